This is an optimization exercise on Yosys and OpenROAD, whose aim is small area and a short achievable clock period, not a production implementation.
RTL that was checked went through simulation tests only; none was proved equivalent to the original.
Order is by start time. A run may have started before the one above it ended, and the first run may already hold edits.
The series may have gaps, and a smaller design here may also do less where the tests do not look.
The RTL of runs 2, 7 to 12, 18 to 20 and 28 was laid out without a check of its function.
The flow treats the clock pin as an ideal source, which a real chip does not have.
Power and IR drop assume default switching activity.

--- flow/config.mk ---
export PLATFORM = sky130hd
export DESIGN_NAME = karatsaub
export DESIGN_NICKNAME = karatsaub
export VERILOG_FILES = /design/flow/design.v
export SDC_FILE = /design/flow/constraint.sdc
export NUM_CORES = 4
export LEC_CHECK = 0
export CAP_MARGIN = 20
export CORE_MARGIN = 2
export CORE_UTILIZATION = 40
export SLEW_MARGIN = 20
--- flow/constraint.sdc ---
create_clock -name core_clock -period 10.0 [get_ports {clk}]
set_input_delay 2.0000 -clock core_clock [delete_from_list [all_inputs] [get_ports {clk}]]
set_output_delay 2.0000 -clock core_clock [all_outputs]
set_load 0.01 [all_outputs]
--- flow/design.v ---
`timescale 1ns / 1ps
module MBA 
#(
    parameter LOGQ       = 64,
    parameter IS_Q_FIXED = 0,
    parameter Q          = 64'd18446744069414584321,
    parameter DELAY_ADD  = 2,   
    parameter DELAY_SUB  = 2,   
    parameter DELAY_MUL  = 2, 
    parameter DELAY_RED  = 3,
    parameter DELAY_BRAM = 1,  
    parameter DELAY_BROM = 1,  
    parameter DELAY_FIFO = 1   
)(
    input                   clk,
    input                   rst,
    input  [LOGQ/4:0]       in_a,
    input  [LOGQ/4:0]       in_b,
    output reg [LOGQ/2+1:0] out_c
);
    localparam NPP = LOGQ/8 + 1;    
    reg [LOGQ/2+1:0] ans [NPP-1:0];
    reg [LOGQ/2+1:0] extended_a_r;
    reg [LOGQ/2+1:0] a_r2;
    reg [LOGQ/2-1:0] extended_b_r;
    reg [2:0] lookme [NPP-1:0];
    reg [2:0] look_r [NPP-1:0];
    reg [LOGQ/2+1:0] out1, out4;
    always @(posedge clk or posedge rst) begin
        if (rst) begin
            extended_a_r <= 0;
            extended_b_r <= 0;
        end else begin
            extended_a_r <= {{LOGQ{1'b0}}, in_a};
            extended_b_r <= {{LOGQ{1'b0}}, in_b};
        end
    end
    generate
        for (genvar m = 0; m <= LOGQ/4; m = m + 2) begin : g_enc
            always @(posedge clk) begin
                lookme[m/2] <= {extended_b_r[m+1], extended_b_r[m], ((m == 0) ? 1'b0 : extended_b_r[m-1])};
            end
        end
    endgenerate
    always @(posedge clk) begin
        a_r2 <= extended_a_r;
    end
    always @(posedge clk) begin : pp_gen
        integer i;
        for (i = 0; i <= LOGQ/4; i = i + 2) begin
            case (lookme[i/2])
                3'b001, 3'b010, 3'b101, 3'b110 : ans[i/2] <= a_r2 << i;
                3'b011, 3'b100                 : ans[i/2] <= a_r2 << (i + 1);
                default                        : ans[i/2] <= 0;
            endcase
            look_r[i/2] <= lookme[i/2];
        end
    end
    always @(posedge clk) begin : acc_lo
        reg [LOGQ/2+1:0] s;
        integer i;
        s = 0;
        for (i = 0; i < LOGQ/8; i = i + 2) begin
            case (look_r[i/2])
                3'b001, 3'b010, 3'b011 : s = s + ans[i/2];
                3'b101, 3'b110, 3'b100 : s = s - ans[i/2];
                default: ;
            endcase
        end
        out1 <= s;
    end
    always @(posedge clk) begin : acc_hi
        reg [LOGQ/2+1:0] s;
        integer i;
        s = 0;
        for (i = LOGQ/8; i <= LOGQ/4; i = i + 2) begin
            case (look_r[i/2])
                3'b001, 3'b010, 3'b011 : s = s + ans[i/2];
                3'b101, 3'b110, 3'b100 : s = s - ans[i/2];
                default: ;
            endcase
        end
        out4 <= s;
    end
    always @(posedge clk) begin
        out_c <= out1 + out4;
    end
endmodule
`timescale 1ns / 1ps
module karatsaub 
#(
    parameter LOGQ       = 64,
    parameter IS_Q_FIXED = 0,
    parameter Q          = 64'd18446744069414584321,
    parameter DELAY_ADD  = 2,   
    parameter DELAY_SUB  = 2,   
    parameter DELAY_MUL  = 2, 
    parameter DELAY_RED  = 3,
    parameter DELAY_BRAM = 1,  
    parameter DELAY_BROM = 1,  
    parameter DELAY_FIFO = 1   
)(
    input                   clk,
    input                   rst,
    input                   in_valid,
    input  [LOGQ/2-1:0]     in_a,
    input  [LOGQ/2-1:0]     in_b,
    output                  out_valid,
    output reg [(LOGQ)-1:0] out_c
);
    localparam LAT = 9;
    reg [(LOGQ)-1:0] z1, inter4;
    reg [LOGQ/4:0] x1, x0, y1, y0;
    reg [LAT-1:0] vld;
    always @(posedge clk or posedge rst) begin
        if (rst) begin
            x0 <= 0;
            x1 <= 0;
            y0 <= 0;
            y1 <= 0;
        end else begin
            x0 <= in_a[(LOGQ/4)-1:0];
            x1 <= in_a[(LOGQ/2)-1:(LOGQ/4)];
            y0 <= in_b[(LOGQ/4)-1:0];
            y1 <= in_b[(LOGQ/2)-1:(LOGQ/4)];
        end
    end
    always @(posedge clk or posedge rst) begin
        if (rst) vld <= 0;
        else     vld <= {vld[LAT-2:0], in_valid};
    end
    assign out_valid = vld[LAT-1];
    wire [LOGQ/4:0] sum_x = x0 + x1;
    wire [LOGQ/4:0] sum_y = y0 + y1;
    wire [LOGQ/2+1:0] z0_wire, z2_wire, z3_wire;
    MBA #(.LOGQ(LOGQ)) inst1 (.clk(clk), .rst(rst), .in_a(x0),    .in_b(y0),    .out_c(z0_wire));
    MBA #(.LOGQ(LOGQ)) inst2 (.clk(clk), .rst(rst), .in_a(x1),    .in_b(y1),    .out_c(z2_wire));
    MBA #(.LOGQ(LOGQ)) inst3 (.clk(clk), .rst(rst), .in_a(sum_x), .in_b(sum_y), .out_c(z3_wire));
    reg [LOGQ/2+1:0] z0_d, z2_d, z3_d, z0_dd, z2_dd;
    always @(posedge clk or posedge rst) begin
        if (rst) begin
            inter4 <= 0;
            z1     <= 0;
            z0_d   <= 0;
            z2_d   <= 0;
            z3_d   <= 0;
            z0_dd  <= 0;
            z2_dd  <= 0;
        end else begin
            inter4 <= -(z2_wire + z0_wire);
            z3_d   <= z3_wire;
            z0_d   <= z0_wire;
            z2_d   <= z2_wire;
            z1     <= z3_d + inter4;
            z0_dd  <= z0_d;
            z2_dd  <= z2_d;
        end
    end
    always @(posedge clk or posedge rst) begin
        if (rst) begin
            out_c <= 0;
        end else begin
            out_c <= (z2_dd << LOGQ/2) + (z1 << (LOGQ/4)) + z0_dd;
        end
    end
endmodule
--- flow/run.sh ---
#!/bin/bash
# synth_recipe.tcl (not shown) runs the flow's synth.tcl, then flattens the netlist and writes it again
# the make line also repeats each setting of config.mk as NAME=value (left out here)
make -C /OpenROAD-flow-scripts/flow DESIGN_CONFIG=/design/flow/config.mk WORK_HOME=/design/flow/orfs CLKGATE_MAP_FILE= SYNTH_SCRIPT=/design/flow/synth_recipe.tcl finish
==> results of run 1 <==
worst max path at each step:
stage	endpoint	slack, ns	cells past startpoint
final	inst1.out4[33]	0.51	42
after global routing	inst1.out4[33]	-0.07	42
after CTS	inst1.out4[33]	0.25	42
after detailed placement	inst1.out4[33]	0.31	42
after global placement	inst1.out4[33]	0.39	42
after floorplan	inst1.out4[33]	1.16	43
cell type report:
cell class / instances / share of cell area [%]
clock buffer: 210 / 4.72
antenna: 4 / 0.0107
sequential: 1392 / 32.3
timing repair buffer: 215 / 2.13
multi-input combinational: 7063 / 54.3
tap: 2805 / 3.74
inverter: 411 / 1.65
clock inverter: 84 / 1.15
stage by stage:
| step | setup WS [ns] | area, um2 |
|---|---|---|
| global placement | 0.394 | 88000 |
| CTS | 0.249 | 93600 |
| floorplan | 1.16 | 83900 |
| detailed placement | 0.305 | 88000 |
| finish | 0.506 | 93900 |
| global route | -0.0663 | 93900 |
routing by layer:
| layer | wire (um) | track usage, % |
|---|---|---|
| met5 | 0 | 0 |
| met4 | 7520 | 7.16 |
| met3 | 11600 | 2.60 |
| met2 | 101000 | 33.9 |
| met1 | 110000 | 29.5 |
sequential cells by signal, indices dropped and copies added, names as in the netlist, 48 cells and up:
signal	count
inst2.ans	152
inter4	48
inst1.ans	152
z1	48
inst3.ans	162
out_c	64
synthesized netlist by cell type (16+ instances only):
| library cell | instances |
|---|---|
| or4_1 | 26 |
| nand3_1 | 139 |
| a211oi_1 | 44 |
| dfrtp_1 | 497 |
| a22o_1 | 417 |
| xor2_1 | 341 |
| a21o_1 | 179 |
| xnor2_1 | 584 |
| a21oi_1 | 581 |
| o211ai_1 | 21 |
| ha_1 | 842 |
| o31ai_1 | 133 |
| nor2_1 | 654 |
| and3_1 | 57 |
| a41oi_1 | 16 |
| o2111ai_1 | 17 |
| buf_1 | 30 |
| o31a_1 | 23 |
| o21bai_1 | 67 |
| mux2_2 | 82 |
| or2_2 | 46 |
| o21ai_0 | 528 |
| inv_1 | 409 |
| mux2i_1 | 56 |
| dfxtp_1 | 895 |
| nor2b_1 | 96 |
| nor3_1 | 271 |
| o21ai_1 | 30 |
| o211a_1 | 18 |
| o41ai_1 | 34 |
| clkbuf_1 | 328 |
| nand2_1 | 649 |
| o21a_1 | 220 |
| a21boi_0 | 45 |
| a31oi_1 | 70 |
| nand2b_1 | 80 |
| nand4_1 | 34 |
| and2_1 | 168 |
| or3_1 | 111 |
| nor3b_1 | 22 |
| nor4_1 | 64 |
| nand3b_1 | 27 |
| a31o_2 | 24 |
layout by cell type, fill, tap and decap left out, types with 82 or more instances in the layout:
cell,n
a21o_1,178
o21a_1,220
nand3_1,138
nor2b_1,93
dfxtp_1,884
inv_1,408
mux2_2,82
nand2_1,648
xor2_1,327
or3_1,111
clkdlybuf4s50_1,131
nor2_1,646
nor3_1,271
dfrtp_1,497
and2_1,167
a22o_1,417
xnor2_1,584
o31ai_1,133
a21oi_1,580
ha_1,842
o21ai_0,526
clkbuf_16,162
timing repair:
item                       in CTS  in global routing
buffers inserted                0                  4
setup endpoints to repair       0                  6
gates resized for setup         0                 29
worst max-delay path: cells and delay by family (launching register included):
family	cells	cell delay, ns
AOI/OAI and AO/OA	22	4.53
and+or+nand+nor	8	1.95
adders and majority gates	4	1.28
xor gates and xnor gates	4	0.66
muxes	2	0.46
DFF	1	0.33
buffers and inverters	2	0.18
cell families after synthesis:
logic type / Yosys count / share of synthesized area [%]
AO/OA/AOI/OAI: 2641 / 21.4
XOR/XNOR: 932 / 9.84
adder cells (fa/ha/maj): 855 / 12.9
buffers and inverters: 774 / 3.48
flip-flops: 1392 / 36.2
multiplexers: 141 / 1.84
AND/OR/NAND/NOR: 2494 / 14.4
==> impl_metrics.env, run 1 <==
export IMPL_fillers=19900
export IMPL_core_area_um2=209000
export IMPL_async_reset_ff_share_pct=35.7
export IMPL_path_max_fanout=6
export IMPL_worstReg2RegStart="inst1.ans[4][9]"
export IMPL_outcome="finished clean"
export IMPL_worstHoldPathType="flop to flop"
export IMPL_rows=168
export IMPL_fin_nets=10200
export IMPL_gp_congestion=0.893
export IMPL_grt_max_degree=179
export IMPL_grt_first_pass_wirelength_um=358000
export IMPL_tns_ns=0
export IMPL_ant_nets=0
export IMPL_multi_input_area_um2=51000
export IMPL_ys_warn_count=5
export IMPL_relSlewSlack_pct=18.2
export IMPL_drt_iter0_markers=4523
export IMPL_grt_use_total_pct=21.2
export IMPL_cpMaxStageDelayCell="or3_1"
export IMPL_r2r_cells=42
export IMPL_critPathMaxStageDelay_ns=0.46
export IMPL_drv_cap=0
export IMPL_yosysUniqueCellTypes=106
export IMPL_holdWs_ns=0.312
export IMPL_synthCells=9229
export IMPL_antenna_found_initial=13
export IMPL_chipWidth_um=462
export IMPL_r2r_end="inst1.out4[33]"
export IMPL_max_freq_mhz=105
export IMPL_worstMarginPinSlew_ns=1.23
export IMPL_drt_total_wl_um=230000
export IMPL_min_delay_start="z0_d[21]"
export IMPL_vias_per_cell=5.48
export IMPL_num_vias=66800
export IMPL_numCtsBuffers=158
export IMPL_ios=132
export IMPL_dr_pass1_iters=6
export IMPL_cts_buffer_depth=3
export IMPL_cp_end_kind="flop"
export IMPL_synth_edf_count=0
export IMPL_period_needed_ns=9.49
export IMPL_crit_arrival_ns=10.18
export IMPL_syn_to_final_growth_pct=11.9
export IMPL_htreeDepth=4
export IMPL_drc=0
export IMPL_final_hold_viol_count=0
export IMPL_syn_area_per_cell_um2=9.09
export IMPL_fin_util_pct=44.9
export IMPL_synth_top_cells_by_area="dfxtp_1, dfrtp_1, ha_1"
export IMPL_fin_crit_sh_pct=94.9
export IMPL_grt_pass1_vias=64500
export IMPL_initial_utilization_pct=40.2
export IMPL_clock_latency_ns=0.83
export IMPL_regToRegSetupSlack_ns=0.51
export IMPL_crit_required_ns=10.69
export IMPL_cts_sinks=1392
export IMPL_overflow=0
export IMPL_cp_startpoint="inst1.ans[4][9]"
export IMPL_die_y_um=462
export IMPL_slew_violations=0
export IMPL_cts_root_buf="clkbuf_16"
export IMPL_fp_dieArea_um2=213000
export IMPL_skew_ns=0.0589
export IMPL_setup_violations=0
export IMPL_ctsHoldBuffers=0
export IMPL_portBuffers=131
export IMPL_place_inst=11900
export IMPL_dp_hpwl_um=178000
export IMPL_synth_top_area_share_pct=21.4
export IMPL_critPathLaunchType="flop"
export IMPL_drive_above_1_share_pct=6.62
export IMPL_ys_seq_area_share_pct=36.2
export IMPL_crit_top_cell="a21o_1"
export IMPL_hold_depth=0
export IMPL_synthFlopType="dfxtp_1"
export IMPL_regArea_um2=30400
export IMPL_final_cells=12200
export IMPL_grt_setup_unrepaired="yes"
export IMPL_clk_pin_slew_ns=0.06
export IMPL_synthesis_area_um2=83900
export IMPL_cts_tree="yes"
export IMPL_wire_per_inst_um=18.9
export IMPL_yosys_area_top_type="dfxtp_1"
export IMPL_synth_seq_cells=1392
export IMPL_criticalPathCategory="flop to flop"
export IMPL_holdPathEnd="z0_dd[21]"
Power of run 1 is left out: the tool's default activity adds up to more than one toggle a clock period on the data nets, which glitch-free logic cannot reach.
--- run 2: outline of the changes from run 1 ---
flow/design.v: 166 -> 2807 lines; modules unchanged: 0
  karatsaub: edited, 77 -> 2806 lines, shown in part
  removed: MBA
  code outside the modules changed too, not shown
==> module karatsaub, changes in run 2, first 57 of 2877 lines <==
@@ -1,77 +1,2806 @@
-module karatsaub 
-#(
-    parameter LOGQ       = 64,
-    parameter IS_Q_FIXED = 0,
-    parameter Q          = 64'd18446744069414584321,
-    parameter DELAY_ADD  = 2,   
-    parameter DELAY_SUB  = 2,   
-    parameter DELAY_MUL  = 2, 
-    parameter DELAY_RED  = 3,
-    parameter DELAY_BRAM = 1,  
-    parameter DELAY_BROM = 1,  
-    parameter DELAY_FIFO = 1   
-)(
-    input                   clk,
-    input                   rst,
-    input                   in_valid,
-    input  [LOGQ/2-1:0]     in_a,
-    input  [LOGQ/2-1:0]     in_b,
-    output                  out_valid,
-    output reg [(LOGQ)-1:0] out_c
+module karatsaub (
+    input             clk,
+    input             rst,
+    input             in_valid,
+    input      [31:0] in_a,
+    input      [31:0] in_b,
+    output            out_valid,
+    output reg [63:0] out_c
 );
-    localparam LAT = 9;
-    reg [(LOGQ)-1:0] z1, inter4;
-    reg [LOGQ/4:0] x1, x0, y1, y0;
-    reg [LAT-1:0] vld;
-    always @(posedge clk or posedge rst) begin
-        if (rst) begin
-            x0 <= 0;
-            x1 <= 0;
-            y0 <= 0;
-            y1 <= 0;
-        end else begin
-            x0 <= in_a[(LOGQ/4)-1:0];
-            x1 <= in_a[(LOGQ/2)-1:(LOGQ/4)];
-            y0 <= in_b[(LOGQ/4)-1:0];
-            y1 <= in_b[(LOGQ/2)-1:(LOGQ/4)];
-        end
-    end
+    reg [2:0] vld;
     always @(posedge clk or posedge rst) begin
         if (rst) vld <= 0;
-        else     vld <= {vld[LAT-2:0], in_valid};
+        else     vld <= {vld[1:0], in_valid};
     end
-    assign out_valid = vld[LAT-1];
-    wire [LOGQ/4:0] sum_x = x0 + x1;
-    wire [LOGQ/4:0] sum_y = y0 + y1;
-    wire [LOGQ/2+1:0] z0_wire, z2_wire, z3_wire;
==> impl_metrics.env, run 2 <==
export IMPL_slew_violations=0
export IMPL_max_freq_mhz=178
export IMPL_seqPwrFrac_pct=19.0
export IMPL_cts_tree="yes"
export IMPL_holdWs_ns=0.331
export IMPL_fin_util_pct=43.3
export IMPL_drive_above_1_share_pct=5.66
export IMPL_grt_max_degree=94
export IMPL_wire_per_inst_um=26.1
export IMPL_synth_seq_cells=317
export IMPL_cts_root_buf="clkbuf_16"
export IMPL_clk_pin_slew_ns=0.06
export IMPL_path_max_fanout=36
export IMPL_async_reset_ff_share_pct=0.946
export IMPL_cpMaxStageDelayCell="dfxtp_2"
export IMPL_final_hold_viol_count=0
export IMPL_fin_area_um2=43300
export IMPL_yosysUniqueCellTypes=59
export IMPL_switchingPower_mw=5.42
export IMPL_crit_required_ns=10.50
export IMPL_synth_edf_count=0
export IMPL_relSlewSlack_pct=18.0
export IMPL_ys_seq_area_share_pct=15.8
export IMPL_crit_arrival_ns=6.12
export IMPL_ctsResizeCount=0
export IMPL_fp_dieArea_um2=103000
export IMPL_leakage_nw=17.3
export IMPL_ant_nets=0
export IMPL_cts_buffer_depth=3
export IMPL_yosysMostFrequentCell="inv_1"
export IMPL_setup_violations=0
export IMPL_regMostFlops="out_c"
export IMPL_postCtsSetupRepairBufs=0
export IMPL_synthCells=5254
export IMPL_ys_top_cells_by_count="inv_1, clkbuf_1, a21oi_1"
export IMPL_syn_to_final_growth_pct=7.60
export IMPL_fin_nets=5523
export IMPL_gp_congestion=1.02
export IMPL_synth_top_cells_by_area="fa_1, dfxtp_1, a21oi_1"
export IMPL_ys_warn_count=1
export IMPL_syn_area_per_cell_um2=7.65
export IMPL_period_needed_ns=5.62
export IMPL_worst_slack_ns=4.38
export IMPL_antenna_found_initial=7
export IMPL_critPathMaxStageDelay_ns=0.77
export IMPL_grt_use_total_pct=31.0
export IMPL_final_cells=6226
export IMPL_placedInstanceArea_um2=41800
export IMPL_skew_ns=0.0458
export IMPL_fin_crit_sh_pct=56.2
export IMPL_ctsHoldBuffers=0
export IMPL_crit_path_cell_trace="buf_4 -> nand2_1 -> o211ai_1 -> o21ai_0 -> o21ai_0 -> fa_1 -> fa_1 -> inv_1 -> fa_1 -> fa_1 -> fa_1"
export IMPL_cts_sinks=317
export IMPL_worstHoldPathType="flop to flop"
export IMPL_clock_latency_ns=0.64
export IMPL_reg_top3="out_c (64), vld (3)"
export IMPL_final_common_cell="inv_1"
export IMPL_grt_setup_unrepaired="no"
export IMPL_core_area_um2=99900
export IMPL_criticalPathCategory="flop to flop"
export IMPL_drt_total_wl_um=162000
export IMPL_rows=116
export IMPL_final_cell_mix="inv_1, a21oi_1, nand2_1"
export IMPL_crit_top_cell="fa_1"
export IMPL_drc=0
export IMPL_grt_pass1_vias=35900
export IMPL_overflow=0
export IMPL_outcome="finished clean"
export IMPL_place_inst=6147
export IMPL_numCtsBuffers=42
export IMPL_internal_power_mw=5.98
export IMPL_chipWidth_um=321
export IMPL_worstMarginPinSlew_ns=1.23
export IMPL_regToRegSetupSlack_ns=4.38
export IMPL_htreeDepth=2
export IMPL_portBuffers=131
export IMPL_ios=132
export IMPL_synthesis_area_um2=40200
export IMPL_dp_hpwl_um=111000
export IMPL_yosys_area_top_type="fa_1"
export IMPL_grt_first_pass_wirelength_um=241000
export IMPL_pre_cts_slack_ns=4.54
export IMPL_drt_iter0_markers=5819
export IMPL_critPathLaunchType="flop"
export IMPL_p_comb_share_pct=66.3
export IMPL_power_total_mw=11.4
export IMPL_num_vias=38800
export IMPL_tns_ns=0
export IMPL_synthFlopType="dfxtp_1"
export IMPL_die_y_um=321
export IMPL_vias_per_cell=6.24
export IMPL_p_sw_share_pct=47.5
export IMPL_largest_reg_flops=64
export IMPL_ir_drop_mv=0.203
export IMPL_dr_pass1_iters=7
export IMPL_power_frac_clock_pct=14.7
export IMPL_initial_utilization_pct=40.3
export IMPL_cp_end_kind="flop"
export IMPL_fillers=10000
export IMPL_power_density_nw_per_um2=264
export IMPL_drv_cap=0
export IMPL_synth_top_area_share_pct=24.5
run 2: cell types whose count changed after synthesis, moves of 215 or more:
cell and delta:
xnor2_1 -533, o22ai_1 +215, a22o_1 -417, dfrtp_1 -494
dfxtp_1 -581, o21a_1 -218, xor2_1 -274, fa_1 +480
nor2_1 -271, nor3_1 -264, ha_1 -772
run 2: cells by family (layout without fill, tap and decap cells):
logic type                 after synthesis  in the layout  synth area share, %
buffers and inverters                 1229            902                 11.5
AOI/OAI and AO/OA                     1742           1742                 27.6
and+or+nand+nor                       1141           1141                 12.2
adders and majority gates              707            707                 30.3
other                                    0              1                    0
xor gates and xnor gates               118            118                 2.57
DFF                                    317            317                 15.8
run 2: worst paths after layout:
path,from,endpoint,depth (start not counted)
max in group asynchronous,rst,vld[1],2
setup reg to reg,r1_in_b_6,r2_n1116,11
setup / recovery,r1_in_b_6,r2_n1116,11
hold reg to reg,r2_n2089,out_c[1],0
min in group asynchronous,rst,vld[2],2
hold / removal,r2_n2089,out_c[1],0
run 2: routing by layer:
metal | vias to the layer above | track usage (%) | part of all wire (%)
li1 | 17100 | - | -
met1 | 18800 | 42.0 | 39
met2 | 2510 | 44.4 | 41
met3 | 416 | 10.1 | 14
met4 | 8 | 14.7 | 5.5
met5 | - | 0 | 0.035
run 2: power groups by stage:
stage | logic, mW | registers, mW | clock network (mW)
4_1_cts | 7.59 | 2.17 | 1.72
5_1_grt | 8.59 | 2.21 | 1.77
6_report | 7.56 | 2.17 | 1.68
3_3_place_gp | 7.39 | 2.19 | 0
3_5_place_dp | 7.54 | 2.19 | 0
2_1_floorplan | 4.99 | 2.13 | 0
run 2: critical path, delay by kind of cell (launching register included):
kind                       cells  cell delay [ns]
DFF                            1             0.77
AOI/OAI and AO/OA              3             0.68
buffers and inverters          2             0.63
and+or+nand+nor                1             0.72
adders and majority gates      5             2.67
run 2: area by class of cell:
type | count | area, um2 | share of cell area [%]
timing repair buffer | 253 | 2230 | 5.15
clock inverter | 27 | 348 | 0.804
inverter | 571 | 2140 | 4.95
antenna | 1 | 2.50 | 0.00578
tap | 1298 | 1620 | 3.75
clock buffer | 51 | 1170 | 2.70
sequential | 317 | 6450 | 14.9
multi-input combinational | 3708 | 29300 | 67.7
--- run 3: outline of the changes from run 2 ---
flow/design.v: 2807 -> 2924 lines; modules unchanged: 0
  fa: new, 10 lines
  ha: new, 9 lines
  karatsaub: edited, 2806 -> 2903 lines, shown in part
  code outside the modules changed too, not shown
==> module fa as of run 3 <==
module fa (
    input  a,
    input  b,
    input  c,
    output s,
    output co
);
    assign s  = a ^ b ^ c;
    assign co = (a & b) | (a & c) | (b & c);
endmodule
==> module ha as of run 3 <==
module ha (
    input  a,
    input  b,
    output s,
    output co
);
    assign s  = a ^ b;
    assign co = a & b;
endmodule
==> module karatsaub, changes in run 3, first 86 of 5537 lines <==
@@ -7,14 +7,12 @@
     output            out_valid,
     output reg [63:0] out_c
 );
-    reg [2:0] vld;
+    reg [3:0] vld;
     always @(posedge clk or posedge rst) begin
         if (rst) vld <= 0;
-        else     vld <= {vld[1:0], in_valid};
+        else     vld <= {vld[2:0], in_valid};
     end
-    assign out_valid = vld[2];
-    reg r1_in_b_0;
-    reg r1_in_b_1;
+    assign out_valid = vld[3];
     reg r1_in_a_0;
     reg r1_in_a_1;
     reg r1_in_a_2;
@@ -47,2443 +45,2454 @@
     reg r1_in_a_29;
     reg r1_in_a_30;
     reg r1_in_a_31;
-    reg r1_in_b_2;
+    reg r1_in_b_0;
+    reg r1_in_b_1;
     reg r1_in_b_3;
-    reg r1_in_b_4;
     reg r1_in_b_5;
-    reg r1_in_b_6;
     reg r1_in_b_7;
-    reg r1_in_b_8;
     reg r1_in_b_9;
-    reg r1_in_b_10;
     reg r1_in_b_11;
-    reg r1_in_b_12;
     reg r1_in_b_13;
-    reg r1_in_b_14;
     reg r1_in_b_15;
-    reg r1_in_b_16;
     reg r1_in_b_17;
-    reg r1_in_b_18;
     reg r1_in_b_19;
-    reg r1_in_b_20;
     reg r1_in_b_21;
-    reg r1_in_b_22;
     reg r1_in_b_23;
-    reg r1_in_b_24;
     reg r1_in_b_25;
-    reg r1_in_b_26;
     reg r1_in_b_27;
-    reg r1_in_b_28;
     reg r1_in_b_29;
-    reg r1_in_b_30;
     reg r1_in_b_31;
-    reg r2_n625;
-    reg r2_n630;
-    reg r2_n627;
-    reg r2_n631;
-    reg r2_n638;
-    reg r2_n657;
-    reg r2_n666;
-    reg r2_n659;
-    reg r2_n667;
-    reg r2_n678;
-    reg r2_n691;
-    reg r2_n704;
-    reg r2_n693;
-    reg r2_n705;
-    reg r2_n718;
-    reg r2_n735;
-    reg r2_n750;
-    reg r2_n737;
-    reg r2_n751;
-    reg r2_n768;
-    reg r2_n769;
-    reg r2_n786;
-    reg r2_n787;
-    reg r2_n806;
-    reg r2_n807;
-    reg r2_n826;
-    reg r2_n827;
-    reg r2_n848;
-    reg r2_n849;
-    reg r2_n870;
-    reg r2_n871;
-    reg r2_n894;
--- a/flow/config.mk
+++ b/flow/config.mk
@@ -5,7 +5,9 @@
 export SDC_FILE = /design/flow/constraint.sdc
 export NUM_CORES = 4
 export LEC_CHECK = 0
+export ABC_AREA = 1
 export CAP_MARGIN = 20
 export CORE_MARGIN = 2
 export CORE_UTILIZATION = 40
 export SLEW_MARGIN = 20
+export SYNTH_HIERARCHICAL = 1
==> impl_metrics.env, run 3 <==
export IMPL_relSlewSlack_pct=23.7
export IMPL_grt_setup_unrepaired="no"
export IMPL_crit_arrival_ns=4.08
export IMPL_crit_required_ns=10.48
export IMPL_p_comb_share_pct=54.2
export IMPL_leakage_nw=15.7
export IMPL_ys_seq_area_share_pct=29.1
export IMPL_switchingPower_mw=4.85
export IMPL_outcome="finished clean"
export IMPL_portBuffers=131
export IMPL_ios=132
export IMPL_setup_violations=0
export IMPL_tns_ns=0
export IMPL_reg_top3="out_c (64), vld (4)"
export IMPL_critPathMaxStageDelay_ns=0.59
export IMPL_antenna_found_initial=2
export IMPL_ant_nets=0
export IMPL_path_max_fanout=33
export IMPL_ir_drop_mv=0.194
export IMPL_grt_max_degree=65
export IMPL_grt_first_pass_wirelength_um=153000
export IMPL_holdWs_ns=0.324
export IMPL_final_common_cell="xor2_1"
export IMPL_cpMaxStageDelayCell="buf_4"
export IMPL_internal_power_mw=7.27
export IMPL_drv_cap=0
export IMPL_worstHoldPathType="flop to flop"
export IMPL_critPathLaunchType="flop"
export IMPL_cts_sinks=471
export IMPL_slew_violations=0
export IMPL_fillers=7442
export IMPL_power_density_nw_per_um2=330
export IMPL_worstMarginPinSlew_ns=1.14
export IMPL_ys_top_cells_by_count="xor2_1, fa_1, o22ai_1"
export IMPL_wire_per_inst_um=23.8
export IMPL_power_frac_clock_pct=17.7
export IMPL_yosysUniqueCellTypes=40
export IMPL_yosys_area_top_type="fa_1"
export IMPL_die_y_um=289
export IMPL_drive_above_1_share_pct=6.89
export IMPL_drt_total_wl_um=100000
export IMPL_regMostFlops="out_c"
export IMPL_p_sw_share_pct=40.0
export IMPL_cts_root_buf="clkbuf_16"
export IMPL_syn_to_final_growth_pct=12.8
export IMPL_diodes=0
export IMPL_synthCells=3089
export IMPL_synth_edf_count=0
export IMPL_regToRegSetupSlack_ns=6.40
export IMPL_synth_seq_cells=471
export IMPL_final_cell_mix="xor2_1, fa_1, o22ai_1"
export IMPL_initial_utilization_pct=40.4
export IMPL_synthesis_area_um2=32500
export IMPL_clock_latency_ns=0.62
export IMPL_cp_end_kind="flop"
export IMPL_ctsHoldBuffers=0
export IMPL_synthFlopType="dfxtp_1"
export IMPL_critPathTopFamily="adder cells"
export IMPL_period_needed_ns=3.60
export IMPL_crit_top_cell="fa_1"
export IMPL_synth_top_area_share_pct=31.3
export IMPL_postCtsSetupRepairBufs=0
export IMPL_seqPwrFrac_pct=28.1
export IMPL_cts_buffer_depth=3
export IMPL_largest_reg_flops=64
export IMPL_synth_top_cells_by_area="fa_1, dfxtp_1, xor2_1"
export IMPL_clk_pin_slew_ns=0.06
export IMPL_gp_congestion=0.926
export IMPL_numCtsBuffers=54
export IMPL_dp_hpwl_um=65300
export IMPL_syn_area_per_cell_um2=10.5
export IMPL_power_total_mw=12.1
export IMPL_yosysMostFrequentCell="xor2_1"
export IMPL_fin_crit_sh_pct=36.0
export IMPL_core_area_um2=80500
export IMPL_grt_use_total_pct=24.4
export IMPL_final_hold_viol_count=0
export IMPL_path_buf_inv=2
export IMPL_cts_tree="yes"
export IMPL_ctsResizeCount=0
export IMPL_htreeDepth=2
export IMPL_drc=0
export IMPL_dr_pass1_iters=6
export IMPL_grt_pass1_vias=24800
export IMPL_criticalPathCategory="flop to flop"
export IMPL_fp_dieArea_um2=83600
export IMPL_async_reset_ff_share_pct=0.849
export IMPL_vias_per_cell=5.54
export IMPL_ys_warn_count=7
export IMPL_crit_path_cell_trace="buf_4 -> inv_1 -> xor2_1 -> fa_1 -> fa_1 -> fa_1"
export IMPL_chipWidth_um=289
export IMPL_skew_ns=0.0237
export IMPL_fin_nets=3735
export IMPL_drt_iter0_markers=2230
export IMPL_max_freq_mhz=278
export IMPL_overflow=0
export IMPL_num_vias=23300
export IMPL_rows=104
-- run 3: changes by cell type in the layout (fill, tap and decap cells not counted), moves of 97 or more --
cell / previous run / this run
nor2_1: 373 / 102
a221oi_1: 110 / 0
nand2_1: 495 / 270
a22oi_1: 198 / 0
nor2b_1: 97 / 0
xor2_1: 67 / 543
a211oi_1: 146 / 0
o22ai_1: 223 / 496
o21ai_0: 330 / 3
dfxtp_1: 258 / 451
inv_1: 562 / 225
a21oi_1: 509 / 34
maj3_1: 144 / 0
-- run 3: cell families (layout without fill, tap and decap cells) --
kind of cell | count (synthesis) | count (layout) | synth area share [%]
compound gates | 552 | 552 | 10.6
xor+xnor | 546 | 546 | 14.7
fa+ha+maj | 566 | 566 | 33.5
buf+inv | 493 | 537 | 5.99
flops | 471 | 471 | 29.1
mux | 15 | 15 | 0.519
other cells | 1 | 16 | 0.0115
simple gates | 445 | 445 | 5.61
-- run 3: metrics by stage --
| step | cell area (um2) | utilization, % | instances | setup WS, ns |
|---|---|---|---|---|
| floorplan | 32600 | - | 3104 | 7.26 |
| global placement | 34700 | 43.1 | 4105 | 6.59 |
| detailed placement | 34700 | 43.1 | 4106 | 6.53 |
| CTS | 36700 | 45.5 | 4208 | 6.40 |
| global route | 36700 | 45.5 | 4208 | 6.39 |
| finish | 36700 | 45.5 | 4208 | 6.40 |
-- run 3: power groups by stage --
stage                     clock network, mW  registers (mW)  logic, mW
after global routing                   2.28            3.51       7.72
after floorplan                           0            3.38       4.39
after CTS                              2.20            3.42       6.73
after detailed placement                  0            3.46       6.65
after global placement                    0            3.45       6.53
final                                  2.14            3.41       6.56
-- run 3: cell type report --
type                    instances  area, um2  area share (%)
multi-input cells            2140      21200            57.7
flip-flops and latches        471       9470            25.8
repair buffers                207       1900            5.18
clock buffers                  77       1610            4.39
well taps                    1060       1330            3.62
inverters                     228        856            2.33
clock inverters                25        344           0.938
-- run 3: Yosys stat by module, one instance, submodules excluded --
module     flip-flops and latches  times used
fa                              0         509
ha                              0          51
karatsaub                     471           1
-- run 3: layer usage --
metal  part of all wire [%]  routed length, um  global-route usage, %  up-vias
met4                    5.5               5550                   12.4        4
li1                       -                  -                      -    10100
met1                     38              38500                   30.8    11400
met2                     44              44100                   37.3     1406
met5                  0.027                 27                      0        -
met3                     12              12000                   8.32      368
-- run 3: final timing paths --
| check | from | endpoint | depth (start not counted) |
|---|---|---|---|
| hold / removal | r3_n1592 | out_c[3] | 0 |
| hold reg to reg | r3_n1592 | out_c[3] | 0 |
| max in group asynchronous | rst | vld[3] | 2 |
| setup / recovery | r1_in_b_9 | r2_n1049_0 | 6 |
| setup reg to reg | r1_in_b_9 | r2_n1049_0 | 6 |
| min in group asynchronous | rst | vld[0] | 2 |
## Run 4: large edit since run 3, in outline
flow/design.v: 2924 -> 3082 lines; modules unchanged: 2
  karatsaub: edited, 2903 -> 3061 lines, shown in part
==> module karatsaub, changes in run 4, first 91 of 2497 lines <==
@@ -67,6 +67,7 @@
     reg r1_n100;
     reg r1_n135;
     reg r1_n136;
+    reg r2_n137;
     reg r1_n171;
     reg r1_n172;
     reg r1_n207;
@@ -93,247 +94,375 @@
     reg r1_n568;
     reg r1_n603;
     reg r1_n604;
-    reg r1_n640;
+    reg r2_n671_0;
+    reg r2_n672_0;
+    reg r2_n672_1;
+    reg r2_n673_0;
     reg r2_n673_1;
-    reg r2_n674_0;
-    reg r2_n674_1;
     reg r2_n675_0;
     reg r2_n677_0;
     reg r2_n678_0;
     reg r2_n678_1;
     reg r2_n681_0;
     reg r2_n681_1;
+    reg r2_n684_1;
     reg r2_n685_0;
+    reg r2_n685_1;
     reg r3_n686_0;
+    reg r2_n687_0;
     reg r2_n688_0;
-    reg r2_n689_0;
-    reg r2_n689_1;
-    reg r2_n694_0;
-    reg r2_n694_1;
+    reg r2_n688_1;
+    reg r2_n692_0;
+    reg r2_n693_0;
+    reg r2_n693_1;
     reg r3_n695_0;
-    reg r2_n699_0;
-    reg r2_n699_1;
+    reg r2_n697_0;
+    reg r2_n698_0;
+    reg r2_n698_1;
     reg r3_n700_0;
+    reg r2_n703_0;
+    reg r2_n703_1;
+    reg r2_n704_0;
     reg r2_n704_1;
-    reg r2_n705_0;
-    reg r2_n705_1;
     reg r3_n706_0;
+    reg r3_n706_1;
+    reg r2_n707_0;
+    reg r2_n708_0;
     reg r2_n709_0;
-    reg r2_n710_0;
-    reg r2_n710_1;
+    reg r2_n709_1;
+    reg r3_n712_0;
+    reg r2_n714_0;
+    reg r2_n715_0;
     reg r2_n716_0;
-    reg r2_n717_0;
-    reg r2_n717_1;
+    reg r2_n716_1;
     reg r3_n719_0;
+    reg r2_n721_0;
+    reg r2_n722_0;
+    reg r2_n722_1;
     reg r2_n723_0;
-    reg r2_n724_0;
-    reg r2_n724_1;
+    reg r2_n723_1;
     reg r3_n726_0;
+    reg r3_n726_1;
+    reg r2_n730_0;
+    reg r2_n730_1;
     reg r2_n731_0;
-    reg r2_n732_0;
-    reg r2_n732_1;
+    reg r2_n731_1;
+    reg r3_n734_0;
+    reg r2_n738_0;
+    reg r2_n738_1;
     reg r2_n739_0;
-    reg r2_n740_0;
-    reg r2_n740_1;
+    reg r2_n739_1;
==> impl_metrics.env, run 4 <==
export IMPL_postCtsSetupRepairBufs=0
export IMPL_synth_top_area_share_pct=32.1
export IMPL_criticalPathCategory="flop to primary output"
export IMPL_largest_reg_flops=64
export IMPL_portBuffers=131
export IMPL_reg_top3="out_c (64), vld (4)"
export IMPL_fp_dieArea_um2=87500
export IMPL_num_vias=24000
export IMPL_multi_input_area_um2=21200
export IMPL_pre_cts_slack_ns=6.82
export IMPL_grt_first_pass_wirelength_um=157000
export IMPL_antenna_found_initial=9
export IMPL_dr_pass1_iters=6
export IMPL_fin_crit_sh_pct=34.7
export IMPL_drive_above_1_share_pct=7.63
export IMPL_placedInstanceArea_um2=36400
export IMPL_min_delay_start="r2_n1590"
export IMPL_yosysUniqueCellTypes=41
export IMPL_yosysMostFrequentCell="dfxtp_1"
export IMPL_worstMarginPinSlew_ns=1.06
export IMPL_core_area_um2=84700
export IMPL_clk_pin_slew_ns=0.06
export IMPL_regArea_um2=11100
export IMPL_final_common_cell="xor2_1"
export IMPL_leakage_nw=16.4
export IMPL_ios=132
export IMPL_grt_pass1_vias=25000
export IMPL_wire_per_inst_um=23.8
export IMPL_cts_tree="yes"
export IMPL_dp_hpwl_um=69600
export IMPL_worstReg2RegStart="r1_n99"
export IMPL_grt_use_total_pct=24.1
export IMPL_path_max_fanout=1
export IMPL_synthesis_area_um2=34100
export IMPL_power_total_mw=13.5
export IMPL_ys_top_cells_by_count="dfxtp_1, xor2_1, fa_1"
export IMPL_power_frac_clock_pct=18.7
export IMPL_initial_utilization_pct=40.2
export IMPL_crit_arrival_ns=1.47
export IMPL_fin_util_pct=45.7
export IMPL_ctsResizeCount=0
export IMPL_drc=0
export IMPL_fillers=7784
export IMPL_regMostFlops="out_c"
export IMPL_async_reset_ff_share_pct=0.727
export IMPL_critPathTopFamily="buffers and inverters"
export IMPL_ir_drop_mv=0.158
export IMPL_worst_slack_ns=6.53
export IMPL_numCtsBuffers=67
export IMPL_ctsHoldBuffers=0
export IMPL_rows=107
export IMPL_vias_per_cell=5.49
export IMPL_internal_power_mw=8.11
export IMPL_synth_top_cells_by_area="dfxtp_1, fa_1, xor2_1"
export IMPL_setup_violations=0
export IMPL_p_comb_share_pct=53.0
export IMPL_htreeDepth=3
export IMPL_synthCells=3151
export IMPL_cpMaxStageDelayCell="clkdlybuf4s50_1"
export IMPL_final_hold_viol_count=0
export IMPL_critPathLaunchType="flop"
export IMPL_p_sw_share_pct=40.0
export IMPL_ys_warn_count=7
export IMPL_diodes=0
export IMPL_seqPwrFrac_pct=28.3
export IMPL_power_density_nw_per_um2=349
export IMPL_drv_cap=0
export IMPL_crit_path_cell_trace="clkdlybuf4s50_1"
export IMPL_ant_nets=0
export IMPL_syn_area_per_cell_um2=10.8
export IMPL_outcome="finished clean"
export IMPL_gp_congestion=0.891
export IMPL_ys_seq_area_share_pct=32.4
export IMPL_relSlewSlack_pct=28.6
export IMPL_slew_violations=0
export IMPL_fin_area_um2=38700
export IMPL_final_cell_mix="xor2_1, dfxtp_1, fa_1"
export IMPL_cts_root_buf="clkbuf_16"
export IMPL_chipWidth_um=296
export IMPL_switchingPower_mw=5.40
export IMPL_cts_buffer_depth=3
export IMPL_drt_total_wl_um=104000
export IMPL_fin_nets=3812
export IMPL_max_freq_mhz=288
export IMPL_period_needed_ns=3.47
export IMPL_die_y_um=296
export IMPL_tns_ns=0
export IMPL_grt_setup_unrepaired="no"
export IMPL_critPathMaxStageDelay_ns=0.56
export IMPL_clock_latency_ns=0.61
export IMPL_holdWs_ns=0.328
export IMPL_path_buf_inv=1
export IMPL_syn_to_final_growth_pct=13.6
export IMPL_cp_end_kind="primary output"
export IMPL_synthFlopType="dfxtp_1"
export IMPL_grt_max_degree=40
export IMPL_cts_sinks=550
export IMPL_synth_edf_count=0
export IMPL_yosys_area_top_type="dfxtp_1"
export IMPL_final_cells=4369
export IMPL_worstHoldPathType="flop to flop"
export IMPL_skew_ns=0.0382
export IMPL_cp_startpoint="out_c[2]"
export IMPL_drt_iter0_markers=2110
export IMPL_synth_seq_cells=550
export IMPL_place_inst=4253
export IMPL_overflow=0
export IMPL_crit_required_ns=8.00
[run 4: cell count changes after synthesis, sizes merged, moves of 5 or more]
cell    change
a21o        -8
clkbuf      +5
o21ai       +6
a21oi       -9
buf         -6
nand2       -7
nand4      +14
nor2        -6
dfxtp      +79
[run 4: power by group through the flow]
stage               Combinational [mW]  Clock (mW)  Sequential, mW
floorplan                         4.76           0            3.80
global placement                  7.12           0            3.86
detailed placement                7.34           0            3.88
CTS                               7.39        2.59            3.84
global route                      8.43        2.68            3.92
finish                            7.16        2.53            3.82
[run 4: logic make-up after synthesis]
logic type / after synthesis / synth area share (%)
muxes: 15 / 0.496
other: 1 / 0.0110
AOI/OAI and AO/OA: 542 / 9.89
xor gates and xnor gates: 545 / 14.0
and+or+nand+nor: 444 / 5.54
DFF: 550 / 32.4
buffers and inverters: 488 / 5.65
adders and majority gates: 566 / 32.0
[run 4: per-layer routing]
layer	track usage [%]	vias up	wire, um
met4	12.4	12	5440
li1	-	10300	-
met3	7.85	338	12200
met1	31.5	11900	41200
met2	35.7	1432	45100
met5	0	-	84
[run 4: path summary, 6_finish.rpt]
| kind | endpoint | slack (ns) | depth (start not counted) |
|---|---|---|---|
| max in group asynchronous | vld[3] | 8.28 | 2 |
| min in group asynchronous | vld[1] | 1.57 | 2 |
| hold / removal | r3_n1590 | 0.33 | 0 |
| setup reg to reg | r2_n873_0 | 6.86 | 5 |
| hold reg to reg | r3_n1590 | 0.33 | 0 |
| setup / recovery | out_c[2] | 6.53 | 1 |
[run 4: cell type report]
class,instances,share of cell area [%]
clock buffers,91,5.09
clock inverters,24,0.860
inverters,224,2.17
multi-input cells,2128,54.7
repair buffers,208,4.93
flip-flops and latches,550,28.6
well taps,1144,3.70
[run 4: Yosys stat by module (local to each module, per instance)]
module	area (um2)	copies in the design	cells
karatsaub	23200	1	2591
ha	12.5	51	1
fa	20.0	509	1
==> run 5: changes to the inputs <==
==> flow/flow/run.sh (new file) <==
#!/bin/bash
# Layout flow: the standard synthesis unchanged, then the standard ORFS
# layout steps with timing repair aimed below the clock period (a larger
# setup slack margin).  Each step's output goes to its own log.
set -e
bash standard.sh synth > synth.log 2>&1
bash standard.sh SETUP_SLACK_MARGIN=6.9 finish > layout.log 2>&1
==> flow/standard.sh (new file) <==
#!/bin/bash
# synth_recipe.tcl (not shown) runs the flow's synth.tcl, then flattens the netlist and writes it again
# the make line also repeats each setting of config.mk as NAME=value (left out here)
make -C /OpenROAD-flow-scripts/flow DESIGN_CONFIG=/design/flow/config.mk WORK_HOME=/design/flow/orfs CLKGATE_MAP_FILE= SYNTH_SCRIPT=/design/flow/synth_recipe.tcl "${@:-finish}"
removed: flow/run.sh
==> impl_metrics.env, run 5 <==
export IMPL_synthCells=3151
export IMPL_grt_max_degree=40
export IMPL_grt_first_pass_wirelength_um=157000
export IMPL_criticalPathCategory="flop to primary output"
export IMPL_final_hold_viol_count=0
export IMPL_core_area_um2=84700
export IMPL_cts_tree="yes"
export IMPL_critPathTopFamily="flip-flops"
export IMPL_final_cell_mix="xor2_1, dfxtp_1, fa_1"
export IMPL_power_density_nw_per_um2=349
export IMPL_clock_latency_ns=0.61
export IMPL_wire_per_inst_um=23.8
export IMPL_synth_seq_cells=550
export IMPL_setup_violations=0
export IMPL_grt_use_total_pct=24.1
export IMPL_fp_dieArea_um2=87500
export IMPL_die_y_um=296
export IMPL_vias_per_cell=5.51
export IMPL_ios=132
export IMPL_cts_root_buf="clkbuf_16"
export IMPL_ctsHoldBuffers=0
export IMPL_cpMaxStageDelayCell="dfrtp_1"
export IMPL_critPathMaxStageDelay_ns=0.38
export IMPL_leakage_nw=16.4
export IMPL_overflow=0
export IMPL_htreeDepth=3
export IMPL_outcome="finished clean"
export IMPL_dr_pass1_iters=5
export IMPL_syn_area_per_cell_um2=10.8
export IMPL_tns_ns=0
export IMPL_place_inst=4253
export IMPL_relSlewSlack_pct=39.7
export IMPL_synthesis_area_um2=34100
export IMPL_num_vias=24100
export IMPL_grt_pass1_vias=25000
export IMPL_numCtsBuffers=67
export IMPL_cts_buffer_depth=3
export IMPL_gp_congestion=0.891
export IMPL_route_met3_wl_um=12300
export IMPL_final_cells=4370
export IMPL_ir_drop_mv=0.157
export IMPL_crit_arrival_ns=1.09
export IMPL_drc=0
export IMPL_skew_ns=0.0379
export IMPL_initial_utilization_pct=40.2
export IMPL_yosysMostFrequentCell="dfxtp_1"
export IMPL_wl_met2_um=45200
export IMPL_reg_top3="out_c (64), vld (4)"
export IMPL_synth_top_cells_by_area="dfxtp_1, fa_1, xor2_1"
export IMPL_worstMarginPinSlew_ns=0.904
export IMPL_worstHoldPathType="flop to flop"
export IMPL_cts_sinks=550
export IMPL_chipWidth_um=296
export IMPL_fin_util_pct=45.3
export IMPL_antenna_found_initial=9
export IMPL_slew_violations=0
export IMPL_fin_nets=3813
export IMPL_routed_top_layer="met5"
export IMPL_yosys_area_top_type="dfxtp_1"
export IMPL_drt_total_wl_um=104000
export IMPL_power_total_mw=13.4
export IMPL_m1WireLength_um=40900
export IMPL_largest_reg_flops=64
export IMPL_portBuffers=131
export IMPL_synthFlopType="dfxtp_1"
export IMPL_dp_hpwl_um=69600
export IMPL_drive_above_1_share_pct=9.80
export IMPL_diodes=0
export IMPL_path_buf_inv=1
export IMPL_rows=107
export IMPL_regMostFlops="out_c"
export IMPL_syn_to_final_growth_pct=12.7
export IMPL_max_freq_mhz=323
export IMPL_fin_crit_sh_pct=30.9
export IMPL_crit_required_ns=8.00
export IMPL_cp_end_kind="primary output"
export IMPL_ys_seq_area_share_pct=32.4
export IMPL_final_common_cell="xor2_1"
export IMPL_yosysUniqueCellTypes=41
export IMPL_synth_top_area_share_pct=32.1
export IMPL_clk_pin_slew_ns=0.07
export IMPL_async_reset_ff_share_pct=0.727
export IMPL_synth_edf_count=0
export IMPL_ys_top_cells_by_count="dfxtp_1, xor2_1, fa_1"
export IMPL_ys_warn_count=7
export IMPL_drt_iter0_markers=2201
export IMPL_crit_path_cell_trace="buf_6"
export IMPL_grt_setup_unrepaired="yes"
export IMPL_period_needed_ns=3.09
export IMPL_path_max_fanout=1
export IMPL_ant_nets=0
export IMPL_critPathLaunchType="flop"
export IMPL_drv_cap=0
==> run 5: cell type report <==
class	count	area [um2]
repair buffers	209	1600
multi-input cells	2128	21200
clock buffers	91	1970
inverters	224	852
well taps	1144	1430
clock inverters	24	333
fillers	7819	46400
flip-flops and latches	550	11100
==> run 5: modules after synthesis (local to each module, per instance) <==
| module | cells | times used | flip-flops and latches | cell area, um2 |
|---|---|---|---|---|
| fa | 1 | 509 | 0 | 20.0 |
| ha | 1 | 51 | 0 | 12.5 |
| karatsaub | 2591 | 1 | 550 | 23200 |
==> run 5: worst paths after layout <==
check | endpoint | cells after the start | startpoint | slack (ns)
worst max-delay path | out_valid | 1 | vld[3] | 6.91
worst min-delay path | r3_n1590 | 0 | r2_n1590 | 0.33
worst max register to register | r2_n860_0 | 6 | r1_in_a_13 | 6.98
worst min register to register | r3_n1590 | 0 | r2_n1590 | 0.33
max in group asynchronous | vld[3] | 2 | rst | 8.28
min in group asynchronous | vld[1] | 2 | rst | 1.57
==> run 5: power by group <==
group          leakage, nW  internal, mW  switching [mW]  total (mW)
combinational         10.6          3.11            3.93        7.04
clock                 1.12          1.54           0.983        2.53
sequential            4.65          3.33           0.487        3.82
total                 16.4          7.99            5.40        13.4
==> run 5: kinds of logic after synthesis <==
| logic type | after synthesis | share of synthesized area (%) |
|---|---|---|
| adders and majority gates | 566 | 32.0 |
| DFF | 550 | 32.4 |
| xor gates and xnor gates | 545 | 14.0 |
| AOI/OAI and AO/OA | 542 | 9.89 |
| buffers and inverters | 488 | 5.65 |
| and+or+nand+nor | 444 | 5.54 |
| muxes | 15 | 0.496 |
| other | 1 | 0.0110 |
==> run 5: worst reg2reg max path, stage by stage, from the launching register on <==
cell,delay (ns)
dfxtp_1,0.37
inv_1,0.69
buf_4,0.39
o22ai_1,0.16
xor2_1,0.19
fa_1,0.64
fa_1,0.44
==> run 5: layer usage <==
metal	track usage, %	vias to the layer above
met5	0	-
met4	12.4	12
met3	7.88	365
met2	35.7	1466
met1	31.5	11900
li1	-	10300
==> run 5: through the flow <==
step                      cell area, um2  hold WS [ns]  worst slack, ns
after floorplan                    34100         0.310             7.35
after global placement             36400         0.311             6.81
after detailed placement           36400         0.312             6.82
after CTS                          38300         0.327             6.82
after global routing               38400         0.347             6.86
final                              38400         0.328             6.91
==> run 5: timing repair <==
| item | CTS | global route |
|---|---|---|
| pin swaps | 0 | 0 |
| endpoints found under the setup margin | 65 | 50 |
| gates resized for setup | 259 | 6 |
| setup buffers | 0 | 1 |
==> run 6: changes to the inputs <==
--- a/flow/flow/run.sh
+++ b/flow/flow/run.sh
@@ -4,4 +4,4 @@
 # setup slack margin).  Each step's output goes to its own log.
 set -e
 bash standard.sh synth > synth.log 2>&1
-bash standard.sh SETUP_SLACK_MARGIN=6.9 finish > layout.log 2>&1
+bash standard.sh SETUP_SLACK_MARGIN=6.9 MATCH_CELL_FOOTPRINT=0 finish > layout.log 2>&1
==> impl_metrics.env, run 6 <==
export IMPL_max_freq_mhz=324
export IMPL_critPathTopFamily="flip-flops"
export IMPL_fin_crit_sh_pct=30.8
export IMPL_regMostFlops="out_c"
export IMPL_syn_area_per_cell_um2=10.8
export IMPL_vias_per_cell=5.50
export IMPL_drive_above_1_share_pct=9.39
export IMPL_overflow=0
export IMPL_final_common_cell="xor2_1"
export IMPL_leakage_nw=16.5
export IMPL_grt_busiest_layer="met2"
export IMPL_grtUsageMet3_pct=7.83
export IMPL_numCtsBuffers=67
export IMPL_crit_path_cell_trace="clkbuf_2"
export IMPL_yosysMostFrequentCell="dfxtp_1"
export IMPL_crit_required_ns=8.00
export IMPL_globalRouteMet1Util_pct=31.6
export IMPL_synthCells=3151
export IMPL_cp_startpoint="vld[3]"
export IMPL_synth_top_cells_by_area="dfxtp_1, fa_1, xor2_1"
export IMPL_synth_top_area_share_pct=32.1
export IMPL_ys_warn_count=7
export IMPL_cp_end_kind="primary output"
export IMPL_dr_pass1_iters=6
export IMPL_r2r_cells=6
export IMPL_p_sw_share_pct=40.3
export IMPL_cts_tree="yes"
export IMPL_cp_depth=1
export IMPL_synthFlopType="dfxtp_1"
export IMPL_relSlewSlack_pct=39.5
export IMPL_chipWidth_um=296
export IMPL_num_vias=24000
export IMPL_wire_per_inst_um=23.8
export IMPL_critPathLaunchType="flop"
export IMPL_grt_setup_unrepaired="yes"
export IMPL_drc=0
export IMPL_drv_cap=0
export IMPL_fin_area_um2=38500
export IMPL_fin_util_pct=45.4
export IMPL_regArea_um2=11100
export IMPL_final_cell_mix="xor2_1, dfxtp_1, fa_1"
export IMPL_cts_sinks=550
export IMPL_multi_input_area_um2=21200
export IMPL_ys_seq_area_share_pct=32.4
export IMPL_cts_buffer_depth=3
export IMPL_placedInstanceArea_um2=36400
export IMPL_path_buf_inv=1
export IMPL_fp_dieArea_um2=87500
export IMPL_crit_end="out_valid"
export IMPL_crit_arrival_ns=1.08
export IMPL_initial_utilization_pct=40.2
export IMPL_synth_edf_count=0
export IMPL_slew_violations=0
export IMPL_fin_nets=3813
export IMPL_portBuffers=131
export IMPL_cts_root_buf="clkbuf_16"
export IMPL_critPathMaxStageDelay_ns=0.36
export IMPL_synthesis_area_um2=34100
export IMPL_final_hold_viol_count=0
export IMPL_rows=107
export IMPL_yosys_area_top_type="dfxtp_1"
export IMPL_ctsHoldBuffers=0
export IMPL_ys_top_cells_by_count="dfxtp_1, xor2_1, fa_1"
export IMPL_setup_violations=0
export IMPL_die_y_um=296
export IMPL_switchingPower_mw=5.40
export IMPL_drt_total_wl_um=104000
export IMPL_clk_pin_slew_ns=0.06
export IMPL_worstReg2RegStart="r1_in_a_13"
export IMPL_htreeDepth=3
export IMPL_power_frac_clock_pct=18.8
export IMPL_ir_drop_mv=0.158
export IMPL_largest_reg_flops=64
export IMPL_use_met2_pct=35.8
export IMPL_worstHoldPathType="flop to flop"
export IMPL_grt_first_pass_wirelength_um=158000
export IMPL_tns_ns=0
export IMPL_ant_nets=0
export IMPL_ios=132
export IMPL_outcome="finished clean"
export IMPL_period_needed_ns=3.08
export IMPL_worstMarginPinSlew_ns=0.908
export IMPL_path_max_fanout=1
export IMPL_seqPwrFrac_pct=28.5
export IMPL_grt_max_degree=40
export IMPL_p_comb_share_pct=52.6
export IMPL_skew_ns=0.0391
export IMPL_gp_congestion=0.891
export IMPL_yosysUniqueCellTypes=41
export IMPL_r2r_end="r2_n860_0"
export IMPL_power_total_mw=13.4
export IMPL_drt_iter0_markers=2100
export IMPL_grt_use_total_pct=24.1
export IMPL_fillers=7823
export IMPL_cpMaxStageDelayCell="dfrtp_1"
export IMPL_internal_power_mw=8.00
export IMPL_criticalPathCategory="flop to primary output"
export IMPL_regToRegSetupSlack_ns=6.99
export IMPL_dp_hpwl_um=69600
export IMPL_syn_to_final_growth_pct=13.0
export IMPL_clock_latency_ns=0.61
export IMPL_async_reset_ff_share_pct=0.727
export IMPL_power_density_nw_per_um2=348
export IMPL_core_area_um2=84700
export IMPL_synth_seq_cells=550
export IMPL_antenna_found_initial=9
export IMPL_reg_top3="out_c (64), vld (4)"
export IMPL_grt_pass1_vias=25100
## run 6: cell counts after synthesis
No cell type changed its count.
## run 6: how the worst min path moves through the flow
stage,startpoint,to,cells after the start
CTS,r2_n1590,r3_n1590,0
global route,r3_n1592,out_c[3],0
floorplan,r3_n1197_0,out_c[0],0
finish,r2_n1590,r3_n1590,0
global placement,r2_n1590,r3_n1590,0
detailed placement,r3_n1593,out_c[4],0
## run 6: logic make-up after synthesis
| group | share of synthesized area [%] |
|---|---|
| adders and majority gates | 32.0 |
| buffers and inverters | 5.65 |
| xor gates and xnor gates | 14.0 |
| and+or+nand+nor | 5.54 |
| muxes | 0.496 |
| DFF | 32.4 |
| AOI/OAI and AO/OA | 9.89 |
| other | 0.0110 |
## run 6: layout make-up
| cell class | count | share of cell area (%) |
|---|---|---|
| inverters | 224 | 2.21 |
| repair buffers | 209 | 4.37 |
| clock inverters | 24 | 0.865 |
| multi-input cells | 2128 | 55.0 |
| well taps | 1144 | 3.72 |
| flip-flops and latches | 550 | 28.7 |
| diodes | 1 | 0.00650 |
| clock buffers | 91 | 5.12 |
## run 6: routing by layer
metal / part of all wire [%] / wire (um) / vias to the layer above
li1: - / - / 10300
met1: 40 / 41400 / 11900
met2: 43 / 44900 / 1452
met3: 11 / 11900 / 372
met4: 5.6 / 5850 / 12
met5: 0.078 / 81 / -
## run 6: what timing repair did
item	in CTS	in global routing
buffers inserted	0	1
gates cloned	0	0
setup endpoints to repair	65	80
gates resized for setup	89	35
## run 6: through the flow
| step | hold slack [ns] | worst slack, ns | cells |
|---|---|---|---|
| 4_1_cts | 0.327 | 6.87 | 4368 |
| 3_5_place_dp | 0.312 | 6.82 | 4253 |
| 6_report | 0.328 | 6.92 | 4371 |
| 2_1_floorplan | 0.310 | 7.35 | 3166 |
| 5_1_grt | 0.347 | 6.86 | 4370 |
| 3_3_place_gp | 0.311 | 6.81 | 4253 |
## run 6: Yosys stat by module (local to each module, per instance)
| module | cell area (um2) | flops+latches |
|---|---|---|
| fa | 20.0 | 0 |
| karatsaub | 23200 | 550 |
| ha | 12.5 | 0 |
## run 6: power groups by stage
stage	combinational, mW	clock [mW]	sequential [mW]
finish	7.05	2.53	3.82
global placement	7.12	0	3.86
floorplan	4.76	0	3.80
global route	8.32	2.68	3.92
detailed placement	7.34	0	3.88
CTS	7.32	2.59	3.83
## Run 7: large edit since run 6, in outline
flow/design.v: 3082 -> 2957 lines; modules unchanged: 2
  karatsaub: edited, 3061 -> 2936 lines, shown in part
==> module karatsaub as of run 7, first 96 of 2936 lines <==
module karatsaub (
    input             clk,
    input             rst,
    input             in_valid,
    input      [31:0] in_a,
    input      [31:0] in_b,
    output            out_valid,
    output reg [63:0] out_c
);
    reg [3:0] vld;
    always @(posedge clk or posedge rst) begin
        if (rst) vld <= 0;
        else     vld <= {vld[2:0], in_valid};
    end
    assign out_valid = vld[3];
    reg r1_in_b_1;
    reg r1_in_b_3;
    reg r1_in_b_5;
    reg r1_in_b_7;
    reg r1_in_b_9;
    reg r1_in_b_11;
    reg r1_in_b_13;
    reg r1_in_b_15;
    reg r1_in_b_17;
    reg r1_in_b_19;
    reg r1_in_b_21;
    reg r1_in_b_23;
    reg r1_in_b_25;
    reg r1_in_b_27;
    reg r1_in_b_29;
    reg r1_in_b_31;
    reg r1_n64;
    reg r1_n65;
    reg r1_n66;
    reg r1_n67;
    reg r1_n68;
    reg r1_n69;
    reg r1_n70;
    reg r1_n71;
    reg r1_n72;
    reg r1_n73;
    reg r1_n74;
    reg r1_n75;
    reg r1_n76;
    reg r1_n77;
    reg r1_n78;
    reg r1_n79;
    reg r1_n80;
    reg r1_n81;
    reg r1_n82;
    reg r1_n83;
    reg r1_n84;
    reg r1_n85;
    reg r1_n86;
    reg r1_n87;
    reg r1_n88;
    reg r1_n89;
    reg r1_n90;
    reg r1_n91;
    reg r1_n92;
    reg r1_n93;
    reg r1_n94;
    reg r1_n95;
    reg r1_n96;
    reg r1_n97;
    reg r1_n132;
    reg r1_n133;
    reg r1_n168;
    reg r1_n169;
    reg r1_n204;
    reg r1_n205;
    reg r1_n240;
    reg r1_n241;
    reg r1_n276;
    reg r1_n277;
    reg r1_n312;
    reg r1_n313;
    reg r1_n348;
    reg r1_n349;
    reg r1_n384;
    reg r1_n385;
    reg r1_n420;
    reg r1_n421;
    reg r1_n456;
    reg r1_n457;
    reg r1_n492;
    reg r1_n493;
    reg r1_n528;
    reg r1_n529;
    reg r1_n564;
    reg r1_n565;
    reg r1_n600;
    reg r1_n601;
    reg r1_n636;
    reg r1_n637;
    reg r1_n673;
--- a/flow/flow/run.sh
+++ b/flow/flow/run.sh
@@ -4,4 +4,4 @@
 # setup slack margin).  Each step's output goes to its own log.
 set -e
 bash standard.sh synth > synth.log 2>&1
-bash standard.sh SETUP_SLACK_MARGIN=6.9 MATCH_CELL_FOOTPRINT=0 finish > layout.log 2>&1
+bash standard.sh SETUP_SLACK_MARGIN=6.95 finish > layout.log 2>&1
==> impl_metrics.env, run 7 <==
export IMPL_outcome="finished clean"
export IMPL_synthFlopType="dfxtp_1"
export IMPL_antenna_found_initial=1
export IMPL_ys_seq_area_share_pct=29.0
export IMPL_yosys_area_top_type="fa_1"
export IMPL_grt_setup_unrepaired="yes"
export IMPL_portBuffers=131
export IMPL_grt_first_pass_wirelength_um=152000
export IMPL_path_max_fanout=1
export IMPL_synthesis_area_um2=32500
export IMPL_num_vias=23500
export IMPL_worstMarginPinSlew_ns=0.994
export IMPL_crit_path_cell_trace="buf_6"
export IMPL_final_cell_mix="xor2_1, fa_1, o22ai_1"
export IMPL_die_y_um=289
export IMPL_worstHoldPathType="flop to flop"
export IMPL_ctsHoldBuffers=0
export IMPL_synth_seq_cells=471
export IMPL_ios=132
export IMPL_yosysMostFrequentCell="xor2_1"
export IMPL_slew_violations=0
export IMPL_async_reset_ff_share_pct=0.849
export IMPL_numCtsBuffers=54
export IMPL_power_density_nw_per_um2=341
export IMPL_crit_required_ns=8.00
export IMPL_vias_per_cell=5.71
export IMPL_ys_top_cells_by_count="xor2_1, fa_1, o22ai_1"
export IMPL_ant_nets=0
export IMPL_drive_above_1_share_pct=11.1
export IMPL_cts_tree="yes"
export IMPL_fin_nets=3645
export IMPL_max_freq_mhz=323
export IMPL_critPathMaxStageDelay_ns=0.37
export IMPL_initial_utilization_pct=40.4
export IMPL_synth_top_area_share_pct=31.3
export IMPL_diodes=0
export IMPL_cp_end_kind="primary output"
export IMPL_clock_latency_ns=0.64
export IMPL_cpMaxStageDelayCell="dfrtp_1"
export IMPL_critPathLaunchType="flop"
export IMPL_crit_arrival_ns=1.09
export IMPL_grt_pass1_vias=25000
export IMPL_skew_ns=0.0476
export IMPL_synth_edf_count=0
export IMPL_tns_ns=0
export IMPL_syn_area_per_cell_um2=10.6
export IMPL_wire_per_inst_um=24.2
export IMPL_yosysUniqueCellTypes=37
export IMPL_core_area_um2=80500
export IMPL_grt_max_degree=36
export IMPL_ys_warn_count=7
export IMPL_critPathTopFamily="flip-flops"
export IMPL_final_hold_viol_count=0
export IMPL_htreeDepth=2
export IMPL_final_cells=4116
export IMPL_cts_sinks=471
export IMPL_grt_use_total_pct=24.1
export IMPL_synthCells=3076
export IMPL_gp_congestion=0.854
export IMPL_place_inst=4015
export IMPL_path_buf_inv=1
export IMPL_fp_dieArea_um2=83600
export IMPL_syn_to_final_growth_pct=11.3
export IMPL_regMostFlops="out_c"
export IMPL_fillers=7449
export IMPL_dr_pass1_iters=6
export IMPL_criticalPathCategory="flop to primary output"
export IMPL_final_common_cell="xor2_1"
export IMPL_fin_crit_sh_pct=30.9
export IMPL_cts_buffer_depth=3
export IMPL_rows=104
export IMPL_cts_root_buf="clkbuf_16"
export IMPL_overflow=0
export IMPL_setup_violations=0
export IMPL_clk_pin_slew_ns=0.06
export IMPL_chipWidth_um=289
export IMPL_drv_cap=0
export IMPL_largest_reg_flops=64
export IMPL_reg_top3="out_c (64), vld (4)"
export IMPL_drc=0
export IMPL_drt_iter0_markers=2546
export IMPL_drt_total_wl_um=99600
export IMPL_dp_hpwl_um=60500
export IMPL_relSlewSlack_pct=33.7
export IMPL_ir_drop_mv=0.176
export IMPL_synth_top_cells_by_area="fa_1, dfxtp_1, xor2_1"
export IMPL_leakage_nw=15.1
export IMPL_period_needed_ns=3.09
-- run 7: changes by cell type after synthesis, moves of 14 or more --
cell      previous run  this run
dfxtp_1            546       467
inv_1              219       144
nor2_1              96       165
nand2_1            260       198
clkbuf_1           210       242
a21oi_1             25        52
mux2_2              15         0
nand2_2              7        22
xnor2_1              5        19
-- run 7: final timing paths --
check / start / end / slack [ns] / depth (start not counted)
min in group asynchronous: rst / vld[3] / 1.57 / 2
worst min-delay path: r3_n1629 / out_c[7] / 0.32 / 0
worst max register to register: r1_n600 / r2_n924_1 / 6.96 / 5
max in group asynchronous: rst / vld[1] / 8.29 / 2
worst min register to register: r3_n1629 / out_c[7] / 0.32 / 0
worst max-delay path: vld[3] / out_valid / 6.91 / 1
-- run 7: cell type report --
cell class | instances | area (um2) | share of cell area (%)
clock buffer | 73 | 1510 | 4.18
clock inverter | 27 | 263 | 0.726
inverter | 149 | 563 | 1.56
multi-input combinational | 2175 | 21400 | 59.0
sequential | 471 | 9720 | 26.8
tap | 1060 | 1330 | 3.66
timing repair buffer | 161 | 1460 | 4.02
-- run 7: Yosys stat by module, one instance, submodules excluded --
module / times used / flops+latches / cells inside
fa: 509 / 0 / 1
karatsaub: 1 / 471 / 2516
ha: 51 / 0 / 1
-- run 7: power by group --
group | internal, mW | switching, mW | leakage, nW
combinational | 3.14 | 3.55 | 10.3
sequential | 2.96 | 0.716 | 4.00
clock | 1.14 | 0.839 | 0.862
-- run 7: timing repair --
| action | in CTS | in global routing |
|---|---|---|
| pin swaps | 0 | 0 |
| setup buffers | 0 | 1 |
| setup endpoints to repair | 155 | 127 |
| gates resized for setup | 321 | 76 |
-- run 7: per-layer routing --
metal	wire length, um	track usage (%)	part of all wire, %	up-vias
met5	0	0	0	-
met4	4240	10.2	4.3	0
met3	12300	7.77	12	361
met2	44400	37.4	45	1551
met1	38600	31.0	39	11600
li1	-	-	-	9955
-- run 7: cells by family after synthesis --
kind of cell    after synthesis  synth area share, %
compound gates              578                 11.0
buf+inv                     445                 5.46
other cells                   1               0.0115
fa+ha+maj                   566                 33.5
simple gates                459                 6.02
xor+xnor                    556                 15.0
flops                       471                 29.0
-- run 7: through the flow --
step	hold WS, ns	util, %	setup slack, ns	area (um2)	total power [mW]
6_report	0.323	44.9	6.91	36200	12.4
3_5_place_dp	0.314	42.6	6.74	34300	10.5
2_1_floorplan	0.310	-	6.99	32600	8.00
5_1_grt	0.335	44.9	6.85	36200	13.7
3_3_place_gp	0.311	42.6	6.76	34300	10.3
4_1_cts	0.328	44.6	6.86	36000	12.5
==> run 8: changes to the inputs <==
--- a/flow/config.mk
+++ b/flow/config.mk
@@ -8,6 +8,6 @@
 export ABC_AREA = 1
 export CAP_MARGIN = 20
 export CORE_MARGIN = 2
-export CORE_UTILIZATION = 40
+export CORE_UTILIZATION = 65
 export SLEW_MARGIN = 20
 export SYNTH_HIERARCHICAL = 1
==> impl_metrics.env, run 8 <==
export IMPL_syn_to_final_growth_pct=9.60
export IMPL_syn_area_per_cell_um2=10.6
export IMPL_worst_slack_ns=6.93
export IMPL_drt_iter0_markers=3046
export IMPL_critPathTopFamily="flip-flops"
export IMPL_multi_input_area_um2=21400
export IMPL_vias_per_cell=6.56
export IMPL_fin_crit_sh_pct=30.7
export IMPL_relSlewSlack_pct=31.8
export IMPL_regArea_um2=9660
export IMPL_yosysUniqueCellTypes=37
export IMPL_num_vias=24400
export IMPL_htreeDepth=2
export IMPL_drv_cap=0
export IMPL_regMostFlops="out_c"
export IMPL_final_cell_mix="xor2_1, fa_1, o22ai_1"
export IMPL_fp_dieArea_um2=51900
export IMPL_crit_required_ns=8.00
export IMPL_setup_violations=0
export IMPL_synth_top_cells_by_area="fa_1, dfxtp_1, xor2_1"
export IMPL_reg_top3="out_c (64), vld (4)"
export IMPL_ys_warn_count=7
export IMPL_synth_seq_cells=471
export IMPL_wire_per_inst_um=25.7
export IMPL_clock_latency_ns=0.61
export IMPL_path_max_fanout=1
export IMPL_critPathLaunchType="flop"
export IMPL_critPathMaxStageDelay_ns=0.35
export IMPL_skew_ns=0.0335
export IMPL_worstHoldPathType="flop to flop"
export IMPL_final_common_cell="xor2_1"
export IMPL_slew_violations=0
export IMPL_period_needed_ns=3.07
export IMPL_grt_first_pass_wirelength_um=149000
export IMPL_crit_arrival_ns=1.07
export IMPL_yosys_area_top_type="fa_1"
export IMPL_core_area_um2=49200
export IMPL_gp_congestion=0.912
export IMPL_cts_tree="yes"
export IMPL_cts_sinks=471
export IMPL_rows=81
export IMPL_largest_reg_flops=64
export IMPL_grt_use_total_pct=37.2
export IMPL_criticalPathCategory="flop to primary output"
export IMPL_dr_pass1_iters=7
export IMPL_yosysMostFrequentCell="xor2_1"
export IMPL_cts_buffer_depth=3
export IMPL_drive_above_1_share_pct=10.4
export IMPL_synth_top_area_share_pct=31.3
export IMPL_cts_root_buf="clkbuf_16"
export IMPL_cpMaxStageDelayCell="dfrtp_1"
export IMPL_portBuffers=131
export IMPL_outcome="finished clean"
export IMPL_fillers=3529
export IMPL_max_freq_mhz=326
export IMPL_synthesis_area_um2=32500
export IMPL_power_density_nw_per_um2=348
export IMPL_clk_pin_slew_ns=0.06
export IMPL_grt_pass1_vias=26500
export IMPL_grt_setup_unrepaired="yes"
export IMPL_synthCells=3076
export IMPL_dp_hpwl_um=59500
export IMPL_fin_nets=3653
export IMPL_async_reset_ff_share_pct=0.849
export IMPL_final_hold_viol_count=0
export IMPL_crit_path_cell_trace="buf_2"
export IMPL_ys_top_cells_by_count="xor2_1, fa_1, o22ai_1"
export IMPL_initial_utilization_pct=66.2
export IMPL_ctsHoldBuffers=0
export IMPL_ir_drop_mv=0.227
export IMPL_grt_max_degree=36
export IMPL_tns_ns=0
export IMPL_antenna_found_initial=4
export IMPL_drc=0
export IMPL_ios=132
export IMPL_chipWidth_um=228
export IMPL_pre_cts_slack_ns=6.76
export IMPL_worstMarginPinSlew_ns=1.02
export IMPL_path_buf_inv=1
export IMPL_overflow=0
export IMPL_leakage_nw=15.2
export IMPL_drt_total_wl_um=95800
export IMPL_cp_end_kind="primary output"
export IMPL_ant_nets=0
export IMPL_ys_seq_area_share_pct=29.0
export IMPL_synth_edf_count=0
export IMPL_die_y_um=228
export IMPL_numCtsBuffers=49
export IMPL_synthFlopType="dfxtp_1"
[run 8: cell count changes in the layout (fill, tap and decap cells not counted), sizes merged]
| cell | before | now |
|---|---|---|
| buf | 95 | 108 |
| bufinv | 3 | 11 |
| clkbuf | 73 | 59 |
| clkinvlp | 7 | 5 |
| diode | 0 | 1 |
| inv | 152 | 150 |
[run 8: stage by stage]
step                instance area [um2]  util, %  power [mW]  instances  hold slack (ns)
floorplan                         32600        -        8.00       3091            0.310
global placement                  33900     69.0        10.2       3631            0.315
detailed placement                33900     69.0        10.5       3631            0.315
CTS                               35400     72.0        12.4       3721            0.326
global route                      35700     72.5        13.6       3723            0.338
finish                            35700     72.5        12.4       3724            0.323
[run 8: modules after synthesis (local to each module, per instance)]
module | cells inside | times used | cell area [um2] | flops+latches
karatsaub | 2516 | 1 | 21700 | 471
fa | 1 | 509 | 20.0 | 0
ha | 1 | 51 | 12.5 | 0
[run 8: cells by family (layout without fill, tap and decap cells)]
family | count (synthesis) | count (layout) | synth area share [%]
AOI/OAI and AO/OA | 578 | 578 | 11.0
xor gates and xnor gates | 556 | 556 | 15.0
adders and majority gates | 566 | 566 | 33.5
buffers and inverters | 445 | 413 | 5.46
DFF | 471 | 471 | 29.0
other | 1 | 17 | 0.0115
and+or+nand+nor | 459 | 459 | 6.02
[run 8: timing repair]
action,CTS,global route
pin swaps,0,0
setup endpoints to repair,112,107
setup buffers,0,2
gates resized for setup,287,73
[run 8: layer usage]
| layer | vias to the layer above | GRT usage (%) | part of all wire, % |
|---|---|---|---|
| met3 | 507 | 13.0 | 13 |
| met4 | 10 | 18.0 | 5.4 |
| li1 | 9975 | - | - |
| met1 | 12100 | 47.4 | 37 |
| met5 | - | 0 | 0.12 |
| met2 | 1846 | 57.1 | 45 |
[run 8: final cells by class]
| type | count | share of cell area, % |
|---|---|---|
| diodes | 1 | 0.00702 |
| repair buffers | 174 | 4.14 |
| clock inverters | 31 | 1.33 |
| well taps | 664 | 2.33 |
| clock buffers | 59 | 3.60 |
| inverters | 149 | 1.58 |
| multi-input cells | 2175 | 59.9 |
| flip-flops and latches | 471 | 27.1 |
[run 8: final timing paths]
kind	from	to	slack, ns	cells after the start
worst max register to register	r1_n601	r2_n1044_0	6.96	5
max in group asynchronous	rst	vld[2]	8.25	2
worst min-delay path	r2_n1230_0	r3_n1230_0	0.32	0
worst min register to register	r2_n1230_0	r3_n1230_0	0.32	0
worst max-delay path	vld[3]	out_valid	6.93	1
min in group asynchronous	rst	vld[0]	1.60	2
[run 8: report_power, final]
| group | internal, mW | total (mW) | switching, mW | leakage [nW] |
|---|---|---|---|---|
| Combinational | 3.15 | 6.81 | 3.65 | 10.3 |
| Sequential | 2.95 | 3.61 | 0.661 | 3.99 |
| Clock | 1.21 | 1.99 | 0.784 | 0.855 |
==> run 9: changes to the inputs <==
--- a/flow/config.mk
+++ b/flow/config.mk
@@ -8,6 +8,8 @@
 export ABC_AREA = 1
 export CAP_MARGIN = 20
 export CORE_MARGIN = 2
-export CORE_UTILIZATION = 65
+export CORE_UTILIZATION = 40
+export CTS_CLUSTER_DIAMETER = 200
+export CTS_CLUSTER_SIZE = 15
 export SLEW_MARGIN = 20
 export SYNTH_HIERARCHICAL = 1
==> impl_metrics.env, run 9 <==
export IMPL_outcome="finished clean"
export IMPL_worstMarginPinSlew_ns=1.01
export IMPL_drt_total_wl_um=99600
export IMPL_numCtsBuffers=37
export IMPL_final_cell_mix="xor2_1, fa_1, o22ai_1"
export IMPL_cts_root_buf="clkbuf_16"
export IMPL_dr_pass1_iters=5
export IMPL_cts_tree="yes"
export IMPL_dp_hpwl_um=60500
export IMPL_synthesis_area_um2=32500
export IMPL_cp_end_kind="flop"
export IMPL_final_common_cell="xor2_1"
export IMPL_fin_nets=3630
export IMPL_core_area_um2=80500
export IMPL_ios=132
export IMPL_chipWidth_um=289
export IMPL_regMostFlops="out_c"
export IMPL_drc=0
export IMPL_drv_cap=0
export IMPL_fin_util_pct=43.8
export IMPL_synth_top_cells_by_area="fa_1, dfxtp_1, xor2_1"
export IMPL_cts_sinks=471
export IMPL_ys_seq_area_share_pct=29.0
export IMPL_ant_nets=0
export IMPL_final_hold_viol_count=0
export IMPL_relSlewSlack_pct=32.9
export IMPL_portBuffers=131
export IMPL_critPathLaunchType="flop"
export IMPL_largest_reg_flops=64
export IMPL_p_sw_share_pct=42.4
export IMPL_worst_slack_ns=6.92
export IMPL_max_freq_mhz=325
export IMPL_yosys_area_top_type="fa_1"
export IMPL_grt_setup_unrepaired="yes"
export IMPL_async_reset_ff_share_pct=0.849
export IMPL_skew_ns=0.0412
export IMPL_synth_edf_count=0
export IMPL_ys_warn_count=7
export IMPL_overflow=0
export IMPL_clock_latency_ns=0.60
export IMPL_die_y_um=289
export IMPL_wire_per_inst_um=24.5
export IMPL_grt_use_total_pct=24.1
export IMPL_synthFlopType="dfxtp_1"
export IMPL_htreeDepth=2
export IMPL_drt_iter0_markers=2370
export IMPL_synth_top_area_share_pct=31.3
export IMPL_grt_first_pass_wirelength_um=152000
export IMPL_vias_per_cell=5.76
export IMPL_power_density_nw_per_um2=332
export IMPL_leakage_nw=14.7
export IMPL_yosysUniqueCellTypes=37
export IMPL_syn_to_final_growth_pct=8.50
export IMPL_fin_crit_sh_pct=30.8
export IMPL_initial_utilization_pct=40.4
export IMPL_fp_dieArea_um2=83600
export IMPL_crit_arrival_ns=3.51
export IMPL_tns_ns=0
export IMPL_grt_max_degree=36
export IMPL_ctsHoldBuffers=0
export IMPL_grt_pass1_vias=24900
export IMPL_criticalPathCategory="flop to flop"
export IMPL_seqPwrFrac_pct=31.2
export IMPL_clk_pin_slew_ns=0.06
export IMPL_syn_area_per_cell_um2=10.6
export IMPL_cts_buffer_depth=3
export IMPL_ys_top_cells_by_count="xor2_1, fa_1, o22ai_1"
export IMPL_yosysMostFrequentCell="xor2_1"
export IMPL_synthCells=3076
export IMPL_crit_required_ns=10.44
export IMPL_setup_violations=0
export IMPL_period_needed_ns=3.08
export IMPL_antenna_found_initial=0
export IMPL_regToRegSetupSlack_ns=6.92
export IMPL_num_vias=23400
export IMPL_reg_top3="out_c (64), vld (4)"
export IMPL_diodes=0
export IMPL_ir_drop_mv=0.168
export IMPL_path_max_fanout=32
export IMPL_gp_congestion=0.854
export IMPL_synth_seq_cells=471
export IMPL_slew_violations=0
export IMPL_worstHoldPathType="flop to flop"
export IMPL_power_frac_clock_pct=12.0
export IMPL_pre_cts_slack_ns=6.74
export IMPL_switchingPower_mw=4.97
export IMPL_p_comb_share_pct=56.8
export IMPL_rows=104
export IMPL_drive_above_1_share_pct=9.37
export IMPL_internal_power_mw=6.74
[run 9: stage by stage]
step	total power, mW	hold WS (ns)	cell area, um2	cells
finish	11.7	0.327	35300	4060
global route	13.1	0.337	35300	4060
CTS	11.9	0.329	35100	4057
detailed placement	10.5	0.314	34300	4015
global placement	10.3	0.311	34300	4015
floorplan	8.00	0.310	32600	3091
[run 9: cell type report]
class	instances	area, um2
Sequential cell	471	9700
Inverter	149	563
Fill cell	7544	45200
Clock inverter	2	20.0
Timing Repair Buffer	163	1340
Clock buffer	40	980
Multi-Input combinational cell	2175	21400
Tap cell	1060	1330
[run 9: worst paths after layout]
check                              start        end  cells past startpoint
min in group asynchronous            rst     vld[3]                      2
worst min register to register  r3_n1626   out_c[4]                      0
worst min-delay path            r3_n1626   out_c[4]                      0
worst max-delay path             r1_n600  r2_n938_0                      5
max in group asynchronous            rst     vld[1]                      2
worst max register to register   r1_n600  r2_n938_0                      5
[run 9: logic make-up (layout without fill, tap and decap cells)]
family,after synthesis,in the layout,share of synthesized area (%)
other,1,16,0.0115
adder cells (fa/ha/maj),566,566,33.5
buffers and inverters,445,354,5.46
XOR/XNOR,556,556,15.0
flip-flops,471,471,29.0
AND/OR/NAND/NOR,459,459,6.02
AO/OA/AOI/OAI,578,578,11.0
[run 9: per-module statistics from Yosys (local to each module, per instance)]
| module | flip-flops and latches | area, um2 | times used |
|---|---|---|---|
| ha | 0 | 12.5 | 51 |
| fa | 0 | 20.0 | 509 |
| karatsaub | 471 | 21700 | 1 |
[run 9: power by group through the flow]
stage	sequential, mW	combinational, mW	clock, mW
5_1_grt	3.74	7.81	1.51
4_1_cts	3.64	6.78	1.45
3_3_place_gp	3.67	6.67	0
3_5_place_dp	3.68	6.83	0
6_report	3.66	6.66	1.40
2_1_floorplan	3.40	4.60	0
[run 9: what timing repair did]
item                       4_1_cts  5_1_grt
gates resized for setup        316       48
setup endpoints to repair      149       78
setup buffers                    0        3
[run 9: worst max-delay path: stages, from the launching register on]
cell and delay [ns]:
dfxtp_2 0.97, o22ai_1 0.19, xor2_1 0.21, fa_1 0.46
fa_1 0.58, fa_1 0.49
[run 9: routing by layer]
| metal | wire [um] | global-route usage [%] | up-vias |
|---|---|---|---|
| met5 | 0 | 0 | - |
| li1 | - | - | 9897 |
| met3 | 11900 | 7.88 | 372 |
| met2 | 44300 | 37.5 | 1499 |
| met1 | 38900 | 30.9 | 11600 |
| met4 | 4440 | 10.2 | 0 |
==> run 10: changes to the inputs <==
--- a/flow/config.mk
+++ b/flow/config.mk
@@ -8,8 +8,8 @@
 export ABC_AREA = 1
 export CAP_MARGIN = 20
 export CORE_MARGIN = 2
-export CORE_UTILIZATION = 40
-export CTS_CLUSTER_DIAMETER = 200
-export CTS_CLUSTER_SIZE = 15
+export CORE_UTILIZATION = 60
+export CTS_CLUSTER_DIAMETER = 150
+export CTS_CLUSTER_SIZE = 25
 export SLEW_MARGIN = 20
 export SYNTH_HIERARCHICAL = 1
==> impl_metrics.env, run 10 <==
export IMPL_holdPathEnd="out_c[1]"
export IMPL_fillers=4301
export IMPL_overflow=0
export IMPL_r2r_end="r2_n1095_0"
export IMPL_portBuffers=131
export IMPL_regMostFlops="out_c"
export IMPL_die_y_um=237
export IMPL_synth_edf_count=0
export IMPL_cpMaxStageDelayCell="dfxtp_1"
export IMPL_worstHoldPathType="flop to flop"
export IMPL_cp_end_kind="primary output"
export IMPL_cts_buffer_depth=3
export IMPL_grt_use_total_pct=34.6
export IMPL_ys_seq_area_share_pct=29.0
export IMPL_routed_top_layer="met4"
export IMPL_regToRegSetupSlack_ns=6.94
export IMPL_outcome="finished clean"
export IMPL_setup_violations=0
export IMPL_synth_top_area_share_pct=31.3
export IMPL_fp_dieArea_um2=56100
export IMPL_vias_per_cell=6.48
export IMPL_rows=85
export IMPL_ios=132
export IMPL_clk_pin_slew_ns=0.09
export IMPL_fin_nets=3620
export IMPL_cts_sinks=471
export IMPL_ys_warn_count=7
export IMPL_fin_area_um2=34500
export IMPL_synthCells=3076
export IMPL_dp_hpwl_um=60100
export IMPL_worstMarginPinSlew_ns=1.06
export IMPL_syn_area_per_cell_um2=10.6
export IMPL_ant_nets=0
export IMPL_async_reset_ff_share_pct=0.849
export IMPL_drc=0
export IMPL_initial_utilization_pct=60.6
export IMPL_max_freq_mhz=324
export IMPL_grt_setup_unrepaired="yes"
export IMPL_numCtsBuffers=22
export IMPL_synth_seq_cells=471
export IMPL_critPathTopFamily="flip-flops"
export IMPL_criticalPathCategory="flop to primary output"
export IMPL_grt_first_pass_wirelength_um=148000
export IMPL_synthFlopType="dfxtp_1"
export IMPL_multi_input_area_um2=21400
export IMPL_wire_per_inst_um=25.9
export IMPL_crit_arrival_ns=1.08
export IMPL_route_met3_wl_um=11900
export IMPL_slew_violations=0
export IMPL_gp_congestion=0.903
export IMPL_crit_required_ns=8.00
export IMPL_skew_ns=0.0319
export IMPL_placedInstanceArea_um2=33900
export IMPL_holdWs_ns=0.332
export IMPL_grt_max_degree=36
export IMPL_yosysUniqueCellTypes=37
export IMPL_worstReg2RegStart="r1_n601"
export IMPL_critPathLaunchType="flop"
export IMPL_cts_root_buf="clkbuf_16"
export IMPL_drt_total_wl_um=95300
export IMPL_final_common_cell="xor2_1"
export IMPL_power_density_nw_per_um2=329
export IMPL_wl_met2_um=42800
export IMPL_m1WireLength_um=36200
export IMPL_chipWidth_um=237
export IMPL_critPathMaxStageDelay_ns=0.34
export IMPL_synthesis_area_um2=32500
export IMPL_clock_latency_ns=0.60
export IMPL_reg_top3="out_c (64), vld (4)"
export IMPL_r2r_cells=5
export IMPL_min_delay_start="r3_n1623"
export IMPL_regArea_um2=9670
export IMPL_leakage_nw=14.6
export IMPL_syn_to_final_growth_pct=5.99
export IMPL_path_max_fanout=1
export IMPL_period_needed_ns=3.08
export IMPL_ctsHoldBuffers=0
export IMPL_crit_path_cell_trace="buf_2"
export IMPL_hold_depth=0
export IMPL_path_buf_inv=1
export IMPL_synth_top_cells_by_area="fa_1, dfxtp_1, xor2_1"
export IMPL_drive_above_1_share_pct=8.50
export IMPL_relSlewSlack_pct=29.3
export IMPL_num_vias=23900
export IMPL_antenna_found_initial=2
export IMPL_tns_ns=0
export IMPL_largest_reg_flops=64
export IMPL_final_cell_mix="xor2_1, fa_1, o22ai_1"
export IMPL_drt_iter0_markers=2256
export IMPL_yosysMostFrequentCell="xor2_1"
export IMPL_core_area_um2=53700
export IMPL_htreeDepth=1
export IMPL_grt_pass1_vias=25500
export IMPL_ys_top_cells_by_count="xor2_1, fa_1, o22ai_1"
export IMPL_dr_pass1_iters=9
export IMPL_final_hold_viol_count=0
export IMPL_cts_tree="yes"
export IMPL_ir_drop_mv=0.221
export IMPL_fin_crit_sh_pct=30.8
export IMPL_yosys_area_top_type="fa_1"
export IMPL_drv_cap=0
==> run 10: final cells by class <==
| type | count | area share (%) |
|---|---|---|
| multi-input cells | 2175 | 62.0 |
| flip-flops and latches | 471 | 28.0 |
| repair buffers | 168 | 4.06 |
| well taps | 696 | 2.53 |
| clock buffers | 24 | 1.68 |
| inverters | 149 | 1.63 |
| clock inverters | 1 | 0.0871 |
| diodes | 1 | 0.00726 |
==> run 10: cells by family after synthesis <==
logic type | after synthesis | synth area share, %
AO/OA/AOI/OAI | 578 | 11.0
XOR/XNOR | 556 | 15.0
adder cells (fa/ha/maj) | 566 | 33.5
buffers and inverters | 445 | 5.46
flip-flops | 471 | 29.0
other | 1 | 0.0115
AND/OR/NAND/NOR | 459 | 6.02
==> run 10: worst register-to-register path, stage by stage (launching register included) <==
cell	delay [ns]
dfxtp_2	1.04
o22ai_1	0.22
xor2_1	0.20
fa_1	0.49
fa_1	0.58
fa_1	0.44
==> run 10: worst max path at each step <==
stage | to | startpoint | cells past startpoint | slack [ns]
after floorplan | r2_n970_0 | r1_in_b_1 | 7 | 6.99
after global placement | r2_n1117_0 | r1_in_b_31 | 7 | 6.68
after detailed placement | r2_n1044_0 | r1_in_b_31 | 7 | 6.59
after CTS | out_c[48] | out_c[48] | 1 | 6.80
after global routing | out_valid | vld[3] | 1 | 6.89
final | out_c[48] | out_c[48] | 1 | 6.92
==> run 10: modules after synthesis, one instance, submodules excluded <==
module / cells inside / cell area (um2)
karatsaub: 2516 / 21700
fa: 1 / 20.0
ha: 1 / 12.5
==> run 10: metal layers <==
metal	GRT usage, %	vias up
li1	-	9858
met1	45.9	11900
met2	53.8	1704
met3	9.35	440
met4	14.8	0
met5	0	-
==> run 10: timing repair <==
action | CTS | global route
pin swaps | 0 | 0
setup endpoints to repair | 132 | 107
setup buffers | 2 | 0
gates resized for setup | 297 | 57
==> run 10: metrics by stage <==
stage               setup slack (ns)  power (mW)  cells  util (%)
floorplan                       6.99        8.00   3091         -
global placement                6.68        10.2   3657      63.1
detailed placement              6.59        10.5   3657      63.1
CTS                             6.80        11.5   3684      63.9
global route                    6.89        12.6   3684      64.2
finish                          6.92        11.4   3685      64.2
==> run 10: power by group <==
group | leakage (nW) | switching, mW | internal (mW) | total [mW]
clock | 0.299 | 0.601 | 0.439 | 1.04
combinational | 10.3 | 3.56 | 3.12 | 6.68
sequential | 3.99 | 0.688 | 2.94 | 3.63
==> run 11: changes to the inputs <==
--- a/flow/design.v
+++ b/flow/design.v
@@ -384,16 +384,19 @@
     reg r3_n1242_1;
     reg r3_n1243_0;
     reg r3_n1244_0;
+    reg r3_n1244_1;
     reg r3_n1245_0;
     reg r3_n1246_0;
     reg r3_n1246_1;
     reg r3_n1247_0;
     reg r3_n1248_0;
+    reg r3_n1248_1;
     reg r3_n1249_0;
     reg r3_n1250_0;
     reg r3_n1250_1;
     reg r3_n1251_0;
     reg r3_n1252_0;
+    reg r3_n1252_1;
     reg r3_n1253_0;
     reg r3_n1254_0;
     reg r3_n1254_1;
@@ -423,9 +426,6 @@
     reg r3_n1293;
     reg r2_n1307;
     reg r3_n1331;
-    reg r3_n1335;
-    reg r3_n1339;
-    reg r3_n1343;
     reg r3_n1373;
     reg r2_n1623;
     reg r3_n1623;
@@ -1930,7 +1930,7 @@
     wire n1129_0, n1129_1;
     fa u1129 (.a(r2_n1117_1), .b(r2_n1127_0), .c(n1118_1), .s(n1129_0), .co(n1129_1));
     wire n1130_0, n1130_1;
-    fa u1130 (.a(n1128_0), .b(n1129_0), .c(n1119_1), .s(n1130_0), .co(n1130_1));
+    fa u1130 (.a(n1128_0), .b(n1119_1), .c(n1129_0), .s(n1130_0), .co(n1130_1));
     wire n1131_0, n1131_1;
     fa u1131 (.a(1'b1), .b(n686), .c(n382), .s(n1131_0), .co(n1131_1));
     wire n1132_0, n1132_1;
@@ -1968,7 +1968,7 @@
     wire n1148_0, n1148_1;
     fa u1148 (.a(r2_n1137_1), .b(r2_n1146_0), .c(n1138_1), .s(n1148_0), .co(n1148_1));
     wire n1149_0, n1149_1;
-    fa u1149 (.a(n1147_0), .b(n1148_0), .c(n1139_1), .s(n1149_0), .co(n1149_1));
+    fa u1149 (.a(n1147_0), .b(n1139_1), .c(n1148_0), .s(n1149_0), .co(n1149_1));
     wire n1150_0, n1150_1;
     fa u1150 (.a(1'b1), .b(n688), .c(n418), .s(n1150_0), .co(n1150_1));
     wire n1151_0, n1151_1;
@@ -2264,15 +2264,15 @@
     wire n1332 = r3_n1240_0 & n1280;
     wire n1333 = r3_n1281 | (n1282 & r3_n1239_1);
     wire n1334 = n1282 & n1280;
-    wire n1335 = n1244_1 | (n1244_0 & n1283);
+    wire n1335 = r3_n1244_1 | (r3_n1244_0 & r3_n1283);
     wire n1336 = r3_n1244_0 & n1284;
     wire n1337 = r3_n1285 | (n1286 & r3_n1283);
     wire n1338 = n1286 & n1284;
-    wire n1339 = n1248_1 | (n1248_0 & n1287);
+    wire n1339 = r3_n1248_1 | (r3_n1248_0 & r3_n1287);
     wire n1340 = r3_n1248_0 & n1288;
     wire n1341 = r3_n1289 | (n1290 & r3_n1287);
     wire n1342 = n1290 & n1288;
-    wire n1343 = n1252_1 | (n1252_0 & n1291);
+    wire n1343 = r3_n1252_1 | (r3_n1252_0 & r3_n1291);
     wire n1344 = r3_n1252_0 & n1292;
     wire n1345 = r3_n1293 | (n1294 & r3_n1291);
     wire n1346 = n1294 & n1292;
@@ -2326,7 +2326,7 @@
     wire n1400 = r3_n1246_0 & n1338;
     wire n1401 = r3_n1287 | (n1288 & n1337);
     wire n1402 = n1288 & n1338;
-    wire n1403 = r3_n1339 | (n1340 & n1337);
+    wire n1403 = n1339 | (n1340 & n1337);
     wire n1404 = n1340 & n1338;
     wire n1405 = n1341 | (n1342 & n1337);
     wire n1406 = n1342 & n1338;
@@ -2380,7 +2380,7 @@
     wire n1464 = r3_n1250_0 & n1406;
     wire n1465 = r3_n1291 | (n1292 & n1405);
     wire n1466 = n1292 & n1406;
-    wire n1467 = r3_n1343 | (n1344 & n1405);
+    wire n1467 = n1343 | (n1344 & n1405);
     wire n1468 = n1344 & n1406;
     wire n1469 = n1345 | (n1346 & n1405);
     wire n1470 = n1346 & n1406;
@@ -2454,7 +2454,7 @@
     wire n1556 = n1492 & n1478;
     wire n1559 = r3_n1242_1 | (r3_n1242_0 & n1525);
     wire n1561 = r3_n1283 | (n1284 & n1525);
-    wire n1563 = r3_n1335 | (n1336 & n1525);
+    wire n1563 = n1335 | (n1336 & n1525);
     wire n1565 = n1337 | (n1338 & n1525);
     wire n1567 = n1399 | (n1400 & n1525);
     wire n1569 = n1401 | (n1402 & n1525);
@@ -2897,16 +2897,19 @@
         r3_n1242_1 <= n1242_1;
         r3_n1243_0 <= n1243_0;
         r3_n1244_0 <= n1244_0;
+        r3_n1244_1 <= n1244_1;
         r3_n1245_0 <= n1245_0;
         r3_n1246_0 <= n1246_0;
         r3_n1246_1 <= n1246_1;
         r3_n1247_0 <= n1247_0;
         r3_n1248_0 <= n1248_0;
+        r3_n1248_1 <= n1248_1;
         r3_n1249_0 <= n1249_0;
         r3_n1250_0 <= n1250_0;
         r3_n1250_1 <= n1250_1;
         r3_n1251_0 <= n1251_0;
         r3_n1252_0 <= n1252_0;
+        r3_n1252_1 <= n1252_1;
         r3_n1253_0 <= n1253_0;
         r3_n1254_0 <= n1254_0;
         r3_n1254_1 <= n1254_1;
@@ -2936,9 +2939,6 @@
         r3_n1293 <= n1293;
         r2_n1307 <= n1307;
         r3_n1331 <= n1331;
-        r3_n1335 <= n1335;
-        r3_n1339 <= n1339;
-        r3_n1343 <= n1343;
         r3_n1373 <= n1373;
         r2_n1623 <= n1623;
         r3_n1623 <= r2_n1623;
==> flow/flow/run.sh (replaced) <==
#!/bin/bash
# Layout flow: the standard synthesis unchanged, then the standard ORFS
# layout steps with timing repair aimed below the clock period (a larger
# setup slack margin), and before CTS the port buffers made plain
# buffers (pre_cts.tcl).  Each step's output goes to its own log.
set -e
bash standard.sh synth > synth.log 2>&1
bash standard.sh SETUP_SLACK_MARGIN=6.95 PRE_CTS_TCL=$PWD/flow/pre_cts.tcl HOOK_IN_BUF=sky130_fd_sc_hd__buf_1 HOOK_OUT_BUF=sky130_fd_sc_hd__buf_4 HOOK_FF_SIZE=2  finish > layout.log 2>&1
==> flow/flow/pre_cts.tcl (new file) <==
# Port buffers: plain buffers instead of delay cells; output-stage flops
# one size up.  Only drive strengths and buffer types change.
set block [ord::get_db_block]
foreach bterm [$block getBTerms] {
  set net [$bterm getNet]
  if {$net == "NULL"} continue
  set name [$bterm getName]
  if {$name == "clk"} continue
  if {[$bterm getIoType] == "INPUT"} {
    foreach it [$net getITerms] {
      set inst [$it getInst]
      set m [[$inst getMaster] getName]
      if {[string match "*dlybuf*" $m] || [string match "*dlygate*" $m]} {
        replace_cell [$inst getName] $::env(HOOK_IN_BUF)
      }
    }
  } else {
    foreach it [$net getITerms] {
      if {![$it isOutputSignal]} continue
      set inst [$it getInst]
      replace_cell [$inst getName] $::env(HOOK_OUT_BUF)
      # the flop behind the output buffer
      foreach it2 [$inst getITerms] {
        if {![$it2 isInputSignal]} continue
        set n2 [$it2 getNet]
        foreach it3 [$n2 getITerms] {
          if {![$it3 isOutputSignal]} continue
          set f [$it3 getInst]
          set fm [[$f getMaster] getName]
          if {[regsub {_1$} $fm "_$::env(HOOK_FF_SIZE)" nm]} {
            if {[string match "*df*" $fm]} { replace_cell [$f getName] $nm }
          }
        }
      }
    }
  }
}
--- a/flow/config.mk
+++ b/flow/config.mk
@@ -9,7 +9,7 @@
 export CAP_MARGIN = 20
 export CORE_MARGIN = 2
 export CORE_UTILIZATION = 60
-export CTS_CLUSTER_DIAMETER = 150
-export CTS_CLUSTER_SIZE = 25
+export CTS_CLUSTER_DIAMETER = 200
+export CTS_CLUSTER_SIZE = 15
 export SLEW_MARGIN = 20
 export SYNTH_HIERARCHICAL = 1
==> impl_metrics.env, run 11 <==
export IMPL_grt_use_total_pct=35.5
export IMPL_crit_required_ns=8.00
export IMPL_ant_nets=0
export IMPL_worstMarginPinSlew_ns=0.967
export IMPL_final_hold_viol_count=0
export IMPL_r2r_cells=5
export IMPL_cp_startpoint="vld[3]"
export IMPL_period_needed_ns=3.08
export IMPL_path_buf_inv=1
export IMPL_wire_per_inst_um=26.6
export IMPL_drt_iter0_markers=2701
export IMPL_yosys_area_top_type="fa_1"
export IMPL_final_cells=3678
export IMPL_grt_setup_unrepaired="yes"
export IMPL_syn_area_per_cell_um2=10.6
export IMPL_grt_first_pass_wirelength_um=150000
export IMPL_leakage_nw=14.6
export IMPL_initial_utilization_pct=60.5
export IMPL_crit_end="out_valid"
export IMPL_ys_warn_count=7
export IMPL_dp_hpwl_um=59600
export IMPL_antenna_found_initial=2
export IMPL_grt_max_degree=36
export IMPL_yosysMostFrequentCell="xor2_1"
export IMPL_cp_end_kind="primary output"
export IMPL_dr_pass1_iters=6
export IMPL_fin_crit_sh_pct=30.8
export IMPL_outcome="finished clean"
export IMPL_grt_pass1_vias=25800
export IMPL_die_y_um=236
export IMPL_ir_drop_mv=0.197
export IMPL_power_density_nw_per_um2=337
export IMPL_rows=85
export IMPL_synthesis_area_um2=32400
export IMPL_crit_path_cell_trace="buf_6"
export IMPL_cp_depth=1
export IMPL_synthCells=3056
export IMPL_numCtsBuffers=37
export IMPL_critPathTopFamily="flip-flops"
export IMPL_cpMaxStageDelayCell="dfrtp_2"
export IMPL_synthFlopType="dfxtp_1"
export IMPL_yosysUniqueCellTypes=37
export IMPL_chipWidth_um=236
export IMPL_core_area_um2=53600
export IMPL_syn_to_final_growth_pct=6.56
export IMPL_synth_edf_count=0
export IMPL_path_max_fanout=1
export IMPL_vias_per_cell=6.49
export IMPL_tns_ns=0
export IMPL_clock_latency_ns=0.59
export IMPL_fin_area_um2=34600
export IMPL_gp_congestion=0.875
export IMPL_largest_reg_flops=64
export IMPL_synth_top_cells_by_area="fa_1, dfxtp_1, xor2_1"
export IMPL_ctsHoldBuffers=0
export IMPL_drc=0
export IMPL_ys_seq_area_share_pct=29.1
export IMPL_reg_top3="out_c (64), vld (4)"
export IMPL_slew_violations=0
export IMPL_synth_seq_cells=471
export IMPL_setup_violations=0
export IMPL_r2r_end="r2_n869_0"
export IMPL_regToRegSetupSlack_ns=6.98
export IMPL_crit_arrival_ns=1.08
export IMPL_final_common_cell="xor2_1"
export IMPL_final_cell_mix="xor2_1, fa_1, o22ai_1"
export IMPL_overflow=0
export IMPL_ys_top_cells_by_count="xor2_1, fa_1, o22ai_1"
export IMPL_place_inst=3635
export IMPL_regMostFlops="out_c"
export IMPL_num_vias=23900
export IMPL_skew_ns=0.0363
export IMPL_fin_util_pct=64.5
export IMPL_worstReg2RegStart="r1_n65"
export IMPL_drt_total_wl_um=97900
export IMPL_cts_tree="yes"
export IMPL_relSlewSlack_pct=35.6
export IMPL_worstHoldPathType="flop to flop"
export IMPL_max_freq_mhz=324
export IMPL_synth_top_area_share_pct=31.4
export IMPL_diodes=0
export IMPL_drv_cap=0
export IMPL_fin_nets=3611
export IMPL_critPathLaunchType="flop"
export IMPL_portBuffers=131
export IMPL_placedInstanceArea_um2=33800
export IMPL_cts_sinks=471
export IMPL_drive_above_1_share_pct=10.5
export IMPL_async_reset_ff_share_pct=0.849
export IMPL_criticalPathCategory="flop to primary output"
export IMPL_critPathMaxStageDelay_ns=0.40
export IMPL_clk_pin_slew_ns=0.07
export IMPL_fp_dieArea_um2=55900
export IMPL_ios=132
-- run 11: how the worst min path moves through the flow --
| stage | startpoint | endpoint | depth (start not counted) |
|---|---|---|---|
| 2_1_floorplan | r3_n1230_0 | out_c[0] | 0 |
| 3_3_place_gp | r2_n1623 | r3_n1623 | 0 |
| 3_5_place_dp | r2_n1230_0 | r3_n1230_0 | 0 |
| 4_1_cts | r3_n1626 | out_c[4] | 0 |
| 5_1_grt | r3_n1626 | out_c[4] | 0 |
| 6_report | r3_n1626 | out_c[4] | 0 |
-- run 11: stage by stage --
stage / setup slack, ns / total power [mW] / hold slack [ns]
final: 6.92 / 11.6 / 0.324
after global routing: 6.88 / 12.9 / 0.325
after CTS: 6.89 / 11.7 / 0.326
after detailed placement: 6.73 / 10.4 / 0.314
after global placement: 6.79 / 10.1 / 0.317
after floorplan: 6.99 / 7.84 / 0.310
-- run 11: kinds of logic (layout without fill, tap and decap cells) --
logic type | Yosys count | after routing | share of synthesized area [%]
AOI/OAI and AO/OA | 570 | 570 | 10.9
xor gates and xnor gates | 560 | 560 | 15.1
adders and majority gates | 566 | 566 | 33.6
buffers and inverters | 443 | 354 | 5.45
DFF | 471 | 471 | 29.1
other | 1 | 16 | 0.0116
and+or+nand+nor | 445 | 445 | 5.77
-- run 11: timing repair --
action,4_1_cts,5_1_grt
resized for setup,35,55
buffers inserted,0,0
setup endpoints to repair,95,95
-- run 11: layer usage --
metal	up-vias	global-route usage, %	routed length, um
met4	4	16.9	5410
met1	11800	44.9	35800
met3	472	11.7	12500
met2	1754	55.2	44100
met5	-	0	27
li1	9819	-	-
-- run 11: layout make-up --
| cell class | count | area, um2 |
|---|---|---|
| repair buffers | 164 | 1140 |
| inverters | 147 | 554 |
| well taps | 696 | 871 |
| clock inverters | 4 | 52.6 |
| flip-flops and latches | 471 | 9730 |
| fillers | 4361 | 19000 |
| clock buffers | 39 | 933 |
| multi-input cells | 2157 | 21300 |
-- run 11: modules after synthesis (local to each module, per instance) --
| module | flops+latches | times used | cell area (um2) | cells inside |
|---|---|---|---|---|
| fa | 0 | 509 | 20.0 | 1 |
| ha | 0 | 51 | 12.5 | 1 |
| karatsaub | 471 | 1 | 21600 | 2496 |
-- run 11: report_power, final --
group / switching, mW / internal (mW)
Sequential: 0.691 / 2.96
Clock: 0.684 / 0.669
Combinational: 3.52 / 3.11
==> run 12: changes to the inputs <==
==> flow/flow/run.sh (replaced) <==
#!/bin/bash
# Layout flow: the standard synthesis unchanged, then the standard ORFS
# layout steps with timing repair aimed below the clock period (a larger
# setup slack margin).  Each step's output goes to its own log.
set -e
bash standard.sh synth > synth.log 2>&1
bash standard.sh SETUP_SLACK_MARGIN=6.95   finish > layout.log 2>&1
removed: flow/flow/pre_cts.tcl
==> impl_metrics.env, run 12 <==
export IMPL_crit_required_ns=8.00
export IMPL_yosysUniqueCellTypes=37
export IMPL_r2r_cells=5
export IMPL_numCtsBuffers=37
export IMPL_critPathTopFamily="flip-flops"
export IMPL_synth_top_cells_by_area="fa_1, dfxtp_1, xor2_1"
export IMPL_power_density_nw_per_um2=332
export IMPL_slew_violations=0
export IMPL_criticalPathCategory="flop to primary output"
export IMPL_final_cell_mix="xor2_1, fa_1, o22ai_1"
export IMPL_synth_edf_count=0
export IMPL_portBuffers=131
export IMPL_yosysMostFrequentCell="xor2_1"
export IMPL_cts_root_buf="clkbuf_16"
export IMPL_cts_tree="yes"
export IMPL_num_vias=23900
export IMPL_setup_violations=0
export IMPL_async_reset_ff_share_pct=0.849
export IMPL_fin_util_pct=64.8
export IMPL_tns_ns=0
export IMPL_ctsHoldBuffers=0
export IMPL_initial_utilization_pct=60.5
export IMPL_ys_warn_count=7
export IMPL_critPathLaunchType="flop"
export IMPL_synth_simple_area_share_pct=5.77
export IMPL_overflow=0
export IMPL_grt_first_pass_wirelength_um=150000
export IMPL_critPathMaxStageDelay_ns=0.36
export IMPL_ys_seq_area_share_pct=29.1
export IMPL_ys_top_cells_by_count="xor2_1, fa_1, o22ai_1"
export IMPL_ant_nets=0
export IMPL_synth_top_family_by_area="adder cells"
export IMPL_final_hold_viol_count=0
export IMPL_period_needed_ns=3.06
export IMPL_core_area_um2=53600
export IMPL_ios=132
export IMPL_synth_compound_area_share_pct=10.9
export IMPL_multi_input_area_um2=21300
export IMPL_worstHoldPathType="flop to flop"
export IMPL_htreeDepth=2
export IMPL_drt_iter0_markers=2790
export IMPL_clk_pin_slew_ns=0.07
export IMPL_synth_xor_area_share_pct=15.1
export IMPL_gp_congestion=0.875
export IMPL_outcome="finished clean"
export IMPL_regMostFlops="out_c"
export IMPL_cp_depth=1
export IMPL_path_max_fanout=1
export IMPL_leakage_nw=14.7
export IMPL_clock_latency_ns=0.59
export IMPL_drt_total_wl_um=97600
export IMPL_crit_path_cell_trace="buf_2"
export IMPL_dp_hpwl_um=59600
export IMPL_dr_pass1_iters=7
export IMPL_drv_cap=0
export IMPL_synthFlopType="dfxtp_1"
export IMPL_grt_setup_unrepaired="yes"
export IMPL_die_y_um=236
export IMPL_chipWidth_um=236
export IMPL_skew_ns=0.0360
export IMPL_wire_per_inst_um=26.5
export IMPL_relSlewSlack_pct=35.2
export IMPL_cp_end_kind="primary output"
export IMPL_path_buf_inv=1
export IMPL_cts_buffer_depth=3
export IMPL_fin_crit_sh_pct=30.6
export IMPL_yosys_area_top_type="fa_1"
export IMPL_synth_top_area_share_pct=31.4
export IMPL_grt_pass1_vias=25800
export IMPL_syn_to_final_growth_pct=7.04
export IMPL_synthCells=3056
export IMPL_rows=85
export IMPL_fin_nets=3611
export IMPL_drc=0
export IMPL_hold_depth=0
export IMPL_cts_sinks=471
export IMPL_ir_drop_mv=0.193
export IMPL_synth_seq_cells=471
export IMPL_fp_dieArea_um2=55900
export IMPL_grt_use_total_pct=35.4
export IMPL_synthesis_area_um2=32400
export IMPL_largest_reg_flops=64
export IMPL_worstMarginPinSlew_ns=0.972
export IMPL_max_freq_mhz=327
export IMPL_vias_per_cell=6.49
export IMPL_syn_area_per_cell_um2=10.6
export IMPL_regArea_um2=9670
export IMPL_fillers=4338
export IMPL_antenna_found_initial=2
export IMPL_diodes=0
export IMPL_cpMaxStageDelayCell="dfrtp_1"
export IMPL_grt_max_degree=36
export IMPL_reg_top3="out_c (64), vld (4)"
export IMPL_crit_arrival_ns=1.06
export IMPL_final_common_cell="xor2_1"
export IMPL_synthMuxAreaShare_pct=0
export IMPL_synth_adder_area_share_pct=33.6
export IMPL_drive_above_1_share_pct=8.92
[run 12: kinds of logic (layout without fill, tap and decap cells)]
kind of cell    count (synthesis)  in the layout
buf+inv                       443            354
compound gates                570            570
xor+xnor                      560            560
other cells                     1             16
simple gates                  445            445
fa+ha+maj                     566            566
flops                         471            471
[run 12: timing repair]
action | 4_1_cts | 5_1_grt
gates resized for setup | 288 | 60
setup endpoints to repair | 153 | 90
buffers inserted | 0 | 0
[run 12: power by group]
part,total [mW],internal (mW),switching [mW]
Combinational,6.56,3.05,3.51
Clock,1.35,0.669,0.686
Sequential,3.62,2.94,0.679
Total,11.5,6.66,4.87
[run 12: worst paths after layout]
kind,start,to,slack [ns]
setup / recovery,vld[3],out_valid,6.94
hold / removal,r3_n1626,out_c[4],0.33
max in group asynchronous,rst,vld[2],8.23
min in group asynchronous,rst,vld[0],1.61
hold reg to reg,r3_n1626,out_c[4],0.33
setup reg to reg,r1_n65,r2_n869_0,6.98
[run 12: per-stage QoR]
stage | hold slack (ns) | power (mW) | cell area [um2] | setup WS (ns) | cells
after floorplan | 0.310 | 7.84 | 32500 | 6.99 | 3071
after global placement | 0.317 | 10.1 | 33800 | 6.79 | 3635
after detailed placement | 0.314 | 10.4 | 33800 | 6.73 | 3635
after CTS | 0.329 | 11.6 | 34500 | 6.85 | 3678
after global routing | 0.325 | 12.8 | 34700 | 6.90 | 3678
final | 0.325 | 11.5 | 34700 | 6.94 | 3678
[run 12: metal layers]
metal / global-route usage (%) / part of all wire (%)
met2: 55.1 / 45
met1: 44.8 / 37
met3: 11.7 / 13
met5: 0 / 0.028
met4: 16.9 / 5.4
[run 12: final cells by class]
class	count	area share, %
Tap cell	696	2.51
Sequential cell	471	27.9
Clock buffer	39	2.69
Clock inverter	4	0.151
Inverter	147	1.60
Multi-Input combinational cell	2157	61.3
Timing Repair Buffer	164	3.91
[run 12: Yosys stat by module (local to each module, per instance)]
module,flops+latches,copies in the design,cells
karatsaub,471,1,2496
fa,0,509,1
ha,0,51,1
==> run 13: changes to the inputs <==
--- a/flow/design.v
+++ b/flow/design.v
@@ -352,8 +352,10 @@
     reg r2_n1220_1;
     reg r2_n1223_0;
     reg r3_n1224_0;
+    reg r3_n1224_1;
     reg r2_n1225_1;
     reg r2_n1226_0;
+    reg r3_n1226_0;
     reg r2_n1226_1;
     reg r2_n1227_0;
     reg r3_n1228_0;
@@ -379,6 +381,7 @@
     reg r3_n1239_0;
     reg r3_n1239_1;
     reg r3_n1240_0;
+    reg r3_n1240_1;
     reg r3_n1241_0;
     reg r3_n1242_0;
     reg r3_n1242_1;
@@ -414,8 +417,6 @@
     reg r3_n1260_1;
     reg r3_n1261_0;
     reg r3_n1261_1;
-    reg r3_n1262_0;
-    reg r3_n1262_1;
     reg r3_n1263_0;
     reg r3_n1281;
     reg r3_n1283;
@@ -424,19 +425,18 @@
     reg r3_n1289;
     reg r3_n1291;
     reg r3_n1293;
-    reg r2_n1307;
-    reg r3_n1331;
-    reg r3_n1373;
-    reg r2_n1623;
-    reg r3_n1623;
-    reg r2_n1624;
-    reg r3_n1624;
-    reg r2_n1625;
-    reg r3_n1625;
-    reg r3_n1626;
-    reg r3_n1627;
-    reg r3_n1628;
-    reg r3_n1629;
+    reg r2_n1305;
+    reg r3_n1336;
+    reg r2_n1480;
+    reg r3_n1480;
+    reg r2_n1481;
+    reg r3_n1481;
+    reg r2_n1482;
+    reg r3_n1482;
+    reg r3_n1483;
+    reg r3_n1484;
+    reg r3_n1485;
+    reg r3_n1486;
     wire n64 = ~in_a[0];
     wire n65 = ~in_a[1];
     wire n66 = ~in_a[2];
@@ -2194,7 +2194,7 @@
     wire n1261_0, n1261_1;
     ha u1261 (.a(n1218_1), .b(n1221_0), .s(n1261_0), .co(n1261_1));
     wire n1262_0, n1262_1;
-    ha u1262 (.a(n1224_1), .b(r2_n1226_0), .s(n1262_0), .co(n1262_1));
+    ha u1262 (.a(r3_n1224_1), .b(r3_n1226_0), .s(n1262_0), .co(n1262_1));
     wire n1263_0, n1263_1;
     ha u1263 (.a(n1228_1), .b(r2_n1229_0), .s(n1263_0), .co(n1263_1));
     wire n1264 = n99 & n1230_1;
@@ -2235,317 +2235,174 @@
     wire n1300 = r3_n1259_0 & r3_n1200_0;
     wire n1301 = r3_n1260_0 & r3_n1210_0;
     wire n1302 = r3_n1261_0 & r3_n1218_0;
-    wire n1303 = r3_n1262_0 & r3_n1224_0;
-    wire n1305 = n704_0 & n1264;
-    wire n1307 = n1266 & n1264;
-    wire n1309 = n712_0 & n1267;
-    wire n1310 = n1268 & n1267;
-    wire n1311 = r3_n728_0 & r3_n1231_1;
-    wire n1312 = r3_n728_0 & n1269;
-    wire n1313 = n1270 & r3_n1231_1;
-    wire n1314 = n1270 & n1269;
-    wire n1315 = r3_n752_0 & r3_n1232_1;
-    wire n1316 = r3_n752_0 & n1271;
-    wire n1317 = n1272 & r3_n1232_1;
-    wire n1318 = n1272 & n1271;
-    wire n1319 = r3_n784_0 & n1273;
-    wire n1320 = r3_n784_0 & n1274;
-    wire n1321 = r3_n1234_1 | (n1275 & n1273);
-    wire n1322 = n1275 & n1274;
-    wire n1323 = r3_n824_0 & r3_n1235_1;
-    wire n1324 = r3_n824_0 & n1276;
-    wire n1325 = r3_n1236_1 | (n1277 & r3_n1235_1);
-    wire n1326 = n1277 & n1276;
-    wire n1327 = r3_n872_0 & r3_n1237_1;
-    wire n1328 = r3_n872_0 & n1278;
-    wire n1329 = r3_n1238_1 | (n1279 & r3_n1237_1);
-    wire n1330 = n1279 & n1278;
-    wire n1331 = n1240_1 | (n1240_0 & n1239_1);
-    wire n1332 = r3_n1240_0 & n1280;
-    wire n1333 = r3_n1281 | (n1282 & r3_n1239_1);
-    wire n1334 = n1282 & n1280;
-    wire n1335 = r3_n1244_1 | (r3_n1244_0 & r3_n1283);
-    wire n1336 = r3_n1244_0 & n1284;
-    wire n1337 = r3_n1285 | (n1286 & r3_n1283);
-    wire n1338 = n1286 & n1284;
-    wire n1339 = r3_n1248_1 | (r3_n1248_0 & r3_n1287);
-    wire n1340 = r3_n1248_0 & n1288;
-    wire n1341 = r3_n1289 | (n1290 & r3_n1287);
-    wire n1342 = n1290 & n1288;
-    wire n1343 = r3_n1252_1 | (r3_n1252_0 & r3_n1291);
-    wire n1344 = r3_n1252_0 & n1292;
-    wire n1345 = r3_n1293 | (n1294 & r3_n1291);
-    wire n1346 = n1294 & n1292;
-    wire n1347 = r3_n1140_0 & r3_n1254_1;
-    wire n1348 = r3_n1140_0 & n1295;
-    wire n1349 = r3_n1255_1 | (n1296 & r3_n1254_1);
-    wire n1350 = n1296 & n1295;
-    wire n1351 = r3_n1174_0 & r3_n1256_1;
-    wire n1352 = r3_n1174_0 & n1297;
-    wire n1353 = r3_n1257_1 | (n1298 & r3_n1256_1);
-    wire n1354 = n1298 & n1297;
-    wire n1355 = r3_n1200_0 & r3_n1258_1;
-    wire n1356 = r3_n1200_0 & n1299;
-    wire n1357 = r3_n1259_1 | (n1300 & r3_n1258_1);
-    wire n1358 = n1300 & n1299;
-    wire n1359 = r3_n1218_0 & r3_n1260_1;
-    wire n1360 = r3_n1218_0 & n1301;
-    wire n1361 = r3_n1261_1 | (n1302 & r3_n1260_1);
-    wire n1362 = n1302 & n1301;
-    wire n1363 = r3_n1228_0 & r3_n1262_1;
-    wire n1364 = r3_n1228_0 & n1303;
-    wire n1367 = r2_n707_0 & r2_n1307;
-    wire n1369 = n1267 & r2_n1307;
-    wire n1371 = n1309 & r2_n1307;
-    wire n1373 = n1310 & r2_n1307;
-    wire n1375 = r3_n739_0 & n1313;
-    wire n1376 = r3_n739_0 & n1314;
-    wire n1377 = r3_n1232_1 | (n1271 & n1313);
-    wire n1378 = n1271 & n1314;
-    wire n1379 = n1315 | (n1316 & n1313);
-    wire n1380 = n1316 & n1314;
-    wire n1381 = n1317 | (n1318 & n1313);
-    wire n1382 = n1318 & n1314;
-    wire n1383 = r3_n803_0 & n1321;
-    wire n1384 = r3_n803_0 & n1322;
-    wire n1385 = r3_n1235_1 | (n1276 & n1321);
-    wire n1386 = n1276 & n1322;
-    wire n1387 = n1323 | (n1324 & n1321);
-    wire n1388 = n1324 & n1322;
-    wire n1389 = n1325 | (n1326 & n1321);
-    wire n1390 = n1326 & n1322;
-    wire n1391 = r3_n899_0 & n1329;
-    wire n1392 = r3_n899_0 & n1330;
-    wire n1393 = r3_n1239_1 | (n1280 & n1329);
-    wire n1394 = n1280 & n1330;
-    wire n1395 = r3_n1331 | (n1332 & n1329);
-    wire n1396 = n1332 & n1330;
-    wire n1397 = n1333 | (n1334 & n1329);
-    wire n1398 = n1334 & n1330;
-    wire n1399 = r3_n1246_1 | (r3_n1246_0 & n1337);
-    wire n1400 = r3_n1246_0 & n1338;
-    wire n1401 = r3_n1287 | (n1288 & n1337);
-    wire n1402 = n1288 & n1338;
-    wire n1403 = n1339 | (n1340 & n1337);
-    wire n1404 = n1340 & n1338;
-    wire n1405 = n1341 | (n1342 & n1337);
-    wire n1406 = n1342 & n1338;
-    wire n1407 = r3_n1120_0 & n1345;
-    wire n1408 = r3_n1120_0 & n1346;
-    wire n1409 = r3_n1254_1 | (n1295 & n1345);
-    wire n1410 = n1295 & n1346;
-    wire n1411 = n1347 | (n1348 & n1345);
-    wire n1412 = n1348 & n1346;
-    wire n1413 = n1349 | (n1350 & n1345);
-    wire n1414 = n1350 & n1346;
-    wire n1415 = r3_n1188_0 & n1353;
-    wire n1416 = r3_n1188_0 & n1354;
-    wire n1417 = r3_n1258_1 | (n1299 & n1353);
-    wire n1418 = n1299 & n1354;
-    wire n1419 = n1355 | (n1356 & n1353);
-    wire n1420 = n1356 & n1354;
-    wire n1421 = n1357 | (n1358 & n1353);
-    wire n1422 = n1358 & n1354;
-    wire n1423 = r3_n1224_0 & n1361;
-    wire n1424 = r3_n1224_0 & n1362;
-    wire n1425 = r3_n1262_1 | (n1303 & n1361);
-    wire n1426 = n1303 & n1362;
-    wire n1427 = n1363 | (n1364 & n1361);
-    wire n1428 = n1364 & n1362;
-    wire n1431 = r3_n719_0 & r3_n1373;
-    wire n1433 = r3_n1231_1 | (n1269 & r3_n1373);
-    wire n1435 = n1311 | (n1312 & r3_n1373);
-    wire n1437 = n1313 | (n1314 & r3_n1373);
-    wire n1439 = n1375 | (n1376 & r3_n1373);
-    wire n1441 = n1377 | (n1378 & r3_n1373);
-    wire n1443 = n1379 | (n1380 & r3_n1373);
-    wire n1445 = n1381 | (n1382 & r3_n1373);
-    wire n1447 = r3_n847_0 & n1389;
-    wire n1448 = r3_n847_0 & n1390;
-    wire n1449 = r3_n1237_1 | (n1278 & n1389);
-    wire n1450 = n1278 & n1390;
-    wire n1451 = n1327 | (n1328 & n1389);
-    wire n1452 = n1328 & n1390;
-    wire n1453 = n1329 | (n1330 & n1389);
-    wire n1454 = n1330 & n1390;
-    wire n1455 = n1391 | (n1392 & n1389);
-    wire n1456 = n1392 & n1390;
-    wire n1457 = n1393 | (n1394 & n1389);
-    wire n1458 = n1394 & n1390;
-    wire n1459 = n1395 | (n1396 & n1389);
-    wire n1460 = n1396 & n1390;
-    wire n1461 = n1397 | (n1398 & n1389);
-    wire n1462 = n1398 & n1390;
-    wire n1463 = r3_n1250_1 | (r3_n1250_0 & n1405);
-    wire n1464 = r3_n1250_0 & n1406;
-    wire n1465 = r3_n1291 | (n1292 & n1405);
-    wire n1466 = n1292 & n1406;
-    wire n1467 = n1343 | (n1344 & n1405);
-    wire n1468 = n1344 & n1406;
-    wire n1469 = n1345 | (n1346 & n1405);
-    wire n1470 = n1346 & n1406;
-    wire n1471 = n1407 | (n1408 & n1405);
-    wire n1472 = n1408 & n1406;
-    wire n1473 = n1409 | (n1410 & n1405);
-    wire n1474 = n1410 & n1406;
-    wire n1475 = n1411 | (n1412 & n1405);
-    wire n1476 = n1412 & n1406;
-    wire n1477 = n1413 | (n1414 & n1405);
-    wire n1478 = n1414 & n1406;
-    wire n1479 = r3_n1210_0 & n1421;
-    wire n1480 = r3_n1210_0 & n1422;
-    wire n1481 = r3_n1260_1 | (n1301 & n1421);
-    wire n1482 = n1301 & n1422;
-    wire n1483 = n1359 | (n1360 & n1421);
-    wire n1484 = n1360 & n1422;
-    wire n1485 = n1361 | (n1362 & n1421);
-    wire n1486 = n1362 & n1422;
-    wire n1487 = n1423 | (n1424 & n1421);
-    wire n1488 = n1424 & n1422;
-    wire n1489 = n1425 | (n1426 & n1421);
-    wire n1490 = n1426 & n1422;
-    wire n1491 = n1427 | (n1428 & n1421);
-    wire n1492 = n1428 & n1422;
-    wire n1495 = r3_n1233_1 | (r3_n1233_0 & n1445);
-    wire n1497 = n1273 | (n1274 & n1445);
-    wire n1499 = n1319 | (n1320 & n1445);
-    wire n1501 = n1321 | (n1322 & n1445);
-    wire n1503 = n1383 | (n1384 & n1445);
-    wire n1505 = n1385 | (n1386 & n1445);
-    wire n1507 = n1387 | (n1388 & n1445);
-    wire n1509 = n1389 | (n1390 & n1445);
-    wire n1511 = n1447 | (n1448 & n1445);
-    wire n1513 = n1449 | (n1450 & n1445);
-    wire n1515 = n1451 | (n1452 & n1445);
-    wire n1517 = n1453 | (n1454 & n1445);
-    wire n1519 = n1455 | (n1456 & n1445);
-    wire n1521 = n1457 | (n1458 & n1445);
-    wire n1523 = n1459 | (n1460 & n1445);
-    wire n1525 = n1461 | (n1462 & n1445);
-    wire n1527 = r3_n1158_0 & n1477;
-    wire n1528 = r3_n1158_0 & n1478;
-    wire n1529 = r3_n1256_1 | (n1297 & n1477);
-    wire n1530 = n1297 & n1478;
-    wire n1531 = n1351 | (n1352 & n1477);
-    wire n1532 = n1352 & n1478;
-    wire n1533 = n1353 | (n1354 & n1477);
-    wire n1534 = n1354 & n1478;
-    wire n1535 = n1415 | (n1416 & n1477);
-    wire n1536 = n1416 & n1478;
-    wire n1537 = n1417 | (n1418 & n1477);
-    wire n1538 = n1418 & n1478;
-    wire n1539 = n1419 | (n1420 & n1477);
-    wire n1540 = n1420 & n1478;
-    wire n1541 = n1421 | (n1422 & n1477);
-    wire n1542 = n1422 & n1478;
-    wire n1543 = n1479 | (n1480 & n1477);
-    wire n1544 = n1480 & n1478;
-    wire n1545 = n1481 | (n1482 & n1477);
-    wire n1546 = n1482 & n1478;
-    wire n1547 = n1483 | (n1484 & n1477);
-    wire n1548 = n1484 & n1478;
-    wire n1549 = n1485 | (n1486 & n1477);
-    wire n1550 = n1486 & n1478;
-    wire n1551 = n1487 | (n1488 & n1477);
-    wire n1552 = n1488 & n1478;
-    wire n1553 = n1489 | (n1490 & n1477);
-    wire n1554 = n1490 & n1478;
-    wire n1555 = n1491 | (n1492 & n1477);
-    wire n1556 = n1492 & n1478;
-    wire n1559 = r3_n1242_1 | (r3_n1242_0 & n1525);
-    wire n1561 = r3_n1283 | (n1284 & n1525);
-    wire n1563 = n1335 | (n1336 & n1525);
-    wire n1565 = n1337 | (n1338 & n1525);
-    wire n1567 = n1399 | (n1400 & n1525);
-    wire n1569 = n1401 | (n1402 & n1525);
-    wire n1571 = n1403 | (n1404 & n1525);
-    wire n1573 = n1405 | (n1406 & n1525);
-    wire n1575 = n1463 | (n1464 & n1525);
-    wire n1577 = n1465 | (n1466 & n1525);
-    wire n1579 = n1467 | (n1468 & n1525);
-    wire n1581 = n1469 | (n1470 & n1525);
-    wire n1583 = n1471 | (n1472 & n1525);
-    wire n1585 = n1473 | (n1474 & n1525);
-    wire n1587 = n1475 | (n1476 & n1525);
-    wire n1589 = n1477 | (n1478 & n1525);
-    wire n1591 = n1527 | (n1528 & n1525);
-    wire n1593 = n1529 | (n1530 & n1525);
-    wire n1595 = n1531 | (n1532 & n1525);
-    wire n1597 = n1533 | (n1534 & n1525);
-    wire n1599 = n1535 | (n1536 & n1525);
-    wire n1601 = n1537 | (n1538 & n1525);
-    wire n1603 = n1539 | (n1540 & n1525);
-    wire n1605 = n1541 | (n1542 & n1525);
-    wire n1607 = n1543 | (n1544 & n1525);
-    wire n1609 = n1545 | (n1546 & n1525);
-    wire n1611 = n1547 | (n1548 & n1525);
-    wire n1613 = n1549 | (n1550 & n1525);
-    wire n1615 = n1551 | (n1552 & n1525);
-    wire n1617 = n1553 | (n1554 & n1525);
-    wire n1619 = n1555 | (n1556 & n1525);
-    wire n1623 = n99 ^ n1230_1;
-    wire n1624 = n704_0 ^ n1264;
-    wire n1625 = n705_0 ^ n1305;
-    wire n1626 = r2_n707_0 ^ r2_n1307;
-    wire n1627 = n709_0 ^ n1367;
-    wire n1628 = n712_0 ^ n1369;
-    wire n1629 = n715_0 ^ n1371;
-    wire n1630 = r3_n719_0 ^ r3_n1373;
-    wire n1631 = r3_n1231_0 ^ n1431;
-    wire n1632 = r3_n728_0 ^ n1433;
-    wire n1633 = r3_n733_0 ^ n1435;
-    wire n1634 = r3_n739_0 ^ n1437;
-    wire n1635 = r3_n1232_0 ^ n1439;
-    wire n1636 = r3_n752_0 ^ n1441;
-    wire n1637 = r3_n759_0 ^ n1443;
-    wire n1638 = r3_n1233_0 ^ n1445;
-    wire n1639 = r3_n775_0 ^ n1495;
-    wire n1640 = r3_n784_0 ^ n1497;
-    wire n1641 = r3_n1234_0 ^ n1499;
-    wire n1642 = r3_n803_0 ^ n1501;
-    wire n1643 = r3_n1235_0 ^ n1503;
-    wire n1644 = r3_n824_0 ^ n1505;
-    wire n1645 = r3_n1236_0 ^ n1507;
-    wire n1646 = r3_n847_0 ^ n1509;
-    wire n1647 = r3_n1237_0 ^ n1511;
-    wire n1648 = r3_n872_0 ^ n1513;
-    wire n1649 = r3_n1238_0 ^ n1515;
-    wire n1650 = r3_n899_0 ^ n1517;
-    wire n1651 = r3_n1239_0 ^ n1519;
-    wire n1652 = r3_n1240_0 ^ n1521;
-    wire n1653 = r3_n1241_0 ^ n1523;
-    wire n1654 = r3_n1242_0 ^ n1525;
-    wire n1655 = r3_n1243_0 ^ n1559;
-    wire n1656 = r3_n1244_0 ^ n1561;
-    wire n1657 = r3_n1245_0 ^ n1563;
-    wire n1658 = r3_n1246_0 ^ n1565;
-    wire n1659 = r3_n1247_0 ^ n1567;
-    wire n1660 = r3_n1248_0 ^ n1569;
-    wire n1661 = r3_n1249_0 ^ n1571;
-    wire n1662 = r3_n1250_0 ^ n1573;
-    wire n1663 = r3_n1251_0 ^ n1575;
-    wire n1664 = r3_n1252_0 ^ n1577;
-    wire n1665 = r3_n1253_0 ^ n1579;
-    wire n1666 = r3_n1120_0 ^ n1581;
-    wire n1667 = r3_n1254_0 ^ n1583;
-    wire n1668 = r3_n1140_0 ^ n1585;
-    wire n1669 = r3_n1255_0 ^ n1587;
-    wire n1670 = r3_n1158_0 ^ n1589;
-    wire n1671 = r3_n1256_0 ^ n1591;
-    wire n1672 = r3_n1174_0 ^ n1593;
-    wire n1673 = r3_n1257_0 ^ n1595;
-    wire n1674 = r3_n1188_0 ^ n1597;
-    wire n1675 = r3_n1258_0 ^ n1599;
-    wire n1676 = r3_n1200_0 ^ n1601;
-    wire n1677 = r3_n1259_0 ^ n1603;
-    wire n1678 = r3_n1210_0 ^ n1605;
-    wire n1679 = r3_n1260_0 ^ n1607;
-    wire n1680 = r3_n1218_0 ^ n1609;
-    wire n1681 = r3_n1261_0 ^ n1611;
-    wire n1682 = r3_n1224_0 ^ n1613;
-    wire n1683 = r3_n1262_0 ^ n1615;
-    wire n1684 = r3_n1228_0 ^ n1617;
-    wire n1685 = r3_n1263_0 ^ n1619;
+    wire n1303 = n1262_0 & r3_n1224_0;
+    wire n1305 = n1266 & n1264;
+    wire n1307 = n1268 & n1267;
+    wire n1308 = n1270 & r3_n1231_1;
+    wire n1309 = n1270 & n1269;
+    wire n1310 = n1272 & r3_n1232_1;
+    wire n1311 = n1272 & n1271;
+    wire n1312 = r3_n1234_1 | (n1275 & n1273);
+    wire n1313 = n1275 & n1274;
+    wire n1314 = r3_n1236_1 | (n1277 & r3_n1235_1);
+    wire n1315 = n1277 & n1276;
+    wire n1316 = r3_n1238_1 | (n1279 & r3_n1237_1);
+    wire n1317 = n1279 & n1278;
+    wire n1318 = r3_n1281 | (n1282 & r3_n1239_1);
+    wire n1319 = n1282 & n1280;
+    wire n1320 = r3_n1285 | (n1286 & r3_n1283);
+    wire n1321 = n1286 & n1284;
+    wire n1322 = r3_n1289 | (n1290 & r3_n1287);
+    wire n1323 = n1290 & n1288;
+    wire n1324 = r3_n1293 | (n1294 & r3_n1291);
+    wire n1325 = n1294 & n1292;
+    wire n1326 = r3_n1255_1 | (n1296 & r3_n1254_1);
+    wire n1327 = n1296 & n1295;
+    wire n1328 = r3_n1257_1 | (n1298 & r3_n1256_1);
+    wire n1329 = n1298 & n1297;
+    wire n1330 = r3_n1259_1 | (n1300 & r3_n1258_1);
+    wire n1331 = n1300 & n1299;
+    wire n1332 = r3_n1261_1 | (n1302 & r3_n1260_1);
+    wire n1333 = n1302 & n1301;
+    wire n1336 = n1307 & r2_n1305;
+    wire n1338 = n1310 | (n1311 & n1308);
+    wire n1339 = n1311 & n1309;
+    wire n1340 = n1314 | (n1315 & n1312);
+    wire n1341 = n1315 & n1313;
+    wire n1342 = n1318 | (n1319 & n1316);
+    wire n1343 = n1319 & n1317;
+    wire n1344 = n1322 | (n1323 & n1320);
+    wire n1345 = n1323 & n1321;
+    wire n1346 = n1326 | (n1327 & n1324);
+    wire n1347 = n1327 & n1325;
+    wire n1348 = n1330 | (n1331 & n1328);
+    wire n1349 = n1331 & n1329;
+    wire n1352 = n1338 | (n1339 & r3_n1336);
+    wire n1354 = n1342 | (n1343 & n1340);
+    wire n1355 = n1343 & n1341;
+    wire n1356 = n1346 | (n1347 & n1344);
+    wire n1357 = n1347 & n1345;
+    wire n1360 = n1354 | (n1355 & n1352);
+    wire n1366 = n1356 | (n1357 & n1360);
+    wire n1368 = n1340 | (n1341 & n1352);
+    wire n1370 = n1344 | (n1345 & n1360);
+    wire n1372 = n1348 | (n1349 & n1366);
+    wire n1374 = n1308 | (n1309 & r3_n1336);
+    wire n1376 = n1312 | (n1313 & n1352);
+    wire n1378 = n1316 | (n1317 & n1368);
+    wire n1380 = n1320 | (n1321 & n1360);
+    wire n1382 = n1324 | (n1325 & n1370);
+    wire n1384 = n1328 | (n1329 & n1366);
+    wire n1386 = n1332 | (n1333 & n1372);
+    wire n1388 = n1267 & r2_n1305;
+    wire n1390 = r3_n1231_1 | (n1269 & r3_n1336);
+    wire n1392 = r3_n1232_1 | (n1271 & n1374);
+    wire n1394 = n1273 | (n1274 & n1352);
+    wire n1396 = r3_n1235_1 | (n1276 & n1376);
+    wire n1398 = r3_n1237_1 | (n1278 & n1368);
+    wire n1400 = r3_n1239_1 | (n1280 & n1378);
+    wire n1402 = r3_n1283 | (n1284 & n1360);
+    wire n1404 = r3_n1287 | (n1288 & n1380);
+    wire n1406 = r3_n1291 | (n1292 & n1370);
+    wire n1408 = r3_n1254_1 | (n1295 & n1382);
+    wire n1410 = r3_n1256_1 | (n1297 & n1366);
+    wire n1412 = r3_n1258_1 | (n1299 & n1384);
+    wire n1414 = r3_n1260_1 | (n1301 & n1372);
+    wire n1416 = n1262_1 | (n1303 & n1386);
+    wire n1418 = n704_0 & n1264;
+    wire n1420 = r2_n707_0 & r2_n1305;
+    wire n1422 = n712_0 & n1388;
+    wire n1424 = r3_n719_0 & r3_n1336;
+    wire n1426 = r3_n728_0 & n1390;
+    wire n1428 = r3_n739_0 & n1374;
+    wire n1430 = r3_n752_0 & n1392;
+    wire n1432 = r3_n1233_1 | (r3_n1233_0 & n1352);
+    wire n1434 = r3_n784_0 & n1394;
+    wire n1436 = r3_n803_0 & n1376;
+    wire n1438 = r3_n824_0 & n1396;
+    wire n1440 = r3_n847_0 & n1368;
+    wire n1442 = r3_n872_0 & n1398;
+    wire n1444 = r3_n899_0 & n1378;
+    wire n1446 = r3_n1240_1 | (r3_n1240_0 & n1400);
+    wire n1448 = r3_n1242_1 | (r3_n1242_0 & n1360);
+    wire n1450 = r3_n1244_1 | (r3_n1244_0 & n1402);
+    wire n1452 = r3_n1246_1 | (r3_n1246_0 & n1380);
+    wire n1454 = r3_n1248_1 | (r3_n1248_0 & n1404);
+    wire n1456 = r3_n1250_1 | (r3_n1250_0 & n1370);
+    wire n1458 = r3_n1252_1 | (r3_n1252_0 & n1406);
+    wire n1460 = r3_n1120_0 & n1382;
+    wire n1462 = r3_n1140_0 & n1408;
+    wire n1464 = r3_n1158_0 & n1366;
+    wire n1466 = r3_n1174_0 & n1410;
+    wire n1468 = r3_n1188_0 & n1384;
+    wire n1470 = r3_n1200_0 & n1412;
+    wire n1472 = r3_n1210_0 & n1372;
+    wire n1474 = r3_n1218_0 & n1414;
+    wire n1476 = r3_n1224_0 & n1386;
+    wire n1478 = r3_n1228_0 & n1416;
+    wire n1480 = n99 ^ n1230_1;
+    wire n1481 = n704_0 ^ n1264;
+    wire n1482 = n705_0 ^ n1418;
+    wire n1483 = r2_n707_0 ^ r2_n1305;
+    wire n1484 = n709_0 ^ n1420;
+    wire n1485 = n712_0 ^ n1388;
+    wire n1486 = n715_0 ^ n1422;
+    wire n1487 = r3_n719_0 ^ r3_n1336;
+    wire n1488 = r3_n1231_0 ^ n1424;
+    wire n1489 = r3_n728_0 ^ n1390;
+    wire n1490 = r3_n733_0 ^ n1426;
+    wire n1491 = r3_n739_0 ^ n1374;
+    wire n1492 = r3_n1232_0 ^ n1428;
+    wire n1493 = r3_n752_0 ^ n1392;
+    wire n1494 = r3_n759_0 ^ n1430;
+    wire n1495 = r3_n1233_0 ^ n1352;
+    wire n1496 = r3_n775_0 ^ n1432;
+    wire n1497 = r3_n784_0 ^ n1394;
+    wire n1498 = r3_n1234_0 ^ n1434;
+    wire n1499 = r3_n803_0 ^ n1376;
+    wire n1500 = r3_n1235_0 ^ n1436;
+    wire n1501 = r3_n824_0 ^ n1396;
+    wire n1502 = r3_n1236_0 ^ n1438;
+    wire n1503 = r3_n847_0 ^ n1368;
+    wire n1504 = r3_n1237_0 ^ n1440;
+    wire n1505 = r3_n872_0 ^ n1398;
+    wire n1506 = r3_n1238_0 ^ n1442;
+    wire n1507 = r3_n899_0 ^ n1378;
+    wire n1508 = r3_n1239_0 ^ n1444;
+    wire n1509 = r3_n1240_0 ^ n1400;
+    wire n1510 = r3_n1241_0 ^ n1446;
+    wire n1511 = r3_n1242_0 ^ n1360;
+    wire n1512 = r3_n1243_0 ^ n1448;
+    wire n1513 = r3_n1244_0 ^ n1402;
+    wire n1514 = r3_n1245_0 ^ n1450;
+    wire n1515 = r3_n1246_0 ^ n1380;
+    wire n1516 = r3_n1247_0 ^ n1452;
+    wire n1517 = r3_n1248_0 ^ n1404;
+    wire n1518 = r3_n1249_0 ^ n1454;
+    wire n1519 = r3_n1250_0 ^ n1370;
+    wire n1520 = r3_n1251_0 ^ n1456;
+    wire n1521 = r3_n1252_0 ^ n1406;
+    wire n1522 = r3_n1253_0 ^ n1458;
+    wire n1523 = r3_n1120_0 ^ n1382;
+    wire n1524 = r3_n1254_0 ^ n1460;
+    wire n1525 = r3_n1140_0 ^ n1408;
+    wire n1526 = r3_n1255_0 ^ n1462;
+    wire n1527 = r3_n1158_0 ^ n1366;
+    wire n1528 = r3_n1256_0 ^ n1464;
+    wire n1529 = r3_n1174_0 ^ n1410;
+    wire n1530 = r3_n1257_0 ^ n1466;
+    wire n1531 = r3_n1188_0 ^ n1384;
+    wire n1532 = r3_n1258_0 ^ n1468;
+    wire n1533 = r3_n1200_0 ^ n1412;
+    wire n1534 = r3_n1259_0 ^ n1470;
+    wire n1535 = r3_n1210_0 ^ n1372;
+    wire n1536 = r3_n1260_0 ^ n1472;
+    wire n1537 = r3_n1218_0 ^ n1414;
+    wire n1538 = r3_n1261_0 ^ n1474;
+    wire n1539 = r3_n1224_0 ^ n1386;
+    wire n1540 = n1262_0 ^ n1476;
+    wire n1541 = r3_n1228_0 ^ n1416;
+    wire n1542 = r3_n1263_0 ^ n1478;
     always @(posedge clk) begin
         r1_in_b_1 <= in_b[1];
         r1_in_b_3 <= in_b[3];
@@ -2865,8 +2722,10 @@
         r2_n1220_1 <= n1220_1;
         r2_n1223_0 <= n1223_0;
         r3_n1224_0 <= n1224_0;
+        r3_n1224_1 <= n1224_1;
         r2_n1225_1 <= n1225_1;
         r2_n1226_0 <= n1226_0;
+        r3_n1226_0 <= r2_n1226_0;
         r2_n1226_1 <= n1226_1;
         r2_n1227_0 <= n1227_0;
         r3_n1228_0 <= n1228_0;
@@ -2892,6 +2751,7 @@
         r3_n1239_0 <= n1239_0;
         r3_n1239_1 <= n1239_1;
         r3_n1240_0 <= n1240_0;
+        r3_n1240_1 <= n1240_1;
         r3_n1241_0 <= n1241_0;
         r3_n1242_0 <= n1242_0;
         r3_n1242_1 <= n1242_1;
@@ -2927,8 +2787,6 @@
         r3_n1260_1 <= n1260_1;
         r3_n1261_0 <= n1261_0;
         r3_n1261_1 <= n1261_1;
-        r3_n1262_0 <= n1262_0;
-        r3_n1262_1 <= n1262_1;
         r3_n1263_0 <= n1263_0;
         r3_n1281 <= n1281;
         r3_n1283 <= n1283;
@@ -2937,21 +2795,20 @@
         r3_n1289 <= n1289;
         r3_n1291 <= n1291;
         r3_n1293 <= n1293;
-        r2_n1307 <= n1307;
-        r3_n1331 <= n1331;
-        r3_n1373 <= n1373;
-        r2_n1623 <= n1623;
-        r3_n1623 <= r2_n1623;
-        r2_n1624 <= n1624;
-        r3_n1624 <= r2_n1624;
-        r2_n1625 <= n1625;
-        r3_n1625 <= r2_n1625;
-        r3_n1626 <= n1626;
-        r3_n1627 <= n1627;
-        r3_n1628 <= n1628;
-        r3_n1629 <= n1629;
+        r2_n1305 <= n1305;
+        r3_n1336 <= n1336;
+        r2_n1480 <= n1480;
+        r3_n1480 <= r2_n1480;
+        r2_n1481 <= n1481;
+        r3_n1481 <= r2_n1481;
+        r2_n1482 <= n1482;
+        r3_n1482 <= r2_n1482;
+        r3_n1483 <= n1483;
+        r3_n1484 <= n1484;
+        r3_n1485 <= n1485;
+        r3_n1486 <= n1486;
     end
     always @(posedge clk) begin
-        out_c <= {n1685, n1684, n1683, n1682, n1681, n1680, n1679, n1678, n1677, n1676, n1675, n1674, n1673, n1672, n1671, n1670, n1669, n1668, n1667, n1666, n1665, n1664, n1663, n1662, n1661, n1660, n1659, n1658, n1657, n1656, n1655, n1654, n1653, n1652, n1651, n1650, n1649, n1648, n1647, n1646, n1645, n1644, n1643, n1642, n1641, n1640, n1639, n1638, n1637, n1636, n1635, n1634, n1633, n1632, n1631, n1630, r3_n1629, r3_n1628, r3_n1627, r3_n1626, r3_n1625, r3_n1624, r3_n1623, r3_n1230_0};
+        out_c <= {n1542, n1541, n1540, n1539, n1538, n1537, n1536, n1535, n1534, n1533, n1532, n1531, n1530, n1529, n1528, n1527, n1526, n1525, n1524, n1523, n1522, n1521, n1520, n1519, n1518, n1517, n1516, n1515, n1514, n1513, n1512, n1511, n1510, n1509, n1508, n1507, n1506, n1505, n1504, n1503, n1502, n1501, n1500, n1499, n1498, n1497, n1496, n1495, n1494, n1493, n1492, n1491, n1490, n1489, n1488, n1487, r3_n1486, r3_n1485, r3_n1484, r3_n1483, r3_n1482, r3_n1481, r3_n1480, r3_n1230_0};
     end
 endmodule
==> flow/flow/run.sh (replaced) <==
#!/bin/bash
# Layout flow: the standard synthesis unchanged, then the standard ORFS
# layout steps with timing repair aimed below the clock period (a larger
# setup slack margin), and before CTS the port buffers made plain
# buffers (pre_cts.tcl).  Each step's output goes to its own log.
set -e
bash standard.sh synth > synth.log 2>&1
bash standard.sh SETUP_SLACK_MARGIN=6.95 PRE_CTS_TCL=$PWD/flow/pre_cts.tcl HOOK_IN_BUF=sky130_fd_sc_hd__buf_1 HOOK_OUT_BUF=sky130_fd_sc_hd__buf_4 HOOK_FF_SIZE=2  finish > layout.log 2>&1
==> flow/flow/pre_cts.tcl (new file) <==
# Port buffers: plain buffers instead of delay cells; output-stage flops
# one size up.  Only drive strengths and buffer types change.
set block [ord::get_db_block]
foreach bterm [$block getBTerms] {
  set net [$bterm getNet]
  if {$net == "NULL"} continue
  set name [$bterm getName]
  if {$name == "clk"} continue
  if {[$bterm getIoType] == "INPUT"} {
    foreach it [$net getITerms] {
      set inst [$it getInst]
      set m [[$inst getMaster] getName]
      if {[string match "*dlybuf*" $m] || [string match "*dlygate*" $m]} {
        replace_cell [$inst getName] $::env(HOOK_IN_BUF)
      }
    }
  } else {
    foreach it [$net getITerms] {
      if {![$it isOutputSignal]} continue
      set inst [$it getInst]
      replace_cell [$inst getName] $::env(HOOK_OUT_BUF)
      # the flop behind the output buffer
      foreach it2 [$inst getITerms] {
        if {![$it2 isInputSignal]} continue
        set n2 [$it2 getNet]
        foreach it3 [$n2 getITerms] {
          if {![$it3 isOutputSignal]} continue
          set f [$it3 getInst]
          set fm [[$f getMaster] getName]
          if {[regsub {_1$} $fm "_$::env(HOOK_FF_SIZE)" nm]} {
            if {[string match "*df*" $fm]} { replace_cell [$f getName] $nm }
          }
        }
      }
    }
  }
}
--- a/flow/config.mk
+++ b/flow/config.mk
@@ -13,3 +13,4 @@
 export CTS_CLUSTER_SIZE = 15
 export SLEW_MARGIN = 20
 export SYNTH_HIERARCHICAL = 1
+export TNS_END_PERCENT = 20
==> impl_metrics.env, run 13 <==
export IMPL_grt_first_pass_wirelength_um=143000
export IMPL_worstHoldPathType="flop to flop"
export IMPL_r2r_end="r2_n924_0"
export IMPL_setup_violations=0
export IMPL_syn_to_final_growth_pct=6.41
export IMPL_regToRegSetupSlack_ns=6.90
export IMPL_fillers=4041
export IMPL_hold_depth=0
export IMPL_synth_edf_count=0
export IMPL_ios=132
export IMPL_antenna_found_initial=1
export IMPL_ys_top_cells_by_count="xor2_1, fa_1, o22ai_1"
export IMPL_yosysUniqueCellTypes=32
export IMPL_synth_compound_area_share_pct=10.8
export IMPL_drv_cap=0
export IMPL_fin_crit_sh_pct=31.0
export IMPL_synthMuxAreaShare_pct=0
export IMPL_grt_use_total_pct=35.5
export IMPL_ir_drop_mv=0.195
export IMPL_yosysMostFrequentCell="xor2_1"
export IMPL_grt_pass1_vias=23600
export IMPL_ys_seq_area_share_pct=30.1
export IMPL_critPathTopFamily="flip-flops"
export IMPL_clk_pin_slew_ns=0.06
export IMPL_fp_dieArea_um2=54200
export IMPL_postCtsSetupRepairBufs=0
export IMPL_crit_path_cell_trace="buf_6"
export IMPL_ant_nets=0
export IMPL_drt_total_wl_um=93300
export IMPL_final_cell_mix="xor2_1, fa_1, o22ai_1"
export IMPL_path_buf_inv=1
export IMPL_regArea_um2=9720
export IMPL_drive_above_1_share_pct=10.7
export IMPL_power_density_nw_per_um2=337
export IMPL_relSlewSlack_pct=28.4
export IMPL_chipWidth_um=233
export IMPL_worstMarginPinSlew_ns=1.07
export IMPL_skew_ns=0.0321
export IMPL_synth_seq_cells=471
export IMPL_final_common_cell="xor2_1"
export IMPL_numCtsBuffers=37
export IMPL_tns_ns=0
export IMPL_period_needed_ns=3.10
export IMPL_gp_congestion=0.878
export IMPL_synthCells=2753
export IMPL_drt_iter0_markers=2580
export IMPL_grt_max_degree=36
export IMPL_yosys_area_top_type="fa_1"
export IMPL_leakage_nw=13.9
export IMPL_cpMaxStageDelayCell="dfrtp_2"
export IMPL_core_area_um2=51500
export IMPL_die_y_um=233
export IMPL_final_hold_viol_count=0
export IMPL_ys_warn_count=7
export IMPL_dp_hpwl_um=57300
export IMPL_r2r_cells=5
export IMPL_synthesis_area_um2=31400
export IMPL_multi_input_area_um2=20600
export IMPL_synth_top_family_by_area="adder cells"
export IMPL_outcome="finished clean"
export IMPL_slew_violations=0
export IMPL_worstReg2RegStart="r1_n600"
export IMPL_num_vias=21900
export IMPL_dr_pass1_iters=7
export IMPL_path_max_fanout=1
export IMPL_critPathMaxStageDelay_ns=0.40
export IMPL_synth_top_cells_by_area="fa_1, dfxtp_1, xor2_1"
export IMPL_syn_area_per_cell_um2=11.4
export IMPL_drc=0
export IMPL_async_reset_ff_share_pct=0.849
export IMPL_fin_nets=3339
export IMPL_synthFlopType="dfxtp_1"
export IMPL_synth_adder_area_share_pct=35.7
export IMPL_largest_reg_flops=64
export IMPL_crit_required_ns=8.00
export IMPL_cts_tree="yes"
export IMPL_diodes=0
export IMPL_overflow=0
export IMPL_crit_arrival_ns=1.10
export IMPL_synth_xor_area_share_pct=16.0
export IMPL_portBuffers=131
export IMPL_rows=83
export IMPL_power_total_mw=11.3
export IMPL_initial_utilization_pct=61.0
export IMPL_wire_per_inst_um=27.8
export IMPL_cts_sinks=471
export IMPL_vias_per_cell=6.51
export IMPL_synth_top_area_share_pct=32.4
export IMPL_regMostFlops="out_c"
export IMPL_max_freq_mhz=322
export IMPL_reg_top3="out_c (64), vld (4)"
export IMPL_holdPathEnd="out_c[4]"
export IMPL_criticalPathCategory="flop to primary output"
export IMPL_grt_setup_unrepaired="yes"
export IMPL_synth_simple_area_share_pct=2.80
export IMPL_min_delay_start="r3_n1483"
export IMPL_clock_latency_ns=0.60
export IMPL_cp_end_kind="primary output"
export IMPL_critPathLaunchType="flop"
[run 13: cell types whose count changed after synthesis, moves of 5 or more]
cell / before / now
ha_1: 57 / 83
nand3_1: 42 / 11
nor2_2: 11 / 3
buf_6: 5 / 0
xor2_1: 540 / 551
nand2_1: 206 / 65
nand4_1: 8 / 3
nand2_2: 12 / 4
a21oi_1: 48 / 19
inv_2: 7 / 0
nor2_1: 151 / 111
inv_1: 138 / 76
[run 13: where the power goes]
part / switching [mW] / internal [mW]
Clock: 0.681 / 0.667
Combinational: 3.30 / 2.99
Sequential: 0.652 / 2.96
[run 13: routing by layer]
layer  up-vias  GRT usage, %  share of wire [%]
met5         -             0              0.014
met4         2          14.6                4.6
met3       390          11.6                 13
met2      1643          51.9                 43
met1     10900          49.0                 39
li1       8929             -                  -
[run 13: per-stage QoR]
| stage | setup WS [ns] | utilization, % | cell area, um2 | cells | hold WS (ns) |
|---|---|---|---|---|---|
| 2_1_floorplan | 6.99 | - | 31500 | 2768 | 0.310 |
| 3_3_place_gp | 6.86 | 63.7 | 32800 | 3321 | 0.316 |
| 3_5_place_dp | 6.78 | 63.7 | 32800 | 3321 | 0.314 |
| 4_1_cts | 6.87 | 64.7 | 33300 | 3363 | 0.321 |
| 5_1_grt | 6.85 | 64.9 | 33400 | 3363 | 0.338 |
| 6_report | 6.90 | 64.9 | 33400 | 3363 | 0.329 |
[run 13: logic make-up (layout without fill, tap and decap cells)]
kind of cell	after synthesis	in the layout
buffers and inverters	366	281
xor gates and xnor gates	574	574
AOI/OAI and AO/OA	541	541
other	1	16
and+or+nand+nor	208	208
DFF	471	471
adders and majority gates	592	592
[run 13: final cells by class]
cell class,count,share of cell area (%)
Sequential cell,471,29.1
Multi-Input combinational cell,1931,61.6
Inverter,76,0.853
Clock buffer,38,2.78
Tap cell,680,2.54
Clock inverter,4,0.157
Timing Repair Buffer,163,2.99
[run 13: how the worst max path moves through the flow]
stage                from          to  slack (ns)  cells past startpoint
2_1_floorplan   r1_in_b_1   r2_n970_0        6.99                      7
3_3_place_gp   r1_in_b_31  r2_n1016_0        6.86                      7
3_5_place_dp   r1_in_b_31  r2_n1016_0        6.78                      7
4_1_cts            vld[3]   out_valid        6.87                      1
5_1_grt            vld[3]   out_valid        6.85                      1
6_report           vld[3]   out_valid        6.90                      1
[run 13: repair_timing]
item                       4_1_cts  5_1_grt
setup endpoints to repair       68      112
resized for setup                3       49
hold buffers                     0        0
[run 13: Yosys stat by module (local to each module, per instance)]
module	cell area, um2	cells inside	flip-flops and latches	times used
karatsaub	20600	2193	471	1
ha	12.5	1	0	51
fa	20.0	1	0	509
==> run 14: changes to the inputs <==
--- a/flow/config.mk
+++ b/flow/config.mk
@@ -13,4 +13,3 @@
 export CTS_CLUSTER_SIZE = 15
 export SLEW_MARGIN = 20
 export SYNTH_HIERARCHICAL = 1
-export TNS_END_PERCENT = 20
==> impl_metrics.env, run 14 <==
export IMPL_path_max_fanout=1
export IMPL_worstMarginPinSlew_ns=1.03
export IMPL_wire_per_inst_um=27.8
export IMPL_crit_path_cell_trace="buf_6"
export IMPL_path_buf_inv=1
export IMPL_syn_to_final_growth_pct=6.73
export IMPL_antenna_found_initial=1
export IMPL_largest_reg_flops=64
export IMPL_synth_seq_cells=471
export IMPL_slew_violations=0
export IMPL_syn_area_per_cell_um2=11.4
export IMPL_numCtsBuffers=37
export IMPL_crit_required_ns=8.00
export IMPL_initial_utilization_pct=61.0
export IMPL_ios=132
export IMPL_final_cell_mix="xor2_1, fa_1, o22ai_1"
export IMPL_final_hold_viol_count=0
export IMPL_dp_hpwl_um=57300
export IMPL_cts_sinks=471
export IMPL_drive_above_1_share_pct=10.7
export IMPL_num_vias=21800
export IMPL_ir_drop_mv=0.199
export IMPL_worst_slack_ns=6.90
export IMPL_grt_max_degree=36
export IMPL_portBuffers=131
export IMPL_diodes=0
export IMPL_ys_seq_area_share_pct=30.1
export IMPL_ant_nets=0
export IMPL_fin_crit_sh_pct=31.0
export IMPL_multi_input_area_um2=20600
export IMPL_synthMuxAreaShare_pct=0
export IMPL_grt_setup_unrepaired="yes"
export IMPL_clk_pin_slew_ns=0.08
export IMPL_fin_util_pct=65.1
export IMPL_grt_first_pass_wirelength_um=143000
export IMPL_regMostFlops="out_c"
export IMPL_synth_top_area_share_pct=32.4
export IMPL_reg_top3="out_c (64), vld (4)"
export IMPL_max_freq_mhz=322
export IMPL_tns_ns=0
export IMPL_relSlewSlack_pct=31.5
export IMPL_rows=83
export IMPL_drt_iter0_markers=2380
export IMPL_synth_edf_count=0
export IMPL_period_needed_ns=3.10
export IMPL_ys_top_cells_by_count="xor2_1, fa_1, o22ai_1"
export IMPL_pre_cts_slack_ns=6.78
export IMPL_yosysUniqueCellTypes=32
export IMPL_final_common_cell="xor2_1"
export IMPL_fp_dieArea_um2=54200
export IMPL_clock_latency_ns=0.59
export IMPL_cpMaxStageDelayCell="dfrtp_2"
export IMPL_critPathLaunchType="flop"
export IMPL_cp_end_kind="primary output"
export IMPL_yosys_area_top_type="fa_1"
export IMPL_skew_ns=0.0296
export IMPL_dr_pass1_iters=5
export IMPL_synth_adder_area_share_pct=35.7
export IMPL_drt_total_wl_um=93300
export IMPL_async_reset_ff_share_pct=0.849
export IMPL_outcome="finished clean"
export IMPL_ys_warn_count=7
export IMPL_holdWs_ns=0.329
export IMPL_cts_tree="yes"
export IMPL_vias_per_cell=6.48
export IMPL_yosysMostFrequentCell="xor2_1"
export IMPL_overflow=0
export IMPL_die_y_um=233
export IMPL_fin_area_um2=33500
export IMPL_placedInstanceArea_um2=32800
export IMPL_critPathTopFamily="flip-flops"
export IMPL_fillers=4024
export IMPL_crit_arrival_ns=1.10
export IMPL_gp_congestion=0.878
export IMPL_criticalPathCategory="flop to primary output"
export IMPL_power_density_nw_per_um2=337
export IMPL_setup_violations=0
export IMPL_worstHoldPathType="flop to flop"
export IMPL_synthesis_area_um2=31400
export IMPL_synthFlopType="dfxtp_1"
export IMPL_drc=0
export IMPL_critPathMaxStageDelay_ns=0.40
export IMPL_regArea_um2=9730
export IMPL_synth_compound_area_share_pct=10.8
export IMPL_synth_top_cells_by_area="fa_1, dfxtp_1, xor2_1"
export IMPL_drv_cap=0
export IMPL_synth_simple_area_share_pct=2.80
export IMPL_leakage_nw=13.9
export IMPL_synthCells=2753
export IMPL_grt_pass1_vias=23600
export IMPL_fin_nets=3339
export IMPL_synth_top_family_by_area="adder cells"
export IMPL_synth_xor_area_share_pct=16.0
export IMPL_grt_use_total_pct=35.5
export IMPL_chipWidth_um=233
export IMPL_core_area_um2=51500
-- run 14: cell count changes in the layout (fill, tap and decap cells not counted) --
cell | before | now
buf_4 | 92 | 66
buf_6 | 4 | 30
dfxtp_2 | 84 | 83
dfxtp_4 | 45 | 46
-- run 14: repair_timing --
action,CTS,global route
endpoints found under the setup margin,68,84
resized for setup,36,43
hold buffers,0,0
buffers inserted,0,0
gates cloned,0,0
-- run 14: area by class of cell --
type / instances / share of cell area [%]
well taps: 680 / 2.54
clock buffers: 38 / 2.77
repair buffers: 163 / 3.27
multi-input cells: 1931 / 61.4
flip-flops and latches: 471 / 29.0
inverters: 76 / 0.851
clock inverters: 4 / 0.157
-- run 14: power breakdown --
group          total (mW)  internal, mW  switching (mW)
registers            3.63          2.96           0.663
clock network        1.35         0.667           0.679
logic                6.32          3.02            3.30
-- run 14: cell families after synthesis --
| family | after synthesis |
|---|---|
| other | 1 |
| AO/OA/AOI/OAI | 541 |
| flip-flops | 471 |
| AND/OR/NAND/NOR | 208 |
| adder cells (fa/ha/maj) | 592 |
| XOR/XNOR | 574 |
| buffers and inverters | 366 |
-- run 14: worst paths after layout --
kind	startpoint	end	slack (ns)	cells past startpoint
min in group asynchronous	rst	vld[0]	1.26	2
worst max register to register	r1_n457	r2_n869_0	6.95	5
worst min-delay path	r2_n1226_0	r3_n1226_0	0.33	0
max in group asynchronous	rst	vld[3]	8.58	2
worst max-delay path	vld[3]	out_valid	6.90	1
worst min register to register	r2_n1226_0	r3_n1226_0	0.33	0
-- run 14: Yosys stat by module, one instance, submodules excluded --
module     area, um2  cells  times used  flops+latches
fa              20.0      1         509              0
ha              12.5      1          51              0
karatsaub      20600   2193           1            471
-- run 14: per-stage QoR --
stage / std cells / total power [mW]
CTS: 3363 / 11.4
floorplan: 2768 / 7.58
global placement: 3321 / 9.81
global route: 3363 / 12.6
finish: 3363 / 11.3
detailed placement: 3321 / 10.0
-- run 14: metal layers --
metal  GRT usage (%)  part of all wire, %  wire, um
met1            48.8                   39     36700
met5               0                0.014        13
met3            11.7                   13     12100
met4            14.7                  4.3      4000
met2            51.9                   43     40500
==> run 15: changes to the inputs <==
==> flow/flow/run.sh (replaced) <==
#!/bin/bash
# Layout flow: the standard synthesis unchanged, then the standard ORFS
# layout steps with timing repair aimed below the clock period (a larger
# setup slack margin), and before CTS the port buffers made plain
# buffers (pre_cts.tcl).  Each step's output goes to its own log.
set -e
bash standard.sh synth > synth.log 2>&1
bash standard.sh SETUP_SLACK_MARGIN=6.95 PRE_CTS_TCL=$PWD/flow/pre_cts.tcl HOOK_IN_BUF=sky130_fd_sc_hd__buf_1 HOOK_OUT_BUF=sky130_fd_sc_hd__buf_2 HOOK_FF_SIZE=2 HOOK_R1_SIZE=  finish > layout.log 2>&1
--- a/flow/flow/pre_cts.tcl
+++ b/flow/flow/pre_cts.tcl
@@ -35,3 +35,17 @@
     }
   }
 }
+if {[info exists ::env(HOOK_R1_SIZE)] && $::env(HOOK_R1_SIZE) != ""} {
+  foreach inst [$block getInsts] {
+    set iname [$inst getName]
+    if {![string match "r1_*" $iname]} continue
+    set m [[$inst getMaster] getName]
+    if {![string match "*dfxtp*" $m]} continue
+    foreach it [$inst getITerms] {
+      if {![$it isOutputSignal]} continue
+      set n [$it getNet]
+      if {$n == "NULL"} continue
+      if {[llength [$n getITerms]] > 17} { replace_cell $iname sky130_fd_sc_hd__dfxtp_$::env(HOOK_R1_SIZE) }
+    }
+  }
+}
--- a/flow/config.mk
+++ b/flow/config.mk
@@ -5,7 +5,6 @@
 export SDC_FILE = /design/flow/constraint.sdc
 export NUM_CORES = 4
 export LEC_CHECK = 0
-export ABC_AREA = 1
 export CAP_MARGIN = 20
 export CORE_MARGIN = 2
 export CORE_UTILIZATION = 60
==> impl_metrics.env, run 15 <==
export IMPL_async_reset_ff_share_pct=0.849
export IMPL_numCtsBuffers=37
export IMPL_fp_dieArea_um2=53800
export IMPL_setup_violations=0
export IMPL_ys_seq_area_share_pct=30.3
export IMPL_synthCells=2690
export IMPL_grt_pass1_vias=24000
export IMPL_rows=83
export IMPL_synth_top_cells_by_area="fa_1, dfxtp_1, xnor2_1"
export IMPL_antenna_found_initial=0
export IMPL_wire_per_inst_um=28.8
export IMPL_syn_area_per_cell_um2=11.6
export IMPL_power_frac_clock_pct=11.8
export IMPL_crit_required_ns=8.00
export IMPL_synth_adder_area_share_pct=36.0
export IMPL_ctsHoldBuffers=0
export IMPL_diodes=0
export IMPL_power_total_mw=11.4
export IMPL_p_sw_share_pct=41.4
export IMPL_cp_end_kind="primary output"
export IMPL_final_cell_mix="xnor2_1, fa_1, o22ai_1"
export IMPL_synthesis_area_um2=31200
export IMPL_synth_seq_cells=471
export IMPL_dp_hpwl_um=58800
export IMPL_gp_congestion=0.859
export IMPL_initial_utilization_pct=60.8
export IMPL_reg_top3="out_c (64), vld (4)"
export IMPL_drv_cap=0
export IMPL_outcome="finished clean"
export IMPL_synth_edf_count=0
export IMPL_chipWidth_um=232
export IMPL_drive_above_1_share_pct=10.3
export IMPL_final_common_cell="xnor2_1"
export IMPL_largest_reg_flops=64
export IMPL_die_y_um=232
export IMPL_holdPathEnd="out_c[2]"
export IMPL_vias_per_cell=6.68
export IMPL_synthFlopType="dfxtp_1"
export IMPL_slew_violations=0
export IMPL_ant_nets=0
export IMPL_portBuffers=131
export IMPL_yosys_area_top_type="fa_1"
export IMPL_fin_util_pct=64.6
export IMPL_crit_arrival_ns=1.08
export IMPL_synthMuxAreaShare_pct=0
export IMPL_crit_path_cell_trace="buf_6"
export IMPL_regToRegSetupSlack_ns=6.93
export IMPL_ctsResizeCount=38
export IMPL_synth_compound_area_share_pct=11.5
export IMPL_clock_latency_ns=0.59
export IMPL_worstHoldPathType="flop to flop"
export IMPL_grt_first_pass_wirelength_um=146000
export IMPL_use_met2_pct=55.6
export IMPL_regMostFlops="out_c"
export IMPL_r2r_end="r2_n1095_0"
export IMPL_grt_busiest_layer="met2"
export IMPL_final_hold_viol_count=0
export IMPL_relSlewSlack_pct=30.8
export IMPL_internal_power_mw=6.67
export IMPL_grt_use_total_pct=36.4
export IMPL_hold_depth=0
export IMPL_drt_iter0_markers=2550
export IMPL_ys_warn_count=7
export IMPL_overflow=0
export IMPL_critPathTopFamily="flip-flops"
export IMPL_num_vias=22100
export IMPL_cts_tree="yes"
export IMPL_worstReg2RegStart="r1_in_b_23"
export IMPL_ir_drop_mv=0.298
export IMPL_yosysMostFrequentCell="xnor2_1"
export IMPL_p_comb_share_pct=56.3
export IMPL_max_freq_mhz=325
export IMPL_grtUsageMet3_pct=11.8
export IMPL_dr_pass1_iters=7
export IMPL_syn_to_final_growth_pct=6.21
export IMPL_synth_top_family_by_area="adder cells"
export IMPL_fin_nets=3287
export IMPL_grt_setup_unrepaired="yes"
export IMPL_fin_crit_sh_pct=30.8
export IMPL_worstMarginPinSlew_ns=1.04
export IMPL_seqPwrFrac_pct=31.9
export IMPL_path_buf_inv=1
export IMPL_critPathMaxStageDelay_ns=0.40
export IMPL_core_area_um2=51300
export IMPL_period_needed_ns=3.08
export IMPL_tns_ns=0
export IMPL_cpMaxStageDelayCell="dfrtp_2"
export IMPL_critPathLaunchType="flop"
export IMPL_globalRouteMet1Util_pct=46.5
export IMPL_yosysUniqueCellTypes=42
export IMPL_criticalPathCategory="flop to primary output"
export IMPL_postCtsSetupRepairBufs=0
export IMPL_power_density_nw_per_um2=344
export IMPL_drc=0
export IMPL_leakage_nw=12.1
export IMPL_r2r_cells=6
export IMPL_synth_simple_area_share_pct=2.07
export IMPL_clk_pin_slew_ns=0.07
export IMPL_cts_sinks=471
export IMPL_switchingPower_mw=4.72
export IMPL_ys_top_cells_by_count="xnor2_1, fa_1, o22ai_1"
export IMPL_path_max_fanout=1
export IMPL_drt_total_wl_um=95400
export IMPL_synth_top_area_share_pct=32.7
export IMPL_min_delay_start="r3_n1481"
export IMPL_synth_xor_area_share_pct=16.1
export IMPL_skew_ns=0.0387
export IMPL_grt_max_degree=66
export IMPL_ios=132
run 15: cell count changes in the layout (fill, tap and decap cells not counted), sizes merged, moves of 8 or more:
cell | before | now
inv | 78 | 57
xnor2 | 23 | 551
nand3 | 13 | 5
xor2 | 551 | 23
nand2 | 74 | 28
a31oi | 0 | 11
run 15: cell families (layout without fill, tap and decap cells):
logic type	count (synthesis)	after routing
compound gates	565	565
xor+xnor	574	574
fa+ha+maj	592	592
buf+inv	329	255
flops	471	471
other cells	1	16
simple gates	158	158
run 15: metrics by stage:
stage          setup slack (ns)  hold WS, ns  area, um2  std cells
2_1_floorplan              7.00        0.310      31200       2705
3_3_place_gp               6.61        0.313      32600       3269
6_report                   6.92        0.327      33100       3311
5_1_grt                    6.90        0.331      33100       3311
3_5_place_dp               6.67        0.314      32600       3269
4_1_cts                    6.90        0.328      33100       3311
run 15: final cells by class:
cell class / count / area [um2]
Timing Repair Buffer: 159 / 822
Clock buffer: 39 / 933
Multi-Input combinational cell: 1905 / 20600
Clock inverter: 3 / 28.8
Sequential cell: 471 / 9700
Inverter: 54 / 233
Tap cell: 680 / 851
Fill cell: 4070 / 18200
run 15: modules after synthesis (local to each module, per instance):
module / area [um2] / flops+latches
karatsaub: 20400 / 471
ha: 12.5 / 0
fa: 20.0 / 0
run 15: how the worst max path moves through the flow:
stage,start,endpoint,slack (ns),cells after the start
final,vld[3],out_valid,6.92,1
after global routing,vld[3],out_valid,6.90,1
after CTS,vld[3],out_valid,6.90,1
after detailed placement,r1_in_b_1,r2_n970_0,6.67,5
after global placement,r1_n97,r2_n939_0,6.61,5
after floorplan,r1_in_b_1,r2_n970_0,7.00,6
run 15: power by group through the flow:
stage                     Sequential [mW]  Clock [mW]  Combinational, mW
final                                3.64        1.34               6.41
after global routing                 3.71        1.44               7.37
after CTS                            3.62        1.37               6.58
after detailed placement             3.64           0               6.64
after global placement               3.62           0               6.41
after floorplan                      3.40           0               4.26
run 15: layer usage:
metal / up-vias / share of wire [%]
met4: 0 / 5.5
met2: 1786 / 45
met1: 11000 / 36
met3: 443 / 14
li1: 8867 / -
met5: - / 0
==> run 16: changes to the inputs <==
--- a/flow/config.mk
+++ b/flow/config.mk
@@ -7,7 +7,7 @@
 export LEC_CHECK = 0
 export CAP_MARGIN = 20
 export CORE_MARGIN = 2
-export CORE_UTILIZATION = 60
+export CORE_UTILIZATION = 70
 export CTS_CLUSTER_DIAMETER = 200
 export CTS_CLUSTER_SIZE = 15
 export SLEW_MARGIN = 20
==> impl_metrics.env, run 16 <==
export IMPL_chipWidth_um=215
export IMPL_synthFlopType="dfxtp_1"
export IMPL_synth_top_area_share_pct=32.7
export IMPL_yosys_area_top_type="fa_1"
export IMPL_grt_max_degree=66
export IMPL_seqPwrFrac_pct=31.0
export IMPL_gp_congestion=0.916
export IMPL_power_frac_clock_pct=11.7
export IMPL_outcome="finished clean"
export IMPL_num_vias=22600
export IMPL_dp_hpwl_um=57500
export IMPL_postCtsSetupRepairBufs=0
export IMPL_cts_tree="yes"
export IMPL_synth_top_cells_by_area="fa_1, dfxtp_1, xnor2_1"
export IMPL_period_needed_ns=3.13
export IMPL_fp_dieArea_um2=46300
export IMPL_tns_ns=0
export IMPL_internal_power_mw=6.67
export IMPL_final_cell_mix="xnor2_1, fa_1, o22ai_1"
export IMPL_drt_total_wl_um=92900
export IMPL_wire_per_inst_um=28.6
export IMPL_ant_nets=0
export IMPL_power_density_nw_per_um2=344
export IMPL_rows=77
export IMPL_syn_to_final_growth_pct=6.03
export IMPL_synth_edf_count=0
export IMPL_reg_top3="out_c (64), vld (4)"
export IMPL_critPathLaunchType="flop"
export IMPL_regMostFlops="out_c"
export IMPL_async_reset_ff_share_pct=0.849
export IMPL_path_max_fanout=32
export IMPL_drc=0
export IMPL_drive_above_1_share_pct=10.0
export IMPL_yosysUniqueCellTypes=42
export IMPL_cp_end_kind="flop"
export IMPL_overflow=0
export IMPL_worstMarginPinSlew_ns=1.05
export IMPL_vias_per_cell=6.96
export IMPL_clk_pin_slew_ns=0.07
export IMPL_synth_seq_cells=471
export IMPL_relSlewSlack_pct=30.1
export IMPL_ys_seq_area_share_pct=30.3
export IMPL_ir_drop_mv=0.332
export IMPL_crit_arrival_ns=3.55
export IMPL_p_sw_share_pct=41.4
export IMPL_final_hold_viol_count=0
export IMPL_grt_use_total_pct=41.2
export IMPL_grt_first_pass_wirelength_um=144000
export IMPL_crit_required_ns=10.42
export IMPL_antenna_found_initial=1
export IMPL_fin_crit_sh_pct=31.3
export IMPL_final_common_cell="xnor2_1"
export IMPL_slew_violations=0
export IMPL_grt_setup_unrepaired="yes"
export IMPL_synthCells=2690
export IMPL_worstHoldPathType="flop to flop"
export IMPL_largest_reg_flops=64
export IMPL_clock_latency_ns=0.59
export IMPL_criticalPathCategory="flop to flop"
export IMPL_cts_sinks=471
export IMPL_p_comb_share_pct=57.3
export IMPL_setup_violations=0
export IMPL_grt_pass1_vias=24900
export IMPL_syn_area_per_cell_um2=11.6
export IMPL_drv_cap=0
export IMPL_yosysMostFrequentCell="xnor2_1"
export IMPL_die_y_um=215
export IMPL_drt_iter0_markers=2959
export IMPL_initial_utilization_pct=70.7
export IMPL_synthesis_area_um2=31200
export IMPL_core_area_um2=44100
export IMPL_ys_warn_count=7
export IMPL_skew_ns=0.0406
export IMPL_switchingPower_mw=4.71
export IMPL_leakage_nw=12.2
export IMPL_power_total_mw=11.4
export IMPL_ctsHoldBuffers=0
export IMPL_portBuffers=131
export IMPL_ios=132
export IMPL_ys_top_cells_by_count="xnor2_1, fa_1, o22ai_1"
export IMPL_max_freq_mhz=320
export IMPL_numCtsBuffers=37
export IMPL_dr_pass1_iters=8
export IMPL_fin_nets=3306
-- run 16: cell counts after synthesis --
Identical to the previous run, type by type.
-- run 16: what timing repair did --
action	in CTS	in global routing
resized for setup	15	28
endpoints found under the setup margin	39	67
pin swaps	0	0
-- run 16: worst paths after layout --
check,from,to,slack (ns),cells after the start
worst max-delay path,r1_n636,r2_n1001_0,6.87,5
worst min-delay path,r3_n1481,out_c[2],0.33,0
worst max register to register,r1_n636,r2_n1001_0,6.87,5
worst min register to register,r3_n1481,out_c[2],0.33,0
max in group asynchronous,rst,vld[3],8.56,2
min in group asynchronous,rst,vld[2],1.28,2
-- run 16: per-module statistics from Yosys (local to each module, per instance) --
module | copies in the design | flops+latches | cells inside
karatsaub | 1 | 471 | 2130
fa | 509 | 0 | 1
ha | 51 | 0 | 1
-- run 16: cells by family after synthesis --
group,synth area share (%)
AO/OA/AOI/OAI,11.5
XOR/XNOR,16.1
adder cells (fa/ha/maj),36.0
buffers and inverters,3.96
flip-flops,30.3
other,0.0120
AND/OR/NAND/NOR,2.07
-- run 16: power by group through the flow --
stage	clock network, mW	logic [mW]	registers [mW]
2_1_floorplan	0	4.26	3.40
3_3_place_gp	0	6.34	3.50
3_5_place_dp	0	6.61	3.54
4_1_cts	1.35	6.62	3.52
5_1_grt	1.42	7.49	3.61
6_report	1.33	6.52	3.53
-- run 16: layout make-up --
class	instances	area, um2
well taps	592	741
fillers	3094	11100
multi-input cells	1905	20600
repair buffers	178	963
inverters	54	233
diodes	1	2.50
clock inverters	3	28.8
clock buffers	38	930
flip-flops and latches	471	9610
-- run 16: critical path, cell delays in order, from the launching register on --
cell,delay [ns]
dfxtp_2,1.03
o22ai_1,0.24
xnor2_1,0.23
fa_1,0.45
fa_1,0.57
fa_1,0.46
-- run 16: through the flow --
| stage | utilization (%) | instances | area [um2] | hold WS (ns) | worst slack (ns) |
|---|---|---|---|---|---|
| floorplan | - | 2705 | 31200 | 0.310 | 7.00 |
| global placement | 74.0 | 3200 | 32600 | 0.312 | 6.70 |
| detailed placement | 74.0 | 3200 | 32700 | 0.312 | 6.84 |
| CTS | 74.8 | 3241 | 33000 | 0.327 | 6.89 |
| global route | 74.9 | 3241 | 33100 | 0.332 | 6.88 |
| finish | 74.9 | 3242 | 33100 | 0.327 | 6.87 |
-- run 16: per-layer routing --
metal | wire length, um | track usage (%)
met5 | 0 | 0
met3 | 13500 | 14.6
met1 | 31200 | 50.8
met2 | 41500 | 63.3
met4 | 6730 | 24.2
==> run 17: changes to the inputs <==
==> flow/flow/run.sh (replaced) <==
#!/bin/bash
# Layout flow: the standard synthesis unchanged, then the standard ORFS
# layout steps with timing repair aimed below the clock period (a larger
# setup slack margin), and before CTS the port buffers made plain
# buffers (pre_cts.tcl).  Each step's output goes to its own log.
set -e
bash standard.sh synth > synth.log 2>&1
bash standard.sh SETUP_SLACK_MARGIN=6.95 PRE_CTS_TCL=$PWD/flow/pre_cts.tcl HOOK_IN_BUF=sky130_fd_sc_hd__buf_1 HOOK_OUT_BUF=sky130_fd_sc_hd__buf_2 HOOK_FF_SIZE=2 HOOK_R1_SIZE=4  finish > layout.log 2>&1
--- a/flow/config.mk
+++ b/flow/config.mk
@@ -7,7 +7,7 @@
 export LEC_CHECK = 0
 export CAP_MARGIN = 20
 export CORE_MARGIN = 2
-export CORE_UTILIZATION = 70
+export CORE_UTILIZATION = 60
 export CTS_CLUSTER_DIAMETER = 200
 export CTS_CLUSTER_SIZE = 15
 export SLEW_MARGIN = 20
==> impl_metrics.env, run 17 <==
export IMPL_outcome="finished clean"
export IMPL_ant_nets=0
export IMPL_core_area_um2=51300
export IMPL_setup_violations=0
export IMPL_ios=132
export IMPL_drc=0
export IMPL_antenna_found_initial=0
export IMPL_worstHoldPathType="flop to flop"
export IMPL_cts_tree="yes"
export IMPL_fp_dieArea_um2=53800
export IMPL_synthFlopType="dfxtp_1"
export IMPL_fin_util_pct=64.7
export IMPL_final_hold_viol_count=0
export IMPL_skew_ns=0.0366
export IMPL_placedInstanceArea_um2=32600
export IMPL_num_vias=22100
export IMPL_ctsHoldBuffers=0
export IMPL_grt_use_total_pct=36.4
export IMPL_synth_top_cells_by_area="fa_1, dfxtp_1, xnor2_1"
export IMPL_grt_pass1_vias=24000
export IMPL_initial_utilization_pct=60.8
export IMPL_final_common_cell="xnor2_1"
export IMPL_crit_required_ns=8.00
export IMPL_fin_nets=3287
export IMPL_wire_per_inst_um=28.7
export IMPL_diodes=0
export IMPL_synthCells=2690
export IMPL_synth_seq_cells=471
export IMPL_critPathTopFamily="flip-flops"
export IMPL_relSlewSlack_pct=47.2
export IMPL_clock_latency_ns=0.58
export IMPL_power_density_nw_per_um2=344
export IMPL_grt_first_pass_wirelength_um=146000
export IMPL_fillers=4076
export IMPL_cp_end_kind="primary output"
export IMPL_reg_top3="out_c (64), vld (4)"
export IMPL_multi_input_area_um2=20600
export IMPL_regArea_um2=9710
export IMPL_period_needed_ns=3.08
export IMPL_path_buf_inv=1
export IMPL_drt_total_wl_um=95300
export IMPL_gp_congestion=0.859
export IMPL_ir_drop_mv=0.309
export IMPL_yosysUniqueCellTypes=42
export IMPL_fin_area_um2=33200
export IMPL_critPathLaunchType="flop"
export IMPL_clk_pin_slew_ns=0.07
export IMPL_async_reset_ff_share_pct=0.849
export IMPL_worstMarginPinSlew_ns=0.792
export IMPL_die_y_um=232
export IMPL_dr_pass1_iters=6
export IMPL_final_cell_mix="xnor2_1, fa_1, o22ai_1"
export IMPL_overflow=0
export IMPL_dp_hpwl_um=58800
export IMPL_holdWs_ns=0.325
export IMPL_path_max_fanout=1
export IMPL_synth_top_area_share_pct=32.7
export IMPL_drv_cap=0
export IMPL_grt_setup_unrepaired="yes"
export IMPL_chipWidth_um=232
export IMPL_numCtsBuffers=37
export IMPL_yosysMostFrequentCell="xnor2_1"
export IMPL_syn_to_final_growth_pct=6.48
export IMPL_max_freq_mhz=325
export IMPL_synthesis_area_um2=31200
export IMPL_yosys_area_top_type="fa_1"
export IMPL_drt_iter0_markers=2724
export IMPL_grt_max_degree=66
export IMPL_drive_above_1_share_pct=10.3
export IMPL_crit_path_cell_trace="buf_6"
export IMPL_syn_area_per_cell_um2=11.6
export IMPL_ys_seq_area_share_pct=30.3
export IMPL_critPathMaxStageDelay_ns=0.40
export IMPL_cpMaxStageDelayCell="dfrtp_2"
export IMPL_ys_top_cells_by_count="xnor2_1, fa_1, o22ai_1"
export IMPL_postCtsSetupRepairBufs=0
export IMPL_cts_sinks=471
export IMPL_regMostFlops="out_c"
export IMPL_synth_edf_count=0
export IMPL_ys_warn_count=7
export IMPL_leakage_nw=12.1
export IMPL_crit_arrival_ns=1.08
export IMPL_vias_per_cell=6.65
export IMPL_criticalPathCategory="flop to primary output"
export IMPL_slew_violations=0
export IMPL_portBuffers=131
export IMPL_rows=83
export IMPL_fin_crit_sh_pct=30.8
export IMPL_largest_reg_flops=64
export IMPL_tns_ns=0
[run 17: repair_timing]
action,4_1_cts,5_1_grt
pin swaps,0,0
resized for setup,17,11
gates cloned,0,0
hold endpoints to repair,0,0
endpoints found under the setup margin,77,27
[run 17: cells by family (layout without fill, tap and decap cells)]
kind of cell    after synthesis  count (layout)  share of synthesized area, %
compound gates              565             565                          11.5
buf+inv                     329             269                          3.96
simple gates                158             158                          2.07
fa+ha+maj                   592             592                          36.0
other cells                   1              16                        0.0120
xor+xnor                    574             574                          16.1
flops                       471             471                          30.3
[run 17: worst register-to-register path, cell delays in order, from the launching register on]
cell	delay, ns
dfxtp_1	0.39
inv_2	0.27
buf_6	0.45
xnor2_1	0.20
fa_1	0.52
fa_1	0.57
fa_1	0.48
[run 17: report_power, final]
part           switching (mW)  internal, mW  leakage, nW
sequential              0.673          2.96         3.99
clock                   0.687         0.687        0.490
combinational            3.37          3.05         7.62
[run 17: final cells by class]
cell class                 instances  share of cell area (%)
tap                              680                    2.56
timing repair buffer             159                    2.52
inverter                          54                   0.701
clock inverter                     3                  0.0867
clock buffer                      53                    2.97
sequential                       471                    29.2
multi-input combinational       1905                    61.9
[run 17: per-layer routing]
metal	wire, um	track usage [%]	part of all wire (%)	vias up
met1	34500	46.7	36	11000
met5	0	0	0	-
li1	-	-	-	8865
met2	42500	55.3	45	1798
met4	5680	19.4	6.0	0
met3	12500	11.5	13	457
[run 17: per-module statistics from Yosys (local to each module, per instance)]
module / cells inside / times used / area (um2)
karatsaub: 2130 / 1 / 20400
ha: 1 / 51 / 12.5
fa: 1 / 509 / 20.0
[run 17: final timing paths]
check	startpoint	to	slack [ns]	depth (start not counted)
setup / recovery	vld[3]	out_valid	6.92	1
hold / removal	r3_n1230_0	out_c[0]	0.33	0
setup reg to reg	r1_in_b_21	r2_n1095_0	6.98	6
hold reg to reg	r3_n1230_0	out_c[0]	0.33	0
max in group asynchronous	rst	vld[3]	8.56	2
min in group asynchronous	rst	vld[3]	1.27	2
[run 17: stage by stage]
stage / std cells / power [mW] / worst slack (ns)
2_1_floorplan: 2705 / 7.66 / 7.00
3_3_place_gp: 3269 / 10.0 / 6.61
3_5_place_dp: 3269 / 10.3 / 6.67
4_1_cts: 3325 / 11.6 / 6.90
5_1_grt: 3325 / 12.6 / 6.90
6_report: 3325 / 11.4 / 6.92
==> run 18: too many edits to list; what changed since run 17 <==
flow/design.v: 2814 -> 2814 lines; modules unchanged: 2
  karatsaub: edited, 2793 -> 2793 lines, shown in part
==> module karatsaub, changes in run 18, first 86 of 2105 lines <==
@@ -211,175 +211,150 @@
     reg r2_n953_1;
     reg r2_n954_0;
     reg r2_n954_1;
-    reg r2_n968_0;
-    reg r2_n968_1;
     reg r2_n969_0;
     reg r2_n969_1;
     reg r2_n970_0;
     reg r2_n970_1;
-    reg r2_n982_0;
-    reg r2_n983_0;
+    reg r2_n971_0;
+    reg r2_n971_1;
     reg r2_n984_0;
-    reg r2_n984_1;
     reg r2_n985_0;
-    reg r2_n985_1;
-    reg r2_n999_0;
-    reg r2_n1000_0;
-    reg r2_n1000_1;
+    reg r2_n986_0;
+    reg r2_n986_1;
+    reg r2_n987_0;
+    reg r2_n987_1;
     reg r2_n1001_0;
-    reg r2_n1001_1;
-    reg r2_n1014_0;
-    reg r2_n1014_1;
-    reg r2_n1015_0;
-    reg r2_n1015_1;
-    reg r2_n1016_0;
-    reg r2_n1016_1;
-    reg r2_n1028_0;
-    reg r2_n1029_0;
-    reg r2_n1029_1;
-    reg r2_n1030_0;
-    reg r2_n1030_1;
-    reg r2_n1042_0;
-    reg r2_n1043_0;
-    reg r2_n1043_1;
-    reg r2_n1044_0;
-    reg r2_n1044_1;
-    reg r2_n1054_0;
-    reg r2_n1055_0;
-    reg r2_n1056_0;
-    reg r2_n1056_1;
-    reg r2_n1057_0;
-    reg r2_n1057_1;
-    reg r2_n1068_0;
-    reg r2_n1069_0;
-    reg r2_n1069_1;
-    reg r2_n1070_0;
-    reg r2_n1070_1;
-    reg r2_n1082_0;
-    reg r2_n1082_1;
-    reg r2_n1083_0;
-    reg r2_n1083_1;
-    reg r2_n1094_0;
-    reg r2_n1094_1;
-    reg r2_n1095_0;
-    reg r2_n1095_1;
-    reg r2_n1104_0;
-    reg r2_n1105_0;
-    reg r2_n1105_1;
-    reg r2_n1106_0;
-    reg r2_n1106_1;
-    reg r2_n1116_0;
-    reg r2_n1116_1;
-    reg r2_n1117_0;
-    reg r2_n1117_1;
-    reg r3_n1120_0;
-    reg r2_n1125_0;
-    reg r2_n1126_0;
-    reg r2_n1127_0;
-    reg r2_n1127_1;
-    reg r2_n1135_0;
-    reg r2_n1136_0;
-    reg r2_n1136_1;
-    reg r2_n1137_0;
-    reg r2_n1137_1;
-    reg r3_n1140_0;
+    reg r2_n1002_0;
+    reg r2_n1002_1;
+    reg r2_n1003_0;
+    reg r2_n1003_1;
==> impl_metrics.env, run 18 <==
export IMPL_worstReg2RegStart="r1_in_b_21"
export IMPL_regToRegSetupSlack_ns=6.94
export IMPL_ant_nets=0
export IMPL_ios=132
export IMPL_critPathLaunchType="flop"
export IMPL_die_y_um=232
export IMPL_ys_seq_area_share_pct=30.2
export IMPL_async_reset_ff_share_pct=0.849
export IMPL_core_area_um2=51400
export IMPL_yosys_area_top_type="fa_1"
export IMPL_criticalPathCategory="flop to primary output"
export IMPL_postCtsSetupRepairBufs=0
export IMPL_tns_ns=0
export IMPL_max_freq_mhz=326
export IMPL_leakage_nw=12.3
export IMPL_grt_max_degree=36
export IMPL_reg_top3="out_c (64), vld (4)"
export IMPL_fin_crit_sh_pct=30.7
export IMPL_grt_setup_unrepaired="yes"
export IMPL_slew_violations=0
export IMPL_largest_reg_flops=64
export IMPL_clk_pin_slew_ns=0.06
export IMPL_drt_total_wl_um=98000
export IMPL_drive_above_1_share_pct=10.2
export IMPL_ys_warn_count=7
export IMPL_fin_nets=3324
export IMPL_diodes=0
export IMPL_regMostFlops="out_c"
export IMPL_cts_tree="yes"
export IMPL_crit_end="out_valid"
export IMPL_r2r_end="r2_n869_0"
export IMPL_cts_sinks=471
export IMPL_gp_congestion=0.873
export IMPL_ys_top_cells_by_count="xnor2_1, o22ai_1, fa_1"
export IMPL_syn_to_final_growth_pct=6.41
export IMPL_drt_iter0_markers=2868
export IMPL_vias_per_cell=6.68
export IMPL_synthFlopType="dfxtp_1"
export IMPL_num_vias=22500
export IMPL_worstMarginPinSlew_ns=0.856
export IMPL_numCtsBuffers=37
export IMPL_yosysUniqueCellTypes=43
export IMPL_synthCells=2737
export IMPL_outcome="finished clean"
export IMPL_skew_ns=0.0444
export IMPL_final_cell_mix="xnor2_1, o22ai_1, fa_1"
export IMPL_initial_utilization_pct=60.9
export IMPL_rows=83
export IMPL_final_cells=3364
export IMPL_synthesis_area_um2=31300
export IMPL_dr_pass1_iters=8
export IMPL_overflow=0
export IMPL_crit_required_ns=8.00
export IMPL_grt_pass1_vias=24200
export IMPL_ctsHoldBuffers=0
export IMPL_worstHoldPathType="flop to flop"
export IMPL_critPathTopFamily="flip-flops"
export IMPL_cp_startpoint="vld[3]"
export IMPL_crit_arrival_ns=1.07
export IMPL_drc=0
export IMPL_grt_use_total_pct=37.3
export IMPL_fin_util_pct=64.8
export IMPL_dp_hpwl_um=60000
export IMPL_multi_input_area_um2=20500
export IMPL_final_hold_viol_count=0
export IMPL_wire_per_inst_um=29.1
export IMPL_clock_latency_ns=0.60
export IMPL_synth_seq_cells=471
export IMPL_r2r_cells=6
export IMPL_syn_area_per_cell_um2=11.4
export IMPL_regArea_um2=9690
export IMPL_cp_end_kind="primary output"
export IMPL_path_buf_inv=1
export IMPL_relSlewSlack_pct=42.9
export IMPL_cp_depth=1
export IMPL_crit_path_cell_trace="buf_6"
export IMPL_fp_dieArea_um2=54000
export IMPL_setup_violations=0
export IMPL_grt_first_pass_wirelength_um=148000
export IMPL_chipWidth_um=232
export IMPL_portBuffers=131
export IMPL_place_inst=3306
export IMPL_drv_cap=0
export IMPL_critPathMaxStageDelay_ns=0.40
export IMPL_ir_drop_mv=0.225
export IMPL_path_max_fanout=1
export IMPL_synth_top_area_share_pct=31.5
export IMPL_synth_top_cells_by_area="fa_1, dfxtp_1, xnor2_1"
export IMPL_fillers=4137
export IMPL_yosysMostFrequentCell="xnor2_1"
export IMPL_final_common_cell="xnor2_1"
export IMPL_period_needed_ns=3.07
export IMPL_synth_edf_count=0
export IMPL_power_density_nw_per_um2=344
export IMPL_cpMaxStageDelayCell="dfrtp_2"
export IMPL_antenna_found_initial=0
-- run 18: modules after synthesis (local to each module, per instance) --
module,copies in the design,cells,flip-flops and latches,cell area (um2)
karatsaub,1,2193,471,20800
fa,493,1,0,20.0
ha,51,1,0,12.5
-- run 18: worst min-delay path by stage --
| stage | from | endpoint | slack [ns] | cells after the start |
|---|---|---|---|---|
| after floorplan | r3_n1246_0 | out_c[0] | 0.31 | 0 |
| after global placement | r2_n1496 | r3_n1496 | 0.32 | 0 |
| after detailed placement | r3_n1502 | out_c[7] | 0.31 | 0 |
| after CTS | r3_n1499 | out_c[4] | 0.33 | 0 |
| after global routing | r2_n1246_0 | r3_n1246_0 | 0.34 | 0 |
| final | r3_n1499 | out_c[4] | 0.33 | 0 |
-- run 18: cell type report --
class	instances	area share (%)
Sequential cell	471	29.1
Tap cell	680	2.55
Timing Repair Buffer	164	2.64
Clock buffer	54	2.97
Inverter	88	1.04
Clock inverter	4	0.158
Multi-Input combinational cell	1903	61.5
-- run 18: power by group --
group / total [mW] / switching (mW) / internal [mW]
Clock: 1.37 / 0.681 / 0.692
Sequential: 3.63 / 0.670 / 2.96
Combinational: 6.44 / 3.41 / 3.04
-- run 18: cells by family (layout without fill, tap and decap cells) --
logic type	after synthesis	count (layout)	synth area share (%)
adder cells (fa/ha/maj)	592	592	35.5
AO/OA/AOI/OAI	569	569	11.6
flip-flops	471	471	30.2
buffers and inverters	363	310	4.35
AND/OR/NAND/NOR	168	168	2.35
XOR/XNOR	574	574	16.1
-- run 18: through the flow --
stage / area, um2 / hold WS (ns) / setup slack [ns] / power, mW
detailed placement: 32700 / 0.313 / 6.58 / 10.2
finish: 33300 / 0.330 / 6.93 / 11.4
global route: 33300 / 0.336 / 6.90 / 12.7
floorplan: 31300 / 0.310 / 7.10 / 7.67
global placement: 32700 / 0.316 / 6.66 / 9.96
CTS: 33300 / 0.332 / 6.91 / 11.6
-- run 18: per-layer routing --
metal | vias up | global-route usage [%] | part of all wire (%)
met3 | 494 | 13.0 | 15
met1 | 11100 | 48.7 | 37
met2 | 1841 | 54.9 | 43
met4 | 0 | 19.4 | 6.0
met5 | - | 0 | 0
li1 | 9031 | - | -
-- run 18: repair_timing --
action | in CTS | in global routing
gates resized for setup | 14 | 8
endpoints found under the setup margin | 55 | 34
hold endpoints to repair | 0 | 0
pin swaps | 0 | 0
==> run 19: changes to the inputs <==
--- a/flow/config.mk
+++ b/flow/config.mk
@@ -8,7 +8,7 @@
 export CAP_MARGIN = 20
 export CORE_MARGIN = 2
 export CORE_UTILIZATION = 60
-export CTS_CLUSTER_DIAMETER = 200
-export CTS_CLUSTER_SIZE = 15
+export CTS_CLUSTER_DIAMETER = 300
+export CTS_CLUSTER_SIZE = 25
 export SLEW_MARGIN = 20
 export SYNTH_HIERARCHICAL = 1
==> impl_metrics.env, run 19 <==
export IMPL_outcome="finished clean"
export IMPL_grt_setup_unrepaired="yes"
export IMPL_synth_xor_area_share_pct=16.1
export IMPL_synth_seq_cells=471
export IMPL_yosysMostFrequentCell="xnor2_1"
export IMPL_crit_path_cell_trace="buf_6"
export IMPL_async_reset_ff_share_pct=0.849
export IMPL_wire_per_inst_um=29.2
export IMPL_path_buf_inv=1
export IMPL_worst_slack_ns=6.88
export IMPL_internal_power_mw=6.56
export IMPL_p_comb_share_pct=58.1
export IMPL_ant_nets=0
export IMPL_reg_top3="out_c (64), vld (4)"
export IMPL_gp_congestion=0.873
export IMPL_grt_use_total_pct=37.0
export IMPL_worstHoldPathType="flop to flop"
export IMPL_regArea_um2=9690
export IMPL_drt_total_wl_um=97600
export IMPL_grt_pass1_vias=24000
export IMPL_slew_violations=0
export IMPL_largest_reg_flops=64
export IMPL_ir_drop_mv=0.214
export IMPL_postCtsSetupRepairBufs=0
export IMPL_drc=0
export IMPL_leakage_nw=12.3
export IMPL_ys_warn_count=7
export IMPL_critPathTopFamily="flip-flops"
export IMPL_ys_seq_area_share_pct=30.2
export IMPL_multi_input_area_um2=20500
export IMPL_dp_hpwl_um=60000
export IMPL_place_inst=3306
export IMPL_final_hold_viol_count=0
export IMPL_holdWs_ns=0.332
export IMPL_chipWidth_um=232
export IMPL_switchingPower_mw=4.70
export IMPL_worstMarginPinSlew_ns=0.846
export IMPL_cts_sinks=471
export IMPL_critPathMaxStageDelay_ns=0.41
export IMPL_regMostFlops="out_c"
export IMPL_fin_crit_sh_pct=31.2
export IMPL_tns_ns=0
export IMPL_synth_top_cells_by_area="fa_1, dfxtp_1, xnor2_1"
export IMPL_max_freq_mhz=321
export IMPL_synthFlopType="dfxtp_1"
export IMPL_fp_dieArea_um2=54000
export IMPL_p_sw_share_pct=41.7
export IMPL_fin_area_um2=33300
export IMPL_synthMuxAreaShare_pct=0
export IMPL_relSlewSlack_pct=43.6
export IMPL_die_y_um=232
export IMPL_critPathLaunchType="flop"
export IMPL_ys_top_cells_by_count="xnor2_1, o22ai_1, fa_1"
export IMPL_ctsHoldBuffers=0
export IMPL_synth_top_area_share_pct=31.5
export IMPL_grt_max_degree=36
export IMPL_synth_edf_count=0
export IMPL_synthCells=2737
export IMPL_syn_to_final_growth_pct=6.25
export IMPL_setup_violations=0
export IMPL_pre_cts_slack_ns=6.58
export IMPL_fin_util_pct=64.7
export IMPL_synth_adder_area_share_pct=35.5
export IMPL_synthesis_area_um2=31300
export IMPL_numCtsBuffers=22
export IMPL_clock_latency_ns=0.62
export IMPL_path_max_fanout=1
export IMPL_vias_per_cell=6.72
export IMPL_drive_above_1_share_pct=9.68
export IMPL_skew_ns=0.0536
export IMPL_cts_tree="yes"
export IMPL_fillers=4124
export IMPL_drv_cap=0
export IMPL_yosys_area_top_type="fa_1"
export IMPL_core_area_um2=51400
export IMPL_placedInstanceArea_um2=32700
export IMPL_power_frac_clock_pct=9.4
export IMPL_cp_end_kind="primary output"
export IMPL_dr_pass1_iters=8
export IMPL_power_density_nw_per_um2=338
export IMPL_syn_area_per_cell_um2=11.4
export IMPL_drt_iter0_markers=2900
export IMPL_synth_simple_area_share_pct=2.35
export IMPL_num_vias=22500
export IMPL_period_needed_ns=3.12
export IMPL_initial_utilization_pct=60.9
export IMPL_ios=132
export IMPL_final_cells=3345
export IMPL_fin_nets=3309
export IMPL_rows=83
export IMPL_clk_pin_slew_ns=0.09
export IMPL_synth_compound_area_share_pct=11.6
export IMPL_power_total_mw=11.3
export IMPL_grt_first_pass_wirelength_um=148000
export IMPL_yosysUniqueCellTypes=43
export IMPL_final_common_cell="xnor2_1"
export IMPL_criticalPathCategory="flop to primary output"
export IMPL_final_cell_mix="xnor2_1, o22ai_1, fa_1"
export IMPL_seqPwrFrac_pct=32.5
export IMPL_synth_top_family_by_area="adder cells"
export IMPL_antenna_found_initial=1
export IMPL_diodes=0
export IMPL_portBuffers=131
export IMPL_crit_required_ns=8.00
export IMPL_overflow=0
export IMPL_crit_arrival_ns=1.12
export IMPL_cpMaxStageDelayCell="dfrtp_2"
run 19: cell count changes in the layout (fill, tap and decap cells not counted), moves of 2 or more:
cell,change
clkinv_8,-2
clkbuf_1,-2
clkbuf_16,-13
buf_2,-53
buf_6,+53
run 19: power by group through the flow:
stage | sequential [mW] | clock (mW) | combinational (mW)
6_report | 3.65 | 1.06 | 6.55
5_1_grt | 3.74 | 1.15 | 7.58
4_1_cts | 3.63 | 1.09 | 6.60
3_5_place_dp | 3.63 | 0 | 6.57
3_3_place_gp | 3.62 | 0 | 6.34
2_1_floorplan | 3.41 | 0 | 4.26
run 19: modules after synthesis, one instance, submodules excluded:
module,cells,flops+latches,cell area (um2),times used
fa,1,0,20.0,493
ha,1,0,12.5,51
karatsaub,2193,471,20800,1
run 19: what timing repair did:
action                     CTS  global route
gates resized for setup     46            32
pin swaps                    0             1
setup endpoints to repair   71            87
run 19: kinds of logic (layout without fill, tap and decap cells):
family	count (synthesis)	in the layout
AO/OA/AOI/OAI	569	569
XOR/XNOR	574	574
adder cells (fa/ha/maj)	592	592
buffers and inverters	363	291
flip-flops	471	471
AND/OR/NAND/NOR	168	168
run 19: layout make-up:
class                           count  area share [%]
Tap cell                          680            2.56
Inverter                           88            1.04
Clock buffer                       39            1.97
Timing Repair Buffer              164            3.64
Multi-Input combinational cell   1903            61.7
Sequential cell                   471            29.1
run 19: worst paths after layout:
| path | startpoint | to | slack [ns] | depth (start not counted) |
|---|---|---|---|---|
| min in group asynchronous | rst | vld[3] | 1.24 | 2 |
| worst max register to register | r1_in_b_21 | r2_n869_0 | 6.91 | 6 |
| worst max-delay path | vld[3] | out_valid | 6.88 | 1 |
| worst min register to register | r3_n1501 | out_c[6] | 0.33 | 0 |
| worst min-delay path | r3_n1501 | out_c[6] | 0.33 | 0 |
| max in group asynchronous | rst | vld[3] | 8.61 | 2 |
run 19: layer usage:
layer,track usage (%),part of all wire [%]
met5,0.827,0.068
met1,48.4,37
met2,54.5,42
met3,12.6,15
met4,19.1,6.3
==> run 20: changes to the inputs <==
==> flow/flow/run.sh (replaced) <==
#!/bin/bash
# Layout flow: the standard synthesis unchanged, then the standard ORFS
# layout steps with timing repair aimed below the clock period (a larger
# setup slack margin), and before CTS the port buffers made plain
# buffers (pre_cts.tcl).  Each step's output goes to its own log.
set -e
bash standard.sh synth > synth.log 2>&1
bash standard.sh SETUP_SLACK_MARGIN=7.05 PRE_CTS_TCL=$PWD/flow/pre_cts.tcl HOOK_IN_BUF=sky130_fd_sc_hd__buf_1 HOOK_OUT_BUF=sky130_fd_sc_hd__buf_2 HOOK_FF_SIZE=2 HOOK_R1_SIZE=4  finish > layout.log 2>&1
--- a/flow/config.mk
+++ b/flow/config.mk
@@ -8,7 +8,7 @@
 export CAP_MARGIN = 20
 export CORE_MARGIN = 2
 export CORE_UTILIZATION = 60
-export CTS_CLUSTER_DIAMETER = 300
-export CTS_CLUSTER_SIZE = 25
+export CTS_CLUSTER_DIAMETER = 200
+export CTS_CLUSTER_SIZE = 15
 export SLEW_MARGIN = 20
 export SYNTH_HIERARCHICAL = 1
==> impl_metrics.env, run 20 <==
export IMPL_crit_arrival_ns=1.07
export IMPL_outcome="finished clean"
export IMPL_fp_dieArea_um2=54000
export IMPL_grt_max_degree=36
export IMPL_syn_area_per_cell_um2=11.4
export IMPL_regToRegSetupSlack_ns=7.05
export IMPL_synth_xor_area_share_pct=16.1
export IMPL_relSlewSlack_pct=50.3
export IMPL_crit_required_ns=8.00
export IMPL_final_hold_viol_count=0
export IMPL_skew_ns=0.0475
export IMPL_critPathTopFamily="flip-flops"
export IMPL_clock_latency_ns=0.60
export IMPL_fin_nets=3328
export IMPL_ys_top_cells_by_count="xnor2_1, o22ai_1, fa_1"
export IMPL_power_frac_clock_pct=11.8
export IMPL_synth_top_area_share_pct=31.5
export IMPL_drive_above_1_share_pct=10.6
export IMPL_max_freq_mhz=326
export IMPL_synth_top_cells_by_area="fa_1, dfxtp_1, xnor2_1"
export IMPL_clk_pin_slew_ns=0.06
export IMPL_yosys_area_top_type="fa_1"
export IMPL_ys_warn_count=7
export IMPL_crit_path_cell_trace="buf_6"
export IMPL_power_density_nw_per_um2=345
export IMPL_drv_cap=0
export IMPL_cp_end_kind="primary output"
export IMPL_final_common_cell="xnor2_1"
export IMPL_drt_total_wl_um=98600
export IMPL_portBuffers=131
export IMPL_grt_use_total_pct=37.3
export IMPL_seqPwrFrac_pct=31.4
export IMPL_criticalPathCategory="flop to primary output"
export IMPL_fin_crit_sh_pct=30.7
export IMPL_period_needed_ns=3.07
export IMPL_core_area_um2=51400
export IMPL_num_vias=22700
export IMPL_reg_top3="out_c (64), vld (4)"
export IMPL_syn_to_final_growth_pct=8.06
export IMPL_antenna_found_initial=1
export IMPL_critPathLaunchType="flop"
export IMPL_setup_violations=0
export IMPL_drt_iter0_markers=2985
export IMPL_final_cell_mix="xnor2_1, o22ai_1, fa_1"
export IMPL_synth_adder_area_share_pct=35.5
export IMPL_die_y_um=232
export IMPL_leakage_nw=12.5
export IMPL_critPathMaxStageDelay_ns=0.40
export IMPL_synth_seq_cells=471
export IMPL_synth_simple_area_share_pct=2.35
export IMPL_holdWs_ns=0.328
export IMPL_synthCells=2737
export IMPL_internal_power_mw=6.84
export IMPL_overflow=0
export IMPL_numCtsBuffers=37
export IMPL_switchingPower_mw=4.82
export IMPL_cts_sinks=471
export IMPL_grt_first_pass_wirelength_um=148000
export IMPL_cts_tree="yes"
export IMPL_synthMuxAreaShare_pct=0
export IMPL_rows=83
export IMPL_ys_seq_area_share_pct=30.2
export IMPL_grt_setup_unrepaired="yes"
export IMPL_drc=0
export IMPL_chipWidth_um=232
export IMPL_ir_drop_mv=0.242
export IMPL_dp_hpwl_um=60000
export IMPL_p_sw_share_pct=41.3
export IMPL_path_max_fanout=1
export IMPL_cpMaxStageDelayCell="dfrtp_2"
export IMPL_worstMarginPinSlew_ns=0.745
export IMPL_async_reset_ff_share_pct=0.849
export IMPL_fin_util_pct=65.8
export IMPL_path_buf_inv=1
export IMPL_gp_congestion=0.873
export IMPL_synth_edf_count=0
export IMPL_p_comb_share_pct=56.8
export IMPL_dr_pass1_iters=7
export IMPL_worstHoldPathType="flop to flop"
export IMPL_synthFlopType="dfxtp_1"
export IMPL_yosysUniqueCellTypes=43
export IMPL_ios=132
export IMPL_slew_violations=0
export IMPL_largest_reg_flops=64
export IMPL_regMostFlops="out_c"
export IMPL_synth_compound_area_share_pct=11.6
export IMPL_ant_nets=0
export IMPL_synth_top_family_by_area="adder cells"
export IMPL_tns_ns=0
export IMPL_vias_per_cell=6.73
export IMPL_wire_per_inst_um=29.3
export IMPL_yosysMostFrequentCell="xnor2_1"
export IMPL_grt_pass1_vias=24200
export IMPL_synthesis_area_um2=31300
export IMPL_initial_utilization_pct=60.9
[run 20: cell count changes in the layout (fill, tap and decap cells not counted), moves of 3 or more]
cell | previous run | this run
clkbuf_8 | 0 | 3
clkbuf_16 | 24 | 37
dfxtp_1 | 357 | 354
dfxtp_2 | 68 | 71
buf_6 | 64 | 70
buf_2 | 8 | 0
[run 20: worst paths after layout]
check	startpoint	endpoint	depth (start not counted)
min in group asynchronous	rst	vld[0]	2
worst min-delay path	r3_n1499	out_c[4]	0
max in group asynchronous	rst	vld[3]	2
worst min register to register	r3_n1499	out_c[4]	0
worst max register to register	r1_n89	r2_n869_0	6
worst max-delay path	vld[3]	out_valid	1
[run 20: final cells by class]
cell class	instances	area, um2
multi-input cells	1903	20500
fillers	4060	17600
flip-flops and latches	471	9700
repair buffers	168	1360
clock buffers	54	990
well taps	680	851
inverters	88	353
clock inverters	4	52.6
diodes	1	2.50
[run 20: logic make-up after synthesis]
kind of cell | after synthesis
adder cells (fa/ha/maj) | 592
AND/OR/NAND/NOR | 168
buffers and inverters | 363
flip-flops | 471
AO/OA/AOI/OAI | 569
XOR/XNOR | 574
[run 20: stage by stage]
step	area [um2]	setup WS, ns	cells	power [mW]
2_1_floorplan	31300	7.10	2737	7.67
3_3_place_gp	32700	6.66	3306	9.96
3_5_place_dp	32700	6.58	3306	10.2
4_1_cts	33700	6.91	3364	11.7
5_1_grt	33800	6.90	3368	12.9
6_report	33800	6.93	3369	11.7
[run 20: per-module statistics from Yosys, one instance, submodules excluded]
module | cells inside | times used | flops+latches
fa | 1 | 493 | 0
karatsaub | 2193 | 1 | 471
ha | 1 | 51 | 0
[run 20: metal layers]
layer	global-route usage, %	part of all wire, %
met5	0	0.018
met4	19.2	5.6
met3	13.1	14
met2	54.9	43
met1	48.7	37
[run 20: what timing repair did]
| item | 4_1_cts | 5_1_grt |
|---|---|---|
| hold buffers | 0 | 0 |
| gates resized for setup | 83 | 19 |
| pin swaps | 0 | 1 |
| setup buffers | 0 | 4 |
| endpoints found under the setup margin | 182 | 110 |
[run 20: worst reg2reg max path: cells and delay by family, from the launching register on]
| family | cells | cell delay [ns] |
|---|---|---|
| buf+inv | 1 | 0.46 |
| flops | 1 | 0.31 |
| xor+xnor | 1 | 0.20 |
| fa+ha+maj | 3 | 1.64 |
| compound gates | 1 | 0.22 |
[run 20: power by group through the flow]
| stage | Combinational (mW) | Clock [mW] | Sequential (mW) |
|---|---|---|---|
| 6_report | 6.62 | 1.37 | 3.66 |
| 5_1_grt | 7.63 | 1.48 | 3.74 |
| 2_1_floorplan | 4.26 | 0 | 3.41 |
| 3_5_place_dp | 6.57 | 0 | 3.63 |
| 4_1_cts | 6.67 | 1.41 | 3.65 |
| 3_3_place_gp | 6.34 | 0 | 3.62 |
==> run 21: changes to the inputs <==
--- a/flow/design.v
+++ b/flow/design.v
@@ -129,9 +129,9 @@
     reg r2_n721_0;
     reg r2_n722_0;
     reg r2_n722_1;
+    reg r3_n723_0;
     reg r2_n727_0;
     reg r2_n727_1;
-    reg r3_n728_0;
     reg r2_n732_0;
     reg r2_n732_1;
     reg r3_n733_0;
@@ -142,10 +142,12 @@
     reg r2_n742_0;
     reg r2_n743_0;
     reg r2_n743_1;
+    reg r3_n745_0;
     reg r2_n749_0;
     reg r2_n750_0;
     reg r2_n750_1;
     reg r3_n752_0;
+    reg r3_n752_1;
     reg r2_n756_0;
     reg r2_n757_0;
     reg r2_n757_1;
@@ -153,6 +155,7 @@
     reg r2_n764_0;
     reg r2_n765_0;
     reg r2_n765_1;
+    reg r3_n767_0;
     reg r2_n772_0;
     reg r2_n773_0;
     reg r2_n773_1;
@@ -162,10 +165,12 @@
     reg r2_n782_0;
     reg r2_n782_1;
     reg r3_n784_0;
+    reg r3_n784_1;
     reg r2_n788_0;
     reg r2_n789_0;
     reg r2_n790_0;
     reg r2_n790_1;
+    reg r3_n793_0;
     reg r2_n798_0;
     reg r2_n799_0;
     reg r2_n800_0;
@@ -175,6 +180,8 @@
     reg r2_n809_0;
     reg r2_n810_0;
     reg r2_n810_1;
+    reg r3_n813_0;
+    reg r3_n813_1;
     reg r2_n819_0;
     reg r2_n820_0;
     reg r2_n820_1;
@@ -185,15 +192,18 @@
     reg r2_n831_1;
     reg r2_n832_0;
     reg r2_n832_1;
+    reg r3_n835_0;
     reg r2_n843_0;
     reg r2_n843_1;
     reg r2_n844_0;
     reg r2_n844_1;
     reg r3_n847_0;
+    reg r3_n847_1;
     reg r2_n855_0;
     reg r2_n855_1;
     reg r2_n856_0;
     reg r2_n856_1;
+    reg r3_n859_0;
     reg r2_n868_0;
     reg r2_n868_1;
     reg r2_n869_0;
@@ -205,6 +215,8 @@
     reg r2_n880_1;
     reg r2_n881_0;
     reg r2_n881_1;
+    reg r3_n885_0;
+    reg r3_n885_1;
     reg r2_n893_0;
     reg r2_n894_0;
     reg r2_n894_1;
@@ -216,79 +228,102 @@
     reg r2_n908_1;
     reg r2_n909_0;
     reg r2_n909_1;
+    reg r3_n913_0;
+    reg r3_n913_1;
     reg r2_n922_0;
     reg r2_n923_0;
     reg r2_n923_1;
     reg r2_n924_0;
     reg r2_n924_1;
+    reg r3_n928_0;
     reg r2_n937_0;
     reg r2_n937_1;
     reg r2_n938_0;
     reg r2_n938_1;
     reg r2_n939_0;
     reg r2_n939_1;
+    reg r3_n943_0;
+    reg r3_n943_1;
     reg r2_n952_0;
     reg r2_n953_0;
     reg r2_n953_1;
     reg r2_n954_0;
     reg r2_n954_1;
+    reg r3_n958_0;
     reg r2_n969_0;
     reg r2_n969_1;
     reg r2_n970_0;
     reg r2_n970_1;
     reg r2_n971_0;
     reg r2_n971_1;
+    reg r3_n974_1;
+    reg r3_n975_0;
+    reg r3_n975_1;
     reg r2_n984_0;
     reg r2_n985_0;
     reg r2_n986_0;
     reg r2_n986_1;
     reg r2_n987_0;
     reg r2_n987_1;
+    reg r3_n991_0;
     reg r2_n1001_0;
     reg r2_n1002_0;
     reg r2_n1002_1;
     reg r2_n1003_0;
     reg r2_n1003_1;
+    reg r3_n1007_0;
     reg r2_n1017_0;
     reg r2_n1017_1;
     reg r2_n1018_0;
     reg r2_n1018_1;
     reg r2_n1019_0;
     reg r2_n1019_1;
+    reg r3_n1023_0;
+    reg r3_n1023_1;
     reg r2_n1031_0;
     reg r2_n1032_0;
     reg r2_n1032_1;
     reg r2_n1033_0;
     reg r2_n1033_1;
+    reg r3_n1037_0;
     reg r2_n1046_0;
     reg r2_n1047_0;
     reg r2_n1047_1;
     reg r2_n1048_0;
     reg r2_n1048_1;
+    reg r3_n1052_0;
+    reg r3_n1052_1;
     reg r2_n1058_0;
     reg r2_n1059_0;
     reg r2_n1060_0;
     reg r2_n1060_1;
     reg r2_n1061_0;
     reg r2_n1061_1;
+    reg r3_n1065_0;
     reg r2_n1073_0;
     reg r2_n1074_0;
     reg r2_n1074_1;
     reg r2_n1075_0;
     reg r2_n1075_1;
+    reg r3_n1079_0;
+    reg r3_n1079_1;
     reg r2_n1087_0;
     reg r2_n1087_1;
     reg r2_n1088_0;
     reg r2_n1088_1;
+    reg r3_n1091_0;
     reg r2_n1100_0;
     reg r2_n1100_1;
     reg r2_n1101_0;
     reg r2_n1101_1;
+    reg r3_n1104_0;
+    reg r3_n1104_1;
     reg r2_n1110_0;
     reg r2_n1111_0;
     reg r2_n1111_1;
     reg r2_n1112_0;
     reg r2_n1112_1;
+    reg r3_n1115_0;
     reg r2_n1123_0;
     reg r2_n1123_1;
     reg r2_n1124_0;
@@ -364,79 +399,35 @@
     reg r3_n1246_0;
     reg r3_n1247_0;
     reg r3_n1247_1;
-    reg r3_n1248_0;
-    reg r3_n1248_1;
-    reg r3_n1249_0;
-    reg r3_n1249_1;
-    reg r3_n1250_0;
-    reg r3_n1250_1;
-    reg r3_n1251_0;
-    reg r3_n1251_1;
-    reg r3_n1252_0;
-    reg r3_n1252_1;
-    reg r3_n1253_0;
-    reg r3_n1253_1;
-    reg r3_n1254_0;
-    reg r3_n1254_1;
-    reg r3_n1255_0;
-    reg r3_n1255_1;
-    reg r3_n1256_0;
-    reg r3_n1256_1;
-    reg r3_n1257_0;
-    reg r3_n1258_0;
-    reg r3_n1258_1;
-    reg r3_n1259_0;
-    reg r3_n1260_0;
-    reg r3_n1260_1;
     reg r3_n1261_0;
+    reg r3_n1261_1;
     reg r3_n1262_0;
     reg r3_n1262_1;
     reg r3_n1263_0;
+    reg r3_n1263_1;
     reg r3_n1264_0;
     reg r3_n1264_1;
     reg r3_n1265_0;
+    reg r3_n1265_1;
     reg r3_n1266_0;
     reg r3_n1266_1;
     reg r3_n1267_0;
+    reg r3_n1267_1;
     reg r3_n1268_0;
     reg r3_n1268_1;
-    reg r3_n1269_0;
     reg r3_n1270_0;
-    reg r3_n1270_1;
-    reg r3_n1271_0;
-    reg r3_n1271_1;
-    reg r3_n1272_0;
-    reg r3_n1272_1;
-    reg r3_n1273_0;
-    reg r3_n1273_1;
-    reg r3_n1274_0;
-    reg r3_n1274_1;
-    reg r3_n1275_0;
-    reg r3_n1275_1;
-    reg r3_n1276_0;
-    reg r3_n1276_1;
-    reg r3_n1277_0;
-    reg r3_n1277_1;
-    reg r3_n1279_0;
-    reg r3_n1297;
-    reg r3_n1299;
-    reg r3_n1301;
-    reg r3_n1303;
-    reg r3_n1305;
-    reg r3_n1307;
-    reg r3_n1309;
-    reg r2_n1321;
-    reg r3_n1352;
-    reg r2_n1496;
-    reg r3_n1496;
-    reg r2_n1497;
-    reg r3_n1497;
-    reg r2_n1498;
-    reg r3_n1498;
-    reg r3_n1499;
-    reg r3_n1500;
-    reg r3_n1501;
-    reg r3_n1502;
+    reg r2_n1310;
+    reg r3_n1337;
+    reg r2_n1481;
+    reg r3_n1481;
+    reg r2_n1482;
+    reg r3_n1482;
+    reg r2_n1483;
+    reg r3_n1483;
+    reg r3_n1484;
+    reg r3_n1485;
+    reg r3_n1486;
+    reg r3_n1487;
     wire n64 = ~in_a[0];
     wire n65 = ~in_a[1];
     wire n66 = ~in_a[2];
@@ -1116,7 +1107,7 @@
     wire n722_0, n722_1;
     fa u722 (.a(n717_1), .b(n720_0), .c(n718_1), .s(n722_0), .co(n722_1));
     wire n723_0, n723_1;
-    ha u723 (.a(r2_n721_0), .b(r2_n722_0), .s(n723_0), .co(n723_1));
+    fa u723 (.a(r2_n721_0), .b(r2_n722_0), .c(n719_1), .s(n723_0), .co(n723_1));
     wire n724_0, n724_1;
     fa u724 (.a(r1_in_b_11), .b(n108), .c(n142), .s(n724_0), .co(n724_1));
     wire n725_0, n725_1;
@@ -1126,7 +1117,7 @@
     wire n727_0, n727_1;
     fa u727 (.a(n725_0), .b(n721_1), .c(n726_0), .s(n727_0), .co(n727_1));
     wire n728_0, n728_1;
-    fa u728 (.a(r2_n722_1), .b(r2_n727_0), .c(n723_1), .s(n728_0), .co(n728_1));
+    ha u728 (.a(r2_n722_1), .b(r2_n727_0), .s(n728_0), .co(n728_1));
     wire n729_0, n729_1;
     fa u729 (.a(n109), .b(n143), .c(n177), .s(n729_0), .co(n729_1));
     wire n730_0, n730_1;
@@ -1160,7 +1151,7 @@
     wire n744_0, n744_1;
     fa u744 (.a(r2_n737_1), .b(r2_n742_0), .c(r2_n743_0), .s(n744_0), .co(n744_1));
     wire n745_0, n745_1;
-    ha u745 (.a(r2_n738_1), .b(n744_0), .s(n745_0), .co(n745_1));
+    fa u745 (.a(r2_n738_1), .b(n744_0), .c(n739_1), .s(n745_0), .co(n745_1));
     wire n746_0, n746_1;
     fa u746 (.a(r1_in_b_15), .b(n112), .c(n146), .s(n746_0), .co(n746_1));
     wire n747_0, n747_1;
@@ -1188,7 +1179,7 @@
     wire n758_0, n758_1;
     fa u758 (.a(r2_n756_0), .b(r2_n750_1), .c(r2_n757_0), .s(n758_0), .co(n758_1));
     wire n759_0, n759_1;
-    fa u759 (.a(n751_1), .b(n758_0), .c(n752_1), .s(n759_0), .co(n759_1));
+    ha u759 (.a(n751_1), .b(n758_0), .s(n759_0), .co(n759_1));
     wire n760_0, n760_1;
     fa u760 (.a(r1_in_b_17), .b(n114), .c(n148), .s(n760_0), .co(n760_1));
     wire n761_0, n761_1;
@@ -1204,7 +1195,7 @@
     wire n766_0, n766_1;
     fa u766 (.a(r2_n764_0), .b(r2_n757_1), .c(r2_n765_0), .s(n766_0), .co(n766_1));
     wire n767_0, n767_1;
-    ha u767 (.a(n758_1), .b(n766_0), .s(n767_0), .co(n767_1));
+    fa u767 (.a(n758_1), .b(n766_0), .c(n759_1), .s(n767_0), .co(n767_1));
     wire n768_0, n768_1;
     fa u768 (.a(n115), .b(n149), .c(n183), .s(n768_0), .co(n768_1));
     wire n769_0, n769_1;
@@ -1296,7 +1287,7 @@
     wire n812_0, n812_1;
     fa u812 (.a(r2_n810_0), .b(n801_1), .c(n811_0), .s(n812_0), .co(n812_1));
     wire n813_0, n813_1;
-    ha u813 (.a(n802_1), .b(n812_0), .s(n813_0), .co(n813_1));
+    fa u813 (.a(n802_1), .b(n812_0), .c(n803_1), .s(n813_0), .co(n813_1));
     wire n814_0, n814_1;
     fa u814 (.a(r1_in_b_23), .b(n120), .c(n154), .s(n814_0), .co(n814_1));
     wire n815_0, n815_1;
@@ -1318,7 +1309,7 @@
     wire n823_0, n823_1;
     fa u823 (.a(r2_n821_0), .b(n811_1), .c(n822_0), .s(n823_0), .co(n823_1));
     wire n824_0, n824_1;
-    fa u824 (.a(n812_1), .b(n823_0), .c(n813_1), .s(n824_0), .co(n824_1));
+    ha u824 (.a(n812_1), .b(n823_0), .s(n824_0), .co(n824_1));
     wire n825_0, n825_1;
     fa u825 (.a(n121), .b(n155), .c(n189), .s(n825_0), .co(n825_1));
     wire n826_0, n826_1;
@@ -1340,7 +1331,7 @@
     wire n834_0, n834_1;
     fa u834 (.a(r2_n832_0), .b(n822_1), .c(n833_0), .s(n834_0), .co(n834_1));
     wire n835_0, n835_1;
-    ha u835 (.a(n823_1), .b(n834_0), .s(n835_0), .co(n835_1));
+    fa u835 (.a(n823_1), .b(n834_0), .c(n824_1), .s(n835_0), .co(n835_1));
     wire n836_0, n836_1;
     fa u836 (.a(r1_in_b_25), .b(n122), .c(n156), .s(n836_0), .co(n836_1));
     wire n837_0, n837_1;
@@ -1440,7 +1431,7 @@
     wire n884_0, n884_1;
     fa u884 (.a(n870_1), .b(n882_0), .c(n883_0), .s(n884_0), .co(n884_1));
     wire n885_0, n885_1;
-    ha u885 (.a(n871_1), .b(n884_0), .s(n885_0), .co(n885_1));
+    fa u885 (.a(n871_1), .b(n884_0), .c(n872_1), .s(n885_0), .co(n885_1));
     wire n886_0, n886_1;
     fa u886 (.a(r1_in_b_29), .b(n126), .c(n160), .s(n886_0), .co(n886_1));
     wire n887_0, n887_1;
@@ -1468,7 +1459,7 @@
     wire n898_0, n898_1;
     fa u898 (.a(n883_1), .b(n896_0), .c(n897_0), .s(n898_0), .co(n898_1));
     wire n899_0, n899_1;
-    fa u899 (.a(n884_1), .b(n885_1), .c(n898_0), .s(n899_0), .co(n899_1));
+    ha u899 (.a(n884_1), .b(n898_0), .s(n899_0), .co(n899_1));
     wire n900_0, n900_1;
     fa u900 (.a(n127), .b(n161), .c(n195), .s(n900_0), .co(n900_1));
     wire n901_0, n901_1;
@@ -1496,7 +1487,7 @@
     wire n912_0, n912_1;
     fa u912 (.a(n910_0), .b(n897_1), .c(n911_0), .s(n912_0), .co(n912_1));
     wire n913_0, n913_1;
-    ha u913 (.a(n898_1), .b(n912_0), .s(n913_0), .co(n913_1));
+    fa u913 (.a(n898_1), .b(n912_0), .c(n899_1), .s(n913_0), .co(n913_1));
     wire n914_0, n914_1;
     fa u914 (.a(r1_in_b_31), .b(n128), .c(n162), .s(n914_0), .co(n914_1));
     wire n915_0, n915_1;
@@ -1556,7 +1547,7 @@
     wire n942_0, n942_1;
     fa u942 (.a(n940_0), .b(n926_1), .c(n941_0), .s(n942_0), .co(n942_1));
     wire n943_0, n943_1;
-    ha u943 (.a(n927_1), .b(n942_0), .s(n943_0), .co(n943_1));
+    fa u943 (.a(n927_1), .b(n942_0), .c(n928_1), .s(n943_0), .co(n943_1));
     wire n944_0, n944_1;
     fa u944 (.a(n672), .b(n130), .c(n164), .s(n944_0), .co(n944_1));
     wire n945_0, n945_1;
@@ -1618,7 +1609,7 @@
     wire n974_0, n974_1;
     fa u974 (.a(n956_1), .b(n972_0), .c(n973_0), .s(n974_0), .co(n974_1));
     wire n975_0, n975_1;
-    ha u975 (.a(n957_1), .b(n974_0), .s(n975_0), .co(n975_1));
+    fa u975 (.a(n957_1), .b(n974_0), .c(n958_1), .s(n975_0), .co(n975_1));
     wire n976 = ~(n674 ^ n960);
     wire n977 = n674 | n960;
     wire n978_0, n978_1;
@@ -1650,7 +1641,7 @@
     wire n991_0, n991_1;
     fa u991 (.a(n989_0), .b(n973_1), .c(n990_0), .s(n991_0), .co(n991_1));
     wire n992_0, n992_1;
-    ha u992 (.a(n974_1), .b(n991_0), .s(n992_0), .co(n992_1));
+    ha u992 (.a(r3_n974_1), .b(r3_n991_0), .s(n992_0), .co(n992_1));
     wire n993_0, n993_1;
     fa u993 (.a(n167), .b(n675), .c(n201), .s(n993_0), .co(n993_1));
     wire n994_0, n994_1;
@@ -1710,7 +1701,7 @@
     wire n1022_0, n1022_1;
     fa u1022 (.a(n1020_0), .b(n1005_1), .c(n1021_0), .s(n1022_0), .co(n1022_1));
     wire n1023_0, n1023_1;
-    ha u1023 (.a(n1006_1), .b(n1022_0), .s(n1023_0), .co(n1023_1));
+    fa u1023 (.a(n1006_1), .b(n1022_0), .c(n1007_1), .s(n1023_0), .co(n1023_1));
     wire n1024_0, n1024_1;
     fa u1024 (.a(n203), .b(n677), .c(n237), .s(n1024_0), .co(n1024_1));
     wire n1025_0, n1025_1;
@@ -1766,7 +1757,7 @@
     wire n1051_0, n1051_1;
     fa u1051 (.a(n1035_1), .b(n1049_0), .c(n1050_0), .s(n1051_0), .co(n1051_1));
     wire n1052_0, n1052_1;
-    ha u1052 (.a(n1036_1), .b(n1051_0), .s(n1052_0), .co(n1052_1));
+    fa u1052 (.a(n1036_1), .b(n1051_0), .c(n1037_1), .s(n1052_0), .co(n1052_1));
     wire n1053_0, n1053_1;
     fa u1053 (.a(n239), .b(n679), .c(n273), .s(n1053_0), .co(n1053_1));
     wire n1054_0, n1054_1;
@@ -1818,7 +1809,7 @@
     wire n1078_0, n1078_1;
     fa u1078 (.a(n1076_0), .b(n1063_1), .c(n1077_0), .s(n1078_0), .co(n1078_1));
     wire n1079_0, n1079_1;
-    ha u1079 (.a(n1064_1), .b(n1078_0), .s(n1079_0), .co(n1079_1));
+    fa u1079 (.a(n1064_1), .b(n1078_0), .c(n1065_1), .s(n1079_0), .co(n1079_1));
     wire n1080_0, n1080_1;
     fa u1080 (.a(n275), .b(n681), .c(n309), .s(n1080_0), .co(n1080_1));
     wire n1081_0, n1081_1;
@@ -1866,7 +1857,7 @@
     wire n1103_0, n1103_1;
     fa u1103 (.a(r2_n1101_0), .b(n1089_1), .c(n1102_0), .s(n1103_0), .co(n1103_1));
     wire n1104_0, n1104_1;
-    ha u1104 (.a(n1090_1), .b(n1103_0), .s(n1104_0), .co(n1104_1));
+    fa u1104 (.a(n1090_1), .b(n1103_0), .c(n1091_1), .s(n1104_0), .co(n1104_1));
     wire n1105_0, n1105_1;
     fa u1105 (.a(n311), .b(n683), .c(n345), .s(n1105_0), .co(n1105_1));
     wire n1106_0, n1106_1;
@@ -2132,277 +2123,253 @@
     wire n1246_0, n1246_1;
     ha u1246 (.a(n98), .b(r1_in_b_1), .s(n1246_0), .co(n1246_1));
     wire n1247_0, n1247_1;
-    ha u1247 (.a(n719_1), .b(n723_0), .s(n1247_0), .co(n1247_1));
+    ha u1247 (.a(n723_1), .b(n728_0), .s(n1247_0), .co(n1247_1));
     wire n1248_0, n1248_1;
-    ha u1248 (.a(n739_1), .b(n745_0), .s(n1248_0), .co(n1248_1));
+    ha u1248 (.a(r3_n752_1), .b(r3_n759_0), .s(n1248_0), .co(n1248_1));
     wire n1249_0, n1249_1;
-    ha u1249 (.a(n759_1), .b(n767_0), .s(n1249_0), .co(n1249_1));
+    ha u1249 (.a(r3_n784_1), .b(r3_n793_0), .s(n1249_0), .co(n1249_1));
     wire n1250_0, n1250_1;
-    ha u1250 (.a(n784_1), .b(n793_0), .s(n1250_0), .co(n1250_1));
+    ha u1250 (.a(r3_n813_1), .b(r3_n824_0), .s(n1250_0), .co(n1250_1));
     wire n1251_0, n1251_1;
-    ha u1251 (.a(n803_1), .b(n813_0), .s(n1251_0), .co(n1251_1));
+    ha u1251 (.a(r3_n847_1), .b(r3_n859_0), .s(n1251_0), .co(n1251_1));
     wire n1252_0, n1252_1;
-    ha u1252 (.a(n824_1), .b(n835_0), .s(n1252_0), .co(n1252_1));
+    ha u1252 (.a(r3_n885_1), .b(r3_n899_0), .s(n1252_0), .co(n1252_1));
     wire n1253_0, n1253_1;
-    ha u1253 (.a(n847_1), .b(n859_0), .s(n1253_0), .co(n1253_1));
+    ha u1253 (.a(r3_n913_1), .b(r3_n928_0), .s(n1253_0), .co(n1253_1));
     wire n1254_0, n1254_1;
-    ha u1254 (.a(n872_1), .b(n885_0), .s(n1254_0), .co(n1254_1));
+    ha u1254 (.a(r3_n943_1), .b(r3_n958_0), .s(n1254_0), .co(n1254_1));
     wire n1255_0, n1255_1;
-    ha u1255 (.a(n899_1), .b(n913_0), .s(n1255_0), .co(n1255_1));
+    ha u1255 (.a(r3_n975_1), .b(n992_0), .s(n1255_0), .co(n1255_1));
     wire n1256_0, n1256_1;
-    ha u1256 (.a(n913_1), .b(n928_0), .s(n1256_0), .co(n1256_1));
+    ha u1256 (.a(n992_1), .b(r3_n1007_0), .s(n1256_0), .co(n1256_1));
     wire n1257_0, n1257_1;
-    ha u1257 (.a(n928_1), .b(n943_0), .s(n1257_0), .co(n1257_1));
+    ha u1257 (.a(r3_n1023_1), .b(r3_n1037_0), .s(n1257_0), .co(n1257_1));
     wire n1258_0, n1258_1;
-    ha u1258 (.a(n943_1), .b(n958_0), .s(n1258_0), .co(n1258_1));
+    ha u1258 (.a(r3_n1052_1), .b(r3_n1065_0), .s(n1258_0), .co(n1258_1));
     wire n1259_0, n1259_1;
-    ha u1259 (.a(n958_1), .b(n975_0), .s(n1259_0), .co(n1259_1));
+    ha u1259 (.a(r3_n1079_1), .b(r3_n1091_0), .s(n1259_0), .co(n1259_1));
     wire n1260_0, n1260_1;
-    ha u1260 (.a(n975_1), .b(n992_0), .s(n1260_0), .co(n1260_1));
+    ha u1260 (.a(r3_n1104_1), .b(r3_n1115_0), .s(n1260_0), .co(n1260_1));
     wire n1261_0, n1261_1;
-    ha u1261 (.a(n992_1), .b(n1007_0), .s(n1261_0), .co(n1261_1));
+    ha u1261 (.a(n1127_1), .b(n1137_0), .s(n1261_0), .co(n1261_1));
     wire n1262_0, n1262_1;
-    ha u1262 (.a(n1007_1), .b(n1023_0), .s(n1262_0), .co(n1262_1));
+    ha u1262 (.a(n1148_1), .b(n1157_0), .s(n1262_0), .co(n1262_1));
     wire n1263_0, n1263_1;
-    ha u1263 (.a(n1023_1), .b(n1037_0), .s(n1263_0), .co(n1263_1));
+    ha u1263 (.a(n1167_1), .b(n1175_0), .s(n1263_0), .co(n1263_1));
     wire n1264_0, n1264_1;
-    ha u1264 (.a(n1037_1), .b(n1052_0), .s(n1264_0), .co(n1264_1));
+    ha u1264 (.a(n1184_1), .b(n1191_0), .s(n1264_0), .co(n1264_1));
     wire n1265_0, n1265_1;
-    ha u1265 (.a(n1052_1), .b(n1065_0), .s(n1265_0), .co(n1265_1));
+    ha u1265 (.a(n1199_1), .b(n1205_0), .s(n1265_0), .co(n1265_1));
     wire n1266_0, n1266_1;
-    ha u1266 (.a(n1065_1), .b(n1079_0), .s(n1266_0), .co(n1266_1));
+    ha u1266 (.a(n1212_1), .b(n1217_0), .s(n1266_0), .co(n1266_1));
     wire n1267_0, n1267_1;
-    ha u1267 (.a(n1079_1), .b(n1091_0), .s(n1267_0), .co(n1267_1));
+    ha u1267 (.a(n1223_1), .b(n1227_0), .s(n1267_0), .co(n1267_1));
     wire n1268_0, n1268_1;
-    ha u1268 (.a(n1091_1), .b(n1104_0), .s(n1268_0), .co(n1268_1));
+    ha u1268 (.a(n1232_1), .b(n1235_0), .s(n1268_0), .co(n1268_1));
     wire n1269_0, n1269_1;
-    ha u1269 (.a(n1104_1), .b(n1115_0), .s(n1269_0), .co(n1269_1));
+    ha u1269 (.a(r3_n1239_1), .b(r3_n1241_0), .s(n1269_0), .co(n1269_1));
     wire n1270_0, n1270_1;
-    ha u1270 (.a(n1127_1), .b(n1137_0), .s(n1270_0), .co(n1270_1));
-    wire n1271_0, n1271_1;
-    ha u1271 (.a(n1148_1), .b(n1157_0), .s(n1271_0), .co(n1271_1));
-    wire n1272_0, n1272_1;
-    ha u1272 (.a(n1167_1), .b(n1175_0), .s(n1272_0), .co(n1272_1));
-    wire n1273_0, n1273_1;
-    ha u1273 (.a(n1184_1), .b(n1191_0), .s(n1273_0), .co(n1273_1));
-    wire n1274_0, n1274_1;
-    ha u1274 (.a(n1199_1), .b(n1205_0), .s(n1274_0), .co(n1274_1));
-    wire n1275_0, n1275_1;
-    ha u1275 (.a(n1212_1), .b(n1217_0), .s(n1275_0), .co(n1275_1));
-    wire n1276_0, n1276_1;
-    ha u1276 (.a(n1223_1), .b(n1227_0), .s(n1276_0), .co(n1276_1));
-    wire n1277_0, n1277_1;
-    ha u1277 (.a(n1232_1), .b(n1235_0), .s(n1277_0), .co(n1277_1));
-    wire n1278_0, n1278_1;
-    ha u1278 (.a(r3_n1239_1), .b(r3_n1241_0), .s(n1278_0), .co(n1278_1));
-    wire n1279_0, n1279_1;
-    ha u1279 (.a(n1244_1), .b(r2_n1245_0), .s(n1279_0), .co(n1279_1));
-    wire n1280 = n99 & n1246_1;
-    wire n1282 = n705_0 & n704_0;
-    wire n1283 = n709_0 & r2_n707_0;
-    wire n1284 = n715_0 & n712_0;
-    wire n1285 = r3_n1247_0 & r3_n719_0;
-    wire n1286 = r3_n733_0 & r3_n728_0;
-    wire n1287 = r3_n1248_0 & r3_n739_0;
-    wire n1288 = r3_n759_0 & r3_n752_0;
-    wire n1289 = r3_n775_0 & r3_n1249_1;
-    wire n1290 = r3_n775_0 & r3_n1249_0;
-    wire n1291 = r3_n1250_0 & r3_n784_0;
-    wire n1292 = r3_n1251_0 & r3_n803_0;
-    wire n1293 = r3_n1252_0 & r3_n824_0;
-    wire n1294 = r3_n1253_0 & r3_n847_0;
-    wire n1295 = r3_n1254_0 & r3_n872_0;
-    wire n1296 = r3_n1255_0 & r3_n899_0;
-    wire n1297 = n1257_1 | (n1257_0 & n1256_1);
-    wire n1298 = r3_n1257_0 & r3_n1256_0;
-    wire n1299 = n1259_1 | (n1259_0 & n1258_1);
-    wire n1300 = r3_n1259_0 & r3_n1258_0;
-    wire n1301 = n1261_1 | (n1261_0 & n1260_1);
-    wire n1302 = r3_n1261_0 & r3_n1260_0;
-    wire n1303 = n1263_1 | (n1263_0 & n1262_1);
-    wire n1304 = r3_n1263_0 & r3_n1262_0;
-    wire n1305 = n1265_1 | (n1265_0 & n1264_1);
-    wire n1306 = r3_n1265_0 & r3_n1264_0;
-    wire n1307 = n1267_1 | (n1267_0 & n1266_1);
-    wire n1308 = r3_n1267_0 & r3_n1266_0;
-    wire n1309 = n1269_1 | (n1269_0 & n1268_1);
-    wire n1310 = r3_n1269_0 & r3_n1268_0;
-    wire n1311 = r3_n1270_0 & r3_n1127_0;
-    wire n1312 = r3_n1271_0 & r3_n1148_0;
-    wire n1313 = r3_n1272_0 & r3_n1167_0;
-    wire n1314 = r3_n1273_0 & r3_n1184_0;
-    wire n1315 = r3_n1274_0 & r3_n1199_0;
-    wire n1316 = r3_n1275_0 & r3_n1212_0;
-    wire n1317 = r3_n1276_0 & r3_n1223_0;
-    wire n1318 = r3_n1277_0 & r3_n1232_0;
-    wire n1319 = n1278_0 & r3_n1239_0;
-    wire n1321 = n1282 & n1280;
-    wire n1323 = n1284 & n1283;
-    wire n1324 = n1286 & r3_n1247_1;
-    wire n1325 = n1286 & n1285;
-    wire n1326 = n1288 & r3_n1248_1;
-    wire n1327 = n1288 & n1287;
-    wire n1328 = r3_n1250_1 | (n1291 & n1289);
-    wire n1329 = n1291 & n1290;
-    wire n1330 = r3_n1252_1 | (n1293 & r3_n1251_1);
-    wire n1331 = n1293 & n1292;
-    wire n1332 = r3_n1254_1 | (n1295 & r3_n1253_1);
-    wire n1333 = n1295 & n1294;
-    wire n1334 = r3_n1297 | (n1298 & r3_n1255_1);
-    wire n1335 = n1298 & n1296;
-    wire n1336 = r3_n1301 | (n1302 & r3_n1299);
-    wire n1337 = n1302 & n1300;
-    wire n1338 = r3_n1305 | (n1306 & r3_n1303);
-    wire n1339 = n1306 & n1304;
-    wire n1340 = r3_n1309 | (n1310 & r3_n1307);
-    wire n1341 = n1310 & n1308;
-    wire n1342 = r3_n1271_1 | (n1312 & r3_n1270_1);
-    wire n1343 = n1312 & n1311;
-    wire n1344 = r3_n1273_1 | (n1314 & r3_n1272_1);
-    wire n1345 = n1314 & n1313;
-    wire n1346 = r3_n1275_1 | (n1316 & r3_n1274_1);
-    wire n1347 = n1316 & n1315;
-    wire n1348 = r3_n1277_1 | (n1318 & r3_n1276_1);
-    wire n1349 = n1318 & n1317;
-    wire n1352 = n1323 & r2_n1321;
-    wire n1354 = n1326 | (n1327 & n1324);
-    wire n1355 = n1327 & n1325;
-    wire n1356 = n1330 | (n1331 & n1328);
-    wire n1357 = n1331 & n1329;
-    wire n1358 = n1334 | (n1335 & n1332);
-    wire n1359 = n1335 & n1333;
-    wire n1360 = n1338 | (n1339 & n1336);
-    wire n1361 = n1339 & n1337;
-    wire n1362 = n1342 | (n1343 & n1340);
-    wire n1363 = n1343 & n1341;
-    wire n1364 = n1346 | (n1347 & n1344);
-    wire n1365 = n1347 & n1345;
-    wire n1368 = n1354 | (n1355 & r3_n1352);
-    wire n1370 = n1358 | (n1359 & n1356);
-    wire n1371 = n1359 & n1357;
-    wire n1372 = n1362 | (n1363 & n1360);
-    wire n1373 = n1363 & n1361;
-    wire n1376 = n1370 | (n1371 & n1368);
-    wire n1382 = n1372 | (n1373 & n1376);
-    wire n1384 = n1356 | (n1357 & n1368);
-    wire n1386 = n1360 | (n1361 & n1376);
-    wire n1388 = n1364 | (n1365 & n1382);
-    wire n1390 = n1324 | (n1325 & r3_n1352);
-    wire n1392 = n1328 | (n1329 & n1368);
-    wire n1394 = n1332 | (n1333 & n1384);
-    wire n1396 = n1336 | (n1337 & n1376);
-    wire n1398 = n1340 | (n1341 & n1386);
-    wire n1400 = n1344 | (n1345 & n1382);
-    wire n1402 = n1348 | (n1349 & n1388);
-    wire n1404 = n1283 & r2_n1321;
-    wire n1406 = r3_n1247_1 | (n1285 & r3_n1352);
-    wire n1408 = r3_n1248_1 | (n1287 & n1390);
-    wire n1410 = n1289 | (n1290 & n1368);
-    wire n1412 = r3_n1251_1 | (n1292 & n1392);
-    wire n1414 = r3_n1253_1 | (n1294 & n1384);
-    wire n1416 = r3_n1255_1 | (n1296 & n1394);
-    wire n1418 = r3_n1299 | (n1300 & n1376);
-    wire n1420 = r3_n1303 | (n1304 & n1396);
-    wire n1422 = r3_n1307 | (n1308 & n1386);
-    wire n1424 = r3_n1270_1 | (n1311 & n1398);
-    wire n1426 = r3_n1272_1 | (n1313 & n1382);
-    wire n1428 = r3_n1274_1 | (n1315 & n1400);
-    wire n1430 = r3_n1276_1 | (n1317 & n1388);
-    wire n1432 = n1278_1 | (n1319 & n1402);
-    wire n1434 = n704_0 & n1280;
-    wire n1436 = r2_n707_0 & r2_n1321;
-    wire n1438 = n712_0 & n1404;
-    wire n1440 = r3_n719_0 & r3_n1352;
-    wire n1442 = r3_n728_0 & n1406;
-    wire n1444 = r3_n739_0 & n1390;
-    wire n1446 = r3_n752_0 & n1408;
-    wire n1448 = r3_n1249_1 | (r3_n1249_0 & n1368);
-    wire n1450 = r3_n784_0 & n1410;
-    wire n1452 = r3_n803_0 & n1392;
-    wire n1454 = r3_n824_0 & n1412;
-    wire n1456 = r3_n847_0 & n1384;
-    wire n1458 = r3_n872_0 & n1414;
-    wire n1460 = r3_n899_0 & n1394;
-    wire n1462 = r3_n1256_1 | (r3_n1256_0 & n1416);
-    wire n1464 = r3_n1258_1 | (r3_n1258_0 & n1376);
-    wire n1466 = r3_n1260_1 | (r3_n1260_0 & n1418);
-    wire n1468 = r3_n1262_1 | (r3_n1262_0 & n1396);
-    wire n1470 = r3_n1264_1 | (r3_n1264_0 & n1420);
-    wire n1472 = r3_n1266_1 | (r3_n1266_0 & n1386);
-    wire n1474 = r3_n1268_1 | (r3_n1268_0 & n1422);
-    wire n1476 = r3_n1127_0 & n1398;
-    wire n1478 = r3_n1148_0 & n1424;
-    wire n1480 = r3_n1167_0 & n1382;
-    wire n1482 = r3_n1184_0 & n1426;
-    wire n1484 = r3_n1199_0 & n1400;
-    wire n1486 = r3_n1212_0 & n1428;
-    wire n1488 = r3_n1223_0 & n1388;
-    wire n1490 = r3_n1232_0 & n1430;
-    wire n1492 = r3_n1239_0 & n1402;
-    wire n1494 = r3_n1244_0 & n1432;
-    wire n1496 = n99 ^ n1246_1;
-    wire n1497 = n704_0 ^ n1280;
-    wire n1498 = n705_0 ^ n1434;
-    wire n1499 = r2_n707_0 ^ r2_n1321;
-    wire n1500 = n709_0 ^ n1436;
-    wire n1501 = n712_0 ^ n1404;
-    wire n1502 = n715_0 ^ n1438;
-    wire n1503 = r3_n719_0 ^ r3_n1352;
-    wire n1504 = r3_n1247_0 ^ n1440;
-    wire n1505 = r3_n728_0 ^ n1406;
-    wire n1506 = r3_n733_0 ^ n1442;
-    wire n1507 = r3_n739_0 ^ n1390;
-    wire n1508 = r3_n1248_0 ^ n1444;
-    wire n1509 = r3_n752_0 ^ n1408;
-    wire n1510 = r3_n759_0 ^ n1446;
-    wire n1511 = r3_n1249_0 ^ n1368;
-    wire n1512 = r3_n775_0 ^ n1448;
-    wire n1513 = r3_n784_0 ^ n1410;
-    wire n1514 = r3_n1250_0 ^ n1450;
-    wire n1515 = r3_n803_0 ^ n1392;
-    wire n1516 = r3_n1251_0 ^ n1452;
-    wire n1517 = r3_n824_0 ^ n1412;
-    wire n1518 = r3_n1252_0 ^ n1454;
-    wire n1519 = r3_n847_0 ^ n1384;
-    wire n1520 = r3_n1253_0 ^ n1456;
-    wire n1521 = r3_n872_0 ^ n1414;
-    wire n1522 = r3_n1254_0 ^ n1458;
-    wire n1523 = r3_n899_0 ^ n1394;
-    wire n1524 = r3_n1255_0 ^ n1460;
-    wire n1525 = r3_n1256_0 ^ n1416;
-    wire n1526 = r3_n1257_0 ^ n1462;
-    wire n1527 = r3_n1258_0 ^ n1376;
-    wire n1528 = r3_n1259_0 ^ n1464;
-    wire n1529 = r3_n1260_0 ^ n1418;
-    wire n1530 = r3_n1261_0 ^ n1466;
-    wire n1531 = r3_n1262_0 ^ n1396;
-    wire n1532 = r3_n1263_0 ^ n1468;
-    wire n1533 = r3_n1264_0 ^ n1420;
-    wire n1534 = r3_n1265_0 ^ n1470;
-    wire n1535 = r3_n1266_0 ^ n1386;
-    wire n1536 = r3_n1267_0 ^ n1472;
-    wire n1537 = r3_n1268_0 ^ n1422;
-    wire n1538 = r3_n1269_0 ^ n1474;
-    wire n1539 = r3_n1127_0 ^ n1398;
-    wire n1540 = r3_n1270_0 ^ n1476;
-    wire n1541 = r3_n1148_0 ^ n1424;
-    wire n1542 = r3_n1271_0 ^ n1478;
-    wire n1543 = r3_n1167_0 ^ n1382;
-    wire n1544 = r3_n1272_0 ^ n1480;
-    wire n1545 = r3_n1184_0 ^ n1426;
-    wire n1546 = r3_n1273_0 ^ n1482;
-    wire n1547 = r3_n1199_0 ^ n1400;
-    wire n1548 = r3_n1274_0 ^ n1484;
-    wire n1549 = r3_n1212_0 ^ n1428;
-    wire n1550 = r3_n1275_0 ^ n1486;
-    wire n1551 = r3_n1223_0 ^ n1388;
-    wire n1552 = r3_n1276_0 ^ n1488;
-    wire n1553 = r3_n1232_0 ^ n1430;
-    wire n1554 = r3_n1277_0 ^ n1490;
-    wire n1555 = r3_n1239_0 ^ n1402;
-    wire n1556 = n1278_0 ^ n1492;
-    wire n1557 = r3_n1244_0 ^ n1432;
-    wire n1558 = r3_n1279_0 ^ n1494;
+    ha u1270 (.a(n1244_1), .b(r2_n1245_0), .s(n1270_0), .co(n1270_1));
+    wire n1271 = n99 & n1246_1;
+    wire n1273 = n705_0 & n704_0;
+    wire n1274 = n709_0 & r2_n707_0;
+    wire n1275 = n715_0 & n712_0;
+    wire n1276 = r3_n723_0 & r3_n719_0;
+    wire n1277 = r3_n733_0 & r3_n1247_1;
+    wire n1278 = r3_n733_0 & r3_n1247_0;
+    wire n1279 = r3_n745_0 & r3_n739_0;
+    wire n1280 = n1248_0 & r3_n752_0;
+    wire n1281 = r3_n775_0 & r3_n767_0;
+    wire n1282 = n1249_0 & r3_n784_0;
+    wire n1283 = r3_n813_0 & r3_n803_0;
+    wire n1284 = r3_n835_0 & n1250_1;
+    wire n1285 = r3_n835_0 & n1250_0;
+    wire n1286 = n1251_0 & r3_n847_0;
+    wire n1287 = r3_n885_0 & r3_n872_0;
+    wire n1288 = r3_n913_0 & n1252_1;
+    wire n1289 = r3_n913_0 & n1252_0;
+    wire n1290 = r3_n943_0 & n1253_1;
+    wire n1291 = r3_n943_0 & n1253_0;
+    wire n1292 = r3_n975_0 & n1254_1;
+    wire n1293 = r3_n975_0 & n1254_0;
+    wire n1294 = n1256_1 | (n1256_0 & n1255_1);
+    wire n1295 = n1256_0 & n1255_0;
+    wire n1296 = n1257_0 & r3_n1023_0;
+    wire n1297 = n1258_0 & r3_n1052_0;
+    wire n1298 = n1259_0 & r3_n1079_0;
+    wire n1299 = n1260_0 & r3_n1104_0;
+    wire n1300 = r3_n1261_0 & r3_n1127_0;
+    wire n1301 = r3_n1262_0 & r3_n1148_0;
+    wire n1302 = r3_n1263_0 & r3_n1167_0;
+    wire n1303 = r3_n1264_0 & r3_n1184_0;
+    wire n1304 = r3_n1265_0 & r3_n1199_0;
+    wire n1305 = r3_n1266_0 & r3_n1212_0;
+    wire n1306 = r3_n1267_0 & r3_n1223_0;
+    wire n1307 = r3_n1268_0 & r3_n1232_0;
+    wire n1308 = n1269_0 & r3_n1239_0;
+    wire n1310 = n1273 & n1271;
+    wire n1312 = n1275 & n1274;
+    wire n1313 = n1278 & n1276;
+    wire n1314 = n1280 & n1279;
+    wire n1315 = n1282 & n1281;
+    wire n1316 = n1285 & n1283;
+    wire n1317 = n1287 & n1251_1;
+    wire n1318 = n1287 & n1286;
+    wire n1319 = n1290 | (n1291 & n1288);
+    wire n1320 = n1291 & n1289;
+    wire n1321 = n1294 | (n1295 & n1292);
+    wire n1322 = n1295 & n1293;
+    wire n1323 = n1258_1 | (n1297 & n1257_1);
+    wire n1324 = n1297 & n1296;
+    wire n1325 = n1260_1 | (n1299 & n1259_1);
+    wire n1326 = n1299 & n1298;
+    wire n1327 = r3_n1262_1 | (n1301 & r3_n1261_1);
+    wire n1328 = n1301 & n1300;
+    wire n1329 = r3_n1264_1 | (n1303 & r3_n1263_1);
+    wire n1330 = n1303 & n1302;
+    wire n1331 = r3_n1266_1 | (n1305 & r3_n1265_1);
+    wire n1332 = n1305 & n1304;
+    wire n1333 = r3_n1268_1 | (n1307 & r3_n1267_1);
+    wire n1334 = n1307 & n1306;
+    wire n1337 = n1312 & r2_n1310;
+    wire n1339 = n1248_1 | (n1314 & n1277);
+    wire n1340 = n1314 & n1313;
+    wire n1341 = n1284 | (n1316 & n1249_1);
+    wire n1342 = n1316 & n1315;
+    wire n1343 = n1319 | (n1320 & n1317);
+    wire n1344 = n1320 & n1318;
+    wire n1345 = n1323 | (n1324 & n1321);
+    wire n1346 = n1324 & n1322;
+    wire n1347 = n1327 | (n1328 & n1325);
+    wire n1348 = n1328 & n1326;
+    wire n1349 = n1331 | (n1332 & n1329);
+    wire n1350 = n1332 & n1330;
+    wire n1353 = n1339 | (n1340 & r3_n1337);
+    wire n1355 = n1343 | (n1344 & n1341);
+    wire n1356 = n1344 & n1342;
+    wire n1357 = n1347 | (n1348 & n1345);
+    wire n1358 = n1348 & n1346;
+    wire n1361 = n1355 | (n1356 & n1353);
+    wire n1367 = n1357 | (n1358 & n1361);
+    wire n1369 = n1341 | (n1342 & n1353);
+    wire n1371 = n1345 | (n1346 & n1361);
+    wire n1373 = n1349 | (n1350 & n1367);
+    wire n1375 = n1277 | (n1313 & r3_n1337);
+    wire n1377 = n1249_1 | (n1315 & n1353);
+    wire n1379 = n1317 | (n1318 & n1369);
+    wire n1381 = n1321 | (n1322 & n1361);
+    wire n1383 = n1325 | (n1326 & n1371);
+    wire n1385 = n1329 | (n1330 & n1367);
+    wire n1387 = n1333 | (n1334 & n1373);
+    wire n1389 = n1274 & r2_n1310;
+    wire n1391 = n1276 & r3_n1337;
+    wire n1393 = n1279 & n1375;
+    wire n1395 = n1281 & n1353;
+    wire n1397 = n1283 & n1377;
+    wire n1399 = n1251_1 | (n1286 & n1369);
+    wire n1401 = n1288 | (n1289 & n1379);
+    wire n1403 = n1292 | (n1293 & n1361);
+    wire n1405 = n1257_1 | (n1296 & n1381);
+    wire n1407 = n1259_1 | (n1298 & n1371);
+    wire n1409 = r3_n1261_1 | (n1300 & n1383);
+    wire n1411 = r3_n1263_1 | (n1302 & n1367);
+    wire n1413 = r3_n1265_1 | (n1304 & n1385);
+    wire n1415 = r3_n1267_1 | (n1306 & n1373);
+    wire n1417 = n1269_1 | (n1308 & n1387);
+    wire n1419 = n704_0 & n1271;
+    wire n1421 = r2_n707_0 & r2_n1310;
+    wire n1423 = n712_0 & n1389;
+    wire n1425 = r3_n719_0 & r3_n1337;
+    wire n1427 = r3_n1247_1 | (r3_n1247_0 & n1391);
+    wire n1429 = r3_n739_0 & n1375;
+    wire n1431 = r3_n752_0 & n1393;
+    wire n1433 = r3_n767_0 & n1353;
+    wire n1435 = r3_n784_0 & n1395;
+    wire n1437 = r3_n803_0 & n1377;
+    wire n1439 = n1250_1 | (n1250_0 & n1397);
+    wire n1441 = r3_n847_0 & n1369;
+    wire n1443 = r3_n872_0 & n1399;
+    wire n1445 = n1252_1 | (n1252_0 & n1379);
+    wire n1447 = n1253_1 | (n1253_0 & n1401);
+    wire n1449 = n1254_1 | (n1254_0 & n1361);
+    wire n1451 = n1255_1 | (n1255_0 & n1403);
+    wire n1453 = r3_n1023_0 & n1381;
+    wire n1455 = r3_n1052_0 & n1405;
+    wire n1457 = r3_n1079_0 & n1371;
+    wire n1459 = r3_n1104_0 & n1407;
+    wire n1461 = r3_n1127_0 & n1383;
+    wire n1463 = r3_n1148_0 & n1409;
+    wire n1465 = r3_n1167_0 & n1367;
+    wire n1467 = r3_n1184_0 & n1411;
+    wire n1469 = r3_n1199_0 & n1385;
+    wire n1471 = r3_n1212_0 & n1413;
+    wire n1473 = r3_n1223_0 & n1373;
+    wire n1475 = r3_n1232_0 & n1415;
+    wire n1477 = r3_n1239_0 & n1387;
+    wire n1479 = r3_n1244_0 & n1417;
+    wire n1481 = n99 ^ n1246_1;
+    wire n1482 = n704_0 ^ n1271;
+    wire n1483 = n705_0 ^ n1419;
+    wire n1484 = r2_n707_0 ^ r2_n1310;
+    wire n1485 = n709_0 ^ n1421;
+    wire n1486 = n712_0 ^ n1389;
+    wire n1487 = n715_0 ^ n1423;
+    wire n1488 = r3_n719_0 ^ r3_n1337;
+    wire n1489 = r3_n723_0 ^ n1425;
+    wire n1490 = r3_n1247_0 ^ n1391;
+    wire n1491 = r3_n733_0 ^ n1427;
+    wire n1492 = r3_n739_0 ^ n1375;
+    wire n1493 = r3_n745_0 ^ n1429;
+    wire n1494 = r3_n752_0 ^ n1393;
+    wire n1495 = n1248_0 ^ n1431;
+    wire n1496 = r3_n767_0 ^ n1353;
+    wire n1497 = r3_n775_0 ^ n1433;
+    wire n1498 = r3_n784_0 ^ n1395;
+    wire n1499 = n1249_0 ^ n1435;
+    wire n1500 = r3_n803_0 ^ n1377;
+    wire n1501 = r3_n813_0 ^ n1437;
+    wire n1502 = n1250_0 ^ n1397;
+    wire n1503 = r3_n835_0 ^ n1439;
+    wire n1504 = r3_n847_0 ^ n1369;
+    wire n1505 = n1251_0 ^ n1441;
+    wire n1506 = r3_n872_0 ^ n1399;
+    wire n1507 = r3_n885_0 ^ n1443;
+    wire n1508 = n1252_0 ^ n1379;
+    wire n1509 = r3_n913_0 ^ n1445;
+    wire n1510 = n1253_0 ^ n1401;
+    wire n1511 = r3_n943_0 ^ n1447;
+    wire n1512 = n1254_0 ^ n1361;
+    wire n1513 = r3_n975_0 ^ n1449;
+    wire n1514 = n1255_0 ^ n1403;
+    wire n1515 = n1256_0 ^ n1451;
+    wire n1516 = r3_n1023_0 ^ n1381;
+    wire n1517 = n1257_0 ^ n1453;
+    wire n1518 = r3_n1052_0 ^ n1405;
+    wire n1519 = n1258_0 ^ n1455;
+    wire n1520 = r3_n1079_0 ^ n1371;
+    wire n1521 = n1259_0 ^ n1457;
+    wire n1522 = r3_n1104_0 ^ n1407;
+    wire n1523 = n1260_0 ^ n1459;
+    wire n1524 = r3_n1127_0 ^ n1383;
+    wire n1525 = r3_n1261_0 ^ n1461;
+    wire n1526 = r3_n1148_0 ^ n1409;
+    wire n1527 = r3_n1262_0 ^ n1463;
+    wire n1528 = r3_n1167_0 ^ n1367;
+    wire n1529 = r3_n1263_0 ^ n1465;
+    wire n1530 = r3_n1184_0 ^ n1411;
+    wire n1531 = r3_n1264_0 ^ n1467;
+    wire n1532 = r3_n1199_0 ^ n1385;
+    wire n1533 = r3_n1265_0 ^ n1469;
+    wire n1534 = r3_n1212_0 ^ n1413;
+    wire n1535 = r3_n1266_0 ^ n1471;
+    wire n1536 = r3_n1223_0 ^ n1373;
+    wire n1537 = r3_n1267_0 ^ n1473;
+    wire n1538 = r3_n1232_0 ^ n1415;
+    wire n1539 = r3_n1268_0 ^ n1475;
+    wire n1540 = r3_n1239_0 ^ n1387;
+    wire n1541 = n1269_0 ^ n1477;
+    wire n1542 = r3_n1244_0 ^ n1417;
+    wire n1543 = r3_n1270_0 ^ n1479;
     always @(posedge clk) begin
         r1_in_b_1 <= in_b[1];
         r1_in_b_3 <= in_b[3];
@@ -2499,9 +2466,9 @@
         r2_n721_0 <= n721_0;
         r2_n722_0 <= n722_0;
         r2_n722_1 <= n722_1;
+        r3_n723_0 <= n723_0;
         r2_n727_0 <= n727_0;
         r2_n727_1 <= n727_1;
-        r3_n728_0 <= n728_0;
         r2_n732_0 <= n732_0;
         r2_n732_1 <= n732_1;
         r3_n733_0 <= n733_0;
@@ -2512,10 +2479,12 @@
         r2_n742_0 <= n742_0;
         r2_n743_0 <= n743_0;
         r2_n743_1 <= n743_1;
+        r3_n745_0 <= n745_0;
         r2_n749_0 <= n749_0;
         r2_n750_0 <= n750_0;
         r2_n750_1 <= n750_1;
         r3_n752_0 <= n752_0;
+        r3_n752_1 <= n752_1;
         r2_n756_0 <= n756_0;
         r2_n757_0 <= n757_0;
         r2_n757_1 <= n757_1;
@@ -2523,6 +2492,7 @@
         r2_n764_0 <= n764_0;
         r2_n765_0 <= n765_0;
         r2_n765_1 <= n765_1;
+        r3_n767_0 <= n767_0;
         r2_n772_0 <= n772_0;
         r2_n773_0 <= n773_0;
         r2_n773_1 <= n773_1;
@@ -2532,10 +2502,12 @@
         r2_n782_0 <= n782_0;
         r2_n782_1 <= n782_1;
         r3_n784_0 <= n784_0;
+        r3_n784_1 <= n784_1;
         r2_n788_0 <= n788_0;
         r2_n789_0 <= n789_0;
         r2_n790_0 <= n790_0;
         r2_n790_1 <= n790_1;
+        r3_n793_0 <= n793_0;
         r2_n798_0 <= n798_0;
         r2_n799_0 <= n799_0;
         r2_n800_0 <= n800_0;
@@ -2545,6 +2517,8 @@
         r2_n809_0 <= n809_0;
         r2_n810_0 <= n810_0;
         r2_n810_1 <= n810_1;
+        r3_n813_0 <= n813_0;
+        r3_n813_1 <= n813_1;
         r2_n819_0 <= n819_0;
         r2_n820_0 <= n820_0;
         r2_n820_1 <= n820_1;
@@ -2555,15 +2529,18 @@
         r2_n831_1 <= n831_1;
         r2_n832_0 <= n832_0;
         r2_n832_1 <= n832_1;
+        r3_n835_0 <= n835_0;
         r2_n843_0 <= n843_0;
         r2_n843_1 <= n843_1;
         r2_n844_0 <= n844_0;
         r2_n844_1 <= n844_1;
         r3_n847_0 <= n847_0;
+        r3_n847_1 <= n847_1;
         r2_n855_0 <= n855_0;
         r2_n855_1 <= n855_1;
         r2_n856_0 <= n856_0;
         r2_n856_1 <= n856_1;
+        r3_n859_0 <= n859_0;
         r2_n868_0 <= n868_0;
         r2_n868_1 <= n868_1;
         r2_n869_0 <= n869_0;
@@ -2575,6 +2552,8 @@
         r2_n880_1 <= n880_1;
         r2_n881_0 <= n881_0;
         r2_n881_1 <= n881_1;
+        r3_n885_0 <= n885_0;
+        r3_n885_1 <= n885_1;
         r2_n893_0 <= n893_0;
         r2_n894_0 <= n894_0;
         r2_n894_1 <= n894_1;
@@ -2586,79 +2565,102 @@
         r2_n908_1 <= n908_1;
         r2_n909_0 <= n909_0;
         r2_n909_1 <= n909_1;
+        r3_n913_0 <= n913_0;
+        r3_n913_1 <= n913_1;
         r2_n922_0 <= n922_0;
         r2_n923_0 <= n923_0;
         r2_n923_1 <= n923_1;
         r2_n924_0 <= n924_0;
         r2_n924_1 <= n924_1;
+        r3_n928_0 <= n928_0;
         r2_n937_0 <= n937_0;
         r2_n937_1 <= n937_1;
         r2_n938_0 <= n938_0;
         r2_n938_1 <= n938_1;
         r2_n939_0 <= n939_0;
         r2_n939_1 <= n939_1;
+        r3_n943_0 <= n943_0;
+        r3_n943_1 <= n943_1;
         r2_n952_0 <= n952_0;
         r2_n953_0 <= n953_0;
         r2_n953_1 <= n953_1;
         r2_n954_0 <= n954_0;
         r2_n954_1 <= n954_1;
+        r3_n958_0 <= n958_0;
         r2_n969_0 <= n969_0;
         r2_n969_1 <= n969_1;
         r2_n970_0 <= n970_0;
         r2_n970_1 <= n970_1;
         r2_n971_0 <= n971_0;
         r2_n971_1 <= n971_1;
+        r3_n974_1 <= n974_1;
+        r3_n975_0 <= n975_0;
+        r3_n975_1 <= n975_1;
         r2_n984_0 <= n984_0;
         r2_n985_0 <= n985_0;
         r2_n986_0 <= n986_0;
         r2_n986_1 <= n986_1;
         r2_n987_0 <= n987_0;
         r2_n987_1 <= n987_1;
+        r3_n991_0 <= n991_0;
         r2_n1001_0 <= n1001_0;
         r2_n1002_0 <= n1002_0;
         r2_n1002_1 <= n1002_1;
         r2_n1003_0 <= n1003_0;
         r2_n1003_1 <= n1003_1;
+        r3_n1007_0 <= n1007_0;
         r2_n1017_0 <= n1017_0;
         r2_n1017_1 <= n1017_1;
         r2_n1018_0 <= n1018_0;
         r2_n1018_1 <= n1018_1;
         r2_n1019_0 <= n1019_0;
         r2_n1019_1 <= n1019_1;
+        r3_n1023_0 <= n1023_0;
+        r3_n1023_1 <= n1023_1;
         r2_n1031_0 <= n1031_0;
         r2_n1032_0 <= n1032_0;
         r2_n1032_1 <= n1032_1;
         r2_n1033_0 <= n1033_0;
         r2_n1033_1 <= n1033_1;
+        r3_n1037_0 <= n1037_0;
         r2_n1046_0 <= n1046_0;
         r2_n1047_0 <= n1047_0;
         r2_n1047_1 <= n1047_1;
         r2_n1048_0 <= n1048_0;
         r2_n1048_1 <= n1048_1;
+        r3_n1052_0 <= n1052_0;
+        r3_n1052_1 <= n1052_1;
         r2_n1058_0 <= n1058_0;
         r2_n1059_0 <= n1059_0;
         r2_n1060_0 <= n1060_0;
         r2_n1060_1 <= n1060_1;
         r2_n1061_0 <= n1061_0;
         r2_n1061_1 <= n1061_1;
+        r3_n1065_0 <= n1065_0;
         r2_n1073_0 <= n1073_0;
         r2_n1074_0 <= n1074_0;
         r2_n1074_1 <= n1074_1;
         r2_n1075_0 <= n1075_0;
         r2_n1075_1 <= n1075_1;
+        r3_n1079_0 <= n1079_0;
+        r3_n1079_1 <= n1079_1;
         r2_n1087_0 <= n1087_0;
         r2_n1087_1 <= n1087_1;
         r2_n1088_0 <= n1088_0;
         r2_n1088_1 <= n1088_1;
+        r3_n1091_0 <= n1091_0;
         r2_n1100_0 <= n1100_0;
         r2_n1100_1 <= n1100_1;
         r2_n1101_0 <= n1101_0;
         r2_n1101_1 <= n1101_1;
+        r3_n1104_0 <= n1104_0;
+        r3_n1104_1 <= n1104_1;
         r2_n1110_0 <= n1110_0;
         r2_n1111_0 <= n1111_0;
         r2_n1111_1 <= n1111_1;
         r2_n1112_0 <= n1112_0;
         r2_n1112_1 <= n1112_1;
+        r3_n1115_0 <= n1115_0;
         r2_n1123_0 <= n1123_0;
         r2_n1123_1 <= n1123_1;
         r2_n1124_0 <= n1124_0;
@@ -2734,81 +2736,37 @@
         r3_n1246_0 <= r2_n1246_0;
         r3_n1247_0 <= n1247_0;
         r3_n1247_1 <= n1247_1;
-        r3_n1248_0 <= n1248_0;
-        r3_n1248_1 <= n1248_1;
-        r3_n1249_0 <= n1249_0;
-        r3_n1249_1 <= n1249_1;
-        r3_n1250_0 <= n1250_0;
-        r3_n1250_1 <= n1250_1;
-        r3_n1251_0 <= n1251_0;
-        r3_n1251_1 <= n1251_1;
-        r3_n1252_0 <= n1252_0;
-        r3_n1252_1 <= n1252_1;
-        r3_n1253_0 <= n1253_0;
-        r3_n1253_1 <= n1253_1;
-        r3_n1254_0 <= n1254_0;
-        r3_n1254_1 <= n1254_1;
-        r3_n1255_0 <= n1255_0;
-        r3_n1255_1 <= n1255_1;
-        r3_n1256_0 <= n1256_0;
-        r3_n1256_1 <= n1256_1;
-        r3_n1257_0 <= n1257_0;
-        r3_n1258_0 <= n1258_0;
-        r3_n1258_1 <= n1258_1;
-        r3_n1259_0 <= n1259_0;
-        r3_n1260_0 <= n1260_0;
-        r3_n1260_1 <= n1260_1;
         r3_n1261_0 <= n1261_0;
+        r3_n1261_1 <= n1261_1;
         r3_n1262_0 <= n1262_0;
         r3_n1262_1 <= n1262_1;
         r3_n1263_0 <= n1263_0;
+        r3_n1263_1 <= n1263_1;
         r3_n1264_0 <= n1264_0;
         r3_n1264_1 <= n1264_1;
         r3_n1265_0 <= n1265_0;
+        r3_n1265_1 <= n1265_1;
         r3_n1266_0 <= n1266_0;
         r3_n1266_1 <= n1266_1;
         r3_n1267_0 <= n1267_0;
+        r3_n1267_1 <= n1267_1;
         r3_n1268_0 <= n1268_0;
         r3_n1268_1 <= n1268_1;
-        r3_n1269_0 <= n1269_0;
         r3_n1270_0 <= n1270_0;
-        r3_n1270_1 <= n1270_1;
-        r3_n1271_0 <= n1271_0;
-        r3_n1271_1 <= n1271_1;
-        r3_n1272_0 <= n1272_0;
-        r3_n1272_1 <= n1272_1;
-        r3_n1273_0 <= n1273_0;
-        r3_n1273_1 <= n1273_1;
-        r3_n1274_0 <= n1274_0;
-        r3_n1274_1 <= n1274_1;
-        r3_n1275_0 <= n1275_0;
-        r3_n1275_1 <= n1275_1;
-        r3_n1276_0 <= n1276_0;
-        r3_n1276_1 <= n1276_1;
-        r3_n1277_0 <= n1277_0;
-        r3_n1277_1 <= n1277_1;
-        r3_n1279_0 <= n1279_0;
-        r3_n1297 <= n1297;
-        r3_n1299 <= n1299;
-        r3_n1301 <= n1301;
-        r3_n1303 <= n1303;
-        r3_n1305 <= n1305;
-        r3_n1307 <= n1307;
-        r3_n1309 <= n1309;
-        r2_n1321 <= n1321;
-        r3_n1352 <= n1352;
-        r2_n1496 <= n1496;
-        r3_n1496 <= r2_n1496;
-        r2_n1497 <= n1497;
-        r3_n1497 <= r2_n1497;
-        r2_n1498 <= n1498;
-        r3_n1498 <= r2_n1498;
-        r3_n1499 <= n1499;
-        r3_n1500 <= n1500;
-        r3_n1501 <= n1501;
-        r3_n1502 <= n1502;
+        r2_n1310 <= n1310;
+        r3_n1337 <= n1337;
+        r2_n1481 <= n1481;
+        r3_n1481 <= r2_n1481;
+        r2_n1482 <= n1482;
+        r3_n1482 <= r2_n1482;
+        r2_n1483 <= n1483;
+        r3_n1483 <= r2_n1483;
+        r3_n1484 <= n1484;
+        r3_n1485 <= n1485;
+        r3_n1486 <= n1486;
+        r3_n1487 <= n1487;
     end
     always @(posedge clk) begin
-        out_c <= {n1558, n1557, n1556, n1555, n1554, n1553, n1552, n1551, n1550, n1549, n1548, n1547, n1546, n1545, n1544, n1543, n1542, n1541, n1540, n1539, n1538, n1537, n1536, n1535, n1534, n1533, n1532, n1531, n1530, n1529, n1528, n1527, n1526, n1525, n1524, n1523, n1522, n1521, n1520, n1519, n1518, n1517, n1516, n1515, n1514, n1513, n1512, n1511, n1510, n1509, n1508, n1507, n1506, n1505, n1504, n1503, r3_n1502, r3_n1501, r3_n1500, r3_n1499, r3_n1498, r3_n1497, r3_n1496, r3_n1246_0};
+        out_c <= {n1543, n1542, n1541, n1540, n1539, n1538, n1537, n1536, n1535, n1534, n1533, n1532, n1531, n1530, n1529, n1528, n1527, n1526, n1525, n1524, n1523, n1522, n1521, n1520, n1519, n1518, n1517, n1516, n1515, n1514, n1513, n1512, n1511, n1510, n1509, n1508, n1507, n1506, n1505, n1504, n1503, n1502, n1501, n1500, n1499, n1498, n1497, n1496, n1495, n1494, n1493, n1492, n1491, n1490, n1489, n1488, r3_n1487, r3_n1486, r3_n1485, r3_n1484, r3_n1483, r3_n1482, r3_n1481, r3_n1246_0};
     end
 endmodule
==> flow/flow/run.sh (replaced) <==
#!/bin/bash
# Layout flow: the standard synthesis unchanged, then the standard ORFS
# layout steps with timing repair aimed below the clock period (a larger
# setup slack margin), and before CTS the port buffers made plain
# buffers (pre_cts.tcl).  Each step's output goes to its own log.
set -e
bash standard.sh synth > synth.log 2>&1
bash standard.sh SETUP_SLACK_MARGIN=6.9 PRE_CTS_TCL=$PWD/flow/pre_cts.tcl HOOK_IN_BUF=sky130_fd_sc_hd__buf_1 HOOK_OUT_BUF=sky130_fd_sc_hd__buf_2 HOOK_FF_SIZE=2 HOOK_R1_SIZE=4  finish > layout.log 2>&1
==> impl_metrics.env, run 21 <==
export IMPL_outcome="finished clean"
export IMPL_regMostFlops="out_c"
export IMPL_dp_hpwl_um=59300
export IMPL_die_y_um=231
export IMPL_num_vias=21900
export IMPL_synthFlopType="dfxtp_1"
export IMPL_synthMuxAreaShare_pct=0
export IMPL_synth_top_family_by_area="adder cells"
export IMPL_period_needed_ns=3.07
export IMPL_max_freq_mhz=326
export IMPL_fin_nets=3270
export IMPL_fin_crit_sh_pct=30.7
export IMPL_final_common_cell="xnor2_1"
export IMPL_holdWs_ns=0.324
export IMPL_critPathLaunchType="flop"
export IMPL_synth_edf_count=0
export IMPL_initial_utilization_pct=60.5
export IMPL_drt_total_wl_um=94900
export IMPL_worstMarginPinSlew_ns=0.826
export IMPL_synth_xor_area_share_pct=16.2
export IMPL_syn_to_final_growth_pct=6.49
export IMPL_yosys_area_top_type="fa_1"
export IMPL_grt_first_pass_wirelength_um=145000
export IMPL_crit_arrival_ns=1.07
export IMPL_crit_required_ns=8.00
export IMPL_power_total_mw=10.7
export IMPL_final_hold_viol_count=0
export IMPL_antenna_found_initial=4
export IMPL_dr_pass1_iters=7
export IMPL_vias_per_cell=6.60
export IMPL_drc=0
export IMPL_ys_seq_area_share_pct=29.9
export IMPL_worst_slack_ns=6.93
export IMPL_portBuffers=131
export IMPL_synth_simple_area_share_pct=2.27
export IMPL_clock_latency_ns=0.59
export IMPL_tns_ns=0
export IMPL_synthCells=2695
export IMPL_largest_reg_flops=64
export IMPL_relSlewSlack_pct=45.0
export IMPL_power_frac_clock_pct=12.5
export IMPL_gp_congestion=0.879
export IMPL_numCtsBuffers=36
export IMPL_leakage_nw=12.1
export IMPL_drt_iter0_markers=2736
export IMPL_fp_dieArea_um2=53500
export IMPL_wire_per_inst_um=28.6
export IMPL_yosysUniqueCellTypes=43
export IMPL_critPathMaxStageDelay_ns=0.40
export IMPL_internal_power_mw=6.31
export IMPL_diodes=0
export IMPL_syn_area_per_cell_um2=11.5
export IMPL_grt_pass1_vias=23800
export IMPL_worstHoldPathType="flop to flop"
export IMPL_cp_end_kind="primary output"
export IMPL_slew_violations=0
export IMPL_synthesis_area_um2=31000
export IMPL_pre_cts_slack_ns=6.56
export IMPL_cts_sinks=462
export IMPL_p_sw_share_pct=41.0
export IMPL_rows=83
export IMPL_ys_top_cells_by_count="xnor2_1, fa_1, o22ai_1"
export IMPL_final_cell_mix="xnor2_1, fa_1, o22ai_1"
export IMPL_criticalPathCategory="flop to primary output"
export IMPL_skew_ns=0.0314
export IMPL_async_reset_ff_share_pct=0.866
export IMPL_power_density_nw_per_um2=324
export IMPL_ys_warn_count=7
export IMPL_overflow=0
export IMPL_synth_adder_area_share_pct=35.7
export IMPL_cpMaxStageDelayCell="dfrtp_2"
export IMPL_switchingPower_mw=4.39
export IMPL_ant_nets=0
export IMPL_synth_top_area_share_pct=32.4
export IMPL_setup_violations=0
export IMPL_drive_above_1_share_pct=10.9
export IMPL_drv_cap=0
export IMPL_ios=132
export IMPL_grt_use_total_pct=36.4
export IMPL_path_buf_inv=1
export IMPL_cts_tree="yes"
export IMPL_critPathTopFamily="flip-flops"
export IMPL_ir_drop_mv=0.218
export IMPL_synth_seq_cells=462
export IMPL_yosysMostFrequentCell="xnor2_1"
export IMPL_synth_compound_area_share_pct=11.5
export IMPL_synth_top_cells_by_area="fa_1, dfxtp_1, xnor2_1"
export IMPL_core_area_um2=51200
export IMPL_seqPwrFrac_pct=33.2
export IMPL_path_max_fanout=1
export IMPL_chipWidth_um=231
export IMPL_clk_pin_slew_ns=0.07
export IMPL_grt_setup_unrepaired="yes"
export IMPL_grt_max_degree=35
export IMPL_reg_top3="out_c (64), vld (4)"
export IMPL_p_comb_share_pct=54.3
export IMPL_crit_path_cell_trace="buf_6"
==> run 21: cell types whose count changed in the layout (fill, tap and decap cells not counted), moves of 4 or more <==
| cell | before | now |
|---|---|---|
| a31o_2 | 1 | 5 |
| nor3_1 | 6 | 2 |
| fa_1 | 493 | 502 |
| dfxtp_4 | 42 | 49 |
| nand2_1 | 35 | 25 |
| o21bai_1 | 6 | 2 |
| ha_1 | 99 | 81 |
| dfxtp_1 | 354 | 342 |
| buf_6 | 70 | 5 |
| buf_2 | 0 | 64 |
| dfxtp_2 | 71 | 67 |
| a21o_1 | 9 | 1 |
==> run 21: stage by stage <==
stage | std cells | area (um2) | utilization (%)
floorplan | 2695 | 31000 | -
global placement | 3257 | 32400 | 63.2
detailed placement | 3258 | 32400 | 63.3
CTS | 3320 | 32900 | 64.3
global route | 3321 | 33000 | 64.4
finish | 3321 | 33000 | 64.4
==> run 21: final cells by class <==
class | instances | area (um2)
Timing Repair Buffer | 162 | 860
Clock buffer | 56 | 997
Sequential cell | 462 | 9540
Inverter | 88 | 345
Clock inverter | 3 | 22.5
Multi-Input combinational cell | 1870 | 20400
Tap cell | 680 | 851
Fill cell | 4019 | 18200
==> run 21: path summary, 6_finish.rpt <==
path / start / to / slack, ns / cells after the start
setup reg to reg: r3_n752_1 / out_c[63] / 6.94 / 13
hold / removal: r3_n1482 / out_c[2] / 0.32 / 0
setup / recovery: vld[3] / out_valid / 6.93 / 1
min in group asynchronous: rst / vld[2] / 1.28 / 2
hold reg to reg: r3_n1482 / out_c[2] / 0.32 / 0
max in group asynchronous: rst / vld[3] / 8.57 / 2
==> run 21: power groups by stage <==
| stage | registers (mW) | logic [mW] | clock network [mW] |
|---|---|---|---|
| after CTS | 3.53 | 5.89 | 1.37 |
| after global placement | 3.53 | 5.76 | 0 |
| after detailed placement | 3.55 | 5.94 | 0 |
| after floorplan | 3.31 | 3.85 | 0 |
| final | 3.55 | 5.81 | 1.34 |
| after global routing | 3.63 | 6.68 | 1.44 |
==> run 21: per-module statistics from Yosys (local to each module, per instance) <==
module / times used / flip-flops and latches / area, um2 / cells
karatsaub: 1 / 462 / 20500 / 2160
ha: 33 / 0 / 12.5 / 1
fa: 502 / 0 / 20.0 / 1
==> run 21: routing by layer <==
layer | track usage [%] | wire length (um) | share of wire [%]
met5 | 0 | 84 | 0.089
met4 | 17.4 | 5480 | 5.8
met1 | 48.7 | 35700 | 38
met3 | 13.5 | 13800 | 15
met2 | 52.4 | 39800 | 42
==> run 21: cell families (layout without fill, tap and decap cells) <==
group / count (synthesis) / count (layout)
xor gates and xnor gates: 574 / 574
AOI/OAI and AO/OA: 554 / 554
DFF: 462 / 462
buffers and inverters: 363 / 309
adders and majority gates: 583 / 583
and+or+nand+nor: 159 / 159
==> run 21: what timing repair did <==
item                       in CTS  in global routing
hold buffers                    0                  0
pin swaps                       3                  3
gates cloned                    0                  0
setup endpoints to repair      41                 27
gates resized for setup         8                 11
buffers inserted                3                  1
==> run 22: changes to the inputs <==
==> flow/flow/run.sh (replaced) <==
#!/bin/bash
# Layout flow: the standard synthesis unchanged, then the standard ORFS
# layout steps with timing repair aimed below the clock period (a larger
# setup slack margin), and before CTS the port buffers made plain
# buffers (pre_cts.tcl).  Each step's output goes to its own log.
set -e
bash standard.sh synth > synth.log 2>&1
bash standard.sh SETUP_SLACK_MARGIN=6.95 PRE_CTS_TCL=$PWD/flow/pre_cts.tcl HOOK_IN_BUF=sky130_fd_sc_hd__buf_1 HOOK_OUT_BUF=sky130_fd_sc_hd__buf_2 HOOK_FF_SIZE=2 HOOK_R1_SIZE=4  finish > layout.log 2>&1
==> impl_metrics.env, run 22 <==
export IMPL_outcome="finished clean"
export IMPL_ir_drop_mv=0.219
export IMPL_placedInstanceArea_um2=32400
export IMPL_synthesis_area_um2=31000
export IMPL_critPathLaunchType="flop"
export IMPL_relSlewSlack_pct=44.3
export IMPL_slew_violations=0
export IMPL_dr_pass1_iters=7
export IMPL_r2r_end="r2_n953_0"
export IMPL_vias_per_cell=6.65
export IMPL_diodes=0
export IMPL_overflow=0
export IMPL_critPathMaxStageDelay_ns=0.40
export IMPL_drt_iter0_markers=2850
export IMPL_reg_top3="out_c (64), vld (4)"
export IMPL_chipWidth_um=231
export IMPL_regMostFlops="out_c"
export IMPL_synthFlopType="dfxtp_1"
export IMPL_synthCells=2695
export IMPL_skew_ns=0.0301
export IMPL_critPathTopFamily="flip-flops"
export IMPL_drt_total_wl_um=95400
export IMPL_grt_setup_unrepaired="yes"
export IMPL_cts_tree="yes"
export IMPL_globalRouteMet1Util_pct=48.7
export IMPL_rows=83
export IMPL_worstMarginPinSlew_ns=0.835
export IMPL_gp_congestion=0.879
export IMPL_crit_required_ns=8.00
export IMPL_grt_first_pass_wirelength_um=145000
export IMPL_async_reset_ff_share_pct=0.866
export IMPL_initial_utilization_pct=60.5
export IMPL_crit_path_cell_trace="buf_6"
export IMPL_die_y_um=231
export IMPL_largest_reg_flops=64
export IMPL_worstHoldPathType="flop to flop"
export IMPL_tns_ns=0
export IMPL_portBuffers=131
export IMPL_grt_pass1_vias=23800
export IMPL_antenna_found_initial=4
export IMPL_ys_top_cells_by_count="xnor2_1, fa_1, o22ai_1"
export IMPL_grt_busiest_layer="met2"
export IMPL_numCtsBuffers=36
export IMPL_max_freq_mhz=325
export IMPL_criticalPathCategory="flop to primary output"
export IMPL_crit_arrival_ns=1.07
export IMPL_drv_cap=0
export IMPL_ys_warn_count=7
export IMPL_power_density_nw_per_um2=325
export IMPL_synth_seq_cells=462
export IMPL_use_met2_pct=52.6
export IMPL_grtUsageMet3_pct=13.4
export IMPL_cp_end_kind="primary output"
export IMPL_grt_use_total_pct=36.4
export IMPL_holdPathEnd="out_c[2]"
export IMPL_fp_dieArea_um2=53500
export IMPL_cpMaxStageDelayCell="dfrtp_2"
export IMPL_clock_latency_ns=0.59
export IMPL_final_cell_mix="xnor2_1, fa_1, o22ai_1"
export IMPL_fin_area_um2=33100
export IMPL_drive_above_1_share_pct=11.1
export IMPL_ios=132
export IMPL_core_area_um2=51200
export IMPL_synth_top_area_share_pct=32.4
export IMPL_final_hold_viol_count=0
export IMPL_drc=0
export IMPL_fin_nets=3272
export IMPL_holdWs_ns=0.324
export IMPL_fin_crit_sh_pct=30.7
export IMPL_worstReg2RegStart="r1_in_b_19"
export IMPL_path_max_fanout=1
export IMPL_final_common_cell="xnor2_1"
export IMPL_power_total_mw=10.7
export IMPL_ys_seq_area_share_pct=29.9
export IMPL_path_buf_inv=1
export IMPL_yosys_area_top_type="fa_1"
export IMPL_dp_hpwl_um=59300
export IMPL_period_needed_ns=3.07
export IMPL_clk_pin_slew_ns=0.07
export IMPL_grt_max_degree=35
export IMPL_yosysMostFrequentCell="xnor2_1"
export IMPL_leakage_nw=12.1
export IMPL_cp_depth=1
export IMPL_num_vias=22100
export IMPL_hold_depth=0
export IMPL_wire_per_inst_um=28.7
export IMPL_r2r_cells=6
export IMPL_regToRegSetupSlack_ns=6.99
export IMPL_syn_to_final_growth_pct=6.83
export IMPL_cts_sinks=462
export IMPL_synth_edf_count=0
export IMPL_ant_nets=0
export IMPL_min_delay_start="r3_n1482"
export IMPL_synth_top_cells_by_area="fa_1, dfxtp_1, xnor2_1"
export IMPL_yosysUniqueCellTypes=43
export IMPL_syn_area_per_cell_um2=11.5
export IMPL_setup_violations=0
==> run 22: cell counts after synthesis <==
Identical to the previous run, type by type.
==> run 22: worst max path at each step <==
stage	from	to	slack (ns)
final	vld[3]	out_valid	6.93
after global routing	vld[3]	out_valid	6.90
after CTS	r3_n752_1	out_c[63]	6.89
after detailed placement	r1_in_b_31	r2_n1033_0	6.56
after global placement	r1_in_b_31	r2_n1003_0	6.67
after floorplan	r1_in_b_31	r2_n954_0	7.10
==> run 22: routing by layer <==
layer,vias up,part of all wire (%)
li1,8853,-
met1,11000,38
met2,1836,42
met3,464,14
met4,8,5.8
met5,-,0.058
==> run 22: area by class of cell <==
cell class | instances | area (um2)
Timing Repair Buffer | 164 | 933
Inverter | 88 | 348
Clock inverter | 3 | 22.5
Tap cell | 680 | 851
Sequential cell | 462 | 9540
Fill cell | 4002 | 18100
Clock buffer | 56 | 997
Multi-Input combinational cell | 1870 | 20400
==> run 22: repair_timing <==
| action | in CTS | in global routing |
|---|---|---|
| gates resized for setup | 11 | 27 |
| pin swaps | 4 | 9 |
| setup buffers | 3 | 3 |
| hold buffers | 0 | 0 |
| endpoints found under the setup margin | 74 | 30 |
==> run 22: cell families (layout without fill, tap and decap cells) <==
group / Yosys count / count (layout) / share of synthesized area, %
AOI/OAI and AO/OA: 554 / 554 / 11.5
xor gates and xnor gates: 574 / 574 / 16.2
DFF: 462 / 462 / 29.9
adders and majority gates: 583 / 583 / 35.7
and+or+nand+nor: 159 / 159 / 2.27
buffers and inverters: 363 / 311 / 4.40
==> run 22: per-stage QoR <==
stage	utilization, %	worst slack (ns)	std cells
3_3_place_gp	63.2	6.67	3257
5_1_grt	64.6	6.90	3323
4_1_cts	64.4	6.89	3320
6_report	64.6	6.93	3323
3_5_place_dp	63.3	6.56	3258
2_1_floorplan	-	7.10	2695
==> run 22: per-module statistics from Yosys (local to each module, per instance) <==
module	cells	times used
karatsaub	2160	1
fa	1	502
ha	1	33
==> run 22: report_power, final <==
part	total, mW	internal, mW	switching, mW
Combinational	5.84	2.76	3.08
Sequential	3.56	2.89	0.668
Clock	1.34	0.688	0.653
Total	10.7	6.33	4.40
==> run 23: changes to the inputs <==
==> flow/flow/run.sh (replaced) <==
#!/bin/bash
# Layout flow: the standard synthesis unchanged, then the standard ORFS
# layout steps with timing repair aimed below the clock period (a larger
# setup slack margin), and before CTS the port buffers made plain
# buffers (pre_cts.tcl).  Each step's output goes to its own log.
set -e
bash standard.sh synth > synth.log 2>&1
bash standard.sh SETUP_SLACK_MARGIN=6.95 PRE_CTS_TCL=$PWD/flow/pre_cts.tcl HOOK_IN_BUF=sky130_fd_sc_hd__buf_1 HOOK_OUT_BUF=sky130_fd_sc_hd__buf_2 HOOK_FF_SIZE=1 HOOK_R1_SIZE=4  finish > layout.log 2>&1
--- a/flow/flow/pre_cts.tcl
+++ b/flow/flow/pre_cts.tcl
@@ -1,5 +1,6 @@
 # Port buffers: plain buffers instead of delay cells; output-stage flops
-# one size up.  Only drive strengths and buffer types change.
+# optionally one size up (HOOK_FF_SIZE).  Only drive strengths and buffer
+# types change.
 set block [ord::get_db_block]
 foreach bterm [$block getBTerms] {
   set net [$bterm getNet]
@@ -27,7 +28,7 @@
           if {![$it3 isOutputSignal]} continue
           set f [$it3 getInst]
           set fm [[$f getMaster] getName]
-          if {[regsub {_1$} $fm "_$::env(HOOK_FF_SIZE)" nm]} {
+          if {$::env(HOOK_FF_SIZE) != 1 && [regsub {_1$} $fm "_$::env(HOOK_FF_SIZE)" nm]} {
             if {[string match "*df*" $fm]} { replace_cell [$f getName] $nm }
           }
         }
==> impl_metrics.env, run 23 <==
export IMPL_portBuffers=131
export IMPL_internal_power_mw=6.31
export IMPL_switchingPower_mw=4.40
export IMPL_seqPwrFrac_pct=33.0
export IMPL_crit_required_ns=8.00
export IMPL_vias_per_cell=6.61
export IMPL_multi_input_area_um2=20400
export IMPL_cp_end_kind="primary output"
export IMPL_critPathTopFamily="flip-flops"
export IMPL_pre_cts_slack_ns=6.56
export IMPL_skew_ns=0.0299
export IMPL_setup_violations=0
export IMPL_ir_drop_mv=0.218
export IMPL_fin_nets=3273
export IMPL_fp_dieArea_um2=53500
export IMPL_clk_pin_slew_ns=0.07
export IMPL_drive_above_1_share_pct=9.00
export IMPL_drc=0
export IMPL_use_met2_pct=52.3
export IMPL_fin_crit_sh_pct=30.5
export IMPL_grt_pass1_vias=23800
export IMPL_chipWidth_um=231
export IMPL_outcome="finished clean"
export IMPL_ys_top_cells_by_count="xnor2_1, fa_1, o22ai_1"
export IMPL_worst_slack_ns=6.95
export IMPL_final_cell_mix="xnor2_1, fa_1, o22ai_1"
export IMPL_path_buf_inv=1
export IMPL_synth_seq_cells=462
export IMPL_max_freq_mhz=328
export IMPL_slew_violations=0
export IMPL_grt_busiest_layer="met2"
export IMPL_grt_setup_unrepaired="yes"
export IMPL_rows=83
export IMPL_antenna_found_initial=4
export IMPL_place_inst=3258
export IMPL_wire_per_inst_um=28.6
export IMPL_p_comb_share_pct=54.5
export IMPL_syn_to_final_growth_pct=6.64
export IMPL_cts_sinks=462
export IMPL_crit_arrival_ns=1.05
export IMPL_synth_edf_count=0
export IMPL_synth_top_cells_by_area="fa_1, dfxtp_1, xnor2_1"
export IMPL_grt_max_degree=35
export IMPL_synth_top_area_share_pct=32.4
export IMPL_largest_reg_flops=64
export IMPL_cts_tree="yes"
export IMPL_yosysUniqueCellTypes=43
export IMPL_leakage_nw=12.1
export IMPL_grtUsageMet3_pct=13.4
export IMPL_yosysMostFrequentCell="xnor2_1"
export IMPL_worstHoldPathType="flop to flop"
export IMPL_dp_hpwl_um=59300
export IMPL_power_density_nw_per_um2=324
export IMPL_async_reset_ff_share_pct=0.866
export IMPL_synthesis_area_um2=31000
export IMPL_crit_path_cell_trace="buf_2"
export IMPL_regArea_um2=9470
export IMPL_period_needed_ns=3.05
export IMPL_grt_first_pass_wirelength_um=145000
export IMPL_final_common_cell="xnor2_1"
export IMPL_regMostFlops="out_c"
export IMPL_p_sw_share_pct=41.1
export IMPL_overflow=0
export IMPL_tns_ns=0
export IMPL_relSlewSlack_pct=43.2
export IMPL_drt_total_wl_um=95200
export IMPL_critPathLaunchType="flop"
export IMPL_initial_utilization_pct=60.5
export IMPL_gp_congestion=0.879
export IMPL_path_max_fanout=1
export IMPL_criticalPathCategory="flop to primary output"
export IMPL_reg_top3="out_c (64), vld (4)"
export IMPL_grt_use_total_pct=36.4
export IMPL_drt_iter0_markers=2642
export IMPL_drv_cap=0
export IMPL_synthFlopType="dfxtp_1"
export IMPL_power_frac_clock_pct=12.5
export IMPL_placedInstanceArea_um2=32400
export IMPL_ant_nets=0
export IMPL_numCtsBuffers=36
export IMPL_dr_pass1_iters=6
export IMPL_ios=132
export IMPL_critPathMaxStageDelay_ns=0.36
export IMPL_worstMarginPinSlew_ns=0.852
export IMPL_syn_area_per_cell_um2=11.5
export IMPL_cpMaxStageDelayCell="dfrtp_1"
export IMPL_die_y_um=231
export IMPL_final_hold_viol_count=0
export IMPL_yosys_area_top_type="fa_1"
export IMPL_ctsHoldBuffers=0
export IMPL_synthCells=2695
export IMPL_globalRouteMet1Util_pct=48.9
export IMPL_fillers=4017
export IMPL_num_vias=22000
export IMPL_final_cells=3325
export IMPL_core_area_um2=51200
export IMPL_clock_latency_ns=0.59
export IMPL_ys_warn_count=7
export IMPL_ys_seq_area_share_pct=29.9
export IMPL_fin_area_um2=33000
export IMPL_fin_util_pct=64.5
==> run 23: cell counts after synthesis <==
No cell type changed its count.
==> run 23: worst paths after layout <==
path	from	end	slack, ns	cells past startpoint
min in group asynchronous	rst	vld[3]	1.28	2
max in group asynchronous	rst	vld[1]	8.58	2
max reg2reg	r1_in_b_19	r2_n953_0	6.96	6
min	r3_n1482	out_c[2]	0.33	0
max	vld[3]	out_valid	6.95	1
min reg2reg	r3_n1482	out_c[2]	0.33	0
==> run 23: layer usage <==
metal | part of all wire, % | wire length [um] | vias up
met5 | 0.059 | 56 | -
met4 | 6.0 | 5680 | 8
met3 | 14 | 13300 | 458
met2 | 42 | 39900 | 1789
met1 | 38 | 36300 | 10900
li1 | - | - | 8837
==> run 23: modules after synthesis (local to each module, per instance) <==
module	cell area, um2	cells
ha	12.5	1
karatsaub	20500	2160
fa	20.0	1
==> run 23: cells by family (layout without fill, tap and decap cells) <==
logic type               Yosys count  after routing  synth area share, %
AND/OR/NAND/NOR                  159            159                 2.27
XOR/XNOR                         574            574                 16.2
AO/OA/AOI/OAI                    554            554                 11.5
flip-flops                       462            462                 29.9
adder cells (fa/ha/maj)          583            583                 35.7
other                              0              1                    0
buffers and inverters            363            312                 4.40
==> run 23: what timing repair did <==
| action | in CTS | in global routing |
|---|---|---|
| endpoints found under the setup margin | 77 | 32 |
| resized for setup | 12 | 34 |
| pin swaps | 4 | 9 |
| setup buffers | 3 | 4 |
==> run 23: through the flow <==
step	power, mW	hold slack [ns]
2_1_floorplan	7.16	0.310
3_3_place_gp	9.29	0.315
3_5_place_dp	9.49	0.313
4_1_cts	10.8	0.330
5_1_grt	11.8	0.332
6_report	10.7	0.326
==> run 23: power groups by stage <==
stage	Combinational [mW]	Sequential [mW]	Clock, mW
5_1_grt	6.72	3.61	1.44
6_report	5.84	3.53	1.34
2_1_floorplan	3.85	3.31	0
3_5_place_dp	5.94	3.55	0
3_3_place_gp	5.76	3.53	0
4_1_cts	5.89	3.51	1.37
==> run 23: layout make-up <==
type	instances	share of cell area, %
Antenna cell	1	0.00758
Clock buffer	56	3.02
Clock inverter	3	0.0682
Inverter	88	1.05
Multi-Input combinational cell	1870	61.8
Sequential cell	462	28.7
Tap cell	680	2.58
Timing Repair Buffer	165	2.85
==> run 24: changes to the inputs <==
==> flow/run.sh (new file) <==
#!/bin/bash
# synth_recipe.tcl (not shown) runs the flow's synth.tcl, then flattens the netlist and writes it again
# the make line also repeats each setting of config.mk as NAME=value (left out here)
make -C /OpenROAD-flow-scripts/flow DESIGN_CONFIG=/design/flow/config.mk WORK_HOME=/design/flow/orfs CLKGATE_MAP_FILE= SYNTH_SCRIPT=/design/flow/synth_recipe.tcl finish
--- a/flow/config.mk
+++ b/flow/config.mk
@@ -10,5 +10,6 @@
 export CORE_UTILIZATION = 60
 export CTS_CLUSTER_DIAMETER = 200
 export CTS_CLUSTER_SIZE = 15
+export SETUP_SLACK_MARGIN = 5
 export SLEW_MARGIN = 20
 export SYNTH_HIERARCHICAL = 1
removed: flow/flow/run.sh
removed: flow/flow/pre_cts.tcl
removed: flow/standard.sh
==> impl_metrics.env, run 24 <==
export IMPL_regMostFlops="out_c"
export IMPL_htreeDepth=2
export IMPL_drv_cap=0
export IMPL_power_density_nw_per_um2=323
export IMPL_cts_sinks=462
export IMPL_grt_max_degree=35
export IMPL_diodes=0
export IMPL_final_cell_mix="xnor2_1, fa_1, o22ai_1"
export IMPL_final_hold_viol_count=0
export IMPL_final_common_cell="xnor2_1"
export IMPL_cpMaxStageDelayCell="clkinv_2"
export IMPL_cts_buffer_depth=3
export IMPL_drive_above_1_share_pct=5.65
export IMPL_largest_reg_flops=64
export IMPL_regToRegSetupSlack_ns=6.52
export IMPL_gp_congestion=0.879
export IMPL_crit_required_ns=10.43
export IMPL_dp_hpwl_um=59300
export IMPL_chipWidth_um=231
export IMPL_ant_nets=0
export IMPL_synth_seq_cells=462
export IMPL_clock_latency_ns=0.59
export IMPL_fin_nets=3266
export IMPL_rows=83
export IMPL_fp_dieArea_um2=53500
export IMPL_crit_top_cell="fa_1"
export IMPL_ios=132
export IMPL_fin_crit_sh_pct=34.8
export IMPL_placedInstanceArea_um2=32400
export IMPL_cp_end_kind="flop"
export IMPL_yosys_area_top_type="fa_1"
export IMPL_place_inst=3258
export IMPL_crit_arrival_ns=3.91
export IMPL_max_freq_mhz=288
export IMPL_holdPathEnd="r3_n1481"
export IMPL_worstReg2RegStart="r1_in_b_7"
export IMPL_grt_pass1_vias=23600
export IMPL_grt_first_pass_wirelength_um=145000
export IMPL_numCtsBuffers=36
export IMPL_min_delay_start="r2_n1481"
export IMPL_period_needed_ns=3.48
export IMPL_ys_seq_area_share_pct=29.9
export IMPL_tns_ns=0
export IMPL_wire_per_inst_um=28.7
export IMPL_synthCells=2695
export IMPL_clk_pin_slew_ns=0.07
export IMPL_setup_violations=0
export IMPL_worstHoldPathType="flop to flop"
export IMPL_antenna_found_initial=5
export IMPL_num_vias=21900
export IMPL_grt_use_total_pct=36.2
export IMPL_holdWs_ns=0.328
export IMPL_fillers=3961
export IMPL_worstMarginPinSlew_ns=1.20
export IMPL_ys_warn_count=7
export IMPL_critPathMaxStageDelay_ns=0.81
export IMPL_ctsHoldBuffers=0
export IMPL_ir_drop_mv=0.219
export IMPL_cts_root_buf="clkbuf_16"
export IMPL_outcome="finished clean"
export IMPL_critPathLaunchType="flop"
export IMPL_syn_area_per_cell_um2=11.5
export IMPL_synth_top_area_share_pct=32.4
export IMPL_reg_top3="out_c (64), vld (4)"
export IMPL_relSlewSlack_pct=19.9
export IMPL_core_area_um2=51200
export IMPL_ctsResizeCount=0
export IMPL_yosysUniqueCellTypes=43
export IMPL_initial_utilization_pct=60.5
export IMPL_final_cells=3300
export IMPL_yosysMostFrequentCell="xnor2_1"
export IMPL_slew_violations=0
export IMPL_dr_pass1_iters=7
export IMPL_drc=0
export IMPL_criticalPathCategory="flop to flop"
export IMPL_path_max_fanout=33
export IMPL_crit_path_cell_trace="clkinv_2 -> xnor2_1 -> fa_1 -> fa_1 -> fa_1"
export IMPL_drt_iter0_markers=2770
export IMPL_synthFlopType="dfxtp_1"
export IMPL_skew_ns=0.0360
export IMPL_overflow=0
export IMPL_critPathTopFamily="adder cells"
export IMPL_synthesis_area_um2=31000
export IMPL_power_total_mw=10.8
export IMPL_path_buf_inv=1
export IMPL_drt_total_wl_um=94700
export IMPL_syn_to_final_growth_pct=7.66
export IMPL_r2r_end="r2_n924_0"
export IMPL_synth_edf_count=0
export IMPL_r2r_cells=5
export IMPL_vias_per_cell=6.64
export IMPL_die_y_um=231
export IMPL_leakage_nw=12.2
export IMPL_hold_depth=0
export IMPL_portBuffers=131
export IMPL_fin_area_um2=33300
export IMPL_ys_top_cells_by_count="xnor2_1, fa_1, o22ai_1"
export IMPL_postCtsSetupRepairBufs=0
export IMPL_async_reset_ff_share_pct=0.866
export IMPL_synth_top_cells_by_area="fa_1, dfxtp_1, xnor2_1"
export IMPL_grt_setup_unrepaired="no"
export IMPL_cts_tree="yes"
run 24: worst reg2reg max path: stages, from the launching register on:
cell,delay (ns)
dfxtp_1,0.42
clkinv_2,0.81
xnor2_1,0.57
fa_1,0.57
fa_1,0.55
fa_1,0.43
run 24: layout make-up:
class | count | area, um2 | area share, %
Clock inverter | 3 | 22.5 | 0.0675
Timing Repair Buffer | 158 | 1530 | 4.60
Clock buffer | 39 | 933 | 2.80
Sequential cell | 462 | 9330 | 28.0
Inverter | 88 | 332 | 0.994
Multi-Input combinational cell | 1870 | 20300 | 61.0
Tap cell | 680 | 851 | 2.55
run 24: per-module statistics from Yosys (local to each module, per instance):
module / flops+latches / cells inside / area, um2 / times used
ha: 0 / 1 / 12.5 / 33
karatsaub: 462 / 2160 / 20500 / 1
fa: 0 / 1 / 20.0 / 502
run 24: cell families after synthesis:
kind of cell	synth area share, %
buffers and inverters	4.40
adders and majority gates	35.7
xor gates and xnor gates	16.2
AOI/OAI and AO/OA	11.5
DFF	29.9
and+or+nand+nor	2.27
run 24: report_power, final:
part           switching, mW  internal [mW]
Combinational           3.07           2.86
Clock                  0.635          0.661
Sequential             0.665           2.87
Total                   4.36           6.39
run 24: metal layers:
layer	share of wire, %	wire length, um	vias to the layer above	global-route usage, %
met5	0.073	69	-	0
met4	5.8	5480	10	17.0
met3	14	13500	465	13.6
met2	42	39800	1794	52.4
met1	38	35900	10800	48.5
li1	-	-	8819	-
run 24: worst max path at each step:
stage,start,to,cells after the start
final,r1_in_b_7,r2_n924_0,5
after detailed placement,r1_in_b_31,r2_n1033_0,6
after global placement,r1_in_b_31,r2_n1003_0,6
after global routing,r1_in_b_31,r2_n1033_0,6
after floorplan,r1_in_b_31,r2_n954_0,7
after CTS,out_c[59],out_c[59],1
run 24: per-stage QoR:
step                      setup slack, ns  utilization (%)
after global placement               6.67             63.2
after CTS                            6.53             65.1
after detailed placement             6.56             63.3
after global routing                 6.37             65.1
after floorplan                      7.10                -
final                                6.52             65.1
--- run 25: outline of the changes from run 24 ---
flow/design.v: 2772 -> 2788 lines; modules unchanged: 2
  karatsaub: edited, 2751 -> 2767 lines, shown in part
==> module karatsaub, changes in run 25, first 94 of 4639 lines <==
@@ -13,22 +13,6 @@
         else     vld <= {vld[2:0], in_valid};
     end
     assign out_valid = vld[3];
-    reg r1_in_b_1;
-    reg r1_in_b_3;
-    reg r1_in_b_5;
-    reg r1_in_b_7;
-    reg r1_in_b_9;
-    reg r1_in_b_11;
-    reg r1_in_b_13;
-    reg r1_in_b_15;
-    reg r1_in_b_17;
-    reg r1_in_b_19;
-    reg r1_in_b_21;
-    reg r1_in_b_23;
-    reg r1_in_b_25;
-    reg r1_in_b_27;
-    reg r1_in_b_29;
-    reg r1_in_b_31;
     reg r1_n64;
     reg r1_n65;
     reg r1_n66;
@@ -63,325 +47,307 @@
     reg r1_n95;
     reg r1_n96;
     reg r1_n97;
-    reg r1_n132;
+    reg r1_n98;
     reg r1_n133;
-    reg r1_n168;
-    reg r1_n169;
-    reg r1_n204;
-    reg r1_n205;
-    reg r1_n240;
-    reg r1_n241;
-    reg r1_n276;
-    reg r1_n277;
-    reg r1_n312;
-    reg r1_n313;
-    reg r1_n348;
-    reg r1_n349;
-    reg r1_n384;
-    reg r1_n385;
-    reg r1_n420;
-    reg r1_n421;
-    reg r1_n456;
-    reg r1_n457;
-    reg r1_n492;
-    reg r1_n493;
-    reg r1_n528;
-    reg r1_n529;
-    reg r1_n564;
-    reg r1_n565;
-    reg r1_n600;
-    reg r1_n601;
-    reg r1_n636;
-    reg r1_n637;
-    reg r1_n673;
-    reg r2_n706_1;
-    reg r2_n707_0;
-    reg r2_n707_1;
-    reg r2_n708_0;
-    reg r2_n710_0;
-    reg r2_n711_0;
-    reg r2_n711_1;
-    reg r2_n714_0;
-    reg r2_n714_1;
-    reg r2_n718_0;
-    reg r3_n719_0;
-    reg r2_n721_0;
-    reg r2_n722_0;
+    reg r1_n134;
+    reg r1_n135;
+    reg r1_n170;
+    reg r1_n171;
+    reg r1_n172;
+    reg r1_n207;
+    reg r1_n208;
+    reg r1_n209;
+    reg r1_n244;
+    reg r1_n245;
+    reg r1_n246;
+    reg r1_n281;
+    reg r1_n282;
+    reg r1_n283;
+    reg r1_n318;
+    reg r1_n319;
+    reg r1_n320;
+    reg r1_n355;
+    reg r1_n356;
+    reg r1_n357;
+    reg r1_n392;
+    reg r1_n393;
removed: flow/run.sh
==> flow/flow/run.sh (new file) <==
#!/bin/bash
# Layout flow: the standard synthesis unchanged, then the standard ORFS
# layout steps with timing repair aimed below the clock period (a larger
# setup slack margin), and before CTS the port buffers made plain
# buffers (pre_cts.tcl).  Each step's output goes to its own log.
set -e
bash standard.sh synth > synth.log 2>&1
bash standard.sh SETUP_SLACK_MARGIN=6.95 PRE_CTS_TCL=$PWD/flow/pre_cts.tcl HOOK_IN_BUF=sky130_fd_sc_hd__buf_1 HOOK_OUT_BUF=sky130_fd_sc_hd__buf_2 HOOK_FF_SIZE=2 HOOK_R1_SIZE=4  finish > layout.log 2>&1
==> flow/flow/pre_cts.tcl (new file) <==
# Port buffers: plain buffers instead of delay cells; output-stage flops
# optionally one size up (HOOK_FF_SIZE).  Only drive strengths and buffer
# types change.
set block [ord::get_db_block]
foreach bterm [$block getBTerms] {
  set net [$bterm getNet]
  if {$net == "NULL"} continue
  set name [$bterm getName]
  if {$name == "clk"} continue
  if {[$bterm getIoType] == "INPUT"} {
    foreach it [$net getITerms] {
      set inst [$it getInst]
      set m [[$inst getMaster] getName]
      if {[string match "*dlybuf*" $m] || [string match "*dlygate*" $m]} {
        replace_cell [$inst getName] $::env(HOOK_IN_BUF)
      }
    }
  } else {
    foreach it [$net getITerms] {
      if {![$it isOutputSignal]} continue
      set inst [$it getInst]
      replace_cell [$inst getName] $::env(HOOK_OUT_BUF)
      # the flop behind the output buffer
      foreach it2 [$inst getITerms] {
        if {![$it2 isInputSignal]} continue
        set n2 [$it2 getNet]
        foreach it3 [$n2 getITerms] {
          if {![$it3 isOutputSignal]} continue
          set f [$it3 getInst]
          set fm [[$f getMaster] getName]
          if {$::env(HOOK_FF_SIZE) != 1 && [regsub {_1$} $fm "_$::env(HOOK_FF_SIZE)" nm]} {
            if {[string match "*df*" $fm]} { replace_cell [$f getName] $nm }
          }
        }
      }
    }
  }
}
if {[info exists ::env(HOOK_R1_SIZE)] && $::env(HOOK_R1_SIZE) != ""} {
  foreach inst [$block getInsts] {
    set iname [$inst getName]
    if {![string match "r1_*" $iname]} continue
    set m [[$inst getMaster] getName]
    if {![string match "*dfxtp*" $m]} continue
    foreach it [$inst getITerms] {
      if {![$it isOutputSignal]} continue
      set n [$it getNet]
      if {$n == "NULL"} continue
      if {[llength [$n getITerms]] > 17} { replace_cell $iname sky130_fd_sc_hd__dfxtp_$::env(HOOK_R1_SIZE) }
    }
  }
}
==> flow/standard.sh (new file) <==
#!/bin/bash
# synth_recipe.tcl (not shown) runs the flow's synth.tcl, then flattens the netlist and writes it again
# the make line also repeats each setting of config.mk as NAME=value (left out here)
make -C /OpenROAD-flow-scripts/flow DESIGN_CONFIG=/design/flow/config.mk WORK_HOME=/design/flow/orfs CLKGATE_MAP_FILE= SYNTH_SCRIPT=/design/flow/synth_recipe.tcl "${@:-finish}"
--- a/flow/config.mk
+++ b/flow/config.mk
@@ -10,6 +10,5 @@
 export CORE_UTILIZATION = 60
 export CTS_CLUSTER_DIAMETER = 200
 export CTS_CLUSTER_SIZE = 15
-export SETUP_SLACK_MARGIN = 5
 export SLEW_MARGIN = 20
 export SYNTH_HIERARCHICAL = 1
==> impl_metrics.env, run 25 <==
export IMPL_critPathMaxStageDelay_ns=0.40
export IMPL_synth_top_cells_by_area="fa_1, dfxtp_1, xnor2_1"
export IMPL_core_area_um2=51300
export IMPL_fin_util_pct=64.5
export IMPL_skew_ns=0.0301
export IMPL_fp_dieArea_um2=53700
export IMPL_grt_max_degree=66
export IMPL_criticalPathCategory="flop to primary output"
export IMPL_placedInstanceArea_um2=32700
export IMPL_tns_ns=0
export IMPL_antenna_found_initial=2
export IMPL_final_cells=3346
export IMPL_ir_drop_mv=0.221
export IMPL_cp_end_kind="primary output"
export IMPL_syn_area_per_cell_um2=11.4
export IMPL_dp_hpwl_um=60700
export IMPL_r2r_end="r2_n1161_0"
export IMPL_final_cell_mix="xnor2_1, fa_1, o22ai_1"
export IMPL_final_common_cell="xnor2_1"
export IMPL_async_reset_ff_share_pct=0.866
export IMPL_slew_violations=0
export IMPL_dr_pass1_iters=7
export IMPL_cpMaxStageDelayCell="dfrtp_2"
export IMPL_hold_depth=0
export IMPL_r2r_cells=7
export IMPL_synth_edf_count=0
export IMPL_clock_latency_ns=0.58
export IMPL_syn_to_final_growth_pct=6.40
export IMPL_ys_seq_area_share_pct=29.8
export IMPL_final_hold_viol_count=0
export IMPL_place_inst=3297
export IMPL_rows=83
export IMPL_regToRegSetupSlack_ns=6.97
export IMPL_multi_input_area_um2=20400
export IMPL_setup_violations=0
export IMPL_holdWs_ns=0.330
export IMPL_drt_iter0_markers=2462
export IMPL_yosys_area_top_type="fa_1"
export IMPL_synth_top_area_share_pct=32.3
export IMPL_drv_cap=0
export IMPL_regMostFlops="out_c"
export IMPL_fin_nets=3305
export IMPL_path_buf_inv=1
export IMPL_largest_reg_flops=64
export IMPL_overflow=0
export IMPL_leakage_nw=12.2
export IMPL_vias_per_cell=6.59
export IMPL_synthCells=2717
export IMPL_worstHoldPathType="flop to flop"
export IMPL_synthesis_area_um2=31100
export IMPL_period_needed_ns=3.07
export IMPL_yosysUniqueCellTypes=44
export IMPL_worstMarginPinSlew_ns=0.797
export IMPL_power_density_nw_per_um2=339
export IMPL_grt_setup_unrepaired="yes"
export IMPL_worstReg2RegStart="r1_n357"
export IMPL_chipWidth_um=232
export IMPL_die_y_um=232
export IMPL_ctsResizeCount=5
export IMPL_crit_arrival_ns=1.07
export IMPL_clk_pin_slew_ns=0.06
export IMPL_cts_sinks=462
export IMPL_ctsHoldBuffers=0
export IMPL_fin_crit_sh_pct=30.7
export IMPL_yosysMostFrequentCell="xnor2_1"
export IMPL_critPathTopFamily="flip-flops"
export IMPL_crit_required_ns=8.00
export IMPL_outcome="finished clean"
export IMPL_postCtsSetupRepairBufs=0
export IMPL_regArea_um2=9450
export IMPL_gp_congestion=0.864
export IMPL_ios=132
export IMPL_numCtsBuffers=36
export IMPL_grt_pass1_vias=23600
export IMPL_synth_seq_cells=462
export IMPL_wire_per_inst_um=28.4
export IMPL_portBuffers=131
export IMPL_synthFlopType="dfxtp_1"
export IMPL_crit_path_cell_trace="buf_6"
export IMPL_ys_top_cells_by_count="xnor2_1, fa_1, o22ai_1"
export IMPL_critPathLaunchType="flop"
export IMPL_path_max_fanout=1
export IMPL_reg_top3="out_c (64), vld (4)"
export IMPL_cts_tree="yes"
export IMPL_drc=0
export IMPL_ys_warn_count=7
export IMPL_grt_first_pass_wirelength_um=146000
export IMPL_max_freq_mhz=326
export IMPL_fillers=4118
export IMPL_drt_total_wl_um=95000
export IMPL_ant_nets=0
export IMPL_relSlewSlack_pct=46.9
export IMPL_drive_above_1_share_pct=11.1
export IMPL_grt_use_total_pct=36.6
export IMPL_initial_utilization_pct=60.6
export IMPL_min_delay_start="r3_n1262_0"
export IMPL_fin_area_um2=33100
export IMPL_num_vias=22100
export IMPL_holdPathEnd="out_c[0]"
## run 25: cell types whose count changed in the layout (fill, tap and decap cells not counted), moves of 29 or more
cell             delta
clkdlybuf4s50_1   -131
dfxtp_1            -52
inv_1              +29
xnor2_1            +33
xor2_1             -33
buf_2              +63
dfxtp_2            +31
buf_1              +66
## run 25: cells by family (layout without fill, tap and decap cells)
kind of cell	count (synthesis)	in the layout	share of synthesized area (%)
compound gates	553	553	11.3
xor+xnor	574	574	16.2
fa+ha+maj	583	583	35.6
buf+inv	392	340	4.73
flops	462	462	29.8
other cells	0	1	0
simple gates	153	153	2.41
## run 25: power by group
| group | switching (mW) | total, mW | internal, mW |
|---|---|---|---|
| Combinational | 3.45 | 6.41 | 2.96 |
| Sequential | 0.567 | 3.47 | 2.90 |
| Clock | 0.656 | 1.33 | 0.670 |
| Total | 4.67 | 11.2 | 6.54 |
## run 25: cell type report
class | instances | share of cell area (%)
inverter | 102 | 1.16
antenna | 1 | 0.00756
tap | 680 | 2.57
clock inverter | 1 | 0.0151
clock buffer | 47 | 2.91
sequential | 462 | 28.6
multi-input combinational | 1863 | 61.5
timing repair buffer | 190 | 3.23
## run 25: how the worst max path moves through the flow
| stage | startpoint | slack, ns | end | cells after the start |
|---|---|---|---|---|
| 3_5_place_dp | r1_n98 | 6.72 | r2_n987_0 | 6 |
| 4_1_cts | vld[3] | 6.90 | out_valid | 1 |
| 3_3_place_gp | r1_n97 | 6.70 | r2_n885_0 | 5 |
| 2_1_floorplan | r1_n98 | 6.97 | r2_n987_0 | 8 |
| 6_report | vld[3] | 6.93 | out_valid | 1 |
| 5_1_grt | vld[3] | 6.90 | out_valid | 1 |
## run 25: modules after synthesis, one instance, submodules excluded
module / times used / area (um2) / flops+latches / cells
ha: 33 / 12.5 / 0 / 1
fa: 502 / 20.0 / 0 / 1
karatsaub: 1 / 20600 / 462 / 2182
## run 25: metrics by stage
step / total power [mW] / worst slack, ns
floorplan: 7.37 / 6.97
global placement: 9.80 / 6.70
detailed placement: 10.0 / 6.72
CTS: 11.4 / 6.90
global route: 12.4 / 6.90
finish: 11.2 / 6.93
## run 25: layer usage
layer	wire (um)	vias to the layer above	global-route usage, %	part of all wire, %
met5	11	-	0	0.012
met4	5430	2	17.9	5.7
met3	12400	420	10.8	13
met2	40600	1644	53.3	43
met1	36600	11100	50.2	38
li1	-	8913	-	-
==> run 26: changes to the inputs <==
==> flow/flow/run.sh (replaced) <==
#!/bin/bash
# Layout flow: the standard synthesis unchanged, then the standard ORFS
# layout steps with timing repair aimed below the clock period (a larger
# setup slack margin), and before CTS the port buffers made plain
# buffers (pre_cts.tcl).  Each step's output goes to its own log.
set -e
bash standard.sh synth > synth.log 2>&1
bash standard.sh SETUP_SLACK_MARGIN=6.95 PRE_CTS_TCL=$PWD/flow/pre_cts.tcl HOOK_IN_BUF=sky130_fd_sc_hd__buf_1 HOOK_OUT_BUF=sky130_fd_sc_hd__buf_2 HOOK_FF_SIZE=1 HOOK_R1_SIZE=4  finish > layout.log 2>&1
==> impl_metrics.env, run 26 <==
export IMPL_outcome="finished clean"
export IMPL_slew_violations=0
export IMPL_yosysUniqueCellTypes=44
export IMPL_cts_tree="yes"
export IMPL_core_area_um2=51300
export IMPL_ys_warn_count=7
export IMPL_num_vias=21900
export IMPL_drc=0
export IMPL_yosys_area_top_type="fa_1"
export IMPL_dp_hpwl_um=60700
export IMPL_cts_sinks=462
export IMPL_ys_seq_area_share_pct=29.8
export IMPL_skew_ns=0.0259
export IMPL_period_needed_ns=3.04
export IMPL_synth_adder_area_share_pct=35.6
export IMPL_final_hold_viol_count=0
export IMPL_seqPwrFrac_pct=30.8
export IMPL_p_sw_share_pct=41.8
export IMPL_portBuffers=131
export IMPL_die_y_um=232
export IMPL_r2r_cells=7
export IMPL_regToRegSetupSlack_ns=6.96
export IMPL_min_delay_start="r2_n1262_0"
export IMPL_chipWidth_um=232
export IMPL_clock_latency_ns=0.58
export IMPL_regMostFlops="out_c"
export IMPL_rows=83
export IMPL_ys_top_cells_by_count="xnor2_1, fa_1, o22ai_1"
export IMPL_tns_ns=0
export IMPL_fin_util_pct=64.3
export IMPL_wire_per_inst_um=28.4
export IMPL_ant_nets=0
export IMPL_synth_compound_area_share_pct=11.3
export IMPL_synth_seq_cells=462
export IMPL_leakage_nw=12.2
export IMPL_p_comb_share_pct=57.3
export IMPL_synth_simple_area_share_pct=2.41
export IMPL_relSlewSlack_pct=46.8
export IMPL_ios=132
export IMPL_criticalPathCategory="flop to primary output"
export IMPL_worstHoldPathType="flop to flop"
export IMPL_crit_path_cell_trace="buf_2"
export IMPL_path_buf_inv=1
export IMPL_antenna_found_initial=2
export IMPL_fp_dieArea_um2=53700
export IMPL_drv_cap=0
export IMPL_path_max_fanout=1
export IMPL_clk_pin_slew_ns=0.06
export IMPL_worstReg2RegStart="r1_n468"
export IMPL_synthMuxAreaShare_pct=0
export IMPL_r2r_end="r2_n1213_0"
export IMPL_holdWs_ns=0.331
export IMPL_grt_setup_unrepaired="yes"
export IMPL_async_reset_ff_share_pct=0.866
export IMPL_largest_reg_flops=64
export IMPL_grt_use_total_pct=36.6
export IMPL_drt_total_wl_um=95000
export IMPL_cp_end_kind="primary output"
export IMPL_ctsHoldBuffers=0
export IMPL_synth_edf_count=0
export IMPL_synth_top_area_share_pct=32.3
export IMPL_synthFlopType="dfxtp_1"
export IMPL_synth_xor_area_share_pct=16.2
export IMPL_synth_top_cells_by_area="fa_1, dfxtp_1, xnor2_1"
export IMPL_synthCells=2717
export IMPL_power_density_nw_per_um2=339
export IMPL_cpMaxStageDelayCell="dfrtp_1"
export IMPL_reg_top3="out_c (64), vld (4)"
export IMPL_holdPathEnd="r3_n1262_0"
export IMPL_vias_per_cell=6.55
export IMPL_ir_drop_mv=0.221
export IMPL_syn_to_final_growth_pct=6.13
export IMPL_postCtsSetupRepairBufs=0
export IMPL_critPathMaxStageDelay_ns=0.35
export IMPL_switchingPower_mw=4.67
export IMPL_power_frac_clock_pct=11.9
export IMPL_final_cell_mix="xnor2_1, fa_1, o22ai_1"
export IMPL_max_freq_mhz=328
export IMPL_hold_depth=0
export IMPL_fin_nets=3305
export IMPL_drive_above_1_share_pct=8.74
export IMPL_dr_pass1_iters=6
export IMPL_setup_violations=0
export IMPL_critPathLaunchType="flop"
export IMPL_grt_pass1_vias=23600
export IMPL_initial_utilization_pct=60.6
export IMPL_numCtsBuffers=36
export IMPL_synthesis_area_um2=31100
export IMPL_overflow=0
export IMPL_gp_congestion=0.864
export IMPL_critPathTopFamily="flip-flops"
export IMPL_fin_crit_sh_pct=30.4
export IMPL_internal_power_mw=6.51
export IMPL_yosysMostFrequentCell="xnor2_1"
export IMPL_crit_required_ns=8.00
export IMPL_syn_area_per_cell_um2=11.4
export IMPL_grt_max_degree=66
export IMPL_drt_iter0_markers=2473
export IMPL_grt_first_pass_wirelength_um=146000
export IMPL_synth_top_family_by_area="adder cells"
export IMPL_crit_arrival_ns=1.04
export IMPL_final_common_cell="xnor2_1"
export IMPL_worstMarginPinSlew_ns=0.798
run 26: cell counts after synthesis:
No cell type changed its count.
run 26: kinds of logic (layout without fill, tap and decap cells):
| group | Yosys count | count (layout) |
|---|---|---|
| adder cells (fa/ha/maj) | 583 | 583 |
| other | 0 | 1 |
| AO/OA/AOI/OAI | 553 | 553 |
| AND/OR/NAND/NOR | 153 | 153 |
| flip-flops | 462 | 462 |
| XOR/XNOR | 574 | 574 |
| buffers and inverters | 392 | 340 |
run 26: how the worst max path moves through the flow:
stage / startpoint / end / slack [ns] / cells after the start
3_5_place_dp: r1_n98 / r2_n987_0 / 6.72 / 6
2_1_floorplan: r1_n98 / r2_n987_0 / 6.97 / 8
6_report: vld[3] / out_valid / 6.96 / 1
3_3_place_gp: r1_n97 / r2_n885_0 / 6.70 / 5
4_1_cts: out_c[63] / out_c[63] / 6.92 / 1
5_1_grt: vld[3] / out_valid / 6.92 / 1
run 26: area by class of cell:
class / count / area, um2
Sequential cell: 462 / 9370
Clock buffer: 47 / 963
Antenna cell: 1 / 2.50
Fill cell: 4134 / 18300
Timing Repair Buffer: 190 / 1060
Tap cell: 680 / 851
Inverter: 102 / 383
Clock inverter: 1 / 5.00
Multi-Input combinational cell: 1863 / 20400
run 26: per-layer routing:
layer / track usage, % / up-vias / part of all wire, %
met3: 10.8 / 369 / 13
met1: 50.2 / 11000 / 39
li1: - / 8916 / -
met4: 17.9 / 2 / 5.5
met5: 0 / - / 0.012
met2: 53.3 / 1609 / 43
run 26: Yosys stat by module (local to each module, per instance):
module     times used  flip-flops and latches  cells  cell area [um2]
ha                 33                       0      1             12.5
karatsaub           1                     462   2182            20600
fa                502                       0      1             20.0
run 26: repair_timing:
action | CTS | global route
cloned | 0 | 0
setup endpoints to repair | 8 | 25
resized for setup | 5 | 12
endpoints found under the hold margin | 0 | 0
run 26: power by group through the flow:
stage	logic (mW)	clock network, mW	registers [mW]
6_report	6.41	1.33	3.45
3_3_place_gp	6.33	0	3.46
4_1_cts	6.54	1.36	3.44
3_5_place_dp	6.56	0	3.48
2_1_floorplan	4.03	0	3.34
5_1_grt	7.37	1.42	3.53
run 26: metrics by stage:
step | area [um2] | instances | setup WS, ns | total power [mW]
after floorplan | 31100 | 2717 | 6.97 | 7.37
after global placement | 32700 | 3297 | 6.70 | 9.80
after detailed placement | 32700 | 3297 | 6.72 | 10.0
after CTS | 33000 | 3345 | 6.92 | 11.3
after global routing | 33000 | 3345 | 6.92 | 12.3
final | 33000 | 3346 | 6.96 | 11.2
==> run 27: changes to the inputs <==
--- a/flow/config.mk
+++ b/flow/config.mk
@@ -7,7 +7,7 @@
 export LEC_CHECK = 0
 export CAP_MARGIN = 20
 export CORE_MARGIN = 2
-export CORE_UTILIZATION = 60
+export CORE_UTILIZATION = 65
 export CTS_CLUSTER_DIAMETER = 200
 export CTS_CLUSTER_SIZE = 15
 export SLEW_MARGIN = 20
==> impl_metrics.env, run 27 <==
export IMPL_final_cells=3283
export IMPL_chipWidth_um=223
export IMPL_final_hold_viol_count=0
export IMPL_wire_per_inst_um=28.8
export IMPL_ant_nets=0
export IMPL_routed_top_layer="met5"
export IMPL_ys_warn_count=7
export IMPL_setup_violations=0
export IMPL_die_y_um=223
export IMPL_critPathMaxStageDelay_ns=0.36
export IMPL_clk_pin_slew_ns=0.07
export IMPL_vias_per_cell=6.83
export IMPL_power_density_nw_per_um2=337
export IMPL_cts_tree="yes"
export IMPL_grt_setup_unrepaired="yes"
export IMPL_grt_max_degree=66
export IMPL_clock_latency_ns=0.58
export IMPL_power_total_mw=11.1
export IMPL_synthCells=2717
export IMPL_path_max_fanout=1
export IMPL_skew_ns=0.0278
export IMPL_drive_above_1_share_pct=8.74
export IMPL_final_cell_mix="xnor2_1, fa_1, o22ai_1"
export IMPL_async_reset_ff_share_pct=0.866
export IMPL_critPathTopFamily="flip-flops"
export IMPL_path_buf_inv=1
export IMPL_relSlewSlack_pct=46.6
export IMPL_yosys_area_top_type="fa_1"
export IMPL_drv_cap=0
export IMPL_fin_nets=3308
export IMPL_rows=80
export IMPL_final_common_cell="xnor2_1"
export IMPL_synth_top_area_share_pct=32.3
export IMPL_slew_violations=0
export IMPL_largest_reg_flops=64
export IMPL_synth_edf_count=0
export IMPL_wl_met2_um=40200
export IMPL_drt_total_wl_um=94600
export IMPL_initial_utilization_pct=65.5
export IMPL_syn_to_final_growth_pct=5.92
export IMPL_synth_top_cells_by_area="fa_1, dfxtp_1, xnor2_1"
export IMPL_ys_top_cells_by_count="xnor2_1, fa_1, o22ai_1"
export IMPL_grt_first_pass_wirelength_um=145000
export IMPL_worstMarginPinSlew_ns=0.801
export IMPL_criticalPathCategory="flop to primary output"
export IMPL_period_needed_ns=3.06
export IMPL_dp_hpwl_um=59800
export IMPL_cpMaxStageDelayCell="dfrtp_1"
export IMPL_place_inst=3235
export IMPL_cp_end_kind="primary output"
export IMPL_cts_sinks=462
export IMPL_crit_arrival_ns=1.06
export IMPL_max_freq_mhz=327
export IMPL_outcome="finished clean"
export IMPL_drt_iter0_markers=2869
export IMPL_overflow=0
export IMPL_route_met3_wl_um=13300
export IMPL_numCtsBuffers=36
export IMPL_critPathLaunchType="flop"
export IMPL_fillers=3578
export IMPL_ctsResizeCount=10
export IMPL_ir_drop_mv=0.220
export IMPL_ios=132
export IMPL_antenna_found_initial=4
export IMPL_postCtsSetupRepairBufs=0
export IMPL_synth_seq_cells=462
export IMPL_gp_congestion=0.898
export IMPL_ys_seq_area_share_pct=29.8
export IMPL_drc=0
export IMPL_m1WireLength_um=35400
export IMPL_leakage_nw=12.2
export IMPL_dr_pass1_iters=6
export IMPL_fin_crit_sh_pct=30.6
export IMPL_yosysUniqueCellTypes=44
export IMPL_grt_use_total_pct=39.2
export IMPL_reg_top3="out_c (64), vld (4)"
export IMPL_regMostFlops="out_c"
export IMPL_synthesis_area_um2=31100
export IMPL_crit_path_cell_trace="buf_2"
export IMPL_ctsHoldBuffers=0
export IMPL_yosysMostFrequentCell="xnor2_1"
export IMPL_tns_ns=0
export IMPL_worstHoldPathType="flop to flop"
export IMPL_core_area_um2=47400
export IMPL_syn_area_per_cell_um2=11.4
export IMPL_grt_pass1_vias=23700
export IMPL_placedInstanceArea_um2=32600
export IMPL_portBuffers=131
export IMPL_num_vias=22400
export IMPL_fin_area_um2=32900
export IMPL_synthFlopType="dfxtp_1"
export IMPL_fp_dieArea_um2=49600
export IMPL_crit_required_ns=8.00
run 27: per-layer routing:
| metal | up-vias | global-route usage (%) |
|---|---|---|
| met5 | - | 0.391 |
| met4 | 2 | 20.4 |
| met3 | 497 | 12.9 |
| met2 | 1823 | 56.7 |
| met1 | 11200 | 53.0 |
| li1 | 8929 | - |
run 27: layout make-up:
type / instances / area, um2 / share of cell area (%)
diodes: 2 / 5.00 / 0.0152
clock buffers: 45 / 956 / 2.90
clock inverters: 1 / 5.00 / 0.0152
inverters: 102 / 383 / 1.16
multi-input cells: 1863 / 20400 / 61.8
flip-flops and latches: 462 / 9360 / 28.4
well taps: 615 / 769 / 2.34
repair buffers: 193 / 1090 / 3.31
run 27: stage by stage:
| step | util (%) | hold WS, ns | setup WS (ns) |
|---|---|---|---|
| final | 69.4 | 0.328 | 6.94 |
| after global routing | 69.4 | 0.336 | 6.91 |
| after CTS | 69.3 | 0.329 | 6.92 |
| after detailed placement | 68.7 | 0.314 | 6.80 |
| after global placement | 68.7 | 0.315 | 6.73 |
| after floorplan | - | 0.310 | 6.97 |
run 27: Yosys stat by module (local to each module, per instance):
module     cells inside  times used  flops+latches
fa                    1         502              0
ha                    1          33              0
karatsaub          2182           1            462
run 27: path summary, 6_finish.rpt:
kind | start | endpoint | slack (ns) | depth (start not counted)
hold reg to reg | r3_n1497 | out_c[1] | 0.33 | 0
min in group asynchronous | rst | vld[2] | 1.28 | 2
setup / recovery | vld[3] | out_valid | 6.94 | 1
max in group asynchronous | rst | vld[3] | 8.58 | 2
hold / removal | r3_n1497 | out_c[1] | 0.33 | 0
setup reg to reg | r1_n431 | r2_n986_0 | 6.96 | 5
run 27: worst reg2reg max path: cells and delay by family, from the launching register on:
family | cells | cell delay (ns)
adders and majority gates | 3 | 1.48
DFF | 1 | 0.77
buffers and inverters | 1 | 0.45
xor gates and xnor gates | 1 | 0.20
run 27: cells by family after synthesis:
kind of cell | count (synthesis) | synth area share, %
adder cells (fa/ha/maj) | 583 | 35.6
XOR/XNOR | 574 | 16.2
AO/OA/AOI/OAI | 553 | 11.3
flip-flops | 462 | 29.8
buffers and inverters | 392 | 4.73
AND/OR/NAND/NOR | 153 | 2.41
run 27: power breakdown:
group / leakage, nW / internal [mW] / switching, mW
logic: 7.80 / 2.92 / 3.39
registers: 3.91 / 2.88 / 0.571
clock network: 0.469 / 0.668 / 0.661
==> run 28: changes to the inputs <==
--- a/flow/design.v
+++ b/flow/design.v
@@ -150,6 +150,8 @@
     reg r2_n772_0;
     reg r2_n773_0;
     reg r2_n773_1;
+    reg r3_n775_0;
+    reg r3_n775_1;
     reg r2_n780_0;
     reg r2_n781_0;
     reg r2_n781_1;
@@ -167,11 +169,13 @@
     reg r2_n805_0;
     reg r2_n806_0;
     reg r2_n806_1;
+    reg r3_n809_0;
     reg r2_n814_0;
     reg r2_n815_0;
     reg r2_n816_0;
     reg r2_n816_1;
     reg r3_n819_0;
+    reg r3_n819_1;
     reg r2_n824_0;
     reg r2_n825_0;
     reg r2_n826_0;
@@ -182,6 +186,7 @@
     reg r2_n836_1;
     reg r2_n837_0;
     reg r2_n837_1;
+    reg r3_n840_0;
     reg r2_n847_0;
     reg r2_n847_1;
     reg r2_n848_0;
@@ -192,10 +197,12 @@
     reg r2_n860_0;
     reg r2_n860_1;
     reg r3_n863_0;
+    reg r3_n863_1;
     reg r2_n871_0;
     reg r2_n871_1;
     reg r2_n872_0;
     reg r2_n872_1;
+    reg r3_n875_0;
     reg r2_n884_0;
     reg r2_n884_1;
     reg r2_n885_0;
@@ -213,6 +220,8 @@
     reg r2_n910_1;
     reg r2_n911_0;
     reg r2_n911_1;
+    reg r3_n915_0;
+    reg r3_n915_1;
     reg r2_n923_0;
     reg r2_n924_0;
     reg r2_n924_1;
@@ -224,6 +233,7 @@
     reg r2_n939_1;
     reg r2_n940_0;
     reg r2_n940_1;
+    reg r3_n944_0;
     reg r2_n953_0;
     reg r2_n953_1;
     reg r2_n954_0;
@@ -231,11 +241,13 @@
     reg r2_n955_0;
     reg r2_n955_1;
     reg r3_n959_0;
+    reg r3_n959_1;
     reg r2_n968_0;
     reg r2_n969_0;
     reg r2_n969_1;
     reg r2_n970_0;
     reg r2_n970_1;
+    reg r3_n974_0;
     reg r2_n985_0;
     reg r2_n985_1;
     reg r2_n986_0;
@@ -371,16 +383,6 @@
     reg r3_n1262_0;
     reg r3_n1263_0;
     reg r3_n1263_1;
-    reg r3_n1264_0;
-    reg r3_n1264_1;
-    reg r3_n1265_0;
-    reg r3_n1265_1;
-    reg r3_n1266_0;
-    reg r3_n1266_1;
-    reg r3_n1267_0;
-    reg r3_n1267_1;
-    reg r3_n1268_0;
-    reg r3_n1268_1;
     reg r3_n1269_0;
     reg r3_n1269_1;
     reg r3_n1270_0;
@@ -412,22 +414,18 @@
     reg r3_n1283_0;
     reg r3_n1283_1;
     reg r3_n1284_0;
-    reg r3_n1284_1;
-    reg r3_n1285_0;
-    reg r3_n1285_1;
-    reg r3_n1286_0;
-    reg r2_n1326;
-    reg r3_n1353;
+    reg r2_n1322;
+    reg r3_n1351;
+    reg r2_n1495;
+    reg r3_n1495;
+    reg r2_n1496;
+    reg r3_n1496;
     reg r2_n1497;
     reg r3_n1497;
-    reg r2_n1498;
     reg r3_n1498;
-    reg r2_n1499;
     reg r3_n1499;
     reg r3_n1500;
     reg r3_n1501;
-    reg r3_n1502;
-    reg r3_n1503;
     wire n64 = ~in_a[0];
     wire n65 = ~in_a[1];
     wire n66 = ~in_a[2];
@@ -1195,7 +1193,7 @@
     wire n774_0, n774_1;
     fa u774 (.a(r2_n772_0), .b(r2_n766_1), .c(r2_n773_0), .s(n774_0), .co(n774_1));
     wire n775_0, n775_1;
-    ha u775 (.a(n767_1), .b(n774_0), .s(n775_0), .co(n775_1));
+    fa u775 (.a(n767_1), .b(n774_0), .c(n768_1), .s(n775_0), .co(n775_1));
     wire n776_0, n776_1;
     fa u776 (.a(n428), .b(n115), .c(n150), .s(n776_0), .co(n776_1));
     wire n777_0, n777_1;
@@ -1211,7 +1209,7 @@
     wire n782_0, n782_1;
     fa u782 (.a(r2_n780_0), .b(r2_n773_1), .c(r2_n781_0), .s(n782_0), .co(n782_1));
     wire n783_0, n783_1;
-    fa u783 (.a(n774_1), .b(n782_0), .c(n775_1), .s(n783_0), .co(n783_1));
+    ha u783 (.a(n774_1), .b(n782_0), .s(n783_0), .co(n783_1));
     wire n784_0, n784_1;
     fa u784 (.a(n116), .b(n151), .c(n186), .s(n784_0), .co(n784_1));
     wire n785_0, n785_1;
@@ -1263,7 +1261,7 @@
     wire n808_0, n808_1;
     fa u808 (.a(r2_n798_1), .b(r2_n806_0), .c(n807_0), .s(n808_0), .co(n808_1));
     wire n809_0, n809_1;
-    ha u809 (.a(n799_1), .b(n808_0), .s(n809_0), .co(n809_1));
+    fa u809 (.a(n799_1), .b(n808_0), .c(n800_1), .s(n809_0), .co(n809_1));
     wire n810_0, n810_1;
     fa u810 (.a(n502), .b(n119), .c(n154), .s(n810_0), .co(n810_1));
     wire n811_0, n811_1;
@@ -1303,7 +1301,7 @@
     wire n828_0, n828_1;
     fa u828 (.a(r2_n826_0), .b(n817_1), .c(n827_0), .s(n828_0), .co(n828_1));
     wire n829_0, n829_1;
-    fa u829 (.a(n818_1), .b(n828_0), .c(n819_1), .s(n829_0), .co(n829_1));
+    ha u829 (.a(n818_1), .b(n828_0), .s(n829_0), .co(n829_1));
     wire n830_0, n830_1;
     fa u830 (.a(n539), .b(n121), .c(n156), .s(n830_0), .co(n830_1));
     wire n831_0, n831_1;
@@ -1325,7 +1323,7 @@
     wire n839_0, n839_1;
     fa u839 (.a(r2_n837_0), .b(n827_1), .c(n838_0), .s(n839_0), .co(n839_1));
     wire n840_0, n840_1;
-    ha u840 (.a(n828_1), .b(n839_0), .s(n840_0), .co(n840_1));
+    fa u840 (.a(n828_1), .b(n839_0), .c(n829_1), .s(n840_0), .co(n840_1));
     wire n841_0, n841_1;
     fa u841 (.a(n122), .b(n157), .c(n192), .s(n841_0), .co(n841_1));
     wire n842_0, n842_1;
@@ -1475,7 +1473,7 @@
     wire n914_0, n914_1;
     fa u914 (.a(n899_1), .b(n912_0), .c(n913_0), .s(n914_0), .co(n914_1));
     wire n915_0, n915_1;
-    ha u915 (.a(n900_1), .b(n914_0), .s(n915_0), .co(n915_1));
+    fa u915 (.a(n900_1), .b(n914_0), .c(n901_1), .s(n915_0), .co(n915_1));
     wire n916_0, n916_1;
     fa u916 (.a(n128), .b(n163), .c(n198), .s(n916_0), .co(n916_1));
     wire n917_0, n917_1;
@@ -1503,7 +1501,7 @@
     wire n928_0, n928_1;
     fa u928 (.a(n926_0), .b(n913_1), .c(n927_0), .s(n928_0), .co(n928_1));
     wire n929_0, n929_1;
-    fa u929 (.a(n914_1), .b(n928_0), .c(n915_1), .s(n929_0), .co(n929_1));
+    ha u929 (.a(n914_1), .b(n928_0), .s(n929_0), .co(n929_1));
     wire n930_0, n930_1;
     fa u930 (.a(n687), .b(n129), .c(n164), .s(n930_0), .co(n930_1));
     wire n931_0, n931_1;
@@ -1533,7 +1531,7 @@
     wire n943_0, n943_1;
     fa u943 (.a(n941_0), .b(n927_1), .c(n942_0), .s(n943_0), .co(n943_1));
     wire n944_0, n944_1;
-    ha u944 (.a(n928_1), .b(n943_0), .s(n944_0), .co(n944_1));
+    fa u944 (.a(n928_1), .b(n943_0), .c(n929_1), .s(n944_0), .co(n944_1));
     wire n945_0, n945_1;
     fa u945 (.a(n130), .b(n165), .c(n200), .s(n945_0), .co(n945_1));
     wire n946_0, n946_1;
@@ -2141,251 +2139,247 @@
     wire n1263_0, n1263_1;
     ha u1263 (.a(n739_1), .b(n744_0), .s(n1263_0), .co(n1263_1));
     wire n1264_0, n1264_1;
-    ha u1264 (.a(n768_1), .b(n775_0), .s(n1264_0), .co(n1264_1));
+    ha u1264 (.a(r3_n775_1), .b(r3_n783_0), .s(n1264_0), .co(n1264_1));
     wire n1265_0, n1265_1;
-    ha u1265 (.a(n800_1), .b(n809_0), .s(n1265_0), .co(n1265_1));
+    ha u1265 (.a(r3_n819_1), .b(r3_n829_0), .s(n1265_0), .co(n1265_1));
     wire n1266_0, n1266_1;
-    ha u1266 (.a(n829_1), .b(n840_0), .s(n1266_0), .co(n1266_1));
+    ha u1266 (.a(r3_n863_1), .b(r3_n875_0), .s(n1266_0), .co(n1266_1));
     wire n1267_0, n1267_1;
-    ha u1267 (.a(n863_1), .b(n875_0), .s(n1267_0), .co(n1267_1));
+    ha u1267 (.a(r3_n915_1), .b(r3_n929_0), .s(n1267_0), .co(n1267_1));
     wire n1268_0, n1268_1;
-    ha u1268 (.a(n901_1), .b(n915_0), .s(n1268_0), .co(n1268_1));
+    ha u1268 (.a(r3_n959_1), .b(r3_n974_0), .s(n1268_0), .co(n1268_1));
     wire n1269_0, n1269_1;
-    ha u1269 (.a(n929_1), .b(n944_0), .s(n1269_0), .co(n1269_1));
+    ha u1269 (.a(n991_1), .b(n1008_0), .s(n1269_0), .co(n1269_1));
     wire n1270_0, n1270_1;
-    ha u1270 (.a(n959_1), .b(n974_0), .s(n1270_0), .co(n1270_1));
+    ha u1270 (.a(n1008_1), .b(n1023_0), .s(n1270_0), .co(n1270_1));
     wire n1271_0, n1271_1;
-    ha u1271 (.a(n991_1), .b(n1008_0), .s(n1271_0), .co(n1271_1));
+    ha u1271 (.a(n1039_1), .b(n1053_0), .s(n1271_0), .co(n1271_1));
     wire n1272_0, n1272_1;
-    ha u1272 (.a(n1008_1), .b(n1023_0), .s(n1272_0), .co(n1272_1));
+    ha u1272 (.a(n1068_1), .b(n1081_0), .s(n1272_0), .co(n1272_1));
     wire n1273_0, n1273_1;
-    ha u1273 (.a(n1039_1), .b(n1053_0), .s(n1273_0), .co(n1273_1));
+    ha u1273 (.a(n1095_1), .b(n1107_0), .s(n1273_0), .co(n1273_1));
     wire n1274_0, n1274_1;
-    ha u1274 (.a(n1068_1), .b(n1081_0), .s(n1274_0), .co(n1274_1));
+    ha u1274 (.a(n1120_1), .b(n1131_0), .s(n1274_0), .co(n1274_1));
     wire n1275_0, n1275_1;
-    ha u1275 (.a(n1095_1), .b(n1107_0), .s(n1275_0), .co(n1275_1));
+    ha u1275 (.a(n1143_1), .b(n1153_0), .s(n1275_0), .co(n1275_1));
     wire n1276_0, n1276_1;
-    ha u1276 (.a(n1120_1), .b(n1131_0), .s(n1276_0), .co(n1276_1));
+    ha u1276 (.a(n1164_1), .b(n1173_0), .s(n1276_0), .co(n1276_1));
     wire n1277_0, n1277_1;
-    ha u1277 (.a(n1143_1), .b(n1153_0), .s(n1277_0), .co(n1277_1));
+    ha u1277 (.a(n1183_1), .b(n1191_0), .s(n1277_0), .co(n1277_1));
     wire n1278_0, n1278_1;
-    ha u1278 (.a(n1164_1), .b(n1173_0), .s(n1278_0), .co(n1278_1));
+    ha u1278 (.a(n1200_1), .b(n1207_0), .s(n1278_0), .co(n1278_1));
     wire n1279_0, n1279_1;
-    ha u1279 (.a(n1183_1), .b(n1191_0), .s(n1279_0), .co(n1279_1));
+    ha u1279 (.a(n1215_1), .b(n1221_0), .s(n1279_0), .co(n1279_1));
     wire n1280_0, n1280_1;
-    ha u1280 (.a(n1200_1), .b(n1207_0), .s(n1280_0), .co(n1280_1));
+    ha u1280 (.a(n1228_1), .b(n1233_0), .s(n1280_0), .co(n1280_1));
     wire n1281_0, n1281_1;
-    ha u1281 (.a(n1215_1), .b(n1221_0), .s(n1281_0), .co(n1281_1));
+    ha u1281 (.a(n1239_1), .b(n1243_0), .s(n1281_0), .co(n1281_1));
     wire n1282_0, n1282_1;
-    ha u1282 (.a(n1228_1), .b(n1233_0), .s(n1282_0), .co(n1282_1));
+    ha u1282 (.a(n1248_1), .b(n1251_0), .s(n1282_0), .co(n1282_1));
     wire n1283_0, n1283_1;
-    ha u1283 (.a(n1239_1), .b(n1243_0), .s(n1283_0), .co(n1283_1));
+    ha u1283 (.a(n1255_1), .b(r2_n1257_0), .s(n1283_0), .co(n1283_1));
     wire n1284_0, n1284_1;
-    ha u1284 (.a(n1248_1), .b(n1251_0), .s(n1284_0), .co(n1284_1));
-    wire n1285_0, n1285_1;
-    ha u1285 (.a(n1255_1), .b(r2_n1257_0), .s(n1285_0), .co(n1285_1));
-    wire n1286_0, n1286_1;
-    ha u1286 (.a(n1260_1), .b(r2_n1261_0), .s(n1286_0), .co(n1286_1));
-    wire n1287 = n100 & n1262_1;
-    wire n1289 = n721_0 & n720_0;
-    wire n1290 = n725_0 & r2_n723_0;
-    wire n1291 = n731_0 & n728_0;
-    wire n1292 = r3_n739_0 & r3_n735_0;
-    wire n1293 = r3_n749_0 & r3_n1263_1;
-    wire n1294 = r3_n749_0 & r3_n1263_0;
-    wire n1295 = r3_n761_0 & r3_n755_0;
-    wire n1296 = r3_n1264_0 & r3_n768_0;
-    wire n1297 = r3_n791_0 & r3_n783_0;
-    wire n1298 = r3_n1265_0 & r3_n800_0;
-    wire n1299 = r3_n829_0 & r3_n819_0;
-    wire n1300 = r3_n851_0 & r3_n1266_1;
-    wire n1301 = r3_n851_0 & r3_n1266_0;
-    wire n1302 = r3_n1267_0 & r3_n863_0;
-    wire n1303 = r3_n901_0 & r3_n888_0;
-    wire n1304 = r3_n929_0 & r3_n1268_1;
-    wire n1305 = r3_n929_0 & r3_n1268_0;
-    wire n1306 = r3_n959_0 & r3_n1269_1;
-    wire n1307 = r3_n959_0 & r3_n1269_0;
-    wire n1308 = r3_n991_0 & r3_n1270_1;
-    wire n1309 = r3_n991_0 & r3_n1270_0;
-    wire n1310 = r3_n1272_1 | (r3_n1272_0 & r3_n1271_1);
-    wire n1311 = r3_n1272_0 & r3_n1271_0;
-    wire n1312 = r3_n1273_0 & r3_n1039_0;
-    wire n1313 = r3_n1274_0 & r3_n1068_0;
-    wire n1314 = r3_n1275_0 & r3_n1095_0;
-    wire n1315 = r3_n1276_0 & r3_n1120_0;
-    wire n1316 = r3_n1277_0 & r3_n1143_0;
-    wire n1317 = r3_n1278_0 & r3_n1164_0;
-    wire n1318 = r3_n1279_0 & r3_n1183_0;
-    wire n1319 = r3_n1280_0 & r3_n1200_0;
-    wire n1320 = r3_n1281_0 & r3_n1215_0;
-    wire n1321 = r3_n1282_0 & r3_n1228_0;
-    wire n1322 = r3_n1283_0 & r3_n1239_0;
-    wire n1323 = r3_n1284_0 & r3_n1248_0;
-    wire n1324 = r3_n1285_0 & r3_n1255_0;
-    wire n1326 = n1289 & n1287;
-    wire n1328 = n1291 & n1290;
-    wire n1329 = n1294 & n1292;
-    wire n1330 = n1296 & n1295;
-    wire n1331 = n1298 & n1297;
-    wire n1332 = n1301 & n1299;
-    wire n1333 = n1303 & r3_n1267_1;
+    ha u1284 (.a(n1260_1), .b(r2_n1261_0), .s(n1284_0), .co(n1284_1));
+    wire n1285 = n100 & n1262_1;
+    wire n1287 = n721_0 & n720_0;
+    wire n1288 = n725_0 & r2_n723_0;
+    wire n1289 = n731_0 & n728_0;
+    wire n1290 = r3_n739_0 & r3_n735_0;
+    wire n1291 = r3_n749_0 & r3_n1263_1;
+    wire n1292 = r3_n749_0 & r3_n1263_0;
+    wire n1293 = r3_n761_0 & r3_n755_0;
+    wire n1294 = r3_n775_0 & r3_n768_0;
+    wire n1295 = r3_n791_0 & n1264_1;
+    wire n1296 = r3_n791_0 & n1264_0;
+    wire n1297 = r3_n809_0 & r3_n800_0;
+    wire n1298 = n1265_0 & r3_n819_0;
+    wire n1299 = r3_n851_0 & r3_n840_0;
+    wire n1300 = n1266_0 & r3_n863_0;
+    wire n1301 = r3_n901_0 & r3_n888_0;
+    wire n1302 = n1267_0 & r3_n915_0;
+    wire n1303 = r3_n959_0 & r3_n944_0;
+    wire n1304 = r3_n991_0 & n1268_1;
+    wire n1305 = r3_n991_0 & n1268_0;
+    wire n1306 = r3_n1270_1 | (r3_n1270_0 & r3_n1269_1);
+    wire n1307 = r3_n1270_0 & r3_n1269_0;
+    wire n1308 = r3_n1271_0 & r3_n1039_0;
+    wire n1309 = r3_n1272_0 & r3_n1068_0;
+    wire n1310 = r3_n1273_0 & r3_n1095_0;
+    wire n1311 = r3_n1274_0 & r3_n1120_0;
+    wire n1312 = r3_n1275_0 & r3_n1143_0;
+    wire n1313 = r3_n1276_0 & r3_n1164_0;
+    wire n1314 = r3_n1277_0 & r3_n1183_0;
+    wire n1315 = r3_n1278_0 & r3_n1200_0;
+    wire n1316 = r3_n1279_0 & r3_n1215_0;
+    wire n1317 = r3_n1280_0 & r3_n1228_0;
+    wire n1318 = r3_n1281_0 & r3_n1239_0;
+    wire n1319 = r3_n1282_0 & r3_n1248_0;
+    wire n1320 = r3_n1283_0 & r3_n1255_0;
+    wire n1322 = n1287 & n1285;
+    wire n1324 = n1289 & n1288;
+    wire n1325 = n1292 & n1290;
+    wire n1326 = n1294 & n1293;
+    wire n1327 = n1297 & n1295;
+    wire n1328 = n1297 & n1296;
+    wire n1329 = n1299 & n1265_1;
+    wire n1330 = n1299 & n1298;
+    wire n1331 = n1301 & n1266_1;
+    wire n1332 = n1301 & n1300;
+    wire n1333 = n1303 & n1267_1;
     wire n1334 = n1303 & n1302;
     wire n1335 = n1306 | (n1307 & n1304);
     wire n1336 = n1307 & n1305;
-    wire n1337 = n1310 | (n1311 & n1308);
-    wire n1338 = n1311 & n1309;
-    wire n1339 = r3_n1274_1 | (n1313 & r3_n1273_1);
-    wire n1340 = n1313 & n1312;
-    wire n1341 = r3_n1276_1 | (n1315 & r3_n1275_1);
-    wire n1342 = n1315 & n1314;
-    wire n1343 = r3_n1278_1 | (n1317 & r3_n1277_1);
-    wire n1344 = n1317 & n1316;
-    wire n1345 = r3_n1280_1 | (n1319 & r3_n1279_1);
-    wire n1346 = n1319 & n1318;
-    wire n1347 = r3_n1282_1 | (n1321 & r3_n1281_1);
-    wire n1348 = n1321 & n1320;
-    wire n1349 = r3_n1284_1 | (n1323 & r3_n1283_1);
-    wire n1350 = n1323 & n1322;
-    wire n1353 = n1328 & r2_n1326;
-    wire n1355 = r3_n1264_1 | (n1330 & n1293);
-    wire n1356 = n1330 & n1329;
-    wire n1357 = n1300 | (n1332 & r3_n1265_1);
-    wire n1358 = n1332 & n1331;
-    wire n1359 = n1335 | (n1336 & n1333);
-    wire n1360 = n1336 & n1334;
-    wire n1361 = n1339 | (n1340 & n1337);
-    wire n1362 = n1340 & n1338;
-    wire n1363 = n1343 | (n1344 & n1341);
-    wire n1364 = n1344 & n1342;
-    wire n1365 = n1347 | (n1348 & n1345);
-    wire n1366 = n1348 & n1346;
-    wire n1369 = n1355 | (n1356 & r3_n1353);
-    wire n1371 = n1359 | (n1360 & n1357);
-    wire n1372 = n1360 & n1358;
-    wire n1373 = n1363 | (n1364 & n1361);
-    wire n1374 = n1364 & n1362;
-    wire n1377 = n1371 | (n1372 & n1369);
-    wire n1383 = n1373 | (n1374 & n1377);
-    wire n1385 = n1357 | (n1358 & n1369);
-    wire n1387 = n1361 | (n1362 & n1377);
-    wire n1389 = n1365 | (n1366 & n1383);
-    wire n1391 = n1293 | (n1329 & r3_n1353);
-    wire n1393 = r3_n1265_1 | (n1331 & n1369);
-    wire n1395 = n1333 | (n1334 & n1385);
-    wire n1397 = n1337 | (n1338 & n1377);
-    wire n1399 = n1341 | (n1342 & n1387);
-    wire n1401 = n1345 | (n1346 & n1383);
-    wire n1403 = n1349 | (n1350 & n1389);
-    wire n1405 = n1290 & r2_n1326;
-    wire n1407 = n1292 & r3_n1353;
-    wire n1409 = n1295 & n1391;
-    wire n1411 = n1297 & n1369;
-    wire n1413 = n1299 & n1393;
-    wire n1415 = r3_n1267_1 | (n1302 & n1385);
-    wire n1417 = n1304 | (n1305 & n1395);
-    wire n1419 = n1308 | (n1309 & n1377);
-    wire n1421 = r3_n1273_1 | (n1312 & n1397);
-    wire n1423 = r3_n1275_1 | (n1314 & n1387);
-    wire n1425 = r3_n1277_1 | (n1316 & n1399);
-    wire n1427 = r3_n1279_1 | (n1318 & n1383);
-    wire n1429 = r3_n1281_1 | (n1320 & n1401);
-    wire n1431 = r3_n1283_1 | (n1322 & n1389);
-    wire n1433 = r3_n1285_1 | (n1324 & n1403);
-    wire n1435 = n720_0 & n1287;
-    wire n1437 = r2_n723_0 & r2_n1326;
-    wire n1439 = n728_0 & n1405;
-    wire n1441 = r3_n735_0 & r3_n1353;
-    wire n1443 = r3_n1263_1 | (r3_n1263_0 & n1407);
-    wire n1445 = r3_n755_0 & n1391;
-    wire n1447 = r3_n768_0 & n1409;
-    wire n1449 = r3_n783_0 & n1369;
-    wire n1451 = r3_n800_0 & n1411;
-    wire n1453 = r3_n819_0 & n1393;
-    wire n1455 = r3_n1266_1 | (r3_n1266_0 & n1413);
-    wire n1457 = r3_n863_0 & n1385;
-    wire n1459 = r3_n888_0 & n1415;
-    wire n1461 = r3_n1268_1 | (r3_n1268_0 & n1395);
-    wire n1463 = r3_n1269_1 | (r3_n1269_0 & n1417);
-    wire n1465 = r3_n1270_1 | (r3_n1270_0 & n1377);
-    wire n1467 = r3_n1271_1 | (r3_n1271_0 & n1419);
-    wire n1469 = r3_n1039_0 & n1397;
-    wire n1471 = r3_n1068_0 & n1421;
-    wire n1473 = r3_n1095_0 & n1387;
-    wire n1475 = r3_n1120_0 & n1423;
-    wire n1477 = r3_n1143_0 & n1399;
-    wire n1479 = r3_n1164_0 & n1425;
-    wire n1481 = r3_n1183_0 & n1383;
-    wire n1483 = r3_n1200_0 & n1427;
-    wire n1485 = r3_n1215_0 & n1401;
-    wire n1487 = r3_n1228_0 & n1429;
-    wire n1489 = r3_n1239_0 & n1389;
-    wire n1491 = r3_n1248_0 & n1431;
-    wire n1493 = r3_n1255_0 & n1403;
-    wire n1495 = r3_n1260_0 & n1433;
-    wire n1497 = n100 ^ n1262_1;
-    wire n1498 = n720_0 ^ n1287;
-    wire n1499 = n721_0 ^ n1435;
-    wire n1500 = r2_n723_0 ^ r2_n1326;
-    wire n1501 = n725_0 ^ n1437;
-    wire n1502 = n728_0 ^ n1405;
-    wire n1503 = n731_0 ^ n1439;
-    wire n1504 = r3_n735_0 ^ r3_n1353;
-    wire n1505 = r3_n739_0 ^ n1441;
-    wire n1506 = r3_n1263_0 ^ n1407;
-    wire n1507 = r3_n749_0 ^ n1443;
-    wire n1508 = r3_n755_0 ^ n1391;
-    wire n1509 = r3_n761_0 ^ n1445;
-    wire n1510 = r3_n768_0 ^ n1409;
-    wire n1511 = r3_n1264_0 ^ n1447;
-    wire n1512 = r3_n783_0 ^ n1369;
-    wire n1513 = r3_n791_0 ^ n1449;
-    wire n1514 = r3_n800_0 ^ n1411;
-    wire n1515 = r3_n1265_0 ^ n1451;
-    wire n1516 = r3_n819_0 ^ n1393;
-    wire n1517 = r3_n829_0 ^ n1453;
-    wire n1518 = r3_n1266_0 ^ n1413;
-    wire n1519 = r3_n851_0 ^ n1455;
-    wire n1520 = r3_n863_0 ^ n1385;
-    wire n1521 = r3_n1267_0 ^ n1457;
-    wire n1522 = r3_n888_0 ^ n1415;
-    wire n1523 = r3_n901_0 ^ n1459;
-    wire n1524 = r3_n1268_0 ^ n1395;
-    wire n1525 = r3_n929_0 ^ n1461;
-    wire n1526 = r3_n1269_0 ^ n1417;
-    wire n1527 = r3_n959_0 ^ n1463;
-    wire n1528 = r3_n1270_0 ^ n1377;
-    wire n1529 = r3_n991_0 ^ n1465;
-    wire n1530 = r3_n1271_0 ^ n1419;
-    wire n1531 = r3_n1272_0 ^ n1467;
-    wire n1532 = r3_n1039_0 ^ n1397;
-    wire n1533 = r3_n1273_0 ^ n1469;
-    wire n1534 = r3_n1068_0 ^ n1421;
-    wire n1535 = r3_n1274_0 ^ n1471;
-    wire n1536 = r3_n1095_0 ^ n1387;
-    wire n1537 = r3_n1275_0 ^ n1473;
-    wire n1538 = r3_n1120_0 ^ n1423;
-    wire n1539 = r3_n1276_0 ^ n1475;
-    wire n1540 = r3_n1143_0 ^ n1399;
-    wire n1541 = r3_n1277_0 ^ n1477;
-    wire n1542 = r3_n1164_0 ^ n1425;
-    wire n1543 = r3_n1278_0 ^ n1479;
-    wire n1544 = r3_n1183_0 ^ n1383;
-    wire n1545 = r3_n1279_0 ^ n1481;
-    wire n1546 = r3_n1200_0 ^ n1427;
-    wire n1547 = r3_n1280_0 ^ n1483;
-    wire n1548 = r3_n1215_0 ^ n1401;
-    wire n1549 = r3_n1281_0 ^ n1485;
-    wire n1550 = r3_n1228_0 ^ n1429;
-    wire n1551 = r3_n1282_0 ^ n1487;
-    wire n1552 = r3_n1239_0 ^ n1389;
-    wire n1553 = r3_n1283_0 ^ n1489;
-    wire n1554 = r3_n1248_0 ^ n1431;
-    wire n1555 = r3_n1284_0 ^ n1491;
-    wire n1556 = r3_n1255_0 ^ n1403;
-    wire n1557 = r3_n1285_0 ^ n1493;
-    wire n1558 = r3_n1260_0 ^ n1433;
-    wire n1559 = r3_n1286_0 ^ n1495;
+    wire n1337 = r3_n1272_1 | (n1309 & r3_n1271_1);
+    wire n1338 = n1309 & n1308;
+    wire n1339 = r3_n1274_1 | (n1311 & r3_n1273_1);
+    wire n1340 = n1311 & n1310;
+    wire n1341 = r3_n1276_1 | (n1313 & r3_n1275_1);
+    wire n1342 = n1313 & n1312;
+    wire n1343 = r3_n1278_1 | (n1315 & r3_n1277_1);
+    wire n1344 = n1315 & n1314;
+    wire n1345 = r3_n1280_1 | (n1317 & r3_n1279_1);
+    wire n1346 = n1317 & n1316;
+    wire n1347 = r3_n1282_1 | (n1319 & r3_n1281_1);
+    wire n1348 = n1319 & n1318;
+    wire n1351 = n1324 & r2_n1322;
+    wire n1353 = n1326 & n1291;
+    wire n1354 = n1326 & n1325;
+    wire n1355 = n1329 | (n1330 & n1327);
+    wire n1356 = n1330 & n1328;
+    wire n1357 = n1333 | (n1334 & n1331);
+    wire n1358 = n1334 & n1332;
+    wire n1359 = n1337 | (n1338 & n1335);
+    wire n1360 = n1338 & n1336;
+    wire n1361 = n1341 | (n1342 & n1339);
+    wire n1362 = n1342 & n1340;
+    wire n1363 = n1345 | (n1346 & n1343);
+    wire n1364 = n1346 & n1344;
+    wire n1367 = n1353 | (n1354 & r3_n1351);
+    wire n1369 = n1357 | (n1358 & n1355);
+    wire n1370 = n1358 & n1356;
+    wire n1371 = n1361 | (n1362 & n1359);
+    wire n1372 = n1362 & n1360;
+    wire n1375 = n1369 | (n1370 & n1367);
+    wire n1381 = n1371 | (n1372 & n1375);
+    wire n1383 = n1355 | (n1356 & n1367);
+    wire n1385 = n1359 | (n1360 & n1375);
+    wire n1387 = n1363 | (n1364 & n1381);
+    wire n1389 = n1291 | (n1325 & r3_n1351);
+    wire n1391 = n1327 | (n1328 & n1367);
+    wire n1393 = n1331 | (n1332 & n1383);
+    wire n1395 = n1335 | (n1336 & n1375);
+    wire n1397 = n1339 | (n1340 & n1385);
+    wire n1399 = n1343 | (n1344 & n1381);
+    wire n1401 = n1347 | (n1348 & n1387);
+    wire n1403 = n1288 & r2_n1322;
+    wire n1405 = n1290 & r3_n1351;
+    wire n1407 = n1293 & n1389;
+    wire n1409 = n1295 | (n1296 & n1367);
+    wire n1411 = n1265_1 | (n1298 & n1391);
+    wire n1413 = n1266_1 | (n1300 & n1383);
+    wire n1415 = n1267_1 | (n1302 & n1393);
+    wire n1417 = n1304 | (n1305 & n1375);
+    wire n1419 = r3_n1271_1 | (n1308 & n1395);
+    wire n1421 = r3_n1273_1 | (n1310 & n1385);
+    wire n1423 = r3_n1275_1 | (n1312 & n1397);
+    wire n1425 = r3_n1277_1 | (n1314 & n1381);
+    wire n1427 = r3_n1279_1 | (n1316 & n1399);
+    wire n1429 = r3_n1281_1 | (n1318 & n1387);
+    wire n1431 = r3_n1283_1 | (n1320 & n1401);
+    wire n1433 = n720_0 & n1285;
+    wire n1435 = r2_n723_0 & r2_n1322;
+    wire n1437 = n728_0 & n1403;
+    wire n1439 = r3_n735_0 & r3_n1351;
+    wire n1441 = r3_n1263_1 | (r3_n1263_0 & n1405);
+    wire n1443 = r3_n755_0 & n1389;
+    wire n1445 = r3_n768_0 & n1407;
+    wire n1447 = n1264_1 | (n1264_0 & n1367);
+    wire n1449 = r3_n800_0 & n1409;
+    wire n1451 = r3_n819_0 & n1391;
+    wire n1453 = r3_n840_0 & n1411;
+    wire n1455 = r3_n863_0 & n1383;
+    wire n1457 = r3_n888_0 & n1413;
+    wire n1459 = r3_n915_0 & n1393;
+    wire n1461 = r3_n944_0 & n1415;
+    wire n1463 = n1268_1 | (n1268_0 & n1375);
+    wire n1465 = r3_n1269_1 | (r3_n1269_0 & n1417);
+    wire n1467 = r3_n1039_0 & n1395;
+    wire n1469 = r3_n1068_0 & n1419;
+    wire n1471 = r3_n1095_0 & n1385;
+    wire n1473 = r3_n1120_0 & n1421;
+    wire n1475 = r3_n1143_0 & n1397;
+    wire n1477 = r3_n1164_0 & n1423;
+    wire n1479 = r3_n1183_0 & n1381;
+    wire n1481 = r3_n1200_0 & n1425;
+    wire n1483 = r3_n1215_0 & n1399;
+    wire n1485 = r3_n1228_0 & n1427;
+    wire n1487 = r3_n1239_0 & n1387;
+    wire n1489 = r3_n1248_0 & n1429;
+    wire n1491 = r3_n1255_0 & n1401;
+    wire n1493 = r3_n1260_0 & n1431;
+    wire n1495 = n100 ^ n1262_1;
+    wire n1496 = n720_0 ^ n1285;
+    wire n1497 = n721_0 ^ n1433;
+    wire n1498 = r2_n723_0 ^ r2_n1322;
+    wire n1499 = n725_0 ^ n1435;
+    wire n1500 = n728_0 ^ n1403;
+    wire n1501 = n731_0 ^ n1437;
+    wire n1502 = r3_n735_0 ^ r3_n1351;
+    wire n1503 = r3_n739_0 ^ n1439;
+    wire n1504 = r3_n1263_0 ^ n1405;
+    wire n1505 = r3_n749_0 ^ n1441;
+    wire n1506 = r3_n755_0 ^ n1389;
+    wire n1507 = r3_n761_0 ^ n1443;
+    wire n1508 = r3_n768_0 ^ n1407;
+    wire n1509 = r3_n775_0 ^ n1445;
+    wire n1510 = n1264_0 ^ n1367;
+    wire n1511 = r3_n791_0 ^ n1447;
+    wire n1512 = r3_n800_0 ^ n1409;
+    wire n1513 = r3_n809_0 ^ n1449;
+    wire n1514 = r3_n819_0 ^ n1391;
+    wire n1515 = n1265_0 ^ n1451;
+    wire n1516 = r3_n840_0 ^ n1411;
+    wire n1517 = r3_n851_0 ^ n1453;
+    wire n1518 = r3_n863_0 ^ n1383;
+    wire n1519 = n1266_0 ^ n1455;
+    wire n1520 = r3_n888_0 ^ n1413;
+    wire n1521 = r3_n901_0 ^ n1457;
+    wire n1522 = r3_n915_0 ^ n1393;
+    wire n1523 = n1267_0 ^ n1459;
+    wire n1524 = r3_n944_0 ^ n1415;
+    wire n1525 = r3_n959_0 ^ n1461;
+    wire n1526 = n1268_0 ^ n1375;
+    wire n1527 = r3_n991_0 ^ n1463;
+    wire n1528 = r3_n1269_0 ^ n1417;
+    wire n1529 = r3_n1270_0 ^ n1465;
+    wire n1530 = r3_n1039_0 ^ n1395;
+    wire n1531 = r3_n1271_0 ^ n1467;
+    wire n1532 = r3_n1068_0 ^ n1419;
+    wire n1533 = r3_n1272_0 ^ n1469;
+    wire n1534 = r3_n1095_0 ^ n1385;
+    wire n1535 = r3_n1273_0 ^ n1471;
+    wire n1536 = r3_n1120_0 ^ n1421;
+    wire n1537 = r3_n1274_0 ^ n1473;
+    wire n1538 = r3_n1143_0 ^ n1397;
+    wire n1539 = r3_n1275_0 ^ n1475;
+    wire n1540 = r3_n1164_0 ^ n1423;
+    wire n1541 = r3_n1276_0 ^ n1477;
+    wire n1542 = r3_n1183_0 ^ n1381;
+    wire n1543 = r3_n1277_0 ^ n1479;
+    wire n1544 = r3_n1200_0 ^ n1425;
+    wire n1545 = r3_n1278_0 ^ n1481;
+    wire n1546 = r3_n1215_0 ^ n1399;
+    wire n1547 = r3_n1279_0 ^ n1483;
+    wire n1548 = r3_n1228_0 ^ n1427;
+    wire n1549 = r3_n1280_0 ^ n1485;
+    wire n1550 = r3_n1239_0 ^ n1387;
+    wire n1551 = r3_n1281_0 ^ n1487;
+    wire n1552 = r3_n1248_0 ^ n1429;
+    wire n1553 = r3_n1282_0 ^ n1489;
+    wire n1554 = r3_n1255_0 ^ n1401;
+    wire n1555 = r3_n1283_0 ^ n1491;
+    wire n1556 = r3_n1260_0 ^ n1431;
+    wire n1557 = r3_n1284_0 ^ n1493;
     always @(posedge clk) begin
         r1_n64 <= n64;
         r1_n65 <= n65;
@@ -2503,6 +2497,8 @@
         r2_n772_0 <= n772_0;
         r2_n773_0 <= n773_0;
         r2_n773_1 <= n773_1;
+        r3_n775_0 <= n775_0;
+        r3_n775_1 <= n775_1;
         r2_n780_0 <= n780_0;
         r2_n781_0 <= n781_0;
         r2_n781_1 <= n781_1;
@@ -2520,11 +2516,13 @@
         r2_n805_0 <= n805_0;
         r2_n806_0 <= n806_0;
         r2_n806_1 <= n806_1;
+        r3_n809_0 <= n809_0;
         r2_n814_0 <= n814_0;
         r2_n815_0 <= n815_0;
         r2_n816_0 <= n816_0;
         r2_n816_1 <= n816_1;
         r3_n819_0 <= n819_0;
+        r3_n819_1 <= n819_1;
         r2_n824_0 <= n824_0;
         r2_n825_0 <= n825_0;
         r2_n826_0 <= n826_0;
@@ -2535,6 +2533,7 @@
         r2_n836_1 <= n836_1;
         r2_n837_0 <= n837_0;
         r2_n837_1 <= n837_1;
+        r3_n840_0 <= n840_0;
         r2_n847_0 <= n847_0;
         r2_n847_1 <= n847_1;
         r2_n848_0 <= n848_0;
@@ -2545,10 +2544,12 @@
         r2_n860_0 <= n860_0;
         r2_n860_1 <= n860_1;
         r3_n863_0 <= n863_0;
+        r3_n863_1 <= n863_1;
         r2_n871_0 <= n871_0;
         r2_n871_1 <= n871_1;
         r2_n872_0 <= n872_0;
         r2_n872_1 <= n872_1;
+        r3_n875_0 <= n875_0;
         r2_n884_0 <= n884_0;
         r2_n884_1 <= n884_1;
         r2_n885_0 <= n885_0;
@@ -2566,6 +2567,8 @@
         r2_n910_1 <= n910_1;
         r2_n911_0 <= n911_0;
         r2_n911_1 <= n911_1;
+        r3_n915_0 <= n915_0;
+        r3_n915_1 <= n915_1;
         r2_n923_0 <= n923_0;
         r2_n924_0 <= n924_0;
         r2_n924_1 <= n924_1;
@@ -2577,6 +2580,7 @@
         r2_n939_1 <= n939_1;
         r2_n940_0 <= n940_0;
         r2_n940_1 <= n940_1;
+        r3_n944_0 <= n944_0;
         r2_n953_0 <= n953_0;
         r2_n953_1 <= n953_1;
         r2_n954_0 <= n954_0;
@@ -2584,11 +2588,13 @@
         r2_n955_0 <= n955_0;
         r2_n955_1 <= n955_1;
         r3_n959_0 <= n959_0;
+        r3_n959_1 <= n959_1;
         r2_n968_0 <= n968_0;
         r2_n969_0 <= n969_0;
         r2_n969_1 <= n969_1;
         r2_n970_0 <= n970_0;
         r2_n970_1 <= n970_1;
+        r3_n974_0 <= n974_0;
         r2_n985_0 <= n985_0;
         r2_n985_1 <= n985_1;
         r2_n986_0 <= n986_0;
@@ -2724,16 +2730,6 @@
         r3_n1262_0 <= r2_n1262_0;
         r3_n1263_0 <= n1263_0;
         r3_n1263_1 <= n1263_1;
-        r3_n1264_0 <= n1264_0;
-        r3_n1264_1 <= n1264_1;
-        r3_n1265_0 <= n1265_0;
-        r3_n1265_1 <= n1265_1;
-        r3_n1266_0 <= n1266_0;
-        r3_n1266_1 <= n1266_1;
-        r3_n1267_0 <= n1267_0;
-        r3_n1267_1 <= n1267_1;
-        r3_n1268_0 <= n1268_0;
-        r3_n1268_1 <= n1268_1;
         r3_n1269_0 <= n1269_0;
         r3_n1269_1 <= n1269_1;
         r3_n1270_0 <= n1270_0;
@@ -2765,24 +2761,20 @@
         r3_n1283_0 <= n1283_0;
         r3_n1283_1 <= n1283_1;
         r3_n1284_0 <= n1284_0;
-        r3_n1284_1 <= n1284_1;
-        r3_n1285_0 <= n1285_0;
-        r3_n1285_1 <= n1285_1;
-        r3_n1286_0 <= n1286_0;
-        r2_n1326 <= n1326;
-        r3_n1353 <= n1353;
+        r2_n1322 <= n1322;
+        r3_n1351 <= n1351;
+        r2_n1495 <= n1495;
+        r3_n1495 <= r2_n1495;
+        r2_n1496 <= n1496;
+        r3_n1496 <= r2_n1496;
         r2_n1497 <= n1497;
         r3_n1497 <= r2_n1497;
-        r2_n1498 <= n1498;
-        r3_n1498 <= r2_n1498;
-        r2_n1499 <= n1499;
-        r3_n1499 <= r2_n1499;
+        r3_n1498 <= n1498;
+        r3_n1499 <= n1499;
         r3_n1500 <= n1500;
         r3_n1501 <= n1501;
-        r3_n1502 <= n1502;
-        r3_n1503 <= n1503;
     end
     always @(posedge clk) begin
-        out_c <= {n1559, n1558, n1557, n1556, n1555, n1554, n1553, n1552, n1551, n1550, n1549, n1548, n1547, n1546, n1545, n1544, n1543, n1542, n1541, n1540, n1539, n1538, n1537, n1536, n1535, n1534, n1533, n1532, n1531, n1530, n1529, n1528, n1527, n1526, n1525, n1524, n1523, n1522, n1521, n1520, n1519, n1518, n1517, n1516, n1515, n1514, n1513, n1512, n1511, n1510, n1509, n1508, n1507, n1506, n1505, n1504, r3_n1503, r3_n1502, r3_n1501, r3_n1500, r3_n1499, r3_n1498, r3_n1497, r3_n1262_0};
+        out_c <= {n1557, n1556, n1555, n1554, n1553, n1552, n1551, n1550, n1549, n1548, n1547, n1546, n1545, n1544, n1543, n1542, n1541, n1540, n1539, n1538, n1537, n1536, n1535, n1534, n1533, n1532, n1531, n1530, n1529, n1528, n1527, n1526, n1525, n1524, n1523, n1522, n1521, n1520, n1519, n1518, n1517, n1516, n1515, n1514, n1513, n1512, n1511, n1510, n1509, n1508, n1507, n1506, n1505, n1504, n1503, n1502, r3_n1501, r3_n1500, r3_n1499, r3_n1498, r3_n1497, r3_n1496, r3_n1495, r3_n1262_0};
     end
 endmodule
--- a/flow/config.mk
+++ b/flow/config.mk
@@ -7,7 +7,7 @@
 export LEC_CHECK = 0
 export CAP_MARGIN = 20
 export CORE_MARGIN = 2
-export CORE_UTILIZATION = 65
+export CORE_UTILIZATION = 60
 export CTS_CLUSTER_DIAMETER = 200
 export CTS_CLUSTER_SIZE = 15
 export SLEW_MARGIN = 20
==> impl_metrics.env, run 28 <==
export IMPL_yosysMostFrequentCell="xnor2_1"
export IMPL_synthMuxAreaShare_pct=0
export IMPL_multi_input_area_um2=20400
export IMPL_ctsHoldBuffers=0
export IMPL_pre_cts_slack_ns=6.77
export IMPL_worstHoldPathType="flop to flop"
export IMPL_path_buf_inv=1
export IMPL_synth_adder_area_share_pct=35.6
export IMPL_antenna_found_initial=4
export IMPL_grt_first_pass_wirelength_um=145000
export IMPL_yosysUniqueCellTypes=43
export IMPL_crit_path_cell_trace="buf_6"
export IMPL_r2r_end="r2_n1117_1"
export IMPL_setup_violations=0
export IMPL_leakage_nw=12.1
export IMPL_synth_seq_cells=460
export IMPL_cts_sinks=460
export IMPL_relSlewSlack_pct=44.6
export IMPL_initial_utilization_pct=60.6
export IMPL_place_inst=3284
export IMPL_hold_depth=0
export IMPL_skew_ns=0.0297
export IMPL_outcome="finished clean"
export IMPL_ys_top_cells_by_count="xnor2_1, fa_1, o22ai_1"
export IMPL_drv_cap=0
export IMPL_max_freq_mhz=329
export IMPL_power_density_nw_per_um2=332
export IMPL_regMostFlops="out_c"
export IMPL_final_cell_mix="xnor2_1, fa_1, o22ai_1"
export IMPL_holdPathEnd="out_c[0]"
export IMPL_cp_end_kind="primary output"
export IMPL_period_needed_ns=3.04
export IMPL_synth_top_family_by_area="adder cells"
export IMPL_worstReg2RegStart="r1_n283"
export IMPL_synth_top_cells_by_area="fa_1, dfxtp_1, xnor2_1"
export IMPL_dr_pass1_iters=9
export IMPL_cp_startpoint="out_c[61]"
export IMPL_chipWidth_um=231
export IMPL_placedInstanceArea_um2=32600
export IMPL_ys_seq_area_share_pct=29.7
export IMPL_power_total_mw=11.0
export IMPL_dp_hpwl_um=60200
export IMPL_worstMarginPinSlew_ns=0.831
export IMPL_synthFlopType="dfxtp_1"
export IMPL_grt_use_total_pct=36.3
export IMPL_drt_iter0_markers=2809
export IMPL_critPathTopFamily="flip-flops"
export IMPL_regArea_um2=9360
export IMPL_yosys_area_top_type="fa_1"
export IMPL_async_reset_ff_share_pct=0.870
export IMPL_slew_violations=0
export IMPL_synth_compound_area_share_pct=11.3
export IMPL_regToRegSetupSlack_ns=6.99
export IMPL_portBuffers=131
export IMPL_reg_top3="out_c (64), vld (4)"
export IMPL_rows=83
export IMPL_syn_area_per_cell_um2=11.5
export IMPL_synthCells=2710
export IMPL_cpMaxStageDelayCell="dfxtp_2"
export IMPL_grt_setup_unrepaired="yes"
export IMPL_drive_above_1_share_pct=8.95
export IMPL_overflow=0
export IMPL_vias_per_cell=6.53
export IMPL_ir_drop_mv=0.226
export IMPL_final_cells=3340
export IMPL_fin_crit_sh_pct=30.4
export IMPL_die_y_um=231
export IMPL_final_common_cell="xnor2_1"
export IMPL_clk_pin_slew_ns=0.07
export IMPL_fin_area_um2=33000
export IMPL_synth_top_area_share_pct=32.5
export IMPL_grt_max_degree=66
export IMPL_numCtsBuffers=36
export IMPL_gp_congestion=0.882
export IMPL_synthesis_area_um2=31000
export IMPL_path_max_fanout=1
export IMPL_grt_pass1_vias=23200
export IMPL_cts_tree="yes"
export IMPL_worst_slack_ns=6.96
export IMPL_crit_arrival_ns=1.04
export IMPL_num_vias=21800
export IMPL_ys_warn_count=7
export IMPL_synth_edf_count=0
export IMPL_final_hold_viol_count=0
export IMPL_criticalPathCategory="flop to primary output"
export IMPL_min_delay_start="r3_n1262_0"
export IMPL_crit_required_ns=8.00
export IMPL_critPathLaunchType="flop"
export IMPL_clock_latency_ns=0.58
export IMPL_core_area_um2=51200
export IMPL_fin_nets=3291
export IMPL_fillers=4047
export IMPL_drt_total_wl_um=94500
export IMPL_ant_nets=0
export IMPL_r2r_cells=7
export IMPL_fp_dieArea_um2=53600
export IMPL_drc=0
export IMPL_syn_to_final_growth_pct=6.34
export IMPL_tns_ns=0
export IMPL_ios=132
export IMPL_synth_xor_area_share_pct=16.2
export IMPL_critPathMaxStageDelay_ns=0.37
export IMPL_largest_reg_flops=64
export IMPL_synth_simple_area_share_pct=2.42
export IMPL_wire_per_inst_um=28.3
run 28: cell types whose count changed in the layout (fill, tap and decap cells not counted), moves of 5 or more:
cell and change:
nor2_1 -7, clkbuf_1 +8, nand2_1 +6, dfxtp_2 +5
buf_4 -6, dfxtp_4 +10, dfxtp_1 -17
run 28: cell type report:
type                       count  share of cell area [%]
multi-input combinational   1857                    61.7
sequential                   460                    28.4
timing repair buffer         185                    3.17
clock buffer                  53                    2.99
tap                          680                    2.58
inverter                     103                    1.17
clock inverter                 1                  0.0227
antenna                        1                 0.00758
run 28: per-stage QoR:
step	util, %	hold slack, ns
final	64.5	0.328
after global routing	64.5	0.336
after CTS	64.4	0.329
after detailed placement	63.6	0.314
after floorplan	-	0.310
after global placement	63.6	0.316
run 28: layer usage:
metal / up-vias / track usage, % / share of wire, %
li1: 8870 / - / -
met1: 11000 / 49.5 / 38
met2: 1611 / 53.9 / 44
met3: 369 / 10.7 / 13
met4: 4 / 16.0 / 5.0
met5: - / 0 / 0.029
run 28: modules after synthesis, one instance, submodules excluded:
| module | cells inside | cell area [um2] | flip-flops and latches |
|---|---|---|---|
| ha | 1 | 12.5 | 0 |
| karatsaub | 2177 | 20600 | 460 |
| fa | 1 | 20.0 | 0 |
run 28: logic make-up after synthesis:
family / count (synthesis)
buffers and inverters: 393
AOI/OAI and AO/OA: 553
DFF: 460
xor gates and xnor gates: 574
adders and majority gates: 581
and+or+nand+nor: 149
run 28: how the worst max path moves through the flow:
stage	end	cells past startpoint
6_report	out_c[61]	1
2_1_floorplan	r2_n987_0	8
5_1_grt	out_valid	1
3_3_place_gp	r2_n885_0	5
4_1_cts	out_valid	1
3_5_place_dp	r2_n987_0	6
run 28: what timing repair did:
action,CTS,global route
gates resized for setup,18,8
setup endpoints to repair,19,36
buffers inserted,0,1
pin swaps,0,1
run 28: worst register-to-register path, delay by kind of cell, from the launching register on:
family | cells | cell delay, ns
XOR/XNOR | 1 | 0.31
flip-flops | 1 | 0.31
adder cells (fa/ha/maj) | 3 | 1.22
buffers and inverters | 3 | 1.04
run 28: power breakdown:
part,internal [mW],switching [mW],leakage (nW),total (mW)
Clock,0.679,0.644,0.475,1.32
Combinational,2.89,3.32,7.72,6.21
Sequential,2.86,0.571,3.90,3.44
==> run 29: changes to the inputs <==
==> flow/design.v: back to that of run 25 <==
--- a/flow/config.mk
+++ b/flow/config.mk
@@ -12,3 +12,4 @@
 export CTS_CLUSTER_SIZE = 15
 export SLEW_MARGIN = 20
 export SYNTH_HIERARCHICAL = 1
+export TNS_END_PERCENT = 50
==> impl_metrics.env, run 29 <==
export IMPL_synth_xor_area_share_pct=16.2
export IMPL_ios=132
export IMPL_crit_required_ns=10.44
export IMPL_final_common_cell="xnor2_1"
export IMPL_overflow=0
export IMPL_grt_setup_unrepaired="yes"
export IMPL_holdWs_ns=0.331
export IMPL_p_comb_share_pct=57.3
export IMPL_outcome="finished clean"
export IMPL_synthCells=2717
export IMPL_fin_area_um2=33000
export IMPL_ant_nets=0
export IMPL_leakage_nw=12.2
export IMPL_seqPwrFrac_pct=30.8
export IMPL_synthesis_area_um2=31100
export IMPL_wire_per_inst_um=28.4
export IMPL_grt_use_total_pct=36.6
export IMPL_max_freq_mhz=321
export IMPL_syn_to_final_growth_pct=6.06
export IMPL_regArea_um2=9370
export IMPL_ys_warn_count=7
export IMPL_core_area_um2=51300
export IMPL_synthFlopType="dfxtp_1"
export IMPL_cts_tree="yes"
export IMPL_multi_input_area_um2=20400
export IMPL_postCtsSetupRepairBufs=0
export IMPL_critPathLaunchType="flop"
export IMPL_crit_arrival_ns=3.56
export IMPL_drc=0
export IMPL_dr_pass1_iters=8
export IMPL_period_needed_ns=3.12
export IMPL_placedInstanceArea_um2=32700
export IMPL_dp_hpwl_um=60700
export IMPL_drt_total_wl_um=95000
export IMPL_final_cell_mix="xnor2_1, fa_1, o22ai_1"
export IMPL_power_density_nw_per_um2=339
export IMPL_syn_area_per_cell_um2=11.4
export IMPL_regMostFlops="out_c"
export IMPL_relSlewSlack_pct=46.4
export IMPL_path_buf_inv=3
export IMPL_clk_pin_slew_ns=0.07
export IMPL_synth_top_cells_by_area="fa_1, dfxtp_1, xnor2_1"
export IMPL_fin_nets=3305
export IMPL_fin_crit_sh_pct=31.2
export IMPL_synth_seq_cells=462
export IMPL_grt_max_degree=66
export IMPL_gp_congestion=0.864
export IMPL_synth_simple_area_share_pct=2.41
export IMPL_reg_top3="out_c (64), vld (4)"
export IMPL_chipWidth_um=232
export IMPL_tns_ns=0
export IMPL_skew_ns=0.0302
export IMPL_setup_violations=0
export IMPL_rows=83
export IMPL_internal_power_mw=6.51
export IMPL_power_frac_clock_pct=11.9
export IMPL_yosysMostFrequentCell="xnor2_1"
export IMPL_path_max_fanout=34
export IMPL_cpMaxStageDelayCell="buf_4"
export IMPL_drt_iter0_markers=2532
export IMPL_cp_end_kind="flop"
export IMPL_synth_compound_area_share_pct=11.3
export IMPL_final_hold_viol_count=0
export IMPL_synth_adder_area_share_pct=35.6
export IMPL_synthMuxAreaShare_pct=0
export IMPL_ys_seq_area_share_pct=29.8
export IMPL_vias_per_cell=6.57
export IMPL_drv_cap=0
export IMPL_critPathTopFamily="adder cells"
export IMPL_clock_latency_ns=0.58
export IMPL_synth_top_area_share_pct=32.3
export IMPL_antenna_found_initial=2
export IMPL_die_y_um=232
export IMPL_worstHoldPathType="flop to flop"
export IMPL_fillers=4133
export IMPL_critPathMaxStageDelay_ns=0.61
export IMPL_numCtsBuffers=36
export IMPL_async_reset_ff_share_pct=0.866
export IMPL_ys_top_cells_by_count="xnor2_1, fa_1, o22ai_1"
export IMPL_cts_sinks=462
export IMPL_ir_drop_mv=0.221
export IMPL_yosys_area_top_type="fa_1"
export IMPL_grt_pass1_vias=23600
export IMPL_p_sw_share_pct=41.8
export IMPL_criticalPathCategory="flop to flop"
export IMPL_num_vias=22000
export IMPL_ctsHoldBuffers=0
export IMPL_crit_path_cell_trace="buf_4 -> inv_1 -> xnor2_1 -> ha_1 -> inv_1 -> fa_1 -> fa_1"
export IMPL_switchingPower_mw=4.67
export IMPL_slew_violations=0
export IMPL_portBuffers=131
export IMPL_yosysUniqueCellTypes=44
export IMPL_grt_first_pass_wirelength_um=146000
export IMPL_synth_edf_count=0
export IMPL_largest_reg_flops=64
export IMPL_drive_above_1_share_pct=8.67
export IMPL_synth_top_family_by_area="adder cells"
export IMPL_worstMarginPinSlew_ns=0.803
export IMPL_initial_utilization_pct=60.6
export IMPL_fp_dieArea_um2=53700
==> run 29: power by group through the flow <==
stage | clock, mW | combinational (mW) | sequential, mW
3_3_place_gp | 0 | 6.33 | 3.46
4_1_cts | 1.36 | 6.53 | 3.44
3_5_place_dp | 0 | 6.56 | 3.48
2_1_floorplan | 0 | 4.03 | 3.34
5_1_grt | 1.42 | 7.36 | 3.53
6_report | 1.33 | 6.41 | 3.44
==> run 29: worst paths after layout <==
path	start	endpoint	slack (ns)	cells past startpoint
max	r1_n542	r2_n1238_0	6.88	7
min	r2_n1498	r3_n1498	0.33	0
max reg2reg	r1_n542	r2_n1238_0	6.88	7
min reg2reg	r2_n1498	r3_n1498	0.33	0
max in group asynchronous	rst	vld[2]	8.58	2
min in group asynchronous	rst	vld[0]	1.28	2
==> run 29: layout make-up <==
class	count	area share, %
multi-input cells	1863	61.7
flip-flops and latches	462	28.4
repair buffers	190	3.17
clock buffers	47	2.92
well taps	680	2.58
inverters	102	1.16
clock inverters	1	0.0152
diodes	1	0.00759
==> run 29: per-module statistics from Yosys (local to each module, per instance) <==
| module | cells | area, um2 | copies in the design |
|---|---|---|---|
| fa | 1 | 20.0 | 502 |
| karatsaub | 2182 | 20600 | 1 |
| ha | 1 | 12.5 | 33 |
==> run 29: metrics by stage <==
stage | power [mW] | utilization [%] | setup slack (ns) | instances
after floorplan | 7.37 | - | 6.97 | 2717
after CTS | 11.3 | 64.2 | 6.92 | 3345
after global routing | 12.3 | 64.3 | 6.90 | 3345
final | 11.2 | 64.3 | 6.88 | 3346
after detailed placement | 10.0 | 63.7 | 6.72 | 3297
after global placement | 9.80 | 63.7 | 6.70 | 3297
==> run 29: kinds of logic after synthesis <==
logic type / after synthesis
compound gates: 553
xor+xnor: 574
fa+ha+maj: 583
buf+inv: 392
flops: 462
simple gates: 153
==> run 29: worst reg2reg max path: stages (launching register included) <==
cell and delay, ns:
dfxtp_2 0.31, buf_4 0.61, inv_1 0.38, xnor2_1 0.41, ha_1 0.30, inv_1 0.13
fa_1 0.42, fa_1 0.45
==> run 29: what timing repair did <==
item	4_1_cts	5_1_grt
setup endpoints to repair	8	42
endpoints found under the hold margin	0	0
resized for setup	3	7
==> run 29: layer usage <==
layer	wire length, um	GRT usage [%]
met5	11	0
met4	5170	17.9
met3	12000	10.8
met2	40900	53.3
met1	36900	50.2

-- static timing again, ports no longer ideal --
The flow's constraints put no driver on any port. The routed layouts listed below were extracted and timed again, unchanged, in two steps.
Step 1 assumes that a clkbuf_16 drives the clock port and a buf_2 every other input.
Step 2 also shifts input and output timing later by t, the mid clock arrival at the registers, as if the neighbouring blocks saw the same clock.
a / b / c = ideal ports / drivers / drivers and shift; a / b = the first two.
run	t (ns)	setup WS [ns]	clock arrival spread, ns	worst register clock-pin slew, ns	cell pins on the clock port's net
run 1	0.895	0.506 / 0.506 / 0.506	0.060 / 0.060	0.07 / 0.07	1
run 2	0.690	4.383 / 4.383 / 4.383	0.049 / 0.049	0.09 / 0.09	1
run 3	0.679	6.400 / 6.400 / 6.400	0.025 / 0.026	0.07 / 0.07	1
run 4	0.663	6.529 / 6.460 / 6.804	0.040 / 0.040	0.07 / 0.07	1
run 5	0.663	6.905 / 6.836 / 6.822	0.040 / 0.039	0.07 / 0.07	1
run 6	0.661	6.916 / 6.849 / 6.813	0.040 / 0.041	0.07 / 0.07	1
run 7	0.683	6.908 / 6.841 / 6.893	0.049 / 0.049	0.07 / 0.07	1
run 8	0.659	6.935 / 6.871 / 6.956	0.034 / 0.033	0.07 / 0.07	1
run 9	0.646	6.921 / 6.876 / 6.900	0.045 / 0.044	0.09 / 0.09	1
run 10	0.651	6.916 / 6.851 / 6.919	0.033 / 0.033	0.12 / 0.12	1
run 11	0.637	6.917 / 6.854 / 6.982	0.037 / 0.037	0.08 / 0.08	1
run 12	0.637	6.939 / 6.876 / 6.940	0.038 / 0.038	0.09 / 0.09	1
run 13	0.641	6.897 / 6.835 / 6.902	0.035 / 0.035	0.08 / 0.08	1
run 14	0.641	6.897 / 6.836 / 6.948	0.034 / 0.034	0.08 / 0.08	1
run 15	0.627	6.921 / 6.862 / 6.930	0.039 / 0.040	0.09 / 0.09	1
run 16	0.629	6.871 / 6.856 / 6.871	0.040 / 0.041	0.09 / 0.09	1
run 17	0.625	6.922 / 6.863 / 6.981	0.038 / 0.037	0.09 / 0.09	1
run 18	0.642	6.929 / 6.864 / 6.939	0.044 / 0.044	0.09 / 0.09	1
run 19	0.651	6.881 / 6.820 / 6.913	0.055 / 0.055	0.12 / 0.12	1
run 20	0.643	6.930 / 6.864 / 7.046	0.048 / 0.047	0.09 / 0.09	1
run 21	0.632	6.928 / 6.867 / 6.935	0.032 / 0.032	0.08 / 0.08	1
run 22	0.633	6.927 / 6.864 / 6.995	0.031 / 0.030	0.08 / 0.08	1
run 23	0.633	6.951 / 6.887 / 6.958	0.031 / 0.032	0.08 / 0.08	1
run 24	0.633	6.524 / 6.495 / 6.524	0.036 / 0.036	0.08 / 0.08	1
run 25	0.630	6.928 / 6.865 / 6.974	0.031 / 0.030	0.09 / 0.09	1
run 26	0.631	6.956 / 6.892 / 6.958	0.027 / 0.026	0.09 / 0.09	1
run 27	0.629	6.943 / 6.884 / 6.960	0.030 / 0.031	0.09 / 0.09	1
run 28	0.623	6.957 / 6.896 / 6.986	0.031 / 0.031	0.08 / 0.08	1
run 29	0.631	6.881 / 6.879 / 6.881	0.031 / 0.031	0.09 / 0.09	1
After both steps every run listed still meets setup and hold. For run 6, which loses most, drivers alone change the setup slack by -0.067 ns; drivers and shift together by -0.103 ns.
